This design comes from an exercise in tuning for small area, a short achievable clock period and few clock cycles on the open sky130 flow, not from production work. RTL that was checked went through simulation tests only; none was proved equivalent to the original. Order is by start time. A run may have started before the one above it ended, and the first run may already hold edits. The series may have gaps, and a smaller design here may also do less where the tests do not look. No functional check of the RTL was part of runs 5 to 8, 10, 12, 13, 16, 37 and 43.

`flow/config.mk`:
```
export PLATFORM = sky130hd
export DESIGN_NAME = CLE
export DESIGN_NICKNAME = CLE
export VERILOG_FILES = /design/flow/design.v
export SDC_FILE = /design/flow/constraint.sdc
export NUM_CORES = 4
export LEC_CHECK = 0
export CAP_MARGIN = 30
export CORE_MARGIN = 2
export CORE_UTILIZATION = 12
export PLACE_DENSITY = 0.2
export SLEW_MARGIN = 20
```
`flow/constraint.sdc`:
```
create_clock -name core_clock -period 9.0 [get_ports {clk}]
set_input_delay 1.8000 -clock core_clock [delete_from_list [all_inputs] [get_ports {clk}]]
set_output_delay 1.8000 -clock core_clock [all_outputs]
set_load 0.01 [all_outputs]
```
`flow/design.v`:
```
`timescale 1ns/10ps
module CLE ( clk, reset, rom_q, rom_a, sram_q, sram_a, sram_d, sram_wen, finish);
input         clk;
input         reset;
input  [7:0]  rom_q;
output [6:0]  rom_a;
input  [7:0]  sram_q;
output [9:0]  sram_a;
output [7:0]  sram_d;
output        sram_wen;
output        finish;
reg finish;
reg sram_wen,sram_wen_next;
reg [9:0] sram_a,sram_a_next;
reg [7:0] sram_d,sram_d_next;
reg [6:0] rom_a,rom_a_next;
reg [3:0] cs,ns;
reg [7:0] rom_buffer [0:127];
reg [7:0] max,max_0,max_1,max_2,max_3;
reg [4:0] X,Y;
reg [7:0] mask [8:0];
reg [7:0] cnt_no; 
reg [2:0] cnt_times;
wire [4:0] X_less_1 = X - 5'd1;
wire [4:0] Y_less_1 = Y - 5'd1;
wire [4:0] X_add_1 = X + 5'd1;
wire [4:0] Y_add_1 = Y + 5'd1;
integer i;
reg [9:0] OBJ_index;
reg OBJ_flag;
parameter IDLE = 4'd0;
parameter READ_ROM = 4'd1;
parameter IS_OBJ = 4'd2;  
parameter READ_OBJ = 4'd3;  
parameter OP_NO = 4'd4;  
parameter WRITE_OBJ = 4'd5;  
parameter FINISH = 4'd7;
parameter IS_OBJ_X = 4'd8;
parameter READ_OBJ_X = 4'd9;
parameter OP_NO_X = 4'd10;
parameter WRITE_OBJ_X = 4'd11;
always@(posedge clk or posedge reset) begin
    if(reset) cs <= IDLE;
    else cs <= ns;
end
always@(*) begin
    case (cs)
    IDLE: ns = READ_ROM;
    READ_ROM: begin
        if({X[1:0],Y} == 7'd127) ns = IS_OBJ;
        else ns = READ_ROM;
    end 
    IS_OBJ: begin
        if({X,Y} == 10'd1023) ns = FINISH;
        else if(OBJ_flag == 1'd1) begin
            ns = READ_OBJ;
        end
        else ns = IS_OBJ;
    end
    READ_OBJ: begin
        if(cnt_times == 3'd5) ns = OP_NO;
        else ns = READ_OBJ;
    end
    OP_NO: begin
        ns = WRITE_OBJ;
    end
    WRITE_OBJ: begin
        if(cnt_times == 3'd4) ns = IS_OBJ;
        else ns = WRITE_OBJ;
    end
    IS_OBJ_X: begin
        if({X,Y} == 10'd1023) ns = FINISH;
        else if(rom_buffer[{X[4:0],Y[4:3]}][~Y[2:0]] == 1'd1) begin
            ns = READ_OBJ_X;
        end
        else ns = IS_OBJ_X;
    end
    READ_OBJ_X: ns = IDLE;
    OP_NO_X: ns = IDLE;
    WRITE_OBJ_X: ns = IDLE;
    FINISH: begin
        ns = FINISH;
    end
    default: ns = IDLE;
    endcase
end
always@(posedge clk or posedge reset) begin
    if(reset) begin
        for (i=0;i<128;i=i+1) begin
            rom_buffer[i] <= 8'd0;
        end
    end
    else if(cs == READ_ROM) begin
        rom_buffer[{X[1:0],Y}-7'd1] <= rom_q;
    end
end
wire [4:0] Y_next = Y + 5'd1;
wire [4:0] X_next = (Y == 5'd31) ? X+5'd1 : X;
always@(posedge clk or posedge reset) begin
    if(reset) begin
        X <= 5'd0;
        Y <= 5'd0;
        OBJ_index <= 10'd0;
        OBJ_flag <= 1'd0;
    end
    else if (cs == READ_ROM) begin
        {X[1:0],Y} <= rom_a_next;
    end
    else if(ns == IS_OBJ) begin
        Y <= Y_next;
        X <= X_next;
        OBJ_index <= {X_next[4:0],Y_next[4:3],~Y_next[2:0]};
        OBJ_flag <= (rom_buffer[{X_next[4:0],Y_next[4:3]}][~Y_next[2:0]] == 1'd1);
    end
end
always@(posedge clk or posedge reset) begin
    if(reset) cnt_times <= 3'd0;
    else if(cs == READ_OBJ) cnt_times <= cnt_times + 3'd1;
    else if(cs == OP_NO) cnt_times <= 3'd0;
    else if(cs == WRITE_OBJ) cnt_times <= cnt_times + 3'd1;
    else if(cs == IS_OBJ) cnt_times <= 3'd0;
end
always@(posedge clk or posedge reset) begin
    if(reset) begin
        for(i=0;i<9;i=i+1) begin
            mask[i] <= 8'd0;
        end
        cnt_no <= 8'hfb;
    end
    else if (cs == READ_OBJ) begin
        if(cnt_times == 3'd0) mask[4] <= cnt_no - 8'd1;
        if(cnt_times == 3'd2) mask[0] <= sram_q;
        else if(cnt_times == 3'd3) mask[1] <= sram_q;
        else if(cnt_times == 3'd4) mask[2] <= sram_q;
        else if(cnt_times == 3'd5) mask[3] <= sram_q;
    end
    else if(cs == OP_NO) begin
        if(mask[0] != 8'd0) mask[0] <= max;
        if(mask[1] != 8'd0) mask[1] <= max;
        if(mask[2] != 8'd0) mask[2] <= max;
        if(mask[3] != 8'd0) mask[3] <= max;
        if(mask[4] != 8'd0) mask[4] <= max;
    end
    else if(cs == WRITE_OBJ) begin
        if(mask[4] == (cnt_no - 8'd1)) cnt_no <= cnt_no - 8'd1;
    end
    else if(cs == IS_OBJ) begin
        for(i=0;i<9;i=i+1) begin
            mask[i] <= 8'd0;
        end
    end
end
always@(*) begin
    if(mask[0] > mask[1]) max_0 = mask[0];
    else max_0 = mask[1];
    if(mask[2] > mask[3]) max_1 = mask[2];
    else max_1 = mask[3];
    if(max_0 > max_1) max_2 = max_0;
    else max_2 = max_1;
    if(max_2 > mask[4]) max = max_2;
    else max = mask[4];
end
always@(*) begin
    if(cs == READ_ROM) begin
        rom_a_next = {X[1:0],Y} + 7'd1;
    end
    else rom_a_next = 7'd0;
end
always@(posedge clk or posedge reset) begin
    if(reset) rom_a <= 7'd0;
    else rom_a <= rom_a_next;
end
always@(*) begin
    if(cs == IS_OBJ) sram_a_next = {X,Y};
    else if(cs == READ_OBJ) begin
        if(cnt_times == 3'd0) sram_a_next = {X_less_1,Y_less_1};
        else if(cnt_times == 3'd1) sram_a_next = {X_less_1,Y};
        else if(cnt_times == 3'd2) sram_a_next = {X_less_1,Y_add_1};
        else if(cnt_times == 3'd3) sram_a_next = {X,Y_less_1};
        else sram_a_next = 10'd0;
    end
    else if(cs == WRITE_OBJ) begin
        if(cnt_times == 3'd0) sram_a_next = {X_less_1,Y_less_1};
        else if(cnt_times == 3'd1) sram_a_next = {X_less_1,Y};
        else if(cnt_times == 3'd2) sram_a_next = {X_less_1,Y_add_1};
        else if(cnt_times == 3'd3) sram_a_next = {X,Y_less_1};
        else if(cnt_times == 3'd4) sram_a_next = {X,Y};
        else sram_a_next = 10'd0;
    end
    else sram_a_next = 10'd0;
end
always @(posedge clk or posedge reset) begin
    if(reset) sram_a <= 10'd0;
    else sram_a <= sram_a_next;
end
always@(*) begin
    if(cs == IS_OBJ) sram_d_next = 8'd0;
    else if(cs == WRITE_OBJ) begin
        sram_d_next = mask[cnt_times];
    end
    else sram_d_next = sram_d;
end
always@(posedge clk or posedge reset) begin
    if(reset) sram_d <= 10'd0;
    else sram_d <= sram_d_next;
end
always@(*) begin
    if(cs == READ_OBJ) sram_wen_next = 1'd1;
    else if(cs == IS_OBJ) sram_wen_next = 1'd0;
    else if(cs == WRITE_OBJ) sram_wen_next = 1'd0;
    else sram_wen_next = 1'd1;
end
always@(posedge clk or posedge reset) begin
    if(reset) sram_wen <= 1'd1;
    else sram_wen <= sram_wen_next;
end
always@(posedge clk or posedge reset) begin
    if(reset) finish <= 1'd0;
    else if(cs == FINISH) finish <= 1'd1;
end
endmodule
```
`flow/run.sh`:
```
#!/bin/bash
# synth_recipe.tcl (not shown) runs the flow's synth.tcl, then flattens the netlist and writes it again
# the make line also repeats each setting of config.mk as NAME=value (left out here)
make -C /OpenROAD-flow-scripts/flow DESIGN_CONFIG=/design/flow/config.mk WORK_HOME=/design/flow/orfs CLKGATE_MAP_FILE= SYNTH_SCRIPT=/design/flow/synth_recipe.tcl finish
```
==> results of run 1 <==
==> per-layer routing <==
| metal | vias up | global-route usage (%) |
|---|---|---|
| li1 | 22300 | - |
| met3 | 1633 | 10.4 |
| met2 | 5279 | 47.3 |
| met1 | 36400 | 42.9 |
| met5 | - | 0.308 |
| met4 | 38 | 25.5 |
==> critical path, cell delays in order, from the launching register on <==
cell	delay, ns
dfrtp_1	0.63
ha_1	0.36
and3_1	0.25
ha_4	0.45
nand4_4	0.24
xnor2_4	0.19
buf_12	0.23
nand4_1	0.69
buf_4	0.33
nor2_1	0.18
buf_4	0.24
buf_4	0.19
a221oi_1	1.04
nand3_1	0.42
or4_1	0.71
nor4_2	0.84
o21ai_0	0.34
a32oi_1	0.24
a311oi_1	0.09
a311o_1	0.31
==> layout make-up <==
type | count | area [um^2] | share of cell area (%)
inverter | 48 | 184 | 0.230
timing repair buffer | 804 | 6690 | 8.37
tap | 6500 | 8130 | 10.2
clock buffer | 238 | 4650 | 5.82
antenna | 163 | 408 | 0.510
multi-input combinational | 3820 | 31400 | 39.3
sequential | 1117 | 28000 | 35.0
clock inverter | 48 | 498 | 0.623
==> sequential cells by signal (all words and copies together) (netlist names), 4 cells and up <==
register,cells
sram_d,8
rom_buffer,1024
sram_a,10
cs,4
Y,5
cnt_no,8
X,5
rom_a,7
mask,40
==> worst min path at each step <==
stage                           end  slack, ns  depth (start not counted)
after global routing         finish       0.50                          1
after global placement       finish       0.47                          1
after detailed placement     finish       0.47                          1
after CTS                    finish       0.49                          1
after floorplan           cnt_no[1]       0.47                          2
final                        finish       0.48                          1
==> placed cells by master (no fill, tap or decap), types with 30 or more instances in the layout <==
master           instances
a221oi_1               161
o21ai_0                 95
nor4_1                  48
nor3_1                  60
dfrtp_1               1104
a22oi_1                478
nor2_2                  79
a21oi_1                 94
mux2i_1                 40
ha_1                    49
clkbuf_1                47
a22o_1                 162
clkdlybuf4s50_1         36
nand2_1                247
nand3_1                170
buf_4                  696
nand4_1                156
clkbuf_16              164
a32oi_1                 53
mux2_2                1070
nor2_1                 262
nor2_4                  33
diode_2                163
xnor2_1                 30
inv_1                   46
==> per-stage QoR <==
step / hold WS [ns] / util [%] / setup slack, ns
final: 0.481 / 16.2 / 0.755
after detailed placement: 0.474 / 15.0 / 1.33
after global routing: 0.501 / 16.1 / 1.23
after CTS: 0.487 / 16.1 / 1.30
after floorplan: 0.465 / - / -8.21
after global placement: 0.468 / 14.8 / 1.41
==> cells by family (layout without fill, tap and decap cells) <==
kind of cell | count (synthesis) | after routing | synth area share [%]
mux | 1114 | 1114 | 21.0
simple gates | 1292 | 1292 | 10.8
fa+ha+maj | 51 | 51 | 1.07
compound gates | 1312 | 1312 | 16.9
other cells | 0 | 163 | 0
xor+xnor | 51 | 51 | 0.914
flops | 1117 | 1117 | 47.0
buf+inv | 319 | 1138 | 2.36
==> summary.md, run 1 <==
| Metric | Value |
|---|---|
| Status | `no timing/DRC/antenna violations` |
| Slew headroom | `5.22%` |
| Worst-Margin Slew | `1.42 ns` |
| GPL Wtd Cong | `1.11` |
| Setup violators final | `0` |
| Top post-synthesis cells by area | `dfrtp_1 (47%), mux2_2 (20%), a22oi_1 (6.1%)` |
| DP HPWL | `725000 um` |
| Asr flop ratio synth | `100%` |
| Core ar. | `494000 um^2` |
| Post-CTS setup buffer count | `0` |
| Count leader, synth | `dfrtp_1` |
| CTS Hold Bufs | `0` |
| Via count | `65600` |
| Count of standard-cell rows | `258` |
| Crit. Startpoint | `Y[1]` |
| Avg Vias per Cell | `5.15` |
| Critical path endpoint | `OBJ_flag` |
| All-Layer GR Usage | `33.7%` |
| Synth Warn # | `3` |
| CTS resizes | `0` |
| Syn Inst Count | `5256` |
| Fill count | `55000` |
| DP Cell Count | `12300` |
| Post-Syn Nets | `5324` |
| Total Routed Length | `873000 um` |
| Max-slew violation count | `0` |
| WL/cell | `68.5 um` |
| Ports | `45` |
| Die width | `708 um` |
| Initial Utilization | `12.1%` |
| Largest net degree at the start of global routing | `143` |
| Post-synth EDFFs | `0` |
| Worst Setup Start Kind | `register` |
| H-tree depth | `4` |
| Initial DRC Count | `10100` |
| Post-route ant nets | `0` |
| Length of routed met3 wiring | `72800 um` |
| Post-route cell area | `79900 um^2` |
| CP arrival | `9.06 ns` |
| Met1 Wirelength | `370000 um` |
| Final nets | `6021` |
| Global route overflow | `0` |
| Chip Height | `708 um` |
| RSZ-0062 raised after global routing | `no` |
| R2R Path End | `OBJ_flag` |
| Max-Cap Viols | `0` |
| Max FO, Critical Path | `42` |
| Reg-to-reg startpoint | `Y[1]` |
| Clock latency (worst-skew pair) | `0.98 ns` |
| Initial antenna violation count | `281` |
| Number of port buffers | `44` |
| Crit share post-route | `91.6%` |
| Vias in the first global route | `59300` |
| Metal2 WL | `351000 um` |
| Cell area after synthesis | `59500 um^2` |
| R2R cell count | `19` |
| CP Capture Type | `register` |
| Final Hold Fails | `0` |
| Cell variety after synth | `99` |
| Hold/Removal Path Class | `register to register` |
| Skew final | `0.0540 ns` |
| #FFs+latches synth | `1117` |
| Max Clk Rate | `121 MHz` |
| Setup TNS | `0 ns` |
| CP Data Required Time | `9.82 ns` |
| Post-synth top area cell | `dfrtp_1` |
| Cell Count, Final, Fillers Out | `12700` |
| DRT Pass-1 Iters | `7` |
| Reg clk slew, reported paths | `0.06 ns` |
| CTS tree | `done` |
| TritonCTS buffer count | `162` |
| Top routing layer used | `met5` |
| First-pass GRT wire length | `1020000 um` |
| Top-area cell type share of the netlist area | `46.6%` |
| Area grow syn2layout | `34.2%` |
| DP Area | `74100 um^2` |
| Synth cell count leaders | `dfrtp_1 (1109), mux2_2 (1070), a22oi_1 (480), nor2_1 (367), nand2_1 (257)` |
| Synthesized area per cell | `11.3 um^2` |
| CTS root buf | `clkbuf_16` |
| Sequential fraction of the synthesis area | `47.0%` |
| Sink Count | `1117` |
| Worst hold start | `finish` |
| Main synth FF type | `dfrtp_1` |
| Die area | `502000 um^2` |
| Critical path class | `register to register` |
| Setup slack, reg-to-reg | `0.75 ns` |
| Final Critical Period | `8.25 ns` |
| Drt drc | `0` |
| Layout cells sized above 1 | `39.1%` |
| Longest Clk Path Bufs | `4` |
Testbench counts, summed over its fixed seeds: cycles 283,812.
Power of run 1 is not shown: the default activity estimate is doubtful for this run.
==> run 2: changes to the inputs <==
==> flow/design.v (replaced) <==
`timescale 1ns/10ps
module CLE ( clk, reset, rom_q, rom_a, sram_q, sram_a, sram_d, sram_wen, finish);
input         clk;
input         reset;
input  [7:0]  rom_q;
output [6:0]  rom_a;
input  [7:0]  sram_q;
output [9:0]  sram_a;
output [7:0]  sram_d;
output        sram_wen;
output        finish;
reg  [9:0] sram_a;
reg  [7:0] sram_d;
reg        sram_wen;
reg        finish;
reg  [7:0] fa;       
reg        rv;       
reg  [7:0] cw;       
reg  [6:0] cwi;
reg  [7:0] nb;       
reg  [6:0] nbi;
reg        nbv;
assign rom_a = (fa[6:0] == 7'd127) ? 7'd0 : fa[6:0];
wire [7:0] q_rev = {rom_q[0], rom_q[1], rom_q[2], rom_q[3],
                    rom_q[4], rom_q[5], rom_q[6], rom_q[7]};
wire [7:0] qm = q_rev & {~(fa[6:0] == 7'd127), 6'b111111, ~(fa[6:0] == 7'd0)};
wire       cw_nz  = |cw;
wire       avail  = cw_nz | nbv;
wire [7:0] srcw   = cw_nz ? cw : nb;
wire [6:0] srci   = cw_nz ? cwi : nbi;
reg  [2:0] off;
always @(*) begin
    casez (srcw)
    8'b???????1: off = 3'd0;
    8'b??????10: off = 3'd1;
    8'b?????100: off = 3'd2;
    8'b????1000: off = 3'd3;
    8'b???10000: off = 3'd4;
    8'b??100000: off = 3'd5;
    8'b?1000000: off = 3'd6;
    default:     off = 3'd7;
    endcase
end
wire [9:0] nextpix = {srci, off};
wire       done    = fa[7] & ~cw_nz & ~nbv;
reg        take;                        
wire       nb_move = nbv & ~cw_nz;      
wire       accept  = rv & ~fa[7] & (~nbv | nb_move);
always @(posedge clk or posedge reset) begin
    if (reset) begin
        fa  <= 8'd0;
        rv  <= 1'b0;
        cw  <= 8'd0;
        nbv <= 1'b0;
    end else begin
        rv <= ~accept;
        if (accept) fa <= fa + 8'd1;
        if (nb_move) begin
            cw  <= take ? (nb & (nb - 8'd1)) : nb;
            cwi <= nbi;
        end else if (take) begin
            cw <= cw & (cw - 8'd1);
        end
        if (accept) begin
            nbv <= |qm;
            nb  <= qm;
            nbi <= fa[6:0];
        end else if (nb_move) begin
            nbv <= 1'b0;
        end
    end
end
localparam WAIT = 4'd0, RS0 = 4'd1, RS1 = 4'd2, RS2 = 4'd3, RS3 = 4'd4,
           RS4 = 4'd5, CMP = 4'd6, PUT = 4'd7, SLW = 4'd8, FIN = 4'd9;
reg  [3:0] st;
reg  [9:0] pos;
reg  [7:0] NWv, Nv, NEv, Wv, NQ, Mv;
reg        Lz;           
reg  [3:0] mods;         
reg  [7:0] newv;         
wire [4:0] r = pos[9:5];
wire [4:0] c = pos[4:0];
wire [4:0] rm1 = r - 5'd1;
wire [7:0] Lval = Lz ? 8'd0 : Mv;
wire [7:0] m01  = (NWv > Nv)  ? NWv : Nv;
wire [7:0] m23  = (NEv > Wv)  ? NEv : Wv;
wire [7:0] max4 = (m01 > m23) ? m01 : m23;
wire       gt   = max4 > newv;
wire [7:0] m    = gt ? max4 : newv;
wire       nz0  = (newv == 8'd0);
wire [3:0] mods_n = {(NWv != 8'd0) & (NWv != m), (Nv != 8'd0) & (Nv != m),
                     (NEv != 8'd0) & (NEv != m), (Wv != 8'd0) & (Wv != m)};
wire       cont = avail & (nextpix == pos + 10'd1) & (c != 5'd31);
always @(*) begin
    take = 1'b0;
    case (st)
    WAIT: take = avail;
    PUT:  take = avail & (mods == 4'd0);
    SLW:  take = avail & ((mods & (mods - 4'd1)) == 4'd0);
    default: take = 1'b0;
    endcase
end
always @(posedge clk or posedge reset) begin
    if (reset) begin
        st       <= WAIT;
        sram_wen <= 1'b1;
        finish   <= 1'b0;
        newv     <= 8'd250;
        Lz       <= 1'b1;
    end else begin
        sram_wen <= 1'b1;
        case (st)
        WAIT: begin
            if (avail) begin
                pos <= nextpix;
                Wv  <= cont ? Lval : 8'd0;
                st  <= RS0;
            end else if (done) st <= FIN;
        end
        RS0: begin
            sram_a <= {rm1, c - 5'd1};
            st <= RS1;
        end
        RS1: begin
            sram_a <= {rm1, c};
            st <= RS2;
        end
        RS2: begin
            sram_a <= {rm1, c + 5'd1};
            NWv <= sram_q;
            st <= RS3;
        end
        RS3: begin
            sram_a <= {rm1, c + 5'd2};
            Nv <= sram_q;
            st <= RS4;
        end
        RS4: begin
            NEv <= sram_q;
            st <= CMP;
        end
        CMP: begin
            sram_a <= {rm1, c + 5'd3};
            NQ   <= sram_q;
            Mv   <= m;
            Lz   <= nz0;
            mods <= mods_n;
            if (nz0 | ~gt) newv <= newv - 8'd1;
            st <= PUT;
        end
        PUT: begin
            sram_a   <= pos;
            sram_d   <= Lval;
            sram_wen <= 1'b0;
            if (mods != 4'd0) st <= SLW;
            else if (cont) begin
                pos <= pos + 10'd1;
                NWv <= Nv;
                Nv  <= NEv;
                NEv <= NQ;
                Wv  <= Lval;
                st  <= CMP;
            end else if (avail) begin
                pos <= nextpix;
                Wv  <= 8'd0;
                st  <= RS0;
            end else if (done) st <= FIN;
            else st <= WAIT;
        end
        SLW: begin
            sram_d   <= Mv;
            sram_wen <= 1'b0;
            if (mods[3])      begin sram_a <= {rm1, c - 5'd1}; mods[3] <= 1'b0; end
            else if (mods[2]) begin sram_a <= {rm1, c};        mods[2] <= 1'b0; end
            else if (mods[1]) begin sram_a <= {rm1, c + 5'd1}; mods[1] <= 1'b0; end
            else              begin sram_a <= {r, c - 5'd1};   mods[0] <= 1'b0; end
            if ((mods & (mods - 4'd1)) == 4'd0) begin
                if (avail) begin
                    pos <= nextpix;
                    Wv  <= cont ? Lval : 8'd0;
                    st  <= RS0;
                end else if (done) st <= FIN;
                else st <= WAIT;
            end
        end
        FIN: begin
            finish <= 1'b1;
        end
        default: st <= WAIT;
        endcase
    end
end
endmodule
==> summary.md, run 2 <==
| Metric | Value |
|---|---|
| Via count | `7641` |
| Met2 Use GR | `16.0%` |
| Commonest non-fill, non-tap cell in the layout | `edfxtp_1` |
| Post-synth top area cell | `edfxtp_1` |
| CP Capture Type | `register` |
| Synthesized area per cell | `9.47 um^2` |
| Max FO, Critical Path | `18` |
| Routing usage on met3 | `2.09%` |
| Status | `no timing/DRC/antenna violations` |
| Post-Syn Nets | `1044` |
| Cell variety after synth | `78` |
| Max-slew violation count | `0` |
| Syn Inst Count | `982` |
| Max-Cap Viols | `0` |
| Core ar. | `77100 um^2` |
| Top-area cell type share of the netlist area | `33.0%` |
| Sink Count | `135` |
| GRT Max-Usage Layer | `met2` |
| Main synth FF type | `edfxtp_1` |
| Chip Height | `282 um` |
| Die area | `79700 um^2` |
| GPL Wtd Cong | `0.749` |
| Drt drc | `0` |
| Regs by FF count | `pos x10, sram_a x10` |
| Largest net degree at the start of global routing | `35` |
| #FFs+latches synth | `135` |
| Skew final | `0.0154 ns` |
| RSZ-0062 raised after global routing | `no` |
| Avg Vias per Cell | `3.71` |
| Met1 GRT Util | `13.8%` |
| Worst Setup Start Kind | `register` |
| Count leader, synth | `edfxtp_1` |
| Total Routed Length | `39300 um` |
| Longest Clk Path Bufs | `2` |
| Final nets | `1070` |
| CTS resizes | `0` |
| H-tree depth | `4` |
| Global route overflow | `0` |
| Critical path class | `register to register` |
| Hold/Removal Path Class | `register to register` |
| DP HPWL | `30000 um` |
| Slew headroom | `40.4%` |
| Area grow syn2layout | `24.6%` |
| Reg clk slew, reported paths | `0.08 ns` |
| WL/cell | `19.1 um` |
| TritonCTS buffer count | `17` |
| Sequential fraction of the synthesis area | `41.9%` |
| Synth Warn # | `1` |
| Count of standard-cell rows | `102` |
| Cell area after synthesis | `9300 um^2` |
| Number of port buffers | `44` |
| Synth cell count leaders | `edfxtp_1 (102), nand2_1 (100), xnor2_1 (79), o21ai_0 (68), a21oi_1 (59)` |
| DRT Pass-1 Iters | `5` |
| Post-synth EDFFs | `102` |
| Final Critical Period | `6.56 ns` |
| Hold_ws | `0.476 ns` |
| Post-route ant nets | `0` |
| Vias in the first global route | `7981` |
| Worst-Margin Slew | `0.884 ns` |
| DP Area | `11000 um^2` |
| Ports | `45` |
| Max Clk Rate | `152 MHz` |
| Crit share post-route | `72.9%` |
| Asr flop ratio synth | `24.4%` |
| Post-CTS setup buffer count | `0` |
| Layout cells sized above 1 | `8.52%` |
| Post-route cell area | `11600 um^2` |
| Setup violators final | `0` |
| Setup TNS | `0 ns` |
| Most frequent cells in the layout | `edfxtp_1 (102), nand2_1 (100), xnor2_1 (79), o21ai_0 (68), a21oi_1 (59)` |
| All-Layer GR Usage | `10.2%` |
| First-pass GRT wire length | `58000 um` |
| Clock latency (worst-skew pair) | `0.49 ns` |
| CP arrival | `6.79 ns` |
| Final Hold Fails | `0` |
| CTS tree | `done` |
| Top post-synthesis cells by area | `edfxtp_1 (33%), xnor2_1 (7.4%), dfrtp_1 (6.7%)` |
| CP Data Required Time | `9.23 ns` |
| Initial Utilization | `12.1%` |
| Initial DRC Count | `471` |
| Die width | `282 um` |
| Initial antenna violation count | `1` |
| CTS Hold Bufs | `0` |
| CTS root buf | `clkbuf_16` |
## run 2: kinds of logic after synthesis
| logic type | synth area share (%) |
|---|---|
| adder cells (fa/ha/maj) | 6.03 |
| buffers and inverters | 4.66 |
| XOR/XNOR | 9.85 |
| multiplexers | 2.67 |
| AO/OA/AOI/OAI | 16.3 |
| flip-flops | 41.9 |
| AND/OR/NAND/NOR | 18.5 |
## run 2: critical path, cell delays in order, from the launching register on
cell and delay (ns):
edfxtp_1 0.63, ha_1 0.43, nand4_1 0.26, o211ai_1 0.36, nand2_2 0.25, o21ai_0 0.76, nand2_1 0.23, ha_1 0.37
nand4_1 0.14, o21a_1 0.20, nor2_1 0.10, buf_4 0.26, mux2i_1 0.64, ha_1 0.27, a21o_1 0.12, a21o_1 0.12
a21oi_1 0.10, a21oi_1 0.41, buf_4 0.30, mux2_2 0.35
## run 2: area by class of cell
type                    instances  area (um^2)
fillers                      8743        65500
flip-flops and latches        135         3900
well taps                    1040         1300
clock buffers                  17          425
multi-input cells             734         4980
clock inverters                15          176
inverters                      57          214
diodes                          1         2.50
repair buffers                 63          584
## run 2: worst paths after layout
path	endpoint	from	cells past startpoint	slack, ns
worst max-delay path	Mv[7]	NWv[5]	19	2.44
worst min-delay path	cwi[6]	nbi[6]	0	0.48
worst max register to register	Mv[7]	NWv[5]	19	2.44
worst min register to register	cwi[6]	nbi[6]	0	0.48
max in group asynchronous	fa[0]	reset	4	6.61
min in group asynchronous	newv[2]	reset	4	1.98
## run 2: metal layers
| layer | share of wire, % | vias to the layer above |
|---|---|---|
| li1 | - | 3637 |
| met1 | 48 | 3809 |
| met2 | 46 | 149 |
| met3 | 3.2 | 44 |
| met4 | 2.3 | 2 |
| met5 | 0.033 | - |
## run 2: stage by stage
| step | utilization [%] | cells | worst slack (ns) |
|---|---|---|---|
| floorplan | - | 982 | 3.35 |
| finish | 15.0 | 2062 | 2.44 |
| detailed placement | 14.2 | 2029 | 2.43 |
| CTS | 15.0 | 2061 | 2.36 |
| global route | 15.0 | 2061 | 1.88 |
| global placement | 14.2 | 2026 | 2.20 |
Testbench counts for the RTL of run 2, summed over its fixed seeds: cycles 59,394.
Power of run 2 is not shown: the default activity estimate is doubtful for this run.
==> run 3: changes to the inputs <==
--- a/flow/config.mk
+++ b/flow/config.mk
@@ -7,6 +7,6 @@
 export LEC_CHECK = 0
 export CAP_MARGIN = 30
 export CORE_MARGIN = 2
-export CORE_UTILIZATION = 12
-export PLACE_DENSITY = 0.2
+export CORE_UTILIZATION = 60
+export PLACE_DENSITY = 0.7
 export SLEW_MARGIN = 20
==> summary.md, run 3 <==
| Metric | Value |
|---|---|
| Worst-Margin Slew | `1.00 ns` |
| Post-CTS setup buffer count | `0` |
| Compound-Gate Fraction of Synth Area | `16.3%` |
| CP Capture Type | `register` |
| Area grow syn2layout | `12.7%` |
| Adder-Cell Fraction of Synth Area | `6.03%` |
| Die area | `16500 um^2` |
| Cell area after synthesis | `9300 um^2` |
| H-tree depth | `4` |
| Avg Vias per Cell | `6.62` |
| CP delay by family, top | `simple AND/OR/NAND/NOR gates` |
| Setup violators final | `0` |
| Area share of xor/xnor cells in the synthesized design | `9.85%` |
| Most frequent CP cell | `o21a_1` |
| Sink Count | `135` |
| #FFs+latches synth | `135` |
| Die width | `128 um` |
| N_diodes | `0` |
| Total Routed Length | `26300 um` |
| Vias in the first global route | `7556` |
| Main synth FF type | `edfxtp_1` |
| WL/cell | `22.0 um` |
| Post-Syn Nets | `1044` |
| Clock latency (worst-skew pair) | `0.42 ns` |
| Final Hold Fails | `0` |
| Top post-synthesis cells by area | `edfxtp_1 (33%), xnor2_1 (7.4%), dfrtp_1 (6.7%)` |
| Most frequent cells in the layout | `edfxtp_1 (102), nand2_1 (100), xnor2_1 (79), o21ai_0 (68), a21oi_1 (59)` |
| DP HPWL | `19700 um` |
| Initial antenna violation count | `0` |
| CTS Hold Bufs | `0` |
| Setup TNS | `0 ns` |
| Syn Inst Count | `982` |
| Count leader, synth | `edfxtp_1` |
| First-pass GRT wire length | `41600 um` |
| Largest net degree at the start of global routing | `35` |
| Slew headroom | `33.0%` |
| Skew final | `0.00957 ns` |
| CTS resizes | `0` |
| Worst Setup Start Kind | `register` |
| CP arrival | `6.99 ns` |
| All-Layer GR Usage | `33.0%` |
| Slowest CP cell | `edfxtp_1` |
| Fill count | `1144` |
| Setup slack, reg-to-reg | `2.36 ns` |
| Number of port buffers | `44` |
| Critical Path, Cell by Cell | `inv_1 -> ha_1 -> nand4_1 -> o21a_1 -> nor2_1 -> a21oi_1 -> ha_1 -> nand4_1 -> o21a_1 -> nor2_1 -> buf_6 -> mux2i_1 -> ha_1 -> nor2b_1 -> o21a_1 -> o21a_1 -> o21bai_1 -> a21o_1 -> o21bai_1 -> nor4b_1 -> xnor2_1` |
| Max-slew violation count | `0` |
| Chip Height | `128 um` |
| Post-synth top area cell | `edfxtp_1` |
| CP peak stage delay | `0.70 ns` |
| Max FO, Critical Path | `13` |
| Post-synthesis mux area share | `2.67%` |
| Initial Utilization | `61.4%` |
| Hold/Removal Path Class | `register to register` |
| Core ar. | `15100 um^2` |
| CTS tree | `done` |
| GPL Wtd Cong | `1.04` |
| Ports | `45` |
| Final nets | `1060` |
| Count of standard-cell rows | `45` |
| Sequential fraction of the synthesis area | `41.9%` |
| Cell variety after synth | `78` |
| Initial DRC Count | `1077` |
| Status | `no timing/DRC/antenna violations` |
| Synth cell count leaders | `edfxtp_1 (102), nand2_1 (100), xnor2_1 (79), o21ai_0 (68), a21oi_1 (59)` |
| Via count | `7936` |
| Final Critical Period | `6.64 ns` |
| Crit share post-route | `73.8%` |
| Synth Warn # | `1` |
| Global route overflow | `0` |
| Longest Clk Path Bufs | `2` |
| Post-synth EDFFs | `102` |
| Commonest non-fill, non-tap cell in the layout | `edfxtp_1` |
| Post-route ant nets | `0` |
| DRT Pass-1 Iters | `7` |
| Largest family of logic cells by synthesized area | `simple AND/OR/NAND/NOR gates` |
| Synth Area in Simple Gates | `18.5%` |
| Synthesized area per cell | `9.47 um^2` |
| Top-area cell type share of the netlist area | `33.0%` |
| Regs by FF count | `pos x10, sram_a x10` |
| TritonCTS buffer count | `17` |
| Critical path buffers and inverters | `2` |
| Max Clk Rate | `151 MHz` |
| Critical path class | `register to register` |
| CTS root buf | `clkbuf_16` |
| CP Data Required Time | `9.35 ns` |
| Reg clk slew, reported paths | `0.06 ns` |
| Max-Cap Viols | `0` |
| Asr flop ratio synth | `24.4%` |
| Drt drc | `0` |
| RSZ-0062 raised after global routing | `no` |
| Layout cells sized above 1 | `7.52%` |
## run 3: cell counts after synthesis
No cell type changed its count.
## run 3: per-stage QoR
stage          cell area [um^2]  util (%)  hold WS (ns)  setup slack [ns]  instances
2_1_floorplan              9300         -         0.426              3.35        982
3_3_place_gp               9790      64.7         0.480              2.36       1163
3_5_place_dp               9820      64.8         0.498              2.60       1166
4_1_cts                   10500      69.1         0.518              2.55       1198
5_1_grt                   10500      69.2         0.537              1.87       1199
6_report                  10500      69.2         0.516              2.36       1199
## run 3: path summary, 6_finish.rpt
path / start / endpoint / cells past startpoint
max reg2reg: Wv[7] / newv[7] / 21
max: Wv[7] / newv[7] / 21
min: nbi[3] / cwi[3] / 0
min reg2reg: nbi[3] / cwi[3] / 0
max in group asynchronous: reset / newv[6] / 3
min in group asynchronous: reset / fa[0] / 3
## run 3: cell type report
cell class	instances	area, um^2	share of cell area (%)
Clock inverter	15	225	2.15
Sequential cell	135	3900	37.2
Timing Repair Buffer	53	512	4.88
Tap cell	188	235	2.25
Multi-Input combinational cell	734	4970	47.4
Clock buffer	17	425	4.06
Inverter	57	214	2.04
## run 3: cell families (layout without fill, tap and decap cells)
logic type	count (synthesis)	count (layout)
AO/OA/AOI/OAI	231	231
multiplexers	24	24
adder cells (fa/ha/maj)	45	45
flip-flops	135	135
XOR/XNOR	103	103
AND/OR/NAND/NOR	331	331
buffers and inverters	113	142
## run 3: layer usage
| layer | up-vias | GRT usage, % | part of all wire [%] |
|---|---|---|---|
| li1 | 3604 | - | - |
| met1 | 3827 | 47.9 | 44 |
| met2 | 456 | 51.3 | 45 |
| met3 | 49 | 5.86 | 9.0 |
| met4 | 0 | 9.31 | 2.0 |
| met5 | - | 0 | 0 |
Power of run 3 is not shown: the default activity estimate is doubtful for this run.
==> run 4: changes to the inputs <==
--- a/flow/config.mk
+++ b/flow/config.mk
@@ -5,6 +5,7 @@
 export SDC_FILE = /design/flow/constraint.sdc
 export NUM_CORES = 4
 export LEC_CHECK = 0
+export ABC_CLOCK_PERIOD_IN_PS = 3000
 export CAP_MARGIN = 30
 export CORE_MARGIN = 2
 export CORE_UTILIZATION = 60
==> summary.md, run 4 <==
| Metric | Value |
|---|---|
| Max-slew violation count | `0` |
| DRT Pass-1 Iters | `7` |
| CP Capture Type | `register` |
| Skew final | `0.00957 ns` |
| Setup violators final | `0` |
| Max FO, Critical Path | `13` |
| WL/cell | `22.0 um` |
| RSZ-0062 raised after global routing | `no` |
| Final Critical Period | `6.64 ns` |
| Main synth FF type | `edfxtp_1` |
| Crit. Startpoint | `Wv[7]` |
| Top post-synthesis cells by area | `edfxtp_1 (33%), xnor2_1 (7.4%), dfrtp_1 (6.7%)` |
| Initial DRC Count | `1077` |
| Count of standard-cell rows | `45` |
| Sink Count | `135` |
| Global route overflow | `0` |
| DP Cell Count | `1166` |
| Post-route ant nets | `0` |
| Drt drc | `0` |
| Clock latency (worst-skew pair) | `0.42 ns` |
| Final Hold Fails | `0` |
| Asr flop ratio synth | `24.4%` |
| Cell Count, Final, Fillers Out | `1199` |
| Crit share post-route | `73.8%` |
| Sequential fraction of the synthesis area | `41.9%` |
| Post-synth EDFFs | `102` |
| Layout cells sized above 1 | `7.52%` |
| Syn Inst Count | `982` |
| TritonCTS buffer count | `17` |
| Initial antenna violation count | `0` |
| Reg clk slew, reported paths | `0.06 ns` |
| Core ar. | `15100 um^2` |
| H-tree depth | `4` |
| Post-synth top area cell | `edfxtp_1` |
| CTS Hold Bufs | `0` |
| DP HPWL | `19700 um` |
| Synth Warn # | `1` |
| Count leader, synth | `edfxtp_1` |
| All-Layer GR Usage | `33.0%` |
| Largest net degree at the start of global routing | `35` |
| CP Data Required Time | `9.35 ns` |
| Initial Utilization | `61.4%` |
| Max-Cap Viols | `0` |
| CTS root buf | `clkbuf_16` |
| Met2 Use GR | `51.3%` |
| Worst-Margin Slew | `1.00 ns` |
| Via count | `7936` |
| Setup slack, reg-to-reg | `2.36 ns` |
| Fill count | `1144` |
| #FFs+latches synth | `135` |
| Number of port buffers | `44` |
| Slew headroom | `33.0%` |
| GRT Max-Usage Layer | `met2` |
| Total Routed Length | `26300 um` |
| GPL Wtd Cong | `1.04` |
| Commonest non-fill, non-tap cell in the layout | `edfxtp_1` |
| Worst hold start | `nbi[3]` |
| Vias in the first global route | `7556` |
| N_diodes | `0` |
| Die width | `128 um` |
| Chip Height | `128 um` |
| Avg Vias per Cell | `6.62` |
| Area grow syn2layout | `12.7%` |
| CTS resizes | `0` |
| Top-area cell type share of the netlist area | `33.0%` |
| Synth cell count leaders | `edfxtp_1 (102), nand2_1 (100), xnor2_1 (79), o21ai_0 (68), a21oi_1 (59)` |
| Regs by FF count | `pos x10, sram_a x10` |
| Cell area after synthesis | `9300 um^2` |
| Post-CTS setup buffer count | `0` |
| Routing usage on met3 | `5.86%` |
| Cell variety after synth | `78` |
| Final nets | `1060` |
| Max Clk Rate | `151 MHz` |
| Longest Clk Path Bufs | `2` |
| Critical path class | `register to register` |
| CTS tree | `done` |
| Most frequent cells in the layout | `edfxtp_1 (102), nand2_1 (100), xnor2_1 (79), o21ai_0 (68), a21oi_1 (59)` |
| Met1 GRT Util | `47.9%` |
| Worst Setup Start Kind | `register` |
| Die area | `16500 um^2` |
| Hold/Removal Path Class | `register to register` |
| Ports | `45` |
| Status | `no timing/DRC/antenna violations` |
| First-pass GRT wire length | `41600 um` |
| Post-Syn Nets | `1044` |
| Setup TNS | `0 ns` |
| CP arrival | `6.99 ns` |
| Synthesized area per cell | `9.47 um^2` |
| Reg-to-reg startpoint | `Wv[7]` |
==> run 4: cell counts after synthesis <==
No cell type changed its count.
==> run 4: worst max-delay path: stages (launching register included) <==
cell	delay, ns
edfxtp_1	0.70
inv_1	0.10
ha_1	0.34
nand4_1	0.17
o21a_1	0.28
nor2_1	0.68
a21oi_1	0.32
ha_1	0.40
nand4_1	0.13
o21a_1	0.20
nor2_1	0.55
buf_6	0.23
mux2i_1	0.26
ha_1	0.28
nor2b_1	0.13
o21a_1	0.16
o21a_1	0.16
o21bai_1	0.20
a21o_1	0.36
o21bai_1	0.30
nor4b_1	0.44
xnor2_1	0.16
==> run 4: final timing paths <==
check	endpoint	depth (start not counted)
min reg2reg	cwi[3]	0
min	cwi[3]	0
max in group asynchronous	newv[6]	3
max reg2reg	newv[7]	21
max	newv[7]	21
min in group asynchronous	fa[0]	3
==> run 4: final cells by class <==
cell class                      instances  area (um^2)  area share [%]
Clock buffer                           17          425            4.06
Clock inverter                         15          225            2.15
Inverter                               57          214            2.04
Multi-Input combinational cell        734         4970            47.4
Sequential cell                       135         3900            37.2
Tap cell                              188          235            2.25
Timing Repair Buffer                   53          512            4.88
==> run 4: routing by layer <==
metal  wire (um)  share of wire [%]
met1       11500                 44
met2       12000                 45
met3        2370                9.0
met4         515                2.0
met5           0                  0
==> run 4: logic make-up (layout without fill, tap and decap cells) <==
family	Yosys count	count (layout)	synth area share (%)
simple gates	331	331	18.5
flops	135	135	41.9
compound gates	231	231	16.3
mux	24	24	2.67
xor+xnor	103	103	9.85
buf+inv	113	142	4.66
fa+ha+maj	45	45	6.03
==> run 4: stage by stage <==
step | setup slack [ns] | area (um^2) | utilization [%] | hold WS (ns)
CTS | 2.55 | 10500 | 69.1 | 0.518
finish | 2.36 | 10500 | 69.2 | 0.516
global route | 1.87 | 10500 | 69.2 | 0.537
detailed placement | 2.60 | 9820 | 64.8 | 0.498
global placement | 2.36 | 9790 | 64.7 | 0.480
floorplan | 3.35 | 9300 | - | 0.426
Power of run 4 is not shown: the default activity estimate is doubtful for this run.
==> run 5: too many edits to list; what changed since run 4 <==
flow/design.v: 193 -> 257 lines; modules unchanged: 0
  CLE: edited, 192 -> 256 lines, shown in part
==> module CLE, changes in run 5, first 59 of 363 lines <==
@@ -9,181 +9,245 @@
 output        sram_wen;
 output        finish;
 reg  [9:0] sram_a;
-reg  [7:0] sram_d;
 reg        sram_wen;
 reg        finish;
-reg  [7:0] fa;       
-reg        rv;       
-reg  [7:0] cw;       
-reg  [6:0] cwi;
-reg  [7:0] nb;       
-reg  [6:0] nbi;
+localparam WAIT = 4'd0, RS0 = 4'd1, RS1 = 4'd2, RS2 = 4'd3, RS3 = 4'd4,
+           RS4  = 4'd5, CMP = 4'd6, PUT = 4'd7, SLW = 4'd8;
+reg  [3:0] st;
+reg        fin_st;       
+reg  [9:0] pos;          
+reg  [7:0] NWv, Nv, NEv; 
+reg        rd1, rd2;     
+reg  [7:0] Mv;           
+reg        Lz;           
+reg        wf;           
+reg  [3:0] mods;         
+reg  [7:0] newv;         
+reg        early;        
+function [1:0] cmp8;
+    input [7:0] a, b;
+    reg   [7:0] g, e;
+    reg   [3:0] g2, e2;
+    reg   [1:0] g4, e4;
+    integer i;
+    begin
+        for (i = 0; i < 8; i = i + 1) begin
+            g[i] = a[i] & ~b[i];
+            e[i] = ~(g[i] | (~a[i] & b[i]));
+        end
+        for (i = 0; i < 4; i = i + 1) begin
+            g2[i] = g[2*i+1] | (e[2*i+1] & g[2*i]);
+            e2[i] = e[2*i+1] & e[2*i];
+        end
+        for (i = 0; i < 2; i = i + 1) begin
+            g4[i] = g2[2*i+1] | (e2[2*i+1] & g2[2*i]);
+            e4[i] = e2[2*i+1] & e2[2*i];
+        end
+        cmp8 = {g4[1] | (e4[1] & g4[0]), e4[1] & e4[0]};
+    end
+endfunction
+reg  [7:0] fa;           
+reg        rv;           
+reg  [7:0] cw;
+reg  [7:0] nb;           
 reg        nbv;
-assign rom_a = (fa[6:0] == 7'd127) ? 7'd0 : fa[6:0];
+reg        nbadj;        
+reg        gap;          
+assign rom_a  = (fa[6:0] == 7'd127) ? 7'd0 : fa[6:0];
+assign sram_d = Mv;
 wire [7:0] q_rev = {rom_q[0], rom_q[1], rom_q[2], rom_q[3],
==> flow/config.mk (replaced) <==
export PLATFORM = sky130hd
export DESIGN_NAME = CLE
export DESIGN_NICKNAME = CLE
export VERILOG_FILES = /design/flow/design.v
export SDC_FILE = /design/flow/constraint.sdc
export NUM_CORES = 4
export LEC_CHECK = 0
export CAP_MARGIN = 30
export CORE_MARGIN = 2
export CORE_UTILIZATION = 50
export PLACE_DENSITY = 0.6
export SLEW_MARGIN = 20
==> summary.md, run 5 <==
| Metric | Value |
|---|---|
| Post-route ant nets | `0` |
| Die width | `134 um` |
| N_diodes | `0` |
| R2R cell count | `11` |
| Core ar. | `16500 um^2` |
| Setup TNS | `0 ns` |
| Skew final | `0.00801 ns` |
| Hold-critical path depth | `0` |
| CTS tree | `done` |
| Max-slew violation count | `0` |
| Syn Inst Count | `922` |
| Final nets | `1062` |
| Clock latency (worst-skew pair) | `0.36 ns` |
| DP HPWL | `19800 um` |
| All-Layer GR Usage | `29.2%` |
| Max FO, Critical Path | `12` |
| TritonCTS buffer count | `9` |
| Sink Count | `103` |
| WL/cell | `21.9 um` |
| Count of standard-cell rows | `47` |
| Area grow syn2layout | `10.6%` |
| Synthesized area per cell | `9.15 um^2` |
| Longest Clk Path Bufs | `2` |
| RSZ-0062 raised after global routing | `no` |
| Reg clk slew, reported paths | `0.08 ns` |
| Main synth FF type | `edfxtp_1` |
| Layout cells sized above 1 | `6.31%` |
| H-tree depth | `3` |
| Cell variety after synth | `80` |
| Commonest non-fill, non-tap cell in the layout | `ha_1` |
| Via count | `7538` |
| CP Capture Type | `register` |
| CTS root buf | `clkbuf_16` |
| CP arrival | `5.33 ns` |
| Top post-synthesis cells by area | `edfxtp_1 (24%), ha_1 (15%), dfrtp_1 (7.7%)` |
| Setup violators final | `0` |
| Critical path class | `register to register` |
| Slew headroom | `36.7%` |
| Die area | `17900 um^2` |
| Synth cell count leaders | `ha_1 (98), nor2_1 (74), nand2_1 (72), edfxtp_1 (67), a21oi_1 (64)` |
| First-pass GRT wire length | `40200 um` |
| Synth Warn # | `1` |
| Final Critical Period | `5.34 ns` |
| Asr flop ratio synth | `34.0%` |
| Hold/Removal Path Class | `register to register` |
| CTS Hold Bufs | `0` |
| Initial Utilization | `51.1%` |
| Worst Setup Start Kind | `register` |
| CTS resizes | `0` |
| Avg Vias per Cell | `6.44` |
| Top-area cell type share of the netlist area | `23.8%` |
| Cell area after synthesis | `8440 um^2` |
| Fill count | `1476` |
| Chip Height | `134 um` |
| Ports | `45` |
| Initial antenna violation count | `0` |
| Total Routed Length | `25700 um` |
| Post-synth EDFFs | `67` |
| Post-synth top area cell | `edfxtp_1` |
| Worst-Margin Slew | `0.946 ns` |
| Vias in the first global route | `7198` |
| Count leader, synth | `ha_1` |
| Sequential fraction of the synthesis area | `34.6%` |
| #FFs+latches synth | `103` |
| Post-CTS setup buffer count | `0` |
| Initial DRC Count | `660` |
| Largest net degree at the start of global routing | `25` |
| Status | `no timing/DRC/antenna violations` |
| Global route overflow | `0` |
| Drt drc | `0` |
| CP Data Required Time | `8.99 ns` |
| Regs by FF count | `pos x10, sram_a x10` |
| Crit share post-route | `59.3%` |
| Max-Cap Viols | `0` |
| Number of port buffers | `44` |
| DRT Pass-1 Iters | `5` |
| Most frequent cells in the layout | `ha_1 (98), nor2_1 (74), nand2_1 (72), edfxtp_1 (67), a21oi_1 (64)` |
| Final Hold Fails | `0` |
| Max Clk Rate | `187 MHz` |
| Post-Syn Nets | `1038` |
| GPL Wtd Cong | `0.984` |
## run 5: changes by cell type after synthesis, sizes merged, moves of 16 or more
| cell | previous run | this run |
|---|---|---|
| ha | 44 | 98 |
| xnor2 | 79 | 34 |
| edfxtp | 102 | 67 |
| nand2 | 101 | 73 |
| a21o | 7 | 33 |
| o21ai | 72 | 46 |
| clkbuf | 47 | 30 |
| nor2 | 58 | 74 |
## run 5: area by class of cell
class                           instances  area, um^2  share of cell area [%]
Timing Repair Buffer                   50         505                    5.42
Clock buffer                            9         225                    2.41
Multi-Input combinational cell        729        5150                    55.3
Inverter                               53         199                    2.13
Clock inverter                          7        51.3                   0.550
Sequential cell                       103        2920                    31.3
Tap cell                              220         275                    2.95
## run 5: logic make-up (layout without fill, tap and decap cells)
kind of cell    Yosys count  in the layout  share of synthesized area [%]
simple gates            307            307                           18.3
compound gates          264            264                           21.4
flops                   103            103                           34.6
fa+ha+maj                99             99                           14.7
buf+inv                  90            119                           4.30
xor+xnor                 47             47                           5.21
mux                      12             12                           1.54
## run 5: final timing paths
kind | from | to | slack [ns]
setup reg to reg | pos[0] | nb[2] | 3.66
hold reg to reg | rd1 | rd2 | 0.39
min in group asynchronous | reset | fa[1] | 2.17
setup / recovery | pos[0] | nb[2] | 3.66
max in group asynchronous | reset | sram_wen | 6.07
hold / removal | rd1 | rd2 | 0.39
## run 5: per-stage QoR
stage          hold slack [ns]  util (%)  cells  worst slack, ns  instance area, um^2
3_5_place_dp             0.354      54.6   1154             3.79                 9030
6_report                 0.394      56.5   1171             3.66                 9330
3_3_place_gp             0.364      54.6   1154             3.94                 9030
5_1_grt                  0.394      56.5   1171             3.28                 9330
4_1_cts                  0.391      56.3   1170             3.73                 9300
2_1_floorplan            0.324         -    922             4.60                 8440
## run 5: worst max-delay path, stage by stage (launching register included)
cell and delay [ns]:
edfxtp_1 0.65, inv_1 0.27, ha_1 0.38, or3_1 0.45, o21a_1 0.26, or3_1 0.52
nor3_1 0.22, buf_4 0.22, nand3_1 0.35, a21oi_1 0.75, o31ai_1 0.25, nor2_1 0.64
## run 5: per-layer routing
| layer | global-route usage [%] | wire [um] |
|---|---|---|
| met1 | 45.5 | 12300 |
| met2 | 41.2 | 10600 |
| met3 | 5.25 | 2330 |
| met4 | 8.16 | 434 |
| met5 | 0 | 0 |
Power of run 5 is not shown: the default activity estimate is doubtful for this run.
--- run 6: outline of the changes from run 5 ---
flow/design.v: 257 -> 250 lines; modules unchanged: 0
  CLE: edited, 256 -> 249 lines, shown in part
==> module CLE, changes in run 6, first 56 of 309 lines <==
@@ -26,30 +26,31 @@
 reg        early;        
 function [1:0] cmp8;
     input [7:0] a, b;
-    reg   [7:0] g, e;
-    reg   [3:0] g2, e2;
-    reg   [1:0] g4, e4;
+    reg   [7:0] g, l;
+    reg   [3:0] g2, l2;
+    reg   [1:0] g4, l4;
     integer i;
     begin
         for (i = 0; i < 8; i = i + 1) begin
             g[i] = a[i] & ~b[i];
-            e[i] = ~(g[i] | (~a[i] & b[i]));
+            l[i] = ~a[i] & b[i];
         end
         for (i = 0; i < 4; i = i + 1) begin
-            g2[i] = g[2*i+1] | (e[2*i+1] & g[2*i]);
-            e2[i] = e[2*i+1] & e[2*i];
+            g2[i] = g[2*i+1] | (~l[2*i+1] & g[2*i]);
+            l2[i] = l[2*i+1] | (~g[2*i+1] & l[2*i]);
         end
         for (i = 0; i < 2; i = i + 1) begin
-            g4[i] = g2[2*i+1] | (e2[2*i+1] & g2[2*i]);
-            e4[i] = e2[2*i+1] & e2[2*i];
-        end
-        cmp8 = {g4[1] | (e4[1] & g4[0]), e4[1] & e4[0]};
+            g4[i] = g2[2*i+1] | (~l2[2*i+1] & g2[2*i]);
+            l4[i] = l2[2*i+1] | (~g2[2*i+1] & l2[2*i]);
+        end
+        cmp8 = {g4[1] | (~l4[1] & g4[0]), l4[1] | (~g4[1] & l4[0])};
     end
 endfunction
 reg  [7:0] fa;           
 reg        rv;           
 reg  [7:0] cw;
 reg  [7:0] nb;           
+reg  [6:0] nbi;
 reg        nbv;
 reg        nbadj;        
 reg        gap;          
@@ -58,69 +59,62 @@
 wire [7:0] q_rev = {rom_q[0], rom_q[1], rom_q[2], rom_q[3],
                     rom_q[4], rom_q[5], rom_q[6], rom_q[7]};
 wire [7:0] qm = q_rev & {~(fa[6:0] == 7'd127), 6'b111111, ~(fa[6:0] == 7'd0)};
-wire [2:0] o = pos[2:0];
-reg  [7:0] gtm;
-always @(*) begin
-    case (o)
-    3'd0: gtm = 8'b11111110;
-    3'd1: gtm = 8'b11111100;
-    3'd2: gtm = 8'b11111000;
-    3'd3: gtm = 8'b11110000;
-    3'd4: gtm = 8'b11100000;
-    3'd5: gtm = 8'b11000000;
==> summary.md, run 6 <==
| Metric | Value |
|---|---|
| Worst-Margin Slew | `1.01 ns` |
| TritonCTS buffer count | `9` |
| CP delay by family, top | `simple AND/OR/NAND/NOR gates` |
| CTS Hold Bufs | `0` |
| Global route overflow | `0` |
| Reg clk slew, reported paths | `0.09 ns` |
| Max FO, Critical Path | `5` |
| CP Capture Type | `output pin` |
| Skew final | `0.0168 ns` |
| CP peak stage delay | `0.53 ns` |
| DP HPWL | `19000 um` |
| DRT Pass-1 Iters | `8` |
| Total Routed Length | `26200 um` |
| Most frequent CP cell | `and3_1` |
| Setup violators final | `0` |
| Synthesized area per cell | `8.52 um^2` |
| #FFs+latches synth | `111` |
| Post-Syn Nets | `1043` |
| Vias in the first global route | `7263` |
| GPL Wtd Cong | `0.940` |
| Syn Inst Count | `1011` |
| Critical Path, Cell by Cell | `ha_1 -> and3_1 -> and3_1 -> nand2_1 -> and2_1 -> clkdlybuf4s50_1` |
| Slew headroom | `32.1%` |
| Sequential fraction of the synthesis area | `35.5%` |
| Max-Cap Viols | `0` |
| Ports | `45` |
| N_diodes | `0` |
| CP arrival | `2.25 ns` |
| Top-area cell type share of the netlist area | `22.7%` |
| Largest net degree at the start of global routing | `36` |
| Commonest non-fill, non-tap cell in the layout | `nor2_1` |
| Post-synth EDFFs | `65` |
| Initial Utilization | `51.6%` |
| Core ar. | `16700 um^2` |
| Top post-synthesis cells by area | `edfxtp_1 (23%), dfrtp_1 (7.8%), maj3_1 (6.3%)` |
| Slowest CP cell | `clkdlybuf4s50_1` |
| WL/cell | `21.4 um` |
| Setup slack, reg-to-reg | `5.30 ns` |
| CP Data Required Time | `7.20 ns` |
| Final nets | `1033` |
| Hold/Removal Path Class | `register to register` |
| CTS tree | `done` |
| Die area | `18300 um^2` |
| Area grow syn2layout | `9.22%` |
| Count of standard-cell rows | `47` |
| Post-route ant nets | `0` |
| Sink Count | `111` |
| Max Clk Rate | `247 MHz` |
| Post-CTS setup buffer count | `0` |
| Initial antenna violation count | `0` |
| Cell area after synthesis | `8610 um^2` |
| DP Cell Count | `1209` |
| Clock latency (worst-skew pair) | `0.38 ns` |
| All-Layer GR Usage | `28.8%` |
| H-tree depth | `3` |
| First-pass GRT wire length | `40800 um` |
| Via count | `8091` |
| Layout cells sized above 1 | `6.16%` |
| Final Hold Fails | `0` |
| Synth Warn # | `1` |
| Main synth FF type | `edfxtp_1` |
| Most frequent cells in the layout | `nor2_1 (88), nand2_1 (74), edfxtp_1 (65), o21ai_0 (61), a21oi_1 (58)` |
| Max-slew violation count | `0` |
| Regs by FF count | `pos x10, sram_a x10` |
| CTS resizes | `0` |
| Final core occ | `56.3%` |
| Avg Vias per Cell | `6.60` |
| Setup TNS | `0 ns` |
| Post-synth top area cell | `edfxtp_1` |
| Die width | `135 um` |
| Drt drc | `0` |
| Final Critical Period | `4.05 ns` |
| Synth cell count leaders | `nor2_1 (88), nand2_1 (74), edfxtp_1 (65), o21ai_0 (61), a21oi_1 (58)` |
| Count leader, synth | `nor2_1` |
| Worst Setup Start Kind | `register` |
| RSZ-0062 raised after global routing | `no` |
| Longest Clk Path Bufs | `2` |
| Cell Count, Final, Fillers Out | `1226` |
| Status | `no timing/DRC/antenna violations` |
| Crit share post-route | `45.0%` |
| Critical path buffers and inverters | `1` |
| Asr flop ratio synth | `31.5%` |
| Initial DRC Count | `995` |
| CTS root buf | `clkbuf_16` |
| Number of port buffers | `44` |
| Cell variety after synth | `90` |
| Critical path class | `register to output pin` |
| Chip Height | `135 um` |
-- run 6: cell types whose count changed after synthesis, moves of 9 or more --
cell	delta
a21o_1	-26
clkbuf_1	+27
dfxtp_1	+10
ha_1	-84
maj3_1	+53
nand2b_1	+17
nand3_1	+11
nor2_1	+14
nor2b_1	+20
nor3_1	+9
o21ai_0	+20
-- run 6: logic make-up after synthesis --
logic type | share of synthesized area, %
AND/OR/NAND/NOR | 22.6
AO/OA/AOI/OAI | 22.0
buffers and inverters | 6.06
flip-flops | 35.5
adder cells (fa/ha/maj) | 8.44
multiplexers | 1.47
XOR/XNOR | 3.86
-- run 6: worst paths after layout --
path                       endpoint  depth (start not counted)  startpoint
max                        rom_a[2]                          6       fa[0]
min                             rd2                          0         rd1
max reg2reg                   Mv[1]                          8      NWv[4]
min reg2reg                     rd2                          0         rd1
max in group asynchronous   newv[6]                          3       reset
min in group asynchronous     cw[5]                          3       reset
-- run 6: worst register-to-register path, cell delays in order (launching register included) --
cell      delay (ns)
edfxtp_1        0.60
nor2b_1         0.23
maj3_1          0.36
maj3_1          0.37
maj3_1          0.37
o21bai_2        0.36
nor4_2          0.89
a22oi_1         0.23
nand4_1         0.14
-- run 6: final cells by class --
cell class	count	area, um^2
fill	1513	7290
multi-input combinational	769	5040
sequential	111	3060
timing repair buffer	51	495
tap	220	275
clock buffer	9	225
inverter	59	221
clock inverter	7	93.8
-- run 6: through the flow --
| step | instance area [um^2] | hold slack, ns | worst slack [ns] |
|---|---|---|---|
| final | 9410 | 0.346 | 4.95 |
| after global routing | 9410 | 0.372 | 4.84 |
| after CTS | 9400 | 0.346 | 4.95 |
| after detailed placement | 9080 | 0.327 | 5.38 |
| after global placement | 9060 | 0.330 | 5.41 |
| after floorplan | 8610 | 0.324 | 5.78 |
-- run 6: per-layer routing --
metal	share of wire [%]	wire (um)	vias to the layer above	GRT usage, %
met3	8.7	2290	48	5.46
met1	48	12700	3874	45.1
met5	0	0	-	0
met4	1.5	401	0	7.29
met2	41	10900	442	40.4
li1	-	-	3727	-
Power of run 6 is not shown: the default activity estimate is doubtful for this run.
==> run 7: changes to the inputs <==
--- a/flow/design.v
+++ b/flow/design.v
@@ -13,7 +13,8 @@
 reg        sram_wen;
 reg        finish;
 localparam WAIT = 4'd0, RS0 = 4'd1, RS1 = 4'd2, RS2 = 4'd3, RS3 = 4'd4,
-           RS4  = 4'd5, CMP = 4'd6, PUT = 4'd7, SLW = 4'd8;
+           RS4  = 4'd5, CMP = 4'd6, PUT = 4'd7, SLW = 4'd8,
+           E1   = 4'd9, E2 = 4'd10, E3 = 4'd11, E4 = 4'd12;
 reg  [3:0] st;
 reg        fin_st;       
 reg  [9:0] pos;          
@@ -24,7 +25,6 @@
 reg        wf;           
 reg  [3:0] mods;         
 reg  [7:0] newv;         
-reg        early;        
 function [1:0] cmp8;
     input [7:0] a, b;
     reg   [7:0] g, l;
@@ -47,7 +47,9 @@
         cmp8 = {g4[1] | (~l4[1] & g4[0]), l4[1] | (~g4[1] & l4[0])};
     end
 endfunction
-reg  [7:0] fa;           
+reg  [6:0] rom_a;        
+reg        f127;         
+reg        fdone;        
 reg        rv;           
 reg  [7:0] cw;
 reg  [7:0] nb;           
@@ -55,11 +57,11 @@
 reg        nbv;
 reg        nbadj;        
 reg        gap;          
-assign rom_a  = (fa[6:0] == 7'd127) ? 7'd0 : fa[6:0];
 assign sram_d = Mv;
 wire [7:0] q_rev = {rom_q[0], rom_q[1], rom_q[2], rom_q[3],
                     rom_q[4], rom_q[5], rom_q[6], rom_q[7]};
-wire [7:0] qm = q_rev & {~(fa[6:0] == 7'd127), 6'b111111, ~(fa[6:0] == 7'd0)};
+wire [7:0] qm = q_rev & {~f127, 6'b111111, ~(~f127 & (rom_a == 7'd0))};
+wire [6:0] fidx = f127 ? 7'd127 : rom_a;
 wire [2:0] o      = pos[2:0];
 wire       rem_nz = |cw;
 wire       avail  = rem_nz | nbv;
@@ -87,23 +89,31 @@
 wire [4:0] nrm1    = rem_nz ? prm1 : nbrm1;
 wire [1:0] nwm1    = wd[1:0] - 2'd1;
 wire [9:0] nx1     = {nrm1, (srcw[0] ? {nwm1, 3'd7} : {wd[1:0], offm1})};
-wire       done    = fa[7] & ~rem_nz & ~nbv;
+wire       done    = fdone & ~rem_nz & ~nbv;
 wire [2:0] op1     = o + 3'd1;
 wire       cont    = rem_nz ? cw[op1]
                             : (nbv & nbadj & nb[0] & (o == 3'd7) & (pos[4:3] != 2'd3));
 reg        take;
 wire       take_nb = take & ~rem_nz;
-wire       accept  = rv & ~fa[7] & ~nbv;
+wire       accept  = rv & ~fdone & ~nbv;
 always @(posedge clk or posedge reset) begin
     if (reset) begin
-        fa  <= 8'd0;
+        rom_a <= 7'd0;
+        f127  <= 1'b0;
+        fdone <= 1'b0;
         rv  <= 1'b0;
         nbv <= 1'b0;
         cw  <= 8'd0;
     end else begin
         if (take) cw <= srcw & ~oneh;
         rv <= ~accept;
-        if (accept) fa <= fa + 8'd1;
+        if (accept) begin
+            if (f127)                    fdone <= 1'b1;
+            else if (rom_a == 7'd126) begin
+                rom_a <= 7'd0;
+                f127  <= 1'b1;
+            end else                     rom_a <= rom_a + 7'd1;
+        end
         if (accept & (qm != 8'd0)) nbv <= 1'b1;
         else if (take_nb)          nbv <= 1'b0;
     end
@@ -111,7 +121,7 @@
 always @(posedge clk) begin
     if (accept) begin
         nb  <= qm;
-        nbi <= fa[6:0];
+        nbi <= fidx;
         if (qm != 8'd0) begin
             nbadj <= ~gap;
             gap   <= 1'b0;
@@ -145,12 +155,14 @@
 wire [4:0] pcp1 = pc + 5'd1;
 wire [4:0] pcp2 = pc + 5'd2;
 wire [4:0] pcp3 = pc + 5'd3;
-wire       hazard = ~rem_nz & ({nbi, off} == {prp1, pcp1});
+wire [4:0] dcol   = pc - {nbi[1:0], off} + 5'd1;
+wire       hazard = ~rem_nz & (nbi[6:2] == prp1) & (dcol[4:2] == 3'd0);
 wire       last_slw = (mods & (mods - 4'd1)) == 4'd0;
 wire       go_early = ~cont & avail & ~hazard;
 always @(*) begin
     case (st)
     WAIT:    take = avail & ~fin_st;
+    E4:      take = 1'b1;
     PUT:     take = avail & (mods == 4'd0);
     SLW:     take = avail & last_slw;
     default: take = 1'b0;
@@ -172,15 +184,16 @@
     RS3:     sram_a <= {prm1, pcp2};
     CMP:     sram_a <= go_early ? nx1 : {prm1, pcp3};
     PUT:     sram_a <= pos;
+    E1:      sram_a <= (mods != 4'd0) ? pos : {sram_a[9:5], sram_a[4:0] + 5'd1};
+    E2, E3:  sram_a <= {sram_a[9:5], sram_a[4:0] + 5'd1};
+    E4:      sram_a <= pos;
     SLW:     sram_a <= mods[3] ? {prm1, pcm1} : mods[2] ? {prm1, pc} :
                        mods[1] ? {prm1, pcp1} : {pr, pcm1};
     default: sram_a <= {prm1, pcp3};
     endcase
-    if (st == CMP) begin
-        Mv    <= m;
-        early <= go_early;
-    end
+    if (st == CMP) Mv <= m;
     if (st == WAIT || st == PUT || st == SLW) wf <= cont;
+    else if (st == E4) wf <= 1'b0;
     if (st == CMP) mods <= mods_n;
     else if (st == SLW) begin
         if (mods[3])      mods[3] <= 1'b0;
@@ -230,13 +243,34 @@
             Lz  <= nz0;
             if (nz0 | s0) newv <= newv - 8'd1;
             rd1 <= 1'b1;
-            st  <= PUT;
+            st  <= go_early ? E1 : PUT;
+        end
+        E1: begin
+            if (mods != 4'd0) begin
+                sram_wen <= Lz;
+                st       <= SLW;
+            end else begin
+                rd1 <= 1'b1;
+                st  <= E2;
+            end
+        end
+        E2: begin
+            rd1 <= 1'b1;
+            st  <= E3;
+        end
+        E3: begin
+            rd1 <= 1'b1;
+            st  <= E4;
+        end
+        E4: begin
+            sram_wen <= Lz;
+            st       <= CMP;
         end
         PUT: begin
             sram_wen <= Lz;
             if (mods != 4'd0) st <= SLW;
             else if (cont)    st <= CMP;
-            else if (avail)   st <= early ? RS1 : RS0;
+            else if (avail)   st <= RS0;
             else              st <= WAIT;
         end
         SLW: begin
--- a/flow/config.mk
+++ b/flow/config.mk
@@ -9,4 +9,5 @@
 export CORE_MARGIN = 2
 export CORE_UTILIZATION = 50
 export PLACE_DENSITY = 0.6
+export SETUP_SLACK_MARGIN = 5
 export SLEW_MARGIN = 20
==> summary.md, run 7 <==
| Metric | Value |
|---|---|
| Max Clk Rate | `246 MHz` |
| Cell variety after synth | `93` |
| Sequential fraction of the synthesis area | `34.7%` |
| Avg Vias per Cell | `6.50` |
| Hold-critical path depth | `0` |
| Regs by FF count | `pos x10, sram_a x10` |
| Total Routed Length | `27000 um` |
| Setup TNS | `0 ns` |
| Asr flop ratio synth | `32.4%` |
| Max FO, Critical Path | `6` |
| Post-Syn Nets | `1094` |
| CP Data Required Time | `9.29 ns` |
| Commonest non-fill, non-tap cell in the layout | `nand2_1` |
| Reg clk slew, reported paths | `0.09 ns` |
| Max-slew violation count | `0` |
| Final nets | `1109` |
| Initial DRC Count | `1009` |
| Synthesized area per cell | `8.48 um^2` |
| Main synth FF type | `edfxtp_1` |
| Largest net degree at the start of global routing | `37` |
| Max-Cap Viols | `0` |
| Syn Inst Count | `1055` |
| All-Layer GR Usage | `29.2%` |
| #FFs+latches synth | `111` |
| N_diodes | `0` |
| TritonCTS buffer count | `9` |
| CTS root buf | `clkbuf_16` |
| Fill count | `1608` |
| Synth Warn # | `1` |
| R2R cell count | `16` |
| CP Capture Type | `register` |
| Skew final | `0.0129 ns` |
| Worst hold start | `rd1` |
| Via count | `8449` |
| R2R Path End | `sram_a[1]` |
| Most frequent cells in the layout | `nand2_1 (96), o21ai_0 (78), a21oi_1 (74), edfxtp_1 (69), nor2_1 (69)` |
| Die area | `19000 um^2` |
| Count leader, synth | `nand2_1` |
| RSZ-0062 raised after global routing | `yes` |
| Final Critical Period | `4.07 ns` |
| Top post-synthesis cells by area | `edfxtp_1 (23%), dfrtp_1 (7.8%), o21ai_0 (4.5%)` |
| Drt drc | `0` |
| Synth cell count leaders | `nand2_1 (97), o21ai_0 (81), a21oi_1 (74), nor2_1 (73), edfxtp_1 (69)` |
| Chip Height | `138 um` |
| Slew headroom | `41.8%` |
| Post-synth EDFFs | `69` |
| Post-route ant nets | `0` |
| Setup violators final | `0` |
| Final Hold Fails | `0` |
| Cell area after synthesis | `8950 um^2` |
| Critical path class | `register to register` |
| Initial Utilization | `51.4%` |
| First-pass GRT wire length | `43000 um` |
| Initial antenna violation count | `0` |
| DRT Pass-1 Iters | `8` |
| Sink Count | `111` |
| H-tree depth | `3` |
| Post-synth top area cell | `edfxtp_1` |
| Clock latency (worst-skew pair) | `0.37 ns` |
| Area grow syn2layout | `13.0%` |
| Worst-Margin Slew | `0.864 ns` |
| Die width | `138 um` |
| Hold/Removal Path Class | `register to register` |
| WL/cell | `20.8 um` |
| Layout cells sized above 1 | `11.6%` |
| Setup slack, reg-to-reg | `4.93 ns` |
| Global route overflow | `0` |
| Core ar. | `17400 um^2` |
| Number of port buffers | `44` |
| Ports | `45` |
| Vias in the first global route | `7565` |
| Count of standard-cell rows | `48` |
| CTS Hold Bufs | `0` |
| DP HPWL | `18900 um` |
| Crit share post-route | `45.2%` |
| Status | `no timing/DRC/antenna violations` |
| CTS tree | `done` |
| Worst Setup Start Kind | `register` |
| Longest Clk Path Bufs | `2` |
| Reg-to-reg startpoint | `cw[6]` |
| GPL Wtd Cong | `0.909` |
| CP arrival | `4.36 ns` |
| Area occupied by multi-input gates | `5380 um^2` |
| Top-area cell type share of the netlist area | `23.2%` |
| Reg area | `3110 um^2` |
| Hold EP | `rd2` |
==> run 7: cell types whose count changed after synthesis, sizes merged, moves of 15 or more <==
cell   delta
maj3     -15
nor2     -16
o21ai    +22
a21oi    +17
nand2    +23
==> run 7: final cells by class <==
class	count	share of cell area [%]
Multi-Input combinational cell	802	53.2
Sequential cell	111	30.8
Timing Repair Buffer	79	7.51
Tap cell	225	2.79
Inverter	67	2.49
Clock buffer	9	2.23
Clock inverter	7	0.978
==> run 7: cell families after synthesis <==
| kind of cell | count (synthesis) | synth area share [%] |
|---|---|---|
| compound gates | 360 | 27.6 |
| xor+xnor | 30 | 2.94 |
| fa+ha+maj | 61 | 7.64 |
| buf+inv | 142 | 6.25 |
| flops | 111 | 34.7 |
| mux | 12 | 1.66 |
| simple gates | 339 | 19.3 |
==> run 7: layer usage <==
layer / up-vias / share of wire (%) / track usage (%)
li1: 3990 / - / -
met1: 4038 / 48 / 46.2
met2: 383 / 42 / 40.3
met3: 38 / 8.4 / 5.48
met4: 0 / 1.5 / 7.31
met5: - / 0 / 0
==> run 7: critical path, stage by stage, from the launching register on <==
cell and delay [ns]:
dfrtp_2 0.44, nor4_4 0.35, and3_4 0.24, a21oi_1 0.06, or3_4 0.35, a31oi_4 0.21
ha_4 0.23, nor2_4 0.11, nand2_2 0.06, fa_2 0.35, xnor2_1 0.15, nor4_1 0.21
nand4_1 0.20, o31ai_4 0.35, buf_12 0.17, mux2_2 0.33, o221ai_1 0.16
==> run 7: worst max path at each step <==
stage / from / endpoint / slack (ns) / cells after the start
2_1_floorplan: cw[7] / sram_a[8] / 4.91 / 17
5_1_grt: cw[6] / sram_a[1] / 4.80 / 16
3_5_place_dp: cw[7] / sram_a[5] / 3.87 / 15
4_1_cts: cw[5] / sram_a[3] / 5.00 / 16
6_report: cw[6] / sram_a[1] / 4.93 / 16
3_3_place_gp: cw[7] / sram_a[5] / 4.01 / 15
==> run 7: through the flow <==
step / utilization, % / area, um^2 / hold WS [ns] / setup slack [ns] / std cells
after floorplan: - / 8960 / 0.324 / 4.91 / 1055
after global placement: 54.1 / 9420 / 0.339 / 4.01 / 1256
after detailed placement: 54.3 / 9470 / 0.348 / 3.87 / 1259
after CTS: 57.8 / 10100 / 0.374 / 5.00 / 1295
after global routing: 58.0 / 10100 / 0.379 / 4.80 / 1300
final: 58.0 / 10100 / 0.360 / 4.93 / 1300
==> run 7: what timing repair did <==
item	in CTS	in global routing
resized for setup	21	7
pin swaps	4	7
hold endpoints to repair	0	0
gates cloned	1	0
setup buffers	19	3
setup endpoints to repair	13	13
Power of run 7 is not shown: the default activity estimate is doubtful for this run.
==> run 8: changes to the inputs <==
--- a/flow/design.v
+++ b/flow/design.v
@@ -12,10 +12,8 @@
 reg  [9:0] sram_a;
 reg        sram_wen;
 reg        finish;
-localparam WAIT = 4'd0, RS0 = 4'd1, RS1 = 4'd2, RS2 = 4'd3, RS3 = 4'd4,
-           RS4  = 4'd5, CMP = 4'd6, PUT = 4'd7, SLW = 4'd8,
-           E1   = 4'd9, E2 = 4'd10, E3 = 4'd11, E4 = 4'd12;
-reg  [3:0] st;
+reg        s_wait, s_rs0, s_a1, s_a2, s_a3, s_a4, s_cmp, s_put, s_slw;
+reg        dw;           
 reg        fin_st;       
 reg  [9:0] pos;          
 reg  [7:0] NWv, Nv, NEv; 
@@ -93,17 +91,19 @@
 wire [2:0] op1     = o + 3'd1;
 wire       cont    = rem_nz ? cw[op1]
                             : (nbv & nbadj & nb[0] & (o == 3'd7) & (pos[4:3] != 2'd3));
-reg        take;
-wire       take_nb = take & ~rem_nz;
-wire       accept  = rv & ~fdone & ~nbv;
+wire       last_slw = (mods & (mods - 4'd1)) == 4'd0;
+wire       nomods   = (mods == 4'd0);
+wire       take     = (s_wait & avail & ~fin_st) | s_rs0 | (s_a4 & dw) | (s_put & nomods & cont);
+wire       take_nb  = take & ~rem_nz;
+wire       accept   = rv & ~fdone & ~nbv;
 always @(posedge clk or posedge reset) begin
     if (reset) begin
         rom_a <= 7'd0;
         f127  <= 1'b0;
         fdone <= 1'b0;
-        rv  <= 1'b0;
-        nbv <= 1'b0;
-        cw  <= 8'd0;
+        rv    <= 1'b0;
+        nbv   <= 1'b0;
+        cw    <= 8'd0;
     end else begin
         if (take) cw <= srcw & ~oneh;
         rv <= ~accept;
@@ -153,21 +153,10 @@
 wire [4:0] prp1 = pr + 5'd1;
 wire [4:0] pcm1 = pc - 5'd1;
 wire [4:0] pcp1 = pc + 5'd1;
-wire [4:0] pcp2 = pc + 5'd2;
 wire [4:0] pcp3 = pc + 5'd3;
 wire [4:0] dcol   = pc - {nbi[1:0], off} + 5'd1;
 wire       hazard = ~rem_nz & (nbi[6:2] == prp1) & (dcol[4:2] == 3'd0);
-wire       last_slw = (mods & (mods - 4'd1)) == 4'd0;
 wire       go_early = ~cont & avail & ~hazard;
-always @(*) begin
-    case (st)
-    WAIT:    take = avail & ~fin_st;
-    E4:      take = 1'b1;
-    PUT:     take = avail & (mods == 4'd0);
-    SLW:     take = avail & last_slw;
-    default: take = 1'b0;
-    endcase
-end
 always @(posedge clk) begin
     rd2 <= rd1;
     if (rd2) begin
@@ -176,26 +165,22 @@
         NEv <= sram_q;
     end
     if (take) pos <= nextpix;
-    case (st)
-    WAIT:    sram_a <= nx1;
-    RS0:     sram_a <= {prm1, pcm1};
-    RS1:     sram_a <= {prm1, pc};
-    RS2:     sram_a <= {prm1, pcp1};
-    RS3:     sram_a <= {prm1, pcp2};
-    CMP:     sram_a <= go_early ? nx1 : {prm1, pcp3};
-    PUT:     sram_a <= pos;
-    E1:      sram_a <= (mods != 4'd0) ? pos : {sram_a[9:5], sram_a[4:0] + 5'd1};
-    E2, E3:  sram_a <= {sram_a[9:5], sram_a[4:0] + 5'd1};
-    E4:      sram_a <= pos;
-    SLW:     sram_a <= mods[3] ? {prm1, pcm1} : mods[2] ? {prm1, pc} :
-                       mods[1] ? {prm1, pcp1} : {pr, pcm1};
-    default: sram_a <= {prm1, pcp3};
-    endcase
-    if (st == CMP) Mv <= m;
-    if (st == WAIT || st == PUT || st == SLW) wf <= cont;
-    else if (st == E4) wf <= 1'b0;
-    if (st == CMP) mods <= mods_n;
-    else if (st == SLW) begin
+    if (s_wait | s_rs0 | (s_cmp & go_early))  sram_a <= nx1;
+    else if (s_cmp)                           sram_a <= {prm1, pcp3};
+    else if ((s_a1 & ~(dw & ~nomods)) | s_a2 | s_a3)
+                                              sram_a <= {sram_a[9:5], sram_a[4:0] + 5'd1};
+    else if (s_slw)
+        sram_a <= mods[3] ? {prm1, pcm1} : mods[2] ? {prm1, pc} :
+                  mods[1] ? {prm1, pcp1} : {pr, pcm1};
+    else                                      sram_a <= pos;
+    if (s_cmp) Mv <= m;
+    if (s_cmp)              dw <= go_early;
+    else if (s_wait | s_rs0) dw <= 1'b0;
+    if (s_wait | s_rs0) wf <= cont;
+    else if (s_a4 & dw) wf <= 1'b0;
+    else if (s_put)     wf <= 1'b1;
+    if (s_cmp) mods <= mods_n;
+    else if (s_slw) begin
         if (mods[3])      mods[3] <= 1'b0;
         else if (mods[2]) mods[2] <= 1'b0;
         else if (mods[1]) mods[1] <= 1'b0;
@@ -204,7 +189,15 @@
 end
 always @(posedge clk or posedge reset) begin
     if (reset) begin
-        st       <= WAIT;
+        s_wait <= 1'b1;
+        s_rs0  <= 1'b0;
+        s_a1   <= 1'b0;
+        s_a2   <= 1'b0;
+        s_a3   <= 1'b0;
+        s_a4   <= 1'b0;
+        s_cmp  <= 1'b0;
+        s_put  <= 1'b0;
+        s_slw  <= 1'b0;
         fin_st   <= 1'b0;
         sram_wen <= 1'b1;
         finish   <= 1'b0;
@@ -212,73 +205,25 @@
         Lz       <= 1'b1;
         rd1      <= 1'b0;
     end else begin
-        sram_wen <= 1'b1;
-        rd1      <= 1'b0;
-        case (st)
-        WAIT: begin
-            if (fin_st) finish <= 1'b1;
-            else if (avail) begin
-                rd1 <= 1'b1;
-                st  <= RS1;
-            end else if (done) fin_st <= 1'b1;
-        end
-        RS0: begin
-            rd1 <= 1'b1;
-            st  <= RS1;
-        end
-        RS1: begin
-            rd1 <= 1'b1;
-            st  <= RS2;
-        end
-        RS2: begin
-            rd1 <= 1'b1;
-            st  <= RS3;
-        end
-        RS3: begin
-            rd1 <= 1'b1;
-            st  <= RS4;
-        end
-        RS4: st <= CMP;
-        CMP: begin
-            Lz  <= nz0;
+        rd1      <= (s_wait & avail & ~fin_st) | s_rs0 | (s_a1 & ~(dw & ~nomods)) |
+                    s_a2 | s_a3 | s_cmp;
+        sram_wen <= ~(((s_put | (s_a1 & dw & ~nomods) | (s_a4 & dw)) & ~Lz) | s_slw);
+        if (s_wait & fin_st) finish <= 1'b1;
+        if (s_wait & ~avail & done) fin_st <= 1'b1;
+        if (s_cmp) begin
+            Lz <= nz0;
             if (nz0 | s0) newv <= newv - 8'd1;
-            rd1 <= 1'b1;
-            st  <= go_early ? E1 : PUT;
-        end
-        E1: begin
-            if (mods != 4'd0) begin
-                sram_wen <= Lz;
-                st       <= SLW;
-            end else begin
-                rd1 <= 1'b1;
-                st  <= E2;
-            end
-        end
-        E2: begin
-            rd1 <= 1'b1;
-            st  <= E3;
-        end
-        E3: begin
-            rd1 <= 1'b1;
-            st  <= E4;
-        end
-        E4: begin
-            sram_wen <= Lz;
-            st       <= CMP;
-        end
-        PUT: begin
-            sram_wen <= Lz;
-            if (mods != 4'd0) st <= SLW;
-            else if (cont)    st <= CMP;
-            else if (avail)   st <= RS0;
-            else              st <= WAIT;
-        end
-        SLW: begin
-            sram_wen <= 1'b0;
-            if (last_slw) st <= avail ? RS0 : WAIT;
-        end
-        default: st <= WAIT;
-        endcase
+        end
+        s_wait <= (s_wait & ~(avail & ~fin_st)) | (s_put & nomods & ~cont & ~avail) |
+                  (s_slw & last_slw & ~avail);
+        s_rs0  <= (s_put & nomods & ~cont & avail) | (s_slw & last_slw & avail);
+        s_a1   <= (s_wait & avail & ~fin_st) | s_rs0 | (s_cmp & go_early);
+        s_a2   <= s_a1 & ~(dw & ~nomods);
+        s_a3   <= s_a2;
+        s_a4   <= s_a3;
+        s_cmp  <= s_a4 | (s_put & nomods & cont);
+        s_put  <= s_cmp & ~go_early;
+        s_slw  <= (s_put & ~nomods) | (s_a1 & dw & ~nomods) | (s_slw & ~last_slw);
     end
 end
 endmodule
==> summary.md, run 8 <==
| Metric | Value |
|---|---|
| Status | `no timing/DRC/antenna violations` |
| Critical Path, Cell by Cell | `or4_4 -> o31ai_4 -> a221oi_2 -> nor3_2 -> nand2b_4 -> ha_4 -> nor2_4 -> nand2b_1 -> fa_2 -> xor2_1 -> nand3_1 -> nor4_4 -> nand4_1 -> mux2i_4 -> nor2_4 -> a211oi_1 -> a311o_1` |
| Setup violators final | `0` |
| Initial DRC Count | `631` |
| Most frequent CP cell | `nor2_4` |
| RSZ-0062 raised after global routing | `yes` |
| Cell variety after synth | `88` |
| Worst path depth | `17` |
| R2R cell count | `17` |
| Fill count | `1370` |
| Cell area after synthesis | `8420 um^2` |
| Critical path class | `register to register` |
| Vias in the first global route | `7527` |
| Most frequent cells in the layout | `nor2_1 (73), edfxtp_1 (70), nand2_1 (63), o21ai_0 (62), inv_1 (61)` |
| TritonCTS buffer count | `17` |
| Reg clk slew, reported paths | `0.06 ns` |
| Reg-to-reg startpoint | `cw[4]` |
| Drt drc | `0` |
| Final core occ | `59.2%` |
| DP HPWL | `17300 um` |
| Setup slack, reg-to-reg | `4.84 ns` |
| Crit share post-route | `46.2%` |
| Core ar. | `16500 um^2` |
| Initial Utilization | `50.9%` |
| Sink Count | `117` |
| Die area | `17900 um^2` |
| Commonest non-fill, non-tap cell in the layout | `nor2_1` |
| Count of standard-cell rows | `47` |
| Total Routed Length | `24300 um` |
| Hold_ws | `0.337 ns` |
| Critical path buffers and inverters | `0` |
| DP Area | `8930 um^2` |
| Slowest CP cell | `or4_4` |
| Max FO, Critical Path | `6` |
| Max-Cap Viols | `0` |
| Hold/Removal Path Class | `register to register` |
| CP delay by family, top | `simple AND/OR/NAND/NOR gates` |
| Post-synth top area cell | `edfxtp_1` |
| Final Critical Period | `4.16 ns` |
| Final Hold Fails | `0` |
| Synth Warn # | `1` |
| CTS tree | `done` |
| Top post-synthesis cells by area | `edfxtp_1 (25%), dfrtp_1 (9.5%), maj3_1 (5.0%)` |
| Worst hold start | `rd1` |
| Regs by FF count | `pos x10, sram_a x10` |
| Worst Setup Start Kind | `register` |
| Hold-critical path depth | `0` |
| Setup TNS | `0 ns` |
| Number of port buffers | `44` |
| Synth cell count leaders | `nor2_1 (75), edfxtp_1 (70), o21ai_0 (65), nand2_1 (64), inv_1 (62)` |
| Max-slew violation count | `0` |
| Post-route ant nets | `0` |
| DRT Pass-1 Iters | `6` |
| WL/cell | `20.4 um` |
| #FFs+latches synth | `117` |
| Max Clk Rate | `241 MHz` |
| Die width | `134 um` |
| Via count | `7531` |
| Post-synth EDFFs | `70` |
| H-tree depth | `4` |
| Global route overflow | `0` |
| Clock latency (worst-skew pair) | `0.43 ns` |
| Slew headroom | `31.0%` |
| Top-area cell type share of the netlist area | `25.0%` |
| Count leader, synth | `nor2_1` |
| Chip Height | `134 um` |
| Longest Clk Path Bufs | `2` |
| GPL Wtd Cong | `0.919` |
| R2R Path End | `sram_a[5]` |
| Asr flop ratio synth | `35.0%` |
| Main synth FF type | `edfxtp_1` |
| Layout cells sized above 1 | `13.8%` |
| Area grow syn2layout | `16.3%` |
| CP Capture Type | `register` |
| First-pass GRT wire length | `39300 um` |
| Skew final | `0.00726 ns` |
| Initial antenna violation count | `0` |
| CP Data Required Time | `9.30 ns` |
| Post-route cell area | `9790 um^2` |
| All-Layer GR Usage | `28.1%` |
| Ports | `45` |
| Largest net degree at the start of global routing | `24` |
| Post-Syn Nets | `964` |
| Hold EP | `rd2` |
| CTS Hold Bufs | `0` |
| CP peak stage delay | `0.59 ns` |
| Syn Inst Count | `929` |
| Worst-Margin Slew | `1.02 ns` |
| Final nets | `993` |
| Sequential fraction of the synthesis area | `38.7%` |
| Avg Vias per Cell | `6.32` |
| CTS root buf | `clkbuf_16` |
| CP arrival | `4.46 ns` |
| Synthesized area per cell | `9.06 um^2` |
| N_diodes | `0` |
run 8: changes by cell type after synthesis, moves of 15 or more:
cell      change
a21oi_1      -20
o21ai_0      -16
nand3_1      -15
nand2_1      -33
a22oi_1      -15
clkbuf_1     -25
run 8: final cells by class:
cell class	instances	area, um^2	area share, %
tap	220	275	2.81
clock inverter	14	123	1.25
sequential	117	3270	33.4
clock buffer	18	429	4.39
multi-input combinational	686	4790	49.0
inverter	66	248	2.53
timing repair buffer	70	651	6.65
run 8: how the worst max path moves through the flow:
stage	startpoint	endpoint	slack, ns
after floorplan	cw[5]	sram_a[5]	5.01
after global placement	cw[3]	sram_a[5]	4.54
after detailed placement	cw[0]	sram_a[5]	4.39
after CTS	cw[4]	sram_a[9]	4.92
after global routing	cw[4]	sram_a[5]	4.63
final	cw[4]	sram_a[5]	4.84
run 8: worst register-to-register path: stages (launching register included):
cell and delay (ns):
dfrtp_2 0.43, or4_4 0.59, o31ai_4 0.23, a221oi_2 0.07, nor3_2 0.22, nand2b_4 0.17
ha_4 0.20, nor2_4 0.09, nand2b_1 0.08, fa_2 0.34, xor2_1 0.13, nand3_1 0.12
nor4_4 0.28, nand4_1 0.20, mux2i_4 0.30, nor2_4 0.09, a211oi_1 0.34, a311o_1 0.16
run 8: repair_timing:
item | CTS | global route
cloned | 1 | 0
pin swaps | 8 | 2
gates resized for setup | 22 | 9
buffers inserted | 19 | 2
endpoints found under the setup margin | 13 | 11
run 8: through the flow:
step                      cells  worst slack (ns)
final                      1191              4.84
after global routing       1191              4.63
after CTS                  1188              4.92
after detailed placement   1136              4.39
after global placement     1135              4.54
after floorplan             929              5.01
run 8: logic make-up (layout without fill, tap and decap cells):
group | after synthesis | after routing | share of synthesized area [%]
XOR/XNOR | 32 | 32 | 3.33
buffers and inverters | 127 | 168 | 6.21
AO/OA/AOI/OAI | 298 | 298 | 24.5
flip-flops | 117 | 117 | 38.7
adder cells (fa/ha/maj) | 65 | 65 | 8.41
multiplexers | 10 | 10 | 1.50
AND/OR/NAND/NOR | 280 | 281 | 17.4
run 8: metal layers:
layer,part of all wire [%],vias to the layer above,global-route usage [%],wire (um)
met3,4.2,71,4.72,1010
met4,3.9,0,13.0,947
met1,40,3676,32.6,9760
met2,52,270,50.7,12600
li1,-,3514,-,-
met5,0,-,0,0
Power of run 8 is not shown: the default activity estimate is doubtful for this run.
==> run 9: changes to the inputs <==
--- a/flow/design.v
+++ b/flow/design.v
@@ -12,8 +12,9 @@
 reg  [9:0] sram_a;
 reg        sram_wen;
 reg        finish;
-reg        s_wait, s_rs0, s_a1, s_a2, s_a3, s_a4, s_cmp, s_put, s_slw;
-reg        dw;           
+localparam WAIT = 4'd0, RS0 = 4'd1, RS1 = 4'd2, RS2 = 4'd3, RS3 = 4'd4,
+           RS4  = 4'd5, CMP = 4'd6, PUT = 4'd7, SLW = 4'd8;
+reg  [3:0] st;
 reg        fin_st;       
 reg  [9:0] pos;          
 reg  [7:0] NWv, Nv, NEv; 
@@ -23,6 +24,7 @@
 reg        wf;           
 reg  [3:0] mods;         
 reg  [7:0] newv;         
+reg        early;        
 function [1:0] cmp8;
     input [7:0] a, b;
     reg   [7:0] g, l;
@@ -91,19 +93,17 @@
 wire [2:0] op1     = o + 3'd1;
 wire       cont    = rem_nz ? cw[op1]
                             : (nbv & nbadj & nb[0] & (o == 3'd7) & (pos[4:3] != 2'd3));
-wire       last_slw = (mods & (mods - 4'd1)) == 4'd0;
-wire       nomods   = (mods == 4'd0);
-wire       take     = (s_wait & avail & ~fin_st) | s_rs0 | (s_a4 & dw) | (s_put & nomods & cont);
-wire       take_nb  = take & ~rem_nz;
-wire       accept   = rv & ~fdone & ~nbv;
+reg        take;
+wire       take_nb = take & ~rem_nz;
+wire       accept  = rv & ~fdone & ~nbv;
 always @(posedge clk or posedge reset) begin
     if (reset) begin
         rom_a <= 7'd0;
         f127  <= 1'b0;
         fdone <= 1'b0;
-        rv    <= 1'b0;
-        nbv   <= 1'b0;
-        cw    <= 8'd0;
+        rv  <= 1'b0;
+        nbv <= 1'b0;
+        cw  <= 8'd0;
     end else begin
         if (take) cw <= srcw & ~oneh;
         rv <= ~accept;
@@ -153,10 +153,19 @@
 wire [4:0] prp1 = pr + 5'd1;
 wire [4:0] pcm1 = pc - 5'd1;
 wire [4:0] pcp1 = pc + 5'd1;
+wire [4:0] pcp2 = pc + 5'd2;
 wire [4:0] pcp3 = pc + 5'd3;
-wire [4:0] dcol   = pc - {nbi[1:0], off} + 5'd1;
-wire       hazard = ~rem_nz & (nbi[6:2] == prp1) & (dcol[4:2] == 3'd0);
+wire       hazard = ~rem_nz & ({nbi, off} == {prp1, pcp1});
+wire       last_slw = (mods & (mods - 4'd1)) == 4'd0;
 wire       go_early = ~cont & avail & ~hazard;
+always @(*) begin
+    case (st)
+    WAIT:    take = avail & ~fin_st;
+    PUT:     take = avail & (mods == 4'd0);
+    SLW:     take = avail & last_slw;
+    default: take = 1'b0;
+    endcase
+end
 always @(posedge clk) begin
     rd2 <= rd1;
     if (rd2) begin
@@ -165,22 +174,25 @@
         NEv <= sram_q;
     end
     if (take) pos <= nextpix;
-    if (s_wait | s_rs0 | (s_cmp & go_early))  sram_a <= nx1;
-    else if (s_cmp)                           sram_a <= {prm1, pcp3};
-    else if ((s_a1 & ~(dw & ~nomods)) | s_a2 | s_a3)
-                                              sram_a <= {sram_a[9:5], sram_a[4:0] + 5'd1};
-    else if (s_slw)
-        sram_a <= mods[3] ? {prm1, pcm1} : mods[2] ? {prm1, pc} :
-                  mods[1] ? {prm1, pcp1} : {pr, pcm1};
-    else                                      sram_a <= pos;
-    if (s_cmp) Mv <= m;
-    if (s_cmp)              dw <= go_early;
-    else if (s_wait | s_rs0) dw <= 1'b0;
-    if (s_wait | s_rs0) wf <= cont;
-    else if (s_a4 & dw) wf <= 1'b0;
-    else if (s_put)     wf <= 1'b1;
-    if (s_cmp) mods <= mods_n;
-    else if (s_slw) begin
+    case (st)
+    WAIT:    sram_a <= nx1;
+    RS0:     sram_a <= {prm1, pcm1};
+    RS1:     sram_a <= {prm1, pc};
+    RS2:     sram_a <= {prm1, pcp1};
+    RS3:     sram_a <= {prm1, pcp2};
+    CMP:     sram_a <= go_early ? nx1 : {prm1, pcp3};
+    PUT:     sram_a <= pos;
+    SLW:     sram_a <= mods[3] ? {prm1, pcm1} : mods[2] ? {prm1, pc} :
+                       mods[1] ? {prm1, pcp1} : {pr, pcm1};
+    default: sram_a <= {prm1, pcp3};
+    endcase
+    if (st == CMP) begin
+        Mv    <= m;
+        early <= go_early;
+    end
+    if (st == WAIT || st == PUT || st == SLW) wf <= cont;
+    if (st == CMP) mods <= mods_n;
+    else if (st == SLW) begin
         if (mods[3])      mods[3] <= 1'b0;
         else if (mods[2]) mods[2] <= 1'b0;
         else if (mods[1]) mods[1] <= 1'b0;
@@ -189,15 +201,7 @@
 end
 always @(posedge clk or posedge reset) begin
     if (reset) begin
-        s_wait <= 1'b1;
-        s_rs0  <= 1'b0;
-        s_a1   <= 1'b0;
-        s_a2   <= 1'b0;
-        s_a3   <= 1'b0;
-        s_a4   <= 1'b0;
-        s_cmp  <= 1'b0;
-        s_put  <= 1'b0;
-        s_slw  <= 1'b0;
+        st       <= WAIT;
         fin_st   <= 1'b0;
         sram_wen <= 1'b1;
         finish   <= 1'b0;
@@ -205,25 +209,52 @@
         Lz       <= 1'b1;
         rd1      <= 1'b0;
     end else begin
-        rd1      <= (s_wait & avail & ~fin_st) | s_rs0 | (s_a1 & ~(dw & ~nomods)) |
-                    s_a2 | s_a3 | s_cmp;
-        sram_wen <= ~(((s_put | (s_a1 & dw & ~nomods) | (s_a4 & dw)) & ~Lz) | s_slw);
-        if (s_wait & fin_st) finish <= 1'b1;
-        if (s_wait & ~avail & done) fin_st <= 1'b1;
-        if (s_cmp) begin
-            Lz <= nz0;
+        sram_wen <= 1'b1;
+        rd1      <= 1'b0;
+        case (st)
+        WAIT: begin
+            if (fin_st) finish <= 1'b1;
+            else if (avail) begin
+                rd1 <= 1'b1;
+                st  <= RS1;
+            end else if (done) fin_st <= 1'b1;
+        end
+        RS0: begin
+            rd1 <= 1'b1;
+            st  <= RS1;
+        end
+        RS1: begin
+            rd1 <= 1'b1;
+            st  <= RS2;
+        end
+        RS2: begin
+            rd1 <= 1'b1;
+            st  <= RS3;
+        end
+        RS3: begin
+            rd1 <= 1'b1;
+            st  <= RS4;
+        end
+        RS4: st <= CMP;
+        CMP: begin
+            Lz  <= nz0;
             if (nz0 | s0) newv <= newv - 8'd1;
-        end
-        s_wait <= (s_wait & ~(avail & ~fin_st)) | (s_put & nomods & ~cont & ~avail) |
-                  (s_slw & last_slw & ~avail);
-        s_rs0  <= (s_put & nomods & ~cont & avail) | (s_slw & last_slw & avail);
-        s_a1   <= (s_wait & avail & ~fin_st) | s_rs0 | (s_cmp & go_early);
-        s_a2   <= s_a1 & ~(dw & ~nomods);
-        s_a3   <= s_a2;
-        s_a4   <= s_a3;
-        s_cmp  <= s_a4 | (s_put & nomods & cont);
-        s_put  <= s_cmp & ~go_early;
-        s_slw  <= (s_put & ~nomods) | (s_a1 & dw & ~nomods) | (s_slw & ~last_slw);
+            rd1 <= 1'b1;
+            st  <= PUT;
+        end
+        PUT: begin
+            sram_wen <= Lz;
+            if (mods != 4'd0) st <= SLW;
+            else if (cont)    st <= CMP;
+            else if (avail)   st <= early ? RS1 : RS0;
+            else              st <= WAIT;
+        end
+        SLW: begin
+            sram_wen <= 1'b0;
+            if (last_slw) st <= avail ? RS0 : WAIT;
+        end
+        default: st <= WAIT;
+        endcase
     end
 end
 endmodule
==> summary.md, run 9 <==
| Metric | Value |
|---|---|
| Top post-synthesis cells by area | `edfxtp_1 (23%), dfrtp_1 (8.3%), o21ai_0 (4.3%)` |
| Syn Inst Count | `987` |
| Asr flop ratio synth | `32.1%` |
| Post-Syn Nets | `1020` |
| Via count | `7863` |
| CP delay by family, top | `flip-flops` |
| Slowest CP cell | `edfxtp_1` |
| RSZ-0062 raised after global routing | `no` |
| Core ar. | `16600 um^2` |
| H-tree depth | `3` |
| CP peak stage delay | `0.75 ns` |
| First-pass GRT wire length | `40400 um` |
| Total Routed Length | `25200 um` |
| Hold/Removal Path Class | `register to register` |
| DRT Pass-1 Iters | `5` |
| Layout cells sized above 1 | `6.72%` |
| Critical Path, Cell by Cell | `clkdlybuf4s50_1` |
| Cell variety after synth | `88` |
| Max FO, Critical Path | `16` |
| Initial antenna violation count | `0` |
| Final Hold Fails | `0` |
| CP Data Required Time | `7.20 ns` |
| Worst Setup Start Kind | `register` |
| DP Cell Count | `1186` |
| Critical path class | `register to output pin` |
| Cell Count, Final, Fillers Out | `1202` |
| Setup TNS | `0 ns` |
| CTS resizes | `0` |
| Status | `no timing/DRC/antenna violations` |
| Post-synth top area cell | `edfxtp_1` |
| Slew headroom | `32.9%` |
| Initial Utilization | `51.0%` |
| Max-slew violation count | `0` |
| TritonCTS buffer count | `9` |
| Chip Height | `134 um` |
| Sequential fraction of the synthesis area | `36.4%` |
| Initial DRC Count | `1077` |
| Setup violators final | `0` |
| Sink Count | `112` |
| Longest Clk Path Bufs | `2` |
| DP HPWL | `18300 um` |
| Area grow syn2layout | `9.47%` |
| Drt drc | `0` |
| Synthesized area per cell | `8.58 um^2` |
| Die area | `18000 um^2` |
| CTS Hold Bufs | `0` |
| Count of standard-cell rows | `47` |
| CP Capture Type | `output pin` |
| Synth cell count leaders | `nor2_1 (84), nand2_1 (73), o21ai_0 (72), a21oi_1 (70), edfxtp_1 (65)` |
| Count leader, synth | `nor2_1` |
| Clock latency (worst-skew pair) | `0.37 ns` |
| Post-CTS setup buffer count | `0` |
| Cell area after synthesis | `8470 um^2` |
| Commonest non-fill, non-tap cell in the layout | `nor2_1` |
| Top-area cell type share of the netlist area | `23.1%` |
| Post-synth EDFFs | `65` |
| Final Critical Period | `3.57 ns` |
| Die width | `134 um` |
| Most frequent cells in the layout | `nor2_1 (84), nand2_1 (73), o21ai_0 (72), a21oi_1 (70), edfxtp_1 (65)` |
| Crit share post-route | `39.7%` |
| Reg clk slew, reported paths | `0.09 ns` |
| N_diodes | `0` |
| WL/cell | `21.0 um` |
| Regs by FF count | `pos x10, sram_a x10` |
| Largest net degree at the start of global routing | `37` |
| Main synth FF type | `edfxtp_1` |
| Number of port buffers | `44` |
| Final nets | `1010` |
| #FFs+latches synth | `112` |
| CP arrival | `1.77 ns` |
| Avg Vias per Cell | `6.54` |
| Critical path buffers and inverters | `1` |
| Post-route ant nets | `0` |
| Global route overflow | `0` |
| Vias in the first global route | `7076` |
| All-Layer GR Usage | `28.5%` |
| Worst-Margin Slew | `1.00 ns` |
| Ports | `45` |
| CTS tree | `done` |
| GPL Wtd Cong | `0.953` |
| Max-Cap Viols | `0` |
| Max Clk Rate | `280 MHz` |
| Synth Warn # | `1` |
| Skew final | `0.0103 ns` |
| CTS root buf | `clkbuf_16` |
## run 9: cell type report
class                      count  area (um^2)
timing repair buffer          47          470
clock inverter                 7         98.8
multi-input combinational    747         4890
fill                        1568         7320
inverter                      60          225
tap                          220          275
clock buffer                   9          225
sequential                   112         3080
## run 9: logic make-up after synthesis
kind of cell / count (synthesis) / synth area share (%)
flops: 112 / 36.4
xor+xnor: 32 / 3.31
simple gates: 328 / 19.8
compound gates: 331 / 27.2
buf+inv: 128 / 5.91
fa+ha+maj: 47 / 6.00
mux: 9 / 1.40
## run 9: worst reg2reg max path, stage by stage (launching register included)
cell and delay, ns:
dfrtp_1 0.69, nor2b_1 0.20, nand3b_1 0.50, clkinv_1 0.91, a211oi_1 0.55, nor2_1 0.08, o21ai_0 0.19, o311a_1 0.22
o31ai_2 0.07
## run 9: layer usage
metal	routed length, um	global-route usage (%)
met5	0	0
met4	408	7.54
met3	2320	5.10
met2	10500	39.3
met1	12000	45.3
## run 9: worst paths after layout
path	from	endpoint	slack (ns)	cells after the start
worst max-delay path	Mv[6]	sram_d[6]	5.43	1
worst min-delay path	rd1	rd2	0.37	0
worst max register to register	st[3]	sram_a[7]	5.47	8
worst min register to register	rd1	rd2	0.37	0
max in group asynchronous	reset	Lz	6.78	3
min in group asynchronous	reset	rom_a[2]	1.84	3
## run 9: through the flow
stage / util (%) / hold slack [ns] / setup WS (ns) / instance area [um^2]
2_1_floorplan: - / 0.324 / 6.25 / 8470
4_1_cts: 55.9 / 0.373 / 5.45 / 9270
3_5_place_dp: 53.9 / 0.346 / 5.50 / 8940
6_report: 55.9 / 0.369 / 5.43 / 9270
3_3_place_gp: 53.8 / 0.343 / 5.62 / 8930
5_1_grt: 55.9 / 0.381 / 5.20 / 9270
Testbench counts for the RTL of run 9, summed over its fixed seeds: cycles 56,519.
Power of run 9 is not shown: the default activity estimate is doubtful for this run.
--- run 10: outline of the changes from run 9 ---
flow/design.v: 260 -> 225 lines; modules unchanged: 0
  CLE: edited, 259 -> 224 lines, shown in part
==> module CLE, changes in run 10, first 55 of 213 lines <==
@@ -11,19 +11,18 @@
 reg  [9:0] sram_a;
 reg        sram_wen;
 reg        finish;
-localparam WAIT = 4'd0, RS0 = 4'd1, RS1 = 4'd2, RS2 = 4'd3, RS3 = 4'd4,
-           RS4  = 4'd5, CMP = 4'd6, PUT = 4'd7, SLW = 4'd8;
-reg  [3:0] st;
+reg        s_wait, s_rs0, s_rs1, s_rs2, s_rs3, s_cmp, s_put, s_slw;
+reg        early;        
 reg        fin_st;       
 reg  [9:0] pos;          
-reg  [7:0] NWv, Nv, NEv; 
-reg        rd1, rd2;     
+reg  [7:0] q;            
+reg  [7:0] NWv, Nv;      
+reg        rd1, rd2, rd3;  
 reg  [7:0] Mv;           
 reg        Lz;           
 reg        wf;           
 reg  [3:0] mods;         
 reg  [7:0] newv;         
-reg        early;        
 function [1:0] cmp8;
     input [7:0] a, b;
     reg   [7:0] g, l;
@@ -92,17 +91,18 @@
 wire [2:0] op1     = o + 3'd1;
 wire       cont    = rem_nz ? cw[op1]
                             : (nbv & nbadj & nb[0] & (o == 3'd7) & (pos[4:3] != 2'd3));
-reg        take;
-wire       take_nb = take & ~rem_nz;
-wire       accept  = rv & ~fdone & ~nbv;
+wire       last_slw = (mods & (mods - 4'd1)) == 4'd0;
+wire       take     = (s_wait & avail & ~fin_st) | s_rs0 | (s_put & nomods_n & (cont | early));
+wire       take_nb  = take & ~rem_nz;
+wire       accept   = rv & ~fdone & ~nbv;
 always @(posedge clk or posedge reset) begin
     if (reset) begin
         rom_a <= 7'd0;
         f127  <= 1'b0;
         fdone <= 1'b0;
-        rv  <= 1'b0;
-        nbv <= 1'b0;
-        cw  <= 8'd0;
+        rv    <= 1'b0;
+        nbv   <= 1'b0;
+        cw    <= 8'd0;
     end else begin
         if (take) cw <= srcw & ~oneh;
         rv <= ~accept;
@@ -128,7 +128,7 @@
     end
 end
 wire [7:0] Wv = (wf & ~Lz) ? Mv : 8'd0;
-wire [7:0] v0 = newv, v1 = NWv, v2 = Nv, v3 = NEv, v4 = Wv;
==> summary.md, run 10 <==
| Metric | Value |
|---|---|
| Status | `no timing/DRC/antenna violations` |
| Reg clk slew, reported paths | `0.06 ns` |
| Synthesized area per cell | `8.72 um^2` |
| Initial DRC Count | `881` |
| N_diodes | `0` |
| All-Layer GR Usage | `28.3%` |
| Syn Inst Count | `936` |
| Vias in the first global route | `7272` |
| CP peak stage delay | `0.65 ns` |
| Post-route ant nets | `0` |
| Worst-Margin Slew | `0.928 ns` |
| TritonCTS buffer count | `17` |
| Drt drc | `0` |
| Cell variety after synth | `97` |
| CP Data Required Time | `9.12 ns` |
| CTS root buf | `clkbuf_16` |
| Final nets | `984` |
| Post-Syn Nets | `968` |
| Chip Height | `132 um` |
| Global route overflow | `0` |
| Top-area cell type share of the netlist area | `21.0%` |
| Final Critical Period | `3.79 ns` |
| Max Clk Rate | `264 MHz` |
| H-tree depth | `4` |
| Count of standard-cell rows | `46` |
| DRT Pass-1 Iters | `7` |
| Post-synth EDFFs | `57` |
| WL/cell | `20.6 um` |
| Slew headroom | `38.0%` |
| Critical Path, Cell by Cell | `clkinvlp_4 -> or4_1 -> and3_1 -> a31oi_1 -> nor4bb_2 -> o22ai_1 -> nor4_4 -> buf_4 -> or2_4` |
| Skew final | `0.0114 ns` |
| Longest Clk Path Bufs | `2` |
| Cell area after synthesis | `8160 um^2` |
| CP arrival | `3.91 ns` |
| CP Capture Type | `register` |
| Largest net degree at the start of global routing | `41` |
| Area grow syn2layout | `14.7%` |
| Initial antenna violation count | `0` |
| Via count | `7611` |
| Hold/Removal Path Class | `register to register` |
| Synth cell count leaders | `nor2_1 (77), nand2_1 (74), edfxtp_1 (57), o21ai_0 (54), inv_1 (53)` |
| Final Hold Fails | `0` |
| Count leader, synth | `nor2_1` |
| Setup slack, reg-to-reg | `5.21 ns` |
| Layout cells sized above 1 | `9.95%` |
| Max FO, Critical Path | `13` |
| Number of port buffers | `44` |
| Regs by FF count | `pos x10, sram_a x10` |
| Sink Count | `117` |
| Setup TNS | `0 ns` |
| Slowest CP cell | `or4_1` |
| Commonest non-fill, non-tap cell in the layout | `nor2_1` |
| Total Routed Length | `24400 um` |
| Critical path class | `register to register` |
| Max-Cap Viols | `0` |
| Ports | `45` |
| Crit share post-route | `42.1%` |
| Die width | `132 um` |
| CTS tree | `done` |
| Worst Setup Start Kind | `register` |
| Initial Utilization | `51.2%` |
| Setup violators final | `0` |
| Avg Vias per Cell | `6.44` |
| First-pass GRT wire length | `38900 um` |
| Post-synth top area cell | `edfxtp_1` |
| Clock latency (worst-skew pair) | `0.43 ns` |
| Core ar. | `15900 um^2` |
| Main synth FF type | `edfxtp_1` |
| Most frequent cells in the layout | `nor2_1 (76), nand2_1 (74), edfxtp_1 (57), o21ai_0 (54), inv_1 (52)` |
| DP HPWL | `17700 um` |
| Top post-synthesis cells by area | `edfxtp_1 (21%), dfrtp_1 (9.5%), dfxtp_1 (4.9%)` |
| Max-slew violation count | `0` |
| Sequential fraction of the synthesis area | `38.3%` |
| Asr flop ratio synth | `34.2%` |
| CTS Hold Bufs | `0` |
| Synth Warn # | `1` |
| #FFs+latches synth | `117` |
| GPL Wtd Cong | `1.05` |
| Die area | `17400 um^2` |
| RSZ-0062 raised after global routing | `no` |
[run 10: repair_timing]
| item | in CTS | in global routing |
|---|---|---|
| pin swaps | 0 | 1 |
| resized for setup | 1 | 6 |
| setup endpoints to repair | 15 | 21 |
| buffers inserted | 4 | 7 |
[run 10: cell type report]
type / instances / area [um^2]
flip-flops and latches: 117 / 3120
clock buffers: 18 / 439
inverters: 58 / 221
repair buffers: 60 / 556
multi-input cells: 698 / 4580
clock inverters: 14 / 164
well taps: 216 / 270
fillers: 1471 / 6580
[run 10: logic make-up (layout without fill, tap and decap cells)]
group / after synthesis / in the layout / synth area share, %
simple gates: 334 / 334 / 21.3
compound gates: 286 / 286 / 24.5
xor+xnor: 27 / 27 / 2.90
flops: 117 / 117 / 38.3
buf+inv: 121 / 150 / 5.95
mux: 12 / 12 / 1.86
fa+ha+maj: 39 / 39 / 5.23
[run 10: worst paths after layout]
check / start / to / cells after the start
min in group asynchronous: reset / rom_a[5] / 3
setup reg to reg: NWv[7] / pos[2] / 9
setup / recovery: NWv[7] / pos[2] / 9
hold reg to reg: rd2 / rd3 / 0
hold / removal: rd2 / rd3 / 0
max in group asynchronous: reset / newv[5] / 3
[run 10: metal layers]
layer  part of all wire [%]  GRT usage, %
met1                     40          33.8
met2                     50          49.1
met3                    5.8          4.23
met4                    4.8          15.3
met5                      0             0
[run 10: stage by stage]
stage	hold WS, ns	cells	util, %	setup slack [ns]	cell area [um^2]
after detailed placement	0.313	1136	54.2	4.95	8640
after global placement	0.310	1136	54.2	5.09	8630
after CTS	0.331	1172	58.2	5.00	9270
after global routing	0.335	1181	58.7	5.05	9360
after floorplan	0.310	936	-	5.90	8160
final	0.331	1181	58.7	5.21	9360
[run 10: critical path, delay by kind of cell (launching register included)]
family	cells	cell delay [ns]
AO/OA/AOI/OAI	2	0.49
buffers and inverters	2	0.58
flip-flops	1	0.58
AND/OR/NAND/NOR	5	1.84
Power of run 10 is not shown: the default activity estimate is doubtful for this run.
==> run 11: changes to the inputs <==
--- a/flow/design.v
+++ b/flow/design.v
@@ -16,9 +16,8 @@
 reg        early;        
 reg        fin_st;       
 reg  [9:0] pos;          
-reg  [7:0] q;            
 reg  [7:0] NWv, Nv;      
-reg        rd1, rd2, rd3;  
+reg        rd1, rd2;     
 reg  [7:0] Mv;           
 reg        Lz;           
 reg        wf;           
@@ -93,7 +92,8 @@
 wire       cont    = rem_nz ? cw[op1]
                             : (nbv & nbadj & nb[0] & (o == 3'd7) & (pos[4:3] != 2'd3));
 wire       last_slw = (mods & (mods - 4'd1)) == 4'd0;
-wire       take     = (s_wait & avail & ~fin_st) | s_rs0 | (s_put & nomods_n & (cont | early));
+wire       nomods   = (mods == 4'd0);
+wire       take     = (s_wait & avail & ~fin_st) | s_rs0 | (s_put & nomods & (cont | early));
 wire       take_nb  = take & ~rem_nz;
 wire       accept   = rv & ~fdone & ~nbv;
 always @(posedge clk or posedge reset) begin
@@ -129,7 +129,7 @@
     end
 end
 wire [7:0] Wv = (wf & ~Lz) ? Mv : 8'd0;
-wire [7:0] v0 = newv, v1 = NWv, v2 = Nv, v3 = q, v4 = Wv;
+wire [7:0] v0 = newv, v1 = NWv, v2 = Nv, v3 = sram_q, v4 = Wv;
 wire [1:0] c01 = cmp8(v0, v1), c02 = cmp8(v0, v2), c03 = cmp8(v0, v3), c04 = cmp8(v0, v4);
 wire [1:0] c12 = cmp8(v1, v2), c13 = cmp8(v1, v3), c14 = cmp8(v1, v4);
 wire [1:0] c23 = cmp8(v2, v3), c24 = cmp8(v2, v4);
@@ -150,7 +150,6 @@
                      (|v2) & (gt02 | gt12 | lt23 | lt24),
                      (|v3) & (gt03 | gt13 | gt23 | lt34),
                      (|v4) & (gt04 | gt14 | gt24 | gt34)};
-wire       nomods_n = (mods_n == 4'd0);
 wire [4:0] prp1 = pr + 5'd1;
 wire [4:0] pcm1 = pc - 5'd1;
 wire [4:0] pcp1 = pc + 5'd1;
@@ -159,11 +158,9 @@
 wire       go_early = ~cont & avail & ~hazard;
 always @(posedge clk) begin
     rd2 <= rd1;
-    rd3 <= rd2;
-    q   <= sram_q;
-    if (rd3) begin
+    if (rd2) begin
         NWv <= Nv;
-        Nv  <= q;
+        Nv  <= sram_q;
     end
     if (take) pos <= nextpix;
     if (s_wait | s_rs0 | (s_cmp & go_early))  sram_a <= nx1;
@@ -174,11 +171,11 @@
         sram_a <= mods[3] ? {prm1, pcm1} : mods[2] ? {prm1, pc} :
                   mods[1] ? {prm1, pcp1} : {pr, pcm1};
     else                                      sram_a <= pos;
-    if (s_put) Mv <= m;
+    if (s_cmp) Mv <= m;
     if (s_cmp) early <= go_early;
     if (s_wait | s_rs0) wf <= cont;
     else if (s_put)     wf <= cont;
-    if (s_put) mods <= mods_n;
+    if (s_cmp) mods <= mods_n;
     else if (s_slw) begin
         if (mods[3])      mods[3] <= 1'b0;
         else if (mods[2]) mods[2] <= 1'b0;
@@ -204,22 +201,22 @@
         rd1      <= 1'b0;
     end else begin
         rd1      <= (s_wait & avail & ~fin_st) | s_rs0 | s_rs1 | s_rs2 | s_cmp;
-        sram_wen <= ~((s_put & ~nz0) | s_slw);
+        sram_wen <= ~((s_put & ~Lz) | s_slw);
         if (s_wait & fin_st) finish <= 1'b1;
         if (s_wait & ~avail & done) fin_st <= 1'b1;
-        if (s_put) begin
+        if (s_cmp) begin
             Lz <= nz0;
             if (nz0 | s0) newv <= newv - 8'd1;
         end
-        s_wait <= (s_wait & ~(avail & ~fin_st)) | (s_put & nomods_n & ~cont & ~early & ~avail) |
+        s_wait <= (s_wait & ~(avail & ~fin_st)) | (s_put & nomods & ~cont & ~early & ~avail) |
                   (s_slw & last_slw & ~avail);
-        s_rs0  <= (s_put & nomods_n & ~cont & ~early & avail) | (s_slw & last_slw & avail);
-        s_rs1  <= (s_wait & avail & ~fin_st) | s_rs0 | (s_put & nomods_n & ~cont & early);
+        s_rs0  <= (s_put & nomods & ~cont & ~early & avail) | (s_slw & last_slw & avail);
+        s_rs1  <= (s_wait & avail & ~fin_st) | s_rs0 | (s_put & nomods & ~cont & early);
         s_rs2  <= s_rs1;
         s_rs3  <= s_rs2;
-        s_cmp  <= s_rs3 | (s_put & nomods_n & cont);
+        s_cmp  <= s_rs3 | (s_put & nomods & cont);
         s_put  <= s_cmp;
-        s_slw  <= (s_put & ~nomods_n) | (s_slw & ~last_slw);
+        s_slw  <= (s_put & ~nomods) | (s_slw & ~last_slw);
     end
 end
 endmodule
==> summary.md, run 11 <==
| Metric | Value |
|---|---|
| Final nets | `923` |
| Worst hold start | `rd1` |
| CP peak stage delay | `0.46 ns` |
| First-pass GRT wire length | `37900 um` |
| Largest net degree at the start of global routing | `41` |
| Sequential fraction of the synthesis area | `37.3%` |
| Critical path class | `input port to register` |
| Total Routed Length | `24000 um` |
| Longest Clk Path Bufs | `2` |
| Slowest CP cell | `maj3_1` |
| Final Critical Period | `3.92 ns` |
| Max-slew violation count | `0` |
| Crit. Startpoint | `sram_q[6]` |
| Status | `no timing/DRC/antenna violations` |
| Sink Count | `108` |
| Top-area cell type share of the netlist area | `21.7%` |
| H-tree depth | `3` |
| DRT Pass-1 Iters | `8` |
| Count of standard-cell rows | `45` |
| Number of port buffers | `44` |
| Global route overflow | `0` |
| Chip Height | `130 um` |
| WL/cell | `21.7 um` |
| Post-route ant nets | `0` |
| CP arrival | `4.03 ns` |
| Asr flop ratio synth | `37.0%` |
| Synth cell count leaders | `nor2_1 (73), nand2_1 (60), edfxtp_1 (57), clkbuf_1 (55)` |
| CP Capture Type | `register` |
| Drt drc | `0` |
| CTS Hold Bufs | `0` |
| GPL Wtd Cong | `0.941` |
| DP HPWL | `17100 um` |
| Initial antenna violation count | `0` |
| Reg-to-reg startpoint | `cw[5]` |
| Clock latency (worst-skew pair) | `0.36 ns` |
| Crit share post-route | `43.5%` |
| CTS tree | `done` |
| Reg clk slew, reported paths | `0.08 ns` |
| Fill count | `1410` |
| Post-synth top area cell | `edfxtp_1` |
| Layout cells sized above 1 | `8.93%` |
| Max Clk Rate | `255 MHz` |
| All-Layer GR Usage | `29.3%` |
| Post-synth EDFFs | `57` |
| Commonest non-fill, non-tap cell in the layout | `nor2_1` |
| Ports | `45` |
| Setup TNS | `0 ns` |
| Synth Warn # | `1` |
| Max FO, Critical Path | `9` |
| Hold_ws | `0.345 ns` |
| Synthesized area per cell | `8.83 um^2` |
| Slew headroom | `44.2%` |
| Initial DRC Count | `863` |
| Post-Syn Nets | `926` |
| Syn Inst Count | `894` |
| Worst-Margin Slew | `0.837 ns` |
| CTS root buf | `clkbuf_16` |
| Via count | `7258` |
| Avg Vias per Cell | `6.56` |
| Final Hold Fails | `0` |
| Worst Setup Start Kind | `input port` |
| Die width | `130 um` |
| Cell variety after synth | `84` |
| TritonCTS buffer count | `9` |
| CP Data Required Time | `9.12 ns` |
| Regs by FF count | `pos x10, sram_a x10` |
| Initial Utilization | `51.5%` |
| Critical Path, Cell by Cell | `dlygate4sd2_1 -> clkinv_2 -> maj3_1 -> a221o_1 -> nor4bb_1 -> buf_4 -> a32oi_1 -> nand3_1` |
| Core ar. | `15300 um^2` |
| Vias in the first global route | `6687` |
| Setup violators final | `0` |
| Max-Cap Viols | `0` |
| Skew final | `0.00943 ns` |
| Area grow syn2layout | `10.3%` |
| Top post-synthesis cells by area | `edfxtp_1 (22%), dfrtp_1 (9.8%), maj3_1 (6.6%)` |
| Cell area after synthesis | `7890 um^2` |
| Most frequent cells in the layout | `nor2_1 (71), nand2_1 (60), edfxtp_1 (57), a21oi_1 (51), maj3_1 (51)` |
| Die area | `16800 um^2` |
| Count leader, synth | `nor2_1` |
| RSZ-0062 raised after global routing | `no` |
| Main synth FF type | `edfxtp_1` |
| #FFs+latches synth | `108` |
| Hold/Removal Path Class | `register to register` |
| N_diodes | `0` |
[run 11: critical path, delay by kind of cell]
| family | cells | cell delay (ns) |
|---|---|---|
| AO/OA/AOI/OAI | 2 | 0.67 |
| AND/OR/NAND/NOR | 2 | 0.25 |
| buffers and inverters | 3 | 0.84 |
| adder cells (fa/ha/maj) | 1 | 0.46 |
[run 11: worst paths after layout]
path	cells after the start	end	slack, ns
max in group asynchronous	3	sram_wen	6.74
min	0	rd2	0.34
max reg2reg	8	sram_a[9]	5.48
min reg2reg	0	rd2	0.34
max	8	Mv[0]	5.08
min in group asynchronous	3	rom_a[3]	1.87
[run 11: cell families after synthesis]
family          share of synthesized area, %
compound gates                          24.7
mux                                     1.35
flops                                   37.3
fa+ha+maj                               8.82
simple gates                            18.4
xor+xnor                                3.22
buf+inv                                 6.17
[run 11: timing repair]
item                                   4_1_cts  5_1_grt
endpoints found under the hold margin        0        0
resized for setup                           21       19
setup buffers                                2        0
setup endpoints to repair                   20       17
pin swaps                                    1        1
[run 11: layout make-up]
| class | count | area [um^2] | share of cell area (%) |
|---|---|---|---|
| Sequential cell | 108 | 2940 | 33.8 |
| Timing Repair Buffer | 52 | 500 | 5.75 |
| Multi-Input combinational cell | 665 | 4500 | 51.7 |
| Tap cell | 211 | 264 | 3.03 |
| Clock buffer | 10 | 229 | 2.63 |
| Clock inverter | 6 | 55.1 | 0.633 |
| Inverter | 55 | 208 | 2.39 |
[run 11: through the flow]
step	utilization, %	instances	cell area, um^2	setup slack (ns)
floorplan	-	894	7910	5.03
global placement	54.5	1087	8350	4.11
detailed placement	54.6	1088	8360	4.02
CTS	56.6	1106	8670	5.00
global route	56.8	1107	8700	5.00
finish	56.8	1107	8700	5.08
[run 11: per-layer routing]
layer	global-route usage (%)	share of wire [%]
met1	46.3	47
met2	40.8	42
met3	5.57	9.7
met4	7.72	1.4
met5	0	0
Testbench counts for the RTL of run 11, summed over its fixed seeds: cycles 52,414.
Power of run 11 is not shown: the default activity estimate is doubtful for this run.
==> run 12: changes to the inputs <==
--- a/flow/design.v
+++ b/flow/design.v
@@ -13,7 +13,7 @@
 reg        sram_wen;
 reg        finish;
 reg        s_wait, s_rs0, s_rs1, s_rs2, s_rs3, s_cmp, s_put, s_slw;
-reg        early;        
+reg        dw;           
 reg        fin_st;       
 reg  [9:0] pos;          
 reg  [7:0] NWv, Nv;      
@@ -93,7 +93,7 @@
                             : (nbv & nbadj & nb[0] & (o == 3'd7) & (pos[4:3] != 2'd3));
 wire       last_slw = (mods & (mods - 4'd1)) == 4'd0;
 wire       nomods   = (mods == 4'd0);
-wire       take     = (s_wait & avail & ~fin_st) | s_rs0 | (s_put & nomods & (cont | early));
+wire       take     = (s_wait & avail & ~fin_st) | s_rs0 | (s_put & nomods & cont) | (s_rs3 & dw);
 wire       take_nb  = take & ~rem_nz;
 wire       accept   = rv & ~fdone & ~nbv;
 always @(posedge clk or posedge reset) begin
@@ -154,7 +154,10 @@
 wire [4:0] pcm1 = pc - 5'd1;
 wire [4:0] pcp1 = pc + 5'd1;
 wire [4:0] pcp2 = pc + 5'd2;
-wire       hazard = ~rem_nz & ({nbi, off} == {prp1, pcp1});
+wire [4:0] ncol   = {nbi[1:0], off};
+wire       hazard = ~rem_nz & (nbi[6:2] == prp1) &
+                    ((ncol == pcp1) | (ncol == pc) | (ncol == pcm1));
+wire       abort  = s_rs1 & dw & ~nomods;
 wire       go_early = ~cont & avail & ~hazard;
 always @(posedge clk) begin
     rd2 <= rd1;
@@ -165,16 +168,17 @@
     if (take) pos <= nextpix;
     if (s_wait | s_rs0 | (s_cmp & go_early))  sram_a <= nx1;
     else if (s_cmp)                           sram_a <= {prm1, pcp2};
-    else if (s_rs1)                           sram_a <= {prm1, pc};
-    else if (s_rs2)                           sram_a <= {prm1, pcp1};
+    else if ((s_rs1 & ~abort) | s_rs2)        sram_a <= {sram_a[9:5], sram_a[4:0] + 5'd1};
     else if (s_slw)
         sram_a <= mods[3] ? {prm1, pcm1} : mods[2] ? {prm1, pc} :
                   mods[1] ? {prm1, pcp1} : {pr, pcm1};
     else                                      sram_a <= pos;
     if (s_cmp) Mv <= m;
-    if (s_cmp) early <= go_early;
+    if (s_cmp)               dw <= go_early;
+    else if (s_wait | s_rs0) dw <= 1'b0;
     if (s_wait | s_rs0) wf <= cont;
     else if (s_put)     wf <= cont;
+    else if (s_rs3 & dw) wf <= 1'b0;
     if (s_cmp) mods <= mods_n;
     else if (s_slw) begin
         if (mods[3])      mods[3] <= 1'b0;
@@ -200,23 +204,23 @@
         Lz       <= 1'b1;
         rd1      <= 1'b0;
     end else begin
-        rd1      <= (s_wait & avail & ~fin_st) | s_rs0 | s_rs1 | s_rs2 | s_cmp;
-        sram_wen <= ~((s_put & ~Lz) | s_slw);
+        rd1      <= (s_wait & avail & ~fin_st) | s_rs0 | (s_rs1 & ~abort) | s_rs2 | s_cmp;
+        sram_wen <= ~(((s_put | abort | (s_rs3 & dw)) & ~Lz) | s_slw);
         if (s_wait & fin_st) finish <= 1'b1;
         if (s_wait & ~avail & done) fin_st <= 1'b1;
         if (s_cmp) begin
             Lz <= nz0;
             if (nz0 | s0) newv <= newv - 8'd1;
         end
-        s_wait <= (s_wait & ~(avail & ~fin_st)) | (s_put & nomods & ~cont & ~early & ~avail) |
+        s_wait <= (s_wait & ~(avail & ~fin_st)) | (s_put & nomods & ~cont & ~avail) |
                   (s_slw & last_slw & ~avail);
-        s_rs0  <= (s_put & nomods & ~cont & ~early & avail) | (s_slw & last_slw & avail);
-        s_rs1  <= (s_wait & avail & ~fin_st) | s_rs0 | (s_put & nomods & ~cont & early);
-        s_rs2  <= s_rs1;
+        s_rs0  <= (s_put & nomods & ~cont & avail) | (s_slw & last_slw & avail);
+        s_rs1  <= (s_wait & avail & ~fin_st) | s_rs0 | (s_cmp & go_early);
+        s_rs2  <= s_rs1 & ~abort;
         s_rs3  <= s_rs2;
         s_cmp  <= s_rs3 | (s_put & nomods & cont);
-        s_put  <= s_cmp;
-        s_slw  <= (s_put & ~nomods) | (s_slw & ~last_slw);
+        s_put  <= s_cmp & ~go_early;
+        s_slw  <= (s_put & ~nomods) | abort | (s_slw & ~last_slw);
     end
 end
 endmodule
==> summary.md, run 12 <==
| Metric | Value |
|---|---|
| DP HPWL | `16600 um` |
| Initial DRC Count | `670` |
| Die area | `17100 um^2` |
| Initial antenna violation count | `0` |
| Main synth FF type | `edfxtp_1` |
| Worst Setup Start Kind | `input port` |
| Critical Path, Cell by Cell | `buf_2 -> nor2b_1 -> maj3_1 -> maj3_1 -> maj3_1 -> a21oi_2 -> inv_2 -> nor3_4 -> buf_6 -> a22oi_1 -> o211ai_1` |
| Vias in the first global route | `6891` |
| Slowest CP cell | `maj3_1` |
| Post-route ant nets | `0` |
| Top-area cell type share of the netlist area | `23.2%` |
| Hold-critical path depth | `0` |
| Slew headroom | `44.9%` |
| CP peak stage delay | `0.41 ns` |
| Synthesized area per cell | `8.66 um^2` |
| CP Capture Type | `register` |
| Total Routed Length | `22700 um` |
| RSZ-0062 raised after global routing | `no` |
| #FFs+latches synth | `108` |
| CP Data Required Time | `9.18 ns` |
| Drt drc | `0` |
| Area grow syn2layout | `12.3%` |
| Crit share post-route | `44.0%` |
| Hold EP | `rd2` |
| Most frequent cells in the layout | `nor2_1 (77), nand2_1 (73), o21ai_0 (64), edfxtp_1 (62), a21oi_1 (60)` |
| CTS root buf | `clkbuf_16` |
| DRT Pass-1 Iters | `7` |
| Clock latency (worst-skew pair) | `0.36 ns` |
| Count of standard-cell rows | `46` |
| N_diodes | `0` |
| Syn Inst Count | `928` |
| Chip Height | `131 um` |
| Setup violators final | `0` |
| Longest Clk Path Bufs | `2` |
| Critical path class | `input port to register` |
| Via count | `7220` |
| Largest net degree at the start of global routing | `41` |
| TritonCTS buffer count | `9` |
| R2R cell count | `9` |
| Sequential fraction of the synthesis area | `37.3%` |
| Area occupied by multi-input gates | `4650 um^2` |
| Cell area after synthesis | `8030 um^2` |
| Global route overflow | `0` |
| Core ar. | `15800 um^2` |
| Fill count | `1451` |
| Max-slew violation count | `0` |
| Asr flop ratio synth | `37.0%` |
| Post-synth top area cell | `edfxtp_1` |
| First-pass GRT wire length | `35600 um` |
| Status | `no timing/DRC/antenna violations` |
| Number of port buffers | `44` |
| Reg clk slew, reported paths | `0.08 ns` |
| WL/cell | `19.6 um` |
| Final Critical Period | `3.96 ns` |
| Max-Cap Viols | `0` |
| Final Hold Fails | `0` |
| Synth Warn # | `1` |
| Layout cells sized above 1 | `10.5%` |
| Post-synth EDFFs | `62` |
| Setup slack, reg-to-reg | `5.33 ns` |
| Initial Utilization | `50.9%` |
| CP arrival | `4.13 ns` |
| Worst-Margin Slew | `0.826 ns` |
| Reg area | `2990 um^2` |
| H-tree depth | `3` |
| CTS tree | `done` |
| Reg-to-reg startpoint | `pos[0]` |
| Count leader, synth | `nor2_1` |
| Synth cell count leaders | `nor2_1 (79), nand2_1 (73), o21ai_0 (65), maj3_1 (63)` |
| Post-Syn Nets | `961` |
| Most frequent CP cell | `maj3_1` |
| Max Clk Rate | `253 MHz` |
| Avg Vias per Cell | `6.25` |
| Ports | `45` |
| Final nets | `967` |
| Setup TNS | `0 ns` |
| Top post-synthesis cells by area | `edfxtp_1 (23%), dfrtp_1 (9.7%), maj3_1 (7.8%)` |
| All-Layer GR Usage | `26.9%` |
| Commonest non-fill, non-tap cell in the layout | `nor2_1` |
| Max FO, Critical Path | `10` |
| R2R Path End | `sram_a[9]` |
| Skew final | `0.0104 ns` |
| Worst hold start | `rd1` |
| Regs by FF count | `pos x10, sram_a x10` |
| Die width | `131 um` |
| Hold/Removal Path Class | `register to register` |
| GPL Wtd Cong | `0.974` |
| Cell variety after synth | `83` |
| Sink Count | `108` |
-- run 12: routing by layer --
metal / routed length [um] / vias to the layer above / track usage [%]
li1: - / 3413 / -
met1: 8860 / 3490 / 31.3
met2: 12000 / 260 / 50.7
met3: 1040 / 57 / 2.73
met4: 738 / 0 / 10.8
met5: 0 / - / 0
-- run 12: final cells by class --
cell class | instances | share of cell area (%)
Timing Repair Buffer | 57 | 5.86
Multi-Input combinational cell | 693 | 51.5
Clock buffer | 10 | 2.65
Tap cell | 216 | 2.99
Inverter | 65 | 2.70
Sequential cell | 108 | 33.2
Clock inverter | 6 | 1.14
-- run 12: cells by family (layout without fill, tap and decap cells) --
family	Yosys count	after routing	synth area share, %
AND/OR/NAND/NOR	286	287	17.8
AO/OA/AOI/OAI	283	283	23.2
buffers and inverters	128	138	6.20
flip-flops	108	108	37.3
adder cells (fa/ha/maj)	78	78	10.2
XOR/XNOR	37	37	4.03
multiplexers	8	8	1.34
-- run 12: worst max-delay path by stage --
stage,startpoint,endpoint,slack (ns),depth (start not counted)
2_1_floorplan,sram_q[5],Mv[7],5.02,11
3_3_place_gp,sram_q[5],Mv[5],3.99,10
3_5_place_dp,sram_q[5],Mv[1],3.92,10
4_1_cts,sram_q[1],Mv[1],5.01,10
5_1_grt,sram_q[4],Mv[5],4.99,11
6_report,sram_q[4],Mv[5],5.04,11
-- run 12: critical path, delay by kind of cell --
family          cells  cell delay [ns]
compound gates      3             0.41
buf+inv             3             0.40
fa+ha+maj           3             1.17
simple gates        2             0.34
-- run 12: what timing repair did --
| action | CTS | global route |
|---|---|---|
| endpoints found under the setup margin | 30 | 23 |
| hold buffers | 0 | 0 |
| gates resized for setup | 20 | 17 |
| gates cloned | 1 | 0 |
| buffers inserted | 7 | 0 |
| pin swaps | 3 | 3 |
| hold endpoints to repair | 0 | 0 |
-- run 12: per-stage QoR --
step | area (um^2) | hold WS (ns) | worst slack (ns) | utilization, % | cells
final | 9020 | 0.355 | 5.04 | 57.2 | 1155
after global routing | 9020 | 0.377 | 4.99 | 57.2 | 1155
after CTS | 9000 | 0.353 | 5.01 | 57.1 | 1155
after detailed placement | 8580 | 0.334 | 3.92 | 54.4 | 1131
after global placement | 8580 | 0.331 | 3.99 | 54.4 | 1131
after floorplan | 8090 | 0.324 | 5.02 | - | 928
Power of run 12 is not shown: the default activity estimate is doubtful for this run.
==> run 13: changes to the inputs <==
--- a/flow/config.mk
+++ b/flow/config.mk
@@ -7,7 +7,7 @@
 export LEC_CHECK = 0
 export CAP_MARGIN = 30
 export CORE_MARGIN = 2
-export CORE_UTILIZATION = 50
-export PLACE_DENSITY = 0.6
+export CORE_UTILIZATION = 70
+export PLACE_DENSITY = 0.8
 export SETUP_SLACK_MARGIN = 5
 export SLEW_MARGIN = 20
==> summary.md, run 13 <==
| Metric | Value |
|---|---|
| Chip Height | `111 um` |
| Cell Count, Final, Fillers Out | `1083` |
| Worst Setup Start Kind | `input port` |
| Clock latency (worst-skew pair) | `0.37 ns` |
| CP Data Required Time | `9.24 ns` |
| Post-synth EDFFs | `62` |
| Compound-Gate Fraction of Synth Area | `23.2%` |
| Ports | `45` |
| N_diodes | `0` |
| Cell area after synthesis | `8030 um^2` |
| Asr flop ratio synth | `37.0%` |
| Final Hold Fails | `0` |
| RSZ-0062 raised after global routing | `no` |
| Count leader, synth | `nor2_1` |
| First-pass GRT wire length | `36800 um` |
| Sequential fraction of the synthesis area | `37.3%` |
| Synth Area in Simple Gates | `17.8%` |
| Place WS | `3.96 ns` |
| Count of standard-cell rows | `39` |
| Synth Warn # | `1` |
| Slew headroom | `45.2%` |
| Drt drc | `0` |
| Initial DRC Count | `981` |
| Max FO, Critical Path | `9` |
| Reg clk slew, reported paths | `0.08 ns` |
| Vias in the first global route | `7420` |
| Core ar. | `11300 um^2` |
| Adder-Cell Fraction of Synth Area | `10.2%` |
| Layout cells sized above 1 | `10.6%` |
| Post-synthesis mux area share | `1.34%` |
| WL/cell | `21.2 um` |
| #FFs+latches synth | `108` |
| TritonCTS buffer count | `9` |
| Status | `no timing/DRC/antenna violations` |
| Longest Clk Path Bufs | `2` |
| CP Capture Type | `register` |
| CTS tree | `done` |
| Main synth FF type | `edfxtp_1` |
| H-tree depth | `3` |
| GPL Wtd Cong | `0.993` |
| Initial Utilization | `71.0%` |
| Regs by FF count | `pos x10, sram_a x10` |
| Final Critical Period | `3.89 ns` |
| Crit share post-route | `43.3%` |
| Number of port buffers | `44` |
| Final nets | `968` |
| Area grow syn2layout | `10.6%` |
| Critical path class | `input port to register` |
| Max Clk Rate | `257 MHz` |
| Post-route ant nets | `0` |
| Hold/Removal Path Class | `register to register` |
| CP arrival | `4.14 ns` |
| Worst setup margin | `5.11 ns` |
| Avg Vias per Cell | `7.02` |
| Setup violators final | `0` |
| Top-area cell type share of the netlist area | `23.2%` |
| Post-synth top area cell | `edfxtp_1` |
| Max-Cap Viols | `0` |
| Largest family of logic cells by synthesized area | `compound AO/OA/AOI/OAI gates` |
| Top routing layer used | `met4` |
| Commonest non-fill, non-tap cell in the layout | `nor2_1` |
| Syn Inst Count | `928` |
| Most frequent cells in the layout | `nor2_1 (76), nand2_1 (73), o21ai_0 (65), edfxtp_1 (62), a21oi_1 (60)` |
| Die width | `111 um` |
| Synth cell count leaders | `nor2_1 (79), nand2_1 (73), o21ai_0 (65), maj3_1 (63)` |
| Sink Count | `108` |
| Die area | `12300 um^2` |
| Met1 Wirelength | `8510 um` |
| Metal2 WL | `11300 um` |
| DP HPWL | `16200 um` |
| Area share of xor/xnor cells in the synthesized design | `4.03%` |
| Worst-Margin Slew | `0.820 ns` |
| DRT Pass-1 Iters | `5` |
| Setup TNS | `0 ns` |
| Global route overflow | `0` |
| Skew final | `0.0112 ns` |
| Length of routed met3 wiring | `1780 um` |
| Via count | `7605` |
| Top post-synthesis cells by area | `edfxtp_1 (23%), dfrtp_1 (9.7%), maj3_1 (7.8%)` |
| Post-Syn Nets | `961` |
| CTS root buf | `clkbuf_16` |
| All-Layer GR Usage | `37.1%` |
| Initial antenna violation count | `0` |
| Hold_ws | `0.347 ns` |
| Total Routed Length | `23000 um` |
| Synthesized area per cell | `8.66 um^2` |
| Max-slew violation count | `0` |
| DP Cell Count | `1057` |
| Cell variety after synth | `83` |
| Largest net degree at the start of global routing | `41` |
-- run 13: changes by cell type in the layout (fill, tap and decap cells not counted), moves of 2 or more --
cell    delta
buf_4      +4
buf_6      -3
inv_6      -2
inv_8      +2
nor2_2     +2
-- run 13: final timing paths --
check	start	end	slack, ns	depth (start not counted)
min in group asynchronous	reset	rd1	1.85	3
max in group asynchronous	reset	nbv	6.76	3
hold reg to reg	rd1	rd2	0.35	0
setup reg to reg	pos[0]	sram_a[8]	5.19	9
hold / removal	rd1	rd2	0.35	0
setup / recovery	sram_q[7]	newv[0]	5.11	9
-- run 13: metal layers --
layer / GRT usage (%) / vias up
li1: - / 3427
met4: 22.5 / 0
met2: 63.1 / 491
met1: 43.7 / 3557
met5: 0 / -
met3: 6.67 / 130
-- run 13: logic make-up (layout without fill, tap and decap cells) --
group / count (synthesis) / count (layout)
compound gates: 283 / 283
xor+xnor: 37 / 37
flops: 108 / 108
mux: 8 / 8
simple gates: 286 / 287
fa+ha+maj: 78 / 78
buf+inv: 128 / 139
-- run 13: layout make-up --
class,count,area (um^2)
Clock buffer,9,225
Timing Repair Buffer,58,524
Fill cell,777,2440
Multi-Input combinational cell,693,4630
Inverter,65,244
Tap cell,143,179
Clock inverter,7,82.6
Sequential cell,108,2990
-- run 13: stage by stage --
stage          utilization, %  area (um^2)
6_report                 78.5         8880
4_1_cts                  78.2         8860
3_3_place_gp             74.9         8480
5_1_grt                  78.5         8880
3_5_place_dp             74.9         8480
2_1_floorplan               -         8090
-- run 13: timing repair --
item                       in CTS  in global routing
gates resized for setup        14                 15
setup endpoints to repair      30                 18
hold endpoints to repair        0                  0
pin swaps                       3                  1
setup buffers                   7                  2
hold buffers                    0                  0
gates cloned                    0                  1
-- run 13: worst max-delay path: stages --
cell and delay [ns]:
clkdlybuf4s50_1 0.62, inv_2 0.22, nor2_1 0.07, o21ai_0 0.21
o21ai_0 0.17, or3_4 0.47, o21ai_4 0.26, nand2_1 0.15
xnor2_1 0.16
Power of run 13 is not shown: the default activity estimate is doubtful for this run.
==> run 14: changes to the inputs <==
==> flow/design.v: back to that of run 11 <==
--- a/flow/config.mk
+++ b/flow/config.mk
@@ -7,7 +7,7 @@
 export LEC_CHECK = 0
 export CAP_MARGIN = 30
 export CORE_MARGIN = 2
-export CORE_UTILIZATION = 70
-export PLACE_DENSITY = 0.8
-export SETUP_SLACK_MARGIN = 5
+export CORE_UTILIZATION = 50
+export PLACE_DENSITY = 0.6
+export SETUP_SLACK_MARGIN = 4
 export SLEW_MARGIN = 20
==> summary.md, run 14 <==
| Metric | Value |
|---|---|
| TritonCTS buffer count | `9` |
| Area share of xor/xnor cells in the synthesized design | `3.22%` |
| Reg area | `2940 um^2` |
| Die width | `130 um` |
| Initial Utilization | `51.5%` |
| Final Critical Period | `4.68 ns` |
| Setup slack, reg-to-reg | `5.21 ns` |
| Worst-Margin Slew | `0.973 ns` |
| Fill count | `1415` |
| CP arrival | `4.90 ns` |
| Slew headroom | `34.9%` |
| Critical path class | `input port to register` |
| Post-synthesis mux area share | `1.35%` |
| #FFs+latches synth | `108` |
| Synthesized area per cell | `8.83 um^2` |
| Vias in the first global route | `6452` |
| Skew final | `0.00898 ns` |
| N_diodes | `0` |
| Post-CTS setup buffer count | `0` |
| Main synth FF type | `edfxtp_1` |
| Final Hold Fails | `0` |
| Cell variety after synth | `84` |
| Number of port buffers | `44` |
| Hold/Removal Path Class | `register to register` |
| Post-route ant nets | `0` |
| Core ar. | `15300 um^2` |
| Regs by FF count | `pos x10, sram_a x10` |
| Setup TNS | `0 ns` |
| Worst Setup Start Kind | `input port` |
| Syn Inst Count | `894` |
| Max Clk Rate | `214 MHz` |
| Sink Count | `108` |
| Avg Vias per Cell | `6.44` |
| Clock latency (worst-skew pair) | `0.35 ns` |
| Top post-synthesis cells by area | `edfxtp_1 (22%), dfrtp_1 (9.8%), maj3_1 (6.6%)` |
| CP Capture Type | `register` |
| Sequential fraction of the synthesis area | `37.3%` |
| Synth cell count leaders | `nor2_1 (73), nand2_1 (60), edfxtp_1 (57), clkbuf_1 (55)` |
| Hold EP | `rd2` |
| Global route overflow | `0` |
| Adder-Cell Fraction of Synth Area | `8.82%` |
| Count of standard-cell rows | `45` |
| First-pass GRT wire length | `37400 um` |
| Reg-to-reg startpoint | `cw[5]` |
| Area grow syn2layout | `9.94%` |
| Area occupied by multi-input gates | `4460 um^2` |
| All-Layer GR Usage | `28.8%` |
| Total Routed Length | `23600 um` |
| Commonest non-fill, non-tap cell in the layout | `nor2_1` |
| Final nets | `921` |
| Most frequent cells in the layout | `nor2_1 (73), nand2_1 (60), edfxtp_1 (57), a21oi_1 (52), maj3_1 (52)` |
| Hold-critical path depth | `0` |
| Worst hold start | `rd1` |
| H-tree depth | `3` |
| CTS root buf | `clkbuf_16` |
| Chip Height | `130 um` |
| GPL Wtd Cong | `0.905` |
| Hold_ws | `0.348 ns` |
| Layout cells sized above 1 | `7.38%` |
| Crit share post-route | `52.0%` |
| R2R Path End | `sram_a[9]` |
| CTS tree | `done` |
| Asr flop ratio synth | `37.0%` |
| R2R cell count | `8` |
| Drt drc | `0` |
| Post-synth EDFFs | `57` |
| Max-Cap Viols | `0` |
| Status | `no timing/DRC/antenna violations` |
| CP Data Required Time | `9.21 ns` |
| DP HPWL | `17000 um` |
| Top-area cell type share of the netlist area | `21.7%` |
| Longest Clk Path Bufs | `2` |
| Ports | `45` |
| Initial DRC Count | `836` |
| Max FO, Critical Path | `13` |
| CTS resizes | `0` |
| Initial antenna violation count | `0` |
| Die area | `16800 um^2` |
| Largest net degree at the start of global routing | `41` |
| Setup violators final | `0` |
| Reg clk slew, reported paths | `0.07 ns` |
| Via count | `7111` |
| Synth Area in Simple Gates | `18.4%` |
| Post-Syn Nets | `926` |
| DRT Pass-1 Iters | `5` |
| Compound-Gate Fraction of Synth Area | `24.7%` |
| Post-synth top area cell | `edfxtp_1` |
| RSZ-0062 raised after global routing | `no` |
| Cell area after synthesis | `7890 um^2` |
| Count leader, synth | `nor2_1` |
| Max-slew violation count | `0` |
| Largest family of logic cells by synthesized area | `compound AO/OA/AOI/OAI gates` |
| CTS Hold Bufs | `0` |
| Synth Warn # | `1` |
| WL/cell | `21.3 um` |
-- run 14: cell count changes in the layout (fill, tap and decap cells not counted), sizes merged, moves of 10 or more --
cell	previous run	this run
a32oi	0	14
a22oi	21	8
nand2	73	61
a21oi	62	52
buf	16	6
o21ai	77	54
maj3	63	52
-- run 14: worst max path at each step --
stage / startpoint / depth (start not counted) / to / slack (ns)
after floorplan: sram_q[5] / 10 / Mv[7] / 4.89
after global placement: sram_q[1] / 9 / newv[0] / 4.03
after detailed placement: sram_q[1] / 9 / newv[6] / 4.00
after CTS: sram_q[1] / 9 / newv[6] / 4.36
after global routing: sram_q[1] / 9 / newv[6] / 4.15
final: sram_q[4] / 9 / Mv[7] / 4.32
-- run 14: critical path: stages --
cell and delay, ns:
clkdlybuf4s50_1 0.66, nor2_1 0.42, a21o_1 0.18, a221oi_1 0.07
a211oi_1 0.52, o21ai_0 0.27, nor4_2 0.67, a22oi_1 0.16
nand3_1 0.14
-- run 14: logic make-up after synthesis --
kind of cell               count (synthesis)
buffers and inverters                    121
AOI/OAI and AO/OA                        273
adders and majority gates                 66
xor gates and xnor gates                  29
DFF                                      108
and+or+nand+nor                          289
muxes                                      8
-- run 14: cell type report --
type | instances | area share, %
flip-flops and latches | 108 | 33.9
well taps | 211 | 3.04
repair buffers | 50 | 5.78
clock buffers | 10 | 2.75
multi-input cells | 665 | 51.4
clock inverters | 6 | 0.692
inverters | 55 | 2.38
-- run 14: per-stage QoR --
stage	setup WS, ns	instances	utilization [%]	area [um^2]
floorplan	4.89	894	-	7890
global placement	4.03	1086	54.4	8340
detailed placement	4.00	1087	54.5	8350
CTS	4.36	1103	56.4	8640
global route	4.15	1105	56.7	8680
finish	4.32	1105	56.7	8680
-- run 14: per-layer routing --
layer / GRT usage (%) / up-vias / wire length (um)
met4: 5.76 / 0 / 299
li1: - / 3313 / -
met2: 40.1 / 337 / 9850
met1: 46.7 / 3434 / 11500
met3: 4.50 / 27 / 1910
met5: 0 / - / 0
Testbench counts for the RTL of run 14, summed over its fixed seeds: cycles 52,414.
Power of run 14 is not shown: the default activity estimate is doubtful for this run.
==> run 15: changes to the inputs <==
--- a/flow/config.mk
+++ b/flow/config.mk
@@ -9,5 +9,5 @@
 export CORE_MARGIN = 2
 export CORE_UTILIZATION = 50
 export PLACE_DENSITY = 0.6
-export SETUP_SLACK_MARGIN = 4
+export SETUP_SLACK_MARGIN = 3
 export SLEW_MARGIN = 20
==> summary.md, run 15 <==
| Metric | Value |
|---|---|
| Via count | `7111` |
| Post-route cell area | `8680 um^2` |
| Final core occ | `56.7%` |
| Post-CTS setup buffer count | `0` |
| Setup violators final | `0` |
| N_diodes | `0` |
| CP Data Required Time | `9.21 ns` |
| Hold/Removal Path Class | `register to register` |
| CP arrival | `4.90 ns` |
| Synth cell count leaders | `nor2_1 (73), nand2_1 (60), edfxtp_1 (57), clkbuf_1 (55)` |
| Final Hold Fails | `0` |
| CTS tree | `done` |
| Initial Utilization | `51.5%` |
| GPL Wtd Cong | `0.905` |
| Initial antenna violation count | `0` |
| Regs by FF count | `pos x10, sram_a x10` |
| Post-Syn Nets | `926` |
| WL/cell | `21.3 um` |
| TritonCTS buffer count | `9` |
| Synthesized area per cell | `8.83 um^2` |
| Asr flop ratio synth | `37.0%` |
| DP Cell Count | `1087` |
| Top-area cell type share of the netlist area | `21.7%` |
| Avg Vias per Cell | `6.44` |
| Chip Height | `130 um` |
| Commonest non-fill, non-tap cell in the layout | `nor2_1` |
| CTS resizes | `0` |
| Count of standard-cell rows | `45` |
| Number of port buffers | `44` |
| Slew headroom | `34.9%` |
| Reg clk slew, reported paths | `0.07 ns` |
| Setup TNS | `0 ns` |
| Worst hold start | `rd1` |
| Core ar. | `15300 um^2` |
| Post-synth top area cell | `edfxtp_1` |
| All-Layer GR Usage | `28.8%` |
| Post-route ant nets | `0` |
| DP Area | `8350 um^2` |
| Max-Cap Viols | `0` |
| Critical path class | `input port to register` |
| Crit. Startpoint | `sram_q[4]` |
| Longest Clk Path Bufs | `2` |
| Crit share post-route | `52.0%` |
| #FFs+latches synth | `108` |
| Skew final | `0.00898 ns` |
| Final Critical Period | `4.68 ns` |
| Area grow syn2layout | `9.94%` |
| Total Routed Length | `23600 um` |
| Drt drc | `0` |
| H-tree depth | `3` |
| Sink Count | `108` |
| Fill count | `1415` |
| Cell variety after synth | `84` |
| Main synth FF type | `edfxtp_1` |
| Final nets | `921` |
| Vias in the first global route | `6452` |
| Layout cells sized above 1 | `7.38%` |
| Top post-synthesis cells by area | `edfxtp_1 (22%), dfrtp_1 (9.8%), maj3_1 (6.6%)` |
| First-pass GRT wire length | `37400 um` |
| Most frequent cells in the layout | `nor2_1 (73), nand2_1 (60), edfxtp_1 (57), a21oi_1 (52), maj3_1 (52)` |
| Worst Setup Start Kind | `input port` |
| Global route overflow | `0` |
| Max FO, Critical Path | `13` |
| Sequential fraction of the synthesis area | `37.3%` |
| Cell Count, Final, Fillers Out | `1105` |
| Ports | `45` |
| Synth Warn # | `1` |
| RSZ-0062 raised after global routing | `no` |
| Max Clk Rate | `214 MHz` |
| DP HPWL | `17000 um` |
| Largest net degree at the start of global routing | `41` |
| Worst-Margin Slew | `0.973 ns` |
| CTS Hold Bufs | `0` |
| Count leader, synth | `nor2_1` |
| Cell area after synthesis | `7890 um^2` |
| Max-slew violation count | `0` |
| DRT Pass-1 Iters | `5` |
| Die width | `130 um` |
| Die area | `16800 um^2` |
| Status | `no timing/DRC/antenna violations` |
| Clock latency (worst-skew pair) | `0.35 ns` |
| Syn Inst Count | `894` |
| CP Capture Type | `register` |
| Reg-to-reg startpoint | `cw[5]` |
| Post-synth EDFFs | `57` |
| CTS root buf | `clkbuf_16` |
| Initial DRC Count | `836` |
-- run 15: final timing paths --
kind / endpoint / slack (ns) / cells after the start
worst max-delay path: Mv[7] / 4.32 / 9
worst min-delay path: rd2 / 0.35 / 0
worst max register to register: sram_a[9] / 5.21 / 8
worst min register to register: rd2 / 0.35 / 0
max in group asynchronous: Lz / 6.80 / 3
min in group asynchronous: rom_a[5] / 1.67 / 2
-- run 15: worst max-delay path, stage by stage --
cell             delay (ns)
clkdlybuf4s50_1        0.66
nor2_1                 0.42
a21o_1                 0.18
a221oi_1               0.07
a211oi_1               0.52
o21ai_0                0.27
nor4_2                 0.67
a22oi_1                0.16
nand3_1                0.14
-- run 15: final cells by class --
| class | count | area [um^2] | share of cell area, % |
|---|---|---|---|
| clock buffer | 10 | 239 | 2.75 |
| inverter | 55 | 206 | 2.38 |
| timing repair buffer | 50 | 502 | 5.78 |
| tap | 211 | 264 | 3.04 |
| clock inverter | 6 | 60.1 | 0.692 |
| multi-input combinational | 665 | 4460 | 51.4 |
| sequential | 108 | 2940 | 33.9 |
-- run 15: through the flow --
step / worst slack, ns / hold slack, ns
global placement: 4.03 / 0.331
global route: 4.15 / 0.366
CTS: 4.36 / 0.350
floorplan: 4.89 / 0.324
finish: 4.32 / 0.348
detailed placement: 4.00 / 0.331
-- run 15: per-layer routing --
layer  GRT usage (%)  wire, um  vias to the layer above
li1                -         -                     3313
met1            46.7     11500                     3434
met2            40.1      9850                      337
met3            4.50      1910                       27
met4            5.76       299                        0
met5               0         0                        -
-- run 15: cell families (layout without fill, tap and decap cells) --
kind of cell / after synthesis / after routing / synth area share, %
buffers and inverters: 121 / 121 / 6.17
adders and majority gates: 66 / 66 / 8.82
and+or+nand+nor: 289 / 289 / 18.4
DFF: 108 / 108 / 37.3
xor gates and xnor gates: 29 / 29 / 3.22
AOI/OAI and AO/OA: 273 / 273 / 24.7
muxes: 8 / 8 / 1.35
Power of run 15 is not shown: the default activity estimate is doubtful for this run.
==> run 16: changes to the inputs <==
--- a/flow/design.v
+++ b/flow/design.v
@@ -16,8 +16,12 @@
 reg        early;        
 reg        fin_st;       
 reg  [9:0] pos;          
-reg  [7:0] NWv, Nv;      
+reg  [7:0] P;            
+reg        pz;
+reg        nNW, nN, nW;  
+reg        fNW, fN, fW;  
 reg        rd1, rd2;     
+reg        t1, t2;       
 reg  [7:0] Mv;           
 reg        Lz;           
 reg        wf;           
@@ -129,27 +133,19 @@
     end
 end
 wire [7:0] Wv = (wf & ~Lz) ? Mv : 8'd0;
-wire [7:0] v0 = newv, v1 = NWv, v2 = Nv, v3 = sram_q, v4 = Wv;
-wire [1:0] c01 = cmp8(v0, v1), c02 = cmp8(v0, v2), c03 = cmp8(v0, v3), c04 = cmp8(v0, v4);
-wire [1:0] c12 = cmp8(v1, v2), c13 = cmp8(v1, v3), c14 = cmp8(v1, v4);
-wire [1:0] c23 = cmp8(v2, v3), c24 = cmp8(v2, v4);
-wire [1:0] c34 = cmp8(v3, v4);
-wire gt01 = c01[1], gt02 = c02[1], gt03 = c03[1], gt04 = c04[1];
-wire gt12 = c12[1], gt13 = c13[1], gt14 = c14[1], gt23 = c23[1], gt24 = c24[1], gt34 = c34[1];
-wire lt01 = c01[0], lt02 = c02[0], lt03 = c03[0], lt04 = c04[0];
-wire lt12 = c12[0], lt13 = c13[0], lt14 = c14[0], lt23 = c23[0], lt24 = c24[0], lt34 = c34[0];
-wire s0 = ~lt01 & ~lt02 & ~lt03 & ~lt04;
-wire s1 = lt01 & ~lt12 & ~lt13 & ~lt14;
-wire s2 = lt02 & lt12 & ~lt23 & ~lt24;
-wire s3 = lt03 & lt13 & lt23 & ~lt34;
-wire s4 = lt04 & lt14 & lt24 & lt34;
-wire [7:0] m = ({8{s0}} & v0) | ({8{s1}} & v1) | ({8{s2}} & v2) |
-               ({8{s3}} & v3) | ({8{s4}} & v4);
-wire       nz0 = ~|v0;
-wire [3:0] mods_n = {(|v1) & (gt01 | lt12 | lt13 | lt14),
-                     (|v2) & (gt02 | gt12 | lt23 | lt24),
-                     (|v3) & (gt03 | gt13 | gt23 | lt34),
-                     (|v4) & (gt04 | gt14 | gt24 | gt34)};
+wire [7:0] Pe = pz ? 8'd0 : P;
+wire [7:0] NE = sram_q;
+wire [7:0] ca = t2 ? Wv : Pe;
+wire [1:0] cab = cmp8(ca, sram_q);
+wire [7:0] pmax = cab[0] ? sram_q : ca;
+wire [1:0] cNP = cmp8(NE, Pe), cNn = cmp8(NE, newv), cPn = cmp8(Pe, newv);
+wire [7:0] m   = (cNP[1] & cNn[1]) ? NE : (cPn[0] ? newv : Pe);
+wire       plt = cPn[0] | cNP[1];           
+wire       nz0 = ~|newv;
+wire       nNE = |NE;
+wire [3:0] mods_n = {nNW & (fNW | plt), nN & (fN | plt),
+                     nNE & (cNP[0] | cNn[0]), nW & (fW | plt)};
+wire       s0  = ~cPn[1] & ~cNn[1];         
 wire [4:0] prp1 = pr + 5'd1;
 wire [4:0] pcm1 = pc - 5'd1;
 wire [4:0] pcp1 = pc + 5'd1;
@@ -158,9 +154,31 @@
 wire       go_early = ~cont & avail & ~hazard;
 always @(posedge clk) begin
     rd2 <= rd1;
-    if (rd2) begin
-        NWv <= Nv;
-        Nv  <= sram_q;
+    t2  <= t1;
+    t1  <= (s_wait & avail & ~fin_st) | s_rs0 | (s_cmp & go_early);
+    if (s_cmp) begin
+        P   <= m;
+        pz  <= nz0 & ~nN & ~nNE;
+        nNW <= nN;
+        nN  <= nNE;
+        nW  <= ~nz0;
+        fNW <= 1'b0;
+        fN  <= 1'b0;
+        fW  <= 1'b0;
+    end else if (rd2) begin
+        P   <= pmax;
+        pz  <= 1'b0;
+        if (t2) begin
+            nNW <= |sram_q;
+            nW  <= wf & ~Lz;
+            fNW <= cab[1];
+            fW  <= cab[0];
+        end else begin
+            nN  <= |sram_q;
+            fN  <= cab[1];
+            fNW <= fNW | cab[0];
+            fW  <= fW | cab[0];
+        end
     end
     if (take) pos <= nextpix;
     if (s_wait | s_rs0 | (s_cmp & go_early))  sram_a <= nx1;
--- a/flow/config.mk
+++ b/flow/config.mk
@@ -9,5 +9,5 @@
 export CORE_MARGIN = 2
 export CORE_UTILIZATION = 50
 export PLACE_DENSITY = 0.6
-export SETUP_SLACK_MARGIN = 3
+export SETUP_SLACK_MARGIN = 5
 export SLEW_MARGIN = 20
==> summary.md, run 16 <==
| Metric | Value |
|---|---|
| Drt drc | `0` |
| Final Critical Period | `3.92 ns` |
| RSZ-0062 raised after global routing | `yes` |
| Initial antenna violation count | `0` |
| CP Capture Type | `register` |
| Slowest CP cell | `dlygate4sd2_1` |
| DRT Pass-1 Iters | `5` |
| Post-synth top area cell | `edfxtp_1` |
| Area share of xor/xnor cells in the synthesized design | `3.12%` |
| Max-Cap Viols | `0` |
| Number of port buffers | `44` |
| Longest Clk Path Bufs | `2` |
| Largest family of logic cells by synthesized area | `compound AO/OA/AOI/OAI gates` |
| Final nets | `795` |
| Core ar. | `13700 um^2` |
| CP peak stage delay | `0.47 ns` |
| Die width | `122 um` |
| Synth Warn # | `1` |
| Sequential fraction of the synthesis area | `42.1%` |
| Avg Vias per Cell | `6.19` |
| Regs by FF count | `pos x10, sram_a x10` |
| CP arrival | `4.03 ns` |
| TritonCTS buffer count | `9` |
| Final Hold Fails | `0` |
| First-pass GRT wire length | `28600 um` |
| Total Routed Length | `17600 um` |
| Sink Count | `109` |
| Max FO, Critical Path | `10` |
| Area grow syn2layout | `13.4%` |
| Post-route ant nets | `0` |
| Largest net degree at the start of global routing | `41` |
| All-Layer GR Usage | `24.6%` |
| GPL Wtd Cong | `0.876` |
| Top-area cell type share of the netlist area | `22.9%` |
| Compound-Gate Fraction of Synth Area | `24.0%` |
| Layout cells sized above 1 | `12.2%` |
| Crit share post-route | `43.6%` |
| Main synth FF type | `edfxtp_1` |
| Skew final | `0.0105 ns` |
| Initial DRC Count | `407` |
| CP Data Required Time | `9.11 ns` |
| #FFs+latches synth | `109` |
| Count of standard-cell rows | `43` |
| Synth Area in Simple Gates | `18.7%` |
| Critical path endpoint | `P[4]` |
| Cell variety after synth | `87` |
| Post-Syn Nets | `773` |
| CTS tree | `done` |
| Critical Path, Cell by Cell | `dlygate4sd2_1 -> nor2_1 -> a2111oi_2 -> nor3_1 -> a221o_1 -> a21boi_2 -> nor2_1 -> a221o_1` |
| R2R cell count | `10` |
| Setup violators final | `0` |
| Chip Height | `122 um` |
| Cell area after synthesis | `6940 um^2` |
| Slew headroom | `50.8%` |
| Setup slack, reg-to-reg | `5.37 ns` |
| Post-synth EDFFs | `53` |
| CTS Hold Bufs | `0` |
| CTS root buf | `clkbuf_16` |
| Worst Setup Start Kind | `input port` |
| Reg-to-reg startpoint | `pos[0]` |
| N_diodes | `0` |
| R2R Path End | `sram_a[8]` |
| Hold/Removal Path Class | `register to register` |
| Top post-synthesis cells by area | `edfxtp_1 (23%), dfrtp_1 (11%), dfxtp_1 (4.6%)` |
| Adder-Cell Fraction of Synth Area | `4.11%` |
| Critical path class | `input port to register` |
| Max Clk Rate | `255 MHz` |
| Initial Utilization | `50.6%` |
| Status | `no timing/DRC/antenna violations` |
| H-tree depth | `3` |
| Asr flop ratio synth | `36.7%` |
| Ports | `45` |
| Syn Inst Count | `741` |
| Crit. Startpoint | `sram_q[7]` |
| Synth cell count leaders | `nor2_1 (62), edfxtp_1 (53), a21oi_1 (49), nand2_1 (46), inv_1 (44)` |
| Die area | `14800 um^2` |
| Worst-Margin Slew | `0.734 ns` |
| Setup TNS | `0 ns` |
| Clock latency (worst-skew pair) | `0.36 ns` |
| Count leader, synth | `nor2_1` |
| Synthesized area per cell | `9.37 um^2` |
| Vias in the first global route | `5547` |
| Most frequent cells in the layout | `nor2_1 (62), edfxtp_1 (53), a21oi_1 (49), nand2_1 (46), inv_1 (41)` |
| Max-slew violation count | `0` |
| Reg clk slew, reported paths | `0.07 ns` |
| DP HPWL | `13000 um` |
| Global route overflow | `0` |
| WL/cell | `18.6 um` |
| Commonest non-fill, non-tap cell in the layout | `nor2_1` |
| Post-synthesis mux area share | `3.23%` |
| Via count | `5866` |
## run 16: changes by cell type after synthesis, moves of 7 or more
cell      before  now
nor4_1         9    2
nand3_1       29   17
o21ai_0       50   35
nor2b_1       30   17
clkbuf_1      55   36
maj3_1        52   11
inv_1         51   44
nor3_1        22   31
a32oi_1       14    2
nor2_1        73   62
nand2_1       60   46
## run 16: routing by layer
layer  global-route usage (%)  vias up  share of wire, %
met5                        0        -                 0
met2                     42.0      200                50
met3                     4.78       25               5.1
met4                     7.90        0               2.0
met1                     31.6     2839                43
li1                         -     2802                 -
## run 16: cell type report
| class | count | area, um^2 |
|---|---|---|
| clock buffers | 9 | 225 |
| clock inverters | 7 | 109 |
| fillers | 1201 | 5850 |
| inverters | 46 | 173 |
| multi-input cells | 547 | 3750 |
| flip-flops and latches | 109 | 2920 |
| well taps | 180 | 225 |
| repair buffers | 50 | 460 |
## run 16: cells by family after synthesis
| logic type | count (synthesis) |
|---|---|
| simple gates | 249 |
| compound gates | 231 |
| flops | 109 |
| buf+inv | 85 |
| fa+ha+maj | 25 |
| xor+xnor | 23 |
| mux | 19 |
## run 16: repair_timing
action | 4_1_cts | 5_1_grt
setup buffers | 1 | 1
pin swaps | 1 | 1
resized for setup | 17 | 12
setup endpoints to repair | 27 | 20
## run 16: worst min path at each step
| stage | start | to | cells after the start |
|---|---|---|---|
| floorplan | t1 | t2 | 0 |
| CTS | t1 | t2 | 0 |
| finish | t1 | t2 | 0 |
| global route | t1 | t2 | 0 |
| detailed placement | t1 | t2 | 0 |
| global placement | t1 | t2 | 0 |
## run 16: through the flow
stage	hold WS (ns)	util, %	area (um^2)	cells	worst slack, ns
3_3_place_gp	0.318	54.5	7480	929	3.80
5_1_grt	0.345	57.4	7870	948	5.00
4_1_cts	0.334	57.3	7860	947	5.01
3_5_place_dp	0.316	54.5	7480	930	3.76
2_1_floorplan	0.310	-	6950	741	5.05
6_report	0.334	57.4	7870	948	5.08
## run 16: critical path: cells and delay by family
kind	cells	cell delay (ns)
buffers and inverters	1	0.47
AOI/OAI and AO/OA	4	1.34
and+or+nand+nor	3	0.42
Power of run 16 is not shown: the default activity estimate is doubtful for this run.
==> run 17: changes to the inputs <==
--- a/flow/design.v
+++ b/flow/design.v
@@ -22,7 +22,6 @@
 reg        fNW, fN, fW;  
 reg        rd1, rd2;     
 reg        t1, t2;       
-reg  [7:0] Mv;           
 reg        Lz;           
 reg        wf;           
 reg  [3:0] mods;         
@@ -54,16 +53,16 @@
 reg        fdone;        
 reg        rv;           
 reg  [7:0] cw;
-reg  [7:0] nb;           
-reg  [6:0] nbi;
-reg        nbv;
-reg        nbadj;        
 reg        gap;          
-assign sram_d = Mv;
+assign sram_d = P;
 wire [7:0] q_rev = {rom_q[0], rom_q[1], rom_q[2], rom_q[3],
                     rom_q[4], rom_q[5], rom_q[6], rom_q[7]};
 wire [7:0] qm = q_rev & {~f127, 6'b111111, ~(~f127 & (rom_a == 7'd0))};
-wire [6:0] fidx = f127 ? 7'd127 : rom_a;
+wire [6:0] nbi  = f127 ? 7'd127 : rom_a;
+wire       qnz  = qm != 8'd0;
+wire       nbv  = rv & ~fdone & qnz;        
+wire [7:0] nb   = qm;
+wire       nbadj = ~gap;                    
 wire [2:0] o      = pos[2:0];
 wire       rem_nz = |cw;
 wire       avail  = rem_nz | nbv;
@@ -99,40 +98,31 @@
 wire       nomods   = (mods == 4'd0);
 wire       take     = (s_wait & avail & ~fin_st) | s_rs0 | (s_put & nomods & (cont | early));
 wire       take_nb  = take & ~rem_nz;
-wire       accept   = rv & ~fdone & ~nbv;
+wire       advance  = (rv & ~fdone & ~qnz) | take_nb;
 always @(posedge clk or posedge reset) begin
     if (reset) begin
         rom_a <= 7'd0;
         f127  <= 1'b0;
         fdone <= 1'b0;
         rv    <= 1'b0;
-        nbv   <= 1'b0;
         cw    <= 8'd0;
     end else begin
         if (take) cw <= srcw & ~oneh;
-        rv <= ~accept;
-        if (accept) begin
+        rv <= ~advance;
+        if (advance) begin
             if (f127)                    fdone <= 1'b1;
             else if (rom_a == 7'd126) begin
                 rom_a <= 7'd0;
                 f127  <= 1'b1;
             end else                     rom_a <= rom_a + 7'd1;
         end
-        if (accept & (qm != 8'd0)) nbv <= 1'b1;
-        else if (take_nb)          nbv <= 1'b0;
     end
 end
 always @(posedge clk) begin
-    if (accept) begin
-        nb  <= qm;
-        nbi <= fidx;
-        if (qm != 8'd0) begin
-            nbadj <= ~gap;
-            gap   <= 1'b0;
-        end else gap <= 1'b1;
-    end
-end
-wire [7:0] Wv = (wf & ~Lz) ? Mv : 8'd0;
+    if (take_nb)     gap <= 1'b0;
+    else if (advance) gap <= 1'b1;
+end
+wire [7:0] Wv = (wf & ~Lz) ? P : 8'd0;
 wire [7:0] Pe = pz ? 8'd0 : P;
 wire [7:0] NE = sram_q;
 wire [7:0] ca = t2 ? Wv : Pe;
@@ -165,7 +155,7 @@
         fNW <= 1'b0;
         fN  <= 1'b0;
         fW  <= 1'b0;
-    end else if (rd2) begin
+    end else if (rd2 & ((t2 & (s_rs1 | s_rs2)) | s_rs3)) begin
         P   <= pmax;
         pz  <= 1'b0;
         if (t2) begin
@@ -189,7 +179,6 @@
         sram_a <= mods[3] ? {prm1, pcm1} : mods[2] ? {prm1, pc} :
                   mods[1] ? {prm1, pcp1} : {pr, pcm1};
     else                                      sram_a <= pos;
-    if (s_cmp) Mv <= m;
     if (s_cmp) early <= go_early;
     if (s_wait | s_rs0) wf <= cont;
     else if (s_put)     wf <= cont;
==> summary.md, run 17 <==
| Metric | Value |
|---|---|
| Largest family of logic cells by synthesized area | `compound AO/OA/AOI/OAI gates` |
| Commonest non-fill, non-tap cell in the layout | `nor2_1` |
| Max-slew violation count | `0` |
| DP Area | `6620 um^2` |
| Synth cell count leaders | `nor2_1 (64), o21ai_0 (62), nand2_1 (53), inv_1 (50), a21oi_1 (38)` |
| Area grow syn2layout | `16.6%` |
| Status | `no timing/DRC/antenna violations` |
| Crit share post-route | `43.9%` |
| Drt drc | `0` |
| Max Clk Rate | `253 MHz` |
| GPL Wtd Cong | `0.911` |
| Post-route ant nets | `0` |
| Cell area after synthesis | `6190 um^2` |
| Global route overflow | `0` |
| Avg Vias per Cell | `6.22` |
| Slew headroom | `40.4%` |
| All-Layer GR Usage | `27.8%` |
| TritonCTS buffer count | `9` |
| Ports | `45` |
| R2R Path End | `rom_a[0]` |
| Slowest CP cell | `clkdlybuf4s50_1` |
| Number of port buffers | `44` |
| H-tree depth | `3` |
| CP peak stage delay | `0.57 ns` |
| Post-synth EDFFs | `28` |
| Synthesized area per cell | `8.64 um^2` |
| Worst-Margin Slew | `0.894 ns` |
| Regs by FF count | `pos x10, sram_a x10` |
| Synth Area in Simple Gates | `19.6%` |
| Asr flop ratio synth | `46.4%` |
| Count leader, synth | `nor2_1` |
| Chip Height | `115 um` |
| DRT Pass-1 Iters | `5` |
| Reg-to-reg startpoint | `pos[0]` |
| First-pass GRT wire length | `28900 um` |
| #FFs+latches synth | `84` |
| Hold EP | `t2` |
| WL/cell | `19.5 um` |
| Final nets | `778` |
| Critical path class | `input port to register` |
| Reg clk slew, reported paths | `0.07 ns` |
| Total Routed Length | `17900 um` |
| Final Critical Period | `3.95 ns` |
| CTS tree | `done` |
| Setup violators final | `0` |
| Longest Clk Path Bufs | `2` |
| Worst Setup Start Kind | `input port` |
| CP arrival | `4.14 ns` |
| Final Hold Fails | `0` |
| DP HPWL | `12800 um` |
| Count of standard-cell rows | `40` |
| Area share of xor/xnor cells in the synthesized design | `3.94%` |
| Die area | `13300 um^2` |
| Vias in the first global route | `5529` |
| Sequential fraction of the synthesis area | `35.0%` |
| Top-area cell type share of the netlist area | `13.6%` |
| Via count | `5718` |
| Sink Count | `84` |
| CTS root buf | `clkbuf_16` |
| Most frequent cells in the layout | `nor2_1 (63), nand2_1 (52), o21ai_0 (51), inv_1 (48), a21oi_1 (35)` |
| Skew final | `0.00715 ns` |
| Main synth FF type | `dfrtp_1` |
| CP Capture Type | `register` |
| R2R cell count | `11` |
| Initial DRC Count | `541` |
| Die width | `115 um` |
| Post-route cell area | `7220 um^2` |
| Post-synthesis mux area share | `3.23%` |
| Post-synth top area cell | `edfxtp_1` |
| Setup slack, reg-to-reg | `5.38 ns` |
| CP Data Required Time | `9.19 ns` |
| N_diodes | `0` |
| Largest net degree at the start of global routing | `41` |
| Fill count | `1094` |
| Post-Syn Nets | `748` |
| Core ar. | `12100 um^2` |
| Setup TNS | `0 ns` |
| Worst hold start | `t1` |
| Layout cells sized above 1 | `13.6%` |
| CTS Hold Bufs | `0` |
| Max FO, Critical Path | `6` |
| Adder-Cell Fraction of Synth Area | `5.26%` |
| Syn Inst Count | `716` |
| Synth Warn # | `1` |
| Compound-Gate Fraction of Synth Area | `26.0%` |
| Hold/Removal Path Class | `register to register` |
| Critical Path, Cell by Cell | `clkdlybuf4s50_1 -> inv_1 -> maj3_1 -> a21oi_4 -> a21oi_1 -> o32ai_4 -> buf_4 -> mux2_2 -> o22ai_1` |
| Initial antenna violation count | `0` |
| Cell variety after synth | `90` |
| Top post-synthesis cells by area | `edfxtp_1 (14%), dfrtp_1 (12%), dfxtp_1 (5.5%)` |
| Hold-critical path depth | `0` |
| RSZ-0062 raised after global routing | `no` |
| Clock latency (worst-skew pair) | `0.35 ns` |
| Initial Utilization | `51.3%` |
| Max-Cap Viols | `0` |
==> run 17: cell count changes after synthesis, moves of 6 or more <==
cell,change
a21oi_1,-11
a221o_1,-6
a31oi_1,-14
and2_1,-6
edfxtp_1,-25
inv_1,+6
nand2_1,+7
nor2b_1,-8
nor3_1,-16
o21ai_0,+27
o311a_1,+11
or2_2,-8
==> run 17: worst max path at each step <==
stage                   start   endpoint  slack [ns]  depth (start not counted)
global placement     rom_q[6]      cw[2]        4.15                          8
global route        sram_q[6]       P[6]        4.96                          9
CTS                  rom_q[3]  sram_a[6]        4.93                          9
detailed placement   rom_q[6]      cw[2]        4.14                          8
floorplan           sram_q[4]       P[1]        5.03                          9
finish              sram_q[6]       P[6]        5.05                          9
==> run 17: cell families after synthesis <==
logic type	count (synthesis)
buf+inv	96
fa+ha+maj	29
xor+xnor	23
mux	16
simple gates	234
flops	84
compound gates	234
==> run 17: per-layer routing <==
layer	vias to the layer above	wire (um)	GRT usage [%]
li1	2709	-	-
met1	2782	7870	36.4
met2	190	8850	46.8
met3	37	764	3.90
met4	0	460	10.8
met5	-	0	0
==> run 17: through the flow <==
| stage | cells | hold slack (ns) | util, % | setup slack (ns) |
|---|---|---|---|---|
| floorplan | 716 | 0.310 | - | 5.03 |
| global placement | 885 | 0.316 | 54.9 | 4.15 |
| detailed placement | 885 | 0.312 | 54.9 | 4.14 |
| CTS | 908 | 0.328 | 58.7 | 4.93 |
| global route | 919 | 0.332 | 59.8 | 4.96 |
| finish | 919 | 0.328 | 59.8 | 5.05 |
==> run 17: final cells by class <==
type                       instances  area [um^2]  share of cell area [%]
multi-input combinational        538         3740                    51.8
sequential                        84         2170                    30.0
timing repair buffer              62          588                    8.15
clock buffer                      12          268                    3.71
tap                              168          210                    2.91
inverter                          51          191                    2.65
clock inverter                     4         55.1                   0.763
==> run 17: what timing repair did <==
item	CTS	global route
cloned	0	2
pin swaps	5	7
setup endpoints to repair	49	28
resized for setup	30	21
setup buffers	7	8
==> run 17: worst max-delay path: cells and delay by family <==
kind | cells | cell delay, ns
buffers and inverters | 3 | 0.93
adders and majority gates | 1 | 0.41
muxes | 1 | 0.34
AOI/OAI and AO/OA | 4 | 0.66
Testbench counts for the RTL of run 17, summed over its fixed seeds: cycles 52,360.
Power of run 17 is not shown: the default activity estimate is doubtful for this run.
==> run 18: changes to the inputs <==
==> flow/flow/run.sh (new file) <==
#!/bin/bash
set -euo pipefail
bash standard.sh SETUP_SLACK_MARGIN=5.7 finish > flow_make.log 2>&1
==> flow/standard.sh (new file) <==
#!/bin/bash
# synth_recipe.tcl (not shown) runs the flow's synth.tcl, then flattens the netlist and writes it again
# the make line also repeats each setting of config.mk as NAME=value (left out here)
make -C /OpenROAD-flow-scripts/flow DESIGN_CONFIG=/design/flow/config.mk WORK_HOME=/design/flow/orfs CLKGATE_MAP_FILE= SYNTH_SCRIPT=/design/flow/synth_recipe.tcl "${@:-finish}"
--- a/flow/config.mk
+++ b/flow/config.mk
@@ -9,5 +9,4 @@
 export CORE_MARGIN = 2
 export CORE_UTILIZATION = 50
 export PLACE_DENSITY = 0.6
-export SETUP_SLACK_MARGIN = 5
 export SLEW_MARGIN = 20
removed: flow/run.sh
==> summary.md, run 18 <==
| Metric | Value |
|---|---|
| CP peak stage delay | `0.58 ns` |
| Global route overflow | `0` |
| All-Layer GR Usage | `30.1%` |
| Setup violators final | `0` |
| Synth cell count leaders | `nor2_1 (64), o21ai_0 (62), nand2_1 (53), inv_1 (50), a21oi_1 (38)` |
| Reg clk slew, reported paths | `0.07 ns` |
| WL/cell | `20.7 um` |
| CP delay by family, top | `compound AO/OA/AOI/OAI gates` |
| Vias in the first global route | `5946` |
| Hold EP | `t2` |
| Fill count | `927` |
| Chip Height | `115 um` |
| Synthesized area per cell | `8.64 um^2` |
| R2R Path End | `pos[5]` |
| Top-area cell type share of the netlist area | `13.6%` |
| CP Capture Type | `register` |
| Synth Warn # | `1` |
| Final Hold Fails | `0` |
| Number of port buffers | `44` |
| CP arrival | `3.92 ns` |
| CTS tree | `done` |
| Critical Path, Cell by Cell | `buf_6 -> or4_4 -> a21oi_4 -> a211o_1 -> o31a_1 -> o2111a_2 -> o21ai_4 -> buf_12 -> a211o_2 -> o221ai_1` |
| Initial antenna violation count | `0` |
| Slew headroom | `47.6%` |
| Final Critical Period | `3.65 ns` |
| Most frequent cells in the layout | `nor2_1 (56), inv_1 (44), nand2_1 (43), o21ai_0 (36)` |
| Critical path class | `input port to register` |
| Final nets | `821` |
| Hold-critical path depth | `0` |
| CTS root buf | `clkbuf_16` |
| Status | `no timing/DRC/antenna violations` |
| H-tree depth | `3` |
| R2R cell count | `10` |
| Setup TNS | `0 ns` |
| Max Clk Rate | `274 MHz` |
| Initial DRC Count | `477` |
| Asr flop ratio synth | `46.4%` |
| #FFs+latches synth | `84` |
| RSZ-0062 raised after global routing | `yes` |
| First-pass GRT wire length | `31200 um` |
| Via count | `6204` |
| Post-synth EDFFs | `28` |
| Commonest non-fill, non-tap cell in the layout | `nor2_1` |
| Slowest CP cell | `or4_4` |
| Worst hold start | `t1` |
| Max-slew violation count | `0` |
| GRT Max-Usage Layer | `met2` |
| Area grow syn2layout | `35.9%` |
| Critical path buffers and inverters | `2` |
| CP Data Required Time | `9.26 ns` |
| Drt drc | `0` |
| Crit share post-route | `40.6%` |
| Reg-to-reg startpoint | `pos[1]` |
| Setup slack, reg-to-reg | `5.50 ns` |
| Worst Setup Start Kind | `input port` |
| N_diodes | `0` |
| DP HPWL | `12900 um` |
| Main synth FF type | `dfrtp_1` |
| Die width | `115 um` |
| Initial Utilization | `51.3%` |
| Layout cells sized above 1 | `32.6%` |
| Top post-synthesis cells by area | `edfxtp_1 (14%), dfrtp_1 (12%), dfxtp_1 (5.5%)` |
| Met1 GRT Util | `36.6%` |
| DRT Pass-1 Iters | `5` |
| Post-Syn Nets | `748` |
| Count of standard-cell rows | `40` |
| Hold/Removal Path Class | `register to register` |
| Sequential fraction of the synthesis area | `35.0%` |
| Syn Inst Count | `716` |
| Post-route ant nets | `0` |
| Avg Vias per Cell | `6.45` |
| Longest Clk Path Bufs | `2` |
| Total Routed Length | `19900 um` |
| Skew final | `0.00891 ns` |
| Worst-Margin Slew | `0.787 ns` |
| Max FO, Critical Path | `5` |
| Die area | `13300 um^2` |
| Sink Count | `84` |
| Routing usage on met3 | `5.48%` |
| Largest net degree at the start of global routing | `40` |
| TritonCTS buffer count | `9` |
| Max-Cap Viols | `0` |
| GPL Wtd Cong | `0.907` |
| Ports | `45` |
| Cell variety after synth | `90` |
| Cell area after synthesis | `6190 um^2` |
| Met2 Use GR | `52.5%` |
| Regs by FF count | `pos x10, sram_a x10` |
| Core ar. | `12100 um^2` |
| Post-synth top area cell | `edfxtp_1` |
| Count leader, synth | `nor2_1` |
| Clock latency (worst-skew pair) | `0.36 ns` |
run 18: cell counts after synthesis:
Identical to the previous run, type by type.
run 18: timing repair:
item | in CTS | in global routing
setup buffers | 36 | 18
resized for setup | 162 | 85
cloned | 5 | 1
setup endpoints to repair | 68 | 71
hold buffers | 0 | 0
pin swaps | 48 | 47
run 18: worst reg2reg max path, cell delays in order (launching register included):
cell and delay (ns):
edfxtp_1 0.50, inv_1 0.13, ha_2 0.47, mux4_1 0.59
mux2i_2 0.32, o31ai_4 0.20, o21ai_4 0.34, a31o_4 0.25
buf_6 0.12, clkinvlp_4 0.15, buf_12 0.18
run 18: worst max path at each step:
| stage | from | to | cells past startpoint |
|---|---|---|---|
| global placement | sram_q[1] | P[4] | 9 |
| CTS | rom_q[6] | sram_a[6] | 10 |
| floorplan | sram_q[0] | P[4] | 9 |
| finish | rom_q[5] | sram_a[6] | 10 |
| detailed placement | sram_q[1] | P[4] | 9 |
| global route | rom_q[5] | sram_a[6] | 10 |
run 18: cell type report:
| class | instances | area [um^2] | share of cell area [%] |
|---|---|---|---|
| inverter | 51 | 208 | 2.47 |
| tap | 168 | 210 | 2.50 |
| sequential | 84 | 2170 | 25.8 |
| clock inverter | 7 | 91.3 | 1.09 |
| clock buffer | 9 | 225 | 2.68 |
| multi-input combinational | 540 | 4400 | 52.3 |
| timing repair buffer | 103 | 1110 | 13.2 |
run 18: per-layer routing:
metal  wire, um  up-vias
met2      10100      270
met4        712        0
met1       8010     3070
met5          0        -
li1           -     2806
met3       1070       58
run 18: kinds of logic (layout without fill, tap and decap cells):
group | count (synthesis) | after routing | share of synthesized area [%]
AO/OA/AOI/OAI | 234 | 237 | 26.0
AND/OR/NAND/NOR | 234 | 235 | 19.6
buffers and inverters | 96 | 170 | 6.98
flip-flops | 84 | 84 | 35.0
adder cells (fa/ha/maj) | 29 | 29 | 5.26
XOR/XNOR | 23 | 23 | 3.94
multiplexers | 16 | 16 | 3.24
run 18: through the flow:
stage | area (um^2) | utilization [%] | instances | worst slack, ns | hold slack [ns]
floorplan | 6430 | - | 716 | 5.10 | 0.310
global placement | 6800 | 56.4 | 886 | 4.21 | 0.317
detailed placement | 6800 | 56.4 | 886 | 4.15 | 0.312
CTS | 7900 | 65.5 | 943 | 5.38 | 0.330
global route | 8410 | 69.7 | 962 | 5.32 | 0.335
finish | 8410 | 69.7 | 962 | 5.35 | 0.328
Power of run 18 is not shown: the default activity estimate is doubtful for this run.
==> run 19: changes to the inputs <==
==> flow/run.sh (new file) <==
#!/bin/bash
# synth_recipe.tcl (not shown) runs the flow's synth.tcl, then flattens the netlist and writes it again
# the make line also repeats each setting of config.mk as NAME=value (left out here)
make -C /OpenROAD-flow-scripts/flow DESIGN_CONFIG=/design/flow/config.mk WORK_HOME=/design/flow/orfs CLKGATE_MAP_FILE= SYNTH_SCRIPT=/design/flow/synth_recipe.tcl finish
removed: flow/flow/run.sh
removed: flow/standard.sh
==> summary.md, run 19 <==
| Metric | Value |
|---|---|
| DP Area | `6610 um^2` |
| Post-synth top area cell | `edfxtp_1` |
| CTS tree | `done` |
| Setup violators final | `0` |
| Synth cell count leaders | `nor2_1 (64), o21ai_0 (62), nand2_1 (53), inv_1 (50), a21oi_1 (38)` |
| Synth Warn # | `1` |
| Count of standard-cell rows | `40` |
| Crit share post-route | `50.9%` |
| Reg area | `2170 um^2` |
| Via count | `5686` |
| Regs by FF count | `pos x10, sram_a x10` |
| CTS resizes | `0` |
| Core ar. | `12100 um^2` |
| Met2 Use GR | `45.5%` |
| Die width | `115 um` |
| Chip Height | `115 um` |
| Area occupied by multi-input gates | `3590 um^2` |
| Top post-synthesis cells by area | `edfxtp_1 (14%), dfrtp_1 (12%), dfxtp_1 (5.5%)` |
| Max-Cap Viols | `0` |
| N_diodes | `0` |
| CP Capture Type | `register` |
| Max FO, Critical Path | `16` |
| Final Critical Period | `4.58 ns` |
| Hold/Removal Path Class | `register to register` |
| Met1 GRT Util | `35.5%` |
| CP arrival | `4.66 ns` |
| Worst Setup Start Kind | `input port` |
| CTS Hold Bufs | `0` |
| Setup TNS | `0 ns` |
| Commonest non-fill, non-tap cell in the layout | `nor2_1` |
| GPL Wtd Cong | `0.919` |
| Die area | `13300 um^2` |
| First-pass GRT wire length | `28400 um` |
| Area grow syn2layout | `11.7%` |
| Post-CTS setup buffer count | `0` |
| Fill count | `1104` |
| Reg clk slew, reported paths | `0.06 ns` |
| Drt drc | `0` |
| CP Data Required Time | `9.08 ns` |
| Post-route ant nets | `0` |
| DP HPWL | `12900 um` |
| Routing usage on met3 | `4.48%` |
| Number of port buffers | `44` |
| #FFs+latches synth | `84` |
| Top-area cell type share of the netlist area | `13.6%` |
| Initial antenna violation count | `0` |
| Max-slew violation count | `0` |
| Final nets | `761` |
| Cell area after synthesis | `6190 um^2` |
| Cell variety after synth | `90` |
| Ports | `45` |
| Critical path class | `input port to register` |
| Most frequent cells in the layout | `nor2_1 (64), o21ai_0 (62), nand2_1 (53), inv_1 (49), clkdlybuf4s50_1 (44)` |
| CTS root buf | `clkbuf_16` |
| Asr flop ratio synth | `46.4%` |
| Synthesized area per cell | `8.64 um^2` |
| Status | `no timing/DRC/antenna violations` |
| Worst-Margin Slew | `1.03 ns` |
| TritonCTS buffer count | `9` |
| Final Hold Fails | `0` |
| Post-Syn Nets | `748` |
| RSZ-0062 raised after global routing | `no` |
| Max Clk Rate | `219 MHz` |
| Syn Inst Count | `716` |
| Longest Clk Path Bufs | `2` |
| Slew headroom | `31.2%` |
| Layout cells sized above 1 | `8.72%` |
| Post-synth EDFFs | `28` |
| Total Routed Length | `17600 um` |
| DRT Pass-1 Iters | `6` |
| Avg Vias per Cell | `6.30` |
| Initial Utilization | `51.3%` |
| GRT Max-Usage Layer | `met2` |
| Main synth FF type | `dfrtp_1` |
| Clock latency (worst-skew pair) | `0.35 ns` |
| Sink Count | `84` |
| WL/cell | `19.5 um` |
| Initial DRC Count | `456` |
| Count leader, synth | `nor2_1` |
| All-Layer GR Usage | `27.3%` |
| Largest net degree at the start of global routing | `40` |
| H-tree depth | `3` |
| Vias in the first global route | `5414` |
| Global route overflow | `0` |
| Post-route cell area | `6920 um^2` |
| Skew final | `0.00844 ns` |
| Sequential fraction of the synthesis area | `35.0%` |
## run 19: cell count changes in the layout (fill, tap and decap cells not counted), moves of 8 or more
cell and delta:
clkdlybuf4s50_1 +16, buf_6 -28, o21ai_0 +26, nor2_1 +8, a21oi_1 +15, o21ai_2 -16
a21oi_2 -9, buf_4 -25, nand2_1 +10
## run 19: area by class of cell
cell class | count | share of cell area, %
multi-input combinational | 536 | 51.9
sequential | 84 | 31.4
timing repair buffer | 47 | 6.69
clock buffer | 11 | 3.37
tap | 168 | 3.04
inverter | 51 | 2.77
clock inverter | 5 | 0.887
## run 19: final timing paths
check,startpoint,endpoint,slack (ns),cells past startpoint
max,sram_q[1],P[4],4.42,9
min,t1,t2,0.32,0
max reg2reg,pz,P[2],5.18,7
min reg2reg,t1,t2,0.32,0
max in group asynchronous,reset,sram_wen,6.74,3
min in group asynchronous,reset,cw[4],1.86,3
## run 19: cell families after synthesis
group                    after synthesis  synth area share [%]
AND/OR/NAND/NOR                      234                  19.6
adder cells (fa/ha/maj)               29                  5.26
AO/OA/AOI/OAI                        234                  26.0
XOR/XNOR                              23                  3.94
flip-flops                            84                  35.0
multiplexers                          16                  3.24
buffers and inverters                 96                  6.98
## run 19: metal layers
| layer | share of wire (%) | vias to the layer above |
|---|---|---|
| met5 | 0 | - |
| met4 | 3.1 | 0 |
| met3 | 5.7 | 41 |
| met2 | 48 | 229 |
| met1 | 43 | 2743 |
| li1 | - | 2673 |
## run 19: through the flow
stage | std cells | util (%) | setup slack, ns | hold WS, ns
2_1_floorplan | 716 | - | 4.93 | 0.310
3_3_place_gp | 885 | 54.8 | 4.15 | 0.313
3_5_place_dp | 885 | 54.8 | 4.09 | 0.312
4_1_cts | 901 | 57.3 | 4.44 | 0.321
5_1_grt | 902 | 57.3 | 4.26 | 0.324
6_report | 902 | 57.3 | 4.42 | 0.319
## run 19: worst max-delay path, cell delays in order
cell and delay [ns]:
clkdlybuf4s50_1 0.59, inv_1 0.14, maj3_1 0.37, maj3_1 0.37, maj3_1 0.35, o311a_1 0.31, a21o_1 0.36, o21ai_0 0.26
o22ai_1 0.10
Power of run 19 is not shown: the default activity estimate is doubtful for this run.
==> run 20: changes to the inputs <==
==> flow/flow/run.sh (new file) <==
#!/bin/bash
set -euo pipefail
bash standard.sh "BUFFER_PORTS_ARGS=-buffer_cell sky130_fd_sc_hd__buf_1" finish > flow_make.log 2>&1
==> flow/standard.sh (new file) <==
#!/bin/bash
# synth_recipe.tcl (not shown) runs the flow's synth.tcl, then flattens the netlist and writes it again
# the make line also repeats each setting of config.mk as NAME=value (left out here)
make -C /OpenROAD-flow-scripts/flow DESIGN_CONFIG=/design/flow/config.mk WORK_HOME=/design/flow/orfs CLKGATE_MAP_FILE= SYNTH_SCRIPT=/design/flow/synth_recipe.tcl "${@:-finish}"
--- a/flow/config.mk
+++ b/flow/config.mk
@@ -9,4 +9,5 @@
 export CORE_MARGIN = 2
 export CORE_UTILIZATION = 50
 export PLACE_DENSITY = 0.6
+export SETUP_SLACK_MARGIN = 5
 export SLEW_MARGIN = 20
removed: flow/run.sh
==> summary.md, run 20 <==
| Metric | Value |
|---|---|
| N_diodes | `0` |
| Setup TNS | `0 ns` |
| Reg-to-reg startpoint | `cw[0]` |
| Asr flop ratio synth | `46.4%` |
| Worst Setup Start Kind | `input port` |
| Count leader, synth | `nor2_1` |
| Post-Syn Nets | `748` |
| Hold/Removal Path Class | `register to register` |
| Chip Height | `115 um` |
| CTS Hold Bufs | `0` |
| GPL Wtd Cong | `0.892` |
| Final Hold Fails | `0` |
| Main synth FF type | `dfrtp_1` |
| Avg Vias per Cell | `6.21` |
| Status | `no timing/DRC/antenna violations` |
| Initial antenna violation count | `0` |
| Total Routed Length | `17400 um` |
| Commonest non-fill, non-tap cell in the layout | `nor2_1` |
| Hold-critical path depth | `0` |
| Final nets | `765` |
| #FFs+latches synth | `84` |
| Count of standard-cell rows | `40` |
| Regs by FF count | `pos x10, sram_a x10` |
| Number of port buffers | `44` |
| Slowest CP cell | `or4_2` |
| RSZ-0062 raised after global routing | `yes` |
| CP Capture Type | `register` |
| Top-area cell type share of the netlist area | `13.6%` |
| Max Clk Rate | `256 MHz` |
| R2R cell count | `8` |
| Sequential fraction of the synthesis area | `35.0%` |
| CTS tree | `done` |
| Critical path class | `input port to register` |
| Reg clk slew, reported paths | `0.06 ns` |
| Initial DRC Count | `426` |
| CP peak stage delay | `0.74 ns` |
| Die width | `115 um` |
| Vias in the first global route | `5526` |
| H-tree depth | `3` |
| Cell area after synthesis | `6190 um^2` |
| Post-synth EDFFs | `28` |
| Worst hold start | `t1` |
| Post-route ant nets | `0` |
| TritonCTS buffer count | `9` |
| Area grow syn2layout | `9.38%` |
| DRT Pass-1 Iters | `5` |
| Synthesized area per cell | `8.64 um^2` |
| WL/cell | `19.2 um` |
| Initial Utilization | `51.3%` |
| All-Layer GR Usage | `27.4%` |
| DP HPWL | `12600 um` |
| Crit share post-route | `43.4%` |
| Global route overflow | `0` |
| Via count | `5629` |
| Hold_ws | `0.341 ns` |
| Final Critical Period | `3.91 ns` |
| Synth cell count leaders | `nor2_1 (64), o21ai_0 (62), nand2_1 (53), inv_1 (50), a21oi_1 (38)` |
| Ports | `45` |
| Max FO, Critical Path | `12` |
| Synth Warn # | `1` |
| CTS root buf | `clkbuf_16` |
| Most frequent cells in the layout | `nor2_1 (64), o21ai_0 (53), nand2_1 (52), inv_1 (49), buf_1 (42)` |
| Worst-Margin Slew | `0.914 ns` |
| Final core occ | `56.1%` |
| Setup slack, reg-to-reg | `5.19 ns` |
| Die area | `13300 um^2` |
| Skew final | `0.00888 ns` |
| Layout cells sized above 1 | `10.6%` |
| Slew headroom | `39.1%` |
| Sink Count | `84` |
| Clock latency (worst-skew pair) | `0.35 ns` |
| Syn Inst Count | `716` |
| Cell variety after synth | `90` |
| Hold EP | `t2` |
| First-pass GRT wire length | `28500 um` |
| Critical Path, Cell by Cell | `buf_1 -> or4_2 -> nor2_1 -> a311o_1 -> o21ai_0 -> nand3_1 -> o21ai_4 -> buf_12 -> a211o_2 -> o221ai_1` |
| Top post-synthesis cells by area | `edfxtp_1 (14%), dfrtp_1 (12%), dfxtp_1 (5.5%)` |
| Setup violators final | `0` |
| Core ar. | `12100 um^2` |
| R2R Path End | `rom_a[5]` |
| Drt drc | `0` |
| Max-Cap Viols | `0` |
| Post-synth top area cell | `edfxtp_1` |
| Largest net degree at the start of global routing | `40` |
| Fill count | `1114` |
| Max-slew violation count | `0` |
| CP arrival | `4.17 ns` |
| CP Data Required Time | `9.26 ns` |
| Longest Clk Path Bufs | `2` |
-- run 20: worst max-delay path by stage --
stage / from / cells past startpoint / slack [ns] / to
after global placement: sram_q[1] / 9 / 4.55 / P[0]
after CTS: rom_q[6] / 8 / 4.99 / cw[2]
after detailed placement: rom_q[6] / 8 / 4.45 / cw[2]
final: rom_q[6] / 10 / 5.09 / sram_a[6]
after global routing: rom_q[6] / 11 / 4.96 / sram_a[3]
after floorplan: sram_q[4] / 9 / 5.03 / P[1]
-- run 20: kinds of logic (layout without fill, tap and decap cells) --
family / count (synthesis) / in the layout / synth area share (%)
XOR/XNOR: 23 / 23 / 3.94
adder cells (fa/ha/maj): 29 / 29 / 5.26
flip-flops: 84 / 84 / 35.0
AND/OR/NAND/NOR: 234 / 234 / 19.6
multiplexers: 16 / 16 / 3.24
buffers and inverters: 96 / 118 / 6.98
AO/OA/AOI/OAI: 234 / 234 / 26.0
-- run 20: timing repair --
action                     4_1_cts  5_1_grt
pin swaps                        0        2
resized for setup                5        8
buffers inserted                 0        4
setup endpoints to repair       28       37
-- run 20: cell type report --
| class | instances | area [um^2] | area share [%] |
|---|---|---|---|
| repair buffers | 51 | 245 | 3.62 |
| flip-flops and latches | 84 | 2170 | 32.0 |
| clock inverters | 4 | 72.6 | 1.07 |
| inverters | 51 | 191 | 2.83 |
| multi-input cells | 536 | 3630 | 53.7 |
| clock buffers | 12 | 246 | 3.64 |
| well taps | 168 | 210 | 3.11 |
-- run 20: metal layers --
layer / part of all wire, % / GRT usage (%) / up-vias
met3: 4.8 / 4.90 / 32
met5: 0 / 0 / -
met4: 2.0 / 10.9 / 0
met1: 45 / 35.4 / 2722
li1: - / - / 2683
met2: 49 / 45.6 / 192
-- run 20: worst max-delay path: cells and delay by family --
kind                   cells  cell delay [ns]
buffers and inverters      2             0.29
AO/OA/AOI/OAI              5             0.97
AND/OR/NAND/NOR            3             1.10
-- run 20: metrics by stage --
stage	cell area [um^2]	std cells	setup slack, ns
floorplan	6200	716	5.03
global placement	6340	885	4.55
detailed placement	6340	885	4.45
CTS	6680	901	4.99
global route	6770	906	4.96
finish	6770	906	5.09
Power of run 20 is not shown: the default activity estimate is doubtful for this run.
==> run 21: changes to the inputs <==
--- a/flow/design.v
+++ b/flow/design.v
@@ -26,6 +26,7 @@
 reg        wf;           
 reg  [3:0] mods;         
 reg  [7:0] newv;         
+reg        decq;         
 function [1:0] cmp8;
     input [7:0] a, b;
     reg   [7:0] g, l;
@@ -93,7 +94,7 @@
 wire       done    = fdone & ~rem_nz & ~nbv;
 wire [2:0] op1     = o + 3'd1;
 wire       cont    = rem_nz ? cw[op1]
-                            : (nbv & nbadj & nb[0] & (o == 3'd7) & (pos[4:3] != 2'd3));
+                            : (rv & ~fdone & nbadj & nb[0] & (o == 3'd7) & (pos[4:3] != 2'd3));
 wire       last_slw = (mods & (mods - 4'd1)) == 4'd0;
 wire       nomods   = (mods == 4'd0);
 wire       take     = (s_wait & avail & ~fin_st) | s_rs0 | (s_put & nomods & (cont | early));
@@ -140,7 +141,21 @@
 wire [4:0] pcm1 = pc - 5'd1;
 wire [4:0] pcp1 = pc + 5'd1;
 wire [4:0] pcp2 = pc + 5'd2;
-wire       hazard = ~rem_nz & ({nbi, off} == {prp1, pcp1});
+reg  [7:0] hoh;            
+always @(*) begin
+    case (pcp1[2:0])
+    3'd0: hoh = 8'b00000001;
+    3'd1: hoh = 8'b00000011;
+    3'd2: hoh = 8'b00000111;
+    3'd3: hoh = 8'b00001111;
+    3'd4: hoh = 8'b00011111;
+    3'd5: hoh = 8'b00111111;
+    3'd6: hoh = 8'b01111111;
+    default: hoh = 8'b11111111;
+    endcase
+end
+wire       hword  = (nbi == {prp1, pcp1[4:3]});
+wire       hazard = ~rem_nz & hword & ((nb & hoh) == (hoh & ~{1'b0, hoh[7:1]}));
 wire       go_early = ~cont & avail & ~hazard;
 always @(posedge clk) begin
     rd2 <= rd1;
@@ -212,9 +227,10 @@
         if (s_wait & fin_st) finish <= 1'b1;
         if (s_wait & ~avail & done) fin_st <= 1'b1;
         if (s_cmp) begin
-            Lz <= nz0;
-            if (nz0 | s0) newv <= newv - 8'd1;
-        end
+            Lz   <= nz0;
+            decq <= nz0 | s0;
+        end
+        if (s_put & decq) newv <= newv - 8'd1;
         s_wait <= (s_wait & ~(avail & ~fin_st)) | (s_put & nomods & ~cont & ~early & ~avail) |
                   (s_slw & last_slw & ~avail);
         s_rs0  <= (s_put & nomods & ~cont & ~early & avail) | (s_slw & last_slw & avail);
==> flow/run.sh (new file) <==
#!/bin/bash
# synth_recipe.tcl (not shown) runs the flow's synth.tcl, then flattens the netlist and writes it again
# the make line also repeats each setting of config.mk as NAME=value (left out here)
make -C /OpenROAD-flow-scripts/flow DESIGN_CONFIG=/design/flow/config.mk WORK_HOME=/design/flow/orfs CLKGATE_MAP_FILE= SYNTH_SCRIPT=/design/flow/synth_recipe.tcl finish
removed: flow/flow/run.sh
removed: flow/standard.sh
==> summary.md, run 21 <==
| Metric | Value |
|---|---|
| CP Data Required Time | `9.10 ns` |
| Main synth FF type | `dfrtp_1` |
| Regs by FF count | `pos x10, sram_a x10` |
| Worst Setup Start Kind | `input port` |
| Via count | `5319` |
| Drt drc | `0` |
| Top-area cell type share of the netlist area | `14.6%` |
| Critical path class | `input port to register` |
| Sink Count | `85` |
| Setup violators final | `0` |
| Longest Clk Path Bufs | `2` |
| CP Capture Type | `register` |
| Worst setup margin | `5.09 ns` |
| Most frequent cells in the layout | `nand2_1 (51), nor2_1 (47), a21oi_1 (46), inv_1 (37), clkdlybuf4s50_1 (37)` |
| DP HPWL | `11800 um` |
| Worst hold start | `rd1` |
| First-pass GRT wire length | `26500 um` |
| Final core occ | `58.9%` |
| Area grow syn2layout | `14.0%` |
| All-Layer GR Usage | `26.1%` |
| Post-route ant nets | `0` |
| Hold/Removal Path Class | `register to register` |
| Synth Warn # | `1` |
| Place WS | `4.32 ns` |
| Final Hold Fails | `0` |
| Initial Utilization | `51.7%` |
| Avg Vias per Cell | `6.35` |
| Post-route cell area | `6790 um^2` |
| Max-slew violation count | `0` |
| Asr flop ratio synth | `45.9%` |
| Setup slack, reg-to-reg | `5.64 ns` |
| H-tree depth | `3` |
| Worst-Margin Slew | `0.924 ns` |
| R2R cell count | `10` |
| Max-Cap Viols | `0` |
| Slew headroom | `38.4%` |
| Layout cells sized above 1 | `11.4%` |
| GPL Wtd Cong | `0.919` |
| R2R Path End | `sram_a[9]` |
| Initial antenna violation count | `0` |
| Top post-synthesis cells by area | `edfxtp_1 (15%), dfrtp_1 (13%), dfxtp_1 (5.7%)` |
| CTS Hold Bufs | `0` |
| Final nets | `726` |
| Largest net degree at the start of global routing | `32` |
| WL/cell | `19.3 um` |
| Skew final | `0.00741 ns` |
| Setup TNS | `0 ns` |
| Clock latency (worst-skew pair) | `0.35 ns` |
| CP arrival | `4.01 ns` |
| DRT Pass-1 Iters | `16` |
| Total Routed Length | `16200 um` |
| Hold-critical path depth | `0` |
| Hold EP | `rd2` |
| Reg-to-reg startpoint | `pos[0]` |
| Global route overflow | `0` |
| CTS root buf | `clkbuf_16` |
| Post-Syn Nets | `695` |
| Synth cell count leaders | `nand2_1 (51), nor2_1 (49), a21oi_1 (47), inv_1 (41), dfrtp_1 (30)` |
| Number of port buffers | `44` |
| Commonest non-fill, non-tap cell in the layout | `nand2_1` |
| Cell variety after synth | `99` |
| Routing usage on met3 | `4.23%` |
| Sequential fraction of the synthesis area | `36.9%` |
| Chip Height | `113 um` |
| Max FO, Critical Path | `7` |
| RSZ-0062 raised after global routing | `yes` |
| GRT Max-Usage Layer | `met2` |
| TritonCTS buffer count | `9` |
| Post-synth top area cell | `edfxtp_1` |
| Synthesized area per cell | `9.03 um^2` |
| Cell area after synthesis | `5950 um^2` |
| Reg clk slew, reported paths | `0.06 ns` |
| Vias in the first global route | `5322` |
| Met1 GRT Util | `31.9%` |
| Met2 Use GR | `45.6%` |
| Ports | `45` |
| Core ar. | `11500 um^2` |
| Syn Inst Count | `659` |
| CTS tree | `done` |
| Count of standard-cell rows | `39` |
| Initial DRC Count | `493` |
| Final Critical Period | `3.91 ns` |
| #FFs+latches synth | `85` |
| Crit share post-route | `43.5%` |
| N_diodes | `0` |
| DP Area | `6430 um^2` |
| Post-synth EDFFs | `29` |
| Status | `no timing/DRC/antenna violations` |
| Die area | `12800 um^2` |
| Count leader, synth | `nand2_1` |
| Die width | `113 um` |
| Max Clk Rate | `256 MHz` |
==> run 21: cell types whose count changed after synthesis, sizes merged, moves of 7 or more <==
| cell | previous run | this run |
|---|---|---|
| o21ai | 65 | 33 |
| clkbuf | 37 | 19 |
| nor3 | 16 | 26 |
| a21oi | 39 | 50 |
| o22ai | 12 | 5 |
| a221o | 1 | 11 |
| o311a | 12 | 0 |
| nor2 | 64 | 49 |
| inv | 50 | 43 |
==> run 21: logic make-up after synthesis <==
kind of cell	after synthesis	synth area share, %
AND/OR/NAND/NOR	233	20.3
adder cells (fa/ha/maj)	34	6.56
buffers and inverters	75	5.32
XOR/XNOR	25	4.16
flip-flops	85	36.9
AO/OA/AOI/OAI	199	24.9
multiplexers	8	1.89
==> run 21: layout make-up <==
| class | instances | area, um^2 |
|---|---|---|
| flip-flops and latches | 85 | 2200 |
| fillers | 1048 | 4730 |
| well taps | 143 | 179 |
| inverters | 45 | 171 |
| multi-input cells | 499 | 3460 |
| clock inverters | 5 | 51.3 |
| repair buffers | 50 | 488 |
| clock buffers | 11 | 233 |
==> run 21: metrics by stage <==
stage | hold WS, ns | instances
after global placement | 0.315 | 817
after global routing | 0.360 | 838
after floorplan | 0.310 | 659
after detailed placement | 0.328 | 817
after CTS | 0.347 | 834
final | 0.342 | 838
==> run 21: routing by layer <==
layer	routed length, um	vias to the layer above	share of wire, %
met5	0	-	0
met3	848	40	5.2
met4	480	0	3.0
li1	-	2493	-
met1	6880	2584	42
met2	8000	202	49
==> run 21: worst max-delay path by stage <==
stage | startpoint | to | slack [ns] | cells after the start
2_1_floorplan | sram_q[0] | P[7] | 5.11 | 8
6_report | sram_q[5] | P[7] | 5.09 | 9
3_5_place_dp | sram_q[4] | P[0] | 4.32 | 9
3_3_place_gp | sram_q[4] | P[0] | 4.37 | 9
5_1_grt | rom_q[4] | rom_a[5] | 4.98 | 10
4_1_cts | sram_q[4] | P[0] | 5.00 | 9
==> run 21: worst max-delay path, cell delays in order <==
cell and delay [ns]:
clkdlybuf4s15_1 0.31, nor2_1 0.12, o22ai_1 0.19, a211oi_1 0.07
or4b_1 0.59, o21ai_4 0.12, a21oi_4 0.10, a32o_4 0.36
a221o_1 0.36
==> run 21: timing repair <==
action                                 in CTS  in global routing
pin swaps                                   3                  5
setup buffers                               1                  4
cloned                                      0                  0
endpoints found under the hold margin       0                  0
setup endpoints to repair                  29                 19
gates resized for setup                    16                 17
Testbench counts for the RTL of run 21, summed over its fixed seeds: cycles 52,360.
Power of run 21 is not shown: the default activity estimate is doubtful for this run.
==> run 22: changes to the inputs <==
--- a/flow/design.v
+++ b/flow/design.v
@@ -26,7 +26,6 @@
 reg        wf;           
 reg  [3:0] mods;         
 reg  [7:0] newv;         
-reg        decq;         
 function [1:0] cmp8;
     input [7:0] a, b;
     reg   [7:0] g, l;
@@ -94,7 +93,7 @@
 wire       done    = fdone & ~rem_nz & ~nbv;
 wire [2:0] op1     = o + 3'd1;
 wire       cont    = rem_nz ? cw[op1]
-                            : (rv & ~fdone & nbadj & nb[0] & (o == 3'd7) & (pos[4:3] != 2'd3));
+                            : (nbv & nbadj & nb[0] & (o == 3'd7) & (pos[4:3] != 2'd3));
 wire       last_slw = (mods & (mods - 4'd1)) == 4'd0;
 wire       nomods   = (mods == 4'd0);
 wire       take     = (s_wait & avail & ~fin_st) | s_rs0 | (s_put & nomods & (cont | early));
@@ -141,21 +140,7 @@
 wire [4:0] pcm1 = pc - 5'd1;
 wire [4:0] pcp1 = pc + 5'd1;
 wire [4:0] pcp2 = pc + 5'd2;
-reg  [7:0] hoh;            
-always @(*) begin
-    case (pcp1[2:0])
-    3'd0: hoh = 8'b00000001;
-    3'd1: hoh = 8'b00000011;
-    3'd2: hoh = 8'b00000111;
-    3'd3: hoh = 8'b00001111;
-    3'd4: hoh = 8'b00011111;
-    3'd5: hoh = 8'b00111111;
-    3'd6: hoh = 8'b01111111;
-    default: hoh = 8'b11111111;
-    endcase
-end
-wire       hword  = (nbi == {prp1, pcp1[4:3]});
-wire       hazard = ~rem_nz & hword & ((nb & hoh) == (hoh & ~{1'b0, hoh[7:1]}));
+wire       hazard = ~rem_nz & ({nbi, off} == {prp1, pcp1});
 wire       go_early = ~cont & avail & ~hazard;
 always @(posedge clk) begin
     rd2 <= rd1;
@@ -227,10 +212,9 @@
         if (s_wait & fin_st) finish <= 1'b1;
         if (s_wait & ~avail & done) fin_st <= 1'b1;
         if (s_cmp) begin
-            Lz   <= nz0;
-            decq <= nz0 | s0;
-        end
-        if (s_put & decq) newv <= newv - 8'd1;
+            Lz <= nz0;
+            if (nz0 | s0) newv <= newv - 8'd1;
+        end
         s_wait <= (s_wait & ~(avail & ~fin_st)) | (s_put & nomods & ~cont & ~early & ~avail) |
                   (s_slw & last_slw & ~avail);
         s_rs0  <= (s_put & nomods & ~cont & ~early & avail) | (s_slw & last_slw & avail);
==> flow/flow/run.sh (new file) <==
#!/bin/bash
set -euo pipefail
bash standard.sh "BUFFER_PORTS_ARGS=-buffer_cell sky130_fd_sc_hd__buf_1" finish > flow_make.log 2>&1
==> flow/standard.sh (new file) <==
#!/bin/bash
# synth_recipe.tcl (not shown) runs the flow's synth.tcl, then flattens the netlist and writes it again
# the make line also repeats each setting of config.mk as NAME=value (left out here)
make -C /OpenROAD-flow-scripts/flow DESIGN_CONFIG=/design/flow/config.mk WORK_HOME=/design/flow/orfs CLKGATE_MAP_FILE= SYNTH_SCRIPT=/design/flow/synth_recipe.tcl "${@:-finish}"
--- a/flow/config.mk
+++ b/flow/config.mk
@@ -8,6 +8,8 @@
 export CAP_MARGIN = 30
 export CORE_MARGIN = 2
 export CORE_UTILIZATION = 50
+export CTS_BUF_LIST = sky130_fd_sc_hd__clkbuf_8
+export CTS_CLUSTER_SIZE = 30
 export PLACE_DENSITY = 0.6
 export SETUP_SLACK_MARGIN = 5
 export SLEW_MARGIN = 20
removed: flow/run.sh
==> summary.md, run 22 <==
| Metric | Value |
|---|---|
| Largest net degree at the start of global routing | `40` |
| Setup violators final | `0` |
| Hold/Removal Path Class | `register to register` |
| Initial Utilization | `51.3%` |
| Ports | `45` |
| N_diodes | `0` |
| CP Capture Type | `register` |
| Critical path buffers and inverters | `2` |
| Skew final | `0.00570 ns` |
| Vias in the first global route | `5483` |
| Asr flop ratio synth | `46.4%` |
| TritonCTS buffer count | `9` |
| WL/cell | `19.1 um` |
| Max-slew violation count | `0` |
| Worst Setup Start Kind | `input port` |
| Initial antenna violation count | `0` |
| Cell variety after synth | `90` |
| Fill count | `1116` |
| GPL Wtd Cong | `0.892` |
| CP delay by family, top | `compound AO/OA/AOI/OAI gates` |
| CP Data Required Time | `9.28 ns` |
| Area occupied by multi-input gates | `3620 um^2` |
| Die area | `13300 um^2` |
| Top-area cell type share of the netlist area | `13.6%` |
| Syn Inst Count | `716` |
| Setup TNS | `0 ns` |
| Clock latency (worst-skew pair) | `0.37 ns` |
| Status | `no timing/DRC/antenna violations` |
| Sequential fraction of the synthesis area | `35.0%` |
| Slew headroom | `39.6%` |
| CTS root buf | `clkbuf_8` |
| Sink Count | `84` |
| Drt drc | `0` |
| Worst-Margin Slew | `0.906 ns` |
| Post-synth top area cell | `edfxtp_1` |
| #FFs+latches synth | `84` |
| Final Critical Period | `3.95 ns` |
| Total Routed Length | `17300 um` |
| Synth Warn # | `1` |
| DRT Pass-1 Iters | `5` |
| RSZ-0062 raised after global routing | `yes` |
| Longest Clk Path Bufs | `2` |
| Final Hold Fails | `0` |
| H-tree depth | `3` |
| CTS Hold Bufs | `0` |
| Initial DRC Count | `431` |
| First-pass GRT wire length | `28300 um` |
| Number of port buffers | `44` |
| Area grow syn2layout | `7.58%` |
| Slowest CP cell | `or4_2` |
| Post-route ant nets | `0` |
| Layout cells sized above 1 | `10.4%` |
| Global route overflow | `0` |
| Count leader, synth | `nor2_1` |
| Commonest non-fill, non-tap cell in the layout | `nor2_1` |
| DP HPWL | `12600 um` |
| Count of standard-cell rows | `40` |
| DP Area | `6340 um^2` |
| Post-synth EDFFs | `28` |
| CP arrival | `4.23 ns` |
| CP peak stage delay | `0.73 ns` |
| Reg clk slew, reported paths | `0.09 ns` |
| CTS tree | `done` |
| Post-Syn Nets | `748` |
| Avg Vias per Cell | `6.23` |
| Via count | `5640` |
| Chip Height | `115 um` |
| Synth cell count leaders | `nor2_1 (64), o21ai_0 (62), nand2_1 (53), inv_1 (50), a21oi_1 (38)` |
| Critical path class | `input port to register` |
| Max Clk Rate | `253 MHz` |
| Regs by FF count | `pos x10, sram_a x10` |
| Reg area | `2170 um^2` |
| Critical Path, Cell by Cell | `buf_1 -> or4_2 -> a21oi_1 -> a211o_1 -> o31a_1 -> o2111a_2 -> o21ai_4 -> buf_12 -> a211o_2 -> o221ai_1` |
| Top post-synthesis cells by area | `edfxtp_1 (14%), dfrtp_1 (12%), dfxtp_1 (5.5%)` |
| Synthesized area per cell | `8.64 um^2` |
| Cell area after synthesis | `6190 um^2` |
| Post-route cell area | `6660 um^2` |
| Final nets | `765` |
| All-Layer GR Usage | `27.1%` |
| Max FO, Critical Path | `12` |
| Die width | `115 um` |
| Most frequent cells in the layout | `nor2_1 (64), o21ai_0 (53), nand2_1 (52), inv_1 (51), buf_1 (42)` |
| Core ar. | `12100 um^2` |
| Main synth FF type | `dfrtp_1` |
| Crit share post-route | `43.9%` |
| Max-Cap Viols | `0` |
## run 22: changes by cell type after synthesis, sizes merged, moves of 7 or more
cell	previous run	this run
o21ai	33	65
clkbuf	19	37
nor2	49	64
o311a	0	12
a21oi	50	39
a221o	11	1
nor3	26	16
inv	43	50
o22ai	5	12
## run 22: routing by layer
metal / GRT usage (%) / share of wire (%)
met1: 35.3 / 44
met2: 45.3 / 49
met3: 4.69 / 4.7
met4: 10.0 / 2.7
met5: 0 / 0
## run 22: per-stage QoR
stage | util, % | setup slack, ns | hold slack (ns) | instances
2_1_floorplan | - | 5.03 | 0.310 | 716
3_3_place_gp | 52.6 | 4.55 | 0.311 | 885
3_5_place_dp | 52.6 | 4.45 | 0.326 | 885
4_1_cts | 54.6 | 5.04 | 0.346 | 901
5_1_grt | 55.2 | 4.98 | 0.350 | 906
6_report | 55.2 | 5.05 | 0.345 | 906
## run 22: cells by family after synthesis
family                     count (synthesis)  share of synthesized area, %
xor gates and xnor gates                  23                          3.94
muxes                                     16                          3.24
AOI/OAI and AO/OA                        234                          26.0
and+or+nand+nor                          234                          19.6
buffers and inverters                     96                          6.98
adders and majority gates                 29                          5.26
DFF                                       84                          35.0
## run 22: cell type report
type,count,area share (%)
clock buffers,10,2.07
clock inverters,6,1.20
inverters,51,2.88
multi-input cells,536,54.4
flip-flops and latches,84,32.6
well taps,168,3.16
repair buffers,51,3.68
## run 22: what timing repair did
action	in CTS	in global routing
cloned	0	0
pin swaps	0	2
buffers inserted	0	4
endpoints found under the setup margin	17	29
resized for setup	5	6
## run 22: path summary, 6_finish.rpt
path,from,to,slack (ns),depth (start not counted)
min,t1,t2,0.35,0
min in group asynchronous,reset,cw[5],1.51,3
max,rom_q[6],sram_a[6],5.05,10
max in group asynchronous,reset,sram_wen,7.10,3
max reg2reg,cw[1],rom_a[5],5.21,8
min reg2reg,t1,t2,0.35,0
Testbench counts for the RTL of run 22, summed over its fixed seeds: cycles 52,360.
Power of run 22 is not shown: the default activity estimate is doubtful for this run.
==> run 23: changes to the inputs <==
--- a/flow/design.v
+++ b/flow/design.v
@@ -26,6 +26,7 @@
 reg        wf;           
 reg  [3:0] mods;         
 reg  [7:0] newv;         
+reg        decq;         
 function [1:0] cmp8;
     input [7:0] a, b;
     reg   [7:0] g, l;
@@ -93,7 +94,7 @@
 wire       done    = fdone & ~rem_nz & ~nbv;
 wire [2:0] op1     = o + 3'd1;
 wire       cont    = rem_nz ? cw[op1]
-                            : (nbv & nbadj & nb[0] & (o == 3'd7) & (pos[4:3] != 2'd3));
+                            : (rv & ~fdone & nbadj & nb[0] & (o == 3'd7) & (pos[4:3] != 2'd3));
 wire       last_slw = (mods & (mods - 4'd1)) == 4'd0;
 wire       nomods   = (mods == 4'd0);
 wire       take     = (s_wait & avail & ~fin_st) | s_rs0 | (s_put & nomods & (cont | early));
@@ -140,7 +141,21 @@
 wire [4:0] pcm1 = pc - 5'd1;
 wire [4:0] pcp1 = pc + 5'd1;
 wire [4:0] pcp2 = pc + 5'd2;
-wire       hazard = ~rem_nz & ({nbi, off} == {prp1, pcp1});
+reg  [7:0] hoh;            
+always @(*) begin
+    case (pcp1[2:0])
+    3'd0: hoh = 8'b00000001;
+    3'd1: hoh = 8'b00000011;
+    3'd2: hoh = 8'b00000111;
+    3'd3: hoh = 8'b00001111;
+    3'd4: hoh = 8'b00011111;
+    3'd5: hoh = 8'b00111111;
+    3'd6: hoh = 8'b01111111;
+    default: hoh = 8'b11111111;
+    endcase
+end
+wire       hword  = (nbi == {prp1, pcp1[4:3]});
+wire       hazard = ~rem_nz & hword & ((nb & hoh) == (hoh & ~{1'b0, hoh[7:1]}));
 wire       go_early = ~cont & avail & ~hazard;
 always @(posedge clk) begin
     rd2 <= rd1;
@@ -212,9 +227,10 @@
         if (s_wait & fin_st) finish <= 1'b1;
         if (s_wait & ~avail & done) fin_st <= 1'b1;
         if (s_cmp) begin
-            Lz <= nz0;
-            if (nz0 | s0) newv <= newv - 8'd1;
-        end
+            Lz   <= nz0;
+            decq <= nz0 | s0;
+        end
+        if (s_put & decq) newv <= newv - 8'd1;
         s_wait <= (s_wait & ~(avail & ~fin_st)) | (s_put & nomods & ~cont & ~early & ~avail) |
                   (s_slw & last_slw & ~avail);
         s_rs0  <= (s_put & nomods & ~cont & ~early & avail) | (s_slw & last_slw & avail);
==> summary.md, run 23 <==
| Metric | Value |
|---|---|
| Clock latency (worst-skew pair) | `0.37 ns` |
| Synthesized area per cell | `9.03 um^2` |
| Synth Warn # | `1` |
| Critical Path, Cell by Cell | `buf_1 -> inv_1 -> maj3_2 -> maj3_1 -> o211ai_1 -> a31o_2 -> nor2_1 -> a32o_4 -> a221o_1` |
| WL/cell | `19.0 um` |
| CP arrival | `4.05 ns` |
| Ports | `45` |
| Main synth FF type | `dfrtp_1` |
| Worst-Margin Slew | `0.865 ns` |
| Worst Setup Start Kind | `input port` |
| Max-slew violation count | `0` |
| RSZ-0062 raised after global routing | `no` |
| Final Critical Period | `3.93 ns` |
| Initial Utilization | `51.7%` |
| Skew final | `0.0154 ns` |
| Vias in the first global route | `4922` |
| Via count | `5177` |
| Reg-to-reg startpoint | `pos[0]` |
| Final nets | `722` |
| Status | `no timing/DRC/antenna violations` |
| H-tree depth | `3` |
| Reg clk slew, reported paths | `0.08 ns` |
| Top-area cell type share of the netlist area | `14.6%` |
| Fill count | `1119` |
| Largest net degree at the start of global routing | `32` |
| Cell area after synthesis | `5950 um^2` |
| CP Capture Type | `register` |
| CP peak stage delay | `0.36 ns` |
| Regs by FF count | `pos x10, sram_a x10` |
| Syn Inst Count | `659` |
| #FFs+latches synth | `85` |
| Core ar. | `11500 um^2` |
| Commonest non-fill, non-tap cell in the layout | `nand2_1` |
| Chip Height | `113 um` |
| Post-synth top area cell | `edfxtp_1` |
| DRT Pass-1 Iters | `16` |
| Count leader, synth | `nand2_1` |
| Max-Cap Viols | `0` |
| Sequential fraction of the synthesis area | `36.9%` |
| Sink Count | `85` |
| Total Routed Length | `15900 um` |
| Global route overflow | `0` |
| Die area | `12800 um^2` |
| Longest Clk Path Bufs | `2` |
| CTS tree | `done` |
| GPL Wtd Cong | `0.943` |
| Slew headroom | `42.3%` |
| Worst hold start | `t1` |
| N_diodes | `0` |
| Post-route ant nets | `0` |
| All-Layer GR Usage | `25.8%` |
| Most frequent cells in the layout | `nand2_1 (51), nor2_1 (49), a21oi_1 (47), inv_1 (42), buf_1 (41)` |
| Slowest CP cell | `maj3_1` |
| Initial antenna violation count | `0` |
| Final Hold Fails | `0` |
| First-pass GRT wire length | `26200 um` |
| Avg Vias per Cell | `6.21` |
| Top post-synthesis cells by area | `edfxtp_1 (15%), dfrtp_1 (13%), dfxtp_1 (5.7%)` |
| Post-CTS setup buffer count | `0` |
| Number of port buffers | `44` |
| Asr flop ratio synth | `45.9%` |
| Final core occ | `54.9%` |
| TritonCTS buffer count | `9` |
| Setup violators final | `0` |
| Max FO, Critical Path | `7` |
| Layout cells sized above 1 | `8.83%` |
| CTS root buf | `clkbuf_8` |
| Initial DRC Count | `379` |
| Die width | `113 um` |
| Reg area | `2200 um^2` |
| Max Clk Rate | `254 MHz` |
| Post-Syn Nets | `695` |
| DP HPWL | `11800 um` |
| Area occupied by multi-input gates | `3440 um^2` |
| Hold/Removal Path Class | `register to register` |
| Cell variety after synth | `99` |
| Drt drc | `0` |
| CP Data Required Time | `9.12 ns` |
| Post-synth EDFFs | `29` |
| Area grow syn2layout | `6.31%` |
| Crit. Startpoint | `sram_q[1]` |
| Crit share post-route | `43.7%` |
| Setup TNS | `0 ns` |
| Hold_ws | `0.331 ns` |
| Count of standard-cell rows | `39` |
| Critical path class | `input port to register` |
| Synth cell count leaders | `nand2_1 (51), nor2_1 (49), a21oi_1 (47), inv_1 (41), dfrtp_1 (30)` |
==> run 23: through the flow <==
stage / cells / setup slack [ns] / cell area, um^2
floorplan: 659 / 5.11 / 5950
global placement: 818 / 4.73 / 6160
detailed placement: 818 / 4.71 / 6160
CTS: 834 / 5.09 / 6320
global route: 834 / 5.01 / 6330
finish: 834 / 5.07 / 6330
==> run 23: logic make-up (layout without fill, tap and decap cells) <==
kind of cell / Yosys count / in the layout / synth area share, %
buf+inv: 75 / 107 / 5.32
fa+ha+maj: 34 / 34 / 6.56
xor+xnor: 25 / 25 / 4.16
compound gates: 199 / 199 / 24.9
flops: 85 / 85 / 36.9
mux: 8 / 8 / 1.89
simple gates: 233 / 233 / 20.3
==> run 23: layout make-up <==
| cell class | count | share of cell area [%] |
|---|---|---|
| flip-flops and latches | 85 | 34.8 |
| multi-input cells | 499 | 54.3 |
| clock buffers | 9 | 1.96 |
| repair buffers | 46 | 2.91 |
| well taps | 143 | 2.83 |
| inverters | 45 | 2.71 |
| clock inverters | 7 | 0.534 |
==> run 23: final timing paths <==
| check | to | slack (ns) | depth (start not counted) |
|---|---|---|---|
| min in group asynchronous | newv[2] | 1.37 | 2 |
| hold reg to reg | t2 | 0.33 | 0 |
| setup / recovery | P[7] | 5.07 | 9 |
| setup reg to reg | rom_a[4] | 5.52 | 10 |
| max in group asynchronous | sram_wen | 6.87 | 3 |
| hold / removal | t2 | 0.33 | 0 |
==> run 23: repair_timing <==
action,CTS,global route
resized for setup,0,3
hold buffers,0,0
endpoints found under the hold margin,0,0
endpoints found under the setup margin,0,3
==> run 23: layer usage <==
| layer | vias to the layer above | wire length [um] | track usage, % |
|---|---|---|---|
| met5 | - | 0 | 0 |
| met4 | 0 | 362 | 9.67 |
| met3 | 25 | 719 | 3.00 |
| met2 | 168 | 7950 | 44.3 |
| met1 | 2508 | 6850 | 33.6 |
| li1 | 2476 | - | - |
==> run 23: worst max-delay path: cells and delay by family <==
| family | cells | cell delay (ns) |
|---|---|---|
| AOI/OAI and AO/OA | 4 | 1.04 |
| buffers and inverters | 2 | 0.39 |
| adders and majority gates | 2 | 0.71 |
| and+or+nand+nor | 1 | 0.11 |
Testbench counts for the RTL of run 23, summed over its fixed seeds: cycles 52,360.
Power of run 23 is not shown: the default activity estimate is doubtful for this run.
==> run 24: changes to the inputs <==
--- a/flow/design.v
+++ b/flow/design.v
@@ -20,8 +20,6 @@
 reg        pz;
 reg        nNW, nN, nW;  
 reg        fNW, fN, fW;  
-reg        rd1, rd2;     
-reg        t1, t2;       
 reg        Lz;           
 reg        wf;           
 reg  [3:0] mods;         
@@ -126,7 +124,8 @@
 wire [7:0] Wv = (wf & ~Lz) ? P : 8'd0;
 wire [7:0] Pe = pz ? 8'd0 : P;
 wire [7:0] NE = sram_q;
-wire [7:0] ca = t2 ? Wv : Pe;
+wire       nwin = early ? s_rs1 : s_rs2;
+wire [7:0] ca = nwin ? Wv : Pe;
 wire [1:0] cab = cmp8(ca, sram_q);
 wire [7:0] pmax = cab[0] ? sram_q : ca;
 wire [1:0] cNP = cmp8(NE, Pe), cNn = cmp8(NE, newv), cPn = cmp8(Pe, newv);
@@ -158,9 +157,6 @@
 wire       hazard = ~rem_nz & hword & ((nb & hoh) == (hoh & ~{1'b0, hoh[7:1]}));
 wire       go_early = ~cont & avail & ~hazard;
 always @(posedge clk) begin
-    rd2 <= rd1;
-    t2  <= t1;
-    t1  <= (s_wait & avail & ~fin_st) | s_rs0 | (s_cmp & go_early);
     if (s_cmp) begin
         P   <= m;
         pz  <= nz0 & ~nN & ~nNE;
@@ -170,10 +166,10 @@
         fNW <= 1'b0;
         fN  <= 1'b0;
         fW  <= 1'b0;
-    end else if (rd2 & ((t2 & (s_rs1 | s_rs2)) | s_rs3)) begin
+    end else if (nwin | s_rs3) begin
         P   <= pmax;
         pz  <= 1'b0;
-        if (t2) begin
+        if (nwin) begin
             nNW <= |sram_q;
             nW  <= wf & ~Lz;
             fNW <= cab[1];
@@ -195,6 +191,7 @@
                   mods[1] ? {prm1, pcp1} : {pr, pcm1};
     else                                      sram_a <= pos;
     if (s_cmp) early <= go_early;
+    else if (s_wait | s_rs0) early <= 1'b0;
     if (s_wait | s_rs0) wf <= cont;
     else if (s_put)     wf <= cont;
     if (s_cmp) mods <= mods_n;
@@ -220,9 +217,7 @@
         finish   <= 1'b0;
         newv     <= 8'd250;
         Lz       <= 1'b1;
-        rd1      <= 1'b0;
     end else begin
-        rd1      <= (s_wait & avail & ~fin_st) | s_rs0 | s_rs1 | s_rs2 | s_cmp;
         sram_wen <= ~((s_put & ~Lz) | s_slw);
         if (s_wait & fin_st) finish <= 1'b1;
         if (s_wait & ~avail & done) fin_st <= 1'b1;
==> flow/run.sh (new file) <==
#!/bin/bash
# synth_recipe.tcl (not shown) runs the flow's synth.tcl, then flattens the netlist and writes it again
# the make line also repeats each setting of config.mk as NAME=value (left out here)
make -C /OpenROAD-flow-scripts/flow DESIGN_CONFIG=/design/flow/config.mk WORK_HOME=/design/flow/orfs CLKGATE_MAP_FILE= SYNTH_SCRIPT=/design/flow/synth_recipe.tcl finish
--- a/flow/config.mk
+++ b/flow/config.mk
@@ -8,8 +8,6 @@
 export CAP_MARGIN = 30
 export CORE_MARGIN = 2
 export CORE_UTILIZATION = 50
-export CTS_BUF_LIST = sky130_fd_sc_hd__clkbuf_8
-export CTS_CLUSTER_SIZE = 30
 export PLACE_DENSITY = 0.6
 export SETUP_SLACK_MARGIN = 5
 export SLEW_MARGIN = 20
removed: flow/flow/run.sh
removed: flow/standard.sh
==> summary.md, run 24 <==
| Metric | Value |
|---|---|
| WL/cell | `18.2 um` |
| Top post-synthesis cells by area | `edfxtp_1 (15%), dfrtp_1 (12%), dfxtp_1 (4.8%)` |
| Clock latency (worst-skew pair) | `0.34 ns` |
| Post-route ant nets | `0` |
| Crit share post-route | `43.6%` |
| Reg clk slew, reported paths | `0.06 ns` |
| Sink Count | `81` |
| Syn Inst Count | `646` |
| Ports | `45` |
| Synth Warn # | `1` |
| Met2 Use GR | `43.6%` |
| Avg Vias per Cell | `6.13` |
| Longest Clk Path Bufs | `2` |
| N_diodes | `0` |
| Routing usage on met3 | `3.59%` |
| Count of standard-cell rows | `39` |
| Sequential fraction of the synthesis area | `36.4%` |
| GRT Max-Usage Layer | `met2` |
| Setup TNS | `0 ns` |
| Status | `no timing/DRC/antenna violations` |
| Hold/Removal Path Class | `register to register` |
| Synthesized area per cell | `8.99 um^2` |
| CP arrival | `4.16 ns` |
| First-pass GRT wire length | `25200 um` |
| Main synth FF type | `edfxtp_1` |
| Initial DRC Count | `255` |
| Die area | `12500 um^2` |
| Vias in the first global route | `5027` |
| Cell variety after synth | `93` |
| Core ar. | `11400 um^2` |
| TritonCTS buffer count | `9` |
| Layout cells sized above 1 | `13.2%` |
| Max FO, Critical Path | `11` |
| Post-Syn Nets | `681` |
| Post-synth EDFFs | `29` |
| Asr flop ratio synth | `46.9%` |
| Max Clk Rate | `255 MHz` |
| CTS Hold Bufs | `0` |
| Post-synth top area cell | `edfxtp_1` |
| Max-slew violation count | `0` |
| Cell area after synthesis | `5810 um^2` |
| Setup violators final | `0` |
| DP HPWL | `11100 um` |
| Synth cell count leaders | `nor2_1 (49), nand2_1 (45), inv_1 (39), o21ai_0 (39), a21oi_1 (37)` |
| Fill count | `1037` |
| Total Routed Length | `15100 um` |
| Via count | `5068` |
| Top-area cell type share of the netlist area | `15.0%` |
| Initial antenna violation count | `0` |
| Chip Height | `112 um` |
| GPL Wtd Cong | `0.909` |
| Final Hold Fails | `0` |
| Final Critical Period | `3.92 ns` |
| Max-Cap Viols | `0` |
| CTS root buf | `clkbuf_16` |
| Slowest CP cell | `clkdlybuf4s50_1` |
| RSZ-0062 raised after global routing | `yes` |
| CTS tree | `done` |
| Final nets | `714` |
| H-tree depth | `3` |
| Area grow syn2layout | `15.5%` |
| Critical path class | `input port to register` |
| Most frequent cells in the layout | `nor2_1 (47), nand2_1 (44), inv_1 (39), o21ai_0 (38), a21oi_1 (36)` |
| Met1 GRT Util | `30.9%` |
| CP Data Required Time | `9.24 ns` |
| All-Layer GR Usage | `24.9%` |
| Worst-Margin Slew | `0.965 ns` |
| Commonest non-fill, non-tap cell in the layout | `nor2_1` |
| Largest net degree at the start of global routing | `30` |
| Count leader, synth | `nor2_1` |
| Worst Setup Start Kind | `input port` |
| Critical Path, Cell by Cell | `clkdlybuf4s50_1 -> or2_2 -> nor4_4 -> a31oi_2 -> a21oi_2 -> a21boi_4 -> clkinv_4 -> a21o_4 -> nand2b_4 -> o31ai_1 -> o41ai_1` |
| Global route overflow | `0` |
| DRT Pass-1 Iters | `4` |
| Number of port buffers | `44` |
| Skew final | `0.00741 ns` |
| Regs by FF count | `pos x10, sram_a x10` |
| CP Capture Type | `register` |
| Slew headroom | `35.3%` |
| #FFs+latches synth | `81` |
| Initial Utilization | `51.1%` |
| Die width | `112 um` |
| Drt drc | `0` |
| CP peak stage delay | `0.45 ns` |
## run 24: changes by cell type after synthesis, sizes merged, moves of 6 or more
cell    delta
nand2      -7
nor2b     +12
nor3      -12
nand4      +8
or3        +7
a21oi     -12
a221o      -9
o21ai     +17
nand2b     -9
a21boi     +6
## run 24: path summary, 6_finish.rpt
path / from / endpoint / slack (ns) / depth (start not counted)
worst max-delay path: rom_q[4] / rom_a[5] / 5.08 / 11
worst min-delay path: finish / finish / 0.49 / 1
worst max register to register: pos[1] / sram_a[6] / 5.62 / 9
worst min register to register: finish / finish / 0.49 / 1
max in group asynchronous: reset / newv[1] / 6.36 / 3
min in group asynchronous: reset / cw[1] / 1.83 / 2
## run 24: critical path: cells and delay by family
family,cells,cell delay (ns)
AND/OR/NAND/NOR,3,0.74
buffers and inverters,2,0.54
AO/OA/AOI/OAI,6,1.08
## run 24: cells by family after synthesis
logic type	Yosys count	share of synthesized area, %
buffers and inverters	72	5.71
AND/OR/NAND/NOR	234	22.1
flip-flops	81	36.4
multiplexers	12	2.54
adder cells (fa/ha/maj)	30	5.95
AO/OA/AOI/OAI	194	23.6
XOR/XNOR	23	3.73
## run 24: area by class of cell
| class | instances | area [um^2] | area share (%) |
|---|---|---|---|
| clock buffers | 10 | 229 | 3.41 |
| clock inverters | 6 | 58.8 | 0.877 |
| inverters | 41 | 159 | 2.37 |
| multi-input cells | 493 | 3480 | 51.8 |
| flip-flops and latches | 81 | 2110 | 31.5 |
| well taps | 143 | 179 | 2.67 |
| repair buffers | 53 | 492 | 7.33 |
## run 24: what timing repair did
action	in CTS	in global routing
endpoints found under the setup margin	42	29
pin swaps	3	8
gates resized for setup	27	18
setup buffers	3	4
## run 24: routing by layer
layer / vias to the layer above / part of all wire [%] / wire [um]
met2: 120 / 51 / 7680
met1: 2465 / 44 / 6580
met4: 0 / 1.7 / 251
met3: 19 / 3.8 / 571
li1: 2464 / - / -
met5: - / 0 / 0
## run 24: per-stage QoR
step	hold slack, ns	setup WS (ns)	cell area, um^2	std cells	util, %
2_1_floorplan	0.349	5.15	5810	646	-
3_3_place_gp	0.482	4.12	6260	804	55.1
3_5_place_dp	0.487	4.10	6260	804	55.1
4_1_cts	0.498	4.99	6660	823	58.5
5_1_grt	0.507	4.99	6710	827	59.0
6_report	0.487	5.08	6710	827	59.0
Testbench counts for the RTL of run 24, summed over its fixed seeds: cycles 52,360.
Power of run 24 is not shown: the default activity estimate is doubtful for this run.
==> run 25: changes to the inputs <==
==> flow/flow/run.sh (new file) <==
#!/bin/bash
set -euo pipefail
bash standard.sh "BUFFER_PORTS_ARGS=-buffer_cell sky130_fd_sc_hd__buf_1" finish > flow_make.log 2>&1
==> flow/standard.sh (new file) <==
#!/bin/bash
# synth_recipe.tcl (not shown) runs the flow's synth.tcl, then flattens the netlist and writes it again
# the make line also repeats each setting of config.mk as NAME=value (left out here)
make -C /OpenROAD-flow-scripts/flow DESIGN_CONFIG=/design/flow/config.mk WORK_HOME=/design/flow/orfs CLKGATE_MAP_FILE= SYNTH_SCRIPT=/design/flow/synth_recipe.tcl "${@:-finish}"
--- a/flow/config.mk
+++ b/flow/config.mk
@@ -8,6 +8,8 @@
 export CAP_MARGIN = 30
 export CORE_MARGIN = 2
 export CORE_UTILIZATION = 50
+export CTS_BUF_LIST = sky130_fd_sc_hd__clkbuf_8
+export CTS_CLUSTER_SIZE = 30
 export PLACE_DENSITY = 0.6
 export SETUP_SLACK_MARGIN = 5
 export SLEW_MARGIN = 20
removed: flow/run.sh
==> summary.md, run 25 <==
| Metric | Value |
|---|---|
| TritonCTS buffer count | `9` |
| Most frequent cells in the layout | `nor2_1 (49), nand2_1 (45), buf_1 (42), inv_1 (41), o21ai_0 (39)` |
| Final core occ | `55.2%` |
| Slew headroom | `37.0%` |
| DRT Pass-1 Iters | `5` |
| Top-area cell type share of the netlist area | `15.0%` |
| Max-slew violation count | `0` |
| Core ar. | `11400 um^2` |
| Drt drc | `0` |
| Initial antenna violation count | `0` |
| Fill count | `1061` |
| Worst-Margin Slew | `0.940 ns` |
| Count leader, synth | `nor2_1` |
| Critical path class | `input port to register` |
| Worst Setup Start Kind | `input port` |
| RSZ-0062 raised after global routing | `yes` |
| First-pass GRT wire length | `25000 um` |
| Post-Syn Nets | `681` |
| Regs by FF count | `pos x10, sram_a x10` |
| Ports | `45` |
| CTS tree | `done` |
| Top post-synthesis cells by area | `edfxtp_1 (15%), dfrtp_1 (12%), dfxtp_1 (4.8%)` |
| Layout cells sized above 1 | `10.6%` |
| Status | `no timing/DRC/antenna violations` |
| Skew final | `0.0152 ns` |
| Die area | `12500 um^2` |
| Crit share post-route | `43.7%` |
| CTS Hold Bufs | `0` |
| Post-synth top area cell | `edfxtp_1` |
| Chip Height | `112 um` |
| Total Routed Length | `15000 um` |
| Post-route ant nets | `0` |
| Clock latency (worst-skew pair) | `0.37 ns` |
| WL/cell | `18.2 um` |
| Max Clk Rate | `254 MHz` |
| Initial Utilization | `51.1%` |
| Final Hold Fails | `0` |
| Adder-Cell Fraction of Synth Area | `5.95%` |
| Largest net degree at the start of global routing | `35` |
| Largest family of logic cells by synthesized area | `compound AO/OA/AOI/OAI gates` |
| Area grow syn2layout | `8.04%` |
| Area share of xor/xnor cells in the synthesized design | `3.73%` |
| N_diodes | `0` |
| Setup slack, reg-to-reg | `5.55 ns` |
| Asr flop ratio synth | `46.9%` |
| CP Data Required Time | `9.09 ns` |
| Die width | `112 um` |
| Hold/Removal Path Class | `register to register` |
| Longest Clk Path Bufs | `2` |
| Main synth FF type | `edfxtp_1` |
| Cell variety after synth | `93` |
| Synth Warn # | `1` |
| CP arrival | `4.02 ns` |
| Initial DRC Count | `412` |
| H-tree depth | `3` |
| Max-Cap Viols | `0` |
| Syn Inst Count | `646` |
| DP Area | `5990 um^2` |
| Compound-Gate Fraction of Synth Area | `23.6%` |
| Cell area after synthesis | `5810 um^2` |
| Sink Count | `81` |
| Setup violators final | `0` |
| Count of standard-cell rows | `39` |
| Post-route cell area | `6270 um^2` |
| GPL Wtd Cong | `0.881` |
| Sequential fraction of the synthesis area | `36.4%` |
| Hold_ws | `0.493 ns` |
| Avg Vias per Cell | `6.13` |
| Post-synth EDFFs | `29` |
| All-Layer GR Usage | `24.7%` |
| DP HPWL | `11100 um` |
| Global route overflow | `0` |
| CTS root buf | `clkbuf_8` |
| Number of port buffers | `44` |
| Reg clk slew, reported paths | `0.08 ns` |
| Synth cell count leaders | `nor2_1 (49), nand2_1 (45), inv_1 (39), o21ai_0 (39), a21oi_1 (37)` |
| Via count | `5041` |
| Vias in the first global route | `4839` |
| Max FO, Critical Path | `10` |
| #FFs+latches synth | `81` |
| Synth Area in Simple Gates | `22.1%` |
| Post-synthesis mux area share | `2.54%` |
| CP Capture Type | `register` |
| Final Critical Period | `3.93 ns` |
| Setup TNS | `0 ns` |
| Commonest non-fill, non-tap cell in the layout | `nor2_1` |
| Final nets | `709` |
| Synthesized area per cell | `8.99 um^2` |
[run 25: changes by cell type in the layout (fill, tap and decap cells not counted), sizes merged]
| cell | before | now |
|---|---|---|
| inv | 40 | 43 |
| dlygate4sd2 | 3 | 0 |
| bufinv | 1 | 2 |
| clkinv | 6 | 1 |
| dlymetal6s2s | 3 | 0 |
| buf | 9 | 46 |
| clkdlybuf4s50 | 34 | 0 |
| clkbuf | 14 | 13 |
[run 25: what timing repair did]
action / CTS / global route
endpoints found under the setup margin: 8 / 14
pin swaps: 0 / 2
gates resized for setup: 4 / 9
setup buffers: 0 / 1
[run 25: path summary, 6_finish.rpt]
kind / from / cells past startpoint / end
max: sram_q[0] / 9 / P[1]
min: gap / 1 / gap
max reg2reg: cw[4] / 10 / rom_a[5]
min reg2reg: gap / 1 / gap
max in group asynchronous: reset / 3 / newv[1]
min in group asynchronous: reset / 2 / s_rs1
[run 25: routing by layer]
layer  wire, um  vias up  share of wire (%)  global-route usage (%)
met5          0        -                  0                       0
met4        308        0                2.1                    8.89
met3        527       18                3.5                    3.97
met2       7390      123                 49                    41.3
met1       6750     2446                 45                    32.5
li1           -     2454                  -                       -
[run 25: cell families (layout without fill, tap and decap cells)]
kind of cell    count (synthesis)  count (layout)
simple gates                  234             234
compound gates                194             194
flops                          81              81
buf+inv                        72             105
fa+ha+maj                      30              30
xor+xnor                       23              23
mux                            12              12
[run 25: final cells by class]
type / instances / area (um^2) / share of cell area, %
clock buffers: 11 / 151 / 2.41
flip-flops and latches: 81 / 2110 / 33.7
repair buffers: 48 / 198 / 3.15
well taps: 143 / 179 / 2.85
clock inverters: 5 / 72.6 / 1.16
multi-input cells: 493 / 3400 / 54.3
inverters: 41 / 156 / 2.49
[run 25: per-stage QoR]
stage,setup slack (ns),instances
CTS,5.07,820
detailed placement,4.40,804
finish,5.07,822
global route,5.00,822
floorplan,5.15,646
global placement,4.54,804
[run 25: worst max-delay path, stage by stage]
cell	delay (ns)
buf_1	0.23
inv_1	0.10
o31a_1	0.29
maj3_2	0.31
maj3_2	0.33
o21ai_2	0.14
a21bo_2	0.32
a31oi_4	0.32
o221ai_1	0.17
Power of run 25 is not shown: the default activity estimate is doubtful for this run.
==> run 26: changes to the inputs <==
--- a/flow/config.mk
+++ b/flow/config.mk
@@ -9,7 +9,8 @@
 export CORE_MARGIN = 2
 export CORE_UTILIZATION = 50
 export CTS_BUF_LIST = sky130_fd_sc_hd__clkbuf_8
-export CTS_CLUSTER_SIZE = 30
+export CTS_CLUSTER_DIAMETER = 150
+export CTS_CLUSTER_SIZE = 40
 export PLACE_DENSITY = 0.6
 export SETUP_SLACK_MARGIN = 5
 export SLEW_MARGIN = 20
==> summary.md, run 26 <==
| Metric | Value |
|---|---|
| Largest net degree at the start of global routing | `35` |
| Final Critical Period | `3.93 ns` |
| Most frequent cells in the layout | `nor2_1 (49), nand2_1 (45), buf_1 (42), inv_1 (41), o21ai_0 (39)` |
| RSZ-0062 raised after global routing | `yes` |
| Max-Cap Viols | `0` |
| Die width | `112 um` |
| Via count | `5041` |
| Count of standard-cell rows | `39` |
| Count leader, synth | `nor2_1` |
| DP HPWL | `11100 um` |
| GPL Wtd Cong | `0.881` |
| Adder-Cell Fraction of Synth Area | `5.95%` |
| Clock latency (worst-skew pair) | `0.37 ns` |
| TritonCTS buffer count | `9` |
| Syn Inst Count | `646` |
| Number of port buffers | `44` |
| Global route overflow | `0` |
| Post-synth EDFFs | `29` |
| Setup TNS | `0 ns` |
| Chip Height | `112 um` |
| All-Layer GR Usage | `24.7%` |
| Largest family of logic cells by synthesized area | `compound AO/OA/AOI/OAI gates` |
| Cell variety after synth | `93` |
| Die area | `12500 um^2` |
| Asr flop ratio synth | `46.9%` |
| #FFs+latches synth | `81` |
| First-pass GRT wire length | `25000 um` |
| CTS tree | `done` |
| Setup violators final | `0` |
| Sink Count | `81` |
| DRT Pass-1 Iters | `5` |
| Layout cells sized above 1 | `10.6%` |
| Hold/Removal Path Class | `register to register` |
| Synth Warn # | `1` |
| Longest Clk Path Bufs | `2` |
| Max FO, Critical Path | `10` |
| Avg Vias per Cell | `6.13` |
| Post-synthesis mux area share | `2.54%` |
| Main synth FF type | `edfxtp_1` |
| N_diodes | `0` |
| Top post-synthesis cells by area | `edfxtp_1 (15%), dfrtp_1 (12%), dfxtp_1 (4.8%)` |
| Area share of xor/xnor cells in the synthesized design | `3.73%` |
| Initial DRC Count | `412` |
| Cell area after synthesis | `5810 um^2` |
| Compound-Gate Fraction of Synth Area | `23.6%` |
| Critical path class | `input port to register` |
| Sequential fraction of the synthesis area | `36.4%` |
| WL/cell | `18.2 um` |
| Vias in the first global route | `4839` |
| H-tree depth | `3` |
| Slew headroom | `37.0%` |
| Status | `no timing/DRC/antenna violations` |
| Initial antenna violation count | `0` |
| Crit share post-route | `43.7%` |
| Reg clk slew, reported paths | `0.08 ns` |
| Initial Utilization | `51.1%` |
| CP Capture Type | `register` |
| Total Routed Length | `15000 um` |
| Skew final | `0.0152 ns` |
| Synth Area in Simple Gates | `22.1%` |
| Final Hold Fails | `0` |
| Ports | `45` |
| Post-Syn Nets | `681` |
| Max Clk Rate | `254 MHz` |
| Max-slew violation count | `0` |
| Worst Setup Start Kind | `input port` |
| Post-synth top area cell | `edfxtp_1` |
| CP arrival | `4.02 ns` |
| CTS Hold Bufs | `0` |
| CTS root buf | `clkbuf_8` |
| Core ar. | `11400 um^2` |
| Synthesized area per cell | `8.99 um^2` |
| Post-route ant nets | `0` |
| Top-area cell type share of the netlist area | `15.0%` |
| Drt drc | `0` |
| Commonest non-fill, non-tap cell in the layout | `nor2_1` |
| Synth cell count leaders | `nor2_1 (49), nand2_1 (45), inv_1 (39), o21ai_0 (39), a21oi_1 (37)` |
| Area grow syn2layout | `8.04%` |
| CP Data Required Time | `9.09 ns` |
| Fill count | `1061` |
| Regs by FF count | `pos x10, sram_a x10` |
| Hold_ws | `0.493 ns` |
| Final nets | `709` |
| Worst-Margin Slew | `0.940 ns` |
==> run 26: cells by family after synthesis <==
family,count (synthesis)
adders and majority gates,30
buffers and inverters,72
AOI/OAI and AO/OA,194
xor gates and xnor gates,23
DFF,81
and+or+nand+nor,234
muxes,12
==> run 26: timing repair <==
item / 4_1_cts / 5_1_grt
endpoints found under the setup margin: 8 / 14
resized for setup: 4 / 9
pin swaps: 0 / 2
buffers inserted: 0 / 1
==> run 26: critical path, stage by stage <==
cell      delay [ns]
buf_1           0.23
inv_1           0.10
o31a_1          0.29
maj3_2          0.31
maj3_2          0.33
o21ai_2         0.14
a21bo_2         0.32
a31oi_4         0.32
o221ai_1        0.17
==> run 26: per-layer routing <==
layer | global-route usage [%] | wire length, um | vias to the layer above
met5 | 0 | 0 | -
met4 | 8.89 | 308 | 0
met3 | 3.97 | 527 | 18
met2 | 41.3 | 7390 | 123
met1 | 32.5 | 6750 | 2446
li1 | - | - | 2454
==> run 26: path summary, 6_finish.rpt <==
kind | from | depth (start not counted) | endpoint | slack, ns
max | sram_q[0] | 9 | P[1] | 5.07
min | gap | 1 | gap | 0.49
max reg2reg | cw[4] | 10 | rom_a[5] | 5.55
min reg2reg | gap | 1 | gap | 0.49
max in group asynchronous | reset | 3 | newv[1] | 6.68
min in group asynchronous | reset | 2 | s_rs1 | 1.50
==> run 26: area by class of cell <==
cell class                 count  area (um^2)  area share, %
multi-input combinational    493         3400           54.3
sequential                    81         2110           33.7
timing repair buffer          48          198           3.15
tap                          143          179           2.85
inverter                      41          156           2.49
clock buffer                  11          151           2.41
clock inverter                 5         72.6           1.16
==> run 26: stage by stage <==
step                cell area [um^2]  cells  utilization [%]  worst slack (ns)
finish                          6270    822             55.2              5.07
global route                    6270    822             55.2              5.00
CTS                             6230    820             54.8              5.07
detailed placement              5990    804             52.7              4.40
global placement                5990    804             52.7              4.54
floorplan                       5810    646                -              5.15
Power of run 26 is not shown: the default activity estimate is doubtful for this run.
==> run 27: changes to the inputs <==
--- a/flow/config.mk
+++ b/flow/config.mk
@@ -8,9 +8,9 @@
 export CAP_MARGIN = 30
 export CORE_MARGIN = 2
 export CORE_UTILIZATION = 50
-export CTS_BUF_LIST = sky130_fd_sc_hd__clkbuf_8
-export CTS_CLUSTER_DIAMETER = 150
-export CTS_CLUSTER_SIZE = 40
+export CTS_BUF_LIST = sky130_fd_sc_hd__clkbuf_4 sky130_fd_sc_hd__clkbuf_8
+export CTS_CLUSTER_DIAMETER = 60
+export CTS_CLUSTER_SIZE = 20
 export PLACE_DENSITY = 0.6
 export SETUP_SLACK_MARGIN = 5
 export SLEW_MARGIN = 20
==> summary.md, run 27 <==
| Metric | Value |
|---|---|
| Initial DRC Count | `436` |
| WL/cell | `18.3 um` |
| Main synth FF type | `edfxtp_1` |
| Chip Height | `112 um` |
| Clock latency (worst-skew pair) | `0.37 ns` |
| Metal2 WL | `7380 um` |
| Initial Utilization | `51.1%` |
| Slew headroom | `38.0%` |
| Max FO, Critical Path | `10` |
| Setup slack, reg-to-reg | `5.56 ns` |
| Length of routed met3 wiring | `537 um` |
| Synth cell count leaders | `nor2_1 (49), nand2_1 (45), inv_1 (39), o21ai_0 (39), a21oi_1 (37)` |
| Number of port buffers | `44` |
| Vias in the first global route | `4842` |
| Longest Clk Path Bufs | `2` |
| Asr flop ratio synth | `46.9%` |
| Hold/Removal Path Class | `register to register` |
| Top-area cell type share of the netlist area | `15.0%` |
| Worst Setup Start Kind | `input port` |
| Met1 Wirelength | `6780 um` |
| Post-Syn Nets | `681` |
| Global route overflow | `0` |
| GPL Wtd Cong | `0.881` |
| Commonest non-fill, non-tap cell in the layout | `nor2_1` |
| All-Layer GR Usage | `24.7%` |
| Max Clk Rate | `255 MHz` |
| Count of standard-cell rows | `39` |
| Skew final | `0.0190 ns` |
| R2R cell count | `10` |
| Most frequent cells in the layout | `nor2_1 (49), nand2_1 (45), buf_1 (42), inv_1 (39), o21ai_0 (39)` |
| Place WS | `4.40 ns` |
| Core ar. | `11400 um^2` |
| Top post-synthesis cells by area | `edfxtp_1 (15%), dfrtp_1 (12%), dfxtp_1 (4.8%)` |
| CTS tree | `done` |
| Max-slew violation count | `0` |
| Final Hold Fails | `0` |
| Final Critical Period | `3.93 ns` |
| Area grow syn2layout | `8.16%` |
| Reg-to-reg startpoint | `cw[4]` |
| Via count | `5059` |
| Largest net degree at the start of global routing | `35` |
| CTS root buf | `clkbuf_8` |
| Post-synth EDFFs | `29` |
| DP HPWL | `11100 um` |
| Worst-Margin Slew | `0.926 ns` |
| TritonCTS buffer count | `9` |
| Ports | `45` |
| Status | `no timing/DRC/antenna violations` |
| Max-Cap Viols | `0` |
| Total Routed Length | `15000 um` |
| Crit share post-route | `43.6%` |
| First-pass GRT wire length | `25000 um` |
| Avg Vias per Cell | `6.15` |
| Initial antenna violation count | `0` |
| Reg clk slew, reported paths | `0.08 ns` |
| Regs by FF count | `pos x10, sram_a x10` |
| Area share of xor/xnor cells in the synthesized design | `3.73%` |
| Synth Warn # | `1` |
| Critical path class | `input port to register` |
| CP Data Required Time | `9.09 ns` |
| Post-synth top area cell | `edfxtp_1` |
| Final nets | `709` |
| Syn Inst Count | `646` |
| Layout cells sized above 1 | `10.9%` |
| R2R Path End | `rom_a[5]` |
| Crit. Startpoint | `sram_q[0]` |
| Cell variety after synth | `93` |
| Top routing layer used | `met4` |
| Die width | `112 um` |
| Count leader, synth | `nor2_1` |
| Hold_ws | `0.492 ns` |
| CP Capture Type | `register` |
| Largest family of logic cells by synthesized area | `compound AO/OA/AOI/OAI gates` |
| Cell area after synthesis | `5810 um^2` |
| Synth Area in Simple Gates | `22.1%` |
| Worst setup margin | `5.07 ns` |
| Post-synthesis mux area share | `2.54%` |
| Compound-Gate Fraction of Synth Area | `23.6%` |
| Die area | `12500 um^2` |
| CP arrival | `4.02 ns` |
| Setup TNS | `0 ns` |
| Drt drc | `0` |
| N_diodes | `0` |
| RSZ-0062 raised after global routing | `yes` |
| #FFs+latches synth | `81` |
| H-tree depth | `3` |
| Adder-Cell Fraction of Synth Area | `5.95%` |
| Setup violators final | `0` |
| Sink Count | `81` |
| Synthesized area per cell | `8.99 um^2` |
| Sequential fraction of the synthesis area | `36.4%` |
| Critical path endpoint | `P[1]` |
| Fill count | `1055` |
| Post-route ant nets | `0` |
| DRT Pass-1 Iters | `5` |
## run 27: cell type report
class,count,area (um^2),area share [%]
Clock buffer,13,166,2.65
Clock inverter,3,65.1,1.04
Inverter,41,156,2.49
Multi-Input combinational cell,493,3400,54.2
Sequential cell,81,2110,33.6
Tap cell,143,179,2.85
Timing Repair Buffer,48,198,3.15
## run 27: stage by stage
step	instances	instance area [um^2]	util, %
after floorplan	646	5810	-
after global placement	804	5990	52.7
after detailed placement	804	5990	52.7
after CTS	820	6240	54.9
after global routing	822	6280	55.3
final	822	6280	55.3
## run 27: worst min path at each step
stage	from	to	slack, ns	cells after the start
6_report	gap	gap	0.49	1
5_1_grt	gap	gap	0.50	1
4_1_cts	gap	gap	0.49	1
3_5_place_dp	gap	gap	0.48	1
3_3_place_gp	gap	gap	0.48	1
2_1_floorplan	s_rs1	s_rs2	0.35	0
## run 27: cells by family after synthesis
logic type               Yosys count
AND/OR/NAND/NOR                  234
multiplexers                      12
AO/OA/AOI/OAI                    194
XOR/XNOR                          23
flip-flops                        81
buffers and inverters             72
adder cells (fa/ha/maj)           30
## run 27: critical path: stages
cell	delay, ns
buf_1	0.23
inv_1	0.10
o31a_1	0.29
maj3_2	0.31
maj3_2	0.33
o21ai_2	0.14
a21bo_2	0.32
a31oi_4	0.32
o221ai_1	0.17
## run 27: repair_timing
action,CTS,global route
pin swaps,0,2
setup buffers,0,1
setup endpoints to repair,8,14
gates resized for setup,4,9
hold buffers,0,0
## run 27: routing by layer
metal | vias to the layer above | track usage [%]
li1 | 2451 | -
met1 | 2464 | 32.5
met2 | 126 | 41.4
met3 | 18 | 3.97
met4 | 0 | 8.89
met5 | - | 0
Power of run 27 is not shown: the default activity estimate is doubtful for this run.
==> run 28: changes to the inputs <==
==> flow/config.mk (replaced) <==
export PLATFORM = sky130hd
export DESIGN_NAME = CLE
export DESIGN_NICKNAME = CLE
export VERILOG_FILES = /design/flow/design.v
export SDC_FILE = /design/flow/constraint.sdc
export NUM_CORES = 4
export LEC_CHECK = 0
export CAP_MARGIN = 30
export CORE_MARGIN = 2
export CORE_UTILIZATION = 70
export CTS_BUF_LIST = sky130_fd_sc_hd__clkbuf_8
export PLACE_DENSITY = 0.8
export SETUP_SLACK_MARGIN = 5
export SLEW_MARGIN = 20
==> summary.md, run 28 <==
| Metric | Value |
|---|---|
| Status | `no timing/DRC/antenna violations` |
| Adder-Cell Fraction of Synth Area | `5.95%` |
| Synthesized area per cell | `8.99 um^2` |
| Reg clk slew, reported paths | `0.09 ns` |
| Die width | `95.1 um` |
| Initial Utilization | `71.4%` |
| Hold/Removal Path Class | `register to register` |
| Regs by FF count | `pos x10, sram_a x10` |
| Count of standard-cell rows | `33` |
| GPL Wtd Cong | `0.900` |
| Initial DRC Count | `337` |
| Count leader, synth | `nor2_1` |
| Area occupied by multi-input gates | `3400 um^2` |
| DRT Pass-1 Iters | `5` |
| Initial antenna violation count | `0` |
| Synth Area in Simple Gates | `22.1%` |
| Longest Clk Path Bufs | `2` |
| Final nets | `708` |
| Max Clk Rate | `255 MHz` |
| #FFs+latches synth | `81` |
| Post-synthesis mux area share | `2.54%` |
| Top-area cell type share of the netlist area | `15.0%` |
| Clock latency (worst-skew pair) | `0.36 ns` |
| Sink Count | `81` |
| Core ar. | `8130 um^2` |
| RSZ-0062 raised after global routing | `no` |
| Max-Cap Viols | `0` |
| Final Hold Fails | `0` |
| CP Capture Type | `register` |
| Drt drc | `0` |
| Fill count | `603` |
| Total Routed Length | `14800 um` |
| Max-slew violation count | `0` |
| Cell variety after synth | `93` |
| Post-Syn Nets | `681` |
| Area share of xor/xnor cells in the synthesized design | `3.73%` |
| CTS Hold Bufs | `0` |
| Post-synth top area cell | `edfxtp_1` |
| Reg area | `2110 um^2` |
| Max FO, Critical Path | `12` |
| CP arrival | `4.18 ns` |
| Number of port buffers | `44` |
| Synth Warn # | `1` |
| Area grow syn2layout | `6.98%` |
| Sequential fraction of the synthesis area | `36.4%` |
| Slew headroom | `36.4%` |
| N_diodes | `0` |
| Setup violators final | `0` |
| Final Critical Period | `3.92 ns` |
| Critical path class | `input port to register` |
| Syn Inst Count | `646` |
| First-pass GRT wire length | `24300 um` |
| H-tree depth | `3` |
| Commonest non-fill, non-tap cell in the layout | `nor2_1` |
| Chip Height | `95.1 um` |
| Setup TNS | `0 ns` |
| Top post-synthesis cells by area | `edfxtp_1 (15%), dfrtp_1 (12%), dfxtp_1 (4.8%)` |
| Main synth FF type | `edfxtp_1` |
| Crit share post-route | `43.6%` |
| TritonCTS buffer count | `9` |
| Most frequent cells in the layout | `nor2_1 (49), nand2_1 (45), buf_1 (42), inv_1 (39), o21ai_0 (39)` |
| Post-synth EDFFs | `29` |
| WL/cell | `18.9 um` |
| Asr flop ratio synth | `46.9%` |
| Post-route ant nets | `0` |
| Ports | `45` |
| Global route overflow | `0` |
| Compound-Gate Fraction of Synth Area | `23.6%` |
| Skew final | `0.00771 ns` |
| Via count | `5265` |
| Worst-Margin Slew | `0.951 ns` |
| Largest net degree at the start of global routing | `39` |
| Avg Vias per Cell | `6.72` |
| CTS tree | `done` |
| All-Layer GR Usage | `34.4%` |
| DP HPWL | `10900 um` |
| Vias in the first global route | `5156` |
| Worst Setup Start Kind | `input port` |
| CTS root buf | `clkbuf_8` |
| Die area | `9040 um^2` |
| Synth cell count leaders | `nor2_1 (49), nand2_1 (45), inv_1 (39), o21ai_0 (39), a21oi_1 (37)` |
| Layout cells sized above 1 | `10.9%` |
| Largest family of logic cells by synthesized area | `compound AO/OA/AOI/OAI gates` |
| Cell area after synthesis | `5810 um^2` |
| CP Data Required Time | `9.26 ns` |
-- run 28: cell counts after synthesis --
Identical to the previous run, type by type.
-- run 28: final timing paths --
kind	startpoint	to	slack, ns	depth (start not counted)
hold reg to reg	s_rs2	s_rs3	0.52	0
max in group asynchronous	reset	newv[6]	7.07	3
min in group asynchronous	reset	newv[2]	1.57	3
setup reg to reg	cw[4]	sram_a[1]	5.51	7
hold / removal	s_rs2	s_rs3	0.52	0
setup / recovery	rom_q[6]	rom_a[4]	5.08	11
-- run 28: timing repair --
item,in CTS,in global routing
pin swaps,0,2
setup endpoints to repair,12,15
resized for setup,2,11
setup buffers,0,1
cloned,0,0
-- run 28: final cells by class --
type / instances / share of cell area [%]
well taps: 105 / 2.11
multi-input cells: 493 / 54.8
clock inverters: 7 / 1.53
repair buffers: 47 / 3.06
inverters: 41 / 2.52
flip-flops and latches: 81 / 34.0
clock buffers: 9 / 1.99
-- run 28: kinds of logic after synthesis --
family	Yosys count
simple gates	234
compound gates	194
flops	81
buf+inv	72
fa+ha+maj	30
xor+xnor	23
mux	12
-- run 28: routing by layer --
metal | GRT usage, % | part of all wire, % | up-vias
met2 | 59.4 | 50 | 264
met1 | 41.6 | 40 | 2497
met5 | 0 | 0 | -
li1 | - | - | 2450
met4 | 19.0 | 4.0 | 0
met3 | 4.27 | 6.2 | 54
-- run 28: critical path: stages --
cell,delay (ns)
buf_1,0.21
or4_4,0.48
o22ai_4,0.17
a31oi_1,0.19
a21oi_2,0.26
a21boi_4,0.29
inv_4,0.13
a21o_4,0.26
nand2b_2,0.19
o31ai_1,0.11
o31ai_1,0.09
-- run 28: per-stage QoR --
| step | setup WS (ns) | utilization, % | cell area, um^2 | hold slack [ns] | cells |
|---|---|---|---|---|---|
| 4_1_cts | 5.05 | 75.8 | 6170 | 0.507 | 782 |
| 5_1_grt | 5.00 | 76.4 | 6210 | 0.535 | 783 |
| 3_3_place_gp | 4.66 | 73.1 | 5940 | 0.476 | 766 |
| 2_1_floorplan | 5.15 | - | 5810 | 0.349 | 646 |
| 3_5_place_dp | 4.57 | 73.1 | 5940 | 0.490 | 766 |
| 6_report | 5.08 | 76.4 | 6210 | 0.520 | 783 |
Power of run 28 is not shown: the default activity estimate is doubtful for this run.
==> run 29: changes to the inputs <==
==> flow/config.mk (replaced) <==
export PLATFORM = sky130hd
export DESIGN_NAME = CLE
export DESIGN_NICKNAME = CLE
export VERILOG_FILES = /design/flow/design.v
export SDC_FILE = /design/flow/constraint.sdc
export NUM_CORES = 4
export LEC_CHECK = 0
export ABC_AREA = 1
export CAP_MARGIN = 30
export CORE_MARGIN = 2
export CORE_UTILIZATION = 50
export CTS_BUF_LIST = sky130_fd_sc_hd__clkbuf_8
export PLACE_DENSITY = 0.6
export SETUP_SLACK_MARGIN = 5
export SLEW_MARGIN = 20
==> summary.md, run 29 <==
| Metric | Value |
|---|---|
| N_diodes | `0` |
| Syn Inst Count | `896` |
| #FFs+latches synth | `81` |
| CP Capture Type | `register` |
| Most frequent cells in the layout | `nand2_1 (248), inv_1 (115), nor2_1 (87), nand3_1 (86), o21ai_0 (52)` |
| Post-CTS setup buffer count | `0` |
| Clock latency (worst-skew pair) | `0.38 ns` |
| Slowest CP cell | `a31oi_1` |
| Synth cell count leaders | `nand2_1 (248), inv_1 (112), nor2_1 (87), nand3_1 (86), o21ai_0 (52)` |
| Number of port buffers | `44` |
| Max-slew violation count | `0` |
| Count leader, synth | `nand2_1` |
| Initial antenna violation count | `0` |
| Ports | `45` |
| DP Area | `6370 um^2` |
| CTS tree | `done` |
| Longest Clk Path Bufs | `2` |
| Die width | `115 um` |
| Area share of xor/xnor cells in the synthesized design | `4.16%` |
| Top-area cell type share of the netlist area | `15.2%` |
| Post-synthesis mux area share | `0.164%` |
| Vias in the first global route | `5873` |
| Global route overflow | `0` |
| Final Hold Fails | `0` |
| TritonCTS buffer count | `9` |
| Avg Vias per Cell | `5.54` |
| Die area | `13100 um^2` |
| Core ar. | `12000 um^2` |
| Final core occ | `54.7%` |
| Worst Setup Start Kind | `input port` |
| Crit share post-route | `36.9%` |
| Drt drc | `0` |
| Synth Area in Simple Gates | `35.8%` |
| CTS root buf | `clkbuf_8` |
| Initial Utilization | `51.1%` |
| Slew headroom | `63.8%` |
| Cell variety after synth | `48` |
| Asr flop ratio synth | `46.9%` |
| CTS resizes | `0` |
| DRT Pass-1 Iters | `5` |
| Max FO, Critical Path | `9` |
| Max-Cap Viols | `0` |
| Total Routed Length | `17900 um` |
| Post-Syn Nets | `931` |
| First-pass GRT wire length | `29200 um` |
| RSZ-0062 raised after global routing | `no` |
| CTS Hold Bufs | `0` |
| Max Clk Rate | `301 MHz` |
| GPL Wtd Cong | `0.964` |
| CP Data Required Time | `9.14 ns` |
| Cell area after synthesis | `6110 um^2` |
| Top post-synthesis cells by area | `nand2_1 (15%), edfxtp_1 (14%), dfrtp_1 (12%)` |
| Count of standard-cell rows | `40` |
| Sequential fraction of the synthesis area | `34.6%` |
| CP peak stage delay | `0.34 ns` |
| DP HPWL | `13900 um` |
| Reg clk slew, reported paths | `0.08 ns` |
| Status | `no timing/DRC/antenna violations` |
| Hold_ws | `0.477 ns` |
| All-Layer GR Usage | `28.7%` |
| Largest net degree at the start of global routing | `32` |
| Layout cells sized above 1 | `8.17%` |
| Most frequent CP cell | `nand2_1` |
| Via count | `6029` |
| Initial DRC Count | `446` |
| CP arrival | `3.46 ns` |
| Compound-Gate Fraction of Synth Area | `12.3%` |
| WL/cell | `16.4 um` |
| Commonest non-fill, non-tap cell in the layout | `nand2_1` |
| Hold/Removal Path Class | `register to register` |
| Sink Count | `81` |
| Main synth FF type | `edfxtp_1` |
| Synthesized area per cell | `6.82 um^2` |
| Critical Path, Cell by Cell | `buf_1 -> inv_1 -> nor2_1 -> a31oi_1 -> inv_1 -> a31oi_1 -> nand2_1 -> nand2_2 -> inv_2 -> nand2_1 -> nand2_1 -> nand2_1 -> nand2_1` |
| Regs by FF count | `pos x10, sram_a x10` |
| Chip Height | `115 um` |
| Setup violators final | `0` |
| Post-synth top area cell | `nand2_1` |
| Synth Warn # | `1` |
| Final nets | `972` |
| Post-synth EDFFs | `29` |
| Largest family of logic cells by synthesized area | `simple AND/OR/NAND/NOR gates` |
| Worst-Margin Slew | `0.543 ns` |
| Skew final | `0.0226 ns` |
| Post-route cell area | `6540 um^2` |
| Post-route ant nets | `0` |
| Critical path class | `input port to register` |
| Final Critical Period | `3.32 ns` |
| Area grow syn2layout | `7.06%` |
| Adder-Cell Fraction of Synth Area | `3.48%` |
| Setup TNS | `0 ns` |
| H-tree depth | `3` |
-- run 29: cell count changes after synthesis, sizes merged, moves of 12 or more --
cell	change
nand2	+221
inv	+81
nand3	+73
nor2	+48
nor2b	-25
xor2	+19
maj3	-13
nand2b	-13
o21ai	+12
xnor2	-12
-- run 29: logic make-up (layout without fill, tap and decap cells) --
group	Yosys count	after routing
simple gates	494	494
buf+inv	143	189
compound gates	131	131
flops	81	81
xor+xnor	29	29
fa+ha+maj	17	17
mux	1	1
-- run 29: worst max-delay path: cells and delay by family --
kind	cells	cell delay, ns
compound gates	2	0.48
buf+inv	4	0.51
simple gates	7	0.66
-- run 29: area by class of cell --
cell class / count / area, um^2
fill: 1242 / 5420
multi-input combinational: 672 / 3410
sequential: 81 / 2110
inverter: 125 / 469
timing repair buffer: 48 / 195
tap: 147 / 184
clock buffer: 10 / 138
clock inverter: 6 / 32.5
-- run 29: metal layers --
metal | up-vias | GRT usage [%] | share of wire (%)
met5 | - | 0 | 0
met4 | 0 | 13.6 | 4.2
met3 | 50 | 3.81 | 3.4
met2 | 170 | 52.0 | 51
met1 | 2809 | 33.3 | 41
li1 | 3000 | - | -
-- run 29: through the flow --
stage | worst slack (ns) | cells
after floorplan | 5.78 | 896
after global placement | 5.33 | 1072
after detailed placement | 5.31 | 1072
after CTS | 5.72 | 1088
after global routing | 5.54 | 1089
final | 5.68 | 1089
-- run 29: final timing paths --
path                             end  cells after the start      start  slack, ns
setup / recovery                P[6]                     13  sram_q[7]       5.68
hold / removal                finish                      2     finish       0.48
setup reg to reg           sram_a[8]                     12     pos[0]       5.86
hold reg to reg               finish                      2     finish       0.48
max in group asynchronous    newv[6]                      3      reset       6.83
min in group asynchronous      cw[3]                      2      reset       1.38
Power of run 29 is not shown: the default activity estimate is doubtful for this run.
==> run 30: changes to the inputs <==
--- a/flow/config.mk
+++ b/flow/config.mk
@@ -8,8 +8,8 @@
 export ABC_AREA = 1
 export CAP_MARGIN = 30
 export CORE_MARGIN = 2
-export CORE_UTILIZATION = 50
+export CORE_UTILIZATION = 70
 export CTS_BUF_LIST = sky130_fd_sc_hd__clkbuf_8
-export PLACE_DENSITY = 0.6
+export PLACE_DENSITY = 0.8
 export SETUP_SLACK_MARGIN = 5
 export SLEW_MARGIN = 20
==> summary.md, run 30 <==
| Metric | Value |
|---|---|
| Core ar. | `8590 um^2` |
| Total Routed Length | `17200 um` |
| Final core occ | `75.8%` |
| Worst Setup Start Kind | `input port` |
| TritonCTS buffer count | `9` |
| Worst-Margin Slew | `0.909 ns` |
| Hold/Removal Path Class | `register to register` |
| Most frequent CP cell | `nand2_1` |
| Slew headroom | `39.2%` |
| Drt drc | `0` |
| Vias in the first global route | `6173` |
| CTS tree | `done` |
| CP arrival | `3.41 ns` |
| Main synth FF type | `edfxtp_1` |
| Post-Syn Nets | `931` |
| Cell variety after synth | `48` |
| Sink Count | `81` |
| Syn Inst Count | `896` |
| Critical Path, Cell by Cell | `buf_1 -> inv_1 -> o21ai_0 -> nand3_1 -> nand2_1 -> nand2_1 -> nand2_1 -> nand2_2 -> inv_2 -> nand2_1 -> nand3_1 -> nand2_1` |
| Top-area cell type share of the netlist area | `15.2%` |
| Count leader, synth | `nand2_1` |
| Asr flop ratio synth | `46.9%` |
| CP Data Required Time | `9.12 ns` |
| Synth Warn # | `1` |
| Crit share post-route | `36.6%` |
| Largest family of logic cells by synthesized area | `simple AND/OR/NAND/NOR gates` |
| #FFs+latches synth | `81` |
| Number of port buffers | `44` |
| Post-synth top area cell | `nand2_1` |
| Post-route ant nets | `0` |
| Initial DRC Count | `553` |
| Count of standard-cell rows | `34` |
| Initial antenna violation count | `0` |
| Initial Utilization | `71.1%` |
| CTS Hold Bufs | `0` |
| H-tree depth | `3` |
| Chip Height | `97.4 um` |
| Die width | `97.4 um` |
| Max-slew violation count | `0` |
| Critical path class | `input port to register` |
| Compound-Gate Fraction of Synth Area | `12.3%` |
| Setup slack, reg-to-reg | `5.76 ns` |
| Post-synthesis mux area share | `0.164%` |
| Largest net degree at the start of global routing | `39` |
| Synth Area in Simple Gates | `35.8%` |
| Via count | `6286` |
| Post-CTS setup buffer count | `0` |
| RSZ-0062 raised after global routing | `no` |
| Max FO, Critical Path | `9` |
| DP HPWL | `13100 um` |
| Commonest non-fill, non-tap cell in the layout | `nand2_1` |
| Regs by FF count | `pos x10, sram_a x10` |
| Area grow syn2layout | `6.55%` |
| Reg clk slew, reported paths | `0.09 ns` |
| Slowest CP cell | `o21ai_0` |
| Adder-Cell Fraction of Synth Area | `3.48%` |
| Hold_ws | `0.497 ns` |
| First-pass GRT wire length | `28700 um` |
| Post-synth EDFFs | `29` |
| Fill count | `672` |
| Final Hold Fails | `0` |
| Most frequent cells in the layout | `nand2_1 (248), inv_1 (112), nor2_1 (87), nand3_1 (86), o21ai_0 (52)` |
| Skew final | `0.0133 ns` |
| Final Critical Period | `3.29 ns` |
| Setup violators final | `0` |
| Sequential fraction of the synthesis area | `34.6%` |
| All-Layer GR Usage | `37.1%` |
| Ports | `45` |
| CTS root buf | `clkbuf_8` |
| Cell area after synthesis | `6110 um^2` |
| Status | `no timing/DRC/antenna violations` |
| WL/cell | `16.4 um` |
| Avg Vias per Cell | `6.00` |
| DRT Pass-1 Iters | `6` |
| Global route overflow | `0` |
| Setup TNS | `0 ns` |
| Final nets | `969` |
| Area share of xor/xnor cells in the synthesized design | `4.16%` |
| Die area | `9490 um^2` |
| Top post-synthesis cells by area | `nand2_1 (15%), edfxtp_1 (14%), dfrtp_1 (12%)` |
| Layout cells sized above 1 | `8.20%` |
| CP peak stage delay | `0.25 ns` |
| Max Clk Rate | `304 MHz` |
| Max-Cap Viols | `0` |
| CP Capture Type | `register` |
| N_diodes | `0` |
| GPL Wtd Cong | `1.03` |
| Longest Clk Path Bufs | `2` |
| CTS resizes | `0` |
| Synthesized area per cell | `6.82 um^2` |
| Clock latency (worst-skew pair) | `0.37 ns` |
| Synth cell count leaders | `nand2_1 (248), inv_1 (112), nor2_1 (87), nand3_1 (86), o21ai_0 (52)` |
==> run 30: stage by stage <==
step / instance area (um^2) / std cells / setup WS, ns
2_1_floorplan: 6110 / 896 / 5.78
3_3_place_gp: 6300 / 1031 / 5.43
3_5_place_dp: 6300 / 1031 / 5.40
4_1_cts: 6510 / 1047 / 5.76
5_1_grt: 6510 / 1047 / 5.50
6_report: 6510 / 1047 / 5.71
==> run 30: final timing paths <==
check / endpoint / startpoint / depth (start not counted)
min in group asynchronous: s_rs3 / reset / 3
max in group asynchronous: newv[7] / reset / 3
max reg2reg: sram_a[2] / pos[0] / 11
min reg2reg: finish / finish / 2
max: P[0] / sram_q[0] / 12
min: finish / finish / 2
==> run 30: cell type report <==
cell class / instances / area, um^2 / area share [%]
multi-input combinational: 672 / 3410 / 52.4
sequential: 81 / 2110 / 32.4
inverter: 125 / 469 / 7.20
timing repair buffer: 45 / 173 / 2.65
tap: 108 / 135 / 2.07
clock buffer: 9 / 124 / 1.90
clock inverter: 7 / 86.3 / 1.33
==> run 30: critical path, delay by kind of cell <==
| kind | cells | cell delay, ns |
|---|---|---|
| AO/OA/AOI/OAI | 1 | 0.25 |
| AND/OR/NAND/NOR | 8 | 0.75 |
| buffers and inverters | 3 | 0.59 |
==> run 30: cells by family after synthesis <==
logic type	after synthesis
adder cells (fa/ha/maj)	17
AO/OA/AOI/OAI	131
AND/OR/NAND/NOR	494
XOR/XNOR	29
multiplexers	1
buffers and inverters	143
flip-flops	81
==> run 30: per-layer routing <==
| layer | share of wire [%] | global-route usage, % | wire (um) | vias up |
|---|---|---|---|---|
| met2 | 49 | 61.4 | 8390 | 350 |
| li1 | - | - | - | 2986 |
| met4 | 4.1 | 20.4 | 708 | 0 |
| met3 | 8.4 | 7.41 | 1440 | 68 |
| met5 | 0 | 0 | 0 | - |
| met1 | 39 | 45.5 | 6640 | 2882 |
Power of run 30 is not shown: the default activity estimate is doubtful for this run.
==> run 31: changes to the inputs <==
--- a/flow/design.v
+++ b/flow/design.v
@@ -20,6 +20,8 @@
 reg        pz;
 reg        nNW, nN, nW;  
 reg        fNW, fN, fW;  
+reg        rd1, rd2;     
+reg        t1, t2;       
 reg        Lz;           
 reg        wf;           
 reg  [3:0] mods;         
@@ -124,8 +126,7 @@
 wire [7:0] Wv = (wf & ~Lz) ? P : 8'd0;
 wire [7:0] Pe = pz ? 8'd0 : P;
 wire [7:0] NE = sram_q;
-wire       nwin = early ? s_rs1 : s_rs2;
-wire [7:0] ca = nwin ? Wv : Pe;
+wire [7:0] ca = t2 ? Wv : Pe;
 wire [1:0] cab = cmp8(ca, sram_q);
 wire [7:0] pmax = cab[0] ? sram_q : ca;
 wire [1:0] cNP = cmp8(NE, Pe), cNn = cmp8(NE, newv), cPn = cmp8(Pe, newv);
@@ -157,6 +158,9 @@
 wire       hazard = ~rem_nz & hword & ((nb & hoh) == (hoh & ~{1'b0, hoh[7:1]}));
 wire       go_early = ~cont & avail & ~hazard;
 always @(posedge clk) begin
+    rd2 <= rd1;
+    t2  <= t1;
+    t1  <= (s_wait & avail & ~fin_st) | s_rs0 | (s_cmp & go_early);
     if (s_cmp) begin
         P   <= m;
         pz  <= nz0 & ~nN & ~nNE;
@@ -166,10 +170,10 @@
         fNW <= 1'b0;
         fN  <= 1'b0;
         fW  <= 1'b0;
-    end else if (nwin | s_rs3) begin
+    end else if (rd2 & ((t2 & (s_rs1 | s_rs2)) | s_rs3)) begin
         P   <= pmax;
         pz  <= 1'b0;
-        if (nwin) begin
+        if (t2) begin
             nNW <= |sram_q;
             nW  <= wf & ~Lz;
             fNW <= cab[1];
@@ -191,7 +195,6 @@
                   mods[1] ? {prm1, pcp1} : {pr, pcm1};
     else                                      sram_a <= pos;
     if (s_cmp) early <= go_early;
-    else if (s_wait | s_rs0) early <= 1'b0;
     if (s_wait | s_rs0) wf <= cont;
     else if (s_put)     wf <= cont;
     if (s_cmp) mods <= mods_n;
@@ -217,7 +220,9 @@
         finish   <= 1'b0;
         newv     <= 8'd250;
         Lz       <= 1'b1;
+        rd1      <= 1'b0;
     end else begin
+        rd1      <= (s_wait & avail & ~fin_st) | s_rs0 | s_rs1 | s_rs2 | s_cmp;
         sram_wen <= ~((s_put & ~Lz) | s_slw);
         if (s_wait & fin_st) finish <= 1'b1;
         if (s_wait & ~avail & done) fin_st <= 1'b1;
--- a/flow/config.mk
+++ b/flow/config.mk
@@ -8,8 +8,8 @@
 export ABC_AREA = 1
 export CAP_MARGIN = 30
 export CORE_MARGIN = 2
-export CORE_UTILIZATION = 70
+export CORE_UTILIZATION = 50
 export CTS_BUF_LIST = sky130_fd_sc_hd__clkbuf_8
-export PLACE_DENSITY = 0.8
+export PLACE_DENSITY = 0.6
 export SETUP_SLACK_MARGIN = 5
 export SLEW_MARGIN = 20
==> summary.md, run 31 <==
| Metric | Value |
|---|---|
| Area grow syn2layout | `7.56%` |
| Slowest CP cell | `buf_1` |
| GPL Wtd Cong | `1.01` |
| Regs by FF count | `pos x10, sram_a x10` |
| Post-synth EDFFs | `29` |
| Commonest non-fill, non-tap cell in the layout | `nand2_1` |
| Final Hold Fails | `0` |
| #FFs+latches synth | `85` |
| Max Clk Rate | `289 MHz` |
| CP delay by family, top | `simple AND/OR/NAND/NOR gates` |
| Worst path depth | `14` |
| Length of routed met3 wiring | `883 um` |
| Post-Syn Nets | `959` |
| Final Critical Period | `3.46 ns` |
| CTS tree | `done` |
| Global route overflow | `0` |
| Synth Warn # | `1` |
| Crit. Startpoint | `sram_q[7]` |
| Initial DRC Count | `494` |
| Critical path class | `input port to register` |
| Max-Cap Viols | `0` |
| Post-route ant nets | `0` |
| First-pass GRT wire length | `28500 um` |
| Die width | `116 um` |
| Max FO, Critical Path | `10` |
| CP Data Required Time | `9.13 ns` |
| Crit share post-route | `38.5%` |
| TritonCTS buffer count | `9` |
| Reg-to-reg startpoint | `pos[0]` |
| CP arrival | `3.59 ns` |
| Avg Vias per Cell | `5.56` |
| Post-synth top area cell | `nand2_1` |
| Reg clk slew, reported paths | `0.10 ns` |
| Syn Inst Count | `923` |
| Clock latency (worst-skew pair) | `0.38 ns` |
| H-tree depth | `3` |
| Chip Height | `116 um` |
| N_diodes | `0` |
| Setup violators final | `0` |
| RSZ-0062 raised after global routing | `no` |
| R2R cell count | `16` |
| R2R Path End | `sram_a[3]` |
| Main synth FF type | `dfrtp_1` |
| DRT Pass-1 Iters | `6` |
| Synthesized area per cell | `6.78 um^2` |
| Layout cells sized above 1 | `7.37%` |
| WL/cell | `15.0 um` |
| Initial Utilization | `51.6%` |
| Hold/Removal Path Class | `register to register` |
| Die area | `13400 um^2` |
| Slew headroom | `36.2%` |
| Met1 Wirelength | `7370 um` |
| CP Capture Type | `register` |
| Worst Setup Start Kind | `input port` |
| Largest net degree at the start of global routing | `40` |
| Setup slack, reg-to-reg | `5.81 ns` |
| Asr flop ratio synth | `45.9%` |
| Critical Path, Cell by Cell | `buf_1 -> inv_1 -> nand2_1 -> nand3_1 -> nand2_1 -> a21oi_1 -> nor2_1 -> nand2_1 -> nand2_1 -> nand2_2 -> nand3_1 -> nand2_1 -> nand2_1 -> nand2_1` |
| Skew final | `0.0164 ns` |
| Max-slew violation count | `0` |
| Status | `no timing/DRC/antenna violations` |
| Most frequent CP cell | `nand2_1` |
| Total Routed Length | `17000 um` |
| All-Layer GR Usage | `26.8%` |
| Metal2 WL | `8190 um` |
| Cell variety after synth | `44` |
| Final nets | `995` |
| Via count | `6297` |
| Critical path buffers and inverters | `2` |
| Cell area after synthesis | `6250 um^2` |
| Sink Count | `85` |
| CTS resizes | `0` |
| Post-CTS setup buffer count | `0` |
| Ports | `45` |
| CTS root buf | `clkbuf_8` |
| Synth cell count leaders | `nand2_1 (274), nand3_1 (122), inv_1 (109), nor2_1 (86), o21ai_0 (44)` |
| CTS Hold Bufs | `0` |
| Drt drc | `0` |
| Worst-Margin Slew | `0.954 ns` |
| Core ar. | `12100 um^2` |
| Count of standard-cell rows | `40` |
| Sequential fraction of the synthesis area | `35.2%` |
| CP peak stage delay | `0.28 ns` |
| Critical path endpoint | `P[2]` |
| Most frequent cells in the layout | `nand2_1 (274), nand3_1 (122), inv_1 (109), nor2_1 (86)` |
| Top post-synthesis cells by area | `nand2_1 (16%), edfxtp_1 (14%), dfrtp_1 (12%)` |
| Number of port buffers | `44` |
| Initial antenna violation count | `0` |
| Vias in the first global route | `5957` |
| Longest Clk Path Bufs | `2` |
| Top-area cell type share of the netlist area | `16.4%` |
| Top routing layer used | `met4` |
| Count leader, synth | `nand2_1` |
| Setup TNS | `0 ns` |
| DP HPWL | `13000 um` |
[run 31: cell count changes in the layout (fill, tap and decap cells not counted), sizes merged, moves of 5 or more]
cell,delta
inv,-5
nand4,+5
o21bai,+5
nor3,-11
nand2,+25
a21oi,-10
nand3,+39
xor2,-6
[run 31: worst min path at each step]
stage,end,startpoint,cells past startpoint
after floorplan,t2,t1,0
after global placement,t2,t1,0
after detailed placement,t2,t1,0
after CTS,t2,t1,0
after global routing,t2,t1,0
final,t2,t1,0
[run 31: kinds of logic (layout without fill, tap and decap cells)]
logic type	Yosys count	count (layout)	share of synthesized area, %
adder cells (fa/ha/maj)	18	18	3.60
flip-flops	85	85	35.2
XOR/XNOR	20	20	2.80
AND/OR/NAND/NOR	543	543	38.3
AO/OA/AOI/OAI	119	119	11.0
buffers and inverters	138	179	9.18
[run 31: final cells by class]
type	count	area, um^2
Fill cell	1230	5390
Multi-Input combinational cell	700	3480
Sequential cell	85	2200
Inverter	118	448
Tap cell	168	210
Timing Repair Buffer	45	173
Clock buffer	9	124
Clock inverter	7	92.6
[run 31: through the flow]
stage	cell area (um^2)	utilization, %	hold WS (ns)	setup slack, ns	cells
final	6730	55.5	0.347	5.54	1132
after global routing	6730	55.5	0.358	5.39	1132
after CTS	6730	55.5	0.342	5.62	1132
after detailed placement	6510	53.8	0.318	5.20	1116
after global placement	6510	53.8	0.313	5.31	1116
after floorplan	6250	-	0.310	5.80	923
[run 31: metal layers]
metal	up-vias	global-route usage, %
li1	3092	-
met1	2897	33.7
met2	256	46.2
met3	52	3.82
met4	0	11.6
met5	-	0
Testbench counts for the RTL of run 31, summed over its fixed seeds: cycles 52,360.
Power of run 31 is not shown: the default activity estimate is doubtful for this run.
==> run 32: changes to the inputs <==
--- a/flow/design.v
+++ b/flow/design.v
@@ -20,8 +20,6 @@
 reg        pz;
 reg        nNW, nN, nW;  
 reg        fNW, fN, fW;  
-reg        rd1, rd2;     
-reg        t1, t2;       
 reg        Lz;           
 reg        wf;           
 reg  [3:0] mods;         
@@ -126,7 +124,8 @@
 wire [7:0] Wv = (wf & ~Lz) ? P : 8'd0;
 wire [7:0] Pe = pz ? 8'd0 : P;
 wire [7:0] NE = sram_q;
-wire [7:0] ca = t2 ? Wv : Pe;
+wire       nwin = early ? s_rs1 : s_rs2;
+wire [7:0] ca = nwin ? Wv : Pe;
 wire [1:0] cab = cmp8(ca, sram_q);
 wire [7:0] pmax = cab[0] ? sram_q : ca;
 wire [1:0] cNP = cmp8(NE, Pe), cNn = cmp8(NE, newv), cPn = cmp8(Pe, newv);
@@ -158,9 +157,6 @@
 wire       hazard = ~rem_nz & hword & ((nb & hoh) == (hoh & ~{1'b0, hoh[7:1]}));
 wire       go_early = ~cont & avail & ~hazard;
 always @(posedge clk) begin
-    rd2 <= rd1;
-    t2  <= t1;
-    t1  <= (s_wait & avail & ~fin_st) | s_rs0 | (s_cmp & go_early);
     if (s_cmp) begin
         P   <= m;
         pz  <= nz0 & ~nN & ~nNE;
@@ -170,10 +166,10 @@
         fNW <= 1'b0;
         fN  <= 1'b0;
         fW  <= 1'b0;
-    end else if (rd2 & ((t2 & (s_rs1 | s_rs2)) | s_rs3)) begin
+    end else if (nwin | s_rs3) begin
         P   <= pmax;
         pz  <= 1'b0;
-        if (t2) begin
+        if (nwin) begin
             nNW <= |sram_q;
             nW  <= wf & ~Lz;
             fNW <= cab[1];
@@ -195,6 +191,7 @@
                   mods[1] ? {prm1, pcp1} : {pr, pcm1};
     else                                      sram_a <= pos;
     if (s_cmp) early <= go_early;
+    else if (s_wait | s_rs0) early <= 1'b0;
     if (s_wait | s_rs0) wf <= cont;
     else if (s_put)     wf <= cont;
     if (s_cmp) mods <= mods_n;
@@ -220,9 +217,7 @@
         finish   <= 1'b0;
         newv     <= 8'd250;
         Lz       <= 1'b1;
-        rd1      <= 1'b0;
     end else begin
-        rd1      <= (s_wait & avail & ~fin_st) | s_rs0 | s_rs1 | s_rs2 | s_cmp;
         sram_wen <= ~((s_put & ~Lz) | s_slw);
         if (s_wait & fin_st) finish <= 1'b1;
         if (s_wait & ~avail & done) fin_st <= 1'b1;
==> flow/flow/run.sh (replaced) <==
#!/bin/bash
set -euo pipefail
bash standard.sh "BUFFER_PORTS_ARGS=-buffer_cell sky130_fd_sc_hd__buf_1" SETUP_SLACK_MARGIN=6.1 finish > flow_make.log 2>&1
--- a/flow/config.mk
+++ b/flow/config.mk
@@ -11,5 +11,4 @@
 export CORE_UTILIZATION = 50
 export CTS_BUF_LIST = sky130_fd_sc_hd__clkbuf_8
 export PLACE_DENSITY = 0.6
-export SETUP_SLACK_MARGIN = 5
 export SLEW_MARGIN = 20
==> summary.md, run 32 <==
| Metric | Value |
|---|---|
| Number of port buffers | `44` |
| Critical path buffers and inverters | `2` |
| Syn Inst Count | `896` |
| Chip Height | `115 um` |
| Crit share post-route | `33.4%` |
| Die area | `13100 um^2` |
| Setup TNS | `0 ns` |
| Initial Utilization | `51.1%` |
| Slowest CP cell | `o21a_1` |
| Final Hold Fails | `0` |
| Longest Clk Path Bufs | `2` |
| Met1 Wirelength | `7510 um` |
| Avg Vias per Cell | `5.61` |
| Clock latency (worst-skew pair) | `0.37 ns` |
| Final nets | `1012` |
| Sequential fraction of the synthesis area | `34.6%` |
| Worst Setup Start Kind | `input port` |
| Cell area after synthesis | `6110 um^2` |
| Ports | `45` |
| Die width | `115 um` |
| Status | `no timing/DRC/antenna violations` |
| Global route overflow | `0` |
| CP Data Required Time | `9.12 ns` |
| Worst hold start | `finish` |
| CTS tree | `done` |
| DP Area | `6380 um^2` |
| Top routing layer used | `met4` |
| Metal2 WL | `9570 um` |
| CP peak stage delay | `0.21 ns` |
| Length of routed met3 wiring | `794 um` |
| Drt drc | `0` |
| First-pass GRT wire length | `29800 um` |
| Synth Warn # | `1` |
| Most frequent CP cell | `nand2_1` |
| CP delay by family, top | `simple AND/OR/NAND/NOR gates` |
| Setup violators final | `0` |
| Slew headroom | `39.6%` |
| Hold-critical path depth | `2` |
| Main synth FF type | `edfxtp_1` |
| Post-synth top area cell | `nand2_1` |
| Sink Count | `81` |
| N_diodes | `0` |
| Top post-synthesis cells by area | `nand2_1 (15%), edfxtp_1 (14%), dfrtp_1 (12%)` |
| Core ar. | `12000 um^2` |
| All-Layer GR Usage | `29.1%` |
| CP Capture Type | `register` |
| Max FO, Critical Path | `5` |
| Hold EP | `finish` |
| WL/cell | `16.6 um` |
| Post-route cell area | `7550 um^2` |
| Reg-to-reg startpoint | `pos[1]` |
| Via count | `6332` |
| Layout cells sized above 1 | `22.9%` |
| Fill count | `1101` |
| R2R cell count | `10` |
| Largest net degree at the start of global routing | `32` |
| Max-slew violation count | `0` |
| Initial antenna violation count | `0` |
| Worst-Margin Slew | `0.900 ns` |
| Most frequent cells in the layout | `nand2_1 (217), inv_1 (99), nor2_1 (75), nand3_1 (74), o21ai_0 (40)` |
| Asr flop ratio synth | `46.9%` |
| Vias in the first global route | `5978` |
| CTS root buf | `clkbuf_8` |
| Count leader, synth | `nand2_1` |
| DP HPWL | `13300 um` |
| RSZ-0062 raised after global routing | `yes` |
| Top-area cell type share of the netlist area | `15.2%` |
| CTS Hold Bufs | `0` |
| Reg clk slew, reported paths | `0.09 ns` |
| CP arrival | `3.13 ns` |
| Setup slack, reg-to-reg | `6.27 ns` |
| Critical path class | `input port to register` |
| Total Routed Length | `18700 um` |
| Hold/Removal Path Class | `register to register` |
| Synth cell count leaders | `nand2_1 (248), inv_1 (112), nor2_1 (87), nand3_1 (86), o21ai_0 (52)` |
| TritonCTS buffer count | `9` |
| Max-Cap Viols | `0` |
| Commonest non-fill, non-tap cell in the layout | `nand2_1` |
| R2R Path End | `sram_a[7]` |
| Max Clk Rate | `332 MHz` |
| Initial DRC Count | `483` |
| Count of standard-cell rows | `40` |
| Final Critical Period | `3.01 ns` |
| H-tree depth | `3` |
| Area grow syn2layout | `23.6%` |
| Regs by FF count | `pos x10, sram_a x10` |
| Post-Syn Nets | `931` |
| Cell variety after synth | `48` |
| Post-route ant nets | `0` |
| GPL Wtd Cong | `0.949` |
| #FFs+latches synth | `81` |
| DRT Pass-1 Iters | `7` |
| Synthesized area per cell | `6.82 um^2` |
| Critical Path, Cell by Cell | `buf_4 -> inv_4 -> nand2_2 -> o21ai_1 -> nand2_1 -> o21a_1 -> nand2_1 -> nand2_2 -> nand2_4 -> o211ai_1 -> nand3_1 -> nand2_1` |
| Post-synth EDFFs | `29` |
| Skew final | `0.0178 ns` |
[run 32: timing repair]
| action | in CTS | in global routing |
|---|---|---|
| endpoints found under the setup margin | 51 | 59 |
| pin swaps | 18 | 46 |
| setup buffers | 16 | 20 |
| cloned | 3 | 3 |
| resized for setup | 65 | 115 |
[run 32: per-stage QoR]
stage | hold WS [ns] | utilization, % | cells | setup WS, ns
2_1_floorplan | 0.416 | - | 896 | 5.88
3_3_place_gp | 0.445 | 53.4 | 1071 | 5.28
3_5_place_dp | 0.453 | 53.4 | 1071 | 5.25
4_1_cts | 0.473 | 58.3 | 1106 | 6.03
5_1_grt | 0.508 | 63.2 | 1129 | 5.90
6_report | 0.474 | 63.2 | 1129 | 5.99
[run 32: final cells by class]
class	count	area [um^2]	area share (%)
well taps	147	184	2.43
clock buffers	9	124	1.64
flip-flops and latches	81	2120	28.0
inverters	125	514	6.81
clock inverters	7	88.8	1.18
multi-input cells	678	3900	51.7
repair buffers	82	623	8.25
[run 32: cells by family (layout without fill, tap and decap cells)]
family	count (synthesis)	after routing	share of synthesized area, %
simple gates	494	500	35.8
buf+inv	143	223	9.60
compound gates	131	131	12.3
flops	81	81	34.6
xor+xnor	29	29	4.16
fa+ha+maj	17	17	3.48
mux	1	1	0.164
[run 32: worst reg2reg max path, stage by stage (launching register included)]
cell and delay, ns:
edfxtp_1 0.52, ha_1 0.28, ha_2 0.45, inv_1 0.15, nor3_1 0.25, xor2_1 0.16, nand3_1 0.17, o21ai_4 0.33
nand2_4 0.15, nand2_2 0.13, nand2_2 0.06
[run 32: how the worst max path moves through the flow]
| stage | start | endpoint | slack, ns | cells past startpoint |
|---|---|---|---|---|
| after floorplan | sram_q[7] | P[3] | 5.88 | 13 |
| after global placement | rom_q[0] | sram_a[6] | 5.28 | 15 |
| after global routing | sram_q[7] | P[4] | 5.90 | 12 |
| final | sram_q[5] | P[4] | 5.99 | 12 |
| after CTS | rom_q[0] | rom_a[3] | 6.03 | 18 |
| after detailed placement | rom_q[0] | sram_a[6] | 5.25 | 15 |
[run 32: per-layer routing]
layer  GRT usage [%]  vias up
met5               0        -
met4            15.0        0
met3            3.92       66
met2            50.9      233
met1            34.7     2942
li1                -     3091
Testbench counts for the RTL of run 32, summed over its fixed seeds: cycles 52,360.
Power of run 32 is not shown: the default activity estimate is doubtful for this run.
==> run 33: changes to the inputs <==
==> flow/flow/run.sh (replaced) <==
#!/bin/bash
set -euo pipefail
bash standard.sh "BUFFER_PORTS_ARGS=-buffer_cell sky130_fd_sc_hd__buf_1" SETUP_SLACK_MARGIN=6.4 finish > flow_make.log 2>&1
==> summary.md, run 33 <==
| Metric | Value |
|---|---|
| Ports | `45` |
| Critical path class | `input port to register` |
| All-Layer GR Usage | `29.7%` |
| Die width | `115 um` |
| Area grow syn2layout | `31.8%` |
| Drt drc | `0` |
| Synthesized area per cell | `6.82 um^2` |
| Asr flop ratio synth | `46.9%` |
| Via count | `6531` |
| DP HPWL | `13500 um` |
| Count of standard-cell rows | `40` |
| Cell Count, Final, Fillers Out | `1158` |
| Skew final | `0.0125 ns` |
| Setup TNS | `0 ns` |
| Hold/Removal Path Class | `register to register` |
| Max Clk Rate | `344 MHz` |
| Hold_ws | `0.471 ns` |
| Worst-Margin Slew | `0.649 ns` |
| WL/cell | `17.0 um` |
| Avg Vias per Cell | `5.64` |
| Status | `no timing/DRC/antenna violations` |
| First-pass GRT wire length | `30200 um` |
| Final Critical Period | `2.91 ns` |
| Initial DRC Count | `428` |
| Met1 Wirelength | `7790 um` |
| Die area | `13100 um^2` |
| Post-Syn Nets | `931` |
| CP arrival | `3.05 ns` |
| Vias in the first global route | `6145` |
| Crit share post-route | `32.3%` |
| TritonCTS buffer count | `9` |
| Final core occ | `67.3%` |
| Setup slack, reg-to-reg | `6.28 ns` |
| CTS tree | `done` |
| #FFs+latches synth | `81` |
| Worst Setup Start Kind | `input port` |
| DRT Pass-1 Iters | `5` |
| R2R cell count | `10` |
| Worst hold start | `finish` |
| Crit. Startpoint | `sram_q[7]` |
| Synth cell count leaders | `nand2_1 (248), inv_1 (112), nor2_1 (87), nand3_1 (86), o21ai_0 (52)` |
| Clock latency (worst-skew pair) | `0.37 ns` |
| Number of port buffers | `44` |
| Sequential fraction of the synthesis area | `34.6%` |
| Largest net degree at the start of global routing | `39` |
| Synth Warn # | `1` |
| H-tree depth | `3` |
| Max FO, Critical Path | `8` |
| Longest Clk Path Bufs | `2` |
| Post-synth top area cell | `nand2_1` |
| Syn Inst Count | `896` |
| Final Hold Fails | `0` |
| Final nets | `1041` |
| Total Routed Length | `19700 um` |
| Sink Count | `81` |
| Max-slew violation count | `0` |
| Max-Cap Viols | `0` |
| Fill count | `1004` |
| Reg area | `2130 um^2` |
| Cell variety after synth | `48` |
| Layout cells sized above 1 | `30.9%` |
| Setup violators final | `0` |
| Cell area after synthesis | `6110 um^2` |
| Length of routed met3 wiring | `837 um` |
| N_diodes | `0` |
| GPL Wtd Cong | `0.924` |
| Slew headroom | `56.6%` |
| Reg clk slew, reported paths | `0.09 ns` |
| Reg-to-reg startpoint | `pos[0]` |
| Hold EP | `finish` |
| Top routing layer used | `met4` |
| Regs by FF count | `pos x10, sram_a x10` |
| Global route overflow | `0` |
| Chip Height | `115 um` |
| CP Capture Type | `register` |
| Count leader, synth | `nand2_1` |
| Post-synth EDFFs | `29` |
| Top-area cell type share of the netlist area | `15.2%` |
| Area occupied by multi-input gates | `4040 um^2` |
| CTS root buf | `clkbuf_8` |
| Most frequent cells in the layout | `nand2_1 (215), inv_1 (91), nand3_1 (72), nor2_1 (70), buf_4 (56)` |
| CP Data Required Time | `9.14 ns` |
| Core ar. | `12000 um^2` |
| DP Cell Count | `1071` |
| Top post-synthesis cells by area | `nand2_1 (15%), edfxtp_1 (14%), dfrtp_1 (12%)` |
| Metal2 WL | `10200 um` |
| Initial Utilization | `51.1%` |
| Commonest non-fill, non-tap cell in the layout | `nand2_1` |
| Main synth FF type | `edfxtp_1` |
| Hold-critical path depth | `2` |
| Post-route ant nets | `0` |
| Initial antenna violation count | `0` |
| RSZ-0062 raised after global routing | `yes` |
| R2R Path End | `early` |
-- run 33: cell counts after synthesis --
No cell type changed its count.
-- run 33: routing by layer --
layer | track usage, % | vias to the layer above
met1 | 33.0 | 3076
met4 | 15.1 | 0
li1 | - | 3153
met2 | 55.0 | 235
met3 | 3.86 | 67
met5 | 0 | -
-- run 33: cell families (layout without fill, tap and decap cells) --
family | count (synthesis) | after routing | synth area share [%]
adders and majority gates | 17 | 17 | 3.48
buffers and inverters | 143 | 254 | 9.60
muxes | 1 | 1 | 0.164
AOI/OAI and AO/OA | 131 | 131 | 12.3
DFF | 81 | 81 | 34.6
and+or+nand+nor | 494 | 498 | 35.8
xor gates and xnor gates | 29 | 29 | 4.16
-- run 33: critical path: stages --
cell	delay [ns]
buf_12	0.12
clkinv_8	0.05
nor2_4	0.03
a31oi_1	0.15
inv_1	0.09
o21a_1	0.19
nand2_1	0.08
nand2_2	0.09
nand2_4	0.13
inv_6	0.05
nand2_1	0.05
nand2_1	0.05
nand2_1	0.10
nand2_1	0.06
-- run 33: worst max path at each step --
| stage | slack (ns) | endpoint | cells after the start |
|---|---|---|---|
| 2_1_floorplan | 5.88 | P[3] | 13 |
| 3_3_place_gp | 5.36 | sram_a[7] | 12 |
| 3_5_place_dp | 5.33 | sram_a[2] | 12 |
| 4_1_cts | 6.11 | P[6] | 14 |
| 5_1_grt | 6.03 | P[6] | 14 |
| 6_report | 6.09 | P[6] | 14 |
-- run 33: stage by stage --
step | area, um^2 | setup WS (ns)
global placement | 6470 | 5.36
finish | 8060 | 6.09
global route | 8060 | 6.03
floorplan | 6260 | 5.88
CTS | 7600 | 6.11
detailed placement | 6470 | 5.33
-- run 33: what timing repair did --
item                       CTS  global route
cloned                       4             1
setup buffers               53            11
hold buffers                 0             0
setup endpoints to repair   87            87
pin swaps                   35            33
gates resized for setup    151            94
-- run 33: area by class of cell --
class | instances | area share [%]
sequential | 81 | 26.4
tap | 147 | 2.28
inverter | 125 | 6.52
clock inverter | 7 | 1.07
multi-input combinational | 676 | 50.1
clock buffer | 9 | 1.54
timing repair buffer | 113 | 12.1
Power of run 33 is not shown: the default activity estimate is doubtful for this run.
==> run 34: changes to the inputs <==
==> flow/flow/run.sh (replaced) <==
#!/bin/bash
set -euo pipefail
bash standard.sh "BUFFER_PORTS_ARGS=-buffer_cell sky130_fd_sc_hd__buf_1" SETUP_SLACK_MARGIN=5.8 finish > flow_make.log 2>&1
==> summary.md, run 34 <==
| Metric | Value |
|---|---|
| Number of port buffers | `44` |
| Max Clk Rate | `324 MHz` |
| Final nets | `975` |
| Sequential fraction of the synthesis area | `34.6%` |
| First-pass GRT wire length | `29000 um` |
| Reg clk slew, reported paths | `0.08 ns` |
| Synthesized area per cell | `6.82 um^2` |
| Max-slew violation count | `0` |
| Count of standard-cell rows | `40` |
| Hold_ws | `0.469 ns` |
| Top-area cell type share of the netlist area | `15.2%` |
| Setup violators final | `0` |
| Critical Path, Cell by Cell | `clkbuf_2 -> nor2_1 -> o21ai_0 -> a31oi_1 -> nand2_1 -> nand2_4 -> o211ai_1 -> nand3_1 -> nand2_1` |
| #FFs+latches synth | `81` |
| CP Data Required Time | `9.13 ns` |
| CTS Hold Bufs | `0` |
| Max-Cap Viols | `0` |
| Metal2 WL | `9110 um` |
| Die area | `13100 um^2` |
| Via count | `6080` |
| Avg Vias per Cell | `5.57` |
| Die width | `115 um` |
| Setup slack, reg-to-reg | `6.06 ns` |
| Final Hold Fails | `0` |
| Vias in the first global route | `5869` |
| H-tree depth | `3` |
| Area occupied by multi-input gates | `3480 um^2` |
| Cell variety after synth | `48` |
| Slew headroom | `47.3%` |
| Length of routed met3 wiring | `706 um` |
| Top routing layer used | `met4` |
| DP Area | `6360 um^2` |
| Post-synth top area cell | `nand2_1` |
| TritonCTS buffer count | `9` |
| Total Routed Length | `18000 um` |
| Commonest non-fill, non-tap cell in the layout | `nand2_1` |
| DRT Pass-1 Iters | `6` |
| Chip Height | `115 um` |
| Initial antenna violation count | `0` |
| Setup TNS | `0 ns` |
| Most frequent CP cell | `nand2_1` |
| CP peak stage delay | `0.35 ns` |
| Global route overflow | `0` |
| N_diodes | `0` |
| Final Critical Period | `3.08 ns` |
| Initial Utilization | `51.1%` |
| Status | `no timing/DRC/antenna violations` |
| Post-route cell area | `6680 um^2` |
| WL/cell | `16.5 um` |
| Drt drc | `0` |
| Layout cells sized above 1 | `9.74%` |
| RSZ-0062 raised after global routing | `no` |
| Crit share post-route | `34.3%` |
| Post-route ant nets | `0` |
| Reg area | `2110 um^2` |
| CTS root buf | `clkbuf_8` |
| Area grow syn2layout | `9.27%` |
| Syn Inst Count | `896` |
| Ports | `45` |
| Asr flop ratio synth | `46.9%` |
| Initial DRC Count | `401` |
| Top post-synthesis cells by area | `nand2_1 (15%), edfxtp_1 (14%), dfrtp_1 (12%)` |
| Most frequent cells in the layout | `nand2_1 (248), inv_1 (110), nor2_1 (87), nand3_1 (86), o21ai_0 (51)` |
| Worst-Margin Slew | `0.786 ns` |
| Met1 Wirelength | `7310 um` |
| Max FO, Critical Path | `9` |
| Synth cell count leaders | `nand2_1 (248), inv_1 (112), nor2_1 (87), nand3_1 (86), o21ai_0 (52)` |
| Longest Clk Path Bufs | `2` |
| Post-synth EDFFs | `29` |
| Regs by FF count | `pos x10, sram_a x10` |
| Skew final | `0.0114 ns` |
| Sink Count | `81` |
| CTS tree | `done` |
| DP HPWL | `14000 um` |
| Core ar. | `12000 um^2` |
| Hold/Removal Path Class | `register to register` |
| Worst Setup Start Kind | `input port` |
| CP Capture Type | `register` |
| Slowest CP cell | `a31oi_1` |
| Clock latency (worst-skew pair) | `0.38 ns` |
| Critical path class | `input port to register` |
| GPL Wtd Cong | `0.956` |
| All-Layer GR Usage | `28.5%` |
| Cell area after synthesis | `6110 um^2` |
| Fill count | `1221` |
| Count leader, synth | `nand2_1` |
| Post-Syn Nets | `931` |
| Main synth FF type | `edfxtp_1` |
| CP arrival | `3.21 ns` |
| Largest net degree at the start of global routing | `32` |
| Synth Warn # | `1` |
| Final core occ | `55.8%` |
run 34: critical path: cells and delay by family:
kind	cells	cell delay, ns
buffers and inverters	1	0.13
AOI/OAI and AO/OA	3	0.63
and+or+nand+nor	5	0.65
run 34: area by class of cell:
type | instances | area share [%]
repair buffers | 50 | 3.20
inverters | 125 | 7.16
clock buffers | 11 | 2.27
flip-flops and latches | 81 | 31.6
clock inverters | 5 | 0.918
multi-input cells | 673 | 52.1
well taps | 147 | 2.75
run 34: what timing repair did:
action / in CTS / in global routing
resized for setup: 2 / 16
buffers inserted: 0 / 3
cloned: 0 / 1
setup endpoints to repair: 24 / 33
run 34: worst paths after layout:
kind / endpoint / depth (start not counted) / start
max in group asynchronous: newv[1] / 3 / reset
max: P[5] / 9 / sram_q[7]
max reg2reg: sram_a[8] / 12 / pos[0]
min in group asynchronous: cw[3] / 2 / reset
min reg2reg: finish / 2 / finish
min: finish / 2 / finish
run 34: layer usage:
| metal | vias up | track usage (%) |
|---|---|---|
| met5 | - | 0 |
| met1 | 2821 | 32.7 |
| li1 | 3007 | - |
| met2 | 193 | 50.5 |
| met3 | 59 | 4.39 |
| met4 | 0 | 15.8 |
run 34: logic make-up (layout without fill, tap and decap cells):
family                   count (synthesis)  in the layout  share of synthesized area (%)
adder cells (fa/ha/maj)                 17             17                           3.48
AO/OA/AOI/OAI                          131            131                           12.3
multiplexers                             1              1                          0.164
AND/OR/NAND/NOR                        494            495                           35.8
buffers and inverters                  143            191                           9.60
XOR/XNOR                                29             29                           4.16
flip-flops                              81             81                           34.6
run 34: metrics by stage:
step	worst slack (ns)	instances
finish	5.92	1092
global route	5.80	1092
CTS	5.82	1087
detailed placement	5.33	1071
global placement	5.32	1071
floorplan	5.88	896
Power of run 34 is not shown: the default activity estimate is doubtful for this run.
==> run 35: changes to the inputs <==
==> flow/flow/run.sh (replaced) <==
#!/bin/bash
set -euo pipefail
bash standard.sh "BUFFER_PORTS_ARGS=-buffer_cell sky130_fd_sc_hd__buf_1" SETUP_SLACK_MARGIN=5.6 finish > flow_make.log 2>&1
==> summary.md, run 35 <==
| Metric | Value |
|---|---|
| CTS root buf | `clkbuf_8` |
| Max-Cap Viols | `0` |
| Post-Syn Nets | `931` |
| CP arrival | `3.40 ns` |
| Max Clk Rate | `307 MHz` |
| TritonCTS buffer count | `9` |
| Sequential fraction of the synthesis area | `34.6%` |
| Ports | `45` |
| Hold/Removal Path Class | `register to register` |
| Top post-synthesis cells by area | `nand2_1 (15%), edfxtp_1 (14%), dfrtp_1 (12%)` |
| Critical path class | `input port to register` |
| Slew headroom | `67.1%` |
| Final nets | `972` |
| Initial DRC Count | `435` |
| CP peak stage delay | `0.23 ns` |
| Most frequent cells in the layout | `nand2_1 (248), inv_1 (114), nor2_1 (87), nand3_1 (86), o21ai_0 (52)` |
| Chip Height | `115 um` |
| WL/cell | `16.5 um` |
| First-pass GRT wire length | `29200 um` |
| Post-CTS setup buffer count | `0` |
| Die width | `115 um` |
| Layout cells sized above 1 | `8.39%` |
| Initial Utilization | `51.1%` |
| GPL Wtd Cong | `0.964` |
| CP Data Required Time | `9.14 ns` |
| Asr flop ratio synth | `46.9%` |
| Post-synth top area cell | `nand2_1` |
| Reg clk slew, reported paths | `0.08 ns` |
| Synth Warn # | `1` |
| Global route overflow | `0` |
| Fill count | `1239` |
| Setup slack, reg-to-reg | `6.00 ns` |
| Core ar. | `12000 um^2` |
| Top-area cell type share of the netlist area | `15.2%` |
| Avg Vias per Cell | `5.52` |
| Worst-Margin Slew | `0.492 ns` |
| Cell variety after synth | `48` |
| Hold EP | `finish` |
| Synthesized area per cell | `6.82 um^2` |
| Regs by FF count | `pos x10, sram_a x10` |
| Total Routed Length | `17900 um` |
| Final Hold Fails | `0` |
| RSZ-0062 raised after global routing | `no` |
| Main synth FF type | `edfxtp_1` |
| R2R Path End | `sram_a[8]` |
| R2R cell count | `12` |
| Reg-to-reg startpoint | `pos[0]` |
| #FFs+latches synth | `81` |
| Longest Clk Path Bufs | `2` |
| Synth cell count leaders | `nand2_1 (248), inv_1 (112), nor2_1 (87), nand3_1 (86), o21ai_0 (52)` |
| Final Critical Period | `3.26 ns` |
| CTS resizes | `0` |
| Setup violators final | `0` |
| Slowest CP cell | `o21a_1` |
| CTS Hold Bufs | `0` |
| Drt drc | `0` |
| DP HPWL | `13900 um` |
| Worst Setup Start Kind | `input port` |
| Initial antenna violation count | `0` |
| Commonest non-fill, non-tap cell in the layout | `nand2_1` |
| All-Layer GR Usage | `28.7%` |
| Setup TNS | `0 ns` |
| CP Capture Type | `register` |
| Most frequent CP cell | `nand2_1` |
| CP delay by family, top | `simple AND/OR/NAND/NOR gates` |
| H-tree depth | `3` |
| Clock latency (worst-skew pair) | `0.38 ns` |
| Max-slew violation count | `0` |
| Syn Inst Count | `896` |
| Worst hold start | `finish` |
| N_diodes | `0` |
| Skew final | `0.0203 ns` |
| Hold-critical path depth | `2` |
| Post-route ant nets | `0` |
| CTS tree | `done` |
| Post-synth EDFFs | `29` |
| Cell area after synthesis | `6110 um^2` |
| Die area | `13100 um^2` |
| Critical path buffers and inverters | `3` |
| Count of standard-cell rows | `40` |
| Crit share post-route | `36.2%` |
| Max FO, Critical Path | `9` |
| Number of port buffers | `44` |
| Area grow syn2layout | `7.35%` |
| Hold_ws | `0.477 ns` |
| Status | `no timing/DRC/antenna violations` |
| Vias in the first global route | `5873` |
| DRT Pass-1 Iters | `5` |
| Critical Path, Cell by Cell | `buf_1 -> inv_2 -> nor2_1 -> nor3_1 -> a21oi_1 -> o21a_1 -> nand2_1 -> nand2_1 -> nand2_2 -> inv_2 -> nand2_1 -> nand3_1 -> o21ai_2` |
| Count leader, synth | `nand2_1` |
| Largest net degree at the start of global routing | `32` |
| Via count | `6016` |
| Sink Count | `81` |
run 35: worst reg2reg max path: stages, from the launching register on:
cell and delay (ns):
edfxtp_1 0.57, ha_1 0.30, ha_1 0.41, o21ai_0 0.28, nand2_1 0.14, nand2_1 0.08
o21ai_0 0.09, nor2_1 0.11, nand3_1 0.15, o21ai_4 0.36, nand2_2 0.24, nand2_1 0.11
nand2_1 0.07
run 35: metrics by stage:
stage | setup slack (ns) | instances | area (um^2) | utilization [%]
after floorplan | 5.78 | 896 | 6110 | -
after global placement | 5.33 | 1072 | 6370 | 53.2
after detailed placement | 5.31 | 1072 | 6370 | 53.2
after CTS | 5.72 | 1088 | 6540 | 54.6
after global routing | 5.60 | 1089 | 6560 | 54.9
final | 5.74 | 1089 | 6560 | 54.9
run 35: layout make-up:
class                           count  area [um^2]  area share, %
Sequential cell                    81         2110           32.2
Timing Repair Buffer               48          195           2.97
Tap cell                          147          184           2.80
Inverter                          125          469           7.15
Clock buffer                       10          138           2.10
Multi-Input combinational cell    672         3430           52.3
Clock inverter                      6         32.5          0.496
run 35: worst max-delay path by stage:
stage,slack (ns),from,to,cells past startpoint
after global routing,5.60,sram_q[7],P[0],13
after floorplan,5.78,sram_q[3],P[2],12
final,5.74,sram_q[7],P[2],13
after global placement,5.33,rom_q[1],sram_a[8],13
after detailed placement,5.31,sram_q[7],P[2],13
after CTS,5.72,sram_q[7],P[2],13
run 35: cell families after synthesis:
logic type,share of synthesized area [%]
compound gates,12.3
xor+xnor,4.16
fa+ha+maj,3.48
buf+inv,9.60
flops,34.6
mux,0.164
simple gates,35.8
run 35: metal layers:
metal  global-route usage (%)  wire length, um
met3                     3.81              648
met1                     33.3             7360
met4                     13.6              740
met2                     52.0             9180
met5                        0                0
Power of run 35 is not shown: the default activity estimate is doubtful for this run.
==> run 36: changes to the inputs <==
==> flow/flow/run.sh (replaced) <==
#!/bin/bash
set -euo pipefail
bash standard.sh "BUFFER_PORTS_ARGS=-buffer_cell sky130_fd_sc_hd__buf_1" SETUP_SLACK_MARGIN=5.95 finish > flow_make.log 2>&1
==> summary.md, run 36 <==
| Metric | Value |
|---|---|
| Die width | `115 um` |
| Worst setup margin | `5.97 ns` |
| Post-synth top area cell | `nand2_1` |
| Core ar. | `12000 um^2` |
| Worst-Margin Slew | `0.916 ns` |
| Sequential fraction of the synthesis area | `34.6%` |
| Max Clk Rate | `331 MHz` |
| Synthesized area per cell | `6.82 um^2` |
| Setup TNS | `0 ns` |
| Setup violators final | `0` |
| Status | `no timing/DRC/antenna violations` |
| Max-Cap Viols | `0` |
| Most frequent cells in the layout | `nand2_1 (241), inv_1 (107), nand3_1 (86), nor2_1 (84), o21ai_0 (50)` |
| Number of port buffers | `44` |
| Sink Count | `81` |
| Post-route ant nets | `0` |
| Count leader, synth | `nand2_1` |
| Crit share post-route | `33.6%` |
| Count of standard-cell rows | `40` |
| Initial DRC Count | `513` |
| Post-Syn Nets | `931` |
| Avg Vias per Cell | `5.53` |
| CP Data Required Time | `9.13 ns` |
| Slew headroom | `38.7%` |
| Clock latency (worst-skew pair) | `0.38 ns` |
| Reg-to-reg startpoint | `pos[0]` |
| N_diodes | `0` |
| Max-slew violation count | `0` |
| TritonCTS buffer count | `9` |
| Layout cells sized above 1 | `12.9%` |
| First-pass GRT wire length | `28900 um` |
| Area grow syn2layout | `13.4%` |
| #FFs+latches synth | `81` |
| Chip Height | `115 um` |
| Asr flop ratio synth | `46.9%` |
| Initial Utilization | `51.1%` |
| DRT Pass-1 Iters | `7` |
| Worst Setup Start Kind | `input port` |
| Reg clk slew, reported paths | `0.09 ns` |
| CTS root buf | `clkbuf_8` |
| RSZ-0062 raised after global routing | `yes` |
| Top post-synthesis cells by area | `nand2_1 (15%), edfxtp_1 (14%), dfrtp_1 (12%)` |
| Critical path endpoint | `P[6]` |
| R2R cell count | `11` |
| Syn Inst Count | `896` |
| CTS Hold Bufs | `0` |
| Top-area cell type share of the netlist area | `15.2%` |
| Ports | `45` |
| Critical path class | `input port to register` |
| Final Critical Period | `3.03 ns` |
| Place WS | `5.35 ns` |
| Global route overflow | `0` |
| Initial antenna violation count | `0` |
| Vias in the first global route | `5896` |
| All-Layer GR Usage | `28.1%` |
| Cell area after synthesis | `6110 um^2` |
| Final nets | `987` |
| Synth Warn # | `1` |
| Total Routed Length | `18000 um` |
| Skew final | `0.0211 ns` |
| Hold/Removal Path Class | `register to register` |
| Die area | `13100 um^2` |
| Post-synth EDFFs | `29` |
| Regs by FF count | `pos x10, sram_a x10` |
| Via count | `6102` |
| Crit. Startpoint | `sram_q[7]` |
| Largest net degree at the start of global routing | `32` |
| R2R Path End | `cw[5]` |
| CTS tree | `done` |
| Final Hold Fails | `0` |
| CP Capture Type | `register` |
| GPL Wtd Cong | `1.01` |
| DP HPWL | `13800 um` |
| Longest Clk Path Bufs | `2` |
| Commonest non-fill, non-tap cell in the layout | `nand2_1` |
| WL/cell | `16.3 um` |
| Cell variety after synth | `48` |
| Setup slack, reg-to-reg | `6.23 ns` |
| Fill count | `1149` |
| Synth cell count leaders | `nand2_1 (248), inv_1 (112), nor2_1 (87), nand3_1 (86), o21ai_0 (52)` |
| Drt drc | `0` |
| Main synth FF type | `edfxtp_1` |
| CP arrival | `3.16 ns` |
| Max FO, Critical Path | `8` |
| H-tree depth | `3` |
## run 36: kinds of logic after synthesis
logic type,count (synthesis),synth area share (%)
xor gates and xnor gates,29,4.16
muxes,1,0.164
and+or+nand+nor,494,35.8
buffers and inverters,143,9.60
DFF,81,34.6
AOI/OAI and AO/OA,131,12.3
adders and majority gates,17,3.48
## run 36: what timing repair did
action                     4_1_cts  5_1_grt
setup buffers                    2       13
gates resized for setup         13       42
pin swaps                        1       11
gates cloned                     0        2
setup endpoints to repair       33       37
## run 36: stage by stage
stage,area [um^2],std cells,util [%],hold WS (ns)
after floorplan,6120,896,-,0.416
after global placement,6360,1071,53.2,0.447
after detailed placement,6360,1071,53.2,0.449
after CTS,6640,1089,55.5,0.473
after global routing,6930,1104,57.9,0.514
final,6930,1104,57.9,0.468
## run 36: how the worst min path moves through the flow
stage / start / end / slack, ns / cells past startpoint
floorplan: s_cmp / s_put / 0.42 / 0
global placement: finish / finish / 0.45 / 2
detailed placement: finish / finish / 0.45 / 2
CTS: finish / finish / 0.47 / 2
global route: gap / gap / 0.51 / 2
finish: finish / finish / 0.47 / 2
## run 36: final cells by class
type / count / area (um^2) / share of cell area [%]
Multi-Input combinational cell: 674 / 3590 / 51.9
Sequential cell: 81 / 2110 / 30.5
Inverter: 125 / 490 / 7.08
Timing Repair Buffer: 61 / 322 / 4.64
Tap cell: 147 / 184 / 2.65
Clock buffer: 9 / 124 / 1.79
Clock inverter: 7 / 100 / 1.44
## run 36: critical path, stage by stage
cell and delay [ns]:
buf_8 0.11, inv_8 0.06, nand2_1 0.05, a31oi_1 0.19, inv_1 0.10, o21a_1 0.24, nand2_1 0.09, nand2_2 0.10
nand2_4 0.14, inv_6 0.06, nand2_1 0.05, nand2_1 0.05, nand2_1 0.06, nand2_1 0.05
## run 36: layer usage
layer / track usage, % / vias to the layer above / part of all wire (%) / wire (um)
li1: - / 3036 / - / -
met1: 32.3 / 2841 / 40 / 7160
met2: 50.9 / 182 / 52 / 9420
met3: 4.71 / 43 / 4.3 / 771
met4: 12.8 / 0 / 3.7 / 669
met5: 0 / - / 0 / 0
Power of run 36 is not shown: the default activity estimate is doubtful for this run.
==> run 37: changes to the inputs <==
--- a/flow/design.v
+++ b/flow/design.v
@@ -97,7 +97,9 @@
 wire       nomods   = (mods == 4'd0);
 wire       take     = (s_wait & avail & ~fin_st) | s_rs0 | (s_put & nomods & (cont | early));
 wire       take_nb  = take & ~rem_nz;
-wire       advance  = (rv & ~fdone & ~qnz) | take_nb;
+wire       cont_nb  = nbadj & nb[0] & (o == 3'd7) & (pos[4:3] != 2'd3);
+wire       take_x   = (s_wait & ~fin_st) | s_rs0 | (s_put & nomods & (cont_nb | early));
+wire       advance  = rv & ~fdone & (~qnz | (~rem_nz & take_x));
 always @(posedge clk or posedge reset) begin
     if (reset) begin
         rom_a <= 7'd0;
@@ -129,7 +131,9 @@
 wire [1:0] cab = cmp8(ca, sram_q);
 wire [7:0] pmax = cab[0] ? sram_q : ca;
 wire [1:0] cNP = cmp8(NE, Pe), cNn = cmp8(NE, newv), cPn = cmp8(Pe, newv);
-wire [7:0] m   = (cNP[1] & cNn[1]) ? NE : (cPn[0] ? newv : Pe);
+wire [7:0] Q   = cPn[0] ? newv : Pe;       
+wire [1:0] cNQ = cmp8(NE, Q);
+wire [7:0] m   = cNQ[1] ? NE : Q;
 wire       plt = cPn[0] | cNP[1];           
 wire       nz0 = ~|newv;
 wire       nNE = |NE;
==> flow/flow/run.sh (replaced) <==
#!/bin/bash
set -euo pipefail
bash standard.sh "BUFFER_PORTS_ARGS=-buffer_cell sky130_fd_sc_hd__buf_1" SETUP_SLACK_MARGIN=5.8 finish > flow_make.log 2>&1
==> summary.md, run 37 <==
| Metric | Value |
|---|---|
| Status | `no timing/DRC/antenna violations` |
| Post-Syn Nets | `903` |
| Via count | `6030` |
| Max-Cap Viols | `0` |
| Main synth FF type | `edfxtp_1` |
| Final Hold Fails | `0` |
| Die width | `114 um` |
| Fill count | `1101` |
| DP HPWL | `12900 um` |
| Hold/Removal Path Class | `register to register` |
| Total Routed Length | `17700 um` |
| Initial antenna violation count | `0` |
| GPL Wtd Cong | `0.897` |
| Sink Count | `81` |
| Regs by FF count | `pos x10, sram_a x10` |
| Critical path class | `input port to register` |
| Number of port buffers | `44` |
| Initial DRC Count | `523` |
| Asr flop ratio synth | `46.9%` |
| CP Capture Type | `register` |
| Cell variety after synth | `54` |
| Final nets | `961` |
| Setup violators final | `0` |
| All-Layer GR Usage | `27.2%` |
| Ports | `45` |
| Count of standard-cell rows | `40` |
| WL/cell | `16.4 um` |
| CTS tree | `done` |
| #FFs+latches synth | `81` |
| Syn Inst Count | `867` |
| CP Data Required Time | `9.07 ns` |
| Skew final | `0.0131 ns` |
| Crit share post-route | `35.4%` |
| Post-synth EDFFs | `29` |
| RSZ-0062 raised after global routing | `yes` |
| CP arrival | `3.25 ns` |
| Final Critical Period | `3.18 ns` |
| H-tree depth | `3` |
| N_diodes | `0` |
| Layout cells sized above 1 | `13.1%` |
| Largest net degree at the start of global routing | `30` |
| Avg Vias per Cell | `5.60` |
| DRT Pass-1 Iters | `5` |
| Setup TNS | `0 ns` |
| Sequential fraction of the synthesis area | `35.1%` |
| Max Clk Rate | `314 MHz` |
| Longest Clk Path Bufs | `2` |
| Synth Warn # | `1` |
| Top post-synthesis cells by area | `edfxtp_1 (14%), dfrtp_1 (12%), nand2_1 (11%)` |
| Chip Height | `114 um` |
| Reg clk slew, reported paths | `0.08 ns` |
| Post-synth top area cell | `edfxtp_1` |
| Top-area cell type share of the netlist area | `14.5%` |
| Cell area after synthesis | `6020 um^2` |
| Commonest non-fill, non-tap cell in the layout | `nand2_1` |
| Core ar. | `11900 um^2` |
| Global route overflow | `0` |
| CTS root buf | `clkbuf_8` |
| Synth cell count leaders | `nand2_1 (178), inv_1 (123), nor2_1 (99), o21ai_0 (84), nand3_1 (71)` |
| Drt drc | `0` |
| Max-slew violation count | `0` |
| Count leader, synth | `nand2_1` |
| Clock latency (worst-skew pair) | `0.38 ns` |
| Slew headroom | `32.4%` |
| Die area | `12900 um^2` |
| Synthesized area per cell | `6.94 um^2` |
| TritonCTS buffer count | `9` |
| Area grow syn2layout | `15.5%` |
| Post-route ant nets | `0` |
| Worst Setup Start Kind | `input port` |
| Max FO, Critical Path | `6` |
| CTS Hold Bufs | `0` |
| Worst-Margin Slew | `1.01 ns` |
| Vias in the first global route | `5633` |
| First-pass GRT wire length | `27600 um` |
| Initial Utilization | `50.7%` |
| Most frequent cells in the layout | `nand2_1 (171), inv_1 (115), nor2_1 (97), o21ai_0 (83), nand3_1 (66)` |
==> run 37: cell types whose count changed after synthesis, sizes merged, moves of 3 or more <==
cell / change
o31ai: +8
a31oi: +4
a211oi: +4
nand2: -74
nand3: -15
nor2: +9
nand3b: -3
xor2: +4
a21oi: -5
o21ai: +30
and2: +4
o211ai: -4
inv: +9
==> run 37: timing repair <==
action | in CTS | in global routing
pin swaps | 2 | 20
setup endpoints to repair | 30 | 46
cloned | 1 | 2
endpoints found under the hold margin | 0 | 0
buffers inserted | 6 | 10
gates resized for setup | 8 | 60
==> run 37: worst paths after layout <==
kind                            depth (start not counted)  slack, ns        end     start
worst max-delay path                                    8       5.82     pos[9]  rom_q[7]
worst min-delay path                                    2       0.47     finish    finish
worst max register to register                         13       6.01  sram_a[3]    pos[1]
worst min register to register                          2       0.47     finish    finish
max in group asynchronous                               3       6.84     s_wait     reset
min in group asynchronous                               2       1.39     finish     reset
==> run 37: metrics by stage <==
step	setup WS (ns)	area (um^2)	hold slack [ns]	utilization (%)	instances
CTS	5.80	6600	0.473	55.7	1065
global route	5.73	6950	0.511	58.6	1077
global placement	5.18	6290	0.447	53.0	1042
finish	5.82	6950	0.468	58.6	1077
detailed placement	5.11	6290	0.452	53.0	1042
floorplan	5.80	6020	0.352	-	867
==> run 37: logic make-up after synthesis <==
kind of cell / after synthesis / share of synthesized area [%]
AO/OA/AOI/OAI: 172 / 16.3
XOR/XNOR: 31 / 4.51
adder cells (fa/ha/maj): 18 / 3.74
buffers and inverters: 152 / 10.1
flip-flops: 81 / 35.1
AND/OR/NAND/NOR: 413 / 30.3
==> run 37: critical path, cell delays in order <==
cell and delay [ns]:
buf_1 0.07, and2_1 0.25, nand2_1 0.15, o31ai_4 0.33, o21ai_1 0.22, nand2_2 0.17
nand2_1 0.07, inv_1 0.19
==> run 37: routing by layer <==
layer  up-vias  wire, um  GRT usage (%)
met4         0       690           12.2
met1      2769      7430           33.3
li1       2979         -              -
met2       235      8610           47.9
met3        47       921           3.72
met5         -         0              0
==> run 37: area by class of cell <==
cell class	instances	area (um^2)	area share, %
well taps	147	184	2.65
clock inverters	7	118	1.69
clock buffers	9	124	1.78
inverters	133	510	7.34
multi-input cells	637	3550	51.1
flip-flops and latches	81	2110	30.4
repair buffers	63	349	5.02
Power of run 37 is not shown: the default activity estimate is doubtful for this run.
==> run 38: changes to the inputs <==
--- a/flow/design.v
+++ b/flow/design.v
@@ -97,9 +97,7 @@
 wire       nomods   = (mods == 4'd0);
 wire       take     = (s_wait & avail & ~fin_st) | s_rs0 | (s_put & nomods & (cont | early));
 wire       take_nb  = take & ~rem_nz;
-wire       cont_nb  = nbadj & nb[0] & (o == 3'd7) & (pos[4:3] != 2'd3);
-wire       take_x   = (s_wait & ~fin_st) | s_rs0 | (s_put & nomods & (cont_nb | early));
-wire       advance  = rv & ~fdone & (~qnz | (~rem_nz & take_x));
+wire       advance  = (rv & ~fdone & ~qnz) | take_nb;
 always @(posedge clk or posedge reset) begin
     if (reset) begin
         rom_a <= 7'd0;
@@ -131,9 +129,7 @@
 wire [1:0] cab = cmp8(ca, sram_q);
 wire [7:0] pmax = cab[0] ? sram_q : ca;
 wire [1:0] cNP = cmp8(NE, Pe), cNn = cmp8(NE, newv), cPn = cmp8(Pe, newv);
-wire [7:0] Q   = cPn[0] ? newv : Pe;       
-wire [1:0] cNQ = cmp8(NE, Q);
-wire [7:0] m   = cNQ[1] ? NE : Q;
+wire [7:0] m   = (cNP[1] & cNn[1]) ? NE : (cPn[0] ? newv : Pe);
 wire       plt = cPn[0] | cNP[1];           
 wire       nz0 = ~|newv;
 wire       nNE = |NE;
--- a/flow/config.mk
+++ b/flow/config.mk
@@ -6,6 +6,7 @@
 export NUM_CORES = 4
 export LEC_CHECK = 0
 export ABC_AREA = 1
+export ABC_CLOCK_PERIOD_IN_PS = 2000
 export CAP_MARGIN = 30
 export CORE_MARGIN = 2
 export CORE_UTILIZATION = 50
==> summary.md, run 38 <==
| Metric | Value |
|---|---|
| Vias in the first global route | `5869` |
| Worst-Margin Slew | `0.786 ns` |
| Hold_ws | `0.469 ns` |
| Synth cell count leaders | `nand2_1 (248), inv_1 (112), nor2_1 (87), nand3_1 (86), o21ai_0 (52)` |
| Routing usage on met3 | `4.39%` |
| Number of port buffers | `44` |
| Final Hold Fails | `0` |
| Chip Height | `115 um` |
| DP HPWL | `14000 um` |
| Die width | `115 um` |
| Commonest non-fill, non-tap cell in the layout | `nand2_1` |
| Top post-synthesis cells by area | `nand2_1 (15%), edfxtp_1 (14%), dfrtp_1 (12%)` |
| Final Critical Period | `3.08 ns` |
| GPL Wtd Cong | `0.956` |
| CP Data Required Time | `9.13 ns` |
| WL/cell | `16.5 um` |
| H-tree depth | `3` |
| Main synth FF type | `edfxtp_1` |
| Layout cells sized above 1 | `9.74%` |
| Met2 Use GR | `50.5%` |
| Skew final | `0.0114 ns` |
| Status | `no timing/DRC/antenna violations` |
| CTS root buf | `clkbuf_8` |
| Max-slew violation count | `0` |
| Post-Syn Nets | `931` |
| Post-route ant nets | `0` |
| Total Routed Length | `18000 um` |
| Synthesized area per cell | `6.82 um^2` |
| Avg Vias per Cell | `5.57` |
| Most frequent cells in the layout | `nand2_1 (248), inv_1 (110), nor2_1 (87), nand3_1 (86), o21ai_0 (51)` |
| Drt drc | `0` |
| Post-synth EDFFs | `29` |
| First-pass GRT wire length | `29000 um` |
| All-Layer GR Usage | `28.5%` |
| GRT Max-Usage Layer | `met2` |
| Longest Clk Path Bufs | `2` |
| Initial DRC Count | `401` |
| TritonCTS buffer count | `9` |
| Count of standard-cell rows | `40` |
| Sequential fraction of the synthesis area | `34.6%` |
| Cell area after synthesis | `6110 um^2` |
| CP arrival | `3.21 ns` |
| DP Area | `6360 um^2` |
| Final nets | `975` |
| Ports | `45` |
| DRT Pass-1 Iters | `6` |
| Max FO, Critical Path | `9` |
| Die area | `13100 um^2` |
| Area grow syn2layout | `9.27%` |
| CTS tree | `done` |
| Max-Cap Viols | `0` |
| #FFs+latches synth | `81` |
| Cell variety after synth | `48` |
| Via count | `6080` |
| Hold/Removal Path Class | `register to register` |
| Count leader, synth | `nand2_1` |
| Reg clk slew, reported paths | `0.08 ns` |
| Clock latency (worst-skew pair) | `0.38 ns` |
| Crit share post-route | `34.3%` |
| Core ar. | `12000 um^2` |
| Setup TNS | `0 ns` |
| Initial antenna violation count | `0` |
| Met1 GRT Util | `32.7%` |
| Max Clk Rate | `324 MHz` |
| N_diodes | `0` |
| Worst Setup Start Kind | `input port` |
| Post-route cell area | `6680 um^2` |
| Initial Utilization | `51.1%` |
| Asr flop ratio synth | `46.9%` |
| Setup violators final | `0` |
| Slew headroom | `47.3%` |
| Critical path class | `input port to register` |
| Largest net degree at the start of global routing | `32` |
| Regs by FF count | `pos x10, sram_a x10` |
| CP Capture Type | `register` |
| Sink Count | `81` |
| Fill count | `1221` |
| Post-synth top area cell | `nand2_1` |
| Synth Warn # | `1` |
| RSZ-0062 raised after global routing | `no` |
| Top-area cell type share of the netlist area | `15.2%` |
| Global route overflow | `0` |
| Syn Inst Count | `896` |
## run 38: changes by cell type after synthesis, moves of 7 or more
cell	delta
nand2_1	+70
nor2_1	-12
o31ai_1	-7
o21ai_0	-32
inv_1	-11
nand3_1	+15
a21oi_1	+7
## run 38: per-stage QoR
| stage | util [%] | setup slack, ns | std cells |
|---|---|---|---|
| finish | 55.8 | 5.92 | 1092 |
| global route | 55.8 | 5.80 | 1092 |
| CTS | 55.0 | 5.82 | 1087 |
| detailed placement | 53.2 | 5.33 | 1071 |
| global placement | 53.2 | 5.32 | 1071 |
| floorplan | - | 5.88 | 896 |
## run 38: layout make-up
| cell class | count | area, um^2 | share of cell area, % |
|---|---|---|---|
| Clock buffer | 11 | 151 | 2.27 |
| Clock inverter | 5 | 61.3 | 0.918 |
| Inverter | 125 | 478 | 7.16 |
| Multi-Input combinational cell | 673 | 3480 | 52.1 |
| Sequential cell | 81 | 2110 | 31.6 |
| Tap cell | 147 | 184 | 2.75 |
| Timing Repair Buffer | 50 | 214 | 3.20 |
## run 38: path summary, 6_finish.rpt
check | from | end | slack (ns) | depth (start not counted)
worst max-delay path | sram_q[7] | P[5] | 5.92 | 9
worst min-delay path | finish | finish | 0.47 | 2
worst max register to register | pos[0] | sram_a[8] | 6.06 | 12
worst min register to register | finish | finish | 0.47 | 2
max in group asynchronous | reset | newv[1] | 6.81 | 3
min in group asynchronous | reset | cw[3] | 1.37 | 2
## run 38: critical path: stages
cell and delay, ns:
clkbuf_2 0.13, nor2_1 0.17, o21ai_0 0.14, a31oi_1 0.35
nand2_1 0.18, nand2_4 0.16, o211ai_1 0.14, nand3_1 0.09
nand2_1 0.05
## run 38: kinds of logic (layout without fill, tap and decap cells)
kind of cell             Yosys count  count (layout)  synth area share, %
AO/OA/AOI/OAI                    131             131                 12.3
XOR/XNOR                          29              29                 4.16
adder cells (fa/ha/maj)           17              17                 3.48
buffers and inverters            143             191                 9.60
flip-flops                        81              81                 34.6
multiplexers                       1               1                0.164
AND/OR/NAND/NOR                  494             495                 35.8
## run 38: metal layers
metal / part of all wire [%] / up-vias
met1: 41 / 2821
met5: 0 / -
met4: 5.0 / 0
li1: - / 3007
met2: 51 / 193
met3: 3.9 / 59
## run 38: timing repair
item,4_1_cts,5_1_grt
gates resized for setup,2,16
buffers inserted,0,3
cloned,0,1
endpoints found under the setup margin,24,33
hold buffers,0,0
Testbench counts for the RTL of run 38, summed over its fixed seeds: cycles 52,360.
Power of run 38 is not shown: the default activity estimate is doubtful for this run.
==> run 39: changes to the inputs <==
--- a/flow/config.mk
+++ b/flow/config.mk
@@ -6,7 +6,7 @@
 export NUM_CORES = 4
 export LEC_CHECK = 0
 export ABC_AREA = 1
-export ABC_CLOCK_PERIOD_IN_PS = 2000
+export ABC_CLOCK_PERIOD_IN_PS = 3000
 export CAP_MARGIN = 30
 export CORE_MARGIN = 2
 export CORE_UTILIZATION = 50
==> summary.md, run 39 <==
| Metric | Value |
|---|---|
| Crit share post-route | `34.3%` |
| Avg Vias per Cell | `5.57` |
| Critical Path, Cell by Cell | `clkbuf_2 -> nor2_1 -> o21ai_0 -> a31oi_1 -> nand2_1 -> nand2_4 -> o211ai_1 -> nand3_1 -> nand2_1` |
| #FFs+latches synth | `81` |
| CTS Hold Bufs | `0` |
| All-Layer GR Usage | `28.5%` |
| CP Capture Type | `register` |
| Core ar. | `12000 um^2` |
| Status | `no timing/DRC/antenna violations` |
| Max-slew violation count | `0` |
| Post-synth top area cell | `nand2_1` |
| Initial antenna violation count | `0` |
| Synthesized area per cell | `6.82 um^2` |
| Synth cell count leaders | `nand2_1 (248), inv_1 (112), nor2_1 (87), nand3_1 (86), o21ai_0 (52)` |
| Sequential fraction of the synthesis area | `34.6%` |
| Most frequent CP cell | `nand2_1` |
| Initial DRC Count | `401` |
| Post-route ant nets | `0` |
| Count leader, synth | `nand2_1` |
| TritonCTS buffer count | `9` |
| Post-synth EDFFs | `29` |
| Sink Count | `81` |
| Longest Clk Path Bufs | `2` |
| CTS tree | `done` |
| Chip Height | `115 um` |
| Clock latency (worst-skew pair) | `0.38 ns` |
| Via count | `6080` |
| Vias in the first global route | `5869` |
| Number of port buffers | `44` |
| Slowest CP cell | `a31oi_1` |
| H-tree depth | `3` |
| Initial Utilization | `51.1%` |
| CTS root buf | `clkbuf_8` |
| Cell area after synthesis | `6110 um^2` |
| Max FO, Critical Path | `9` |
| Ports | `45` |
| First-pass GRT wire length | `29000 um` |
| Reg clk slew, reported paths | `0.08 ns` |
| Setup violators final | `0` |
| Critical path buffers and inverters | `1` |
| Top-area cell type share of the netlist area | `15.2%` |
| CP arrival | `3.21 ns` |
| Worst Setup Start Kind | `input port` |
| GPL Wtd Cong | `0.956` |
| RSZ-0062 raised after global routing | `no` |
| Largest net degree at the start of global routing | `32` |
| Cell variety after synth | `48` |
| Worst hold start | `finish` |
| Reg-to-reg startpoint | `pos[0]` |
| Worst-Margin Slew | `0.786 ns` |
| Asr flop ratio synth | `46.9%` |
| Critical path class | `input port to register` |
| CP delay by family, top | `simple AND/OR/NAND/NOR gates` |
| Syn Inst Count | `896` |
| Regs by FF count | `pos x10, sram_a x10` |
| Global route overflow | `0` |
| Max-Cap Viols | `0` |
| Final Hold Fails | `0` |
| Skew final | `0.0114 ns` |
| Total Routed Length | `18000 um` |
| Area grow syn2layout | `9.27%` |
| Final Critical Period | `3.08 ns` |
| CP peak stage delay | `0.35 ns` |
| Drt drc | `0` |
| Final nets | `975` |
| WL/cell | `16.5 um` |
| N_diodes | `0` |
| Top post-synthesis cells by area | `nand2_1 (15%), edfxtp_1 (14%), dfrtp_1 (12%)` |
| Setup TNS | `0 ns` |
| Count of standard-cell rows | `40` |
| Commonest non-fill, non-tap cell in the layout | `nand2_1` |
| Die width | `115 um` |
| Most frequent cells in the layout | `nand2_1 (248), inv_1 (110), nor2_1 (87), nand3_1 (86), o21ai_0 (51)` |
| CP Data Required Time | `9.13 ns` |
| Crit. Startpoint | `sram_q[7]` |
| Slew headroom | `47.3%` |
| Die area | `13100 um^2` |
| Max Clk Rate | `324 MHz` |
| Hold/Removal Path Class | `register to register` |
| Main synth FF type | `edfxtp_1` |
| Synth Warn # | `1` |
| DRT Pass-1 Iters | `6` |
| Post-Syn Nets | `931` |
| DP HPWL | `14000 um` |
| Layout cells sized above 1 | `9.74%` |
[run 39: cells by family after synthesis]
kind of cell             synth area share, %
multiplexers                           0.164
AO/OA/AOI/OAI                           12.3
XOR/XNOR                                4.16
adder cells (fa/ha/maj)                 3.48
buffers and inverters                   9.60
AND/OR/NAND/NOR                         35.8
flip-flops                              34.6
[run 39: worst paths after layout]
check                       endpoint  cells after the start  slack [ns]
max in group asynchronous    newv[1]                      3        6.81
hold reg to reg               finish                      2        0.47
hold / removal                finish                      2        0.47
setup reg to reg           sram_a[8]                     12        6.06
setup / recovery                P[5]                      9        5.92
min in group asynchronous      cw[3]                      2        1.37
[run 39: worst register-to-register path, cell delays in order (launching register included)]
cell and delay [ns]:
edfxtp_1 0.57, ha_1 0.30, ha_1 0.40, o21ai_0 0.28
nand2_1 0.14, nand2_1 0.07, o21ai_0 0.10, nor2_1 0.11
nand3_1 0.14, o21ai_4 0.37, nand2_4 0.18, nand2_1 0.10
nand2_1 0.07
[run 39: area by class of cell]
type / count / area (um^2)
fill: 1221 / 5280
tap: 147 / 184
multi-input combinational: 673 / 3480
sequential: 81 / 2110
clock buffer: 11 / 151
inverter: 125 / 478
timing repair buffer: 50 / 214
clock inverter: 5 / 61.3
[run 39: metrics by stage]
stage / hold slack (ns) / cell area (um^2) / setup WS (ns) / util (%) / instances
2_1_floorplan: 0.416 / 6110 / 5.88 / - / 896
3_3_place_gp: 0.445 / 6360 / 5.32 / 53.2 / 1071
3_5_place_dp: 0.451 / 6360 / 5.33 / 53.2 / 1071
4_1_cts: 0.472 / 6580 / 5.82 / 55.0 / 1087
5_1_grt: 0.523 / 6680 / 5.80 / 55.8 / 1092
6_report: 0.469 / 6680 / 5.92 / 55.8 / 1092
[run 39: timing repair]
action / in CTS / in global routing
resized for setup: 2 / 16
setup buffers: 0 / 3
endpoints found under the setup margin: 24 / 33
cloned: 0 / 1
[run 39: layer usage]
layer / part of all wire, % / vias up / GRT usage [%]
li1: - / 3007 / -
met1: 41 / 2821 / 32.7
met2: 51 / 193 / 50.5
met3: 3.9 / 59 / 4.39
met4: 5.0 / 0 / 15.8
met5: 0 / - / 0
Power of run 39 is not shown: the default activity estimate is doubtful for this run.
==> run 40: changes to the inputs <==
--- a/flow/config.mk
+++ b/flow/config.mk
@@ -6,10 +6,9 @@
 export NUM_CORES = 4
 export LEC_CHECK = 0
 export ABC_AREA = 1
-export ABC_CLOCK_PERIOD_IN_PS = 3000
 export CAP_MARGIN = 30
 export CORE_MARGIN = 2
-export CORE_UTILIZATION = 50
+export CORE_UTILIZATION = 60
 export CTS_BUF_LIST = sky130_fd_sc_hd__clkbuf_8
-export PLACE_DENSITY = 0.6
+export PLACE_DENSITY = 0.75
 export SLEW_MARGIN = 20
==> summary.md, run 40 <==
| Metric | Value |
|---|---|
| Die area | `11000 um^2` |
| Metal2 WL | `7260 um` |
| Synth cell count leaders | `nand2_1 (248), inv_1 (112), nor2_1 (87), nand3_1 (86), o21ai_0 (52)` |
| Top routing layer used | `met4` |
| Slew headroom | `44.1%` |
| Syn Inst Count | `896` |
| R2R cell count | `12` |
| DP HPWL | `13100 um` |
| Total Routed Length | `17200 um` |
| CP peak stage delay | `0.23 ns` |
| Setup TNS | `0 ns` |
| Final Hold Fails | `0` |
| Worst-Margin Slew | `0.835 ns` |
| DRT Pass-1 Iters | `8` |
| R2R Path End | `pos[7]` |
| GPL Wtd Cong | `1.01` |
| Skew final | `0.00959 ns` |
| Critical path class | `input port to register` |
| Reg clk slew, reported paths | `0.09 ns` |
| #FFs+latches synth | `81` |
| Sink Count | `81` |
| Hold/Removal Path Class | `register to register` |
| Longest Clk Path Bufs | `2` |
| Status | `no timing/DRC/antenna violations` |
| Setup slack, reg-to-reg | `6.19 ns` |
| Count of standard-cell rows | `36` |
| Worst Setup Start Kind | `input port` |
| Layout cells sized above 1 | `9.71%` |
| Synth Warn # | `1` |
| Count leader, synth | `nand2_1` |
| Hold-critical path depth | `2` |
| Slowest CP cell | `buf_1` |
| Worst hold start | `gap` |
| Most frequent CP cell | `nand2_1` |
| Post-Syn Nets | `931` |
| Initial DRC Count | `581` |
| Largest net degree at the start of global routing | `39` |
| Regs by FF count | `pos x10, sram_a x10` |
| Ports | `45` |
| CP Data Required Time | `9.14 ns` |
| Setup violators final | `0` |
| Asr flop ratio synth | `46.9%` |
| WL/cell | `16.0 um` |
| Final nets | `977` |
| Post-route cell area | `6650 um^2` |
| Max FO, Critical Path | `10` |
| Vias in the first global route | `5484` |
| All-Layer GR Usage | `31.4%` |
| TritonCTS buffer count | `9` |
| Reg-to-reg startpoint | `pos[1]` |
| Post-synth top area cell | `nand2_1` |
| Core ar. | `9820 um^2` |
| DP Area | `6350 um^2` |
| Max Clk Rate | `320 MHz` |
| Drt drc | `0` |
| Most frequent cells in the layout | `nand2_1 (248), inv_1 (111), nor2_1 (87), nand3_1 (86), o21ai_0 (52)` |
| Number of port buffers | `44` |
| Chip Height | `105 um` |
| Crit. Startpoint | `sram_q[4]` |
| Avg Vias per Cell | `5.79` |
| Top post-synthesis cells by area | `nand2_1 (15%), edfxtp_1 (14%), dfrtp_1 (12%)` |
| Area grow syn2layout | `8.72%` |
| CTS tree | `done` |
| Commonest non-fill, non-tap cell in the layout | `nand2_1` |
| Die width | `105 um` |
| CTS root buf | `clkbuf_8` |
| Cell variety after synth | `48` |
| Final Critical Period | `3.13 ns` |
| Post-route ant nets | `0` |
| Crit share post-route | `34.7%` |
| Clock latency (worst-skew pair) | `0.38 ns` |
| Main synth FF type | `edfxtp_1` |
| First-pass GRT wire length | `27400 um` |
| Met1 Wirelength | `8110 um` |
| Initial Utilization | `62.2%` |
| DP Cell Count | `1058` |
| Length of routed met3 wiring | `1730 um` |
| Critical path buffers and inverters | `2` |
| Initial antenna violation count | `0` |
| Global route overflow | `0` |
| Synthesized area per cell | `6.82 um^2` |
| CP arrival | `3.27 ns` |
| Max-Cap Viols | `0` |
| Cell area after synthesis | `6110 um^2` |
| Critical Path, Cell by Cell | `buf_1 -> inv_1 -> nand2_1 -> nand2_1 -> nand2_1 -> nor2_2 -> nor2_2 -> nand2_4 -> nand2_4 -> nand2_1 -> nand3_1 -> nand2_1` |
| N_diodes | `0` |
| Cell Count, Final, Fillers Out | `1080` |
| Via count | `6249` |
| Max-slew violation count | `0` |
| CTS Hold Bufs | `0` |
| Top-area cell type share of the netlist area | `15.2%` |
| CP delay by family, top | `simple AND/OR/NAND/NOR gates` |
| Sequential fraction of the synthesis area | `34.6%` |
| Post-synth EDFFs | `29` |
| Hold EP | `gap` |
| CP Capture Type | `register` |
| Worst path depth | `12` |
| RSZ-0062 raised after global routing | `no` |
| H-tree depth | `3` |
## run 40: timing repair
action                     in CTS  in global routing
setup endpoints to repair       0                 33
buffers inserted                0                  6
resized for setup               0                 14
## run 40: metal layers
layer | global-route usage, % | vias to the layer above
li1 | - | 3008
met1 | 49.0 | 2891
met2 | 43.6 | 334
met3 | 7.55 | 16
met4 | 7.24 | 0
met5 | 0 | -
## run 40: cell families after synthesis
logic type	count (synthesis)	share of synthesized area (%)
AO/OA/AOI/OAI	131	12.3
XOR/XNOR	29	4.16
adder cells (fa/ha/maj)	17	3.48
buffers and inverters	143	9.60
flip-flops	81	34.6
multiplexers	1	0.164
AND/OR/NAND/NOR	494	35.8
## run 40: layout make-up
cell class	instances	area [um^2]
sequential	81	2110
clock buffer	10	138
clock inverter	6	58.8
fill	856	3170
multi-input combinational	672	3460
inverter	125	475
tap	133	166
timing repair buffer	53	236
## run 40: how the worst max path moves through the flow
stage / end / slack (ns)
floorplan: P[3] / 5.88
CTS: sram_a[0] / 5.80
finish: P[4] / 5.87
detailed placement: sram_a[0] / 5.39
global placement: pos[8] / 5.46
global route: P[4] / 5.82
## run 40: per-stage QoR
stage	setup WS [ns]	util [%]	hold WS (ns)
3_3_place_gp	5.46	64.7	0.447
3_5_place_dp	5.39	64.7	0.472
5_1_grt	5.82	67.7	0.505
4_1_cts	5.80	66.7	0.483
6_report	5.87	67.7	0.483
2_1_floorplan	5.88	-	0.416
## run 40: tightest hold or removal path: stages (launching register included)
cell	delay [ns]
dfxtp_1	0.31
inv_1	0.07
a21oi_1	0.06
Power of run 40 is not shown: the default activity estimate is doubtful for this run.
==> run 41: changes to the inputs <==
--- a/flow/config.mk
+++ b/flow/config.mk
@@ -8,7 +8,8 @@
 export ABC_AREA = 1
 export CAP_MARGIN = 30
 export CORE_MARGIN = 2
-export CORE_UTILIZATION = 60
+export CORE_UTILIZATION = 50
 export CTS_BUF_LIST = sky130_fd_sc_hd__clkbuf_8
-export PLACE_DENSITY = 0.75
+export GPL_ROUTABILITY_DRIVEN = 0
+export PLACE_DENSITY = 0.6
 export SLEW_MARGIN = 20
==> summary.md, run 41 <==
| Metric | Value |
|---|---|
| Status | `no timing/DRC/antenna violations` |
| Max-Cap Viols | `0` |
| Sink Count | `81` |
| Adder-Cell Fraction of Synth Area | `3.48%` |
| Post-synth top area cell | `nand2_1` |
| CP Data Required Time | `9.16 ns` |
| Crit. Startpoint | `sram_q[4]` |
| RSZ-0062 raised after global routing | `yes` |
| Post-synthesis mux area share | `0.164%` |
| Post-route ant nets | `0` |
| WL/cell | `15.8 um` |
| #FFs+latches synth | `81` |
| CP arrival | `3.24 ns` |
| Cell area after synthesis | `6110 um^2` |
| Drt drc | `0` |
| Count of standard-cell rows | `40` |
| Area grow syn2layout | `9.52%` |
| Largest net degree at the start of global routing | `32` |
| Final Hold Fails | `0` |
| Most frequent cells in the layout | `nand2_1 (247), inv_1 (109), nor2_1 (86), nand3_1 (86), o21ai_0 (52)` |
| Top post-synthesis cells by area | `nand2_1 (15%), edfxtp_1 (14%), dfrtp_1 (12%)` |
| Die width | `115 um` |
| Max-slew violation count | `0` |
| Total Routed Length | `17200 um` |
| Hold/Removal Path Class | `register to register` |
| Synth cell count leaders | `nand2_1 (248), inv_1 (112), nor2_1 (87), nand3_1 (86), o21ai_0 (52)` |
| Syn Inst Count | `896` |
| DRT Pass-1 Iters | `5` |
| Skew final | `0.0149 ns` |
| Setup TNS | `0 ns` |
| Count leader, synth | `nand2_1` |
| Number of port buffers | `44` |
| Post-synth EDFFs | `29` |
| All-Layer GR Usage | `27.1%` |
| Synth Warn # | `1` |
| Synthesized area per cell | `6.82 um^2` |
| Global route overflow | `0` |
| Vias in the first global route | `5839` |
| Synth Area in Simple Gates | `35.8%` |
| CTS root buf | `clkbuf_8` |
| Layout cells sized above 1 | `10.3%` |
| Post-Syn Nets | `931` |
| Avg Vias per Cell | `5.53` |
| Critical path class | `input port to register` |
| CP peak stage delay | `0.34 ns` |
| Initial DRC Count | `358` |
| Main synth FF type | `edfxtp_1` |
| N_diodes | `0` |
| Most frequent CP cell | `nand2_1` |
| Area share of xor/xnor cells in the synthesized design | `4.16%` |
| TritonCTS buffer count | `9` |
| Final Critical Period | `3.08 ns` |
| Slew headroom | `62.9%` |
| Initial antenna violation count | `0` |
| Sequential fraction of the synthesis area | `34.6%` |
| Via count | `6044` |
| Crit share post-route | `34.2%` |
| Die area | `13100 um^2` |
| Commonest non-fill, non-tap cell in the layout | `nand2_1` |
| Max FO, Critical Path | `9` |
| Core ar. | `12000 um^2` |
| Clock latency (worst-skew pair) | `0.39 ns` |
| Regs by FF count | `pos x10, sram_a x10` |
| DP HPWL | `13300 um` |
| Compound-Gate Fraction of Synth Area | `12.3%` |
| Worst Setup Start Kind | `input port` |
| Chip Height | `115 um` |
| Slowest CP cell | `a31oi_1` |
| Reg clk slew, reported paths | `0.10 ns` |
| Longest Clk Path Bufs | `2` |
| Worst-Margin Slew | `0.555 ns` |
| Cell variety after synth | `48` |
| CTS Hold Bufs | `0` |
| CP Capture Type | `register` |
| Top-area cell type share of the netlist area | `15.2%` |
| CTS tree | `done` |
| Ports | `45` |
| Max Clk Rate | `325 MHz` |
| H-tree depth | `3` |
| Worst hold start | `finish` |
| Reg-to-reg startpoint | `pos[0]` |
| Setup violators final | `0` |
| First-pass GRT wire length | `27900 um` |
| Initial Utilization | `51.1%` |
| Critical Path, Cell by Cell | `buf_1 -> inv_1 -> o21ai_0 -> a31oi_1 -> nand2_1 -> nand2_4 -> inv_4 -> nand2_1 -> nand2_1 -> nand2_1 -> nand2_1` |
| Largest family of logic cells by synthesized area | `simple AND/OR/NAND/NOR gates` |
| Asr flop ratio synth | `46.9%` |
| Final nets | `976` |
-- run 41: cell types whose count changed in the layout (fill, tap and decap cells not counted), sizes merged --
cell,change
buf,-2
inv,+2
clkinv,-1
clkinvlp,-1
nand2,+1
-- run 41: metal layers --
layer  wire, um  up-vias  track usage (%)
met2       8720      176             47.7
met1       7140     2810             32.3
li1           -     3005                -
met3        723       53             3.65
met5          0        -                0
met4        657        0             13.7
-- run 41: final timing paths --
| kind | slack (ns) | cells past startpoint | to |
|---|---|---|---|
| worst max register to register | 6.15 | 15 | rom_a[2] |
| worst min register to register | 0.48 | 2 | finish |
| worst min-delay path | 0.48 | 2 | finish |
| max in group asynchronous | 6.87 | 3 | sram_wen |
| min in group asynchronous | 1.37 | 2 | cw[3] |
| worst max-delay path | 5.92 | 11 | P[3] |
-- run 41: area by class of cell --
| class | count | area [um^2] |
|---|---|---|
| timing repair buffer | 51 | 221 |
| clock buffer | 10 | 138 |
| fill | 1193 | 5270 |
| clock inverter | 6 | 71.3 |
| inverter | 125 | 478 |
| tap | 147 | 184 |
| multi-input combinational | 673 | 3490 |
| sequential | 81 | 2110 |
-- run 41: critical path, delay by kind of cell --
family	cells	cell delay, ns
AO/OA/AOI/OAI	2	0.48
buffers and inverters	3	0.38
AND/OR/NAND/NOR	6	0.56
-- run 41: cell families (layout without fill, tap and decap cells) --
| family | count (synthesis) | after routing |
|---|---|---|
| buffers and inverters | 143 | 192 |
| adders and majority gates | 17 | 17 |
| and+or+nand+nor | 494 | 495 |
| muxes | 1 | 1 |
| xor gates and xnor gates | 29 | 29 |
| AOI/OAI and AO/OA | 131 | 131 |
| DFF | 81 | 81 |
-- run 41: what timing repair did --
item	4_1_cts	5_1_grt
gates cloned	0	1
buffers inserted	1	2
endpoints found under the setup margin	24	33
gates resized for setup	6	15
-- run 41: metrics by stage --
stage	util (%)	setup slack, ns	area (um^2)	hold WS (ns)	std cells
6_report	56.0	5.92	6690	0.483	1093
5_1_grt	56.0	5.80	6690	0.517	1093
4_1_cts	55.2	5.82	6610	0.487	1089
3_5_place_dp	53.2	5.32	6370	0.464	1072
3_3_place_gp	53.2	5.33	6370	0.449	1072
2_1_floorplan	-	5.88	6110	0.416	896
Power of run 41 is not shown: the default activity estimate is doubtful for this run.
==> run 42: changes to the inputs <==
--- a/flow/config.mk
+++ b/flow/config.mk
@@ -6,10 +6,9 @@
 export NUM_CORES = 4
 export LEC_CHECK = 0
 export ABC_AREA = 1
-export CAP_MARGIN = 30
+export CAP_MARGIN = 10
 export CORE_MARGIN = 2
 export CORE_UTILIZATION = 50
 export CTS_BUF_LIST = sky130_fd_sc_hd__clkbuf_8
-export GPL_ROUTABILITY_DRIVEN = 0
 export PLACE_DENSITY = 0.6
-export SLEW_MARGIN = 20
+export SLEW_MARGIN = 10
==> summary.md, run 42 <==
| Metric | Value |
|---|---|
| Status | `no timing/DRC/antenna violations` |
| Initial Utilization | `51.1%` |
| Layout cells sized above 1 | `9.85%` |
| Top post-synthesis cells by area | `nand2_1 (15%), edfxtp_1 (14%), dfrtp_1 (12%)` |
| Sink Count | `81` |
| Largest net degree at the start of global routing | `32` |
| Max Clk Rate | `323 MHz` |
| Skew final | `0.0105 ns` |
| Critical path buffers and inverters | `3` |
| Chip Height | `115 um` |
| Cell variety after synth | `48` |
| Slew headroom | `29.2%` |
| DP HPWL | `14000 um` |
| Count leader, synth | `nand2_1` |
| Ports | `45` |
| Routing usage on met3 | `4.39%` |
| Max FO, Critical Path | `10` |
| Post-synth top area cell | `nand2_1` |
| Post-synth EDFFs | `29` |
| Reg clk slew, reported paths | `0.08 ns` |
| Slowest CP cell | `o21ai_2` |
| Post-Syn Nets | `931` |
| Worst Setup Start Kind | `input port` |
| Critical Path, Cell by Cell | `buf_1 -> clkinvlp_4 -> buf_4 -> nand3_1 -> nand2_1 -> o21ai_2 -> nand2_4 -> nand2_4 -> nand2_1 -> nand3_1 -> nand2_1` |
| Die width | `115 um` |
| First-pass GRT wire length | `29000 um` |
| Worst-Margin Slew | `1.06 ns` |
| CP delay by family, top | `simple AND/OR/NAND/NOR gates` |
| H-tree depth | `3` |
| Sequential fraction of the synthesis area | `34.6%` |
| Area occupied by multi-input gates | `3480 um^2` |
| Initial antenna violation count | `0` |
| Die area | `13100 um^2` |
| Fill count | `1221` |
| Final nets | `974` |
| #FFs+latches synth | `81` |
| Commonest non-fill, non-tap cell in the layout | `nand2_1` |
| Synth cell count leaders | `nand2_1 (248), inv_1 (112), nor2_1 (87), nand3_1 (86), o21ai_0 (52)` |
| Core ar. | `12000 um^2` |
| CP Data Required Time | `9.13 ns` |
| Vias in the first global route | `5869` |
| Main synth FF type | `edfxtp_1` |
| Syn Inst Count | `896` |
| Post-route cell area | `6680 um^2` |
| Max-slew violation count | `0` |
| CP arrival | `3.23 ns` |
| WL/cell | `16.5 um` |
| Initial DRC Count | `307` |
| Post-route ant nets | `0` |
| N_diodes | `0` |
| CP Capture Type | `register` |
| CTS root buf | `clkbuf_8` |
| Longest Clk Path Bufs | `2` |
| Global route overflow | `0` |
| Synthesized area per cell | `6.82 um^2` |
| Max-Cap Viols | `0` |
| Hold/Removal Path Class | `register to register` |
| Clock latency (worst-skew pair) | `0.38 ns` |
| CTS tree | `done` |
| Critical path class | `input port to register` |
| Setup violators final | `0` |
| RSZ-0062 raised after global routing | `yes` |
| Reg area | `2110 um^2` |
| DRT Pass-1 Iters | `5` |
| Most frequent cells in the layout | `nand2_1 (248), inv_1 (109), nor2_1 (87), nand3_1 (86), o21ai_0 (51)` |
| Crit share post-route | `34.4%` |
| Drt drc | `0` |
| DP Area | `6360 um^2` |
| Total Routed Length | `18000 um` |
| TritonCTS buffer count | `9` |
| Asr flop ratio synth | `46.9%` |
| All-Layer GR Usage | `28.5%` |
| CP peak stage delay | `0.23 ns` |
| Number of port buffers | `44` |
| Most frequent CP cell | `nand2_1` |
| Cell area after synthesis | `6110 um^2` |
| Avg Vias per Cell | `5.59` |
| Count of standard-cell rows | `40` |
| Area grow syn2layout | `9.21%` |
| GRT Max-Usage Layer | `met2` |
| Met1 GRT Util | `32.7%` |
| Via count | `6096` |
| GPL Wtd Cong | `0.956` |
| Setup TNS | `0 ns` |
| Final Critical Period | `3.10 ns` |
| CTS Hold Bufs | `0` |
| Regs by FF count | `pos x10, sram_a x10` |
| Synth Warn # | `1` |
| Top-area cell type share of the netlist area | `15.2%` |
| Final Hold Fails | `0` |
| Met2 Use GR | `50.5%` |
[run 42: logic make-up (layout without fill, tap and decap cells)]
logic type / Yosys count / in the layout / synth area share (%)
adders and majority gates: 17 / 17 / 3.48
and+or+nand+nor: 494 / 495 / 35.8
muxes: 1 / 1 / 0.164
AOI/OAI and AO/OA: 131 / 131 / 12.3
xor gates and xnor gates: 29 / 29 / 4.16
buffers and inverters: 143 / 190 / 9.60
DFF: 81 / 81 / 34.6
[run 42: worst reg2reg max path, stage by stage (launching register included)]
cell and delay, ns:
edfxtp_1 0.56, ha_1 0.30, ha_1 0.40, o21ai_0 0.29, nand2_1 0.14, nand2_1 0.07
o21ai_0 0.10, nor2_1 0.11, nand3_1 0.14, o21ai_4 0.37, nand2_4 0.17, nand2_1 0.12
nand2_1 0.07
[run 42: final timing paths]
path	startpoint	endpoint	slack [ns]	cells after the start
worst max-delay path	sram_q[2]	P[5]	5.90	11
worst min-delay path	finish	finish	0.47	2
worst max register to register	pos[0]	sram_a[8]	6.03	12
worst min register to register	finish	finish	0.47	2
max in group asynchronous	reset	newv[1]	6.82	3
min in group asynchronous	reset	cw[3]	1.36	2
[run 42: final cells by class]
| class | instances | area share (%) |
|---|---|---|
| repair buffers | 49 | 3.09 |
| multi-input cells | 673 | 52.2 |
| flip-flops and latches | 81 | 31.7 |
| clock buffers | 11 | 2.27 |
| inverters | 125 | 7.12 |
| clock inverters | 5 | 0.918 |
| well taps | 147 | 2.76 |
[run 42: timing repair]
action | 4_1_cts | 5_1_grt
setup endpoints to repair | 24 | 33
gates resized for setup | 2 | 17
setup buffers | 0 | 3
gates cloned | 0 | 1
[run 42: per-layer routing]
layer	wire length, um	up-vias
met5	0	-
li1	-	3010
met2	9120	188
met4	889	0
met1	7330	2843
met3	687	55
[run 42: through the flow]
| stage | instances | hold WS (ns) | setup slack [ns] | util (%) |
|---|---|---|---|---|
| after floorplan | 896 | 0.416 | 5.88 | - |
| after global placement | 1071 | 0.445 | 5.32 | 53.2 |
| after detailed placement | 1071 | 0.451 | 5.33 | 53.2 |
| after CTS | 1087 | 0.472 | 5.82 | 55.0 |
| after global routing | 1091 | 0.523 | 5.79 | 55.8 |
| final | 1091 | 0.469 | 5.90 | 55.8 |
Power of run 42 is not shown: the default activity estimate is doubtful for this run.
==> run 43: changes to the inputs <==
--- a/flow/design.v
+++ b/flow/design.v
@@ -12,7 +12,12 @@
 reg  [9:0] sram_a;
 reg        sram_wen;
 reg        finish;
-reg        s_wait, s_rs0, s_rs1, s_rs2, s_rs3, s_cmp, s_put, s_slw;
+localparam WAIT = 3'd0, RS0 = 3'd1, RS1 = 3'd2, RS2 = 3'd3, RS3 = 3'd4,
+           CMP  = 3'd5, PUT = 3'd6, SLW = 3'd7;
+reg  [2:0] st;
+wire       s_wait = (st == WAIT), s_rs0 = (st == RS0), s_rs1 = (st == RS1),
+           s_rs2  = (st == RS2),  s_rs3 = (st == RS3), s_cmp = (st == CMP),
+           s_put  = (st == PUT),  s_slw = (st == SLW);
 reg        early;        
 reg        fin_st;       
 reg  [9:0] pos;          
@@ -204,14 +209,7 @@
 end
 always @(posedge clk or posedge reset) begin
     if (reset) begin
-        s_wait <= 1'b1;
-        s_rs0  <= 1'b0;
-        s_rs1  <= 1'b0;
-        s_rs2  <= 1'b0;
-        s_rs3  <= 1'b0;
-        s_cmp  <= 1'b0;
-        s_put  <= 1'b0;
-        s_slw  <= 1'b0;
+        st       <= WAIT;
         fin_st   <= 1'b0;
         sram_wen <= 1'b1;
         finish   <= 1'b0;
@@ -226,15 +224,16 @@
             decq <= nz0 | s0;
         end
         if (s_put & decq) newv <= newv - 8'd1;
-        s_wait <= (s_wait & ~(avail & ~fin_st)) | (s_put & nomods & ~cont & ~early & ~avail) |
-                  (s_slw & last_slw & ~avail);
-        s_rs0  <= (s_put & nomods & ~cont & ~early & avail) | (s_slw & last_slw & avail);
-        s_rs1  <= (s_wait & avail & ~fin_st) | s_rs0 | (s_put & nomods & ~cont & early);
-        s_rs2  <= s_rs1;
-        s_rs3  <= s_rs2;
-        s_cmp  <= s_rs3 | (s_put & nomods & cont);
-        s_put  <= s_cmp;
-        s_slw  <= (s_put & ~nomods) | (s_slw & ~last_slw);
+        case (st)
+        WAIT:    st <= (avail & ~fin_st) ? RS1 : WAIT;
+        RS0:     st <= RS1;
+        RS1:     st <= RS2;
+        RS2:     st <= RS3;
+        RS3:     st <= CMP;
+        CMP:     st <= PUT;
+        PUT:     st <= ~nomods ? SLW : cont ? CMP : early ? RS1 : avail ? RS0 : WAIT;
+        default: st <= ~last_slw ? SLW : avail ? RS0 : WAIT;
+        endcase
     end
 end
 endmodule
--- a/flow/config.mk
+++ b/flow/config.mk
@@ -6,9 +6,9 @@
 export NUM_CORES = 4
 export LEC_CHECK = 0
 export ABC_AREA = 1
-export CAP_MARGIN = 10
+export CAP_MARGIN = 30
 export CORE_MARGIN = 2
 export CORE_UTILIZATION = 50
 export CTS_BUF_LIST = sky130_fd_sc_hd__clkbuf_8
 export PLACE_DENSITY = 0.6
-export SLEW_MARGIN = 10
+export SLEW_MARGIN = 20
==> summary.md, run 43 <==
| Metric | Value |
|---|---|
| All-Layer GR Usage | `28.3%` |
| #FFs+latches synth | `76` |
| Commonest non-fill, non-tap cell in the layout | `nand2_1` |
| Synth cell count leaders | `nand2_1 (260), inv_1 (119), nand3_1 (102), nor2_1 (77), o21ai_0 (57)` |
| Main synth FF type | `edfxtp_1` |
| CP Capture Type | `register` |
| Layout cells sized above 1 | `9.51%` |
| N_diodes | `0` |
| First-pass GRT wire length | `28700 um` |
| Core ar. | `11900 um^2` |
| Asr flop ratio synth | `43.4%` |
| Initial antenna violation count | `0` |
| Clock latency (worst-skew pair) | `0.37 ns` |
| Ports | `45` |
| WL/cell | `16.2 um` |
| Post-synth EDFFs | `29` |
| DP HPWL | `13500 um` |
| Post-synth top area cell | `nand2_1` |
| Hold/Removal Path Class | `register to register` |
| Fill count | `1218` |
| Reg clk slew, reported paths | `0.09 ns` |
| CTS root buf | `clkbuf_8` |
| Sequential fraction of the synthesis area | `33.1%` |
| GPL Wtd Cong | `0.952` |
| Initial Utilization | `50.6%` |
| H-tree depth | `3` |
| Sink Count | `76` |
| Max-slew violation count | `0` |
| Crit share post-route | `34.4%` |
| Number of port buffers | `44` |
| Initial DRC Count | `504` |
| DRT Pass-1 Iters | `8` |
| Slew headroom | `49.1%` |
| R2R cell count | `16` |
| Cell variety after synth | `46` |
| Vias in the first global route | `5717` |
| Critical path class | `input port to register` |
| Area grow syn2layout | `11.8%` |
| Largest net degree at the start of global routing | `22` |
| Max Clk Rate | `323 MHz` |
| Final Critical Period | `3.09 ns` |
| Hold-critical path depth | `2` |
| Syn Inst Count | `907` |
| Final Hold Fails | `0` |
| Die area | `12900 um^2` |
| Die width | `114 um` |
| Synthesized area per cell | `6.62 um^2` |
| CP arrival | `3.22 ns` |
| Top-area cell type share of the netlist area | `16.3%` |
| Global route overflow | `0` |
| Avg Vias per Cell | `5.60` |
| Post-route ant nets | `0` |
| Worst-Margin Slew | `0.762 ns` |
| Setup violators final | `0` |
| RSZ-0062 raised after global routing | `no` |
| Post-Syn Nets | `942` |
| Setup slack, reg-to-reg | `6.01 ns` |
| Total Routed Length | `18100 um` |
| Status | `no timing/DRC/antenna violations` |
| Most frequent cells in the layout | `nand2_1 (257), inv_1 (117), nand3_1 (102), nor2_1 (75), o21ai_0 (56)` |
| Count of standard-cell rows | `40` |
| Drt drc | `0` |
| Top post-synthesis cells by area | `nand2_1 (16%), edfxtp_1 (14%), dfrtp_1 (10%)` |
| Chip Height | `114 um` |
| Synth Warn # | `1` |
| Via count | `6241` |
| Hold_ws | `0.470 ns` |
| Skew final | `0.0118 ns` |
| Worst Setup Start Kind | `input port` |
| CTS tree | `done` |
| Cell area after synthesis | `6010 um^2` |
| CP Data Required Time | `9.13 ns` |
| Max-Cap Viols | `0` |
| Count leader, synth | `nand2_1` |
| Max FO, Critical Path | `10` |
| Regs by FF count | `pos x10, sram_a x10` |
| Setup TNS | `0 ns` |
| Longest Clk Path Bufs | `2` |
| Final nets | `997` |
| TritonCTS buffer count | `9` |
==> run 43: cell count changes after synthesis, moves of 5 or more <==
cell / change
nand3_1: +16
inv_1: +7
nand2_1: +12
o21ai_0: +5
nor2_1: -10
==> run 43: stage by stage <==
| stage | std cells | cell area (um^2) | worst slack (ns) | utilization [%] |
|---|---|---|---|---|
| finish | 1114 | 6720 | 5.91 | 56.6 |
| CTS | 1102 | 6560 | 5.81 | 55.3 |
| global route | 1114 | 6720 | 5.76 | 56.6 |
| global placement | 1085 | 6300 | 5.17 | 53.1 |
| detailed placement | 1085 | 6300 | 4.98 | 53.1 |
| floorplan | 907 | 6010 | 5.80 | - |
==> run 43: logic make-up after synthesis <==
group	synth area share (%)
mux	0.167
flops	33.1
compound gates	12.4
xor+xnor	4.08
fa+ha+maj	3.54
buf+inv	9.29
simple gates	37.4
==> run 43: routing by layer <==
layer | GRT usage [%] | up-vias | routed length [um] | share of wire (%)
li1 | - | 3081 | - | -
met1 | 41.1 | 2899 | 8420 | 47
met2 | 44.0 | 242 | 8130 | 45
met3 | 4.57 | 19 | 1240 | 6.9
met4 | 7.56 | 0 | 276 | 1.5
met5 | 0 | - | 0 | 0
==> run 43: worst max-delay path, stage by stage <==
cell	delay, ns
buf_1	0.11
inv_1	0.19
nor2_1	0.08
o31ai_1	0.28
o21a_1	0.18
nand2_1	0.10
nand2_4	0.16
inv_4	0.08
nand2_1	0.06
nand2_1	0.06
nand2_1	0.05
nand2_1	0.05
==> run 43: path summary, 6_finish.rpt <==
path | from | endpoint
setup / recovery | sram_q[7] | P[3]
hold / removal | fW | fW
setup reg to reg | pos[0] | early
hold reg to reg | fW | fW
max in group asynchronous | reset | newv[1]
min in group asynchronous | reset | cw[5]
==> run 43: final cells by class <==
type / instances / area [um^2] / area share [%]
Clock inverter: 7 / 98.8 / 1.47
Inverter: 127 / 483 / 7.19
Sequential cell: 76 / 1990 / 29.6
Tap cell: 147 / 184 / 2.74
Clock buffer: 9 / 124 / 1.84
Timing Repair Buffer: 59 / 282 / 4.19
Multi-Input combinational cell: 689 / 3560 / 53.0
==> run 43: what timing repair did <==
action | in CTS | in global routing
cloned | 1 | 0
hold buffers | 0 | 0
resized for setup | 8 | 18
pin swaps | 0 | 3
buffers inserted | 0 | 12
setup endpoints to repair | 31 | 35
Power of run 43 is not shown: the default activity estimate is doubtful for this run.
==> run 44: changes to the inputs <==
--- a/flow/design.v
+++ b/flow/design.v
@@ -12,14 +12,8 @@
 reg  [9:0] sram_a;
 reg        sram_wen;
 reg        finish;
-localparam WAIT = 3'd0, RS0 = 3'd1, RS1 = 3'd2, RS2 = 3'd3, RS3 = 3'd4,
-           CMP  = 3'd5, PUT = 3'd6, SLW = 3'd7;
-reg  [2:0] st;
-wire       s_wait = (st == WAIT), s_rs0 = (st == RS0), s_rs1 = (st == RS1),
-           s_rs2  = (st == RS2),  s_rs3 = (st == RS3), s_cmp = (st == CMP),
-           s_put  = (st == PUT),  s_slw = (st == SLW);
+reg        s_wait, s_rs0, s_rs1, s_rs2, s_rs3, s_cmp, s_put, s_slw;
 reg        early;        
-reg        fin_st;       
 reg  [9:0] pos;          
 reg  [7:0] P;            
 reg        pz;
@@ -100,7 +94,7 @@
                             : (rv & ~fdone & nbadj & nb[0] & (o == 3'd7) & (pos[4:3] != 2'd3));
 wire       last_slw = (mods & (mods - 4'd1)) == 4'd0;
 wire       nomods   = (mods == 4'd0);
-wire       take     = (s_wait & avail & ~fin_st) | s_rs0 | (s_put & nomods & (cont | early));
+wire       take     = (s_wait & avail & ~finish) | s_rs0 | (s_put & nomods & (cont | early));
 wire       take_nb  = take & ~rem_nz;
 wire       advance  = (rv & ~fdone & ~qnz) | take_nb;
 always @(posedge clk or posedge reset) begin
@@ -142,9 +136,7 @@
                      nNE & (cNP[0] | cNn[0]), nW & (fW | plt)};
 wire       s0  = ~cPn[1] & ~cNn[1];         
 wire [4:0] prp1 = pr + 5'd1;
-wire [4:0] pcm1 = pc - 5'd1;
 wire [4:0] pcp1 = pc + 5'd1;
-wire [4:0] pcp2 = pc + 5'd2;
 reg  [7:0] hoh;            
 always @(*) begin
     case (pcp1[2:0])
@@ -161,6 +153,15 @@
 wire       hword  = (nbi == {prp1, pcp1[4:3]});
 wire       hazard = ~rem_nz & hword & ((nb & hoh) == (hoh & ~{1'b0, hoh[7:1]}));
 wire       go_early = ~cont & avail & ~hazard;
+wire       slw_w = s_slw & ~mods[3] & ~mods[2] & ~mods[1];
+wire [4:0] arow  = (s_cmp | s_rs1 | s_rs2 | (s_slw & ~slw_w)) ? prm1 : pr;
+reg  [4:0] acol;
+always @(*) begin
+    if (s_cmp)      acol = 5'd2;
+    else if (s_rs2) acol = 5'd1;
+    else if (s_slw) acol = mods[3] ? 5'd31 : mods[2] ? 5'd0 : mods[1] ? 5'd1 : 5'd31;
+    else            acol = 5'd0;
+end
 always @(posedge clk) begin
     if (s_cmp) begin
         P   <= m;
@@ -187,14 +188,8 @@
         end
     end
     if (take) pos <= nextpix;
-    if (s_wait | s_rs0 | (s_cmp & go_early))  sram_a <= nx1;
-    else if (s_cmp)                           sram_a <= {prm1, pcp2};
-    else if (s_rs1)                           sram_a <= {prm1, pc};
-    else if (s_rs2)                           sram_a <= {prm1, pcp1};
-    else if (s_slw)
-        sram_a <= mods[3] ? {prm1, pcm1} : mods[2] ? {prm1, pc} :
-                  mods[1] ? {prm1, pcp1} : {pr, pcm1};
-    else                                      sram_a <= pos;
+    if (s_wait | s_rs0 | (s_cmp & go_early)) sram_a <= nx1;
+    else                                     sram_a <= {arow, pc + acol};
     if (s_cmp) early <= go_early;
     else if (s_wait | s_rs0) early <= 1'b0;
     if (s_wait | s_rs0) wf <= cont;
@@ -209,31 +204,35 @@
 end
 always @(posedge clk or posedge reset) begin
     if (reset) begin
-        st       <= WAIT;
-        fin_st   <= 1'b0;
+        s_wait <= 1'b1;
+        s_rs0  <= 1'b0;
+        s_rs1  <= 1'b0;
+        s_rs2  <= 1'b0;
+        s_rs3  <= 1'b0;
+        s_cmp  <= 1'b0;
+        s_put  <= 1'b0;
+        s_slw  <= 1'b0;
         sram_wen <= 1'b1;
         finish   <= 1'b0;
         newv     <= 8'd250;
         Lz       <= 1'b1;
     end else begin
         sram_wen <= ~((s_put & ~Lz) | s_slw);
-        if (s_wait & fin_st) finish <= 1'b1;
-        if (s_wait & ~avail & done) fin_st <= 1'b1;
+        if (s_wait & ~avail & done) finish <= 1'b1;
         if (s_cmp) begin
             Lz   <= nz0;
             decq <= nz0 | s0;
         end
         if (s_put & decq) newv <= newv - 8'd1;
-        case (st)
-        WAIT:    st <= (avail & ~fin_st) ? RS1 : WAIT;
-        RS0:     st <= RS1;
-        RS1:     st <= RS2;
-        RS2:     st <= RS3;
-        RS3:     st <= CMP;
-        CMP:     st <= PUT;
-        PUT:     st <= ~nomods ? SLW : cont ? CMP : early ? RS1 : avail ? RS0 : WAIT;
-        default: st <= ~last_slw ? SLW : avail ? RS0 : WAIT;
-        endcase
+        s_wait <= (s_wait & ~(avail & ~finish)) | (s_put & nomods & ~cont & ~early & ~avail) |
+                  (s_slw & last_slw & ~avail);
+        s_rs0  <= (s_put & nomods & ~cont & ~early & avail) | (s_slw & last_slw & avail);
+        s_rs1  <= (s_wait & avail & ~finish) | s_rs0 | (s_put & nomods & ~cont & early);
+        s_rs2  <= s_rs1;
+        s_rs3  <= s_rs2;
+        s_cmp  <= s_rs3 | (s_put & nomods & cont);
+        s_put  <= s_cmp;
+        s_slw  <= (s_put & ~nomods) | (s_slw & ~last_slw);
     end
 end
 endmodule
==> summary.md, run 44 <==
| Metric | Value |
|---|---|
| Status | `no timing/DRC/antenna violations` |
| Met2 Use GR | `47.4%` |
| Vias in the first global route | `5689` |
| Max Clk Rate | `323 MHz` |
| Initial Utilization | `51.5%` |
| Count of standard-cell rows | `39` |
| CP delay by family, top | `simple AND/OR/NAND/NOR gates` |
| Most frequent CP cell | `nand2_1` |
| Syn Inst Count | `863` |
| Slowest CP cell | `a31oi_1` |
| Post-synth EDFFs | `29` |
| First-pass GRT wire length | `27500 um` |
| Sink Count | `80` |
| Post-Syn Nets | `900` |
| Final Critical Period | `3.10 ns` |
| Asr flop ratio synth | `46.3%` |
| Cell area after synthesis | `5900 um^2` |
| Synth Warn # | `1` |
| Die width | `113 um` |
| Synth cell count leaders | `nand2_1 (237), nand3_1 (120), inv_1 (113), nor2_1 (82), o21ai_0 (51)` |
| Max FO, Critical Path | `9` |
| Ports | `45` |
| Core ar. | `11500 um^2` |
| All-Layer GR Usage | `27.2%` |
| Number of port buffers | `44` |
| Commonest non-fill, non-tap cell in the layout | `nand2_1` |
| CP arrival | `3.23 ns` |
| Layout cells sized above 1 | `8.57%` |
| Setup slack, reg-to-reg | `6.16 ns` |
| TritonCTS buffer count | `9` |
| Drt drc | `0` |
| Initial DRC Count | `553` |
| N_diodes | `0` |
| DP HPWL | `12900 um` |
| H-tree depth | `3` |
| Routing usage on met3 | `4.00%` |
| Final core occ | `56.5%` |
| CTS tree | `done` |
| Sequential fraction of the synthesis area | `35.4%` |
| CP peak stage delay | `0.22 ns` |
| CTS root buf | `clkbuf_8` |
| Longest Clk Path Bufs | `2` |
| Post-route ant nets | `0` |
| #FFs+latches synth | `80` |
| Area grow syn2layout | `9.86%` |
| GPL Wtd Cong | `0.932` |
| RSZ-0062 raised after global routing | `yes` |
| Hold/Removal Path Class | `register to register` |
| WL/cell | `15.9 um` |
| Cell Count, Final, Fillers Out | `1065` |
| Critical path buffers and inverters | `3` |
| Initial antenna violation count | `0` |
| Total Routed Length | `16900 um` |
| Post-synth top area cell | `nand2_1` |
| Top-area cell type share of the netlist area | `15.1%` |
| Critical Path, Cell by Cell | `buf_2 -> inv_1 -> nand2_1 -> nand3_1 -> nand2_1 -> a31oi_1 -> nand2_1 -> nand2_4 -> inv_4 -> nand2_1 -> nand2_1 -> nand2_1 -> nand2_1` |
| DP Cell Count | `1040` |
| Slew headroom | `35.3%` |
| Die area | `12700 um^2` |
| Clock latency (worst-skew pair) | `0.38 ns` |
| CP Data Required Time | `9.13 ns` |
| Global route overflow | `0` |
| Reg clk slew, reported paths | `0.08 ns` |
| Worst-Margin Slew | `0.966 ns` |
| Final nets | `954` |
| Max-slew violation count | `0` |
| Setup violators final | `0` |
| Top post-synthesis cells by area | `nand2_1 (15%), edfxtp_1 (15%), dfrtp_1 (12%)` |
| Regs by FF count | `pos x10, sram_a x10` |
| Max-Cap Viols | `0` |
| Chip Height | `113 um` |
| Largest net degree at the start of global routing | `24` |
| Final Hold Fails | `0` |
| Count leader, synth | `nand2_1` |
| GRT Max-Usage Layer | `met2` |
| Most frequent cells in the layout | `nand2_1 (236), nand3_1 (120), inv_1 (113), nor2_1 (82), o21ai_0 (50)` |
| CP Capture Type | `register` |
| Crit share post-route | `34.5%` |
| Skew final | `0.0126 ns` |
| Cell variety after synth | `46` |
| Synthesized area per cell | `6.84 um^2` |
| DRT Pass-1 Iters | `5` |
| Critical path class | `input port to register` |
| Worst Setup Start Kind | `input port` |
| CTS Hold Bufs | `0` |
| Via count | `5885` |
| Met1 GRT Util | `33.0%` |
| Setup TNS | `0 ns` |
| Main synth FF type | `edfxtp_1` |
| Avg Vias per Cell | `5.53` |
==> run 44: cell types whose count changed in the layout (fill, tap and decap cells not counted), sizes merged, moves of 4 or more <==
| cell | delta |
|---|---|
| nand2 | -17 |
| nand3 | +16 |
| a21oi | -10 |
| o21ai | -7 |
| nor3 | -6 |
| nand4 | -5 |
| inv | -4 |
| or2 | -4 |
==> run 44: routing by layer <==
layer  routed length [um]  vias to the layer above
li1                     -                     2940
met1                 7170                     2730
met2                 8380                      173
met3                  735                       42
met4                  613                        0
met5                    0                        -
==> run 44: stage by stage <==
stage | cell area [um^2] | hold slack [ns] | setup WS [ns]
floorplan | 5900 | 0.352 | 5.92
global placement | 6190 | 0.399 | 5.39
detailed placement | 6190 | 0.409 | 5.36
CTS | 6380 | 0.427 | 5.80
global route | 6480 | 0.462 | 5.80
finish | 6480 | 0.428 | 5.90
==> run 44: path summary, 6_finish.rpt <==
kind	from	endpoint	cells past startpoint
max	sram_q[7]	P[4]	13
min	s_rs1	s_rs2	0
max reg2reg	pos[0]	sram_a[7]	15
min reg2reg	s_rs1	s_rs2	0
max in group asynchronous	reset	s_wait	3
min in group asynchronous	reset	newv[4]	2
==> run 44: kinds of logic after synthesis <==
family                   after synthesis  share of synthesized area [%]
flip-flops                            80                           35.4
buffers and inverters                133                           8.82
adder cells (fa/ha/maj)               19                           4.16
AO/OA/AOI/OAI                        111                           10.5
AND/OR/NAND/NOR                      493                           37.1
multiplexers                           1                          0.170
XOR/XNOR                              26                           3.86
==> run 44: final cells by class <==
type	instances	area, um^2
inverter	121	457
tap	143	179
multi-input combinational	651	3320
clock buffer	9	124
clock inverter	7	63.8
fill	1143	4980
timing repair buffer	54	248
sequential	80	2090
==> run 44: timing repair <==
action	CTS	global route
cloned	0	1
pin swaps	0	1
setup buffers	0	7
endpoints found under the setup margin	16	34
endpoints found under the hold margin	0	0
gates resized for setup	2	10
Testbench counts for the RTL of run 44, summed over its fixed seeds: cycles 52,296.
Power of run 44 is not shown: the default activity estimate is doubtful for this run.
==> run 45: changes to the inputs <==
==> flow/flow/run.sh (replaced) <==
#!/bin/bash
set -euo pipefail
bash standard.sh "BUFFER_PORTS_ARGS=-buffer_cell sky130_fd_sc_hd__buf_1" SETUP_SLACK_MARGIN=5.7 finish > flow_make.log 2>&1
==> summary.md, run 45 <==
| Metric | Value |
|---|---|
| Synth Warn # | `1` |
| Crit share post-route | `35.2%` |
| Layout cells sized above 1 | `7.53%` |
| Critical path class | `input port to register` |
| Fill count | `1146` |
| Post-Syn Nets | `900` |
| Worst-Margin Slew | `0.948 ns` |
| Top-area cell type share of the netlist area | `15.1%` |
| Met2 Use GR | `47.4%` |
| Sequential fraction of the synthesis area | `35.4%` |
| Global route overflow | `0` |
| DP HPWL | `12900 um` |
| Max Clk Rate | `315 MHz` |
| Max FO, Critical Path | `9` |
| Main synth FF type | `edfxtp_1` |
| Worst Setup Start Kind | `input port` |
| Core ar. | `11500 um^2` |
| Avg Vias per Cell | `5.55` |
| Asr flop ratio synth | `46.3%` |
| Skew final | `0.0135 ns` |
| TritonCTS buffer count | `9` |
| Via count | `5873` |
| Reg area | `2090 um^2` |
| Chip Height | `113 um` |
| Vias in the first global route | `5689` |
| Area grow syn2layout | `8.69%` |
| Longest Clk Path Bufs | `2` |
| Count leader, synth | `nand2_1` |
| Sink Count | `80` |
| H-tree depth | `3` |
| CP arrival | `3.29 ns` |
| Slew headroom | `36.6%` |
| Ports | `45` |
| Initial Utilization | `51.5%` |
| CTS root buf | `clkbuf_8` |
| WL/cell | `15.8 um` |
| Synthesized area per cell | `6.84 um^2` |
| #FFs+latches synth | `80` |
| CTS tree | `done` |
| CP Data Required Time | `9.12 ns` |
| Count of standard-cell rows | `39` |
| Die area | `12700 um^2` |
| Routing usage on met3 | `4.00%` |
| Post-route ant nets | `0` |
| Cell area after synthesis | `5900 um^2` |
| Largest net degree at the start of global routing | `24` |
| Top post-synthesis cells by area | `nand2_1 (15%), edfxtp_1 (15%), dfrtp_1 (12%)` |
| Final nets | `948` |
| Area occupied by multi-input gates | `3300 um^2` |
| Setup TNS | `0 ns` |
| Regs by FF count | `pos x10, sram_a x10` |
| Clock latency (worst-skew pair) | `0.37 ns` |
| Setup violators final | `0` |
| Die width | `113 um` |
| First-pass GRT wire length | `27500 um` |
| Drt drc | `0` |
| GRT Max-Usage Layer | `met2` |
| Initial antenna violation count | `0` |
| Initial DRC Count | `508` |
| Final Critical Period | `3.17 ns` |
| Hold/Removal Path Class | `register to register` |
| Synth cell count leaders | `nand2_1 (237), nand3_1 (120), inv_1 (113), nor2_1 (82), o21ai_0 (51)` |
| RSZ-0062 raised after global routing | `no` |
| Total Routed Length | `16800 um` |
| GPL Wtd Cong | `0.932` |
| Final Hold Fails | `0` |
| Status | `no timing/DRC/antenna violations` |
| Met1 GRT Util | `33.0%` |
| DRT Pass-1 Iters | `6` |
| Post-synth top area cell | `nand2_1` |
| All-Layer GR Usage | `27.2%` |
| N_diodes | `0` |
| CP Capture Type | `register` |
| Cell variety after synth | `46` |
| Final core occ | `55.9%` |
| Post-synth EDFFs | `29` |
| Commonest non-fill, non-tap cell in the layout | `nand2_1` |
| Reg clk slew, reported paths | `0.08 ns` |
| Syn Inst Count | `863` |
| Number of port buffers | `44` |
| Most frequent cells in the layout | `nand2_1 (236), nand3_1 (120), inv_1 (115), nor2_1 (82), o21ai_0 (51)` |
| Max-slew violation count | `0` |
| Max-Cap Viols | `0` |
[run 45: cell counts after synthesis]
No cell type changed its count.
[run 45: what timing repair did]
item | CTS | global route
hold buffers | 0 | 0
buffers inserted | 0 | 2
endpoints found under the setup margin | 0 | 18
gates resized for setup | 0 | 4
[run 45: final timing paths]
kind,end,cells past startpoint,from,slack [ns]
max,P[4],14,sram_q[7],5.83
min,s_rs2,0,s_rs1,0.43
max reg2reg,sram_a[9],15,pos[1],5.98
min reg2reg,s_rs2,0,s_rs1,0.43
max in group asynchronous,sram_wen,3,reset,6.97
min in group asynchronous,newv[4],2,reset,1.67
[run 45: layout make-up]
class	count	area share, %
tap	143	2.79
sequential	80	32.6
multi-input combinational	650	51.4
timing repair buffer	49	3.28
clock buffer	9	1.93
inverter	121	7.08
clock inverter	7	0.995
[run 45: critical path: stages]
cell      delay [ns]
clkbuf_2        0.17
inv_1           0.22
nand2_1         0.08
nand3_1         0.08
nand2_1         0.08
o21a_1          0.19
nand2_1         0.07
nand2_1         0.07
nand2_2         0.19
inv_2           0.11
nand2_1         0.08
nand2_1         0.05
nand2_1         0.05
nand2_1         0.06
[run 45: stage by stage]
step | instance area [um^2] | instances | hold slack, ns | setup slack, ns
after global placement | 6190 | 1039 | 0.399 | 5.39
final | 6410 | 1059 | 0.428 | 5.83
after detailed placement | 6190 | 1040 | 0.409 | 5.36
after floorplan | 5900 | 863 | 0.352 | 5.92
after global routing | 6410 | 1059 | 0.462 | 5.70
after CTS | 6380 | 1056 | 0.427 | 5.75
[run 45: logic make-up (layout without fill, tap and decap cells)]
| kind of cell | Yosys count | count (layout) | synth area share, % |
|---|---|---|---|
| AOI/OAI and AO/OA | 111 | 111 | 10.5 |
| xor gates and xnor gates | 26 | 26 | 3.86 |
| adders and majority gates | 19 | 19 | 4.16 |
| buffers and inverters | 133 | 186 | 8.82 |
| DFF | 80 | 80 | 35.4 |
| muxes | 1 | 1 | 0.170 |
| and+or+nand+nor | 493 | 493 | 37.1 |
[run 45: per-layer routing]
metal	wire length (um)	up-vias	part of all wire, %
li1	-	2919	-
met1	7140	2723	43
met2	8220	189	49
met3	765	42	4.6
met4	638	0	3.8
met5	0	-	0
Power of run 45 is not shown: the default activity estimate is doubtful for this run.
==> run 46: changes to the inputs <==
==> flow/flow/run.sh (replaced) <==
#!/bin/bash
set -euo pipefail
bash standard.sh "BUFFER_PORTS_ARGS=-buffer_cell sky130_fd_sc_hd__buf_1" SETUP_SLACK_MARGIN=5.9 finish > flow_make.log 2>&1
==> summary.md, run 46 <==
| Metric | Value |
|---|---|
| N_diodes | `0` |
| CTS tree | `done` |
| Fill count | `1132` |
| Setup violators final | `0` |
| Cell variety after synth | `46` |
| Critical path class | `input port to register` |
| Asr flop ratio synth | `46.3%` |
| Longest Clk Path Bufs | `2` |
| Hold/Removal Path Class | `register to register` |
| Area occupied by multi-input gates | `3350 um^2` |
| Global route overflow | `0` |
| Count of standard-cell rows | `39` |
| #FFs+latches synth | `80` |
| All-Layer GR Usage | `27.4%` |
| Vias in the first global route | `5695` |
| Largest net degree at the start of global routing | `24` |
| CP delay by family, top | `simple AND/OR/NAND/NOR gates` |
| Final Critical Period | `3.00 ns` |
| Die area | `12700 um^2` |
| Max Clk Rate | `333 MHz` |
| DP HPWL | `12900 um` |
| Most frequent cells in the layout | `nand2_1 (236), nand3_1 (120), inv_1 (110), nor2_1 (81), o21ai_0 (49)` |
| Top post-synthesis cells by area | `nand2_1 (15%), edfxtp_1 (15%), dfrtp_1 (12%)` |
| Most frequent CP cell | `nand2_1` |
| Drt drc | `0` |
| Synth cell count leaders | `nand2_1 (237), nand3_1 (120), inv_1 (113), nor2_1 (82), o21ai_0 (51)` |
| Max-slew violation count | `0` |
| CP Data Required Time | `9.12 ns` |
| Post-Syn Nets | `900` |
| Count leader, synth | `nand2_1` |
| CP peak stage delay | `0.22 ns` |
| Initial antenna violation count | `0` |
| Initial DRC Count | `499` |
| Post-synth EDFFs | `29` |
| Post-synth top area cell | `nand2_1` |
| Clock latency (worst-skew pair) | `0.38 ns` |
| Critical Path, Cell by Cell | `buf_2 -> inv_2 -> nand2_1 -> nand3_1 -> nand2_1 -> a31oi_1 -> nand2_1 -> nand2_4 -> inv_4 -> nand2_1 -> nand2_1 -> nand2_1 -> nand2_1` |
| Synthesized area per cell | `6.84 um^2` |
| WL/cell | `16.0 um` |
| Slew headroom | `28.7%` |
| Post-route cell area | `6530 um^2` |
| CP Capture Type | `register` |
| Syn Inst Count | `863` |
| Skew final | `0.0134 ns` |
| Critical path endpoint | `P[4]` |
| Regs by FF count | `pos x10, sram_a x10` |
| Initial Utilization | `51.5%` |
| CTS Hold Bufs | `0` |
| R2R Path End | `sram_a[7]` |
| Synth Warn # | `1` |
| Setup TNS | `0 ns` |
| Final Hold Fails | `0` |
| TritonCTS buffer count | `9` |
| Sequential fraction of the synthesis area | `35.4%` |
| Slowest CP cell | `a31oi_1` |
| Avg Vias per Cell | `5.52` |
| First-pass GRT wire length | `27700 um` |
| Ports | `45` |
| Worst path depth | `13` |
| GPL Wtd Cong | `0.932` |
| Die width | `113 um` |
| RSZ-0062 raised after global routing | `no` |
| Main synth FF type | `edfxtp_1` |
| Top-area cell type share of the netlist area | `15.1%` |
| Area grow syn2layout | `10.7%` |
| Sink Count | `80` |
| Crit share post-route | `33.4%` |
| CTS root buf | `clkbuf_8` |
| Reg area | `2090 um^2` |
| Final core occ | `57.0%` |
| Core ar. | `11500 um^2` |
| Max FO, Critical Path | `9` |
| Max-Cap Viols | `0` |
| Final nets | `957` |
| Commonest non-fill, non-tap cell in the layout | `nand2_1` |
| Reg clk slew, reported paths | `0.08 ns` |
| CP arrival | `3.13 ns` |
| Setup slack, reg-to-reg | `6.19 ns` |
| H-tree depth | `3` |
| R2R cell count | `15` |
| Reg-to-reg startpoint | `pos[0]` |
| Total Routed Length | `17100 um` |
| Via count | `5893` |
| Layout cells sized above 1 | `10.1%` |
| Cell area after synthesis | `5900 um^2` |
| Number of port buffers | `44` |
| Status | `no timing/DRC/antenna violations` |
| DP Area | `6190 um^2` |
| Post-route ant nets | `0` |
| DRT Pass-1 Iters | `8` |
| Chip Height | `113 um` |
| Crit. Startpoint | `sram_q[7]` |
| Worst-Margin Slew | `1.07 ns` |
| Critical path buffers and inverters | `3` |
| Worst Setup Start Kind | `input port` |
## run 46: cell types whose count changed in the layout (fill, tap and decap cells not counted), sizes merged
cell	delta
buf	+3
nand2	+1
nand3	+1
inv	-1
clkinv	+1
clkbuf	+4
## run 46: layer usage
metal	global-route usage [%]	wire length (um)
met3	3.94	704
met2	48.0	8510
met4	11.9	573
met5	0	0
met1	33.4	7350
## run 46: stage by stage
step	instances	hold WS [ns]	worst slack (ns)
6_report	1068	0.425	6.00
5_1_grt	1068	0.462	5.89
3_5_place_dp	1040	0.409	5.36
3_3_place_gp	1039	0.399	5.39
2_1_floorplan	863	0.352	5.92
4_1_cts	1057	0.427	5.90
## run 46: how the worst min path moves through the flow
stage	end	cells past startpoint	from
after floorplan	s_put	0	s_cmp
after global placement	s_rs2	0	s_rs1
after detailed placement	s_rs2	0	s_rs1
after global routing	s_rs2	0	s_rs1
final	s_rs2	0	s_rs1
after CTS	s_rs2	0	s_rs1
## run 46: final cells by class
class,count,share of cell area (%)
inverter,121,7.01
tap,143,2.74
clock buffer,9,1.90
clock inverter,7,0.977
multi-input combinational,652,51.3
timing repair buffer,56,4.14
sequential,80,32.0
## run 46: what timing repair did
item,4_1_cts,5_1_grt
resized for setup,4,22
gates cloned,1,1
setup buffers,0,9
pin swaps,0,2
endpoints found under the setup margin,28,37
## run 46: cell families after synthesis
logic type	count (synthesis)	share of synthesized area, %
AO/OA/AOI/OAI	111	10.5
XOR/XNOR	26	3.86
adder cells (fa/ha/maj)	19	4.16
buffers and inverters	133	8.82
flip-flops	80	35.4
multiplexers	1	0.170
AND/OR/NAND/NOR	493	37.1
Power of run 46 is not shown: the default activity estimate is doubtful for this run.
==> run 47: changes to the inputs <==
--- a/flow/design.v
+++ b/flow/design.v
@@ -13,6 +13,7 @@
 reg        sram_wen;
 reg        finish;
 reg        s_wait, s_rs0, s_rs1, s_rs2, s_rs3, s_cmp, s_put, s_slw;
+reg        kp;           
 reg        early;        
 reg  [9:0] pos;          
 reg  [7:0] P;            
@@ -94,7 +95,8 @@
                             : (rv & ~fdone & nbadj & nb[0] & (o == 3'd7) & (pos[4:3] != 2'd3));
 wire       last_slw = (mods & (mods - 4'd1)) == 4'd0;
 wire       nomods   = (mods == 4'd0);
-wire       take     = (s_wait & avail & ~finish) | s_rs0 | (s_put & nomods & (cont | early));
+wire       take     = (s_wait & avail & ~finish) | s_rs0 | (s_put & nomods & (cont | early)) |
+                      (s_slw & last_slw & cont);
 wire       take_nb  = take & ~rem_nz;
 wire       advance  = (rv & ~fdone & ~qnz) | take_nb;
 always @(posedge clk or posedge reset) begin
@@ -123,7 +125,7 @@
 wire [7:0] Wv = (wf & ~Lz) ? P : 8'd0;
 wire [7:0] Pe = pz ? 8'd0 : P;
 wire [7:0] NE = sram_q;
-wire       nwin = early ? s_rs1 : s_rs2;
+wire       nwin = ~kp & (early ? s_rs1 : s_rs2);
 wire [7:0] ca = nwin ? Wv : Pe;
 wire [1:0] cab = cmp8(ca, sram_q);
 wire [7:0] pmax = cab[0] ? sram_q : ca;
@@ -172,7 +174,7 @@
         fNW <= 1'b0;
         fN  <= 1'b0;
         fW  <= 1'b0;
-    end else if (nwin | s_rs3) begin
+    end else if (nwin | (s_rs3 & ~kp)) begin
         P   <= pmax;
         pz  <= 1'b0;
         if (nwin) begin
@@ -216,6 +218,7 @@
         finish   <= 1'b0;
         newv     <= 8'd250;
         Lz       <= 1'b1;
+        kp       <= 1'b0;
     end else begin
         sram_wen <= ~((s_put & ~Lz) | s_slw);
         if (s_wait & ~avail & done) finish <= 1'b1;
@@ -225,10 +228,12 @@
         end
         if (s_put & decq) newv <= newv - 8'd1;
         s_wait <= (s_wait & ~(avail & ~finish)) | (s_put & nomods & ~cont & ~early & ~avail) |
-                  (s_slw & last_slw & ~avail);
-        s_rs0  <= (s_put & nomods & ~cont & ~early & avail) | (s_slw & last_slw & avail);
+                  (s_slw & last_slw & ~cont & ~avail);
+        s_rs0  <= (s_put & nomods & ~cont & ~early & avail) | (s_slw & last_slw & ~cont & avail);
         s_rs1  <= (s_wait & avail & ~finish) | s_rs0 | (s_put & nomods & ~cont & early);
-        s_rs2  <= s_rs1;
+        s_rs2  <= s_rs1 | (s_slw & last_slw & cont);
+        if (s_slw & last_slw) kp <= cont;
+        else if (s_cmp)       kp <= 1'b0;
         s_rs3  <= s_rs2;
         s_cmp  <= s_rs3 | (s_put & nomods & cont);
         s_put  <= s_cmp;
==> summary.md, run 47 <==
| Metric | Value |
|---|---|
| Critical path class | `input port to register` |
| Fill count | `1152` |
| H-tree depth | `3` |
| Count of standard-cell rows | `39` |
| Slew headroom | `44.0%` |
| Initial DRC Count | `461` |
| WL/cell | `15.5 um` |
| Via count | `5897` |
| Initial antenna violation count | `0` |
| Total Routed Length | `16600 um` |
| Post-route ant nets | `0` |
| First-pass GRT wire length | `27300 um` |
| Post-synthesis mux area share | `0.337%` |
| RSZ-0062 raised after global routing | `yes` |
| CP arrival | `3.14 ns` |
| Final Hold Fails | `0` |
| Max FO, Critical Path | `8` |
| #FFs+latches synth | `81` |
| CP delay by family, top | `simple AND/OR/NAND/NOR gates` |
| Final nets | `957` |
| Setup TNS | `0 ns` |
| Largest family of logic cells by synthesized area | `simple AND/OR/NAND/NOR gates` |
| DP HPWL | `12600 um` |
| TritonCTS buffer count | `9` |
| Crit share post-route | `33.4%` |
| Avg Vias per Cell | `5.52` |
| Setup violators final | `0` |
| Sequential fraction of the synthesis area | `35.6%` |
| Max-slew violation count | `0` |
| Most frequent cells in the layout | `nand2_1 (240), nand3_1 (100), inv_1 (99), nor2_1 (83), o21ai_0 (45)` |
| Global route overflow | `0` |
| Place WS | `5.46 ns` |
| Longest Clk Path Bufs | `2` |
| Number of port buffers | `44` |
| Status | `no timing/DRC/antenna violations` |
| Worst setup margin | `6.00 ns` |
| Adder-Cell Fraction of Synth Area | `4.13%` |
| Top post-synthesis cells by area | `nand2_1 (15%), edfxtp_1 (15%), dfrtp_1 (12%)` |
| Hold/Removal Path Class | `register to register` |
| Cell variety after synth | `42` |
| Vias in the first global route | `5716` |
| Synthesized area per cell | `6.85 um^2` |
| Initial Utilization | `51.5%` |
| Die width | `113 um` |
| Layout cells sized above 1 | `12.3%` |
| Area grow syn2layout | `11.4%` |
| Cell area after synthesis | `5940 um^2` |
| Max Clk Rate | `333 MHz` |
| Compound-Gate Fraction of Synth Area | `9.99%` |
| Commonest non-fill, non-tap cell in the layout | `nand2_1` |
| Largest net degree at the start of global routing | `31` |
| Die area | `12800 um^2` |
| Slowest CP cell | `a31oi_2` |
| Worst Setup Start Kind | `input port` |
| Drt drc | `0` |
| DRT Pass-1 Iters | `17` |
| Synth Warn # | `1` |
| Critical Path, Cell by Cell | `clkbuf_2 -> inv_4 -> nand2_1 -> a31oi_2 -> a31oi_2 -> nand2_1 -> nand2_1 -> nand2_4 -> inv_4 -> nand2_1 -> nand2_1 -> nand2_1 -> nand2_1` |
| Final Critical Period | `3.00 ns` |
| Count leader, synth | `nand2_1` |
| Asr flop ratio synth | `46.9%` |
| Synth cell count leaders | `nand2_1 (243), inv_1 (105), nand3_1 (100), nor2_1 (87), o21ai_0 (47)` |
| Synth Area in Simple Gates | `36.7%` |
| All-Layer GR Usage | `26.9%` |
| Sink Count | `81` |
| Clock latency (worst-skew pair) | `0.38 ns` |
| CP peak stage delay | `0.21 ns` |
| Regs by FF count | `pos x10, sram_a x10` |
| Core ar. | `11500 um^2` |
| Top-area cell type share of the netlist area | `15.4%` |
| Critical path buffers and inverters | `3` |
| Area share of xor/xnor cells in the synthesized design | `4.13%` |
| Post-synth top area cell | `nand2_1` |
| N_diodes | `0` |
| CP Data Required Time | `9.14 ns` |
| Most frequent CP cell | `nand2_1` |
| Reg clk slew, reported paths | `0.10 ns` |
| Main synth FF type | `edfxtp_1` |
| CTS root buf | `clkbuf_8` |
| Max-Cap Viols | `0` |
| Skew final | `0.0168 ns` |
| Post-synth EDFFs | `29` |
| Worst-Margin Slew | `0.836 ns` |
| Post-Syn Nets | `904` |
| CP Capture Type | `register` |
| Hold_ws | `0.429 ns` |
| Reg area | `2110 um^2` |
| CTS tree | `done` |
| GPL Wtd Cong | `0.923` |
| Chip Height | `113 um` |
| CTS Hold Bufs | `0` |
| Area occupied by multi-input gates | `3400 um^2` |
| Ports | `45` |
| Syn Inst Count | `867` |
[run 47: worst register-to-register path, stage by stage, from the launching register on]
cell        delay, ns
edfxtp_1         0.56
ha_1             0.28
ha_1             0.38
inv_1            0.18
nand3_1          0.10
nand2_1          0.10
nand2_2          0.11
a21oi_2          0.41
nand2_8          0.15
nand2_8          0.13
clkinvlp_4       0.15
[run 47: per-stage QoR]
stage,instance area (um^2),instances,utilization (%)
finish,6610,1068,57.4
detailed placement,6220,1042,54.0
floorplan,5940,867,-
CTS,6440,1060,55.9
global placement,6220,1042,54.0
global route,6610,1068,57.4
[run 47: final timing paths]
| check | startpoint | to | slack, ns | cells past startpoint |
|---|---|---|---|---|
| worst max register to register | pos[1] | pos[9] | 6.19 | 10 |
| max in group asynchronous | reset | s_wait | 6.77 | 3 |
| worst max-delay path | sram_q[7] | P[4] | 6.00 | 13 |
| min in group asynchronous | reset | newv[0] | 1.42 | 2 |
| worst min register to register | s_rs2 | s_rs3 | 0.43 | 0 |
| worst min-delay path | s_rs2 | s_rs3 | 0.43 | 0 |
[run 47: cell families (layout without fill, tap and decap cells)]
family	count (synthesis)	in the layout
DFF	81	81
xor gates and xnor gates	28	28
adders and majority gates	19	19
muxes	2	2
and+or+nand+nor	495	497
buffers and inverters	137	193
AOI/OAI and AO/OA	105	105
[run 47: what timing repair did]
action,4_1_cts,5_1_grt
pin swaps,0,4
gates resized for setup,4,33
cloned,0,2
endpoints found under the setup margin,13,36
buffers inserted,2,6
[run 47: metal layers]
metal / track usage, % / wire length, um
met4: 11.2 / 394
met5: 0 / 0
met1: 33.0 / 7090
met2: 48.0 / 8300
met3: 3.21 / 814
[run 47: final cells by class]
class                   instances  area share (%)
multi-input cells             651            51.4
flip-flops and latches         81            32.0
inverters                     122            7.06
repair buffers                 55            3.88
well taps                     143            2.71
clock buffers                   9            1.87
clock inverters                 7            1.15
Testbench counts for the RTL of run 47, summed over its fixed seeds: cycles 51,512.
Power of run 47 is not shown: the default activity estimate is doubtful for this run.

what the ideal ports hide:
In the flow no input, the clock included, has a driving cell. The finished layouts below were timed again as built, in two steps. Step 1 assumes that a clkbuf_16 drives the clock port and a buf_2 every other input. Step 2 also shifts input and output timing later by t, the mid clock arrival at the registers, as if the neighbouring blocks saw the same clock. a / b / c = ideal / step 1 / step 2; a / b = the first two.
run	t (ns)	setup slack, ns	latest minus earliest clock arrival (ns)
run 1	1.062	0.755 / 0.755 / 0.755	0.072 / 0.071
run 2	0.541	2.442 / 2.442 / 2.442	0.017 / 0.016
run 3	0.463	2.362 / 2.362 / 2.362	0.010 / 0.010
run 4	0.463	2.362 / 2.362 / 2.362	0.010 / 0.010
run 5	0.399	3.663 / 3.663 / 3.663	0.008 / 0.008
run 6	0.414	4.949 / 4.904 / 5.297	0.017 / 0.017
run 7	0.411	4.929 / 4.929 / 4.929	0.013 / 0.013
run 8	0.469	4.844 / 4.844 / 4.844	0.009 / 0.008
run 9	0.416	5.427 / 5.379 / 5.470	0.011 / 0.011
run 10	0.464	5.207 / 5.207 / 5.207	0.012 / 0.011
run 11	0.400	5.082 / 5.095 / 4.695	0.010 / 0.009
run 12	0.398	5.043 / 5.060 / 4.662	0.011 / 0.010
run 13	0.408	5.106 / 5.130 / 4.721	0.011 / 0.011
run 14	0.390	4.317 / 4.332 / 3.943	0.009 / 0.009
run 15	0.390	4.317 / 4.332 / 3.943	0.009 / 0.009
run 16	0.397	5.079 / 5.076 / 4.680	0.010 / 0.011
run 17	0.385	5.047 / 5.061 / 4.676	0.007 / 0.008
run 18	0.390	5.349 / 5.355 / 4.966	0.009 / 0.009
run 19	0.383	4.423 / 4.439 / 4.056	0.008 / 0.009
run 20	0.386	5.093 / 5.114 / 4.728	0.009 / 0.008
run 21	0.388	5.087 / 5.096 / 4.708	0.007 / 0.007
run 22	0.402	5.052 / 5.068 / 4.666	0.005 / 0.005
run 23	0.403	5.070 / 5.081 / 4.678	0.016 / 0.016
run 24	0.383	5.080 / 5.102 / 4.719	0.008 / 0.008
run 25	0.397	5.071 / 5.085 / 4.689	0.016 / 0.015
run 26	0.397	5.071 / 5.085 / 4.689	0.016 / 0.015
run 27	0.399	5.073 / 5.088 / 4.688	0.020 / 0.019
run 28	0.393	5.080 / 5.092 / 4.699	0.008 / 0.008
run 29	0.404	5.682 / 5.693 / 5.289	0.023 / 0.023
run 30	0.399	5.706 / 5.720 / 5.321	0.013 / 0.013
run 31	0.410	5.538 / 5.549 / 5.138	0.016 / 0.017
run 32	0.401	5.992 / 6.006 / 5.605	0.018 / 0.018
run 33	0.404	6.093 / 6.078 / 5.674	0.013 / 0.013
run 34	0.415	5.915 / 5.932 / 5.517	0.013 / 0.013
run 35	0.403	5.741 / 5.751 / 5.348	0.021 / 0.021
run 36	0.403	5.975 / 5.970 / 5.566	0.021 / 0.021
run 37	0.407	5.815 / 5.820 / 5.413	0.013 / 0.014
run 38	0.415	5.915 / 5.932 / 5.517	0.013 / 0.013
run 39	0.415	5.915 / 5.932 / 5.517	0.013 / 0.013
run 40	0.410	5.874 / 5.885 / 5.475	0.010 / 0.010
run 41	0.417	5.918 / 5.934 / 5.516	0.015 / 0.015
run 42	0.415	5.904 / 5.920 / 5.505	0.012 / 0.012
run 43	0.401	5.908 / 5.922 / 5.521	0.012 / 0.012
run 44	0.407	5.899 / 5.915 / 5.508	0.013 / 0.012
run 45	0.401	5.828 / 5.840 / 5.439	0.013 / 0.013
run 46	0.406	5.997 / 6.012 / 5.606	0.013 / 0.013
run 47	0.403	5.998 / 6.012 / 5.608	0.017 / 0.017
After both steps every run listed still meets setup and hold. For run 33, which loses most, drivers alone change the setup slack by -0.015 ns; drivers and shift together by -0.419 ns.
